This is an optimization exercise on Yosys and OpenROAD, whose aim is small area and a short achievable clock period, not a production implementation. At most, simulation tests tie the RTL to the original design; equivalence was not proved. Order is by start time. A run may have started before the one above it ended, and the first run may already hold edits. Not every run is shown, and edits may drop behaviour that the tests do not exercise. The RTL of runs 2 to 6, 8 to 12 and 21 was laid out without a check of its function. Power is estimated from default activity; no workload was simulated.

==> design.v <==
module bit_population_counter #(
  parameter WIDTH = 24
)(
  input  logic                       clk_i,
  input  logic                       srst_i,
  input  logic [WIDTH - 1:0]         data_i,
  input  logic                       data_val_i,
  output logic [$clog2(WIDTH) - 1:0] data_o,
  output logic                       data_val_o
);
  localparam WIDTH_ALLIGNED     = 2**$clog2(WIDTH);
  localparam OUT_DATA_SIZE      = $clog2(WIDTH);
  localparam LNUMBER_OF_WINDOWS = $clog2(WIDTH_ALLIGNED / 4);
  localparam NUMBER_OF_BUFFERS  = LNUMBER_OF_WINDOWS + 1;
  logic [WIDTH_ALLIGNED - 1:0]                                                 data_i_buf;
  logic [LNUMBER_OF_WINDOWS - 1:0]                                             data_val_buf;
  logic [NUMBER_OF_BUFFERS - 1:0][WIDTH_ALLIGNED/4 - 1:0][OUT_DATA_SIZE - 1:0] buffers;
  assign data_i_buf = (WIDTH_ALLIGNED)'(data_i);
  genvar k;
  generate
    for ( k = 0; k < WIDTH_ALLIGNED / 4; k++ )
      begin: initial_count
        assign buffers[0][k] = data_i_buf[k*4] + data_i_buf[k*4 + 1] + data_i_buf[k*4 + 2] + data_i_buf[k*4 + 3];
      end
  endgenerate
  genvar i;
  generate
    for ( i = 1; i < LNUMBER_OF_WINDOWS + 1; i++ )
      begin: adding
        always_ff @( posedge clk_i )
          begin
            for ( int j = 0; j < WIDTH_ALLIGNED / (2**(2+i)); j++ )
              begin
                buffers[i][j] <= buffers[i - 1][j*2] + buffers[i - 1][j*2 + 1];
              end
          end
      end
  endgenerate
  assign data_o = buffers[NUMBER_OF_BUFFERS - 1][0];
  always_ff @( posedge clk_i )
    begin
      if ( srst_i )
        data_val_buf <= '0;
      else
        data_val_buf <= { data_val_buf[LNUMBER_OF_WINDOWS - 2:0], data_val_i };  
    end
  assign data_val_o = data_val_buf[LNUMBER_OF_WINDOWS - 1];
endmodule
module bit_population_counter_top (
  input  logic                    clk_i,
  input  logic                    srst_i,
  input  logic [127:0]             data_i,
  input  logic                     data_val_i,
  output logic [$clog2(128) - 1:0] data_o,
  output logic                     data_val_o
);
  logic                     srst;
  logic [127:0]              data;
  logic                      data_val;
  logic [$clog2(128) - 1:0] data_output;
  logic                     data_val_output;
  always_ff @( posedge clk_i )
    begin
      srst     <= srst_i;
      data     <= data_i;
      data_val <= data_val_i; 
    end 
  bit_population_counter #(
    .WIDTH      ( 128              )
  ) bit_population_counter (
    .clk_i      ( clk_i           ),
    .srst_i     ( srst            ),
    .data_i     ( data            ),
    .data_val_i ( data_val        ),
    .data_o     ( data_output     ),
    .data_val_o ( data_val_output )  
);
  always_ff @( posedge clk_i )
    begin
      data_o     <= data_output;
      data_val_o <= data_val_output;
    end
endmodule
==> run.sh <==
#!/bin/bash
# synth_recipe.tcl (not shown) runs the flow's synth.tcl, then flattens the netlist and writes it again
# the make line also repeats each setting of config.mk as NAME=value (left out here)
make -C /OpenROAD-flow-scripts/flow DESIGN_CONFIG=/design/flow/config.mk WORK_HOME=/design/flow/orfs CLKGATE_MAP_FILE= SYNTH_SCRIPT=/design/flow/synth_recipe.tcl finish
==> config.mk <==
export PLATFORM = sky130hd
export DESIGN_NAME = bit_population_counter_top
export DESIGN_NICKNAME = bit_population_counter_top
export VERILOG_FILES = /design/flow/design.v
export SDC_FILE = /design/flow/constraint.sdc
export NUM_CORES = 4
export LEC_CHECK = 0
export CAP_MARGIN = 20
export CORE_MARGIN = 2
export CORE_UTILIZATION = 40
export SLEW_MARGIN = 20
==> constraint.sdc <==
create_clock -name core_clock -period 2.6 [get_ports {clk_i}]
set_input_delay 0.5200 -clock core_clock [delete_from_list [all_inputs] [get_ports {clk_i}]]
set_output_delay 0.5200 -clock core_clock [all_outputs]
set_load 0.01 [all_outputs]
==> flow_metrics.env, run 1 <==
export IMPL_status="complete, no violations"
export IMPL_synth_nets=1372
export IMPL_die_area_um2=31300
export IMPL_ys_warn_count=2
export IMPL_p_leak_nw=7.28
export IMPL_slew_limit_headroom_pct=85.1
export IMPL_period_share_pct=96.1
export IMPL_cp_start_kind="flip-flop"
export IMPL_crit_top_cell="inv_1"
export IMPL_layout_commonest_cell="dfxtp_1"
export IMPL_cp_arrival_ns=2.89
export IMPL_max_freq_mhz=400
export IMPL_htreeDepth=2
export IMPL_design_core_area_um2=29500
export IMPL_grt_pass1_wl_um=29300
export IMPL_max_stage_delay_ns=0.52
export IMPL_drv_cap=0
export IMPL_gp_congestion=0.710
export IMPL_slew_violations=0
export IMPL_num_vias=6465
export IMPL_cts_made_buffers=34
export IMPL_initial_utilization_pct=40.5
export IMPL_grt_max_degree=14
export IMPL_dr_pass1_iters=4
export IMPL_drc=0
export IMPL_avgSynthCellArea_um2=12.2
export IMPL_setup_violations=0
export IMPL_io_buffers=138
export IMPL_end_kind="flip-flop"
export IMPL_drt_iter0_drc=133
export IMPL_clkLatencyLatePin_ns=0.49
export IMPL_ant_nets=0
export IMPL_die_h_um=177
export IMPL_num_fill_cells=2614
export IMPL_seq_area_um2=5850
export IMPL_grt_pass1_vias=6760
export IMPL_cpMaxStageDelayCell="fa_2"
export IMPL_grt_overflow=0
export IMPL_cts_sinks=292
export IMPL_chipWidth_um=177
export IMPL_diodes=0
export IMPL_skew_ns=0.0118
export IMPL_final_util_pct=51.0
export IMPL_tightest_slew_ns=0.223
export IMPL_finalCriticalPeriod_ns=2.50
export IMPL_wl_um=16300
export IMPL_cp_num_buf_inv=4
export IMPL_clkTransAtPathRegs_ns=0.06
export IMPL_dp_hpwl_um=12500
export IMPL_cts_tree="built"
export IMPL_vias_per_cell=4.13
export IMPL_layout_common_cells="dfxtp_1 (290), inv_1 (217), ha_1 (176), clkdlybuf4s50_1 (138), fa_1 (76)"
export IMPL_crit_required_ns=2.99
export IMPL_syn_inst=980
export IMPL_drive_gt1_share_pct=5.69
export IMPL_multiInputGateArea_um2=5320
export IMPL_wl_per_cell_um=10.4
export IMPL_layout_nets=1547
export IMPL_ys_ff_latch=292
export IMPL_cts_hold_buf=0
export IMPL_synth_distinct_cells=17
export IMPL_clock_tree_root_cell="clkbuf_16"
export IMPL_worstSetupPathType="reg -> reg"
export IMPL_syn_area_um2=11900
export IMPL_ir_drop_uv=525
export IMPL_crit_chain="ha_1 -> fa_1 -> inv_1 -> fa_1 -> inv_1 -> ha_2 -> inv_1 -> fa_2 -> inv_1"
export IMPL_hold_class="reg -> reg"
export IMPL_cp_max_fo=2
export IMPL_cellPowerDensity_nw_per_um2=1090
export IMPL_grt_usage_pct=11.3
export IMPL_final_hold_viol_count=0
export IMPL_io_pins=139
export IMPL_crit_family="adder cells"
export IMPL_clockBufferDepth=3
export IMPL_synth_seq_area_share_pct=48.9
export IMPL_reg2reg_slack_ns=0.10
export IMPL_tns_ns=0
export IMPL_syn_to_final_growth_pct=25.9
export IMPL_fp_row_count=63
export IMPL_antenna_found_initial=0
cell families after synthesis:
family | after synthesis | share of synthesized area (%)
simple gates | 39 | 1.79
compound gates | 118 | 6.29
flops | 292 | 48.9
buf+inv | 218 | 6.85
xor+xnor | 52 | 3.81
fa+ha+maj | 261 | 32.3
per-layer routing:
metal	global-route usage (%)	routed length (um)	part of all wire [%]
met3	2.66	856	5.2
met4	4.41	422	2.6
met1	14.6	7590	47
met2	18.5	7440	46
met5	0	0	0
area by class of cell:
class	count	share of cell area [%]
clock inverters	10	1.16
clock buffers	48	6.63
flip-flops and latches	292	38.9
inverters	218	5.44
well taps	390	3.25
repair buffers	139	9.24
multi-input cells	470	35.4
synth_stat cells (all sizes together):
cell type    n  area share (%)
a211oi      16             1.1
a21o        22             1.4
a21oi       36             1.5
dfxtp      292              49
fa          79              13
ha         182              19
inv        218             6.9
nand2b      14            0.73
nor2        12            0.38
nor2b       13            0.68
o21ai       24             1.0
o21bai      20             1.3
xnor2       34             2.5
xor2        18             1.3
final timing paths:
path,from,end,cells after the start
min,bit_population_counter.buffers[1124],data_o[4],0
max,data[61],bit_population_counter.buffers[274],9
max reg2reg,data[61],bit_population_counter.buffers[274],9
min reg2reg,bit_population_counter.buffers[1124],data_o[4],0
timing repair:
action | 4_1_cts | 5_1_grt
setup buffers | 0 | 1
resized for setup | 0 | 12
endpoints found under the setup margin | 0 | 6
worst register-to-register path, cell delays in order, from the launching register on:
cell     delay, ns
dfxtp_1       0.30
ha_1          0.30
fa_1          0.50
inv_1         0.05
fa_1          0.42
inv_1         0.07
ha_2          0.17
inv_1         0.05
fa_2          0.52
inv_1         0.04
state kept, by name, summed over array words and instances (netlist names):
| register | cells |
|---|---|
| data_val | 1 |
| bit_population_counter.data_val_buf | 5 |
| data_val_o | 1 |
| srst | 1 |
| data_o | 7 |
| data | 128 |
| bit_population_counter.buffers | 149 |
per-stage QoR:
stage	hold WS (ns)	std cells	power, mW	setup slack (ns)	area [um2]
4_1_cts	0.328	1566	16.6	0.0899	15000
5_1_grt	0.332	1567	17.8	-0.0104	15000
3_5_place_dp	0.313	1508	11.6	0.0770	13800
6_report	0.325	1567	16.3	0.100	15000
2_1_floorplan	0.310	980	10.2	0.176	11900
3_3_place_gp	0.312	1508	11.5	0.135	13800
power breakdown:
group | total, mW | switching [mW] | internal (mW)
Combinational | 5.15 | 2.50 | 2.64
Clock | 4.90 | 1.74 | 3.16
Sequential | 6.29 | 0.495 | 5.79
==> run 2: changes to the inputs <==
==> design.v (replaced) <==
module bit_population_counter_top (
  input  logic         clk_i,
  input  logic         srst_i,
  input  logic [127:0] data_i,
  input  logic         data_val_i,
  output logic [6:0]   data_o,
  output logic         data_val_o
);
  wire s1 = data_i[0] ^ data_i[100] ^ data_i[101];
  wire c2 = (data_i[0] & data_i[100]) | (data_i[0] & data_i[101]) | (data_i[100] & data_i[101]);
  wire s3 = data_i[102] ^ data_i[103] ^ data_i[104];
  wire c4 = (data_i[102] & data_i[103]) | (data_i[102] & data_i[104]) | (data_i[103] & data_i[104]);
  wire s5 = data_i[105] ^ data_i[106] ^ data_i[107];
  wire c6 = (data_i[105] & data_i[106]) | (data_i[105] & data_i[107]) | (data_i[106] & data_i[107]);
  wire s7 = data_i[108] ^ data_i[109] ^ data_i[10];
  wire c8 = (data_i[108] & data_i[109]) | (data_i[108] & data_i[10]) | (data_i[109] & data_i[10]);
  wire s9 = data_i[110] ^ data_i[111] ^ data_i[112];
  wire c10 = (data_i[110] & data_i[111]) | (data_i[110] & data_i[112]) | (data_i[111] & data_i[112]);
  wire s11 = data_i[113] ^ data_i[114] ^ data_i[115];
  wire c12 = (data_i[113] & data_i[114]) | (data_i[113] & data_i[115]) | (data_i[114] & data_i[115]);
  wire s13 = data_i[116] ^ data_i[117] ^ data_i[118];
  wire c14 = (data_i[116] & data_i[117]) | (data_i[116] & data_i[118]) | (data_i[117] & data_i[118]);
  wire s15 = data_i[119] ^ data_i[11] ^ data_i[120];
  wire c16 = (data_i[119] & data_i[11]) | (data_i[119] & data_i[120]) | (data_i[11] & data_i[120]);
  wire s17 = data_i[121] ^ data_i[122] ^ data_i[123];
  wire c18 = (data_i[121] & data_i[122]) | (data_i[121] & data_i[123]) | (data_i[122] & data_i[123]);
  wire s19 = data_i[124] ^ data_i[125] ^ data_i[126];
  wire c20 = (data_i[124] & data_i[125]) | (data_i[124] & data_i[126]) | (data_i[125] & data_i[126]);
  wire s21 = data_i[127] ^ data_i[12] ^ data_i[13];
  wire c22 = (data_i[127] & data_i[12]) | (data_i[127] & data_i[13]) | (data_i[12] & data_i[13]);
  wire s23 = data_i[14] ^ data_i[15] ^ data_i[16];
  wire c24 = (data_i[14] & data_i[15]) | (data_i[14] & data_i[16]) | (data_i[15] & data_i[16]);
  wire s25 = data_i[17] ^ data_i[18] ^ data_i[19];
  wire c26 = (data_i[17] & data_i[18]) | (data_i[17] & data_i[19]) | (data_i[18] & data_i[19]);
  wire s27 = data_i[1] ^ data_i[20] ^ data_i[21];
  wire c28 = (data_i[1] & data_i[20]) | (data_i[1] & data_i[21]) | (data_i[20] & data_i[21]);
  wire s29 = data_i[22] ^ data_i[23] ^ data_i[24];
  wire c30 = (data_i[22] & data_i[23]) | (data_i[22] & data_i[24]) | (data_i[23] & data_i[24]);
  wire s31 = data_i[25] ^ data_i[26] ^ data_i[27];
  wire c32 = (data_i[25] & data_i[26]) | (data_i[25] & data_i[27]) | (data_i[26] & data_i[27]);
  wire s33 = data_i[28] ^ data_i[29] ^ data_i[2];
  wire c34 = (data_i[28] & data_i[29]) | (data_i[28] & data_i[2]) | (data_i[29] & data_i[2]);
  wire s35 = data_i[30] ^ data_i[31] ^ data_i[32];
  wire c36 = (data_i[30] & data_i[31]) | (data_i[30] & data_i[32]) | (data_i[31] & data_i[32]);
  wire s37 = data_i[33] ^ data_i[34] ^ data_i[35];
  wire c38 = (data_i[33] & data_i[34]) | (data_i[33] & data_i[35]) | (data_i[34] & data_i[35]);
  wire s39 = data_i[36] ^ data_i[37] ^ data_i[38];
  wire c40 = (data_i[36] & data_i[37]) | (data_i[36] & data_i[38]) | (data_i[37] & data_i[38]);
  wire s41 = data_i[39] ^ data_i[3] ^ data_i[40];
  wire c42 = (data_i[39] & data_i[3]) | (data_i[39] & data_i[40]) | (data_i[3] & data_i[40]);
  wire s43 = data_i[41] ^ data_i[42] ^ data_i[43];
  wire c44 = (data_i[41] & data_i[42]) | (data_i[41] & data_i[43]) | (data_i[42] & data_i[43]);
  wire s45 = data_i[44] ^ data_i[45] ^ data_i[46];
  wire c46 = (data_i[44] & data_i[45]) | (data_i[44] & data_i[46]) | (data_i[45] & data_i[46]);
  wire s47 = data_i[47] ^ data_i[48] ^ data_i[49];
  wire c48 = (data_i[47] & data_i[48]) | (data_i[47] & data_i[49]) | (data_i[48] & data_i[49]);
  wire s49 = data_i[4] ^ data_i[50] ^ data_i[51];
  wire c50 = (data_i[4] & data_i[50]) | (data_i[4] & data_i[51]) | (data_i[50] & data_i[51]);
  wire s51 = data_i[52] ^ data_i[53] ^ data_i[54];
  wire c52 = (data_i[52] & data_i[53]) | (data_i[52] & data_i[54]) | (data_i[53] & data_i[54]);
  wire s53 = data_i[55] ^ data_i[56] ^ data_i[57];
  wire c54 = (data_i[55] & data_i[56]) | (data_i[55] & data_i[57]) | (data_i[56] & data_i[57]);
  wire s55 = data_i[58] ^ data_i[59] ^ data_i[5];
  wire c56 = (data_i[58] & data_i[59]) | (data_i[58] & data_i[5]) | (data_i[59] & data_i[5]);
  wire s57 = data_i[60] ^ data_i[61] ^ data_i[62];
  wire c58 = (data_i[60] & data_i[61]) | (data_i[60] & data_i[62]) | (data_i[61] & data_i[62]);
  wire s59 = data_i[63] ^ data_i[64] ^ data_i[65];
  wire c60 = (data_i[63] & data_i[64]) | (data_i[63] & data_i[65]) | (data_i[64] & data_i[65]);
  wire s61 = data_i[66] ^ data_i[67] ^ data_i[68];
  wire c62 = (data_i[66] & data_i[67]) | (data_i[66] & data_i[68]) | (data_i[67] & data_i[68]);
  wire s63 = data_i[69] ^ data_i[6] ^ data_i[70];
  wire c64 = (data_i[69] & data_i[6]) | (data_i[69] & data_i[70]) | (data_i[6] & data_i[70]);
  wire s65 = data_i[71] ^ data_i[72] ^ data_i[73];
  wire c66 = (data_i[71] & data_i[72]) | (data_i[71] & data_i[73]) | (data_i[72] & data_i[73]);
  wire s67 = data_i[74] ^ data_i[75] ^ data_i[76];
  wire c68 = (data_i[74] & data_i[75]) | (data_i[74] & data_i[76]) | (data_i[75] & data_i[76]);
  wire s69 = data_i[77] ^ data_i[78] ^ data_i[79];
  wire c70 = (data_i[77] & data_i[78]) | (data_i[77] & data_i[79]) | (data_i[78] & data_i[79]);
  wire s71 = data_i[7] ^ data_i[80] ^ data_i[81];
  wire c72 = (data_i[7] & data_i[80]) | (data_i[7] & data_i[81]) | (data_i[80] & data_i[81]);
  wire s73 = data_i[82] ^ data_i[83] ^ data_i[84];
  wire c74 = (data_i[82] & data_i[83]) | (data_i[82] & data_i[84]) | (data_i[83] & data_i[84]);
  wire s75 = data_i[85] ^ data_i[86] ^ data_i[87];
  wire c76 = (data_i[85] & data_i[86]) | (data_i[85] & data_i[87]) | (data_i[86] & data_i[87]);
  wire s77 = data_i[88] ^ data_i[89] ^ data_i[8];
  wire c78 = (data_i[88] & data_i[89]) | (data_i[88] & data_i[8]) | (data_i[89] & data_i[8]);
  wire s79 = data_i[90] ^ data_i[91] ^ data_i[92];
  wire c80 = (data_i[90] & data_i[91]) | (data_i[90] & data_i[92]) | (data_i[91] & data_i[92]);
  wire s81 = data_i[93] ^ data_i[94] ^ data_i[95];
  wire c82 = (data_i[93] & data_i[94]) | (data_i[93] & data_i[95]) | (data_i[94] & data_i[95]);
  wire s83 = data_i[96] ^ data_i[97] ^ data_i[98];
  wire c84 = (data_i[96] & data_i[97]) | (data_i[96] & data_i[98]) | (data_i[97] & data_i[98]);
  wire s85 = data_i[99] ^ data_i[9] ^ s1;
  wire c86 = (data_i[99] & data_i[9]) | (data_i[99] & s1) | (data_i[9] & s1);
  wire s87 = s11 ^ s13 ^ s15;
  wire c88 = (s11 & s13) | (s11 & s15) | (s13 & s15);
  wire s89 = s17 ^ s19 ^ s21;
  wire c90 = (s17 & s19) | (s17 & s21) | (s19 & s21);
  wire s91 = s23 ^ s25 ^ s27;
  wire c92 = (s23 & s25) | (s23 & s27) | (s25 & s27);
  wire s93 = s29 ^ s3 ^ s31;
  wire c94 = (s29 & s3) | (s29 & s31) | (s3 & s31);
  wire s95 = s33 ^ s35 ^ s37;
  wire c96 = (s33 & s35) | (s33 & s37) | (s35 & s37);
  wire s97 = s39 ^ s41 ^ s43;
  wire c98 = (s39 & s41) | (s39 & s43) | (s41 & s43);
  wire s99 = s45 ^ s47 ^ s49;
  wire c100 = (s45 & s47) | (s45 & s49) | (s47 & s49);
  wire s101 = s5 ^ s51 ^ s53;
  wire c102 = (s5 & s51) | (s5 & s53) | (s51 & s53);
  wire s103 = s55 ^ s57 ^ s59;
  wire c104 = (s55 & s57) | (s55 & s59) | (s57 & s59);
  wire s105 = s61 ^ s63 ^ s65;
  wire c106 = (s61 & s63) | (s61 & s65) | (s63 & s65);
  wire s107 = s67 ^ s69 ^ s7;
  wire c108 = (s67 & s69) | (s67 & s7) | (s69 & s7);
  wire s109 = s71 ^ s73 ^ s75;
  wire c110 = (s71 & s73) | (s71 & s75) | (s73 & s75);
  wire s111 = s77 ^ s79 ^ s81;
  wire c112 = (s77 & s79) | (s77 & s81) | (s79 & s81);
  wire s113 = s83 ^ s9 ^ s101;
  wire c114 = (s83 & s9) | (s83 & s101) | (s9 & s101);
  wire s115 = s103 ^ s105 ^ s107;
  wire c116 = (s103 & s105) | (s103 & s107) | (s105 & s107);
  wire s117 = s109 ^ s111 ^ s85;
  wire c118 = (s109 & s111) | (s109 & s85) | (s111 & s85);
  wire s119 = s87 ^ s89 ^ s91;
  wire c120 = (s87 & s89) | (s87 & s91) | (s89 & s91);
  wire s121 = s93 ^ s95 ^ s97;
  wire c122 = (s93 & s95) | (s93 & s97) | (s95 & s97);
  wire s123 = c10 ^ c12 ^ c14;
  wire c124 = (c10 & c12) | (c10 & c14) | (c12 & c14);
  wire s125 = c16 ^ c18 ^ c2;
  wire c126 = (c16 & c18) | (c16 & c2) | (c18 & c2);
  wire s127 = c20 ^ c22 ^ c24;
  wire c128 = (c20 & c22) | (c20 & c24) | (c22 & c24);
  wire s129 = c26 ^ c28 ^ c30;
  wire c130 = (c26 & c28) | (c26 & c30) | (c28 & c30);
  wire s131 = c32 ^ c34 ^ c36;
  wire c132 = (c32 & c34) | (c32 & c36) | (c34 & c36);
  wire s133 = c38 ^ c4 ^ c40;
  wire c134 = (c38 & c4) | (c38 & c40) | (c4 & c40);
  wire s135 = c42 ^ c44 ^ c46;
  wire c136 = (c42 & c44) | (c42 & c46) | (c44 & c46);
  wire s137 = c48 ^ c50 ^ c52;
  wire c138 = (c48 & c50) | (c48 & c52) | (c50 & c52);
  wire s139 = c54 ^ c56 ^ c58;
  wire c140 = (c54 & c56) | (c54 & c58) | (c56 & c58);
  wire s141 = c6 ^ c60 ^ c62;
  wire c142 = (c6 & c60) | (c6 & c62) | (c60 & c62);
  wire s143 = c64 ^ c66 ^ c68;
  wire c144 = (c64 & c66) | (c64 & c68) | (c66 & c68);
  wire s145 = c70 ^ c72 ^ c74;
  wire c146 = (c70 & c72) | (c70 & c74) | (c72 & c74);
  wire s147 = c76 ^ c78 ^ c8;
  wire c148 = (c76 & c78) | (c76 & c8) | (c78 & c8);
  wire s149 = c80 ^ c82 ^ c84;
  wire c150 = (c80 & c82) | (c80 & c84) | (c82 & c84);
  wire s151 = c100 ^ c102 ^ c104;
  wire c152 = (c100 & c102) | (c100 & c104) | (c102 & c104);
  wire s153 = c106 ^ c108 ^ c110;
  wire c154 = (c106 & c108) | (c106 & c110) | (c108 & c110);
  wire s155 = c112 ^ c86 ^ c88;
  wire c156 = (c112 & c86) | (c112 & c88) | (c86 & c88);
  wire s157 = c90 ^ c92 ^ c94;
  wire c158 = (c90 & c92) | (c90 & c94) | (c92 & c94);
  wire s159 = c96 ^ c98 ^ s123;
  wire c160 = (c96 & c98) | (c96 & s123) | (c98 & s123);
  wire s161 = s125 ^ s127 ^ s129;
  wire c162 = (s125 & s127) | (s125 & s129) | (s127 & s129);
  wire s163 = s131 ^ s133 ^ s135;
  wire c164 = (s131 & s133) | (s131 & s135) | (s133 & s135);
  wire s165 = s137 ^ s139 ^ s141;
  wire c166 = (s137 & s139) | (s137 & s141) | (s139 & s141);
  wire s167 = s143 ^ s145 ^ s147;
  wire c168 = (s143 & s145) | (s143 & s147) | (s145 & s147);
  wire s169 = c124 ^ c126 ^ c128;
  wire c170 = (c124 & c126) | (c124 & c128) | (c126 & c128);
  wire s171 = c130 ^ c132 ^ c134;
  wire c172 = (c130 & c132) | (c130 & c134) | (c132 & c134);
  wire s173 = c136 ^ c138 ^ c140;
  wire c174 = (c136 & c138) | (c136 & c140) | (c138 & c140);
  wire s175 = c142 ^ c144 ^ c146;
  wire c176 = (c142 & c144) | (c142 & c146) | (c144 & c146);
  logic [39:0] p0;
  wire s177 = p0[0] ^ p0[1] ^ p0[2];
  wire c178 = (p0[0] & p0[1]) | (p0[0] & p0[2]) | (p0[1] & p0[2]);
  wire s179 = p0[3] ^ p0[4] ^ p0[5];
  wire c180 = (p0[3] & p0[4]) | (p0[3] & p0[5]) | (p0[4] & p0[5]);
  wire s181 = p0[10] ^ p0[11] ^ p0[12];
  wire c182 = (p0[10] & p0[11]) | (p0[10] & p0[12]) | (p0[11] & p0[12]);
  wire s183 = p0[13] ^ p0[14] ^ p0[15];
  wire c184 = (p0[13] & p0[14]) | (p0[13] & p0[15]) | (p0[14] & p0[15]);
  wire s185 = p0[16] ^ p0[17] ^ p0[18];
  wire c186 = (p0[16] & p0[17]) | (p0[16] & p0[18]) | (p0[17] & p0[18]);
  wire s187 = p0[19] ^ p0[20] ^ p0[6];
  wire c188 = (p0[19] & p0[20]) | (p0[19] & p0[6]) | (p0[20] & p0[6]);
  wire s189 = p0[7] ^ p0[8] ^ p0[9];
  wire c190 = (p0[7] & p0[8]) | (p0[7] & p0[9]) | (p0[8] & p0[9]);
  wire s191 = c178 ^ c180 ^ s181;
  wire c192 = (c178 & c180) | (c178 & s181) | (c180 & s181);
  wire s193 = s183 ^ s185 ^ s187;
  wire c194 = (s183 & s185) | (s183 & s187) | (s185 & s187);
  wire s195 = s189 ^ s191 ^ s193;
  wire c196 = (s189 & s191) | (s189 & s193) | (s191 & s193);
  wire s197 = p0[21] ^ p0[22] ^ p0[23];
  wire c198 = (p0[21] & p0[22]) | (p0[21] & p0[23]) | (p0[22] & p0[23]);
  wire s199 = p0[24] ^ p0[25] ^ p0[26];
  wire c200 = (p0[24] & p0[25]) | (p0[24] & p0[26]) | (p0[25] & p0[26]);
  wire s201 = p0[27] ^ p0[28] ^ p0[29];
  wire c202 = (p0[27] & p0[28]) | (p0[27] & p0[29]) | (p0[28] & p0[29]);
  wire s203 = p0[30] ^ p0[31] ^ p0[32];
  wire c204 = (p0[30] & p0[31]) | (p0[30] & p0[32]) | (p0[31] & p0[32]);
  wire s205 = p0[33] ^ p0[34] ^ p0[35];
  wire c206 = (p0[33] & p0[34]) | (p0[33] & p0[35]) | (p0[34] & p0[35]);
  wire s207 = c182 ^ c184 ^ c186;
  wire c208 = (c182 & c184) | (c182 & c186) | (c184 & c186);
  wire s209 = c188 ^ c190 ^ s197;
  wire c210 = (c188 & c190) | (c188 & s197) | (c190 & s197);
  wire s211 = s199 ^ s201 ^ s203;
  wire c212 = (s199 & s201) | (s199 & s203) | (s201 & s203);
  wire s213 = s205 ^ c192 ^ c194;
  wire c214 = (s205 & c192) | (s205 & c194) | (c192 & c194);
  wire s215 = s207 ^ s209 ^ s211;
  wire c216 = (s207 & s209) | (s207 & s211) | (s209 & s211);
  wire s217 = p0[36] ^ p0[37] ^ p0[38];
  wire c218 = (p0[36] & p0[37]) | (p0[36] & p0[38]) | (p0[37] & p0[38]);
  wire s219 = p0[39] ^ c198 ^ c200;
  wire c220 = (p0[39] & c198) | (p0[39] & c200) | (c198 & c200);
  wire s221 = c202 ^ c204 ^ c206;
  wire c222 = (c202 & c204) | (c202 & c206) | (c204 & c206);
  wire s223 = s217 ^ c208 ^ c210;
  wire c224 = (s217 & c208) | (s217 & c210) | (c208 & c210);
  wire s225 = c212 ^ s219 ^ s221;
  wire c226 = (c212 & s219) | (c212 & s221) | (s219 & s221);
  wire s227 = c214 ^ c216 ^ s223;
  wire c228 = (c214 & c216) | (c214 & s223) | (c216 & s223);
  wire s229 = c218 ^ c220 ^ c222;
  wire c230 = (c218 & c220) | (c218 & c222) | (c220 & c222);
  wire s231 = c224 ^ c226 ^ s229;
  wire c232 = (c224 & c226) | (c224 & s229) | (c226 & s229);
  logic [11:0] p1;
  wire s233 = p1[3] ^ p1[4] ^ p1[5];
  wire c234 = (p1[3] & p1[4]) | (p1[3] & p1[5]) | (p1[4] & p1[5]);
  wire s235 = p1[6] ^ p1[7] ^ c234;
  wire c236 = (p1[6] & p1[7]) | (p1[6] & c234) | (p1[7] & c234);
  wire s237 = p1[8] ^ p1[9] ^ c236;
  wire c238 = (p1[8] & p1[9]) | (p1[8] & c236) | (p1[9] & c236);
  wire s239 = p1[10] ^ p1[11] ^ c238;
  wire c240 = (p1[10] & p1[11]) | (p1[10] & c238) | (p1[11] & c238);
  logic [7:0] p2;
  wire s241 = p2[0] ^ p2[1];
  wire c242 = p2[0] & p2[1];
  wire s243 = p2[2] ^ c242;
  wire c244 = p2[2] & c242;
  wire s245 = p2[3] ^ c244;
  wire c246 = p2[3] & c244;
  wire s247 = p2[4] ^ c246;
  wire c248 = p2[4] & c246;
  wire s249 = p2[5] ^ c248;
  wire c250 = p2[5] & c248;
  wire s251 = p2[6] ^ c250;
  wire c252 = p2[6] & c250;
  wire s253 = p2[7] ^ c252;
  always_ff @( posedge clk_i )
    begin
      p0[0] <= s99;
      p0[1] <= s113;
      p0[2] <= s115;
      p0[3] <= s117;
      p0[4] <= s119;
      p0[5] <= s121;
      p0[6] <= s149;
      p0[7] <= c114;
      p0[8] <= c116;
      p0[9] <= c118;
      p0[10] <= c120;
      p0[11] <= c122;
      p0[12] <= s151;
      p0[13] <= s153;
      p0[14] <= s155;
      p0[15] <= s157;
      p0[16] <= s159;
      p0[17] <= s161;
      p0[18] <= s163;
      p0[19] <= s165;
      p0[20] <= s167;
      p0[21] <= c148;
      p0[22] <= c150;
      p0[23] <= c152;
      p0[24] <= c154;
      p0[25] <= c156;
      p0[26] <= c158;
      p0[27] <= c160;
      p0[28] <= c162;
      p0[29] <= c164;
      p0[30] <= c166;
      p0[31] <= c168;
      p0[32] <= s169;
      p0[33] <= s171;
      p0[34] <= s173;
      p0[35] <= s175;
      p0[36] <= c170;
      p0[37] <= c172;
      p0[38] <= c174;
      p0[39] <= c176;
      p1[0] <= s177;
      p1[1] <= s179;
      p1[2] <= s195;
      p1[3] <= c196;
      p1[4] <= s213;
      p1[5] <= s215;
      p1[6] <= s225;
      p1[7] <= s227;
      p1[8] <= s231;
      p1[9] <= c228;
      p1[10] <= c230;
      p1[11] <= c232;
      p2[0] <= p1[0];
      p2[1] <= p1[1];
      p2[2] <= p1[2];
      p2[3] <= s233;
      p2[4] <= s235;
      p2[5] <= s237;
      p2[6] <= s239;
      p2[7] <= c240;
    end
  wire [6:0] count = {s253, s251, s249, s247, s245, s243, s241};
  logic [2:0] val;
  always_ff @( posedge clk_i )
    begin
      if ( srst_i )
        val <= '0;
      else
        val <= { val[1:0], data_val_i };
    end
  assign data_val_o = val[2];
  assign data_o = count;
endmodule
==> flow/run.sh (new file) <==
#!/bin/bash
# The standard layout, with plain buffers (instead of the default delay
# buffers) on the ports. Each tool's output goes to flow.log.
set -euo pipefail
cat >> config.mk <<'CFG'
export BUFFER_PORTS_ARGS = -buffer_cell sky130_fd_sc_hd__buf_2
CFG
bash standard.sh finish > flow.log 2>&1
==> standard.sh (new file) <==
#!/bin/bash
# synth_recipe.tcl (not shown) runs the flow's synth.tcl, then flattens the netlist and writes it again
# the make line also repeats each setting of config.mk as NAME=value (left out here)
make -C /OpenROAD-flow-scripts/flow DESIGN_CONFIG=/design/flow/config.mk WORK_HOME=/design/flow/orfs CLKGATE_MAP_FILE= SYNTH_SCRIPT=/design/flow/synth_recipe.tcl "${@:-finish}"
--- a/config.mk
+++ b/config.mk
@@ -9,3 +9,4 @@
 export CORE_MARGIN = 2
 export CORE_UTILIZATION = 40
 export SLEW_MARGIN = 20
+export BUFFER_PORTS_ARGS = -buffer_cell sky130_fd_sc_hd__buf_2
removed: run.sh
==> flow_metrics.env, run 2 <==
export IMPL_p_leak_nw=3.33
export IMPL_cpMaxStageDelayCell="dfxtp_1"
export IMPL_initial_utilization_pct=40.7
export IMPL_wl_per_cell_um=10.6
export IMPL_max_freq_mhz=407
export IMPL_max_stage_delay_ns=0.30
export IMPL_layout_nets=813
export IMPL_avgSynthCellArea_um2=11.2
export IMPL_hold_class="reg -> reg"
export IMPL_syn_inst=414
export IMPL_num_fill_cells=1002
export IMPL_clockBufferDepth=2
export IMPL_end_kind="output pin"
export IMPL_die_area_um2=12400
export IMPL_worstSetupPathType="reg -> out"
export IMPL_top_regs="p0 x40, p1 x12, p2 x8"
export IMPL_synth_distinct_cells=7
export IMPL_cp_num_buf_inv=1
export IMPL_setup_violations=0
export IMPL_grt_pass1_vias=3182
export IMPL_drive_gt1_share_pct=27.6
export IMPL_cp_max_fo=1
export IMPL_slew_violations=0
export IMPL_status="complete, no violations"
export IMPL_ys_top_cells_by_count="inv_1 (214), fa_1 (120), dfxtp_1 (63)"
export IMPL_rsz0062_at_grt="no"
export IMPL_vias_per_cell=3.90
export IMPL_cp_depth=8
export IMPL_reg2reg_slack_ns=0.15
export IMPL_grt_use_met2_pct=25.2
export IMPL_clock_tree_root_cell="clkbuf_16"
export IMPL_dp_hpwl_um=7120
export IMPL_io_pins=139
export IMPL_clkLatencyLatePin_ns=0.32
export IMPL_cp_start_kind="flip-flop"
export IMPL_synth_most_common_cell="inv_1"
export IMPL_grt_pass1_wl_um=13500
export IMPL_antenna_found_initial=0
export IMPL_cts_tree="built"
export IMPL_syn_area_um2=4620
export IMPL_finalCriticalPeriod_ns=2.46
export IMPL_hold_depth=0
export IMPL_grt_max_degree=12
export IMPL_final_util_pct=51.2
export IMPL_ir_drop_uv=783
export IMPL_gr_usage_met3_pct=3.65
export IMPL_hold_path_end="p2[2]"
export IMPL_drc=0
export IMPL_gp_congestion=0.766
export IMPL_io_buffers=138
export IMPL_r2r_start="p0[24]"
export IMPL_yosysTopAreaCell="fa_1"
export IMPL_met1_usage_pct=15.8
export IMPL_ys_ff_latch=63
export IMPL_layout_commonest_cell="inv_1"
export IMPL_design_core_area_um2=11400
export IMPL_largest_register_ffs=40
export IMPL_drt_iter0_drc=69
export IMPL_diodes=0
export IMPL_synth_nets=671
export IMPL_slew_limit_headroom_pct=91.3
export IMPL_cp_arrival_ns=1.94
export IMPL_crit_required_ns=2.08
export IMPL_final_hold_viol_count=0
export IMPL_synth_edf_count=0
export IMPL_crit_chain="ha_1 -> ha_1 -> ha_1 -> ha_2 -> ha_1 -> ha_2 -> xor2_1 -> buf_2"
export IMPL_min_delay_start="p1[2]"
export IMPL_ys_dominant_reg_cell="dfxtp_1"
export IMPL_rr_worst_depth=6
export IMPL_grt_usage_pct=13.9
export IMPL_htreeDepth=3
export IMPL_die_h_um=111
export IMPL_cellPowerDensity_nw_per_um2=1030
export IMPL_ys_warn_count=1
export IMPL_synth_top_cell_area_share_pct=52.0
export IMPL_skew_ns=0.00538
export IMPL_syn_to_final_growth_pct=25.8
export IMPL_crit_top_cell="ha_1"
export IMPL_cts_made_buffers=9
export IMPL_drv_cap=0
export IMPL_r2r_end="p1[7]"
export IMPL_wl_um=7460
export IMPL_num_vias=2743
export IMPL_grt_busiest_layer="met2"
export IMPL_tightest_slew_ns=0.131
export IMPL_period_share_pct=94.6
export IMPL_dr_pass1_iters=4
export IMPL_crit_family="adder cells"
export IMPL_grt_overflow=0
export IMPL_dpl_cell_area_um2=5440
export IMPL_fp_row_count=39
export IMPL_layout_common_cells="inv_1 (214), buf_2 (138), fa_1 (120), dfxtp_1 (63), clkbuf_16 (9)"
export IMPL_synth_seq_area_share_pct=27.3
export IMPL_clkTransAtPathRegs_ns=0.05
export IMPL_chipWidth_um=111
export IMPL_largest_register="p0"
export IMPL_cts_sinks=63
export IMPL_ant_nets=0
export IMPL_design_area_um2=5820
export IMPL_synthArstFlopShare_pct=0
export IMPL_synthTopCellsByArea="fa_1 (52%), dfxtp_1 (27%), inv_1 (17%)"
export IMPL_tns_ns=0
## run 2: cell type report
cell class                 instances  area [um2]  share of cell area (%)
multi-input combinational        130        2510                    43.2
sequential                        63        1260                    21.7
inverter                         214         803                    13.8
timing repair buffer             138         691                    11.9
clock buffer                      11         243                    4.17
tap                              143         179                    3.08
clock inverter                     5         129                    2.22
## run 2: routing by layer
metal / part of all wire, % / up-vias
met4: 1.9 / 0
li1: - / 1317
met2: 54 / 74
met1: 38 / 1341
met3: 5.2 / 11
met5: 0 / -
## run 2: stage by stage
stage / setup slack, ns / cells / hold WS, ns / power [mW]
2_1_floorplan: 0.229 / 414 / 0.310 / 3.76
3_3_place_gp: 0.199 / 688 / 0.314 / 4.50
3_5_place_dp: 0.125 / 688 / 0.313 / 4.70
4_1_cts: 0.0512 / 704 / 0.325 / 6.16
5_1_grt: 0.00467 / 704 / 0.337 / 6.76
6_report: 0.141 / 704 / 0.324 / 6.00
## run 2: timing repair
item,CTS,global route
endpoints found under the setup margin,0,1
hold buffers,0,0
resized for setup,0,2
setup buffers,0,0
## run 2: power by group
group          leakage, nW  switching, mW  internal [mW]
Sequential           0.531          0.179           1.50
Combinational         2.62           1.59           1.28
Clock                0.180          0.391           1.06
Total                 3.33           2.16           3.84
## run 2: kinds of logic after synthesis
| logic type | share of synthesized area (%) |
|---|---|
| xor+xnor | 0.190 |
| fa+ha+maj | 53.6 |
| buf+inv | 18.5 |
| flops | 27.3 |
| simple gates | 0.406 |
## run 2: worst max path at each step
stage	startpoint	endpoint
finish	p2[0]	data_o[6]
global route	p2[0]	data_o[6]
CTS	p2[0]	data_o[6]
detailed placement	p0[24]	p1[7]
global placement	data_i[0]	p0[3]
floorplan	p0[24]	p1[7]
==> run 3: changes to the inputs <==
==> run.sh (new file) <==
#!/bin/bash
# synth_recipe.tcl (not shown) runs the flow's synth.tcl, then flattens the netlist and writes it again
# the make line also repeats each setting of config.mk as NAME=value (left out here)
make -C /OpenROAD-flow-scripts/flow DESIGN_CONFIG=/design/flow/config.mk WORK_HOME=/design/flow/orfs CLKGATE_MAP_FILE= SYNTH_SCRIPT=/design/flow/synth_recipe.tcl finish
--- a/config.mk
+++ b/config.mk
@@ -9,4 +9,3 @@
 export CORE_MARGIN = 2
 export CORE_UTILIZATION = 40
 export SLEW_MARGIN = 20
-export BUFFER_PORTS_ARGS = -buffer_cell sky130_fd_sc_hd__buf_2
removed: flow/run.sh
removed: standard.sh
==> flow_metrics.env, run 3 <==
export IMPL_status="complete, no violations"
export IMPL_synth_most_common_cell="inv_1"
export IMPL_io_pins=139
export IMPL_antenna_found_initial=0
export IMPL_hold_depth=0
export IMPL_clock_tree_root_cell="clkbuf_16"
export IMPL_drc=0
export IMPL_synthArstFlopShare_pct=0
export IMPL_synth_edf_count=0
export IMPL_initial_utilization_pct=40.7
export IMPL_cp_depth=8
export IMPL_clockBufferDepth=2
export IMPL_place_ws_ns=-0.146
export IMPL_grt_overflow=0
export IMPL_synth_nets=671
export IMPL_max_stage_delay_ns=0.30
export IMPL_ys_ff_latch=63
export IMPL_skew_ns=0.00295
export IMPL_vias_per_cell=3.92
export IMPL_largest_register_ffs=40
export IMPL_synth_seq_area_share_pct=27.3
export IMPL_drive_gt1_share_pct=3.21
export IMPL_placed_cells=688
export IMPL_crit_family="adder cells"
export IMPL_cp_start_kind="flip-flop"
export IMPL_cpMaxStageDelayCell="dfxtp_1"
export IMPL_final_hold_viol_count=0
export IMPL_yosysTopAreaCell="fa_1"
export IMPL_ys_top_cells_by_count="inv_1 (214), fa_1 (120), dfxtp_1 (63)"
export IMPL_grt_pass1_wl_um=14200
export IMPL_io_buffers=138
export IMPL_p_clk_share_pct=19.6
export IMPL_die_area_um2=12400
export IMPL_layout_commonest_cell="inv_1"
export IMPL_r2r_end="p1[7]"
export IMPL_gp_congestion=0.816
export IMPL_finalWorstSetupSlack_ns=0.133
export IMPL_stdcell_count=704
export IMPL_layout_common_cells="inv_1 (214), clkdlybuf4s50_1 (135), fa_1 (120), dfxtp_1 (63), clkbuf_16 (9)"
export IMPL_wl_per_cell_um=11.4
export IMPL_design_area_um2=6410
export IMPL_chipWidth_um=111
export IMPL_num_vias=2760
export IMPL_p_int_mw=3.68
export IMPL_cts_setup_buffers=0
export IMPL_reg2reg_slack_ns=0.14
export IMPL_period_share_pct=94.9
export IMPL_crit_chain="ha_1 -> ha_2 -> ha_1 -> ha_1 -> ha_1 -> ha_2 -> xor2_1 -> buf_2"
export IMPL_grt_max_degree=11
export IMPL_diodes=0
export IMPL_clkLatencyLatePin_ns=0.32
export IMPL_worstSetupPathType="reg -> out"
export IMPL_synth_distinct_cells=7
export IMPL_htreeDepth=3
export IMPL_grt_pass1_vias=3365
export IMPL_design_core_area_um2=11400
export IMPL_dpl_cell_area_um2=6130
export IMPL_die_h_um=111
export IMPL_crit_required_ns=2.08
export IMPL_cts_sinks=63
export IMPL_p_leak_nw=3.29
export IMPL_ant_nets=0
export IMPL_p_comb_share_pct=51.6
export IMPL_power_share_switching_pct=36.9
export IMPL_startpoint="p2[0]"
export IMPL_top_regs="p0 x40, p1 x12, p2 x8"
export IMPL_wl_um=8050
export IMPL_layout_nets=813
export IMPL_hold_path_end="p2[1]"
export IMPL_cts_made_buffers=9
export IMPL_clkTransAtPathRegs_ns=0.05
export IMPL_avgSynthCellArea_um2=11.2
export IMPL_setup_violations=0
export IMPL_min_delay_start="p1[1]"
export IMPL_tightest_slew_ns=0.135
export IMPL_dr_pass1_iters=3
export IMPL_cellPowerDensity_nw_per_um2=909
export IMPL_drt_iter0_drc=46
export IMPL_drv_cap=0
export IMPL_rr_worst_depth=6
export IMPL_cp_num_buf_inv=1
export IMPL_dp_hpwl_um=7620
export IMPL_ys_warn_count=1
export IMPL_p_total_mw=5.83
export IMPL_crit_top_cell="ha_1"
export IMPL_slew_limit_headroom_pct=91.0
export IMPL_max_freq_mhz=405
export IMPL_ir_drop_uv=908
export IMPL_grt_usage_pct=14.6
export IMPL_syn_inst=414
export IMPL_syn_to_final_growth_pct=38.8
export IMPL_hold_class="reg -> reg"
export IMPL_ys_dominant_reg_cell="dfxtp_1"
export IMPL_synthTopCellsByArea="fa_1 (52%), dfxtp_1 (27%), inv_1 (17%)"
export IMPL_cts_tree="built"
export IMPL_rsz0062_at_grt="no"
export IMPL_fp_row_count=39
export IMPL_largest_register="p0"
export IMPL_seq_power_share_pct=28.8
export IMPL_whs_ns=0.325
export IMPL_syn_area_um2=4620
export IMPL_synth_top_cell_area_share_pct=52.0
export IMPL_p_sw_mw=2.15
export IMPL_slew_violations=0
export IMPL_end_kind="output pin"
export IMPL_cp_max_fo=1
export IMPL_r2r_start="p0[24]"
export IMPL_finalCriticalPeriod_ns=2.47
export IMPL_cp_arrival_ns=1.95
run 3: kinds of logic (layout without fill, tap and decap cells):
logic type	after synthesis	in the layout	share of synthesized area (%)
buffers and inverters	221	368	18.5
adders and majority gates	126	126	53.6
DFF	63	63	27.3
and+or+nand+nor	3	3	0.406
xor gates and xnor gates	1	1	0.190
run 3: layout make-up:
class                   count  area (um2)
inverters                 214         803
flip-flops and latches     63        1260
well taps                 143         179
clock buffers              12         246
repair buffers            138        1370
multi-input cells         130        2510
fillers                  1002        4950
clock inverters             4        45.0
run 3: what timing repair did:
item                                    4_1_cts  5_1_grt
endpoints found under the setup margin        3        2
hold buffers                                  0        0
gates resized for setup                       7        3
pin swaps                                     0        1
run 3: power by group through the flow:
stage | registers, mW | logic [mW] | clock network [mW]
final | 1.68 | 3.01 | 1.14
after global routing | 1.72 | 3.64 | 1.22
after CTS | 1.69 | 3.11 | 1.17
after detailed placement | 1.71 | 3.10 | 0
after global placement | 1.70 | 2.98 | 0
after floorplan | 1.64 | 2.12 | 0
run 3: per-stage QoR:
| step | setup TNS [ns] | util (%) |
|---|---|---|
| after floorplan | 0 | - |
| after global placement | -1.25 | 53.9 |
| after detailed placement | -1.46 | 53.9 |
| after CTS | 0 | 56.4 |
| after global routing | 0 | 56.4 |
| final | 0 | 56.4 |
run 3: worst max path at each step:
stage | to | slack, ns
after floorplan | p1[7] | 0.23
after global placement | p0[3] | -0.13
after detailed placement | p0[5] | -0.15
after CTS | data_o[5] | 0.003
after global routing | data_o[6] | 0.01
final | data_o[6] | 0.13
run 3: worst reg2reg max path, stage by stage (launching register included):
cell and delay, ns:
dfxtp_1 0.30, inv_1 0.05, fa_1 0.53, inv_1 0.05, fa_1 0.48, fa_1 0.46, fa_1 0.46
run 3: layer usage:
layer | vias up | GRT usage (%) | part of all wire (%)
li1 | 1314 | - | -
met1 | 1371 | 17.2 | 40
met2 | 67 | 26.9 | 55
met3 | 8 | 3.70 | 4.6
met4 | 0 | 3.46 | 0.93
met5 | - | 0 | 0
==> run 4: changes to the inputs <==
==> design.v (replaced) <==
module bit_population_counter_top (
  input  logic         clk_i,
  input  logic         srst_i,
  input  logic [127:0] data_i,
  input  logic         data_val_i,
  output logic [6:0]   data_o,
  output logic         data_val_o
);
  wire s1 = data_i[0] ^ data_i[100] ^ data_i[101];
  wire c2 = (data_i[0] & data_i[100]) | (data_i[0] & data_i[101]) | (data_i[100] & data_i[101]);
  wire s3 = data_i[102] ^ data_i[103] ^ data_i[104];
  wire c4 = (data_i[102] & data_i[103]) | (data_i[102] & data_i[104]) | (data_i[103] & data_i[104]);
  wire s5 = data_i[105] ^ data_i[106] ^ data_i[107];
  wire c6 = (data_i[105] & data_i[106]) | (data_i[105] & data_i[107]) | (data_i[106] & data_i[107]);
  wire s7 = data_i[108] ^ data_i[109] ^ data_i[10];
  wire c8 = (data_i[108] & data_i[109]) | (data_i[108] & data_i[10]) | (data_i[109] & data_i[10]);
  wire s9 = data_i[110] ^ data_i[111] ^ data_i[112];
  wire c10 = (data_i[110] & data_i[111]) | (data_i[110] & data_i[112]) | (data_i[111] & data_i[112]);
  wire s11 = data_i[113] ^ data_i[114] ^ data_i[115];
  wire c12 = (data_i[113] & data_i[114]) | (data_i[113] & data_i[115]) | (data_i[114] & data_i[115]);
  wire s13 = data_i[116] ^ data_i[117] ^ data_i[118];
  wire c14 = (data_i[116] & data_i[117]) | (data_i[116] & data_i[118]) | (data_i[117] & data_i[118]);
  wire s15 = data_i[119] ^ data_i[11] ^ data_i[120];
  wire c16 = (data_i[119] & data_i[11]) | (data_i[119] & data_i[120]) | (data_i[11] & data_i[120]);
  wire s17 = data_i[121] ^ data_i[122] ^ data_i[123];
  wire c18 = (data_i[121] & data_i[122]) | (data_i[121] & data_i[123]) | (data_i[122] & data_i[123]);
  wire s19 = data_i[124] ^ data_i[125] ^ data_i[126];
  wire c20 = (data_i[124] & data_i[125]) | (data_i[124] & data_i[126]) | (data_i[125] & data_i[126]);
  wire s21 = data_i[127] ^ data_i[12] ^ data_i[13];
  wire c22 = (data_i[127] & data_i[12]) | (data_i[127] & data_i[13]) | (data_i[12] & data_i[13]);
  wire s23 = data_i[14] ^ data_i[15] ^ data_i[16];
  wire c24 = (data_i[14] & data_i[15]) | (data_i[14] & data_i[16]) | (data_i[15] & data_i[16]);
  wire s25 = data_i[17] ^ data_i[18] ^ data_i[19];
  wire c26 = (data_i[17] & data_i[18]) | (data_i[17] & data_i[19]) | (data_i[18] & data_i[19]);
  wire s27 = data_i[1] ^ data_i[20] ^ data_i[21];
  wire c28 = (data_i[1] & data_i[20]) | (data_i[1] & data_i[21]) | (data_i[20] & data_i[21]);
  wire s29 = data_i[22] ^ data_i[23] ^ data_i[24];
  wire c30 = (data_i[22] & data_i[23]) | (data_i[22] & data_i[24]) | (data_i[23] & data_i[24]);
  wire s31 = data_i[25] ^ data_i[26] ^ data_i[27];
  wire c32 = (data_i[25] & data_i[26]) | (data_i[25] & data_i[27]) | (data_i[26] & data_i[27]);
  wire s33 = data_i[28] ^ data_i[29] ^ data_i[2];
  wire c34 = (data_i[28] & data_i[29]) | (data_i[28] & data_i[2]) | (data_i[29] & data_i[2]);
  wire s35 = data_i[30] ^ data_i[31] ^ data_i[32];
  wire c36 = (data_i[30] & data_i[31]) | (data_i[30] & data_i[32]) | (data_i[31] & data_i[32]);
  wire s37 = data_i[33] ^ data_i[34] ^ data_i[35];
  wire c38 = (data_i[33] & data_i[34]) | (data_i[33] & data_i[35]) | (data_i[34] & data_i[35]);
  wire s39 = data_i[36] ^ data_i[37] ^ data_i[38];
  wire c40 = (data_i[36] & data_i[37]) | (data_i[36] & data_i[38]) | (data_i[37] & data_i[38]);
  wire s41 = data_i[39] ^ data_i[3] ^ data_i[40];
  wire c42 = (data_i[39] & data_i[3]) | (data_i[39] & data_i[40]) | (data_i[3] & data_i[40]);
  wire s43 = data_i[41] ^ data_i[42] ^ data_i[43];
  wire c44 = (data_i[41] & data_i[42]) | (data_i[41] & data_i[43]) | (data_i[42] & data_i[43]);
  wire s45 = data_i[44] ^ data_i[45] ^ data_i[46];
  wire c46 = (data_i[44] & data_i[45]) | (data_i[44] & data_i[46]) | (data_i[45] & data_i[46]);
  wire s47 = data_i[47] ^ data_i[48] ^ data_i[49];
  wire c48 = (data_i[47] & data_i[48]) | (data_i[47] & data_i[49]) | (data_i[48] & data_i[49]);
  wire s49 = data_i[4] ^ data_i[50] ^ data_i[51];
  wire c50 = (data_i[4] & data_i[50]) | (data_i[4] & data_i[51]) | (data_i[50] & data_i[51]);
  wire s51 = data_i[52] ^ data_i[53] ^ data_i[54];
  wire c52 = (data_i[52] & data_i[53]) | (data_i[52] & data_i[54]) | (data_i[53] & data_i[54]);
  wire s53 = data_i[55] ^ data_i[56] ^ data_i[57];
  wire c54 = (data_i[55] & data_i[56]) | (data_i[55] & data_i[57]) | (data_i[56] & data_i[57]);
  wire s55 = data_i[58] ^ data_i[59] ^ data_i[5];
  wire c56 = (data_i[58] & data_i[59]) | (data_i[58] & data_i[5]) | (data_i[59] & data_i[5]);
  wire s57 = data_i[60] ^ data_i[61] ^ data_i[62];
  wire c58 = (data_i[60] & data_i[61]) | (data_i[60] & data_i[62]) | (data_i[61] & data_i[62]);
  wire s59 = data_i[63] ^ data_i[64] ^ data_i[65];
  wire c60 = (data_i[63] & data_i[64]) | (data_i[63] & data_i[65]) | (data_i[64] & data_i[65]);
  wire s61 = data_i[66] ^ data_i[67] ^ data_i[68];
  wire c62 = (data_i[66] & data_i[67]) | (data_i[66] & data_i[68]) | (data_i[67] & data_i[68]);
  wire s63 = data_i[69] ^ data_i[6] ^ data_i[70];
  wire c64 = (data_i[69] & data_i[6]) | (data_i[69] & data_i[70]) | (data_i[6] & data_i[70]);
  wire s65 = data_i[71] ^ data_i[72] ^ data_i[73];
  wire c66 = (data_i[71] & data_i[72]) | (data_i[71] & data_i[73]) | (data_i[72] & data_i[73]);
  wire s67 = data_i[74] ^ data_i[75] ^ data_i[76];
  wire c68 = (data_i[74] & data_i[75]) | (data_i[74] & data_i[76]) | (data_i[75] & data_i[76]);
  wire s69 = data_i[77] ^ data_i[78] ^ data_i[79];
  wire c70 = (data_i[77] & data_i[78]) | (data_i[77] & data_i[79]) | (data_i[78] & data_i[79]);
  wire s71 = data_i[7] ^ data_i[80] ^ data_i[81];
  wire c72 = (data_i[7] & data_i[80]) | (data_i[7] & data_i[81]) | (data_i[80] & data_i[81]);
  wire s73 = data_i[82] ^ data_i[83] ^ data_i[84];
  wire c74 = (data_i[82] & data_i[83]) | (data_i[82] & data_i[84]) | (data_i[83] & data_i[84]);
  wire s75 = data_i[85] ^ data_i[86] ^ data_i[87];
  wire c76 = (data_i[85] & data_i[86]) | (data_i[85] & data_i[87]) | (data_i[86] & data_i[87]);
  wire s77 = data_i[88] ^ data_i[89] ^ data_i[8];
  wire c78 = (data_i[88] & data_i[89]) | (data_i[88] & data_i[8]) | (data_i[89] & data_i[8]);
  wire s79 = data_i[90] ^ data_i[91] ^ data_i[92];
  wire c80 = (data_i[90] & data_i[91]) | (data_i[90] & data_i[92]) | (data_i[91] & data_i[92]);
  wire s81 = data_i[93] ^ data_i[94] ^ data_i[95];
  wire c82 = (data_i[93] & data_i[94]) | (data_i[93] & data_i[95]) | (data_i[94] & data_i[95]);
  wire s83 = data_i[96] ^ data_i[97] ^ data_i[98];
  wire c84 = (data_i[96] & data_i[97]) | (data_i[96] & data_i[98]) | (data_i[97] & data_i[98]);
  wire s85 = data_i[99] ^ data_i[9] ^ s1;
  wire c86 = (data_i[99] & data_i[9]) | (data_i[99] & s1) | (data_i[9] & s1);
  wire s87 = s11 ^ s13 ^ s15;
  wire c88 = (s11 & s13) | (s11 & s15) | (s13 & s15);
  wire s89 = s17 ^ s19 ^ s21;
  wire c90 = (s17 & s19) | (s17 & s21) | (s19 & s21);
  wire s91 = s23 ^ s25 ^ s27;
  wire c92 = (s23 & s25) | (s23 & s27) | (s25 & s27);
  wire s93 = s29 ^ s3 ^ s31;
  wire c94 = (s29 & s3) | (s29 & s31) | (s3 & s31);
  wire s95 = s33 ^ s35 ^ s37;
  wire c96 = (s33 & s35) | (s33 & s37) | (s35 & s37);
  wire s97 = s39 ^ s41 ^ s43;
  wire c98 = (s39 & s41) | (s39 & s43) | (s41 & s43);
  wire s99 = s45 ^ s47 ^ s49;
  wire c100 = (s45 & s47) | (s45 & s49) | (s47 & s49);
  wire s101 = s5 ^ s51 ^ s53;
  wire c102 = (s5 & s51) | (s5 & s53) | (s51 & s53);
  wire s103 = s55 ^ s57 ^ s59;
  wire c104 = (s55 & s57) | (s55 & s59) | (s57 & s59);
  wire s105 = s61 ^ s63 ^ s65;
  wire c106 = (s61 & s63) | (s61 & s65) | (s63 & s65);
  wire s107 = s67 ^ s69 ^ s7;
  wire c108 = (s67 & s69) | (s67 & s7) | (s69 & s7);
  wire s109 = s71 ^ s73 ^ s75;
  wire c110 = (s71 & s73) | (s71 & s75) | (s73 & s75);
  wire s111 = s77 ^ s79 ^ s81;
  wire c112 = (s77 & s79) | (s77 & s81) | (s79 & s81);
  wire s113 = c10 ^ c12 ^ c14;
  wire c114 = (c10 & c12) | (c10 & c14) | (c12 & c14);
  wire s115 = c16 ^ c18 ^ c2;
  wire c116 = (c16 & c18) | (c16 & c2) | (c18 & c2);
  wire s117 = c20 ^ c22 ^ c24;
  wire c118 = (c20 & c22) | (c20 & c24) | (c22 & c24);
  wire s119 = c26 ^ c28 ^ c30;
  wire c120 = (c26 & c28) | (c26 & c30) | (c28 & c30);
  wire s121 = c32 ^ c34 ^ c36;
  wire c122 = (c32 & c34) | (c32 & c36) | (c34 & c36);
  wire s123 = c38 ^ c4 ^ c40;
  wire c124 = (c38 & c4) | (c38 & c40) | (c4 & c40);
  wire s125 = c42 ^ c44 ^ c46;
  wire c126 = (c42 & c44) | (c42 & c46) | (c44 & c46);
  wire s127 = c48 ^ c50 ^ c52;
  wire c128 = (c48 & c50) | (c48 & c52) | (c50 & c52);
  wire s129 = c54 ^ c56 ^ c58;
  wire c130 = (c54 & c56) | (c54 & c58) | (c56 & c58);
  wire s131 = c6 ^ c60 ^ c62;
  wire c132 = (c6 & c60) | (c6 & c62) | (c60 & c62);
  wire s133 = c64 ^ c66 ^ c68;
  wire c134 = (c64 & c66) | (c64 & c68) | (c66 & c68);
  wire s135 = c70 ^ c72 ^ c74;
  wire c136 = (c70 & c72) | (c70 & c74) | (c72 & c74);
  wire s137 = c76 ^ c78 ^ c8;
  wire c138 = (c76 & c78) | (c76 & c8) | (c78 & c8);
  wire s139 = c80 ^ c82 ^ c84;
  wire c140 = (c80 & c82) | (c80 & c84) | (c82 & c84);
  logic [57:0] p0;
  wire s141 = p0[0] ^ p0[10] ^ p0[11];
  wire c142 = (p0[0] & p0[10]) | (p0[0] & p0[11]) | (p0[10] & p0[11]);
  wire s143 = p0[12] ^ p0[13] ^ p0[14];
  wire c144 = (p0[12] & p0[13]) | (p0[12] & p0[14]) | (p0[13] & p0[14]);
  wire s145 = p0[15] ^ p0[1] ^ p0[2];
  wire c146 = (p0[15] & p0[1]) | (p0[15] & p0[2]) | (p0[1] & p0[2]);
  wire s147 = p0[3] ^ p0[4] ^ p0[5];
  wire c148 = (p0[3] & p0[4]) | (p0[3] & p0[5]) | (p0[4] & p0[5]);
  wire s149 = p0[6] ^ p0[7] ^ p0[8];
  wire c150 = (p0[6] & p0[7]) | (p0[6] & p0[8]) | (p0[7] & p0[8]);
  wire s151 = p0[9] ^ s141 ^ s143;
  wire c152 = (p0[9] & s141) | (p0[9] & s143) | (s141 & s143);
  wire s153 = s145 ^ s147 ^ s149;
  wire c154 = (s145 & s147) | (s145 & s149) | (s147 & s149);
  wire s155 = p0[16] ^ p0[17] ^ p0[18];
  wire c156 = (p0[16] & p0[17]) | (p0[16] & p0[18]) | (p0[17] & p0[18]);
  wire s157 = p0[19] ^ p0[20] ^ p0[21];
  wire c158 = (p0[19] & p0[20]) | (p0[19] & p0[21]) | (p0[20] & p0[21]);
  wire s159 = p0[22] ^ p0[23] ^ p0[24];
  wire c160 = (p0[22] & p0[23]) | (p0[22] & p0[24]) | (p0[23] & p0[24]);
  wire s161 = p0[25] ^ p0[26] ^ p0[27];
  wire c162 = (p0[25] & p0[26]) | (p0[25] & p0[27]) | (p0[26] & p0[27]);
  wire s163 = p0[28] ^ p0[29] ^ p0[30];
  wire c164 = (p0[28] & p0[29]) | (p0[28] & p0[30]) | (p0[29] & p0[30]);
  wire s165 = p0[31] ^ p0[32] ^ p0[33];
  wire c166 = (p0[31] & p0[32]) | (p0[31] & p0[33]) | (p0[32] & p0[33]);
  wire s167 = p0[34] ^ p0[35] ^ p0[36];
  wire c168 = (p0[34] & p0[35]) | (p0[34] & p0[36]) | (p0[35] & p0[36]);
  wire s169 = p0[37] ^ p0[38] ^ p0[39];
  wire c170 = (p0[37] & p0[38]) | (p0[37] & p0[39]) | (p0[38] & p0[39]);
  wire s171 = p0[40] ^ p0[41] ^ p0[42];
  wire c172 = (p0[40] & p0[41]) | (p0[40] & p0[42]) | (p0[41] & p0[42]);
  wire s173 = p0[43] ^ c142 ^ c144;
  wire c174 = (p0[43] & c142) | (p0[43] & c144) | (c142 & c144);
  wire s175 = c146 ^ c148 ^ c150;
  wire c176 = (c146 & c148) | (c146 & c150) | (c148 & c150);
  wire s177 = s155 ^ s157 ^ s159;
  wire c178 = (s155 & s157) | (s155 & s159) | (s157 & s159);
  wire s179 = s161 ^ s163 ^ s165;
  wire c180 = (s161 & s163) | (s161 & s165) | (s163 & s165);
  wire s181 = s167 ^ s169 ^ s171;
  wire c182 = (s167 & s169) | (s167 & s171) | (s169 & s171);
  wire s183 = c152 ^ c154 ^ s173;
  wire c184 = (c152 & c154) | (c152 & s173) | (c154 & s173);
  wire s185 = s175 ^ s177 ^ s179;
  wire c186 = (s175 & s177) | (s175 & s179) | (s177 & s179);
  wire s187 = p0[44] ^ p0[45] ^ p0[46];
  wire c188 = (p0[44] & p0[45]) | (p0[44] & p0[46]) | (p0[45] & p0[46]);
  wire s189 = p0[47] ^ p0[48] ^ p0[49];
  wire c190 = (p0[47] & p0[48]) | (p0[47] & p0[49]) | (p0[48] & p0[49]);
  wire s191 = p0[50] ^ p0[51] ^ p0[52];
  wire c192 = (p0[50] & p0[51]) | (p0[50] & p0[52]) | (p0[51] & p0[52]);
  wire s193 = p0[53] ^ p0[54] ^ p0[55];
  wire c194 = (p0[53] & p0[54]) | (p0[53] & p0[55]) | (p0[54] & p0[55]);
  wire s195 = p0[56] ^ p0[57] ^ c156;
  wire c196 = (p0[56] & p0[57]) | (p0[56] & c156) | (p0[57] & c156);
  wire s197 = c158 ^ c160 ^ c162;
  wire c198 = (c158 & c160) | (c158 & c162) | (c160 & c162);
  wire s199 = c164 ^ c166 ^ c168;
  wire c200 = (c164 & c166) | (c164 & c168) | (c166 & c168);
  wire s201 = c170 ^ c172 ^ s187;
  wire c202 = (c170 & c172) | (c170 & s187) | (c172 & s187);
  wire s203 = s189 ^ s191 ^ s193;
  wire c204 = (s189 & s191) | (s189 & s193) | (s191 & s193);
  wire s205 = c174 ^ c176 ^ c178;
  wire c206 = (c174 & c176) | (c174 & c178) | (c176 & c178);
  wire s207 = c180 ^ c182 ^ s195;
  wire c208 = (c180 & c182) | (c180 & s195) | (c182 & s195);
  wire s209 = s197 ^ s199 ^ s201;
  wire c210 = (s197 & s199) | (s197 & s201) | (s199 & s201);
  wire s211 = c188 ^ c190 ^ c192;
  wire c212 = (c188 & c190) | (c188 & c192) | (c190 & c192);
  wire s213 = c194 ^ c196 ^ c198;
  wire c214 = (c194 & c196) | (c194 & c198) | (c196 & c198);
  wire s215 = c200 ^ c202 ^ c204;
  wire c216 = (c200 & c202) | (c200 & c204) | (c202 & c204);
  logic [19:0] p1;
  wire s217 = p1[2] ^ p1[3] ^ p1[4];
  wire c218 = (p1[2] & p1[3]) | (p1[2] & p1[4]) | (p1[3] & p1[4]);
  wire s219 = p1[10] ^ p1[5] ^ p1[6];
  wire c220 = (p1[10] & p1[5]) | (p1[10] & p1[6]) | (p1[5] & p1[6]);
  wire s221 = p1[7] ^ p1[8] ^ p1[9];
  wire c222 = (p1[7] & p1[8]) | (p1[7] & p1[9]) | (p1[8] & p1[9]);
  wire s223 = c218 ^ s219 ^ s221;
  wire c224 = (c218 & s219) | (c218 & s221) | (s219 & s221);
  wire s225 = p1[11] ^ p1[12] ^ p1[13];
  wire c226 = (p1[11] & p1[12]) | (p1[11] & p1[13]) | (p1[12] & p1[13]);
  wire s227 = p1[14] ^ p1[15] ^ p1[16];
  wire c228 = (p1[14] & p1[15]) | (p1[14] & p1[16]) | (p1[15] & p1[16]);
  wire s229 = c220 ^ c222 ^ s225;
  wire c230 = (c220 & c222) | (c220 & s225) | (c222 & s225);
  wire s231 = s227 ^ c224 ^ s229;
  wire c232 = (s227 & c224) | (s227 & s229) | (c224 & s229);
  wire s233 = p1[17] ^ p1[18] ^ p1[19];
  wire c234 = (p1[17] & p1[18]) | (p1[17] & p1[19]) | (p1[18] & p1[19]);
  wire s235 = c226 ^ c228 ^ s233;
  wire c236 = (c226 & c228) | (c226 & s233) | (c228 & s233);
  logic [9:0] p2;
  wire s237 = p2[5] ^ p2[6] ^ p2[7];
  wire c238 = (p2[5] & p2[6]) | (p2[5] & p2[7]) | (p2[6] & p2[7]);
  wire s239 = p2[8] ^ p2[9] ^ c238;
  wire c240 = (p2[8] & p2[9]) | (p2[8] & c238) | (p2[9] & c238);
  logic [7:0] p3;
  wire s241 = p3[0] ^ p3[1];
  wire c242 = p3[0] & p3[1];
  wire o243 = p3[2] ^ c242;
  wire g244 = (p3[2] & c242);
  wire o245 = p3[3] ^ g244;
  wire q246 = p3[3] & p3[2];
  wire g247 = (q246 & c242);
  wire o248 = p3[4] ^ g247;
  wire q249 = p3[4] & p3[3];
  wire g250 = (q249 & g244);
  wire o251 = p3[5] ^ g250;
  wire q252 = p3[5] & p3[4];
  wire q253 = q252 & p3[3];
  wire g254 = (q253 & g244);
  wire o255 = p3[6] ^ g254;
  wire q256 = p3[6] & p3[5];
  wire q257 = q256 & p3[4];
  wire g258 = (q257 & g247);
  wire o259 = p3[7] ^ g258;
  always_ff @( posedge clk_i )
    begin
      p0[0] <= s83;
      p0[1] <= s9;
      p0[2] <= s101;
      p0[3] <= s103;
      p0[4] <= s105;
      p0[5] <= s107;
      p0[6] <= s109;
      p0[7] <= s111;
      p0[8] <= s85;
      p0[9] <= s87;
      p0[10] <= s89;
      p0[11] <= s91;
      p0[12] <= s93;
      p0[13] <= s95;
      p0[14] <= s97;
      p0[15] <= s99;
      p0[16] <= c100;
      p0[17] <= c102;
      p0[18] <= c104;
      p0[19] <= c106;
      p0[20] <= c108;
      p0[21] <= c110;
      p0[22] <= c112;
      p0[23] <= c86;
      p0[24] <= c88;
      p0[25] <= c90;
      p0[26] <= c92;
      p0[27] <= c94;
      p0[28] <= c96;
      p0[29] <= c98;
      p0[30] <= s113;
      p0[31] <= s115;
      p0[32] <= s117;
      p0[33] <= s119;
      p0[34] <= s121;
      p0[35] <= s123;
      p0[36] <= s125;
      p0[37] <= s127;
      p0[38] <= s129;
      p0[39] <= s131;
      p0[40] <= s133;
      p0[41] <= s135;
      p0[42] <= s137;
      p0[43] <= s139;
      p0[44] <= c114;
      p0[45] <= c116;
      p0[46] <= c118;
      p0[47] <= c120;
      p0[48] <= c122;
      p0[49] <= c124;
      p0[50] <= c126;
      p0[51] <= c128;
      p0[52] <= c130;
      p0[53] <= c132;
      p0[54] <= c134;
      p0[55] <= c136;
      p0[56] <= c138;
      p0[57] <= c140;
      p1[0] <= s151;
      p1[1] <= s153;
      p1[2] <= s181;
      p1[3] <= s183;
      p1[4] <= s185;
      p1[5] <= s203;
      p1[6] <= c184;
      p1[7] <= c186;
      p1[8] <= s205;
      p1[9] <= s207;
      p1[10] <= s209;
      p1[11] <= s211;
      p1[12] <= c206;
      p1[13] <= c208;
      p1[14] <= s213;
      p1[15] <= c210;
      p1[16] <= s215;
      p1[17] <= c212;
      p1[18] <= c214;
      p1[19] <= c216;
      p2[0] <= p1[0];
      p2[1] <= p1[1];
      p2[2] <= s217;
      p2[3] <= s223;
      p2[4] <= s231;
      p2[5] <= c230;
      p2[6] <= s235;
      p2[7] <= c232;
      p2[8] <= c234;
      p2[9] <= c236;
      p3[0] <= p2[0];
      p3[1] <= p2[1];
      p3[2] <= p2[2];
      p3[3] <= p2[3];
      p3[4] <= p2[4];
      p3[5] <= s237;
      p3[6] <= s239;
      p3[7] <= c240;
    end
  wire [6:0] count = {o259, o255, o251, o248, o245, o243, s241};
  logic [3:0] val;
  always_ff @( posedge clk_i )
    begin
      if ( srst_i )
        val <= '0;
      else
        val <= { val[2:0], data_val_i };
    end
  assign data_val_o = val[3];
  assign data_o = count;
endmodule
==> flow/run.sh (new file) <==
#!/bin/bash
# The standard layout (standard.sh) with three changes to its settings:
#  - Yosys's synth runs without its early "abc -fast" pass (SYNTH_ARGS=-noabc),
#    so extract_fa keeps the RTL's full adders in their true polarity instead
#    of adding inverters around them; the registers are the same;
#  - ports are buffered with plain buf_1 cells instead of delay buffers;
#  - CTS inserts no dummy loads and uses small clock buffers.
# make's output (every step's log is also kept under orfs/logs) goes to flow.log.
set -euo pipefail
cat >> config.mk <<'CFG'
export SYNTH_ARGS = -noabc
export BUFFER_PORTS_ARGS = -buffer_cell sky130_fd_sc_hd__buf_1
export CTS_ARGS = -sink_clustering_enable -repair_clock_nets -dont_use_dummy_load -buf_list {sky130_fd_sc_hd__clkbuf_4 sky130_fd_sc_hd__clkbuf_8}
CFG
bash standard.sh finish > flow.log 2>&1
==> standard.sh (new file) <==
#!/bin/bash
# synth_recipe.tcl (not shown) runs the flow's synth.tcl, then flattens the netlist and writes it again
# the make line also repeats each setting of config.mk as NAME=value (left out here)
make -C /OpenROAD-flow-scripts/flow DESIGN_CONFIG=/design/flow/config.mk WORK_HOME=/design/flow/orfs CLKGATE_MAP_FILE= SYNTH_SCRIPT=/design/flow/synth_recipe.tcl "${@:-finish}"
--- a/config.mk
+++ b/config.mk
@@ -9,3 +9,6 @@
 export CORE_MARGIN = 2
 export CORE_UTILIZATION = 40
 export SLEW_MARGIN = 20
+export SYNTH_ARGS = -noabc
+export BUFFER_PORTS_ARGS = -buffer_cell sky130_fd_sc_hd__buf_1
+export CTS_ARGS = -sink_clustering_enable -repair_clock_nets -dont_use_dummy_load -buf_list {sky130_fd_sc_hd__clkbuf_4 sky130_fd_sc_hd__clkbuf_8}
removed: run.sh
==> flow_metrics.env, run 4 <==
export IMPL_seq_power_share_pct=45.4
export IMPL_clkLatencyLatePin_ns=0.36
export IMPL_layout_commonest_cell="buf_1"
export IMPL_cp_arrival_ns=1.50
export IMPL_io_pins=139
export IMPL_clockBufferDepth=2
export IMPL_layout_nets=638
export IMPL_p_sw_mw=1.87
export IMPL_synth_top_cell_area_share_pct=52.4
export IMPL_synth_edf_count=0
export IMPL_seq_area_um2=2000
export IMPL_num_vias=2204
export IMPL_synth_seq_area_share_pct=43.6
export IMPL_crit_required_ns=2.08
export IMPL_ys_warn_count=1
export IMPL_period_share_pct=77.7
export IMPL_p_int_mw=3.59
export IMPL_grt_pass1_vias=2700
export IMPL_antenna_found_initial=0
export IMPL_p_comb_share_pct=40.8
export IMPL_final_hold_viol_count=0
export IMPL_chipWidth_um=111
export IMPL_status="complete, no violations"
export IMPL_finalCriticalPeriod_ns=2.02
export IMPL_syn_inst=243
export IMPL_avgSynthCellArea_um2=18.9
export IMPL_post_cts_resized=0
export IMPL_grt_usage_pct=13.3
export IMPL_dr_pass1_iters=4
export IMPL_setup_violations=0
export IMPL_initial_utilization_pct=40.5
export IMPL_tightest_slew_ns=0.179
export IMPL_clock_tree_root_cell="clkbuf_8"
export IMPL_cp_max_fo=3
export IMPL_die_h_um=111
export IMPL_drive_gt1_share_pct=3.13
export IMPL_ant_nets=0
export IMPL_grt_overflow=0
export IMPL_final_util_pct=47.3
export IMPL_grt_max_degree=16
export IMPL_top_regs="p0 x58, p1 x20, p2 x10"
export IMPL_yosysTopAreaCell="fa_1"
export IMPL_largest_register_ffs=58
export IMPL_synth_distinct_cells=11
export IMPL_syn_area_um2=4590
export IMPL_ir_drop_uv=440
export IMPL_clkTransAtPathRegs_ns=0.08
export IMPL_cts_made_buffers=9
export IMPL_htreeDepth=3
export IMPL_ys_dominant_reg_cell="dfxtp_1"
export IMPL_max_freq_mhz=495
export IMPL_p_leak_nw=2.00
export IMPL_drv_cap=0
export IMPL_design_core_area_um2=11300
export IMPL_fp_row_count=39
export IMPL_tns_ns=0
export IMPL_p_clk_share_pct=13.8
export IMPL_cellPowerDensity_nw_per_um2=1020
export IMPL_num_fill_cells=995
export IMPL_layout_common_cells="buf_1 (138), fa_1 (120), dfxtp_1 (100), clkbuf_8 (9), nor2b_1 (4)"
export IMPL_rsz0062_at_grt="no"
export IMPL_ys_ff_latch=100
export IMPL_cts_tree="built"
export IMPL_design_area_um2=5360
export IMPL_dpl_cell_area_um2=5230
export IMPL_die_area_um2=12300
export IMPL_synthTopCellsByArea="fa_1 (52%), dfxtp_1 (44%), buf_4 (1.1%)"
export IMPL_syn_to_final_growth_pct=16.7
export IMPL_largest_register="p0"
export IMPL_power_share_switching_pct=34.2
export IMPL_worstSetupPathType="reg -> out"
export IMPL_finalWorstSetupSlack_ns=0.579
export IMPL_wl_per_cell_um=13.8
export IMPL_synth_most_common_cell="fa_1"
export IMPL_slew_limit_headroom_pct=88.0
export IMPL_cts_setup_buffers=0
export IMPL_cts_sinks=100
export IMPL_vias_per_cell=4.19
export IMPL_gp_congestion=0.734
export IMPL_drc=0
export IMPL_synthArstFlopShare_pct=0
export IMPL_drt_iter0_drc=55
export IMPL_multiInputGateArea_um2=2530
export IMPL_end_kind="output pin"
export IMPL_cp_start_kind="flip-flop"
export IMPL_grt_pass1_wl_um=12500
export IMPL_skew_ns=0.0233
export IMPL_place_ws_ns=0.610
export IMPL_wl_um=7270
export IMPL_hold_class="reg -> reg"
export IMPL_ys_top_cells_by_count="fa_1 (120), dfxtp_1 (100), buf_4 (7)"
export IMPL_cts_hold_buf=0
export IMPL_io_buffers=138
export IMPL_slew_violations=0
export IMPL_dp_hpwl_um=6600
export IMPL_diodes=0
export IMPL_synth_nets=496
export IMPL_whs_ns=0.331
run 4: path summary, 6_finish.rpt:
check | cells after the start | slack [ns] | end | start
hold reg to reg | 0 | 0.33 | p3[4] | p2[4]
setup reg to reg | 3 | 0.64 | p1[4] | p0[16]
setup / recovery | 5 | 0.58 | data_o[5] | p3[0]
hold / removal | 0 | 0.33 | p3[4] | p2[4]
run 4: metal layers:
metal	vias to the layer above	part of all wire [%]	track usage, %
met5	-	0	0
met3	9	4.1	3.34
met4	0	1.3	3.95
met1	1123	39	15.6
li1	1010	-	-
met2	62	55	24.1
run 4: cell families (layout without fill, tap and decap cells):
family                     Yosys count  count (layout)  share of synthesized area (%)
DFF                                100             100                           43.6
xor gates and xnor gates             5               5                          0.955
buffers and inverters                7             147                           1.15
and+or+nand+nor                      9               9                           1.36
adders and majority gates          122             122                           52.9
run 4: per-stage QoR:
stage	cells	total power, mW
6_report	526	5.45
5_1_grt	526	6.04
4_1_cts	526	5.61
3_5_place_dp	517	4.86
3_3_place_gp	517	4.75
2_1_floorplan	243	4.08
run 4: cell type report:
cell class	instances	share of cell area, %
Clock buffer	9	2.31
Sequential cell	100	37.4
Timing Repair Buffer	138	9.67
Multi-Input combinational cell	136	47.3
Tap cell	143	3.34
run 4: critical path, cell delays in order (launching register included):
cell	delay (ns)
dfxtp_1	0.34
ha_1	0.19
ha_1	0.21
nand4_1	0.11
xnor2_1	0.14
buf_1	0.16
run 4: power groups by stage:
stage | Clock, mW | Sequential (mW) | Combinational, mW
2_1_floorplan | 0 | 2.45 | 1.62
3_3_place_gp | 0 | 2.51 | 2.24
3_5_place_dp | 0 | 2.53 | 2.33
4_1_cts | 0.786 | 2.49 | 2.33
5_1_grt | 0.843 | 2.54 | 2.65
6_report | 0.753 | 2.47 | 2.22
==> run 5: changes to the inputs <==
==> design.v (replaced) <==
module bit_population_counter_top (
  input  logic         clk_i,
  input  logic         srst_i,
  input  logic [127:0] data_i,
  input  logic         data_val_i,
  output logic [6:0]   data_o,
  output logic         data_val_o
);
  wire s1 = data_i[0] ^ data_i[100] ^ data_i[101];
  wire c2 = (data_i[0] & data_i[100]) | (data_i[0] & data_i[101]) | (data_i[100] & data_i[101]);
  wire s3 = data_i[102] ^ data_i[103] ^ data_i[104];
  wire c4 = (data_i[102] & data_i[103]) | (data_i[102] & data_i[104]) | (data_i[103] & data_i[104]);
  wire s5 = data_i[105] ^ data_i[106] ^ data_i[107];
  wire c6 = (data_i[105] & data_i[106]) | (data_i[105] & data_i[107]) | (data_i[106] & data_i[107]);
  wire s7 = data_i[108] ^ data_i[109] ^ data_i[10];
  wire c8 = (data_i[108] & data_i[109]) | (data_i[108] & data_i[10]) | (data_i[109] & data_i[10]);
  wire s9 = data_i[110] ^ data_i[111] ^ data_i[112];
  wire c10 = (data_i[110] & data_i[111]) | (data_i[110] & data_i[112]) | (data_i[111] & data_i[112]);
  wire s11 = data_i[113] ^ data_i[114] ^ data_i[115];
  wire c12 = (data_i[113] & data_i[114]) | (data_i[113] & data_i[115]) | (data_i[114] & data_i[115]);
  wire s13 = data_i[116] ^ data_i[117] ^ data_i[118];
  wire c14 = (data_i[116] & data_i[117]) | (data_i[116] & data_i[118]) | (data_i[117] & data_i[118]);
  wire s15 = data_i[119] ^ data_i[11] ^ data_i[120];
  wire c16 = (data_i[119] & data_i[11]) | (data_i[119] & data_i[120]) | (data_i[11] & data_i[120]);
  wire s17 = data_i[121] ^ data_i[122] ^ data_i[123];
  wire c18 = (data_i[121] & data_i[122]) | (data_i[121] & data_i[123]) | (data_i[122] & data_i[123]);
  wire s19 = data_i[124] ^ data_i[125] ^ data_i[126];
  wire c20 = (data_i[124] & data_i[125]) | (data_i[124] & data_i[126]) | (data_i[125] & data_i[126]);
  wire s21 = data_i[127] ^ data_i[12] ^ data_i[13];
  wire c22 = (data_i[127] & data_i[12]) | (data_i[127] & data_i[13]) | (data_i[12] & data_i[13]);
  wire s23 = data_i[14] ^ data_i[15] ^ data_i[16];
  wire c24 = (data_i[14] & data_i[15]) | (data_i[14] & data_i[16]) | (data_i[15] & data_i[16]);
  wire s25 = data_i[17] ^ data_i[18] ^ data_i[19];
  wire c26 = (data_i[17] & data_i[18]) | (data_i[17] & data_i[19]) | (data_i[18] & data_i[19]);
  wire s27 = data_i[1] ^ data_i[20] ^ data_i[21];
  wire c28 = (data_i[1] & data_i[20]) | (data_i[1] & data_i[21]) | (data_i[20] & data_i[21]);
  wire s29 = data_i[22] ^ data_i[23] ^ data_i[24];
  wire c30 = (data_i[22] & data_i[23]) | (data_i[22] & data_i[24]) | (data_i[23] & data_i[24]);
  wire s31 = data_i[25] ^ data_i[26] ^ data_i[27];
  wire c32 = (data_i[25] & data_i[26]) | (data_i[25] & data_i[27]) | (data_i[26] & data_i[27]);
  wire s33 = data_i[28] ^ data_i[29] ^ data_i[2];
  wire c34 = (data_i[28] & data_i[29]) | (data_i[28] & data_i[2]) | (data_i[29] & data_i[2]);
  wire s35 = data_i[30] ^ data_i[31] ^ data_i[32];
  wire c36 = (data_i[30] & data_i[31]) | (data_i[30] & data_i[32]) | (data_i[31] & data_i[32]);
  wire s37 = data_i[33] ^ data_i[34] ^ data_i[35];
  wire c38 = (data_i[33] & data_i[34]) | (data_i[33] & data_i[35]) | (data_i[34] & data_i[35]);
  wire s39 = data_i[36] ^ data_i[37] ^ data_i[38];
  wire c40 = (data_i[36] & data_i[37]) | (data_i[36] & data_i[38]) | (data_i[37] & data_i[38]);
  wire s41 = data_i[39] ^ data_i[3] ^ data_i[40];
  wire c42 = (data_i[39] & data_i[3]) | (data_i[39] & data_i[40]) | (data_i[3] & data_i[40]);
  wire s43 = data_i[41] ^ data_i[42] ^ data_i[43];
  wire c44 = (data_i[41] & data_i[42]) | (data_i[41] & data_i[43]) | (data_i[42] & data_i[43]);
  wire s45 = data_i[44] ^ data_i[45] ^ data_i[46];
  wire c46 = (data_i[44] & data_i[45]) | (data_i[44] & data_i[46]) | (data_i[45] & data_i[46]);
  wire s47 = data_i[47] ^ data_i[48] ^ data_i[49];
  wire c48 = (data_i[47] & data_i[48]) | (data_i[47] & data_i[49]) | (data_i[48] & data_i[49]);
  wire s49 = data_i[4] ^ data_i[50] ^ data_i[51];
  wire c50 = (data_i[4] & data_i[50]) | (data_i[4] & data_i[51]) | (data_i[50] & data_i[51]);
  wire s51 = data_i[52] ^ data_i[53] ^ data_i[54];
  wire c52 = (data_i[52] & data_i[53]) | (data_i[52] & data_i[54]) | (data_i[53] & data_i[54]);
  wire s53 = data_i[55] ^ data_i[56] ^ data_i[57];
  wire c54 = (data_i[55] & data_i[56]) | (data_i[55] & data_i[57]) | (data_i[56] & data_i[57]);
  wire s55 = data_i[58] ^ data_i[59] ^ data_i[5];
  wire c56 = (data_i[58] & data_i[59]) | (data_i[58] & data_i[5]) | (data_i[59] & data_i[5]);
  wire s57 = data_i[60] ^ data_i[61] ^ data_i[62];
  wire c58 = (data_i[60] & data_i[61]) | (data_i[60] & data_i[62]) | (data_i[61] & data_i[62]);
  wire s59 = data_i[63] ^ data_i[64] ^ data_i[65];
  wire c60 = (data_i[63] & data_i[64]) | (data_i[63] & data_i[65]) | (data_i[64] & data_i[65]);
  wire s61 = data_i[66] ^ data_i[67] ^ data_i[68];
  wire c62 = (data_i[66] & data_i[67]) | (data_i[66] & data_i[68]) | (data_i[67] & data_i[68]);
  wire s63 = data_i[69] ^ data_i[6] ^ data_i[70];
  wire c64 = (data_i[69] & data_i[6]) | (data_i[69] & data_i[70]) | (data_i[6] & data_i[70]);
  wire s65 = data_i[71] ^ data_i[72] ^ data_i[73];
  wire c66 = (data_i[71] & data_i[72]) | (data_i[71] & data_i[73]) | (data_i[72] & data_i[73]);
  wire s67 = data_i[74] ^ data_i[75] ^ data_i[76];
  wire c68 = (data_i[74] & data_i[75]) | (data_i[74] & data_i[76]) | (data_i[75] & data_i[76]);
  wire s69 = data_i[77] ^ data_i[78] ^ data_i[79];
  wire c70 = (data_i[77] & data_i[78]) | (data_i[77] & data_i[79]) | (data_i[78] & data_i[79]);
  wire s71 = data_i[7] ^ data_i[80] ^ data_i[81];
  wire c72 = (data_i[7] & data_i[80]) | (data_i[7] & data_i[81]) | (data_i[80] & data_i[81]);
  wire s73 = data_i[82] ^ data_i[83] ^ data_i[84];
  wire c74 = (data_i[82] & data_i[83]) | (data_i[82] & data_i[84]) | (data_i[83] & data_i[84]);
  wire s75 = data_i[85] ^ data_i[86] ^ data_i[87];
  wire c76 = (data_i[85] & data_i[86]) | (data_i[85] & data_i[87]) | (data_i[86] & data_i[87]);
  wire s77 = data_i[88] ^ data_i[89] ^ data_i[8];
  wire c78 = (data_i[88] & data_i[89]) | (data_i[88] & data_i[8]) | (data_i[89] & data_i[8]);
  wire s79 = data_i[90] ^ data_i[91] ^ data_i[92];
  wire c80 = (data_i[90] & data_i[91]) | (data_i[90] & data_i[92]) | (data_i[91] & data_i[92]);
  wire s81 = data_i[93] ^ data_i[94] ^ data_i[95];
  wire c82 = (data_i[93] & data_i[94]) | (data_i[93] & data_i[95]) | (data_i[94] & data_i[95]);
  wire s83 = data_i[96] ^ data_i[97] ^ data_i[98];
  wire c84 = (data_i[96] & data_i[97]) | (data_i[96] & data_i[98]) | (data_i[97] & data_i[98]);
  wire s85 = data_i[99] ^ data_i[9] ^ s1;
  wire c86 = (data_i[99] & data_i[9]) | (data_i[99] & s1) | (data_i[9] & s1);
  wire s87 = s11 ^ s13 ^ s15;
  wire c88 = (s11 & s13) | (s11 & s15) | (s13 & s15);
  wire s89 = s17 ^ s19 ^ s21;
  wire c90 = (s17 & s19) | (s17 & s21) | (s19 & s21);
  wire s91 = s23 ^ s25 ^ s27;
  wire c92 = (s23 & s25) | (s23 & s27) | (s25 & s27);
  wire s93 = s29 ^ s3 ^ s31;
  wire c94 = (s29 & s3) | (s29 & s31) | (s3 & s31);
  wire s95 = s33 ^ s35 ^ s37;
  wire c96 = (s33 & s35) | (s33 & s37) | (s35 & s37);
  wire s97 = s39 ^ s41 ^ s43;
  wire c98 = (s39 & s41) | (s39 & s43) | (s41 & s43);
  wire s99 = s45 ^ s47 ^ s49;
  wire c100 = (s45 & s47) | (s45 & s49) | (s47 & s49);
  wire s101 = s5 ^ s51 ^ s53;
  wire c102 = (s5 & s51) | (s5 & s53) | (s51 & s53);
  wire s103 = s55 ^ s57 ^ s59;
  wire c104 = (s55 & s57) | (s55 & s59) | (s57 & s59);
  wire s105 = s61 ^ s63 ^ s65;
  wire c106 = (s61 & s63) | (s61 & s65) | (s63 & s65);
  wire s107 = s67 ^ s69 ^ s7;
  wire c108 = (s67 & s69) | (s67 & s7) | (s69 & s7);
  wire s109 = s71 ^ s73 ^ s75;
  wire c110 = (s71 & s73) | (s71 & s75) | (s73 & s75);
  wire s111 = s77 ^ s79 ^ s81;
  wire c112 = (s77 & s79) | (s77 & s81) | (s79 & s81);
  wire s113 = s83 ^ s9 ^ s101;
  wire c114 = (s83 & s9) | (s83 & s101) | (s9 & s101);
  wire s115 = s103 ^ s105 ^ s107;
  wire c116 = (s103 & s105) | (s103 & s107) | (s105 & s107);
  wire s117 = s109 ^ s111 ^ s85;
  wire c118 = (s109 & s111) | (s109 & s85) | (s111 & s85);
  wire s119 = s87 ^ s89 ^ s91;
  wire c120 = (s87 & s89) | (s87 & s91) | (s89 & s91);
  wire s121 = s93 ^ s95 ^ s97;
  wire c122 = (s93 & s95) | (s93 & s97) | (s95 & s97);
  wire s123 = c10 ^ c12 ^ c14;
  wire c124 = (c10 & c12) | (c10 & c14) | (c12 & c14);
  wire s125 = c16 ^ c18 ^ c2;
  wire c126 = (c16 & c18) | (c16 & c2) | (c18 & c2);
  wire s127 = c20 ^ c22 ^ c24;
  wire c128 = (c20 & c22) | (c20 & c24) | (c22 & c24);
  wire s129 = c26 ^ c28 ^ c30;
  wire c130 = (c26 & c28) | (c26 & c30) | (c28 & c30);
  wire s131 = c32 ^ c34 ^ c36;
  wire c132 = (c32 & c34) | (c32 & c36) | (c34 & c36);
  wire s133 = c38 ^ c4 ^ c40;
  wire c134 = (c38 & c4) | (c38 & c40) | (c4 & c40);
  wire s135 = c42 ^ c44 ^ c46;
  wire c136 = (c42 & c44) | (c42 & c46) | (c44 & c46);
  wire s137 = c48 ^ c50 ^ c52;
  wire c138 = (c48 & c50) | (c48 & c52) | (c50 & c52);
  wire s139 = c54 ^ c56 ^ c58;
  wire c140 = (c54 & c56) | (c54 & c58) | (c56 & c58);
  wire s141 = c6 ^ c60 ^ c62;
  wire c142 = (c6 & c60) | (c6 & c62) | (c60 & c62);
  wire s143 = c64 ^ c66 ^ c68;
  wire c144 = (c64 & c66) | (c64 & c68) | (c66 & c68);
  wire s145 = c70 ^ c72 ^ c74;
  wire c146 = (c70 & c72) | (c70 & c74) | (c72 & c74);
  wire s147 = c76 ^ c78 ^ c8;
  wire c148 = (c76 & c78) | (c76 & c8) | (c78 & c8);
  wire s149 = c80 ^ c82 ^ c84;
  wire c150 = (c80 & c82) | (c80 & c84) | (c82 & c84);
  wire s151 = c100 ^ c102 ^ c104;
  wire c152 = (c100 & c102) | (c100 & c104) | (c102 & c104);
  wire s153 = c106 ^ c108 ^ c110;
  wire c154 = (c106 & c108) | (c106 & c110) | (c108 & c110);
  wire s155 = c112 ^ c86 ^ c88;
  wire c156 = (c112 & c86) | (c112 & c88) | (c86 & c88);
  wire s157 = c90 ^ c92 ^ c94;
  wire c158 = (c90 & c92) | (c90 & c94) | (c92 & c94);
  wire s159 = c96 ^ c98 ^ s123;
  wire c160 = (c96 & c98) | (c96 & s123) | (c98 & s123);
  wire s161 = s125 ^ s127 ^ s129;
  wire c162 = (s125 & s127) | (s125 & s129) | (s127 & s129);
  wire s163 = s131 ^ s133 ^ s135;
  wire c164 = (s131 & s133) | (s131 & s135) | (s133 & s135);
  wire s165 = s137 ^ s139 ^ s141;
  wire c166 = (s137 & s139) | (s137 & s141) | (s139 & s141);
  wire s167 = s143 ^ s145 ^ s147;
  wire c168 = (s143 & s145) | (s143 & s147) | (s145 & s147);
  wire s169 = c124 ^ c126 ^ c128;
  wire c170 = (c124 & c126) | (c124 & c128) | (c126 & c128);
  wire s171 = c130 ^ c132 ^ c134;
  wire c172 = (c130 & c132) | (c130 & c134) | (c132 & c134);
  wire s173 = c136 ^ c138 ^ c140;
  wire c174 = (c136 & c138) | (c136 & c140) | (c138 & c140);
  wire s175 = c142 ^ c144 ^ c146;
  wire c176 = (c142 & c144) | (c142 & c146) | (c144 & c146);
  logic [39:0] p0;
  wire s177 = p0[0] ^ p0[1] ^ p0[2];
  wire c178 = (p0[0] & p0[1]) | (p0[0] & p0[2]) | (p0[1] & p0[2]);
  wire s179 = p0[3] ^ p0[4] ^ p0[5];
  wire c180 = (p0[3] & p0[4]) | (p0[3] & p0[5]) | (p0[4] & p0[5]);
  wire s181 = p0[10] ^ p0[11] ^ p0[12];
  wire c182 = (p0[10] & p0[11]) | (p0[10] & p0[12]) | (p0[11] & p0[12]);
  wire s183 = p0[13] ^ p0[14] ^ p0[15];
  wire c184 = (p0[13] & p0[14]) | (p0[13] & p0[15]) | (p0[14] & p0[15]);
  wire s185 = p0[16] ^ p0[17] ^ p0[18];
  wire c186 = (p0[16] & p0[17]) | (p0[16] & p0[18]) | (p0[17] & p0[18]);
  wire s187 = p0[19] ^ p0[20] ^ p0[6];
  wire c188 = (p0[19] & p0[20]) | (p0[19] & p0[6]) | (p0[20] & p0[6]);
  wire s189 = p0[7] ^ p0[8] ^ p0[9];
  wire c190 = (p0[7] & p0[8]) | (p0[7] & p0[9]) | (p0[8] & p0[9]);
  wire s191 = c178 ^ c180 ^ s181;
  wire c192 = (c178 & c180) | (c178 & s181) | (c180 & s181);
  wire s193 = s183 ^ s185 ^ s187;
  wire c194 = (s183 & s185) | (s183 & s187) | (s185 & s187);
  wire s195 = s189 ^ s191 ^ s193;
  wire c196 = (s189 & s191) | (s189 & s193) | (s191 & s193);
  wire s197 = p0[21] ^ p0[22] ^ p0[23];
  wire c198 = (p0[21] & p0[22]) | (p0[21] & p0[23]) | (p0[22] & p0[23]);
  wire s199 = p0[24] ^ p0[25] ^ p0[26];
  wire c200 = (p0[24] & p0[25]) | (p0[24] & p0[26]) | (p0[25] & p0[26]);
  wire s201 = p0[27] ^ p0[28] ^ p0[29];
  wire c202 = (p0[27] & p0[28]) | (p0[27] & p0[29]) | (p0[28] & p0[29]);
  wire s203 = p0[30] ^ p0[31] ^ p0[32];
  wire c204 = (p0[30] & p0[31]) | (p0[30] & p0[32]) | (p0[31] & p0[32]);
  wire s205 = p0[33] ^ p0[34] ^ p0[35];
  wire c206 = (p0[33] & p0[34]) | (p0[33] & p0[35]) | (p0[34] & p0[35]);
  wire s207 = c182 ^ c184 ^ c186;
  wire c208 = (c182 & c184) | (c182 & c186) | (c184 & c186);
  wire s209 = c188 ^ c190 ^ s197;
  wire c210 = (c188 & c190) | (c188 & s197) | (c190 & s197);
  wire s211 = s199 ^ s201 ^ s203;
  wire c212 = (s199 & s201) | (s199 & s203) | (s201 & s203);
  wire s213 = s205 ^ c192 ^ c194;
  wire c214 = (s205 & c192) | (s205 & c194) | (c192 & c194);
  wire s215 = s207 ^ s209 ^ s211;
  wire c216 = (s207 & s209) | (s207 & s211) | (s209 & s211);
  wire s217 = p0[36] ^ p0[37] ^ p0[38];
  wire c218 = (p0[36] & p0[37]) | (p0[36] & p0[38]) | (p0[37] & p0[38]);
  wire s219 = p0[39] ^ c198 ^ c200;
  wire c220 = (p0[39] & c198) | (p0[39] & c200) | (c198 & c200);
  wire s221 = c202 ^ c204 ^ c206;
  wire c222 = (c202 & c204) | (c202 & c206) | (c204 & c206);
  wire s223 = s217 ^ c208 ^ c210;
  wire c224 = (s217 & c208) | (s217 & c210) | (c208 & c210);
  wire s225 = c212 ^ s219 ^ s221;
  wire c226 = (c212 & s219) | (c212 & s221) | (s219 & s221);
  wire s227 = c218 ^ c220 ^ c222;
  wire c228 = (c218 & c220) | (c218 & c222) | (c220 & c222);
  logic [13:0] p1;
  wire s229 = p1[3] ^ p1[4] ^ p1[5];
  wire c230 = (p1[3] & p1[4]) | (p1[3] & p1[5]) | (p1[4] & p1[5]);
  wire s231 = p1[6] ^ p1[7] ^ p1[8];
  wire c232 = (p1[6] & p1[7]) | (p1[6] & p1[8]) | (p1[7] & p1[8]);
  wire s233 = p1[9] ^ c230 ^ s231;
  wire c234 = (p1[9] & c230) | (p1[9] & s231) | (c230 & s231);
  wire s235 = p1[10] ^ p1[11] ^ p1[12];
  wire c236 = (p1[10] & p1[11]) | (p1[10] & p1[12]) | (p1[11] & p1[12]);
  wire s237 = c232 ^ s235 ^ c234;
  wire c238 = (c232 & s235) | (c232 & c234) | (s235 & c234);
  logic [8:0] p2;
  wire s239 = p2[6] ^ p2[7] ^ p2[8];
  wire c240 = (p2[6] & p2[7]) | (p2[6] & p2[8]) | (p2[7] & p2[8]);
  wire s241 = p2[0] ^ p2[1];
  wire c242 = p2[0] & p2[1];
  wire o243 = p2[2] ^ c242;
  wire g244 = (p2[2] & c242);
  wire o245 = p2[3] ^ g244;
  wire q246 = p2[3] & p2[2];
  wire g247 = (q246 & c242);
  wire o248 = p2[4] ^ g247;
  wire q249 = p2[4] & p2[3];
  wire g250 = (q249 & g244);
  wire o251 = p2[5] ^ g250;
  wire q252 = p2[5] & p2[4];
  wire q253 = q252 & p2[3];
  wire g254 = (q253 & g244);
  wire o255 = s239 ^ g254;
  wire q256 = s239 & p2[5];
  wire q257 = q256 & p2[4];
  wire g258 = (q257 & g247);
  wire o259 = c240 ^ g258;
  always_ff @( posedge clk_i )
    begin
      p0[0] <= s99;
      p0[1] <= s113;
      p0[2] <= s115;
      p0[3] <= s117;
      p0[4] <= s119;
      p0[5] <= s121;
      p0[6] <= s149;
      p0[7] <= c114;
      p0[8] <= c116;
      p0[9] <= c118;
      p0[10] <= c120;
      p0[11] <= c122;
      p0[12] <= s151;
      p0[13] <= s153;
      p0[14] <= s155;
      p0[15] <= s157;
      p0[16] <= s159;
      p0[17] <= s161;
      p0[18] <= s163;
      p0[19] <= s165;
      p0[20] <= s167;
      p0[21] <= c148;
      p0[22] <= c150;
      p0[23] <= c152;
      p0[24] <= c154;
      p0[25] <= c156;
      p0[26] <= c158;
      p0[27] <= c160;
      p0[28] <= c162;
      p0[29] <= c164;
      p0[30] <= c166;
      p0[31] <= c168;
      p0[32] <= s169;
      p0[33] <= s171;
      p0[34] <= s173;
      p0[35] <= s175;
      p0[36] <= c170;
      p0[37] <= c172;
      p0[38] <= c174;
      p0[39] <= c176;
      p1[0] <= s177;
      p1[1] <= s179;
      p1[2] <= s195;
      p1[3] <= c196;
      p1[4] <= s213;
      p1[5] <= s215;
      p1[6] <= c214;
      p1[7] <= c216;
      p1[8] <= s223;
      p1[9] <= s225;
      p1[10] <= c224;
      p1[11] <= c226;
      p1[12] <= s227;
      p1[13] <= c228;
      p2[0] <= p1[0];
      p2[1] <= p1[1];
      p2[2] <= p1[2];
      p2[3] <= s229;
      p2[4] <= s233;
      p2[5] <= s237;
      p2[6] <= p1[13];
      p2[7] <= c236;
      p2[8] <= c238;
    end
  wire [6:0] count = {o259, o255, o251, o248, o245, o243, s241};
  logic [2:0] val;
  always_ff @( posedge clk_i )
    begin
      if ( srst_i )
        val <= '0;
      else
        val <= { val[1:0], data_val_i };
    end
  assign data_val_o = val[2];
  assign data_o = count;
endmodule
==> flow_metrics.env, run 5 <==
export IMPL_post_cts_resized=0
export IMPL_clockBufferDepth=2
export IMPL_dpl_cell_area_um2=4530
export IMPL_wl_per_cell_um=13.5
export IMPL_r2r_end="p1[2]"
export IMPL_layout_nets=603
export IMPL_ant_nets=0
export IMPL_num_vias=1985
export IMPL_clkTransAtPathRegs_ns=0.05
export IMPL_layout_common_cells="buf_1 (138), fa_1 (120), dfxtp_1 (66), clkbuf_8 (9)"
export IMPL_p_leak_nw=1.71
export IMPL_max_stage_delay_ns=0.57
export IMPL_tightest_slew_ns=0.231
export IMPL_largest_register="p0"
export IMPL_initial_utilization_pct=40.6
export IMPL_crit_end="data_o[6]"
export IMPL_io_buffers=138
export IMPL_clock_tree_root_cell="clkbuf_8"
export IMPL_worstSetupPathType="reg -> out"
export IMPL_grt_usage_pct=14.5
export IMPL_synth_distinct_cells=11
export IMPL_wl_um=6510
export IMPL_antenna_found_initial=0
export IMPL_synth_most_common_cell="fa_1"
export IMPL_syn_area_um2=3900
export IMPL_drt_iter0_drc=46
export IMPL_design_core_area_um2=9590
export IMPL_diodes=0
export IMPL_max_freq_mhz=454
export IMPL_layout_commonest_cell="buf_1"
export IMPL_cts_sinks=66
export IMPL_yosysTopAreaCell="fa_1"
export IMPL_end_kind="output pin"
export IMPL_cts_setup_buffers=0
export IMPL_r2r_start="p0[0]"
export IMPL_top_regs="p0 x40, p1 x14, p2 x9"
export IMPL_synth_edf_count=0
export IMPL_reg2reg_slack_ns=0.66
export IMPL_grt_pass1_wl_um=10800
export IMPL_skew_ns=0.0212
export IMPL_final_hold_viol_count=0
export IMPL_cp_start_kind="flip-flop"
export IMPL_syn_inst=208
export IMPL_startpoint="p2[6]"
export IMPL_rr_worst_depth=3
export IMPL_cp_arrival_ns=1.68
export IMPL_synth_nets=461
export IMPL_synthTopCellsByArea="fa_1 (62%), dfxtp_1 (34%), buf_4 (1.3%)"
export IMPL_dr_pass1_iters=4
export IMPL_rsz0062_at_grt="no"
export IMPL_synth_seq_area_share_pct=33.9
export IMPL_ys_dominant_reg_cell="dfxtp_1"
export IMPL_ys_top_cells_by_count="fa_1 (120), dfxtp_1 (66), buf_4 (7)"
export IMPL_die_area_um2=10500
export IMPL_largest_register_ffs=40
export IMPL_slew_limit_headroom_pct=84.6
export IMPL_vias_per_cell=4.13
export IMPL_setup_violations=0
export IMPL_period_share_pct=84.7
export IMPL_drc=0
export IMPL_design_area_um2=4650
export IMPL_tns_ns=0
export IMPL_clkLatencyLatePin_ns=0.34
export IMPL_synthArstFlopShare_pct=0
export IMPL_slew_violations=0
export IMPL_hold_class="reg -> reg"
export IMPL_cp_max_fo=2
export IMPL_die_h_um=103
export IMPL_grt_overflow=0
export IMPL_crit_chain="fa_1 -> nand3_1 -> nor2_2 -> xor2_1 -> buf_1"
export IMPL_gp_congestion=0.802
export IMPL_stdcell_count=481
export IMPL_cellPowerDensity_nw_per_um2=1030
export IMPL_ir_drop_uv=415
export IMPL_num_fill_cells=857
export IMPL_dp_hpwl_um=6200
export IMPL_status="complete, no violations"
export IMPL_synth_top_cell_area_share_pct=61.7
export IMPL_placed_cells=472
export IMPL_ys_warn_count=1
export IMPL_finalCriticalPeriod_ns=2.20
export IMPL_cts_tree="built"
export IMPL_avgSynthCellArea_um2=18.7
export IMPL_drive_gt1_share_pct=3.16
export IMPL_grt_max_degree=13
export IMPL_syn_to_final_growth_pct=19.4
export IMPL_cpMaxStageDelayCell="fa_1"
export IMPL_chipWidth_um=103
export IMPL_crit_family="adder cells"
export IMPL_drv_cap=0
export IMPL_ys_ff_latch=66
export IMPL_cts_made_buffers=9
export IMPL_fp_row_count=36
export IMPL_crit_required_ns=2.08
export IMPL_cts_hold_buf=0
export IMPL_cp_depth=5
export IMPL_grt_pass1_vias=2330
export IMPL_htreeDepth=3
export IMPL_io_pins=139
export IMPL_cp_num_buf_inv=1
==> run 5: changes by cell type in the layout (fill, tap and decap cells not counted) <==
cell,change
dfxtp_1,-34
nand3_1,+1
nor2b_1,-1
nand3_2,-1
==> run 5: routing by layer <==
metal  part of all wire [%]  track usage [%]
met5                      0                0
met4                    1.3             4.31
met3                    5.8             3.86
met2                     54             24.8
met1                     39             18.2
==> run 5: how the worst min path moves through the flow <==
stage | from | end | cells past startpoint
2_1_floorplan | p1[0] | p2[0] | 0
3_3_place_gp | p1[1] | p2[1] | 0
3_5_place_dp | p1[0] | p2[0] | 0
4_1_cts | p1[2] | p2[2] | 0
5_1_grt | p1[2] | p2[2] | 0
6_report | p1[2] | p2[2] | 0
==> run 5: kinds of logic (layout without fill, tap and decap cells) <==
family                   after synthesis  after routing  synth area share, %
adder cells (fa/ha/maj)              122            122                 62.3
flip-flops                            66             66                 33.9
AND/OR/NAND/NOR                        8              8                 1.32
buffers and inverters                  7            147                 1.35
XOR/XNOR                               5              5                 1.12
==> run 5: worst reg2reg max path: stages (launching register included) <==
cell and delay [ns]:
dfxtp_1 0.32, fa_1 0.49, fa_1 0.59, fa_1 0.41
==> run 5: layout make-up <==
cell class | count | area [um2] | area share (%)
flip-flops and latches | 66 | 1320 | 28.4
multi-input cells | 135 | 2520 | 54.2
well taps | 133 | 166 | 3.58
clock buffers | 9 | 124 | 2.66
repair buffers | 138 | 518 | 11.1
==> run 5: metrics by stage <==
step | setup WS, ns | hold slack [ns] | util (%) | total power, mW
floorplan | 0.483 | 0.310 | - | 3.57
global placement | 0.296 | 0.311 | 47.2 | 4.23
detailed placement | 0.278 | 0.312 | 47.2 | 4.34
CTS | 0.353 | 0.329 | 48.5 | 4.96
global route | 0.259 | 0.331 | 48.5 | 5.43
finish | 0.397 | 0.326 | 48.5 | 4.80
==> run 5: power by group <==
group          switching [mW]  internal [mW]  leakage (nW)  total (mW)
clock network           0.309          0.307        0.0647       0.616
logic                    1.20           1.16          1.08        2.36
registers               0.269           1.56         0.556        1.83
total                    1.78           3.02          1.71        4.80
==> run 6: changes to the inputs <==
--- a/design.v
+++ b/design.v
@@ -335,14 +335,15 @@
       p2[8] <= c238;
     end
   wire [6:0] count = {o259, o255, o251, o248, o245, o243, s241};
-  logic [2:0] val;
+  logic [3:0] val;
   always_ff @( posedge clk_i )
     begin
       if ( srst_i )
         val <= '0;
       else
-        val <= { val[1:0], data_val_i };
+        val <= { val[2:0], data_val_i };
     end
-  assign data_val_o = val[2];
-  assign data_o = count;
+  assign data_val_o = val[3];
+  always_ff @( posedge clk_i )
+    data_o <= count;
 endmodule
==> flow_metrics.env, run 6 <==
export IMPL_stdcell_count=490
export IMPL_synth_seq_area_share_pct=37.0
export IMPL_final_hold_viol_count=0
export IMPL_drt_iter0_drc=56
export IMPL_grt_max_degree=13
export IMPL_largest_register="p0"
export IMPL_status="complete, no violations"
export IMPL_clockBufferDepth=2
export IMPL_p_leak_nw=1.78
export IMPL_wl_per_cell_um=14.0
export IMPL_hold_depth=0
export IMPL_setup_violations=0
export IMPL_synth_nets=463
export IMPL_reg2reg_slack_ns=0.68
export IMPL_synth_edf_count=0
export IMPL_antenna_found_initial=0
export IMPL_post_cts_resized=0
export IMPL_place_ws_ns=0.286
export IMPL_r2r_start="p0[13]"
export IMPL_finalCriticalPeriod_ns=1.96
export IMPL_ys_ff_latch=74
export IMPL_cts_tree="built"
export IMPL_drc=0
export IMPL_cts_setup_buffers=0
export IMPL_p_int_mw=3.19
export IMPL_dp_hpwl_um=6390
export IMPL_ant_nets=0
export IMPL_grt_pass1_wl_um=11500
export IMPL_fp_row_count=36
export IMPL_io_buffers=138
export IMPL_placed_cells=481
export IMPL_r2r_end="p1[2]"
export IMPL_cp_max_fo=1
export IMPL_design_core_area_um2=9730
export IMPL_tightest_slew_ns=0.188
export IMPL_dpl_cell_area_um2=4690
export IMPL_grt_usage_pct=14.0
export IMPL_htreeDepth=3
export IMPL_chipWidth_um=104
export IMPL_grt_overflow=0
export IMPL_worstSetupPathType="in -> reg"
export IMPL_skew_ns=0.0109
export IMPL_max_stage_delay_ns=0.62
export IMPL_cts_hold_buf=0
export IMPL_tns_ns=0
export IMPL_startpoint="data_i[0]"
export IMPL_drv_cap=0
export IMPL_cellPowerDensity_nw_per_um2=1030
export IMPL_design_area_um2=4810
export IMPL_syn_inst=210
export IMPL_cp_arrival_ns=2.17
export IMPL_yosysTopAreaCell="fa_1"
export IMPL_ys_warn_count=1
export IMPL_period_share_pct=75.3
export IMPL_ys_dominant_reg_cell="dfxtp_1"
export IMPL_cp_num_buf_inv=1
export IMPL_seq_power_share_pct=40.8
export IMPL_clock_tree_root_cell="clkbuf_8"
export IMPL_initial_utilization_pct=41.2
export IMPL_die_h_um=104
export IMPL_synthTopCellsByArea="fa_1 (60%), dfxtp_1 (37%), xnor2_1 (0.87%)"
export IMPL_ir_drop_uv=451
export IMPL_cts_made_buffers=9
export IMPL_num_vias=2046
export IMPL_synth_most_common_cell="fa_1"
export IMPL_die_area_um2=10800
export IMPL_cpMaxStageDelayCell="fa_1"
export IMPL_p_sw_mw=1.76
export IMPL_rsz0062_at_grt="no"
export IMPL_dr_pass1_iters=4
export IMPL_p_total_mw=4.96
export IMPL_gp_congestion=0.798
export IMPL_layout_nets=612
export IMPL_p_comb_share_pct=46.2
export IMPL_multiInputGateArea_um2=2520
export IMPL_max_freq_mhz=511
export IMPL_syn_to_final_growth_pct=20.2
export IMPL_clkTransAtPathRegs_ns=0.07
export IMPL_end_kind="flip-flop"
export IMPL_synth_top_cell_area_share_pct=60.0
export IMPL_vias_per_cell=4.18
export IMPL_cp_start_kind="primary input"
export IMPL_p_clk_share_pct=13.0
export IMPL_grt_pass1_vias=2496
export IMPL_slew_violations=0
export IMPL_hold_class="reg -> reg"
export IMPL_crit_chain="buf_1 -> fa_1 -> fa_1 -> fa_1"
export IMPL_largest_register_ffs=40
export IMPL_finalWorstSetupSlack_ns=0.642
export IMPL_diodes=0
export IMPL_crit_family="adder cells"
export IMPL_synth_distinct_cells=10
export IMPL_avgSynthCellArea_um2=19.1
export IMPL_cts_sinks=74
export IMPL_power_share_switching_pct=35.5
export IMPL_min_delay_start="p1[0]"
export IMPL_slew_limit_headroom_pct=87.4
export IMPL_synthArstFlopShare_pct=0
export IMPL_layout_commonest_cell="buf_1"
export IMPL_ys_top_cells_by_count="fa_1 (120), dfxtp_1 (74), nor2b_1 (4), xnor2_1 (4)"
export IMPL_crit_required_ns=2.81
export IMPL_clkLatencyLatePin_ns=0.33
export IMPL_hold_path_end="p2[0]"
export IMPL_top_regs="p0 x40, p1 x14, p2 x9"
export IMPL_num_fill_cells=877
export IMPL_io_pins=139
export IMPL_seq_area_um2=1480
export IMPL_layout_common_cells="buf_1 (138), fa_1 (120), dfxtp_1 (74), clkbuf_8 (9)"
export IMPL_crit_top_cell="fa_1"
export IMPL_drive_gt1_share_pct=2.52
export IMPL_rr_worst_depth=3
export IMPL_syn_area_um2=4000
export IMPL_wl_um=6840
[run 6: how the worst max path moves through the flow]
stage | end | slack (ns) | cells after the start
floorplan | p0[2] | 0.48 | 3
global placement | p0[3] | 0.29 | 4
detailed placement | p0[3] | 0.29 | 4
CTS | p0[3] | 0.65 | 4
global route | p0[3] | 0.59 | 4
finish | p0[3] | 0.64 | 4
[run 6: cells by family after synthesis]
kind of cell | count (synthesis) | synth area share (%)
adder cells (fa/ha/maj) | 122 | 60.6
flip-flops | 74 | 37.0
AND/OR/NAND/NOR | 9 | 1.28
XOR/XNOR | 5 | 1.09
[run 6: area by class of cell]
cell class                      instances  share of cell area [%]
Sequential cell                        74                    30.8
Timing Repair Buffer                  138                    10.8
Tap cell                              133                    3.46
Multi-Input combinational cell        136                    52.4
Clock buffer                            9                    2.57
[run 6: stage by stage]
step                      hold slack, ns  utilization (%)
final                              0.321             49.5
after global routing               0.341             49.5
after detailed placement           0.312             48.2
after floorplan                    0.310                -
after CTS                          0.321             49.5
after global placement             0.311             48.2
[run 6: routing by layer]
metal	wire length (um)	vias to the layer above	GRT usage, %	part of all wire [%]
met2	3720	75	25.4	54
met4	53	0	3.47	0.77
li1	-	933	-	-
met1	2700	1031	16.8	39
met3	362	7	3.45	5.3
met5	0	-	0	0
[run 6: power by group through the flow]
stage / combinational, mW / sequential, mW / clock, mW
3_5_place_dp: 2.37 / 2.06 / 0
2_1_floorplan: 1.57 / 2.00 / 0
5_1_grt: 2.75 / 2.08 / 0.709
6_report: 2.29 / 2.02 / 0.644
4_1_cts: 2.37 / 2.04 / 0.672
3_3_place_gp: 2.30 / 2.04 / 0
==> run 7: changes to the inputs <==
==> design.v (replaced) <==
module bit_population_counter_top (
  input  logic         clk_i,
  input  logic         srst_i,
  input  logic [127:0] data_i,
  input  logic         data_val_i,
  output logic [6:0]   data_o,
  output logic         data_val_o
);
  wire s1 = data_i[0] ^ data_i[100] ^ data_i[101];
  wire c2 = (data_i[0] & data_i[100]) | (data_i[0] & data_i[101]) | (data_i[100] & data_i[101]);
  wire s3 = data_i[102] ^ data_i[103] ^ data_i[104];
  wire c4 = (data_i[102] & data_i[103]) | (data_i[102] & data_i[104]) | (data_i[103] & data_i[104]);
  wire s5 = data_i[105] ^ data_i[106] ^ data_i[107];
  wire c6 = (data_i[105] & data_i[106]) | (data_i[105] & data_i[107]) | (data_i[106] & data_i[107]);
  wire s7 = data_i[108] ^ data_i[109] ^ data_i[10];
  wire c8 = (data_i[108] & data_i[109]) | (data_i[108] & data_i[10]) | (data_i[109] & data_i[10]);
  wire s9 = data_i[110] ^ data_i[111] ^ data_i[112];
  wire c10 = (data_i[110] & data_i[111]) | (data_i[110] & data_i[112]) | (data_i[111] & data_i[112]);
  wire s11 = data_i[113] ^ data_i[114] ^ data_i[115];
  wire c12 = (data_i[113] & data_i[114]) | (data_i[113] & data_i[115]) | (data_i[114] & data_i[115]);
  wire s13 = data_i[116] ^ data_i[117] ^ data_i[118];
  wire c14 = (data_i[116] & data_i[117]) | (data_i[116] & data_i[118]) | (data_i[117] & data_i[118]);
  wire s15 = data_i[119] ^ data_i[11] ^ data_i[120];
  wire c16 = (data_i[119] & data_i[11]) | (data_i[119] & data_i[120]) | (data_i[11] & data_i[120]);
  wire s17 = data_i[121] ^ data_i[122] ^ data_i[123];
  wire c18 = (data_i[121] & data_i[122]) | (data_i[121] & data_i[123]) | (data_i[122] & data_i[123]);
  wire s19 = data_i[124] ^ data_i[125] ^ data_i[126];
  wire c20 = (data_i[124] & data_i[125]) | (data_i[124] & data_i[126]) | (data_i[125] & data_i[126]);
  wire s21 = data_i[127] ^ data_i[12] ^ data_i[13];
  wire c22 = (data_i[127] & data_i[12]) | (data_i[127] & data_i[13]) | (data_i[12] & data_i[13]);
  wire s23 = data_i[14] ^ data_i[15] ^ data_i[16];
  wire c24 = (data_i[14] & data_i[15]) | (data_i[14] & data_i[16]) | (data_i[15] & data_i[16]);
  wire s25 = data_i[17] ^ data_i[18] ^ data_i[19];
  wire c26 = (data_i[17] & data_i[18]) | (data_i[17] & data_i[19]) | (data_i[18] & data_i[19]);
  wire s27 = data_i[1] ^ data_i[20] ^ data_i[21];
  wire c28 = (data_i[1] & data_i[20]) | (data_i[1] & data_i[21]) | (data_i[20] & data_i[21]);
  wire s29 = data_i[22] ^ data_i[23] ^ data_i[24];
  wire c30 = (data_i[22] & data_i[23]) | (data_i[22] & data_i[24]) | (data_i[23] & data_i[24]);
  wire s31 = data_i[25] ^ data_i[26] ^ data_i[27];
  wire c32 = (data_i[25] & data_i[26]) | (data_i[25] & data_i[27]) | (data_i[26] & data_i[27]);
  wire s33 = data_i[28] ^ data_i[29] ^ data_i[2];
  wire c34 = (data_i[28] & data_i[29]) | (data_i[28] & data_i[2]) | (data_i[29] & data_i[2]);
  wire s35 = data_i[30] ^ data_i[31] ^ data_i[32];
  wire c36 = (data_i[30] & data_i[31]) | (data_i[30] & data_i[32]) | (data_i[31] & data_i[32]);
  wire s37 = data_i[33] ^ data_i[34] ^ data_i[35];
  wire c38 = (data_i[33] & data_i[34]) | (data_i[33] & data_i[35]) | (data_i[34] & data_i[35]);
  wire s39 = data_i[36] ^ data_i[37] ^ data_i[38];
  wire c40 = (data_i[36] & data_i[37]) | (data_i[36] & data_i[38]) | (data_i[37] & data_i[38]);
  wire s41 = data_i[39] ^ data_i[3] ^ data_i[40];
  wire c42 = (data_i[39] & data_i[3]) | (data_i[39] & data_i[40]) | (data_i[3] & data_i[40]);
  wire s43 = data_i[41] ^ data_i[42] ^ data_i[43];
  wire c44 = (data_i[41] & data_i[42]) | (data_i[41] & data_i[43]) | (data_i[42] & data_i[43]);
  wire s45 = data_i[44] ^ data_i[45] ^ data_i[46];
  wire c46 = (data_i[44] & data_i[45]) | (data_i[44] & data_i[46]) | (data_i[45] & data_i[46]);
  wire s47 = data_i[47] ^ data_i[48] ^ data_i[49];
  wire c48 = (data_i[47] & data_i[48]) | (data_i[47] & data_i[49]) | (data_i[48] & data_i[49]);
  wire s49 = data_i[4] ^ data_i[50] ^ data_i[51];
  wire c50 = (data_i[4] & data_i[50]) | (data_i[4] & data_i[51]) | (data_i[50] & data_i[51]);
  wire s51 = data_i[52] ^ data_i[53] ^ data_i[54];
  wire c52 = (data_i[52] & data_i[53]) | (data_i[52] & data_i[54]) | (data_i[53] & data_i[54]);
  wire s53 = data_i[55] ^ data_i[56] ^ data_i[57];
  wire c54 = (data_i[55] & data_i[56]) | (data_i[55] & data_i[57]) | (data_i[56] & data_i[57]);
  wire s55 = data_i[58] ^ data_i[59] ^ data_i[5];
  wire c56 = (data_i[58] & data_i[59]) | (data_i[58] & data_i[5]) | (data_i[59] & data_i[5]);
  wire s57 = data_i[60] ^ data_i[61] ^ data_i[62];
  wire c58 = (data_i[60] & data_i[61]) | (data_i[60] & data_i[62]) | (data_i[61] & data_i[62]);
  wire s59 = data_i[63] ^ data_i[64] ^ data_i[65];
  wire c60 = (data_i[63] & data_i[64]) | (data_i[63] & data_i[65]) | (data_i[64] & data_i[65]);
  wire s61 = data_i[66] ^ data_i[67] ^ data_i[68];
  wire c62 = (data_i[66] & data_i[67]) | (data_i[66] & data_i[68]) | (data_i[67] & data_i[68]);
  wire s63 = data_i[69] ^ data_i[6] ^ data_i[70];
  wire c64 = (data_i[69] & data_i[6]) | (data_i[69] & data_i[70]) | (data_i[6] & data_i[70]);
  wire s65 = data_i[71] ^ data_i[72] ^ data_i[73];
  wire c66 = (data_i[71] & data_i[72]) | (data_i[71] & data_i[73]) | (data_i[72] & data_i[73]);
  wire s67 = data_i[74] ^ data_i[75] ^ data_i[76];
  wire c68 = (data_i[74] & data_i[75]) | (data_i[74] & data_i[76]) | (data_i[75] & data_i[76]);
  wire s69 = data_i[77] ^ data_i[78] ^ data_i[79];
  wire c70 = (data_i[77] & data_i[78]) | (data_i[77] & data_i[79]) | (data_i[78] & data_i[79]);
  wire s71 = data_i[7] ^ data_i[80] ^ data_i[81];
  wire c72 = (data_i[7] & data_i[80]) | (data_i[7] & data_i[81]) | (data_i[80] & data_i[81]);
  wire s73 = data_i[82] ^ data_i[83] ^ data_i[84];
  wire c74 = (data_i[82] & data_i[83]) | (data_i[82] & data_i[84]) | (data_i[83] & data_i[84]);
  wire s75 = data_i[85] ^ data_i[86] ^ data_i[87];
  wire c76 = (data_i[85] & data_i[86]) | (data_i[85] & data_i[87]) | (data_i[86] & data_i[87]);
  wire s77 = data_i[88] ^ data_i[89] ^ data_i[8];
  wire c78 = (data_i[88] & data_i[89]) | (data_i[88] & data_i[8]) | (data_i[89] & data_i[8]);
  wire s79 = data_i[90] ^ data_i[91] ^ data_i[92];
  wire c80 = (data_i[90] & data_i[91]) | (data_i[90] & data_i[92]) | (data_i[91] & data_i[92]);
  wire s81 = data_i[93] ^ data_i[94] ^ data_i[95];
  wire c82 = (data_i[93] & data_i[94]) | (data_i[93] & data_i[95]) | (data_i[94] & data_i[95]);
  wire s83 = data_i[96] ^ data_i[97] ^ data_i[98];
  wire c84 = (data_i[96] & data_i[97]) | (data_i[96] & data_i[98]) | (data_i[97] & data_i[98]);
  wire s85 = data_i[99] ^ data_i[9] ^ s1;
  wire c86 = (data_i[99] & data_i[9]) | (data_i[99] & s1) | (data_i[9] & s1);
  wire s87 = s11 ^ s13 ^ s15;
  wire c88 = (s11 & s13) | (s11 & s15) | (s13 & s15);
  wire s89 = s17 ^ s19 ^ s21;
  wire c90 = (s17 & s19) | (s17 & s21) | (s19 & s21);
  wire s91 = s23 ^ s25 ^ s27;
  wire c92 = (s23 & s25) | (s23 & s27) | (s25 & s27);
  wire s93 = s29 ^ s3 ^ s31;
  wire c94 = (s29 & s3) | (s29 & s31) | (s3 & s31);
  wire s95 = s33 ^ s35 ^ s37;
  wire c96 = (s33 & s35) | (s33 & s37) | (s35 & s37);
  wire s97 = s39 ^ s41 ^ s43;
  wire c98 = (s39 & s41) | (s39 & s43) | (s41 & s43);
  wire s99 = s45 ^ s47 ^ s49;
  wire c100 = (s45 & s47) | (s45 & s49) | (s47 & s49);
  wire s101 = s5 ^ s51 ^ s53;
  wire c102 = (s5 & s51) | (s5 & s53) | (s51 & s53);
  wire s103 = s55 ^ s57 ^ s59;
  wire c104 = (s55 & s57) | (s55 & s59) | (s57 & s59);
  wire s105 = s61 ^ s63 ^ s65;
  wire c106 = (s61 & s63) | (s61 & s65) | (s63 & s65);
  wire s107 = s67 ^ s69 ^ s7;
  wire c108 = (s67 & s69) | (s67 & s7) | (s69 & s7);
  wire s109 = s71 ^ s73 ^ s75;
  wire c110 = (s71 & s73) | (s71 & s75) | (s73 & s75);
  wire s111 = s77 ^ s79 ^ s81;
  wire c112 = (s77 & s79) | (s77 & s81) | (s79 & s81);
  wire s113 = c10 ^ c12 ^ c14;
  wire c114 = (c10 & c12) | (c10 & c14) | (c12 & c14);
  wire s115 = c16 ^ c18 ^ c2;
  wire c116 = (c16 & c18) | (c16 & c2) | (c18 & c2);
  wire s117 = c20 ^ c22 ^ c24;
  wire c118 = (c20 & c22) | (c20 & c24) | (c22 & c24);
  wire s119 = c26 ^ c28 ^ c30;
  wire c120 = (c26 & c28) | (c26 & c30) | (c28 & c30);
  wire s121 = c32 ^ c34 ^ c36;
  wire c122 = (c32 & c34) | (c32 & c36) | (c34 & c36);
  wire s123 = c38 ^ c4 ^ c40;
  wire c124 = (c38 & c4) | (c38 & c40) | (c4 & c40);
  wire s125 = c42 ^ c44 ^ c46;
  wire c126 = (c42 & c44) | (c42 & c46) | (c44 & c46);
  wire s127 = c48 ^ c50 ^ c52;
  wire c128 = (c48 & c50) | (c48 & c52) | (c50 & c52);
  wire s129 = c54 ^ c56 ^ c58;
  wire c130 = (c54 & c56) | (c54 & c58) | (c56 & c58);
  wire s131 = c6 ^ c60 ^ c62;
  wire c132 = (c6 & c60) | (c6 & c62) | (c60 & c62);
  wire s133 = c64 ^ c66 ^ c68;
  wire c134 = (c64 & c66) | (c64 & c68) | (c66 & c68);
  wire s135 = c70 ^ c72 ^ c74;
  wire c136 = (c70 & c72) | (c70 & c74) | (c72 & c74);
  wire s137 = c76 ^ c78 ^ c8;
  wire c138 = (c76 & c78) | (c76 & c8) | (c78 & c8);
  wire s139 = c80 ^ c82 ^ c84;
  wire c140 = (c80 & c82) | (c80 & c84) | (c82 & c84);
  logic [57:0] p0;
  wire s141 = p0[0] ^ p0[10] ^ p0[11];
  wire c142 = (p0[0] & p0[10]) | (p0[0] & p0[11]) | (p0[10] & p0[11]);
  wire s143 = p0[12] ^ p0[13] ^ p0[14];
  wire c144 = (p0[12] & p0[13]) | (p0[12] & p0[14]) | (p0[13] & p0[14]);
  wire s145 = p0[15] ^ p0[1] ^ p0[2];
  wire c146 = (p0[15] & p0[1]) | (p0[15] & p0[2]) | (p0[1] & p0[2]);
  wire s147 = p0[3] ^ p0[4] ^ p0[5];
  wire c148 = (p0[3] & p0[4]) | (p0[3] & p0[5]) | (p0[4] & p0[5]);
  wire s149 = p0[6] ^ p0[7] ^ p0[8];
  wire c150 = (p0[6] & p0[7]) | (p0[6] & p0[8]) | (p0[7] & p0[8]);
  wire s151 = p0[9] ^ s141 ^ s143;
  wire c152 = (p0[9] & s141) | (p0[9] & s143) | (s141 & s143);
  wire s153 = s145 ^ s147 ^ s149;
  wire c154 = (s145 & s147) | (s145 & s149) | (s147 & s149);
  wire s155 = p0[16] ^ p0[17] ^ p0[18];
  wire c156 = (p0[16] & p0[17]) | (p0[16] & p0[18]) | (p0[17] & p0[18]);
  wire s157 = p0[19] ^ p0[20] ^ p0[21];
  wire c158 = (p0[19] & p0[20]) | (p0[19] & p0[21]) | (p0[20] & p0[21]);
  wire s159 = p0[22] ^ p0[23] ^ p0[24];
  wire c160 = (p0[22] & p0[23]) | (p0[22] & p0[24]) | (p0[23] & p0[24]);
  wire s161 = p0[25] ^ p0[26] ^ p0[27];
  wire c162 = (p0[25] & p0[26]) | (p0[25] & p0[27]) | (p0[26] & p0[27]);
  wire s163 = p0[28] ^ p0[29] ^ p0[30];
  wire c164 = (p0[28] & p0[29]) | (p0[28] & p0[30]) | (p0[29] & p0[30]);
  wire s165 = p0[31] ^ p0[32] ^ p0[33];
  wire c166 = (p0[31] & p0[32]) | (p0[31] & p0[33]) | (p0[32] & p0[33]);
  wire s167 = p0[34] ^ p0[35] ^ p0[36];
  wire c168 = (p0[34] & p0[35]) | (p0[34] & p0[36]) | (p0[35] & p0[36]);
  wire s169 = p0[37] ^ p0[38] ^ p0[39];
  wire c170 = (p0[37] & p0[38]) | (p0[37] & p0[39]) | (p0[38] & p0[39]);
  wire s171 = p0[40] ^ p0[41] ^ p0[42];
  wire c172 = (p0[40] & p0[41]) | (p0[40] & p0[42]) | (p0[41] & p0[42]);
  wire s173 = p0[43] ^ c142 ^ c144;
  wire c174 = (p0[43] & c142) | (p0[43] & c144) | (c142 & c144);
  wire s175 = c146 ^ c148 ^ c150;
  wire c176 = (c146 & c148) | (c146 & c150) | (c148 & c150);
  wire s177 = s155 ^ s157 ^ s159;
  wire c178 = (s155 & s157) | (s155 & s159) | (s157 & s159);
  wire s179 = s161 ^ s163 ^ s165;
  wire c180 = (s161 & s163) | (s161 & s165) | (s163 & s165);
  wire s181 = s167 ^ s169 ^ s171;
  wire c182 = (s167 & s169) | (s167 & s171) | (s169 & s171);
  wire s183 = p0[44] ^ p0[45] ^ p0[46];
  wire c184 = (p0[44] & p0[45]) | (p0[44] & p0[46]) | (p0[45] & p0[46]);
  wire s185 = p0[47] ^ p0[48] ^ p0[49];
  wire c186 = (p0[47] & p0[48]) | (p0[47] & p0[49]) | (p0[48] & p0[49]);
  wire s187 = p0[50] ^ p0[51] ^ p0[52];
  wire c188 = (p0[50] & p0[51]) | (p0[50] & p0[52]) | (p0[51] & p0[52]);
  wire s189 = p0[53] ^ p0[54] ^ p0[55];
  wire c190 = (p0[53] & p0[54]) | (p0[53] & p0[55]) | (p0[54] & p0[55]);
  wire s191 = p0[56] ^ p0[57] ^ c156;
  wire c192 = (p0[56] & p0[57]) | (p0[56] & c156) | (p0[57] & c156);
  wire s193 = c158 ^ c160 ^ c162;
  wire c194 = (c158 & c160) | (c158 & c162) | (c160 & c162);
  wire s195 = c164 ^ c166 ^ c168;
  wire c196 = (c164 & c166) | (c164 & c168) | (c166 & c168);
  wire s197 = c170 ^ c172 ^ s183;
  wire c198 = (c170 & c172) | (c170 & s183) | (c172 & s183);
  wire s199 = s185 ^ s187 ^ s189;
  wire c200 = (s185 & s187) | (s185 & s189) | (s187 & s189);
  wire s201 = c184 ^ c186 ^ c188;
  wire c202 = (c184 & c186) | (c184 & c188) | (c186 & c188);
  logic [26:0] p1;
  wire s203 = p1[2] ^ p1[3] ^ p1[4];
  wire c204 = (p1[2] & p1[3]) | (p1[2] & p1[4]) | (p1[3] & p1[4]);
  wire s205 = p1[5] ^ p1[6] ^ p1[7];
  wire c206 = (p1[5] & p1[6]) | (p1[5] & p1[7]) | (p1[6] & p1[7]);
  wire s207 = p1[8] ^ s203 ^ s205;
  wire c208 = (p1[8] & s203) | (p1[8] & s205) | (s203 & s205);
  wire s209 = p1[10] ^ p1[11] ^ p1[12];
  wire c210 = (p1[10] & p1[11]) | (p1[10] & p1[12]) | (p1[11] & p1[12]);
  wire s211 = p1[13] ^ p1[14] ^ p1[15];
  wire c212 = (p1[13] & p1[14]) | (p1[13] & p1[15]) | (p1[14] & p1[15]);
  wire s213 = p1[16] ^ p1[17] ^ p1[18];
  wire c214 = (p1[16] & p1[17]) | (p1[16] & p1[18]) | (p1[17] & p1[18]);
  wire s215 = p1[9] ^ c204 ^ c206;
  wire c216 = (p1[9] & c204) | (p1[9] & c206) | (c204 & c206);
  wire s217 = s209 ^ s211 ^ s213;
  wire c218 = (s209 & s211) | (s209 & s213) | (s211 & s213);
  wire s219 = p1[19] ^ p1[20] ^ p1[21];
  wire c220 = (p1[19] & p1[20]) | (p1[19] & p1[21]) | (p1[20] & p1[21]);
  wire s221 = p1[22] ^ p1[23] ^ p1[24];
  wire c222 = (p1[22] & p1[23]) | (p1[22] & p1[24]) | (p1[23] & p1[24]);
  wire s223 = p1[25] ^ c210 ^ c212;
  wire c224 = (p1[25] & c210) | (p1[25] & c212) | (c210 & c212);
  wire s225 = c214 ^ s219 ^ s221;
  wire c226 = (c214 & s219) | (c214 & s221) | (s219 & s221);
  wire s227 = p1[26] ^ c220 ^ c222;
  wire c228 = (p1[26] & c220) | (p1[26] & c222) | (c220 & c222);
  logic [13:0] p2;
  wire s229 = p2[3] ^ p2[4] ^ p2[5];
  wire c230 = (p2[3] & p2[4]) | (p2[3] & p2[5]) | (p2[4] & p2[5]);
  wire s231 = p2[6] ^ p2[7] ^ p2[8];
  wire c232 = (p2[6] & p2[7]) | (p2[6] & p2[8]) | (p2[7] & p2[8]);
  wire s233 = p2[9] ^ c230 ^ s231;
  wire c234 = (p2[9] & c230) | (p2[9] & s231) | (c230 & s231);
  wire s235 = p2[10] ^ p2[11] ^ p2[12];
  wire c236 = (p2[10] & p2[11]) | (p2[10] & p2[12]) | (p2[11] & p2[12]);
  logic [9:0] p3;
  wire s237 = p3[5] ^ p3[6] ^ p3[7];
  wire c238 = (p3[5] & p3[6]) | (p3[5] & p3[7]) | (p3[6] & p3[7]);
  wire s239 = p3[8] ^ p3[9] ^ c238;
  wire c240 = (p3[8] & p3[9]) | (p3[8] & c238) | (p3[9] & c238);
  logic [7:0] p4;
  wire s241 = p4[0] ^ p4[1];
  wire c242 = p4[0] & p4[1];
  wire o243 = p4[2] ^ c242;
  wire g244 = (p4[2] & c242);
  wire o245 = p4[3] ^ g244;
  wire q246 = p4[3] & p4[2];
  wire g247 = (q246 & c242);
  wire o248 = p4[4] ^ g247;
  wire q249 = p4[4] & p4[3];
  wire g250 = (q249 & g244);
  wire o251 = p4[5] ^ g250;
  wire q252 = p4[5] & p4[4];
  wire q253 = q252 & p4[3];
  wire g254 = (q253 & g244);
  wire o255 = p4[6] ^ g254;
  wire q256 = p4[6] & p4[5];
  wire q257 = q256 & p4[4];
  wire g258 = (q257 & g247);
  wire o259 = p4[7] ^ g258;
  always_ff @( posedge clk_i )
    begin
      p0[0] <= s83;
      p0[1] <= s9;
      p0[2] <= s101;
      p0[3] <= s103;
      p0[4] <= s105;
      p0[5] <= s107;
      p0[6] <= s109;
      p0[7] <= s111;
      p0[8] <= s85;
      p0[9] <= s87;
      p0[10] <= s89;
      p0[11] <= s91;
      p0[12] <= s93;
      p0[13] <= s95;
      p0[14] <= s97;
      p0[15] <= s99;
      p0[16] <= c100;
      p0[17] <= c102;
      p0[18] <= c104;
      p0[19] <= c106;
      p0[20] <= c108;
      p0[21] <= c110;
      p0[22] <= c112;
      p0[23] <= c86;
      p0[24] <= c88;
      p0[25] <= c90;
      p0[26] <= c92;
      p0[27] <= c94;
      p0[28] <= c96;
      p0[29] <= c98;
      p0[30] <= s113;
      p0[31] <= s115;
      p0[32] <= s117;
      p0[33] <= s119;
      p0[34] <= s121;
      p0[35] <= s123;
      p0[36] <= s125;
      p0[37] <= s127;
      p0[38] <= s129;
      p0[39] <= s131;
      p0[40] <= s133;
      p0[41] <= s135;
      p0[42] <= s137;
      p0[43] <= s139;
      p0[44] <= c114;
      p0[45] <= c116;
      p0[46] <= c118;
      p0[47] <= c120;
      p0[48] <= c122;
      p0[49] <= c124;
      p0[50] <= c126;
      p0[51] <= c128;
      p0[52] <= c130;
      p0[53] <= c132;
      p0[54] <= c134;
      p0[55] <= c136;
      p0[56] <= c138;
      p0[57] <= c140;
      p1[0] <= s151;
      p1[1] <= s153;
      p1[2] <= c152;
      p1[3] <= c154;
      p1[4] <= s173;
      p1[5] <= s175;
      p1[6] <= s177;
      p1[7] <= s179;
      p1[8] <= s181;
      p1[9] <= c174;
      p1[10] <= c176;
      p1[11] <= c178;
      p1[12] <= c180;
      p1[13] <= c182;
      p1[14] <= s191;
      p1[15] <= s193;
      p1[16] <= s195;
      p1[17] <= s197;
      p1[18] <= s199;
      p1[19] <= c190;
      p1[20] <= c192;
      p1[21] <= c194;
      p1[22] <= c196;
      p1[23] <= c198;
      p1[24] <= c200;
      p1[25] <= s201;
      p1[26] <= c202;
      p2[0] <= p1[0];
      p2[1] <= p1[1];
      p2[2] <= s207;
      p2[3] <= c208;
      p2[4] <= s215;
      p2[5] <= s217;
      p2[6] <= c216;
      p2[7] <= c218;
      p2[8] <= s223;
      p2[9] <= s225;
      p2[10] <= c224;
      p2[11] <= c226;
      p2[12] <= s227;
      p2[13] <= c228;
      p3[0] <= p2[0];
      p3[1] <= p2[1];
      p3[2] <= p2[2];
      p3[3] <= s229;
      p3[4] <= s233;
      p3[5] <= c232;
      p3[6] <= s235;
      p3[7] <= c234;
      p3[8] <= p2[13];
      p3[9] <= c236;
      p4[0] <= p3[0];
      p4[1] <= p3[1];
      p4[2] <= p3[2];
      p4[3] <= p3[3];
      p4[4] <= p3[4];
      p4[5] <= s237;
      p4[6] <= s239;
      p4[7] <= c240;
    end
  wire [6:0] count = {o259, o255, o251, o248, o245, o243, s241};
  logic [5:0] val;
  always_ff @( posedge clk_i )
    begin
      if ( srst_i )
        val <= '0;
      else
        val <= { val[4:0], data_val_i };
    end
  assign data_val_o = val[5];
  always_ff @( posedge clk_i )
    data_o <= count;
endmodule
==> flow_metrics.env, run 7 <==
export IMPL_status="complete, no violations"
export IMPL_cts_made_buffers=17
export IMPL_synth_most_common_cell="dfxtp_1"
export IMPL_r2r_end="p1[8]"
export IMPL_initial_utilization_pct=40.9
export IMPL_grt_pass1_wl_um=13400
export IMPL_hold_class="reg -> reg"
export IMPL_yosysTopAreaCell="dfxtp_1"
export IMPL_min_delay_start="p2[0]"
export IMPL_die_h_um=117
export IMPL_wl_um=7920
export IMPL_place_ws_ns=0.790
export IMPL_grt_max_degree=17
export IMPL_ys_warn_count=1
export IMPL_ys_ff_latch=130
export IMPL_largest_register_ffs=58
export IMPL_design_area_um2=6100
export IMPL_startpoint="p0[34]"
export IMPL_dp_hpwl_um=6970
export IMPL_synth_distinct_cells=10
export IMPL_top_regs="p0 x58, p1 x27, p2 x14"
export IMPL_largest_register="p0"
export IMPL_rr_worst_depth=2
export IMPL_cp_start_kind="flip-flop"
export IMPL_synth_seq_area_share_pct=50.7
export IMPL_max_freq_mhz=659
export IMPL_tns_ns=0
export IMPL_period_share_pct=58.4
export IMPL_tightest_slew_ns=0.216
export IMPL_io_pins=139
export IMPL_wl_per_cell_um=13.3
export IMPL_synthArstFlopShare_pct=0
export IMPL_htreeDepth=4
export IMPL_worstSetupPathType="reg -> reg"
export IMPL_syn_inst=268
export IMPL_cts_sinks=130
export IMPL_synth_nets=521
export IMPL_cp_max_fo=1
export IMPL_design_core_area_um2=12600
export IMPL_skew_ns=0.0233
export IMPL_layout_nets=678
export IMPL_grt_overflow=0
export IMPL_drt_iter0_drc=60
export IMPL_setup_violations=0
export IMPL_slew_violations=0
export IMPL_layout_common_cells="buf_1 (138), dfxtp_1 (130), fa_1 (120), clkbuf_8 (17), nor2b_1 (6)"
export IMPL_avgSynthCellArea_um2=19.2
export IMPL_diodes=0
export IMPL_grt_usage_pct=13.0
export IMPL_finalCriticalPeriod_ns=1.52
export IMPL_cellPowerDensity_nw_per_um2=1020
export IMPL_syn_area_um2=5140
export IMPL_ys_top_cells_by_count="dfxtp_1 (130), fa_1 (120), nor2b_1 (6)"
export IMPL_r2r_start="p0[34]"
export IMPL_io_buffers=138
export IMPL_ys_dominant_reg_cell="dfxtp_1"
export IMPL_max_stage_delay_ns=0.53
export IMPL_vias_per_cell=4.10
export IMPL_synth_edf_count=0
export IMPL_syn_to_final_growth_pct=18.8
export IMPL_ir_drop_uv=400
export IMPL_synth_top_cell_area_share_pct=50.7
export IMPL_rsz0062_at_grt="no"
export IMPL_final_hold_viol_count=0
export IMPL_end_kind="flip-flop"
export IMPL_gp_congestion=0.766
export IMPL_synthTopCellsByArea="dfxtp_1 (51%), fa_1 (47%), nor2b_1 (0.73%)"
export IMPL_drc=0
export IMPL_cp_depth=2
export IMPL_crit_top_cell="fa_1"
export IMPL_grt_pass1_vias=2862
export IMPL_cts_hold_buf=0
export IMPL_antenna_found_initial=0
export IMPL_clockBufferDepth=2
export IMPL_crit_chain="fa_1 -> fa_1"
export IMPL_cts_tree="built"
export IMPL_dr_pass1_iters=4
export IMPL_slew_limit_headroom_pct=85.6
export IMPL_cts_setup_buffers=0
export IMPL_reg2reg_slack_ns=1.08
export IMPL_cpMaxStageDelayCell="fa_1"
export IMPL_p_leak_nw=2.31
export IMPL_cp_arrival_ns=1.76
export IMPL_ant_nets=0
export IMPL_post_cts_resized=0
export IMPL_cp_num_buf_inv=0
export IMPL_fp_row_count=41
export IMPL_num_vias=2440
export IMPL_clkLatencyLatePin_ns=0.40
export IMPL_clkTransAtPathRegs_ns=0.06
export IMPL_drive_gt1_share_pct=4.02
export IMPL_dpl_cell_area_um2=5870
export IMPL_p_total_mw=6.23
export IMPL_layout_commonest_cell="buf_1"
export IMPL_die_area_um2=13800
export IMPL_finalWorstSetupSlack_ns=1.08
export IMPL_drv_cap=0
export IMPL_clock_tree_root_cell="clkbuf_8"
export IMPL_hold_path_end="p3[0]"
export IMPL_placed_cells=578
export IMPL_stdcell_count=595
export IMPL_hold_depth=0
export IMPL_crit_family="adder cells"
export IMPL_crit_required_ns=2.84
export IMPL_chipWidth_um=117
run 7: metal layers:
| layer | wire length, um | GRT usage (%) | vias up |
|---|---|---|---|
| met5 | 0 | 0 | - |
| met4 | 139 | 3.61 | 0 |
| met3 | 407 | 4.23 | 7 |
| met2 | 4400 | 23.6 | 77 |
| met1 | 2970 | 14.6 | 1232 |
| li1 | - | - | 1124 |
run 7: cell type report:
type                            instances  area (um2)
Timing Repair Buffer                  138         518
Clock buffer                           17         234
Tap cell                              172         215
Sequential cell                       130        2600
Fill cell                            1097        6460
Multi-Input combinational cell        138        2530
run 7: through the flow:
stage | hold slack (ns) | utilization (%)
detailed placement | 0.312 | 46.7
global placement | 0.311 | 46.7
floorplan | 0.310 | -
CTS | 0.318 | 48.6
finish | 0.324 | 48.6
global route | 0.312 | 48.6
run 7: where the power goes:
group	leakage [nW]	switching, mW	internal, mW	total [mW]
clock	0.122	0.592	0.574	1.17
sequential	1.10	0.388	2.86	3.25
combinational	1.09	0.906	0.904	1.81
total	2.31	1.89	4.34	6.23
run 7: worst max path at each step:
stage | to | slack [ns]
floorplan | p0[10] | 0.99
global placement | p0[8] | 0.78
detailed placement | p0[8] | 0.79
CTS | p1[8] | 1.05
global route | p1[8] | 1.03
finish | p1[8] | 1.08
run 7: kinds of logic after synthesis:
| family | synth area share (%) |
|---|---|
| xor gates and xnor gates | 0.852 |
| adders and majority gates | 47.2 |
| and+or+nand+nor | 1.24 |
| DFF | 50.7 |
run 7: worst register-to-register path, cell delays in order, from the launching register on:
cell and delay [ns]:
dfxtp_1 0.32, fa_1 0.53, fa_1 0.52
==> run 8: changes to the inputs <==
==> design.v (replaced) <==
module bit_population_counter_top (
  input  logic         clk_i,
  input  logic         srst_i,
  input  logic [127:0] data_i,
  input  logic         data_val_i,
  output logic [6:0]   data_o,
  output logic         data_val_o
);
  wire s1 = data_i[0] ^ data_i[100] ^ data_i[101];
  wire c2 = (data_i[0] & data_i[100]) | (data_i[0] & data_i[101]) | (data_i[100] & data_i[101]);
  wire s3 = data_i[102] ^ data_i[103] ^ data_i[104];
  wire c4 = (data_i[102] & data_i[103]) | (data_i[102] & data_i[104]) | (data_i[103] & data_i[104]);
  wire s5 = data_i[105] ^ data_i[106] ^ data_i[107];
  wire c6 = (data_i[105] & data_i[106]) | (data_i[105] & data_i[107]) | (data_i[106] & data_i[107]);
  wire s7 = data_i[108] ^ data_i[109] ^ data_i[10];
  wire c8 = (data_i[108] & data_i[109]) | (data_i[108] & data_i[10]) | (data_i[109] & data_i[10]);
  wire s9 = data_i[110] ^ data_i[111] ^ data_i[112];
  wire c10 = (data_i[110] & data_i[111]) | (data_i[110] & data_i[112]) | (data_i[111] & data_i[112]);
  wire s11 = data_i[113] ^ data_i[114] ^ data_i[115];
  wire c12 = (data_i[113] & data_i[114]) | (data_i[113] & data_i[115]) | (data_i[114] & data_i[115]);
  wire s13 = data_i[116] ^ data_i[117] ^ data_i[118];
  wire c14 = (data_i[116] & data_i[117]) | (data_i[116] & data_i[118]) | (data_i[117] & data_i[118]);
  wire s15 = data_i[119] ^ data_i[11] ^ data_i[120];
  wire c16 = (data_i[119] & data_i[11]) | (data_i[119] & data_i[120]) | (data_i[11] & data_i[120]);
  wire s17 = data_i[121] ^ data_i[122] ^ data_i[123];
  wire c18 = (data_i[121] & data_i[122]) | (data_i[121] & data_i[123]) | (data_i[122] & data_i[123]);
  wire s19 = data_i[124] ^ data_i[125] ^ data_i[126];
  wire c20 = (data_i[124] & data_i[125]) | (data_i[124] & data_i[126]) | (data_i[125] & data_i[126]);
  wire s21 = data_i[127] ^ data_i[12] ^ data_i[13];
  wire c22 = (data_i[127] & data_i[12]) | (data_i[127] & data_i[13]) | (data_i[12] & data_i[13]);
  wire s23 = data_i[14] ^ data_i[15] ^ data_i[16];
  wire c24 = (data_i[14] & data_i[15]) | (data_i[14] & data_i[16]) | (data_i[15] & data_i[16]);
  wire s25 = data_i[17] ^ data_i[18] ^ data_i[19];
  wire c26 = (data_i[17] & data_i[18]) | (data_i[17] & data_i[19]) | (data_i[18] & data_i[19]);
  wire s27 = data_i[1] ^ data_i[20] ^ data_i[21];
  wire c28 = (data_i[1] & data_i[20]) | (data_i[1] & data_i[21]) | (data_i[20] & data_i[21]);
  wire s29 = data_i[22] ^ data_i[23] ^ data_i[24];
  wire c30 = (data_i[22] & data_i[23]) | (data_i[22] & data_i[24]) | (data_i[23] & data_i[24]);
  wire s31 = data_i[25] ^ data_i[26] ^ data_i[27];
  wire c32 = (data_i[25] & data_i[26]) | (data_i[25] & data_i[27]) | (data_i[26] & data_i[27]);
  wire s33 = data_i[28] ^ data_i[29] ^ data_i[2];
  wire c34 = (data_i[28] & data_i[29]) | (data_i[28] & data_i[2]) | (data_i[29] & data_i[2]);
  wire s35 = data_i[30] ^ data_i[31] ^ data_i[32];
  wire c36 = (data_i[30] & data_i[31]) | (data_i[30] & data_i[32]) | (data_i[31] & data_i[32]);
  wire s37 = data_i[33] ^ data_i[34] ^ data_i[35];
  wire c38 = (data_i[33] & data_i[34]) | (data_i[33] & data_i[35]) | (data_i[34] & data_i[35]);
  wire s39 = data_i[36] ^ data_i[37] ^ data_i[38];
  wire c40 = (data_i[36] & data_i[37]) | (data_i[36] & data_i[38]) | (data_i[37] & data_i[38]);
  wire s41 = data_i[39] ^ data_i[3] ^ data_i[40];
  wire c42 = (data_i[39] & data_i[3]) | (data_i[39] & data_i[40]) | (data_i[3] & data_i[40]);
  wire s43 = data_i[41] ^ data_i[42] ^ data_i[43];
  wire c44 = (data_i[41] & data_i[42]) | (data_i[41] & data_i[43]) | (data_i[42] & data_i[43]);
  wire s45 = data_i[44] ^ data_i[45] ^ data_i[46];
  wire c46 = (data_i[44] & data_i[45]) | (data_i[44] & data_i[46]) | (data_i[45] & data_i[46]);
  wire s47 = data_i[47] ^ data_i[48] ^ data_i[49];
  wire c48 = (data_i[47] & data_i[48]) | (data_i[47] & data_i[49]) | (data_i[48] & data_i[49]);
  wire s49 = data_i[4] ^ data_i[50] ^ data_i[51];
  wire c50 = (data_i[4] & data_i[50]) | (data_i[4] & data_i[51]) | (data_i[50] & data_i[51]);
  wire s51 = data_i[52] ^ data_i[53] ^ data_i[54];
  wire c52 = (data_i[52] & data_i[53]) | (data_i[52] & data_i[54]) | (data_i[53] & data_i[54]);
  wire s53 = data_i[55] ^ data_i[56] ^ data_i[57];
  wire c54 = (data_i[55] & data_i[56]) | (data_i[55] & data_i[57]) | (data_i[56] & data_i[57]);
  wire s55 = data_i[58] ^ data_i[59] ^ data_i[5];
  wire c56 = (data_i[58] & data_i[59]) | (data_i[58] & data_i[5]) | (data_i[59] & data_i[5]);
  wire s57 = data_i[60] ^ data_i[61] ^ data_i[62];
  wire c58 = (data_i[60] & data_i[61]) | (data_i[60] & data_i[62]) | (data_i[61] & data_i[62]);
  wire s59 = data_i[63] ^ data_i[64] ^ data_i[65];
  wire c60 = (data_i[63] & data_i[64]) | (data_i[63] & data_i[65]) | (data_i[64] & data_i[65]);
  wire s61 = data_i[66] ^ data_i[67] ^ data_i[68];
  wire c62 = (data_i[66] & data_i[67]) | (data_i[66] & data_i[68]) | (data_i[67] & data_i[68]);
  wire s63 = data_i[69] ^ data_i[6] ^ data_i[70];
  wire c64 = (data_i[69] & data_i[6]) | (data_i[69] & data_i[70]) | (data_i[6] & data_i[70]);
  wire s65 = data_i[71] ^ data_i[72] ^ data_i[73];
  wire c66 = (data_i[71] & data_i[72]) | (data_i[71] & data_i[73]) | (data_i[72] & data_i[73]);
  wire s67 = data_i[74] ^ data_i[75] ^ data_i[76];
  wire c68 = (data_i[74] & data_i[75]) | (data_i[74] & data_i[76]) | (data_i[75] & data_i[76]);
  wire s69 = data_i[77] ^ data_i[78] ^ data_i[79];
  wire c70 = (data_i[77] & data_i[78]) | (data_i[77] & data_i[79]) | (data_i[78] & data_i[79]);
  wire s71 = data_i[7] ^ data_i[80] ^ data_i[81];
  wire c72 = (data_i[7] & data_i[80]) | (data_i[7] & data_i[81]) | (data_i[80] & data_i[81]);
  wire s73 = data_i[82] ^ data_i[83] ^ data_i[84];
  wire c74 = (data_i[82] & data_i[83]) | (data_i[82] & data_i[84]) | (data_i[83] & data_i[84]);
  wire s75 = data_i[85] ^ data_i[86] ^ data_i[87];
  wire c76 = (data_i[85] & data_i[86]) | (data_i[85] & data_i[87]) | (data_i[86] & data_i[87]);
  wire s77 = data_i[88] ^ data_i[89] ^ data_i[8];
  wire c78 = (data_i[88] & data_i[89]) | (data_i[88] & data_i[8]) | (data_i[89] & data_i[8]);
  wire s79 = data_i[90] ^ data_i[91] ^ data_i[92];
  wire c80 = (data_i[90] & data_i[91]) | (data_i[90] & data_i[92]) | (data_i[91] & data_i[92]);
  wire s81 = data_i[93] ^ data_i[94] ^ data_i[95];
  wire c82 = (data_i[93] & data_i[94]) | (data_i[93] & data_i[95]) | (data_i[94] & data_i[95]);
  wire s83 = data_i[96] ^ data_i[97] ^ data_i[98];
  wire c84 = (data_i[96] & data_i[97]) | (data_i[96] & data_i[98]) | (data_i[97] & data_i[98]);
  wire s85 = data_i[99] ^ data_i[9] ^ s1;
  wire c86 = (data_i[99] & data_i[9]) | (data_i[99] & s1) | (data_i[9] & s1);
  wire s87 = s11 ^ s13 ^ s15;
  wire c88 = (s11 & s13) | (s11 & s15) | (s13 & s15);
  wire s89 = s17 ^ s19 ^ s21;
  wire c90 = (s17 & s19) | (s17 & s21) | (s19 & s21);
  wire s91 = s23 ^ s25 ^ s27;
  wire c92 = (s23 & s25) | (s23 & s27) | (s25 & s27);
  wire s93 = s29 ^ s3 ^ s31;
  wire c94 = (s29 & s3) | (s29 & s31) | (s3 & s31);
  wire s95 = s33 ^ s35 ^ s37;
  wire c96 = (s33 & s35) | (s33 & s37) | (s35 & s37);
  wire s97 = s39 ^ s41 ^ s43;
  wire c98 = (s39 & s41) | (s39 & s43) | (s41 & s43);
  wire s99 = s45 ^ s47 ^ s49;
  wire c100 = (s45 & s47) | (s45 & s49) | (s47 & s49);
  wire s101 = s5 ^ s51 ^ s53;
  wire c102 = (s5 & s51) | (s5 & s53) | (s51 & s53);
  wire s103 = s55 ^ s57 ^ s59;
  wire c104 = (s55 & s57) | (s55 & s59) | (s57 & s59);
  wire s105 = s61 ^ s63 ^ s65;
  wire c106 = (s61 & s63) | (s61 & s65) | (s63 & s65);
  wire s107 = s67 ^ s69 ^ s7;
  wire c108 = (s67 & s69) | (s67 & s7) | (s69 & s7);
  wire s109 = s71 ^ s73 ^ s75;
  wire c110 = (s71 & s73) | (s71 & s75) | (s73 & s75);
  wire s111 = s77 ^ s79 ^ s81;
  wire c112 = (s77 & s79) | (s77 & s81) | (s79 & s81);
  wire s113 = s83 ^ s9 ^ s101;
  wire c114 = (s83 & s9) | (s83 & s101) | (s9 & s101);
  wire s115 = s103 ^ s105 ^ s107;
  wire c116 = (s103 & s105) | (s103 & s107) | (s105 & s107);
  wire s117 = s109 ^ s111 ^ s85;
  wire c118 = (s109 & s111) | (s109 & s85) | (s111 & s85);
  wire s119 = s87 ^ s89 ^ s91;
  wire c120 = (s87 & s89) | (s87 & s91) | (s89 & s91);
  wire s121 = s93 ^ s95 ^ s97;
  wire c122 = (s93 & s95) | (s93 & s97) | (s95 & s97);
  wire s123 = c10 ^ c12 ^ c14;
  wire c124 = (c10 & c12) | (c10 & c14) | (c12 & c14);
  wire s125 = c16 ^ c18 ^ c2;
  wire c126 = (c16 & c18) | (c16 & c2) | (c18 & c2);
  wire s127 = c20 ^ c22 ^ c24;
  wire c128 = (c20 & c22) | (c20 & c24) | (c22 & c24);
  wire s129 = c26 ^ c28 ^ c30;
  wire c130 = (c26 & c28) | (c26 & c30) | (c28 & c30);
  wire s131 = c32 ^ c34 ^ c36;
  wire c132 = (c32 & c34) | (c32 & c36) | (c34 & c36);
  wire s133 = c38 ^ c4 ^ c40;
  wire c134 = (c38 & c4) | (c38 & c40) | (c4 & c40);
  wire s135 = c42 ^ c44 ^ c46;
  wire c136 = (c42 & c44) | (c42 & c46) | (c44 & c46);
  wire s137 = c48 ^ c50 ^ c52;
  wire c138 = (c48 & c50) | (c48 & c52) | (c50 & c52);
  wire s139 = c54 ^ c56 ^ c58;
  wire c140 = (c54 & c56) | (c54 & c58) | (c56 & c58);
  wire s141 = c6 ^ c60 ^ c62;
  wire c142 = (c6 & c60) | (c6 & c62) | (c60 & c62);
  wire s143 = c64 ^ c66 ^ c68;
  wire c144 = (c64 & c66) | (c64 & c68) | (c66 & c68);
  wire s145 = c70 ^ c72 ^ c74;
  wire c146 = (c70 & c72) | (c70 & c74) | (c72 & c74);
  wire s147 = c76 ^ c78 ^ c8;
  wire c148 = (c76 & c78) | (c76 & c8) | (c78 & c8);
  wire s149 = c80 ^ c82 ^ c84;
  wire c150 = (c80 & c82) | (c80 & c84) | (c82 & c84);
  wire s151 = c100 ^ c102 ^ c104;
  wire c152 = (c100 & c102) | (c100 & c104) | (c102 & c104);
  wire s153 = c106 ^ c108 ^ c110;
  wire c154 = (c106 & c108) | (c106 & c110) | (c108 & c110);
  wire s155 = c112 ^ c86 ^ c88;
  wire c156 = (c112 & c86) | (c112 & c88) | (c86 & c88);
  wire s157 = c90 ^ c92 ^ c94;
  wire c158 = (c90 & c92) | (c90 & c94) | (c92 & c94);
  wire s159 = c96 ^ c98 ^ s123;
  wire c160 = (c96 & c98) | (c96 & s123) | (c98 & s123);
  wire s161 = s125 ^ s127 ^ s129;
  wire c162 = (s125 & s127) | (s125 & s129) | (s127 & s129);
  wire s163 = s131 ^ s133 ^ s135;
  wire c164 = (s131 & s133) | (s131 & s135) | (s133 & s135);
  wire s165 = s137 ^ s139 ^ s141;
  wire c166 = (s137 & s139) | (s137 & s141) | (s139 & s141);
  wire s167 = s143 ^ s145 ^ s147;
  wire c168 = (s143 & s145) | (s143 & s147) | (s145 & s147);
  wire s169 = c124 ^ c126 ^ c128;
  wire c170 = (c124 & c126) | (c124 & c128) | (c126 & c128);
  wire s171 = c130 ^ c132 ^ c134;
  wire c172 = (c130 & c132) | (c130 & c134) | (c132 & c134);
  wire s173 = c136 ^ c138 ^ c140;
  wire c174 = (c136 & c138) | (c136 & c140) | (c138 & c140);
  wire s175 = c142 ^ c144 ^ c146;
  wire c176 = (c142 & c144) | (c142 & c146) | (c144 & c146);
  logic [39:0] p0;
  wire s177 = p0[0] ^ p0[1] ^ p0[2];
  wire c178 = (p0[0] & p0[1]) | (p0[0] & p0[2]) | (p0[1] & p0[2]);
  wire s179 = p0[3] ^ p0[4] ^ p0[5];
  wire c180 = (p0[3] & p0[4]) | (p0[3] & p0[5]) | (p0[4] & p0[5]);
  wire s181 = p0[10] ^ p0[11] ^ p0[12];
  wire c182 = (p0[10] & p0[11]) | (p0[10] & p0[12]) | (p0[11] & p0[12]);
  wire s183 = p0[13] ^ p0[14] ^ p0[15];
  wire c184 = (p0[13] & p0[14]) | (p0[13] & p0[15]) | (p0[14] & p0[15]);
  wire s185 = p0[16] ^ p0[17] ^ p0[18];
  wire c186 = (p0[16] & p0[17]) | (p0[16] & p0[18]) | (p0[17] & p0[18]);
  wire s187 = p0[19] ^ p0[20] ^ p0[6];
  wire c188 = (p0[19] & p0[20]) | (p0[19] & p0[6]) | (p0[20] & p0[6]);
  wire s189 = p0[7] ^ p0[8] ^ p0[9];
  wire c190 = (p0[7] & p0[8]) | (p0[7] & p0[9]) | (p0[8] & p0[9]);
  wire s191 = c178 ^ c180 ^ s181;
  wire c192 = (c178 & c180) | (c178 & s181) | (c180 & s181);
  wire s193 = s183 ^ s185 ^ s187;
  wire c194 = (s183 & s185) | (s183 & s187) | (s185 & s187);
  wire s195 = s189 ^ s191 ^ s193;
  wire c196 = (s189 & s191) | (s189 & s193) | (s191 & s193);
  wire s197 = p0[21] ^ p0[22] ^ p0[23];
  wire c198 = (p0[21] & p0[22]) | (p0[21] & p0[23]) | (p0[22] & p0[23]);
  wire s199 = p0[24] ^ p0[25] ^ p0[26];
  wire c200 = (p0[24] & p0[25]) | (p0[24] & p0[26]) | (p0[25] & p0[26]);
  wire s201 = p0[27] ^ p0[28] ^ p0[29];
  wire c202 = (p0[27] & p0[28]) | (p0[27] & p0[29]) | (p0[28] & p0[29]);
  wire s203 = p0[30] ^ p0[31] ^ p0[32];
  wire c204 = (p0[30] & p0[31]) | (p0[30] & p0[32]) | (p0[31] & p0[32]);
  wire s205 = p0[33] ^ p0[34] ^ p0[35];
  wire c206 = (p0[33] & p0[34]) | (p0[33] & p0[35]) | (p0[34] & p0[35]);
  wire s207 = c182 ^ c184 ^ c186;
  wire c208 = (c182 & c184) | (c182 & c186) | (c184 & c186);
  wire s209 = c188 ^ c190 ^ s197;
  wire c210 = (c188 & c190) | (c188 & s197) | (c190 & s197);
  wire s211 = s199 ^ s201 ^ s203;
  wire c212 = (s199 & s201) | (s199 & s203) | (s201 & s203);
  wire s213 = s205 ^ c192 ^ c194;
  wire c214 = (s205 & c192) | (s205 & c194) | (c192 & c194);
  wire s215 = s207 ^ s209 ^ s211;
  wire c216 = (s207 & s209) | (s207 & s211) | (s209 & s211);
  wire s217 = p0[36] ^ p0[37] ^ p0[38];
  wire c218 = (p0[36] & p0[37]) | (p0[36] & p0[38]) | (p0[37] & p0[38]);
  wire s219 = p0[39] ^ c198 ^ c200;
  wire c220 = (p0[39] & c198) | (p0[39] & c200) | (c198 & c200);
  wire s221 = c202 ^ c204 ^ c206;
  wire c222 = (c202 & c204) | (c202 & c206) | (c204 & c206);
  wire s223 = s217 ^ c208 ^ c210;
  wire c224 = (s217 & c208) | (s217 & c210) | (c208 & c210);
  wire s225 = c212 ^ s219 ^ s221;
  wire c226 = (c212 & s219) | (c212 & s221) | (s219 & s221);
  wire s227 = c218 ^ c220 ^ c222;
  wire c228 = (c218 & c220) | (c218 & c222) | (c220 & c222);
  logic [13:0] p1;
  wire s229 = p1[3] ^ p1[4] ^ p1[5];
  wire c230 = (p1[3] & p1[4]) | (p1[3] & p1[5]) | (p1[4] & p1[5]);
  wire s231 = p1[6] ^ p1[7] ^ p1[8];
  wire c232 = (p1[6] & p1[7]) | (p1[6] & p1[8]) | (p1[7] & p1[8]);
  wire s233 = p1[9] ^ c230 ^ s231;
  wire c234 = (p1[9] & c230) | (p1[9] & s231) | (c230 & s231);
  wire s235 = p1[10] ^ p1[11] ^ p1[12];
  wire c236 = (p1[10] & p1[11]) | (p1[10] & p1[12]) | (p1[11] & p1[12]);
  wire s237 = c232 ^ s235 ^ c234;
  wire c238 = (c232 & s235) | (c232 & c234) | (s235 & c234);
  logic [8:0] p2;
  wire s239 = p2[6] ^ p2[7] ^ p2[8];
  wire c240 = (p2[6] & p2[7]) | (p2[6] & p2[8]) | (p2[7] & p2[8]);
  logic [7:0] p3;
  wire s241 = p3[0] ^ p3[1];
  wire c242 = p3[0] & p3[1];
  wire o243 = p3[2] ^ c242;
  wire g244 = (p3[2] & c242);
  wire o245 = p3[3] ^ g244;
  wire q246 = p3[3] & p3[2];
  wire g247 = (q246 & c242);
  wire o248 = p3[4] ^ g247;
  wire q249 = p3[4] & p3[3];
  wire g250 = (q249 & g244);
  wire o251 = p3[5] ^ g250;
  wire q252 = p3[5] & p3[4];
  wire q253 = q252 & p3[3];
  wire g254 = (q253 & g244);
  wire o255 = p3[6] ^ g254;
  wire q256 = p3[6] & p3[5];
  wire q257 = q256 & p3[4];
  wire g258 = (q257 & g247);
  wire o259 = p3[7] ^ g258;
  always_ff @( posedge clk_i )
    begin
      p0[0] <= s99;
      p0[1] <= s113;
      p0[2] <= s115;
      p0[3] <= s117;
      p0[4] <= s119;
      p0[5] <= s121;
      p0[6] <= s149;
      p0[7] <= c114;
      p0[8] <= c116;
      p0[9] <= c118;
      p0[10] <= c120;
      p0[11] <= c122;
      p0[12] <= s151;
      p0[13] <= s153;
      p0[14] <= s155;
      p0[15] <= s157;
      p0[16] <= s159;
      p0[17] <= s161;
      p0[18] <= s163;
      p0[19] <= s165;
      p0[20] <= s167;
      p0[21] <= c148;
      p0[22] <= c150;
      p0[23] <= c152;
      p0[24] <= c154;
      p0[25] <= c156;
      p0[26] <= c158;
      p0[27] <= c160;
      p0[28] <= c162;
      p0[29] <= c164;
      p0[30] <= c166;
      p0[31] <= c168;
      p0[32] <= s169;
      p0[33] <= s171;
      p0[34] <= s173;
      p0[35] <= s175;
      p0[36] <= c170;
      p0[37] <= c172;
      p0[38] <= c174;
      p0[39] <= c176;
      p1[0] <= s177;
      p1[1] <= s179;
      p1[2] <= s195;
      p1[3] <= c196;
      p1[4] <= s213;
      p1[5] <= s215;
      p1[6] <= c214;
      p1[7] <= c216;
      p1[8] <= s223;
      p1[9] <= s225;
      p1[10] <= c224;
      p1[11] <= c226;
      p1[12] <= s227;
      p1[13] <= c228;
      p2[0] <= p1[0];
      p2[1] <= p1[1];
      p2[2] <= p1[2];
      p2[3] <= s229;
      p2[4] <= s233;
      p2[5] <= s237;
      p2[6] <= p1[13];
      p2[7] <= c236;
      p2[8] <= c238;
      p3[0] <= p2[0];
      p3[1] <= p2[1];
      p3[2] <= p2[2];
      p3[3] <= p2[3];
      p3[4] <= p2[4];
      p3[5] <= p2[5];
      p3[6] <= s239;
      p3[7] <= c240;
    end
  wire [6:0] count = {o259, o255, o251, o248, o245, o243, s241};
  logic [3:0] val;
  always_ff @( posedge clk_i )
    begin
      if ( srst_i )
        val <= '0;
      else
        val <= { val[2:0], data_val_i };
    end
  assign data_val_o = val[3];
  assign data_o = count;
endmodule
==> flow_metrics.env, run 8 <==
export IMPL_drc=0
export IMPL_chipWidth_um=105
export IMPL_final_hold_viol_count=0
export IMPL_ys_warn_count=1
export IMPL_cp_arrival_ns=1.51
export IMPL_cp_start_kind="flip-flop"
export IMPL_gp_congestion=0.792
export IMPL_largest_register="p0"
export IMPL_fp_row_count=36
export IMPL_tns_ns=0
export IMPL_io_buffers=138
export IMPL_layout_nets=613
export IMPL_tightest_slew_ns=0.164
export IMPL_skew_ns=0.0151
export IMPL_num_vias=2047
export IMPL_yosys_area_share_adder_pct=59.5
export IMPL_drive_gt1_share_pct=3.07
export IMPL_vias_per_cell=4.17
export IMPL_setup_violations=0
export IMPL_design_area_um2=4840
export IMPL_hold_class="reg -> reg"
export IMPL_cellPowerDensity_nw_per_um2=1020
export IMPL_post_cts_resized=0
export IMPL_end_kind="output pin"
export IMPL_clockBufferDepth=2
export IMPL_synth_xor_area_share_pct=1.07
export IMPL_cts_hold_buf=0
export IMPL_layout_commonest_cell="buf_1"
export IMPL_crit_required_ns=2.08
export IMPL_die_h_um=105
export IMPL_period_share_pct=78.3
export IMPL_syn_to_final_growth_pct=18.5
export IMPL_grt_overflow=0
export IMPL_grt_pass1_vias=2522
export IMPL_seq_power_share_pct=41.4
export IMPL_ir_drop_uv=462
export IMPL_antenna_found_initial=0
export IMPL_yosysTopAreaCell="fa_1"
export IMPL_synth_compound_area_share_pct=0
export IMPL_finalWorstSetupSlack_ns=0.565
export IMPL_drv_cap=0
export IMPL_htreeDepth=3
export IMPL_syn_inst=218
export IMPL_rsz0062_at_grt="no"
export IMPL_avgSynthCellArea_um2=18.7
export IMPL_die_area_um2=11000
export IMPL_wl_um=6690
export IMPL_ys_top_cells_by_count="fa_1 (120), dfxtp_1 (75), buf_4 (7)"
export IMPL_diodes=0
export IMPL_place_ws_ns=0.274
export IMPL_syn_area_um2=4080
export IMPL_stdcell_count=491
export IMPL_synthArstFlopShare_pct=0
export IMPL_cts_sinks=75
export IMPL_synth_distinct_cells=11
export IMPL_cts_made_buffers=9
export IMPL_clkTransAtPathRegs_ns=0.07
export IMPL_clkLatencyLatePin_ns=0.33
export IMPL_p_clk_share_pct=12.8
export IMPL_largest_register_ffs=40
export IMPL_p_sw_mw=1.75
export IMPL_ys_ff_latch=75
export IMPL_synth_seq_area_share_pct=36.8
export IMPL_grt_usage_pct=14.1
export IMPL_p_comb_share_pct=45.8
export IMPL_drt_iter0_drc=65
export IMPL_grt_max_degree=13
export IMPL_p_leak_nw=1.78
export IMPL_placed_cells=482
export IMPL_cp_max_fo=3
export IMPL_cts_tree="built"
export IMPL_wl_per_cell_um=13.6
export IMPL_io_pins=139
export IMPL_max_freq_mhz=491
export IMPL_status="complete, no violations"
export IMPL_dpl_cell_area_um2=4710
export IMPL_synth_top_cell_area_share_pct=58.8
export IMPL_grt_pass1_wl_um=11700
export IMPL_p_int_mw=3.19
export IMPL_synth_most_common_cell="fa_1"
export IMPL_ys_dominant_reg_cell="dfxtp_1"
export IMPL_clock_tree_root_cell="clkbuf_8"
export IMPL_finalCriticalPeriod_ns=2.03
export IMPL_synth_edf_count=0
export IMPL_ant_nets=0
export IMPL_dp_hpwl_um=6290
export IMPL_worstSetupPathType="reg -> out"
export IMPL_slew_violations=0
export IMPL_design_core_area_um2=9820
export IMPL_synth_top_family_by_area="adder cells"
export IMPL_initial_utilization_pct=41.6
export IMPL_slew_limit_headroom_pct=89.1
export IMPL_power_share_switching_pct=35.4
export IMPL_synthTopCellsByArea="fa_1 (59%), dfxtp_1 (37%), buf_4 (1.3%)"
export IMPL_layout_common_cells="buf_1 (138), fa_1 (120), dfxtp_1 (75), clkbuf_8 (9), nor2b_1 (4)"
export IMPL_top_regs="p0 x40, p1 x14, p2 x9"
export IMPL_cts_setup_buffers=0
export IMPL_reg2reg_slack_ns=0.67
export IMPL_dr_pass1_iters=4
export IMPL_muxShareOfSynthArea_pct=0
export IMPL_synth_simple_area_share_pct=1.41
export IMPL_synth_nets=471
## run 8: metal layers
| metal | vias to the layer above | global-route usage [%] | wire length [um] |
|---|---|---|---|
| met5 | - | 0 | 0 |
| met4 | 0 | 3.43 | 44 |
| met3 | 4 | 4.05 | 392 |
| met2 | 74 | 24.7 | 3650 |
| met1 | 1033 | 17.0 | 2610 |
| li1 | 936 | - | - |
## run 8: path summary, 6_finish.rpt
kind | end | cells after the start | from
min reg2reg | p2[1] | 0 | p1[1]
max reg2reg | p1[5] | 3 | p0[24]
min | p2[1] | 0 | p1[1]
max | data_o[5] | 5 | p3[0]
## run 8: cell type report
class,count,area (um2)
clock buffers,9,124
multi-input cells,136,2530
fillers,875,4980
flip-flops and latches,75,1500
well taps,133,166
repair buffers,138,518
## run 8: per-stage QoR
stage	util (%)	hold WS (ns)	power, mW
after floorplan	-	0.310	3.71
after global placement	48.0	0.310	4.36
after detailed placement	48.0	0.312	4.44
after CTS	49.3	0.317	5.08
after global routing	49.3	0.336	5.55
final	49.3	0.320	4.94
## run 8: critical path, cell delays in order, from the launching register on
cell and delay (ns):
dfxtp_1 0.32, ha_1 0.19, ha_1 0.23, nand4_1 0.13, xnor2_1 0.14, buf_1 0.16
## run 8: kinds of logic after synthesis
logic type	Yosys count
fa+ha+maj	122
xor+xnor	5
flops	75
buf+inv	7
simple gates	9
## run 8: power by group through the flow
stage	clock, mW	combinational, mW	sequential, mW
after floorplan	0	1.71	2.00
after global placement	0	2.29	2.07
after detailed placement	0	2.36	2.08
after CTS	0.666	2.36	2.06
after global routing	0.709	2.74	2.10
final	0.630	2.26	2.05
==> run 9: changes to the inputs <==
==> design.v (replaced) <==
module bit_population_counter_top (
  input  logic         clk_i,
  input  logic         srst_i,
  input  logic [127:0] data_i,
  input  logic         data_val_i,
  output logic [6:0]   data_o,
  output logic         data_val_o
);
  wire t3 = data_i[0] ^ data_i[100];
  wire s1 = t3 ^ data_i[101];
  wire c2 = t3 ? data_i[101] : data_i[0];
  wire t6 = data_i[102] ^ data_i[103];
  wire s4 = t6 ^ data_i[104];
  wire c5 = t6 ? data_i[104] : data_i[102];
  wire t9 = data_i[105] ^ data_i[106];
  wire s7 = t9 ^ data_i[107];
  wire c8 = t9 ? data_i[107] : data_i[105];
  wire t12 = data_i[108] ^ data_i[109];
  wire s10 = t12 ^ data_i[10];
  wire c11 = t12 ? data_i[10] : data_i[108];
  wire t15 = data_i[110] ^ data_i[111];
  wire s13 = t15 ^ data_i[112];
  wire c14 = t15 ? data_i[112] : data_i[110];
  wire t18 = data_i[113] ^ data_i[114];
  wire s16 = t18 ^ data_i[115];
  wire c17 = t18 ? data_i[115] : data_i[113];
  wire t21 = data_i[116] ^ data_i[117];
  wire s19 = t21 ^ data_i[118];
  wire c20 = t21 ? data_i[118] : data_i[116];
  wire t24 = data_i[119] ^ data_i[11];
  wire s22 = t24 ^ data_i[120];
  wire c23 = t24 ? data_i[120] : data_i[119];
  wire t27 = data_i[121] ^ data_i[122];
  wire s25 = t27 ^ data_i[123];
  wire c26 = t27 ? data_i[123] : data_i[121];
  wire t30 = data_i[124] ^ data_i[125];
  wire s28 = t30 ^ data_i[126];
  wire c29 = t30 ? data_i[126] : data_i[124];
  wire t33 = data_i[127] ^ data_i[12];
  wire s31 = t33 ^ data_i[13];
  wire c32 = t33 ? data_i[13] : data_i[127];
  wire t36 = data_i[14] ^ data_i[15];
  wire s34 = t36 ^ data_i[16];
  wire c35 = t36 ? data_i[16] : data_i[14];
  wire t39 = data_i[17] ^ data_i[18];
  wire s37 = t39 ^ data_i[19];
  wire c38 = t39 ? data_i[19] : data_i[17];
  wire t42 = data_i[1] ^ data_i[20];
  wire s40 = t42 ^ data_i[21];
  wire c41 = t42 ? data_i[21] : data_i[1];
  wire t45 = data_i[22] ^ data_i[23];
  wire s43 = t45 ^ data_i[24];
  wire c44 = t45 ? data_i[24] : data_i[22];
  wire t48 = data_i[25] ^ data_i[26];
  wire s46 = t48 ^ data_i[27];
  wire c47 = t48 ? data_i[27] : data_i[25];
  wire t51 = data_i[28] ^ data_i[29];
  wire s49 = t51 ^ data_i[2];
  wire c50 = t51 ? data_i[2] : data_i[28];
  wire t54 = data_i[30] ^ data_i[31];
  wire s52 = t54 ^ data_i[32];
  wire c53 = t54 ? data_i[32] : data_i[30];
  wire t57 = data_i[33] ^ data_i[34];
  wire s55 = t57 ^ data_i[35];
  wire c56 = t57 ? data_i[35] : data_i[33];
  wire t60 = data_i[36] ^ data_i[37];
  wire s58 = t60 ^ data_i[38];
  wire c59 = t60 ? data_i[38] : data_i[36];
  wire t63 = data_i[39] ^ data_i[3];
  wire s61 = t63 ^ data_i[40];
  wire c62 = t63 ? data_i[40] : data_i[39];
  wire t66 = data_i[41] ^ data_i[42];
  wire s64 = t66 ^ data_i[43];
  wire c65 = t66 ? data_i[43] : data_i[41];
  wire t69 = data_i[44] ^ data_i[45];
  wire s67 = t69 ^ data_i[46];
  wire c68 = t69 ? data_i[46] : data_i[44];
  wire t72 = data_i[47] ^ data_i[48];
  wire s70 = t72 ^ data_i[49];
  wire c71 = t72 ? data_i[49] : data_i[47];
  wire t75 = data_i[4] ^ data_i[50];
  wire s73 = t75 ^ data_i[51];
  wire c74 = t75 ? data_i[51] : data_i[4];
  wire t78 = data_i[52] ^ data_i[53];
  wire s76 = t78 ^ data_i[54];
  wire c77 = t78 ? data_i[54] : data_i[52];
  wire t81 = data_i[55] ^ data_i[56];
  wire s79 = t81 ^ data_i[57];
  wire c80 = t81 ? data_i[57] : data_i[55];
  wire t84 = data_i[58] ^ data_i[59];
  wire s82 = t84 ^ data_i[5];
  wire c83 = t84 ? data_i[5] : data_i[58];
  wire t87 = data_i[60] ^ data_i[61];
  wire s85 = t87 ^ data_i[62];
  wire c86 = t87 ? data_i[62] : data_i[60];
  wire t90 = data_i[63] ^ data_i[64];
  wire s88 = t90 ^ data_i[65];
  wire c89 = t90 ? data_i[65] : data_i[63];
  wire t93 = data_i[66] ^ data_i[67];
  wire s91 = t93 ^ data_i[68];
  wire c92 = t93 ? data_i[68] : data_i[66];
  wire t96 = data_i[69] ^ data_i[6];
  wire s94 = t96 ^ data_i[70];
  wire c95 = t96 ? data_i[70] : data_i[69];
  wire t99 = data_i[71] ^ data_i[72];
  wire s97 = t99 ^ data_i[73];
  wire c98 = t99 ? data_i[73] : data_i[71];
  wire t102 = data_i[74] ^ data_i[75];
  wire s100 = t102 ^ data_i[76];
  wire c101 = t102 ? data_i[76] : data_i[74];
  wire t105 = data_i[77] ^ data_i[78];
  wire s103 = t105 ^ data_i[79];
  wire c104 = t105 ? data_i[79] : data_i[77];
  wire t108 = data_i[7] ^ data_i[80];
  wire s106 = t108 ^ data_i[81];
  wire c107 = t108 ? data_i[81] : data_i[7];
  wire t111 = data_i[82] ^ data_i[83];
  wire s109 = t111 ^ data_i[84];
  wire c110 = t111 ? data_i[84] : data_i[82];
  wire t114 = data_i[85] ^ data_i[86];
  wire s112 = t114 ^ data_i[87];
  wire c113 = t114 ? data_i[87] : data_i[85];
  wire t117 = data_i[88] ^ data_i[89];
  wire s115 = t117 ^ data_i[8];
  wire c116 = t117 ? data_i[8] : data_i[88];
  wire t120 = data_i[90] ^ data_i[91];
  wire s118 = t120 ^ data_i[92];
  wire c119 = t120 ? data_i[92] : data_i[90];
  wire t123 = data_i[93] ^ data_i[94];
  wire s121 = t123 ^ data_i[95];
  wire c122 = t123 ? data_i[95] : data_i[93];
  wire t126 = data_i[96] ^ data_i[97];
  wire s124 = t126 ^ data_i[98];
  wire c125 = t126 ? data_i[98] : data_i[96];
  wire t129 = data_i[99] ^ data_i[9];
  wire s127 = t129 ^ s1;
  wire c128 = t129 ? s1 : data_i[99];
  wire t132 = s10 ^ s100;
  wire s130 = t132 ^ s103;
  wire c131 = t132 ? s103 : s10;
  wire t135 = s106 ^ s109;
  wire s133 = t135 ^ s112;
  wire c134 = t135 ? s112 : s106;
  wire t138 = s115 ^ s118;
  wire s136 = t138 ^ s121;
  wire c137 = t138 ? s121 : s115;
  wire t141 = s124 ^ s13;
  wire s139 = t141 ^ s16;
  wire c140 = t141 ? s16 : s124;
  wire t144 = s19 ^ s22;
  wire s142 = t144 ^ s25;
  wire c143 = t144 ? s25 : s19;
  wire t147 = s28 ^ s31;
  wire s145 = t147 ^ s34;
  wire c146 = t147 ? s34 : s28;
  wire t150 = s37 ^ s4;
  wire s148 = t150 ^ s40;
  wire c149 = t150 ? s40 : s37;
  wire t153 = s43 ^ s46;
  wire s151 = t153 ^ s49;
  wire c152 = t153 ? s49 : s43;
  wire t156 = s52 ^ s55;
  wire s154 = t156 ^ s58;
  wire c155 = t156 ? s58 : s52;
  wire t159 = s61 ^ s64;
  wire s157 = t159 ^ s67;
  wire c158 = t159 ? s67 : s61;
  wire t162 = s7 ^ s70;
  wire s160 = t162 ^ s73;
  wire c161 = t162 ? s73 : s7;
  wire t165 = s76 ^ s79;
  wire s163 = t165 ^ s82;
  wire c164 = t165 ? s82 : s76;
  wire t168 = s85 ^ s88;
  wire s166 = t168 ^ s91;
  wire c167 = t168 ? s91 : s85;
  wire t171 = s94 ^ s97;
  wire s169 = t171 ^ s127;
  wire c170 = t171 ? s127 : s94;
  wire t174 = c101 ^ c104;
  wire s172 = t174 ^ c107;
  wire c173 = t174 ? c107 : c101;
  wire t177 = c11 ^ c110;
  wire s175 = t177 ^ c113;
  wire c176 = t177 ? c113 : c11;
  wire t180 = c116 ^ c119;
  wire s178 = t180 ^ c122;
  wire c179 = t180 ? c122 : c116;
  wire t183 = c125 ^ c14;
  wire s181 = t183 ^ c17;
  wire c182 = t183 ? c17 : c125;
  wire t186 = c2 ^ c20;
  wire s184 = t186 ^ c23;
  wire c185 = t186 ? c23 : c2;
  wire t189 = c26 ^ c29;
  wire s187 = t189 ^ c32;
  wire c188 = t189 ? c32 : c26;
  wire t192 = c35 ^ c38;
  wire s190 = t192 ^ c41;
  wire c191 = t192 ? c41 : c35;
  wire t195 = c44 ^ c47;
  wire s193 = t195 ^ c5;
  wire c194 = t195 ? c5 : c44;
  wire t198 = c50 ^ c53;
  wire s196 = t198 ^ c56;
  wire c197 = t198 ? c56 : c50;
  wire t201 = c59 ^ c62;
  wire s199 = t201 ^ c65;
  wire c200 = t201 ? c65 : c59;
  wire t204 = c68 ^ c71;
  wire s202 = t204 ^ c74;
  wire c203 = t204 ? c74 : c68;
  wire t207 = c77 ^ c8;
  wire s205 = t207 ^ c80;
  wire c206 = t207 ? c80 : c77;
  wire t210 = c83 ^ c86;
  wire s208 = t210 ^ c89;
  wire c209 = t210 ? c89 : c83;
  wire t213 = c92 ^ c95;
  wire s211 = t213 ^ c98;
  wire c212 = t213 ? c98 : c92;
  wire t216 = c128 ^ c131;
  wire s214 = t216 ^ c134;
  wire c215 = t216 ? c134 : c128;
  wire t219 = c137 ^ c140;
  wire s217 = t219 ^ c143;
  wire c218 = t219 ? c143 : c137;
  wire t222 = c146 ^ c149;
  wire s220 = t222 ^ c152;
  wire c221 = t222 ? c152 : c146;
  wire t225 = c155 ^ c158;
  wire s223 = t225 ^ c161;
  wire c224 = t225 ? c161 : c155;
  wire t228 = c164 ^ c167;
  wire s226 = t228 ^ s172;
  wire c227 = t228 ? s172 : c164;
  wire t231 = s175 ^ s178;
  wire s229 = t231 ^ s181;
  wire c230 = t231 ? s181 : s175;
  wire t234 = s184 ^ s187;
  wire s232 = t234 ^ s190;
  wire c233 = t234 ? s190 : s184;
  wire t237 = s193 ^ s196;
  wire s235 = t237 ^ s199;
  wire c236 = t237 ? s199 : s193;
  wire t240 = s202 ^ s205;
  wire s238 = t240 ^ s208;
  wire c239 = t240 ? s208 : s202;
  wire t243 = c173 ^ c176;
  wire s241 = t243 ^ c179;
  wire c242 = t243 ? c179 : c173;
  wire t246 = c182 ^ c185;
  wire s244 = t246 ^ c188;
  wire c245 = t246 ? c188 : c182;
  wire t249 = c191 ^ c194;
  wire s247 = t249 ^ c197;
  wire c248 = t249 ? c197 : c191;
  wire t252 = c200 ^ c203;
  wire s250 = t252 ^ c206;
  wire c251 = t252 ? c206 : c200;
  logic [43:0] p0;
  wire t255 = p0[0] ^ p0[10];
  wire s253 = t255 ^ p0[11];
  wire c254 = t255 ? p0[11] : p0[0];
  wire t258 = p0[12] ^ p0[13];
  wire s256 = t258 ^ p0[1];
  wire c257 = t258 ? p0[1] : p0[12];
  wire t261 = p0[2] ^ p0[3];
  wire s259 = t261 ^ p0[4];
  wire c260 = t261 ? p0[4] : p0[2];
  wire t264 = p0[5] ^ p0[6];
  wire s262 = t264 ^ p0[7];
  wire c263 = t264 ? p0[7] : p0[5];
  wire t267 = p0[8] ^ p0[9];
  wire s265 = t267 ^ s253;
  wire c266 = t267 ? s253 : p0[8];
  wire t270 = s256 ^ s259;
  wire s268 = t270 ^ s262;
  wire c269 = t270 ? s262 : s256;
  wire t273 = p0[14] ^ p0[15];
  wire s271 = t273 ^ p0[16];
  wire c272 = t273 ? p0[16] : p0[14];
  wire t276 = p0[17] ^ p0[18];
  wire s274 = t276 ^ p0[19];
  wire c275 = t276 ? p0[19] : p0[17];
  wire t279 = p0[20] ^ p0[21];
  wire s277 = t279 ^ p0[22];
  wire c278 = t279 ? p0[22] : p0[20];
  wire t282 = p0[23] ^ p0[24];
  wire s280 = t282 ^ c254;
  wire c281 = t282 ? c254 : p0[23];
  wire t285 = c257 ^ c260;
  wire s283 = t285 ^ c263;
  wire c284 = t285 ? c263 : c257;
  wire t288 = s271 ^ s274;
  wire s286 = t288 ^ s277;
  wire c287 = t288 ? s277 : s271;
  wire t291 = s280 ^ c266;
  wire s289 = t291 ^ c269;
  wire c290 = t291 ? c269 : s280;
  wire t294 = p0[25] ^ p0[26];
  wire s292 = t294 ^ p0[27];
  wire c293 = t294 ? p0[27] : p0[25];
  wire t297 = p0[28] ^ p0[29];
  wire s295 = t297 ^ p0[30];
  wire c296 = t297 ? p0[30] : p0[28];
  wire t300 = p0[31] ^ p0[32];
  wire s298 = t300 ^ p0[33];
  wire c299 = t300 ? p0[33] : p0[31];
  wire t303 = p0[34] ^ p0[35];
  wire s301 = t303 ^ p0[36];
  wire c302 = t303 ? p0[36] : p0[34];
  wire t306 = p0[37] ^ p0[38];
  wire s304 = t306 ^ p0[39];
  wire c305 = t306 ? p0[39] : p0[37];
  wire t309 = c272 ^ c275;
  wire s307 = t309 ^ c278;
  wire c308 = t309 ? c278 : c272;
  wire t312 = s292 ^ s295;
  wire s310 = t312 ^ s298;
  wire c311 = t312 ? s298 : s292;
  wire t315 = s301 ^ s304;
  wire s313 = t315 ^ c281;
  wire c314 = t315 ? c281 : s301;
  wire t318 = c284 ^ c287;
  wire s316 = t318 ^ s307;
  wire c317 = t318 ? s307 : c284;
  wire t321 = p0[40] ^ p0[41];
  wire s319 = t321 ^ p0[42];
  wire c320 = t321 ? p0[42] : p0[40];
  wire t324 = p0[43] ^ c293;
  wire s322 = t324 ^ c296;
  wire c323 = t324 ? c296 : p0[43];
  wire t327 = c299 ^ c302;
  wire s325 = t327 ^ c305;
  wire c326 = t327 ? c305 : c299;
  wire t330 = s319 ^ c308;
  wire s328 = t330 ^ c311;
  wire c329 = t330 ? c311 : s319;
  wire t333 = c314 ^ s322;
  wire s331 = t333 ^ s325;
  wire c332 = t333 ? s325 : c314;
  wire t336 = c320 ^ c323;
  wire s334 = t336 ^ c326;
  wire c335 = t336 ? c326 : c320;
  logic [15:0] p1;
  wire t339 = p1[2] ^ p1[3];
  wire s337 = t339 ^ p1[4];
  wire c338 = t339 ? p1[4] : p1[2];
  wire t342 = p1[5] ^ p1[6];
  wire s340 = t342 ^ p1[7];
  wire c341 = t342 ? p1[7] : p1[5];
  wire t345 = p1[8] ^ c338;
  wire s343 = t345 ^ s340;
  wire c344 = t345 ? s340 : p1[8];
  wire t348 = p1[10] ^ p1[11];
  wire s346 = t348 ^ p1[9];
  wire c347 = t348 ? p1[9] : p1[10];
  wire t351 = c341 ^ s346;
  wire s349 = t351 ^ c344;
  wire c350 = t351 ? c344 : c341;
  wire t354 = p1[12] ^ p1[13];
  wire s352 = t354 ^ p1[14];
  wire c353 = t354 ? p1[14] : p1[12];
  wire t357 = c347 ^ s352;
  wire s355 = t357 ^ c350;
  wire c356 = t357 ? c350 : c347;
  logic [8:0] p2;
  wire t360 = p2[6] ^ p2[7];
  wire s358 = t360 ^ p2[8];
  wire c359 = t360 ? p2[8] : p2[6];
  wire s361 = p2[0] ^ p2[1];
  wire c362 = p2[0] & p2[1];
  wire o363 = p2[2] ^ c362;
  wire g364 = (p2[2] & c362);
  wire o365 = p2[3] ^ g364;
  wire q366 = p2[3] & p2[2];
  wire g367 = (q366 & c362);
  wire o368 = p2[4] ^ g367;
  wire q369 = p2[4] & p2[3];
  wire g370 = (q369 & g364);
  wire o371 = p2[5] ^ g370;
  wire q372 = p2[5] & p2[4];
  wire q373 = q372 & p2[3];
  wire g374 = (q373 & g364);
  wire o375 = s358 ^ g374;
  wire q376 = s358 & p2[5];
  wire q377 = q376 & p2[4];
  wire g378 = (q377 & g367);
  wire o379 = c359 ^ g378;
  always_ff @( posedge clk_i )
    begin
      p0[0] <= s130;
      p0[1] <= s133;
      p0[2] <= s136;
      p0[3] <= s139;
      p0[4] <= s142;
      p0[5] <= s145;
      p0[6] <= s148;
      p0[7] <= s151;
      p0[8] <= s154;
      p0[9] <= s157;
      p0[10] <= s160;
      p0[11] <= s163;
      p0[12] <= s166;
      p0[13] <= s169;
      p0[14] <= s211;
      p0[15] <= c170;
      p0[16] <= s214;
      p0[17] <= s217;
      p0[18] <= s220;
      p0[19] <= s223;
      p0[20] <= s226;
      p0[21] <= s229;
      p0[22] <= s232;
      p0[23] <= s235;
      p0[24] <= s238;
      p0[25] <= c209;
      p0[26] <= c212;
      p0[27] <= c215;
      p0[28] <= c218;
      p0[29] <= c221;
      p0[30] <= c224;
      p0[31] <= c227;
      p0[32] <= c230;
      p0[33] <= c233;
      p0[34] <= c236;
      p0[35] <= c239;
      p0[36] <= s241;
      p0[37] <= s244;
      p0[38] <= s247;
      p0[39] <= s250;
      p0[40] <= c242;
      p0[41] <= c245;
      p0[42] <= c248;
      p0[43] <= c251;
      p1[0] <= s265;
      p1[1] <= s268;
      p1[2] <= s283;
      p1[3] <= s286;
      p1[4] <= s289;
      p1[5] <= s310;
      p1[6] <= s313;
      p1[7] <= c290;
      p1[8] <= s316;
      p1[9] <= c317;
      p1[10] <= s328;
      p1[11] <= s331;
      p1[12] <= c329;
      p1[13] <= c332;
      p1[14] <= s334;
      p1[15] <= c335;
      p2[0] <= p1[0];
      p2[1] <= p1[1];
      p2[2] <= s337;
      p2[3] <= s343;
      p2[4] <= s349;
      p2[5] <= s355;
      p2[6] <= p1[15];
      p2[7] <= c353;
      p2[8] <= c356;
    end
  wire [6:0] count = {o379, o375, o371, o368, o365, o363, s361};
  logic [3:0] val;
  always_ff @( posedge clk_i )
    begin
      if ( srst_i )
        val <= '0;
      else
        val <= { val[2:0], data_val_i };
    end
  assign data_val_o = val[3];
  always_ff @( posedge clk_i )
    data_o <= count;
endmodule
==> flow_metrics.env, run 9 <==
export IMPL_status="complete, no violations"
export IMPL_clkLatencyLatePin_ns=0.35
export IMPL_synthTopCellsByArea="xnor2_1 (31%), dfxtp_1 (30%), maj3_1 (19%)"
export IMPL_top_regs="p0 x44, p1 x16, p2 x9"
export IMPL_io_pins=139
export IMPL_largest_register_ffs=44
export IMPL_p_leak_nw=1.98
export IMPL_synthArstFlopShare_pct=0
export IMPL_cts_tree="built"
export IMPL_num_fill_cells=1252
export IMPL_crit_required_ns=2.85
export IMPL_cp_num_buf_inv=0
export IMPL_num_vias=3799
export IMPL_drv_cap=0
export IMPL_dpl_cell_area_um2=5980
export IMPL_drive_gt1_share_pct=2.01
export IMPL_tightest_slew_ns=0.524
export IMPL_seq_power_share_pct=32.7
export IMPL_cp_arrival_ns=2.23
export IMPL_diodes=0
export IMPL_power_share_switching_pct=38.4
export IMPL_syn_inst=506
export IMPL_ys_ff_latch=80
export IMPL_clockBufferDepth=2
export IMPL_ant_nets=0
export IMPL_synth_nets=639
export IMPL_ir_drop_uv=455
export IMPL_syn_to_final_growth_pct=15.9
export IMPL_drc=0
export IMPL_dr_pass1_iters=4
export IMPL_max_stage_delay_ns=0.48
export IMPL_synth_top_cell_area_share_pct=31.4
export IMPL_largest_register="p0"
export IMPL_wl_per_cell_um=12.0
export IMPL_cts_made_buffers=9
export IMPL_final_util_pct=48.0
export IMPL_grt_pass1_vias=3840
export IMPL_avgSynthCellArea_um2=10.4
export IMPL_p_sw_mw=2.72
export IMPL_placed_cells=811
export IMPL_max_freq_mhz=506
export IMPL_end_kind="flip-flop"
export IMPL_tns_ns=0
export IMPL_whs_ns=0.335
export IMPL_initial_utilization_pct=41.4
export IMPL_synth_most_common_cell="xnor2_1"
export IMPL_cp_max_fo=7
export IMPL_clock_tree_root_cell="clkbuf_8"
export IMPL_htreeDepth=3
export IMPL_synth_seq_area_share_pct=30.4
export IMPL_synth_edf_count=0
export IMPL_skew_ns=0.0285
export IMPL_p_comb_share_pct=57.7
export IMPL_cts_sinks=80
export IMPL_drt_iter0_drc=70
export IMPL_setup_violations=0
export IMPL_period_share_pct=76.0
export IMPL_ys_dominant_reg_cell="dfxtp_1"
export IMPL_rsz0062_at_grt="no"
export IMPL_fp_row_count=41
export IMPL_grt_usage_pct=14.3
export IMPL_grt_pass1_wl_um=16400
export IMPL_finalCriticalPeriod_ns=1.98
export IMPL_design_area_um2=6110
export IMPL_crit_family="adder cells"
export IMPL_clkTransAtPathRegs_ns=0.08
export IMPL_hold_class="reg -> reg"
export IMPL_die_h_um=119
export IMPL_ys_top_cells_by_count="xnor2_1 (189), maj3_1 (99), dfxtp_1 (80)"
export IMPL_grt_max_degree=16
export IMPL_p_total_mw=7.09
export IMPL_cpMaxStageDelayCell="nor3_1"
export IMPL_slew_violations=0
export IMPL_design_core_area_um2=12700
export IMPL_stdcell_count=820
export IMPL_gp_congestion=0.826
export IMPL_ys_warn_count=1
export IMPL_p_int_mw=4.37
export IMPL_wl_um=9830
export IMPL_worstSetupPathType="reg -> reg"
export IMPL_slew_limit_headroom_pct=64.8
export IMPL_grt_overflow=0
export IMPL_cellPowerDensity_nw_per_um2=1160
export IMPL_layout_common_cells="xnor2_1 (189), buf_1 (138), maj3_1 (99), dfxtp_1 (80), xor2_1 (31)"
export IMPL_crit_chain="maj3_4 -> a2111oi_1 -> nor3_1 -> o21ai_0 -> maj3_1 -> a21oi_1"
export IMPL_final_hold_viol_count=0
export IMPL_post_cts_resized=0
export IMPL_layout_nets=783
export IMPL_io_buffers=138
export IMPL_die_area_um2=14100
export IMPL_p_clk_share_pct=9.6
export IMPL_layout_commonest_cell="xnor2_1"
export IMPL_cp_start_kind="flip-flop"
export IMPL_syn_area_um2=5270
export IMPL_chipWidth_um=119
export IMPL_cts_hold_buf=0
export IMPL_cts_setup_buffers=0
export IMPL_vias_per_cell=4.63
export IMPL_place_ws_ns=0.626
export IMPL_antenna_found_initial=0
export IMPL_finalWorstSetupSlack_ns=0.624
export IMPL_synth_distinct_cells=29
export IMPL_yosysTopAreaCell="xnor2_1"
export IMPL_dp_hpwl_um=8680
run 9: cell count changes in the layout (fill, tap and decap cells not counted), moves of 4 or more:
cell	delta
maj3_1	+99
o21ai_0	+4
nor2_1	+22
dfxtp_1	+5
a21oi_1	+14
xnor2_1	+186
xor3_1	+10
nand2_1	+18
xor2_1	+29
fa_1	-120
run 9: layout make-up:
| type | instances | area, um2 | share of cell area [%] |
|---|---|---|---|
| multi-input cells | 418 | 3640 | 59.5 |
| flip-flops and latches | 80 | 1600 | 26.2 |
| repair buffers | 138 | 518 | 8.48 |
| well taps | 172 | 215 | 3.52 |
| clock buffers | 9 | 124 | 2.03 |
| inverters | 3 | 11.3 | 0.184 |
run 9: final timing paths:
path	from	endpoint	slack [ns]	cells past startpoint
max	p1[3]	p2[8]	0.62	6
min	p1[0]	p2[0]	0.34	0
max reg2reg	p1[3]	p2[8]	0.62	6
min reg2reg	p1[0]	p2[0]	0.34	0
run 9: per-layer routing:
layer / wire [um] / global-route usage, %
met1: 4070 / 15.7
met2: 5250 / 27.3
met3: 316 / 2.32
met4: 191 / 5.21
met5: 0 / 0
run 9: power groups by stage:
stage / Combinational (mW) / Sequential [mW] / Clock [mW]
after detailed placement: 4.12 / 2.35 / 0
after floorplan: 3.45 / 2.21 / 0
after global routing: 4.53 / 2.39 / 0.755
final: 4.09 / 2.32 / 0.681
after CTS: 4.16 / 2.32 / 0.709
after global placement: 4.03 / 2.32 / 0
run 9: cell families after synthesis:
family | after synthesis | synth area share (%)
and+or+nand+nor | 59 | 5.15
buffers and inverters | 8 | 0.593
adders and majority gates | 102 | 19.5
AOI/OAI and AO/OA | 27 | 3.23
xor gates and xnor gates | 230 | 41.1
DFF | 80 | 30.4
==> run 10: changes to the inputs <==
==> design.v (replaced) <==
module bit_population_counter_top (
  input  logic         clk_i,
  input  logic         srst_i,
  input  logic [127:0] data_i,
  input  logic         data_val_i,
  output logic [6:0]   data_o,
  output logic         data_val_o
);
  wire s1 = data_i[0] ^ data_i[100] ^ data_i[101];
  wire c2 = (data_i[0] & data_i[100]) | (data_i[0] & data_i[101]) | (data_i[100] & data_i[101]);
  wire s3 = data_i[102] ^ data_i[103] ^ data_i[104];
  wire c4 = (data_i[102] & data_i[103]) | (data_i[102] & data_i[104]) | (data_i[103] & data_i[104]);
  wire s5 = data_i[105] ^ data_i[106] ^ data_i[107];
  wire c6 = (data_i[105] & data_i[106]) | (data_i[105] & data_i[107]) | (data_i[106] & data_i[107]);
  wire s7 = data_i[108] ^ data_i[109] ^ data_i[10];
  wire c8 = (data_i[108] & data_i[109]) | (data_i[108] & data_i[10]) | (data_i[109] & data_i[10]);
  wire s9 = data_i[110] ^ data_i[111] ^ data_i[112];
  wire c10 = (data_i[110] & data_i[111]) | (data_i[110] & data_i[112]) | (data_i[111] & data_i[112]);
  wire s11 = data_i[113] ^ data_i[114] ^ data_i[115];
  wire c12 = (data_i[113] & data_i[114]) | (data_i[113] & data_i[115]) | (data_i[114] & data_i[115]);
  wire s13 = data_i[116] ^ data_i[117] ^ data_i[118];
  wire c14 = (data_i[116] & data_i[117]) | (data_i[116] & data_i[118]) | (data_i[117] & data_i[118]);
  wire s15 = data_i[119] ^ data_i[11] ^ data_i[120];
  wire c16 = (data_i[119] & data_i[11]) | (data_i[119] & data_i[120]) | (data_i[11] & data_i[120]);
  wire s17 = data_i[121] ^ data_i[122] ^ data_i[123];
  wire c18 = (data_i[121] & data_i[122]) | (data_i[121] & data_i[123]) | (data_i[122] & data_i[123]);
  wire s19 = data_i[124] ^ data_i[125] ^ data_i[126];
  wire c20 = (data_i[124] & data_i[125]) | (data_i[124] & data_i[126]) | (data_i[125] & data_i[126]);
  wire s21 = data_i[127] ^ data_i[12] ^ data_i[13];
  wire c22 = (data_i[127] & data_i[12]) | (data_i[127] & data_i[13]) | (data_i[12] & data_i[13]);
  wire s23 = data_i[14] ^ data_i[15] ^ data_i[16];
  wire c24 = (data_i[14] & data_i[15]) | (data_i[14] & data_i[16]) | (data_i[15] & data_i[16]);
  wire s25 = data_i[17] ^ data_i[18] ^ data_i[19];
  wire c26 = (data_i[17] & data_i[18]) | (data_i[17] & data_i[19]) | (data_i[18] & data_i[19]);
  wire s27 = data_i[1] ^ data_i[20] ^ data_i[21];
  wire c28 = (data_i[1] & data_i[20]) | (data_i[1] & data_i[21]) | (data_i[20] & data_i[21]);
  wire s29 = data_i[22] ^ data_i[23] ^ data_i[24];
  wire c30 = (data_i[22] & data_i[23]) | (data_i[22] & data_i[24]) | (data_i[23] & data_i[24]);
  wire s31 = data_i[25] ^ data_i[26] ^ data_i[27];
  wire c32 = (data_i[25] & data_i[26]) | (data_i[25] & data_i[27]) | (data_i[26] & data_i[27]);
  wire s33 = data_i[28] ^ data_i[29] ^ data_i[2];
  wire c34 = (data_i[28] & data_i[29]) | (data_i[28] & data_i[2]) | (data_i[29] & data_i[2]);
  wire s35 = data_i[30] ^ data_i[31] ^ data_i[32];
  wire c36 = (data_i[30] & data_i[31]) | (data_i[30] & data_i[32]) | (data_i[31] & data_i[32]);
  wire s37 = data_i[33] ^ data_i[34] ^ data_i[35];
  wire c38 = (data_i[33] & data_i[34]) | (data_i[33] & data_i[35]) | (data_i[34] & data_i[35]);
  wire s39 = data_i[36] ^ data_i[37] ^ data_i[38];
  wire c40 = (data_i[36] & data_i[37]) | (data_i[36] & data_i[38]) | (data_i[37] & data_i[38]);
  wire s41 = data_i[39] ^ data_i[3] ^ data_i[40];
  wire c42 = (data_i[39] & data_i[3]) | (data_i[39] & data_i[40]) | (data_i[3] & data_i[40]);
  wire s43 = data_i[41] ^ data_i[42] ^ data_i[43];
  wire c44 = (data_i[41] & data_i[42]) | (data_i[41] & data_i[43]) | (data_i[42] & data_i[43]);
  wire s45 = data_i[44] ^ data_i[45] ^ data_i[46];
  wire c46 = (data_i[44] & data_i[45]) | (data_i[44] & data_i[46]) | (data_i[45] & data_i[46]);
  wire s47 = data_i[47] ^ data_i[48] ^ data_i[49];
  wire c48 = (data_i[47] & data_i[48]) | (data_i[47] & data_i[49]) | (data_i[48] & data_i[49]);
  wire s49 = data_i[4] ^ data_i[50] ^ data_i[51];
  wire c50 = (data_i[4] & data_i[50]) | (data_i[4] & data_i[51]) | (data_i[50] & data_i[51]);
  wire s51 = data_i[52] ^ data_i[53] ^ data_i[54];
  wire c52 = (data_i[52] & data_i[53]) | (data_i[52] & data_i[54]) | (data_i[53] & data_i[54]);
  wire s53 = data_i[55] ^ data_i[56] ^ data_i[57];
  wire c54 = (data_i[55] & data_i[56]) | (data_i[55] & data_i[57]) | (data_i[56] & data_i[57]);
  wire s55 = data_i[58] ^ data_i[59] ^ data_i[5];
  wire c56 = (data_i[58] & data_i[59]) | (data_i[58] & data_i[5]) | (data_i[59] & data_i[5]);
  wire s57 = data_i[60] ^ data_i[61] ^ data_i[62];
  wire c58 = (data_i[60] & data_i[61]) | (data_i[60] & data_i[62]) | (data_i[61] & data_i[62]);
  wire s59 = data_i[63] ^ data_i[64] ^ data_i[65];
  wire c60 = (data_i[63] & data_i[64]) | (data_i[63] & data_i[65]) | (data_i[64] & data_i[65]);
  wire s61 = data_i[66] ^ data_i[67] ^ data_i[68];
  wire c62 = (data_i[66] & data_i[67]) | (data_i[66] & data_i[68]) | (data_i[67] & data_i[68]);
  wire s63 = data_i[69] ^ data_i[6] ^ data_i[70];
  wire c64 = (data_i[69] & data_i[6]) | (data_i[69] & data_i[70]) | (data_i[6] & data_i[70]);
  wire s65 = data_i[71] ^ data_i[72] ^ data_i[73];
  wire c66 = (data_i[71] & data_i[72]) | (data_i[71] & data_i[73]) | (data_i[72] & data_i[73]);
  wire s67 = data_i[74] ^ data_i[75] ^ data_i[76];
  wire c68 = (data_i[74] & data_i[75]) | (data_i[74] & data_i[76]) | (data_i[75] & data_i[76]);
  wire s69 = data_i[77] ^ data_i[78] ^ data_i[79];
  wire c70 = (data_i[77] & data_i[78]) | (data_i[77] & data_i[79]) | (data_i[78] & data_i[79]);
  wire s71 = data_i[7] ^ data_i[80] ^ data_i[81];
  wire c72 = (data_i[7] & data_i[80]) | (data_i[7] & data_i[81]) | (data_i[80] & data_i[81]);
  wire s73 = data_i[82] ^ data_i[83] ^ data_i[84];
  wire c74 = (data_i[82] & data_i[83]) | (data_i[82] & data_i[84]) | (data_i[83] & data_i[84]);
  wire s75 = data_i[85] ^ data_i[86] ^ data_i[87];
  wire c76 = (data_i[85] & data_i[86]) | (data_i[85] & data_i[87]) | (data_i[86] & data_i[87]);
  wire s77 = data_i[88] ^ data_i[89] ^ data_i[8];
  wire c78 = (data_i[88] & data_i[89]) | (data_i[88] & data_i[8]) | (data_i[89] & data_i[8]);
  wire s79 = data_i[90] ^ data_i[91] ^ data_i[92];
  wire c80 = (data_i[90] & data_i[91]) | (data_i[90] & data_i[92]) | (data_i[91] & data_i[92]);
  wire s81 = data_i[93] ^ data_i[94] ^ data_i[95];
  wire c82 = (data_i[93] & data_i[94]) | (data_i[93] & data_i[95]) | (data_i[94] & data_i[95]);
  wire s83 = data_i[96] ^ data_i[97] ^ data_i[98];
  wire c84 = (data_i[96] & data_i[97]) | (data_i[96] & data_i[98]) | (data_i[97] & data_i[98]);
  wire s85 = data_i[99] ^ data_i[9] ^ s1;
  wire c86 = (data_i[99] & data_i[9]) | (data_i[99] & s1) | (data_i[9] & s1);
  wire s87 = s11 ^ s13 ^ s15;
  wire c88 = (s11 & s13) | (s11 & s15) | (s13 & s15);
  wire s89 = s17 ^ s19 ^ s21;
  wire c90 = (s17 & s19) | (s17 & s21) | (s19 & s21);
  wire s91 = s23 ^ s25 ^ s27;
  wire c92 = (s23 & s25) | (s23 & s27) | (s25 & s27);
  wire s93 = s29 ^ s3 ^ s31;
  wire c94 = (s29 & s3) | (s29 & s31) | (s3 & s31);
  wire s95 = s33 ^ s35 ^ s37;
  wire c96 = (s33 & s35) | (s33 & s37) | (s35 & s37);
  wire s97 = s39 ^ s41 ^ s43;
  wire c98 = (s39 & s41) | (s39 & s43) | (s41 & s43);
  wire s99 = s45 ^ s47 ^ s49;
  wire c100 = (s45 & s47) | (s45 & s49) | (s47 & s49);
  wire s101 = s5 ^ s51 ^ s53;
  wire c102 = (s5 & s51) | (s5 & s53) | (s51 & s53);
  wire s103 = s55 ^ s57 ^ s59;
  wire c104 = (s55 & s57) | (s55 & s59) | (s57 & s59);
  wire s105 = s61 ^ s63 ^ s65;
  wire c106 = (s61 & s63) | (s61 & s65) | (s63 & s65);
  wire s107 = s67 ^ s69 ^ s7;
  wire c108 = (s67 & s69) | (s67 & s7) | (s69 & s7);
  wire s109 = s71 ^ s73 ^ s75;
  wire c110 = (s71 & s73) | (s71 & s75) | (s73 & s75);
  wire s111 = s77 ^ s79 ^ s81;
  wire c112 = (s77 & s79) | (s77 & s81) | (s79 & s81);
  wire t115 = s83 ^ s9;
  wire s113 = t115 ^ s101;
  wire c114 = t115 ? s101 : s83;
  wire s116 = c10 ^ c12 ^ c14;
  wire c117 = (c10 & c12) | (c10 & c14) | (c12 & c14);
  wire s118 = c16 ^ c18 ^ c2;
  wire c119 = (c16 & c18) | (c16 & c2) | (c18 & c2);
  wire s120 = c20 ^ c22 ^ c24;
  wire c121 = (c20 & c22) | (c20 & c24) | (c22 & c24);
  wire s122 = c26 ^ c28 ^ c30;
  wire c123 = (c26 & c28) | (c26 & c30) | (c28 & c30);
  wire s124 = c32 ^ c34 ^ c36;
  wire c125 = (c32 & c34) | (c32 & c36) | (c34 & c36);
  wire s126 = c38 ^ c4 ^ c40;
  wire c127 = (c38 & c4) | (c38 & c40) | (c4 & c40);
  wire s128 = c42 ^ c44 ^ c46;
  wire c129 = (c42 & c44) | (c42 & c46) | (c44 & c46);
  wire s130 = c48 ^ c50 ^ c52;
  wire c131 = (c48 & c50) | (c48 & c52) | (c50 & c52);
  wire s132 = c54 ^ c56 ^ c58;
  wire c133 = (c54 & c56) | (c54 & c58) | (c56 & c58);
  wire s134 = c6 ^ c60 ^ c62;
  wire c135 = (c6 & c60) | (c6 & c62) | (c60 & c62);
  wire s136 = c64 ^ c66 ^ c68;
  wire c137 = (c64 & c66) | (c64 & c68) | (c66 & c68);
  wire s138 = c70 ^ c72 ^ c74;
  wire c139 = (c70 & c72) | (c70 & c74) | (c72 & c74);
  wire s140 = c76 ^ c78 ^ c8;
  wire c141 = (c76 & c78) | (c76 & c8) | (c78 & c8);
  wire s142 = c80 ^ c82 ^ c84;
  wire c143 = (c80 & c82) | (c80 & c84) | (c82 & c84);
  wire t146 = c100 ^ c102;
  wire s144 = t146 ^ c104;
  wire c145 = t146 ? c104 : c100;
  wire t149 = c106 ^ c108;
  wire s147 = t149 ^ c110;
  wire c148 = t149 ? c110 : c106;
  wire t152 = c112 ^ c86;
  wire s150 = t152 ^ c88;
  wire c151 = t152 ? c88 : c112;
  wire t155 = c90 ^ c92;
  wire s153 = t155 ^ c94;
  wire c154 = t155 ? c94 : c90;
  wire t158 = c96 ^ c98;
  wire s156 = t158 ^ s116;
  wire c157 = t158 ? s116 : c96;
  wire t161 = s118 ^ s120;
  wire s159 = t161 ^ s122;
  wire c160 = t161 ? s122 : s118;
  wire t164 = s124 ^ s126;
  wire s162 = t164 ^ s128;
  wire c163 = t164 ? s128 : s124;
  wire t167 = s130 ^ s132;
  wire s165 = t167 ^ s134;
  wire c166 = t167 ? s134 : s130;
  wire t170 = s136 ^ s138;
  wire s168 = t170 ^ s140;
  wire c169 = t170 ? s140 : s136;
  wire t173 = c117 ^ c119;
  wire s171 = t173 ^ c121;
  wire c172 = t173 ? c121 : c117;
  wire t176 = c123 ^ c125;
  wire s174 = t176 ^ c127;
  wire c175 = t176 ? c127 : c123;
  wire t179 = c129 ^ c131;
  wire s177 = t179 ^ c133;
  wire c178 = t179 ? c133 : c129;
  wire t182 = c135 ^ c137;
  wire s180 = t182 ^ c139;
  wire c181 = t182 ? c139 : c135;
  logic [43:0] p0;
  wire s183 = p0[0] ^ p0[10] ^ p0[11];
  wire c184 = (p0[0] & p0[10]) | (p0[0] & p0[11]) | (p0[10] & p0[11]);
  wire s185 = p0[12] ^ p0[13] ^ p0[1];
  wire c186 = (p0[12] & p0[13]) | (p0[12] & p0[1]) | (p0[13] & p0[1]);
  wire s187 = p0[2] ^ p0[3] ^ p0[4];
  wire c188 = (p0[2] & p0[3]) | (p0[2] & p0[4]) | (p0[3] & p0[4]);
  wire s189 = p0[5] ^ p0[6] ^ p0[7];
  wire c190 = (p0[5] & p0[6]) | (p0[5] & p0[7]) | (p0[6] & p0[7]);
  wire s191 = p0[8] ^ p0[9] ^ s183;
  wire c192 = (p0[8] & p0[9]) | (p0[8] & s183) | (p0[9] & s183);
  wire s193 = s185 ^ s187 ^ s189;
  wire c194 = (s185 & s187) | (s185 & s189) | (s187 & s189);
  wire s195 = p0[14] ^ p0[15] ^ p0[16];
  wire c196 = (p0[14] & p0[15]) | (p0[14] & p0[16]) | (p0[15] & p0[16]);
  wire s197 = p0[17] ^ p0[18] ^ p0[19];
  wire c198 = (p0[17] & p0[18]) | (p0[17] & p0[19]) | (p0[18] & p0[19]);
  wire s199 = p0[20] ^ p0[21] ^ p0[22];
  wire c200 = (p0[20] & p0[21]) | (p0[20] & p0[22]) | (p0[21] & p0[22]);
  wire s201 = p0[23] ^ p0[24] ^ c184;
  wire c202 = (p0[23] & p0[24]) | (p0[23] & c184) | (p0[24] & c184);
  wire s203 = c186 ^ c188 ^ c190;
  wire c204 = (c186 & c188) | (c186 & c190) | (c188 & c190);
  wire s205 = s195 ^ s197 ^ s199;
  wire c206 = (s195 & s197) | (s195 & s199) | (s197 & s199);
  wire t209 = c192 ^ c194;
  wire s207 = t209 ^ s201;
  wire c208 = t209 ? s201 : c192;
  wire s210 = p0[25] ^ p0[26] ^ p0[27];
  wire c211 = (p0[25] & p0[26]) | (p0[25] & p0[27]) | (p0[26] & p0[27]);
  wire s212 = p0[28] ^ p0[29] ^ p0[30];
  wire c213 = (p0[28] & p0[29]) | (p0[28] & p0[30]) | (p0[29] & p0[30]);
  wire s214 = p0[31] ^ p0[32] ^ p0[33];
  wire c215 = (p0[31] & p0[32]) | (p0[31] & p0[33]) | (p0[32] & p0[33]);
  wire s216 = p0[34] ^ p0[35] ^ p0[36];
  wire c217 = (p0[34] & p0[35]) | (p0[34] & p0[36]) | (p0[35] & p0[36]);
  wire s218 = p0[37] ^ p0[38] ^ p0[39];
  wire c219 = (p0[37] & p0[38]) | (p0[37] & p0[39]) | (p0[38] & p0[39]);
  wire s220 = c196 ^ c198 ^ c200;
  wire c221 = (c196 & c198) | (c196 & c200) | (c198 & c200);
  wire s222 = s210 ^ s212 ^ s214;
  wire c223 = (s210 & s212) | (s210 & s214) | (s212 & s214);
  wire t226 = s216 ^ s218;
  wire s224 = t226 ^ c202;
  wire c225 = t226 ? c202 : s216;
  wire t229 = c204 ^ c206;
  wire s227 = t229 ^ s220;
  wire c228 = t229 ? s220 : c204;
  wire s230 = p0[40] ^ p0[41] ^ p0[42];
  wire c231 = (p0[40] & p0[41]) | (p0[40] & p0[42]) | (p0[41] & p0[42]);
  wire s232 = p0[43] ^ c211 ^ c213;
  wire c233 = (p0[43] & c211) | (p0[43] & c213) | (c211 & c213);
  wire s234 = c215 ^ c217 ^ c219;
  wire c235 = (c215 & c217) | (c215 & c219) | (c217 & c219);
  wire t238 = s230 ^ c221;
  wire s236 = t238 ^ c223;
  wire c237 = t238 ? c223 : s230;
  wire t241 = s232 ^ s234;
  wire s239 = t241 ^ c225;
  wire c240 = t241 ? c225 : s232;
  wire t244 = c231 ^ c233;
  wire s242 = t244 ^ c235;
  wire c243 = t244 ? c235 : c231;
  logic [15:0] p1;
  wire s245 = p1[2] ^ p1[3] ^ p1[4];
  wire c246 = (p1[2] & p1[3]) | (p1[2] & p1[4]) | (p1[3] & p1[4]);
  wire s247 = p1[5] ^ p1[6] ^ p1[7];
  wire c248 = (p1[5] & p1[6]) | (p1[5] & p1[7]) | (p1[6] & p1[7]);
  wire s249 = p1[8] ^ c246 ^ s247;
  wire c250 = (p1[8] & c246) | (p1[8] & s247) | (c246 & s247);
  wire s251 = p1[10] ^ p1[11] ^ p1[9];
  wire c252 = (p1[10] & p1[11]) | (p1[10] & p1[9]) | (p1[11] & p1[9]);
  wire t255 = c248 ^ s251;
  wire s253 = t255 ^ c250;
  wire c254 = t255 ? c250 : c248;
  wire s256 = p1[12] ^ p1[13] ^ p1[14];
  wire c257 = (p1[12] & p1[13]) | (p1[12] & p1[14]) | (p1[13] & p1[14]);
  wire t260 = c252 ^ s256;
  wire s258 = t260 ^ c254;
  wire c259 = t260 ? c254 : c252;
  logic [8:0] p2;
  wire s261 = p2[6] ^ p2[7] ^ p2[8];
  wire c262 = (p2[6] & p2[7]) | (p2[6] & p2[8]) | (p2[7] & p2[8]);
  wire s263 = p2[0] ^ p2[1];
  wire c264 = p2[0] & p2[1];
  wire o265 = p2[2] ^ c264;
  wire g266 = (p2[2] & c264);
  wire o267 = p2[3] ^ g266;
  wire q268 = p2[3] & p2[2];
  wire g269 = (q268 & c264);
  wire o270 = p2[4] ^ g269;
  wire q271 = p2[4] & p2[3];
  wire g272 = (q271 & g266);
  wire o273 = p2[5] ^ g272;
  wire q274 = p2[5] & p2[4];
  wire q275 = q274 & p2[3];
  wire g276 = (q275 & g266);
  wire o277 = s261 ^ g276;
  wire q278 = s261 & p2[5];
  wire q279 = q278 & p2[4];
  wire g280 = (q279 & g269);
  wire o281 = c262 ^ g280;
  always_ff @( posedge clk_i )
    begin
      p0[0] <= s103;
      p0[1] <= s105;
      p0[2] <= s107;
      p0[3] <= s109;
      p0[4] <= s111;
      p0[5] <= s85;
      p0[6] <= s87;
      p0[7] <= s89;
      p0[8] <= s91;
      p0[9] <= s93;
      p0[10] <= s95;
      p0[11] <= s97;
      p0[12] <= s99;
      p0[13] <= s113;
      p0[14] <= s142;
      p0[15] <= c114;
      p0[16] <= s144;
      p0[17] <= s147;
      p0[18] <= s150;
      p0[19] <= s153;
      p0[20] <= s156;
      p0[21] <= s159;
      p0[22] <= s162;
      p0[23] <= s165;
      p0[24] <= s168;
      p0[25] <= c141;
      p0[26] <= c143;
      p0[27] <= s171;
      p0[28] <= s174;
      p0[29] <= s177;
      p0[30] <= s180;
      p0[31] <= c145;
      p0[32] <= c148;
      p0[33] <= c151;
      p0[34] <= c154;
      p0[35] <= c157;
      p0[36] <= c160;
      p0[37] <= c163;
      p0[38] <= c166;
      p0[39] <= c169;
      p0[40] <= c172;
      p0[41] <= c175;
      p0[42] <= c178;
      p0[43] <= c181;
      p1[0] <= s191;
      p1[1] <= s193;
      p1[2] <= s203;
      p1[3] <= s205;
      p1[4] <= s207;
      p1[5] <= s222;
      p1[6] <= s224;
      p1[7] <= c208;
      p1[8] <= s227;
      p1[9] <= s236;
      p1[10] <= c228;
      p1[11] <= s239;
      p1[12] <= c237;
      p1[13] <= s242;
      p1[14] <= c240;
      p1[15] <= c243;
      p2[0] <= p1[0];
      p2[1] <= p1[1];
      p2[2] <= s245;
      p2[3] <= s249;
      p2[4] <= s253;
      p2[5] <= s258;
      p2[6] <= p1[15];
      p2[7] <= c257;
      p2[8] <= c259;
    end
  wire [6:0] count = {o281, o277, o273, o270, o267, o265, s263};
  logic [3:0] val;
  always_ff @( posedge clk_i )
    begin
      if ( srst_i )
        val <= '0;
      else
        val <= { val[2:0], data_val_i };
    end
  assign data_val_o = val[3];
  always_ff @( posedge clk_i )
    data_o <= count;
endmodule
==> flow_metrics.env, run 10 <==
export IMPL_antenna_found_initial=0
export IMPL_drt_iter0_drc=41
export IMPL_ys_top_cells_by_count="fa_1 (98), dfxtp_1 (80), xnor2_1 (47)"
export IMPL_place_ws_ns=0.405
export IMPL_finalWorstSetupSlack_ns=0.583
export IMPL_layout_commonest_cell="buf_1"
export IMPL_io_buffers=138
export IMPL_r2r_start="p0[0]"
export IMPL_initial_utilization_pct=41.4
export IMPL_max_freq_mhz=496
export IMPL_largest_register_ffs=44
export IMPL_fp_row_count=37
export IMPL_tightest_slew_ns=0.238
export IMPL_rr_worst_depth=4
export IMPL_cts_hold_buf=0
export IMPL_wl_per_cell_um=13.6
export IMPL_syn_to_final_growth_pct=18.9
export IMPL_r2r_end="p1[14]"
export IMPL_synth_most_common_cell="fa_1"
export IMPL_largest_register="p0"
export IMPL_p_comb_share_pct=52.3
export IMPL_clkTransAtPathRegs_ns=0.07
export IMPL_worstSetupPathType="reg -> reg"
export IMPL_htreeDepth=3
export IMPL_grt_pass1_vias=2793
export IMPL_syn_area_um2=4290
export IMPL_clkLatencyLatePin_ns=0.35
export IMPL_gp_congestion=0.765
export IMPL_finalCriticalPeriod_ns=2.02
export IMPL_grt_pass1_wl_um=12600
export IMPL_cts_tree="built"
export IMPL_vias_per_cell=4.39
export IMPL_design_core_area_um2=10400
export IMPL_seq_power_share_pct=36.5
export IMPL_dr_pass1_iters=4
export IMPL_synthArstFlopShare_pct=0
export IMPL_power_share_switching_pct=34.6
export IMPL_end_kind="flip-flop"
export IMPL_clock_tree_root_cell="clkbuf_8"
export IMPL_syn_inst=260
export IMPL_cp_start_kind="flip-flop"
export IMPL_top_regs="p0 x44, p1 x16, p2 x9"
export IMPL_rsz0062_at_grt="no"
export IMPL_skew_ns=0.0199
export IMPL_num_vias=2382
export IMPL_cp_arrival_ns=2.23
export IMPL_layout_common_cells="buf_1 (138), fa_1 (98), dfxtp_1 (80), xnor2_1 (47), maj3_1 (18)"
export IMPL_synth_top_cell_area_share_pct=45.7
export IMPL_crit_chain="fa_1 -> fa_1 -> maj3_2 -> maj3_2"
export IMPL_io_pins=139
export IMPL_cts_setup_buffers=0
export IMPL_cts_made_buffers=9
export IMPL_cp_max_fo=2
export IMPL_wl_um=7390
export IMPL_reg2reg_slack_ns=0.58
export IMPL_status="complete, no violations"
export IMPL_tns_ns=0
export IMPL_ir_drop_uv=489
export IMPL_synthTopCellsByArea="fa_1 (46%), dfxtp_1 (37%), xnor2_1 (9.6%)"
export IMPL_drive_gt1_share_pct=3.19
export IMPL_slew_limit_headroom_pct=84.0
export IMPL_die_h_um=108
export IMPL_synth_edf_count=0
export IMPL_grt_overflow=0
export IMPL_cellPowerDensity_nw_per_um2=1160
export IMPL_setup_violations=0
export IMPL_grt_usage_pct=14.5
export IMPL_whs_ns=0.331
export IMPL_p_int_mw=3.88
export IMPL_p_clk_share_pct=11.2
export IMPL_cts_sinks=80
export IMPL_ys_warn_count=1
export IMPL_placed_cells=534
export IMPL_ys_dominant_reg_cell="dfxtp_1"
export IMPL_synth_nets=491
export IMPL_max_stage_delay_ns=0.47
export IMPL_yosysTopAreaCell="fa_1"
export IMPL_cpMaxStageDelayCell="fa_1"
export IMPL_chipWidth_um=108
export IMPL_diodes=0
export IMPL_grt_max_degree=14
export IMPL_p_sw_mw=2.05
export IMPL_final_hold_viol_count=0
export IMPL_crit_end="p1[14]"
export IMPL_ys_ff_latch=80
export IMPL_synth_seq_area_share_pct=37.3
export IMPL_avgSynthCellArea_um2=16.5
export IMPL_drv_cap=0
export IMPL_post_cts_resized=0
export IMPL_period_share_pct=77.6
export IMPL_p_leak_nw=1.81
export IMPL_ant_nets=0
export IMPL_clockBufferDepth=2
export IMPL_layout_nets=640
export IMPL_crit_required_ns=2.81
export IMPL_drc=0
export IMPL_synth_distinct_cells=11
export IMPL_slew_violations=0
export IMPL_stdcell_count=543
export IMPL_startpoint="p0[0]"
export IMPL_dp_hpwl_um=6830
export IMPL_hold_class="reg -> reg"
export IMPL_die_area_um2=11600
## run 10: cell types whose count changed in the layout (fill, tap and decap cells not counted), moves of 3 or more
cell	previous run	this run
a21oi_1	14	0
fa_1	0	98
inv_1	3	0
maj3_1	99	18
maj3_2	0	4
nand2_1	18	0
nand4_1	4	1
nor2_1	22	1
o21ai_0	4	0
xnor2_1	189	47
xor2_1	31	2
xor3_1	10	0
## run 10: through the flow
stage	utilization (%)	instance area, um2	total power, mW
5_1_grt	49.2	5100	6.54
2_1_floorplan	-	4290	4.57
6_report	49.2	5100	5.93
3_5_place_dp	48.0	4980	5.40
4_1_cts	49.2	5100	6.07
3_3_place_gp	48.0	4980	5.32
## run 10: cell type report
type	instances	area (um2)
Fill cell	938	5270
Multi-Input combinational cell	180	2690
Sequential cell	80	1600
Timing Repair Buffer	138	518
Tap cell	136	170
Clock buffer	9	124
## run 10: worst min-delay path by stage
stage / startpoint / to / depth (start not counted)
CTS: p1[1] / p2[1] / 0
floorplan: p1[0] / p2[0] / 0
detailed placement: p1[0] / p2[0] / 0
global route: p1[1] / p2[1] / 0
finish: p1[1] / p2[1] / 0
global placement: p1[1] / p2[1] / 0
## run 10: logic make-up after synthesis
kind of cell               synth area share, %
xor gates and xnor gates                  10.0
adders and majority gates                 51.5
DFF                                       37.3
and+or+nand+nor                           1.17
## run 10: critical path: cells and delay by family, from the launching register on
kind,cells,cell delay (ns)
DFF,1,0.32
adders and majority gates,4,1.58
## run 10: power by group through the flow
stage          logic, mW  clock network, mW  registers, mW
6_report            3.10              0.667           2.17
5_1_grt             3.57              0.741           2.23
4_1_cts             3.19              0.698           2.18
3_5_place_dp        3.19                  0           2.21
3_3_place_gp        3.13                  0           2.19
2_1_floorplan       2.42                  0           2.16
## run 10: metal layers
metal	global-route usage (%)	wire, um	up-vias
li1	-	-	1109
met1	15.8	2660	1194
met2	27.0	4270	70
met3	4.54	379	9
met4	3.85	84	0
met5	0	0	-
==> run 11: changes to the inputs <==
==> design.v (replaced) <==
module bit_population_counter_top (
  input  logic         clk_i,
  input  logic         srst_i,
  input  logic [127:0] data_i,
  input  logic         data_val_i,
  output logic [6:0]   data_o,
  output logic         data_val_o
);
  wire s1 = data_i[0] ^ data_i[100] ^ data_i[101];
  wire c2 = (data_i[0] & data_i[100]) | (data_i[0] & data_i[101]) | (data_i[100] & data_i[101]);
  wire s3 = data_i[102] ^ data_i[103] ^ data_i[104];
  wire c4 = (data_i[102] & data_i[103]) | (data_i[102] & data_i[104]) | (data_i[103] & data_i[104]);
  wire s5 = data_i[105] ^ data_i[106] ^ data_i[107];
  wire c6 = (data_i[105] & data_i[106]) | (data_i[105] & data_i[107]) | (data_i[106] & data_i[107]);
  wire s7 = data_i[108] ^ data_i[109] ^ data_i[10];
  wire c8 = (data_i[108] & data_i[109]) | (data_i[108] & data_i[10]) | (data_i[109] & data_i[10]);
  wire s9 = data_i[110] ^ data_i[111] ^ data_i[112];
  wire c10 = (data_i[110] & data_i[111]) | (data_i[110] & data_i[112]) | (data_i[111] & data_i[112]);
  wire s11 = data_i[113] ^ data_i[114] ^ data_i[115];
  wire c12 = (data_i[113] & data_i[114]) | (data_i[113] & data_i[115]) | (data_i[114] & data_i[115]);
  wire s13 = data_i[116] ^ data_i[117] ^ data_i[118];
  wire c14 = (data_i[116] & data_i[117]) | (data_i[116] & data_i[118]) | (data_i[117] & data_i[118]);
  wire s15 = data_i[119] ^ data_i[11] ^ data_i[120];
  wire c16 = (data_i[119] & data_i[11]) | (data_i[119] & data_i[120]) | (data_i[11] & data_i[120]);
  wire s17 = data_i[121] ^ data_i[122] ^ data_i[123];
  wire c18 = (data_i[121] & data_i[122]) | (data_i[121] & data_i[123]) | (data_i[122] & data_i[123]);
  wire s19 = data_i[124] ^ data_i[125] ^ data_i[126];
  wire c20 = (data_i[124] & data_i[125]) | (data_i[124] & data_i[126]) | (data_i[125] & data_i[126]);
  wire s21 = data_i[127] ^ data_i[12] ^ data_i[13];
  wire c22 = (data_i[127] & data_i[12]) | (data_i[127] & data_i[13]) | (data_i[12] & data_i[13]);
  wire s23 = data_i[14] ^ data_i[15] ^ data_i[16];
  wire c24 = (data_i[14] & data_i[15]) | (data_i[14] & data_i[16]) | (data_i[15] & data_i[16]);
  wire s25 = data_i[17] ^ data_i[18] ^ data_i[19];
  wire c26 = (data_i[17] & data_i[18]) | (data_i[17] & data_i[19]) | (data_i[18] & data_i[19]);
  wire s27 = data_i[1] ^ data_i[20] ^ data_i[21];
  wire c28 = (data_i[1] & data_i[20]) | (data_i[1] & data_i[21]) | (data_i[20] & data_i[21]);
  wire s29 = data_i[22] ^ data_i[23] ^ data_i[24];
  wire c30 = (data_i[22] & data_i[23]) | (data_i[22] & data_i[24]) | (data_i[23] & data_i[24]);
  wire s31 = data_i[25] ^ data_i[26] ^ data_i[27];
  wire c32 = (data_i[25] & data_i[26]) | (data_i[25] & data_i[27]) | (data_i[26] & data_i[27]);
  wire s33 = data_i[28] ^ data_i[29] ^ data_i[2];
  wire c34 = (data_i[28] & data_i[29]) | (data_i[28] & data_i[2]) | (data_i[29] & data_i[2]);
  wire s35 = data_i[30] ^ data_i[31] ^ data_i[32];
  wire c36 = (data_i[30] & data_i[31]) | (data_i[30] & data_i[32]) | (data_i[31] & data_i[32]);
  wire s37 = data_i[33] ^ data_i[34] ^ data_i[35];
  wire c38 = (data_i[33] & data_i[34]) | (data_i[33] & data_i[35]) | (data_i[34] & data_i[35]);
  wire s39 = data_i[36] ^ data_i[37] ^ data_i[38];
  wire c40 = (data_i[36] & data_i[37]) | (data_i[36] & data_i[38]) | (data_i[37] & data_i[38]);
  wire s41 = data_i[39] ^ data_i[3] ^ data_i[40];
  wire c42 = (data_i[39] & data_i[3]) | (data_i[39] & data_i[40]) | (data_i[3] & data_i[40]);
  wire s43 = data_i[41] ^ data_i[42] ^ data_i[43];
  wire c44 = (data_i[41] & data_i[42]) | (data_i[41] & data_i[43]) | (data_i[42] & data_i[43]);
  wire s45 = data_i[44] ^ data_i[45] ^ data_i[46];
  wire c46 = (data_i[44] & data_i[45]) | (data_i[44] & data_i[46]) | (data_i[45] & data_i[46]);
  wire s47 = data_i[47] ^ data_i[48] ^ data_i[49];
  wire c48 = (data_i[47] & data_i[48]) | (data_i[47] & data_i[49]) | (data_i[48] & data_i[49]);
  wire s49 = data_i[4] ^ data_i[50] ^ data_i[51];
  wire c50 = (data_i[4] & data_i[50]) | (data_i[4] & data_i[51]) | (data_i[50] & data_i[51]);
  wire s51 = data_i[52] ^ data_i[53] ^ data_i[54];
  wire c52 = (data_i[52] & data_i[53]) | (data_i[52] & data_i[54]) | (data_i[53] & data_i[54]);
  wire s53 = data_i[55] ^ data_i[56] ^ data_i[57];
  wire c54 = (data_i[55] & data_i[56]) | (data_i[55] & data_i[57]) | (data_i[56] & data_i[57]);
  wire s55 = data_i[58] ^ data_i[59] ^ data_i[5];
  wire c56 = (data_i[58] & data_i[59]) | (data_i[58] & data_i[5]) | (data_i[59] & data_i[5]);
  wire s57 = data_i[60] ^ data_i[61] ^ data_i[62];
  wire c58 = (data_i[60] & data_i[61]) | (data_i[60] & data_i[62]) | (data_i[61] & data_i[62]);
  wire s59 = data_i[63] ^ data_i[64] ^ data_i[65];
  wire c60 = (data_i[63] & data_i[64]) | (data_i[63] & data_i[65]) | (data_i[64] & data_i[65]);
  wire s61 = data_i[66] ^ data_i[67] ^ data_i[68];
  wire c62 = (data_i[66] & data_i[67]) | (data_i[66] & data_i[68]) | (data_i[67] & data_i[68]);
  wire s63 = data_i[69] ^ data_i[6] ^ data_i[70];
  wire c64 = (data_i[69] & data_i[6]) | (data_i[69] & data_i[70]) | (data_i[6] & data_i[70]);
  wire s65 = data_i[71] ^ data_i[72] ^ data_i[73];
  wire c66 = (data_i[71] & data_i[72]) | (data_i[71] & data_i[73]) | (data_i[72] & data_i[73]);
  wire s67 = data_i[74] ^ data_i[75] ^ data_i[76];
  wire c68 = (data_i[74] & data_i[75]) | (data_i[74] & data_i[76]) | (data_i[75] & data_i[76]);
  wire s69 = data_i[77] ^ data_i[78] ^ data_i[79];
  wire c70 = (data_i[77] & data_i[78]) | (data_i[77] & data_i[79]) | (data_i[78] & data_i[79]);
  wire s71 = data_i[7] ^ data_i[80] ^ data_i[81];
  wire c72 = (data_i[7] & data_i[80]) | (data_i[7] & data_i[81]) | (data_i[80] & data_i[81]);
  wire s73 = data_i[82] ^ data_i[83] ^ data_i[84];
  wire c74 = (data_i[82] & data_i[83]) | (data_i[82] & data_i[84]) | (data_i[83] & data_i[84]);
  wire s75 = data_i[85] ^ data_i[86] ^ data_i[87];
  wire c76 = (data_i[85] & data_i[86]) | (data_i[85] & data_i[87]) | (data_i[86] & data_i[87]);
  wire s77 = data_i[88] ^ data_i[89] ^ data_i[8];
  wire c78 = (data_i[88] & data_i[89]) | (data_i[88] & data_i[8]) | (data_i[89] & data_i[8]);
  wire s79 = data_i[90] ^ data_i[91] ^ data_i[92];
  wire c80 = (data_i[90] & data_i[91]) | (data_i[90] & data_i[92]) | (data_i[91] & data_i[92]);
  wire s81 = data_i[93] ^ data_i[94] ^ data_i[95];
  wire c82 = (data_i[93] & data_i[94]) | (data_i[93] & data_i[95]) | (data_i[94] & data_i[95]);
  wire s83 = data_i[96] ^ data_i[97] ^ data_i[98];
  wire c84 = (data_i[96] & data_i[97]) | (data_i[96] & data_i[98]) | (data_i[97] & data_i[98]);
  wire t87 = data_i[99] ^ data_i[9];
  wire s85 = t87 ^ s1;
  wire c86 = t87 ? s1 : data_i[99];
  wire t90 = s11 ^ s13;
  wire s88 = t90 ^ s15;
  wire c89 = t90 ? s15 : s11;
  wire t93 = s17 ^ s19;
  wire s91 = t93 ^ s21;
  wire c92 = t93 ? s21 : s17;
  wire t96 = s23 ^ s25;
  wire s94 = t96 ^ s27;
  wire c95 = t96 ? s27 : s23;
  wire t99 = s29 ^ s3;
  wire s97 = t99 ^ s31;
  wire c98 = t99 ? s31 : s29;
  wire t102 = s33 ^ s35;
  wire s100 = t102 ^ s37;
  wire c101 = t102 ? s37 : s33;
  wire t105 = s39 ^ s41;
  wire s103 = t105 ^ s43;
  wire c104 = t105 ? s43 : s39;
  wire t108 = s45 ^ s47;
  wire s106 = t108 ^ s49;
  wire c107 = t108 ? s49 : s45;
  wire t111 = s5 ^ s51;
  wire s109 = t111 ^ s53;
  wire c110 = t111 ? s53 : s5;
  wire t114 = s55 ^ s57;
  wire s112 = t114 ^ s59;
  wire c113 = t114 ? s59 : s55;
  wire t117 = s61 ^ s63;
  wire s115 = t117 ^ s65;
  wire c116 = t117 ? s65 : s61;
  wire t120 = s67 ^ s69;
  wire s118 = t120 ^ s7;
  wire c119 = t120 ? s7 : s67;
  wire t123 = s71 ^ s73;
  wire s121 = t123 ^ s75;
  wire c122 = t123 ? s75 : s71;
  wire t126 = s77 ^ s79;
  wire s124 = t126 ^ s81;
  wire c125 = t126 ? s81 : s77;
  wire t129 = s83 ^ s9;
  wire s127 = t129 ^ s85;
  wire c128 = t129 ? s85 : s83;
  wire t132 = c10 ^ c12;
  wire s130 = t132 ^ c14;
  wire c131 = t132 ? c14 : c10;
  wire t135 = c16 ^ c18;
  wire s133 = t135 ^ c2;
  wire c134 = t135 ? c2 : c16;
  wire t138 = c20 ^ c22;
  wire s136 = t138 ^ c24;
  wire c137 = t138 ? c24 : c20;
  wire t141 = c26 ^ c28;
  wire s139 = t141 ^ c30;
  wire c140 = t141 ? c30 : c26;
  wire t144 = c32 ^ c34;
  wire s142 = t144 ^ c36;
  wire c143 = t144 ? c36 : c32;
  wire t147 = c38 ^ c4;
  wire s145 = t147 ^ c40;
  wire c146 = t147 ? c40 : c38;
  wire t150 = c42 ^ c44;
  wire s148 = t150 ^ c46;
  wire c149 = t150 ? c46 : c42;
  wire t153 = c48 ^ c50;
  wire s151 = t153 ^ c52;
  wire c152 = t153 ? c52 : c48;
  wire t156 = c54 ^ c56;
  wire s154 = t156 ^ c58;
  wire c155 = t156 ? c58 : c54;
  wire t159 = c6 ^ c60;
  wire s157 = t159 ^ c62;
  wire c158 = t159 ? c62 : c6;
  wire t162 = c64 ^ c66;
  wire s160 = t162 ^ c68;
  wire c161 = t162 ? c68 : c64;
  wire t165 = c70 ^ c72;
  wire s163 = t165 ^ c74;
  wire c164 = t165 ? c74 : c70;
  wire t168 = c76 ^ c78;
  wire s166 = t168 ^ c8;
  wire c167 = t168 ? c8 : c76;
  wire t171 = c80 ^ c82;
  wire s169 = t171 ^ c84;
  wire c170 = t171 ? c84 : c80;
  logic [56:0] p0;
  wire s172 = p0[0] ^ p0[10] ^ p0[11];
  wire c173 = (p0[0] & p0[10]) | (p0[0] & p0[11]) | (p0[10] & p0[11]);
  wire s174 = p0[12] ^ p0[13] ^ p0[1];
  wire c175 = (p0[12] & p0[13]) | (p0[12] & p0[1]) | (p0[13] & p0[1]);
  wire s176 = p0[2] ^ p0[3] ^ p0[4];
  wire c177 = (p0[2] & p0[3]) | (p0[2] & p0[4]) | (p0[3] & p0[4]);
  wire s178 = p0[5] ^ p0[6] ^ p0[7];
  wire c179 = (p0[5] & p0[6]) | (p0[5] & p0[7]) | (p0[6] & p0[7]);
  wire t182 = p0[8] ^ p0[9];
  wire s180 = t182 ^ s172;
  wire c181 = t182 ? s172 : p0[8];
  wire t185 = s174 ^ s176;
  wire s183 = t185 ^ s178;
  wire c184 = t185 ? s178 : s174;
  wire s186 = p0[14] ^ p0[15] ^ p0[16];
  wire c187 = (p0[14] & p0[15]) | (p0[14] & p0[16]) | (p0[15] & p0[16]);
  wire s188 = p0[17] ^ p0[18] ^ p0[19];
  wire c189 = (p0[17] & p0[18]) | (p0[17] & p0[19]) | (p0[18] & p0[19]);
  wire s190 = p0[20] ^ p0[21] ^ p0[22];
  wire c191 = (p0[20] & p0[21]) | (p0[20] & p0[22]) | (p0[21] & p0[22]);
  wire s192 = p0[23] ^ p0[24] ^ p0[25];
  wire c193 = (p0[23] & p0[24]) | (p0[23] & p0[25]) | (p0[24] & p0[25]);
  wire s194 = p0[26] ^ p0[27] ^ p0[28];
  wire c195 = (p0[26] & p0[27]) | (p0[26] & p0[28]) | (p0[27] & p0[28]);
  wire s196 = p0[29] ^ p0[30] ^ p0[31];
  wire c197 = (p0[29] & p0[30]) | (p0[29] & p0[31]) | (p0[30] & p0[31]);
  wire s198 = p0[32] ^ p0[33] ^ p0[34];
  wire c199 = (p0[32] & p0[33]) | (p0[32] & p0[34]) | (p0[33] & p0[34]);
  wire s200 = p0[35] ^ p0[36] ^ p0[37];
  wire c201 = (p0[35] & p0[36]) | (p0[35] & p0[37]) | (p0[36] & p0[37]);
  wire s202 = p0[38] ^ p0[39] ^ p0[40];
  wire c203 = (p0[38] & p0[39]) | (p0[38] & p0[40]) | (p0[39] & p0[40]);
  wire t206 = p0[41] ^ p0[42];
  wire s204 = t206 ^ c173;
  wire c205 = t206 ? c173 : p0[41];
  wire t209 = c175 ^ c177;
  wire s207 = t209 ^ c179;
  wire c208 = t209 ? c179 : c175;
  wire t212 = s186 ^ s188;
  wire s210 = t212 ^ s190;
  wire c211 = t212 ? s190 : s186;
  wire t215 = s192 ^ s194;
  wire s213 = t215 ^ s196;
  wire c214 = t215 ? s196 : s192;
  wire t218 = s198 ^ s200;
  wire s216 = t218 ^ s202;
  wire c217 = t218 ? s202 : s198;
  wire s219 = p0[43] ^ p0[44] ^ p0[45];
  wire c220 = (p0[43] & p0[44]) | (p0[43] & p0[45]) | (p0[44] & p0[45]);
  wire s221 = p0[46] ^ p0[47] ^ p0[48];
  wire c222 = (p0[46] & p0[47]) | (p0[46] & p0[48]) | (p0[47] & p0[48]);
  wire s223 = p0[49] ^ p0[50] ^ p0[51];
  wire c224 = (p0[49] & p0[50]) | (p0[49] & p0[51]) | (p0[50] & p0[51]);
  wire s225 = p0[52] ^ p0[53] ^ p0[54];
  wire c226 = (p0[52] & p0[53]) | (p0[52] & p0[54]) | (p0[53] & p0[54]);
  wire t229 = p0[55] ^ p0[56];
  wire s227 = t229 ^ c187;
  wire c228 = t229 ? c187 : p0[55];
  wire t232 = c189 ^ c191;
  wire s230 = t232 ^ c193;
  wire c231 = t232 ? c193 : c189;
  wire t235 = c195 ^ c197;
  wire s233 = t235 ^ c199;
  wire c234 = t235 ? c199 : c195;
  wire t238 = c201 ^ c203;
  wire s236 = t238 ^ s219;
  wire c237 = t238 ? s219 : c201;
  wire t241 = s221 ^ s223;
  wire s239 = t241 ^ s225;
  wire c240 = t241 ? s225 : s221;
  wire t244 = c220 ^ c222;
  wire s242 = t244 ^ c224;
  wire c243 = t244 ? c224 : c220;
  logic [26:0] p1;
  wire s245 = p1[2] ^ p1[3] ^ p1[4];
  wire c246 = (p1[2] & p1[3]) | (p1[2] & p1[4]) | (p1[3] & p1[4]);
  wire s247 = p1[5] ^ p1[6] ^ p1[7];
  wire c248 = (p1[5] & p1[6]) | (p1[5] & p1[7]) | (p1[6] & p1[7]);
  wire t251 = p1[8] ^ s245;
  wire s249 = t251 ^ s247;
  wire c250 = t251 ? s247 : p1[8];
  wire s252 = p1[10] ^ p1[11] ^ p1[12];
  wire c253 = (p1[10] & p1[11]) | (p1[10] & p1[12]) | (p1[11] & p1[12]);
  wire s254 = p1[13] ^ p1[14] ^ p1[15];
  wire c255 = (p1[13] & p1[14]) | (p1[13] & p1[15]) | (p1[14] & p1[15]);
  wire s256 = p1[16] ^ p1[17] ^ p1[18];
  wire c257 = (p1[16] & p1[17]) | (p1[16] & p1[18]) | (p1[17] & p1[18]);
  wire t260 = p1[9] ^ c246;
  wire s258 = t260 ^ c248;
  wire c259 = t260 ? c248 : p1[9];
  wire t263 = s252 ^ s254;
  wire s261 = t263 ^ s256;
  wire c262 = t263 ? s256 : s252;
  wire s264 = p1[19] ^ p1[20] ^ p1[21];
  wire c265 = (p1[19] & p1[20]) | (p1[19] & p1[21]) | (p1[20] & p1[21]);
  wire s266 = p1[22] ^ p1[23] ^ p1[24];
  wire c267 = (p1[22] & p1[23]) | (p1[22] & p1[24]) | (p1[23] & p1[24]);
  wire t270 = p1[25] ^ c253;
  wire s268 = t270 ^ c255;
  wire c269 = t270 ? c255 : p1[25];
  wire t273 = c257 ^ s264;
  wire s271 = t273 ^ s266;
  wire c272 = t273 ? s266 : c257;
  wire t276 = p1[26] ^ c265;
  wire s274 = t276 ^ c267;
  wire c275 = t276 ? c267 : p1[26];
  logic [13:0] p2;
  wire s277 = p2[3] ^ p2[4] ^ p2[5];
  wire c278 = (p2[3] & p2[4]) | (p2[3] & p2[5]) | (p2[4] & p2[5]);
  wire s279 = p2[6] ^ p2[7] ^ p2[8];
  wire c280 = (p2[6] & p2[7]) | (p2[6] & p2[8]) | (p2[7] & p2[8]);
  wire t283 = p2[9] ^ c278;
  wire s281 = t283 ^ s279;
  wire c282 = t283 ? s279 : p2[9];
  wire s284 = p2[10] ^ p2[11] ^ p2[12];
  wire c285 = (p2[10] & p2[11]) | (p2[10] & p2[12]) | (p2[11] & p2[12]);
  logic [9:0] p3;
  wire s286 = p3[5] ^ p3[6] ^ p3[7];
  wire c287 = (p3[5] & p3[6]) | (p3[5] & p3[7]) | (p3[6] & p3[7]);
  wire t290 = p3[8] ^ p3[9];
  wire s288 = t290 ^ c287;
  wire c289 = t290 ? c287 : p3[8];
  logic [7:0] p4;
  wire s291 = p4[0] ^ p4[1];
  wire c292 = p4[0] & p4[1];
  wire o293 = p4[2] ^ c292;
  wire g294 = (p4[2] & c292);
  wire o295 = p4[3] ^ g294;
  wire q296 = p4[3] & p4[2];
  wire g297 = (q296 & c292);
  wire o298 = p4[4] ^ g297;
  wire q299 = p4[4] & p4[3];
  wire g300 = (q299 & g294);
  wire o301 = p4[5] ^ g300;
  wire q302 = p4[5] & p4[4];
  wire q303 = q302 & p4[3];
  wire g304 = (q303 & g294);
  wire o305 = p4[6] ^ g304;
  wire q306 = p4[6] & p4[5];
  wire q307 = q306 & p4[4];
  wire g308 = (q307 & g297);
  wire o309 = p4[7] ^ g308;
  always_ff @( posedge clk_i )
    begin
      p0[0] <= s100;
      p0[1] <= s103;
      p0[2] <= s106;
      p0[3] <= s109;
      p0[4] <= s112;
      p0[5] <= s115;
      p0[6] <= s118;
      p0[7] <= s121;
      p0[8] <= s124;
      p0[9] <= s127;
      p0[10] <= s88;
      p0[11] <= s91;
      p0[12] <= s94;
      p0[13] <= s97;
      p0[14] <= c86;
      p0[15] <= s130;
      p0[16] <= s133;
      p0[17] <= s136;
      p0[18] <= s139;
      p0[19] <= s142;
      p0[20] <= s145;
      p0[21] <= s148;
      p0[22] <= s151;
      p0[23] <= s154;
      p0[24] <= s157;
      p0[25] <= s160;
      p0[26] <= s163;
      p0[27] <= s166;
      p0[28] <= s169;
      p0[29] <= c101;
      p0[30] <= c104;
      p0[31] <= c107;
      p0[32] <= c110;
      p0[33] <= c113;
      p0[34] <= c116;
      p0[35] <= c119;
      p0[36] <= c122;
      p0[37] <= c125;
      p0[38] <= c89;
      p0[39] <= c92;
      p0[40] <= c95;
      p0[41] <= c98;
      p0[42] <= c128;
      p0[43] <= c131;
      p0[44] <= c134;
      p0[45] <= c137;
      p0[46] <= c140;
      p0[47] <= c143;
      p0[48] <= c146;
      p0[49] <= c149;
      p0[50] <= c152;
      p0[51] <= c155;
      p0[52] <= c158;
      p0[53] <= c161;
      p0[54] <= c164;
      p0[55] <= c167;
      p0[56] <= c170;
      p1[0] <= s180;
      p1[1] <= s183;
      p1[2] <= s204;
      p1[3] <= c181;
      p1[4] <= s207;
      p1[5] <= c184;
      p1[6] <= s210;
      p1[7] <= s213;
      p1[8] <= s216;
      p1[9] <= c205;
      p1[10] <= s227;
      p1[11] <= c208;
      p1[12] <= s230;
      p1[13] <= s233;
      p1[14] <= s236;
      p1[15] <= c211;
      p1[16] <= c214;
      p1[17] <= c217;
      p1[18] <= s239;
      p1[19] <= c226;
      p1[20] <= c228;
      p1[21] <= c231;
      p1[22] <= c234;
      p1[23] <= c237;
      p1[24] <= s242;
      p1[25] <= c240;
      p1[26] <= c243;
      p2[0] <= p1[0];
      p2[1] <= p1[1];
      p2[2] <= s249;
      p2[3] <= s258;
      p2[4] <= c250;
      p2[5] <= s261;
      p2[6] <= c259;
      p2[7] <= s268;
      p2[8] <= c262;
      p2[9] <= s271;
      p2[10] <= c269;
      p2[11] <= s274;
      p2[12] <= c272;
      p2[13] <= c275;
      p3[0] <= p2[0];
      p3[1] <= p2[1];
      p3[2] <= p2[2];
      p3[3] <= s277;
      p3[4] <= s281;
      p3[5] <= c280;
      p3[6] <= s284;
      p3[7] <= c282;
      p3[8] <= p2[13];
      p3[9] <= c285;
      p4[0] <= p3[0];
      p4[1] <= p3[1];
      p4[2] <= p3[2];
      p4[3] <= p3[3];
      p4[4] <= p3[4];
      p4[5] <= s286;
      p4[6] <= s288;
      p4[7] <= c289;
    end
  wire [6:0] count = {o309, o305, o301, o298, o295, o293, s291};
  logic [5:0] val;
  always_ff @( posedge clk_i )
    begin
      if ( srst_i )
        val <= '0;
      else
        val <= { val[4:0], data_val_i };
    end
  assign data_val_o = val[5];
  always_ff @( posedge clk_i )
    data_o <= count;
endmodule
==> flow_metrics.env, run 11 <==
export IMPL_status="complete, no violations"
export IMPL_syn_inst=367
export IMPL_grt_max_degree=17
export IMPL_worstSetupPathType="in -> reg"
export IMPL_dp_hpwl_um=7440
export IMPL_ys_top_cells_by_count="dfxtp_1 (129), xnor2_1 (103), fa_1 (70)"
export IMPL_rsz0062_at_grt="no"
export IMPL_dr_pass1_iters=4
export IMPL_drive_gt1_share_pct=3.45
export IMPL_tightest_slew_ns=0.269
export IMPL_tns_ns=0
export IMPL_die_h_um=121
export IMPL_largest_register_ffs=57
export IMPL_cp_start_kind="primary input"
export IMPL_syn_area_um2=5490
export IMPL_ys_warn_count=1
export IMPL_design_core_area_um2=13300
export IMPL_grt_pass1_wl_um=14300
export IMPL_stdcell_count=698
export IMPL_grt_pass1_vias=3236
export IMPL_top_regs="p0 x57, p1 x27, p2 x14"
export IMPL_hold_class="reg -> reg"
export IMPL_grt_overflow=0
export IMPL_clkTransAtPathRegs_ns=0.06
export IMPL_die_area_um2=14700
export IMPL_num_fill_cells=1251
export IMPL_p_leak_nw=2.25
export IMPL_syn_to_final_growth_pct=17.7
export IMPL_synth_edf_count=0
export IMPL_antenna_found_initial=0
export IMPL_cp_max_fo=2
export IMPL_layout_nets=727
export IMPL_period_share_pct=56.7
export IMPL_ant_nets=0
export IMPL_final_hold_viol_count=0
export IMPL_drv_cap=0
export IMPL_slew_limit_headroom_pct=81.9
export IMPL_gp_congestion=0.798
export IMPL_vias_per_cell=4.29
export IMPL_synth_top_cell_area_share_pct=47.0
export IMPL_multiInputGateArea_um2=2910
export IMPL_drc=0
export IMPL_hold_depth=0
export IMPL_cts_setup_buffers=0
export IMPL_largest_register="p0"
export IMPL_synth_nets=570
export IMPL_ys_dominant_reg_cell="dfxtp_1"
export IMPL_post_cts_resized=0
export IMPL_fp_row_count=42
export IMPL_wl_um=8480
export IMPL_cp_arrival_ns=1.76
export IMPL_skew_ns=0.0223
export IMPL_crit_required_ns=2.89
export IMPL_wl_per_cell_um=12.1
export IMPL_cts_sinks=129
export IMPL_io_buffers=138
export IMPL_ir_drop_uv=502
export IMPL_cts_made_buffers=17
export IMPL_slew_violations=0
export IMPL_chipWidth_um=121
export IMPL_cts_tree="built"
export IMPL_synth_distinct_cells=11
export IMPL_max_freq_mhz=678
export IMPL_clockBufferDepth=2
export IMPL_io_pins=139
export IMPL_cellPowerDensity_nw_per_um2=1150
export IMPL_clkLatencyLatePin_ns=0.41
export IMPL_ys_ff_latch=129
export IMPL_grt_usage_pct=12.9
export IMPL_placed_cells=681
export IMPL_synth_seq_area_share_pct=47.0
export IMPL_htreeDepth=4
export IMPL_yosysTopAreaCell="dfxtp_1"
export IMPL_seq_area_um2=2580
export IMPL_avgSynthCellArea_um2=15.0
export IMPL_synth_most_common_cell="dfxtp_1"
export IMPL_setup_violations=0
export IMPL_initial_utilization_pct=41.2
export IMPL_layout_commonest_cell="buf_1"
export IMPL_drt_iter0_drc=58
export IMPL_finalCriticalPeriod_ns=1.47
export IMPL_synthArstFlopShare_pct=0
export IMPL_num_vias=2996
export IMPL_end_kind="flip-flop"
export IMPL_clock_tree_root_cell="clkbuf_8"
export IMPL_cts_hold_buf=0
export IMPL_diodes=0
export IMPL_synthTopCellsByArea="dfxtp_1 (47%), fa_1 (26%), xnor2_1 (16%)"
export IMPL_layout_common_cells="buf_1 (138), dfxtp_1 (129), xnor2_1 (103), fa_1 (70), maj3_1 (49)"
export IMPL_rr_worst_depth=2
==> run 11: cell types whose count changed after synthesis <==
cell	before	now
maj3_1	18	49
maj3_2	4	1
fa_1	98	70
dfxtp_1	80	129
nor2b_1	4	6
xnor2_1	47	103
==> run 11: final cells by class <==
cell class	count	share of cell area (%)
flip-flops and latches	129	39.9
well taps	176	3.41
clock buffers	17	3.62
multi-input cells	238	45.0
repair buffers	138	8.01
==> run 11: kinds of logic (layout without fill, tap and decap cells) <==
family | after synthesis | in the layout | share of synthesized area, %
flip-flops | 129 | 129 | 47.0
adder cells (fa/ha/maj) | 122 | 122 | 35.1
buffers and inverters | 0 | 155 | 0
XOR/XNOR | 105 | 105 | 16.7
AND/OR/NAND/NOR | 11 | 11 | 1.14
==> run 11: path summary, 6_finish.rpt <==
path,start,endpoint,slack [ns]
worst max-delay path,data_i[0],p0[42],1.13
worst max register to register,p0[38],p1[17],1.25
worst min-delay path,p3[4],p4[4],0.32
worst min register to register,p3[4],p4[4],0.32
==> run 11: worst max-delay path, cell delays in order <==
cell and delay, ns:
buf_1 0.09, fa_1 0.57, xnor2_1 0.14, xnor2_1 0.13, maj3_2 0.31
==> run 11: power by group <==
group,leakage [nW],internal (mW),switching (mW)
clock,0.122,0.574,0.590
combinational,1.04,1.74,1.29
sequential,1.09,2.85,0.413
==> run 11: through the flow <==
stage	cell area, um2	utilization (%)	setup WS [ns]	total power [mW]	hold slack, ns
finish	6460	48.4	1.13	7.46	0.319
detailed placement	6230	46.7	0.706	6.42	0.315
global route	6460	48.4	1.09	8.07	0.316
global placement	6230	46.7	0.717	6.33	0.311
floorplan	5490	-	0.856	5.68	0.310
CTS	6460	48.4	1.14	7.59	0.320
==> run 11: metal layers <==
layer | vias up | part of all wire [%] | global-route usage, %
met5 | - | 0 | 0
met1 | 1428 | 40 | 14.7
met3 | 8 | 5.0 | 3.85
met4 | 0 | 1.1 | 5.39
met2 | 81 | 54 | 22.6
li1 | 1479 | - | -
==> run 12: changes to the inputs <==
==> design.v (replaced) <==
module bit_population_counter_top (
  input  logic         clk_i,
  input  logic         srst_i,
  input  logic [127:0] data_i,
  input  logic         data_val_i,
  output logic [6:0]   data_o,
  output logic         data_val_o
);
  wire s1 = data_i[0] ^ data_i[100] ^ data_i[101];
  wire c2 = (data_i[0] & data_i[100]) | (data_i[0] & data_i[101]) | (data_i[100] & data_i[101]);
  wire s3 = data_i[102] ^ data_i[103] ^ data_i[104];
  wire c4 = (data_i[102] & data_i[103]) | (data_i[102] & data_i[104]) | (data_i[103] & data_i[104]);
  wire s5 = data_i[105] ^ data_i[106] ^ data_i[107];
  wire c6 = (data_i[105] & data_i[106]) | (data_i[105] & data_i[107]) | (data_i[106] & data_i[107]);
  wire s7 = data_i[108] ^ data_i[109] ^ data_i[10];
  wire c8 = (data_i[108] & data_i[109]) | (data_i[108] & data_i[10]) | (data_i[109] & data_i[10]);
  wire s9 = data_i[110] ^ data_i[111] ^ data_i[112];
  wire c10 = (data_i[110] & data_i[111]) | (data_i[110] & data_i[112]) | (data_i[111] & data_i[112]);
  wire s11 = data_i[113] ^ data_i[114] ^ data_i[115];
  wire c12 = (data_i[113] & data_i[114]) | (data_i[113] & data_i[115]) | (data_i[114] & data_i[115]);
  wire s13 = data_i[116] ^ data_i[117] ^ data_i[118];
  wire c14 = (data_i[116] & data_i[117]) | (data_i[116] & data_i[118]) | (data_i[117] & data_i[118]);
  wire s15 = data_i[119] ^ data_i[11] ^ data_i[120];
  wire c16 = (data_i[119] & data_i[11]) | (data_i[119] & data_i[120]) | (data_i[11] & data_i[120]);
  wire s17 = data_i[121] ^ data_i[122] ^ data_i[123];
  wire c18 = (data_i[121] & data_i[122]) | (data_i[121] & data_i[123]) | (data_i[122] & data_i[123]);
  wire s19 = data_i[124] ^ data_i[125] ^ data_i[126];
  wire c20 = (data_i[124] & data_i[125]) | (data_i[124] & data_i[126]) | (data_i[125] & data_i[126]);
  wire s21 = data_i[127] ^ data_i[12] ^ data_i[13];
  wire c22 = (data_i[127] & data_i[12]) | (data_i[127] & data_i[13]) | (data_i[12] & data_i[13]);
  wire s23 = data_i[14] ^ data_i[15] ^ data_i[16];
  wire c24 = (data_i[14] & data_i[15]) | (data_i[14] & data_i[16]) | (data_i[15] & data_i[16]);
  wire s25 = data_i[17] ^ data_i[18] ^ data_i[19];
  wire c26 = (data_i[17] & data_i[18]) | (data_i[17] & data_i[19]) | (data_i[18] & data_i[19]);
  wire s27 = data_i[1] ^ data_i[20] ^ data_i[21];
  wire c28 = (data_i[1] & data_i[20]) | (data_i[1] & data_i[21]) | (data_i[20] & data_i[21]);
  wire s29 = data_i[22] ^ data_i[23] ^ data_i[24];
  wire c30 = (data_i[22] & data_i[23]) | (data_i[22] & data_i[24]) | (data_i[23] & data_i[24]);
  wire s31 = data_i[25] ^ data_i[26] ^ data_i[27];
  wire c32 = (data_i[25] & data_i[26]) | (data_i[25] & data_i[27]) | (data_i[26] & data_i[27]);
  wire s33 = data_i[28] ^ data_i[29] ^ data_i[2];
  wire c34 = (data_i[28] & data_i[29]) | (data_i[28] & data_i[2]) | (data_i[29] & data_i[2]);
  wire s35 = data_i[30] ^ data_i[31] ^ data_i[32];
  wire c36 = (data_i[30] & data_i[31]) | (data_i[30] & data_i[32]) | (data_i[31] & data_i[32]);
  wire s37 = data_i[33] ^ data_i[34] ^ data_i[35];
  wire c38 = (data_i[33] & data_i[34]) | (data_i[33] & data_i[35]) | (data_i[34] & data_i[35]);
  wire s39 = data_i[36] ^ data_i[37] ^ data_i[38];
  wire c40 = (data_i[36] & data_i[37]) | (data_i[36] & data_i[38]) | (data_i[37] & data_i[38]);
  wire s41 = data_i[39] ^ data_i[3] ^ data_i[40];
  wire c42 = (data_i[39] & data_i[3]) | (data_i[39] & data_i[40]) | (data_i[3] & data_i[40]);
  wire s43 = data_i[41] ^ data_i[42] ^ data_i[43];
  wire c44 = (data_i[41] & data_i[42]) | (data_i[41] & data_i[43]) | (data_i[42] & data_i[43]);
  wire s45 = data_i[44] ^ data_i[45] ^ data_i[46];
  wire c46 = (data_i[44] & data_i[45]) | (data_i[44] & data_i[46]) | (data_i[45] & data_i[46]);
  wire s47 = data_i[47] ^ data_i[48] ^ data_i[49];
  wire c48 = (data_i[47] & data_i[48]) | (data_i[47] & data_i[49]) | (data_i[48] & data_i[49]);
  wire s49 = data_i[4] ^ data_i[50] ^ data_i[51];
  wire c50 = (data_i[4] & data_i[50]) | (data_i[4] & data_i[51]) | (data_i[50] & data_i[51]);
  wire s51 = data_i[52] ^ data_i[53] ^ data_i[54];
  wire c52 = (data_i[52] & data_i[53]) | (data_i[52] & data_i[54]) | (data_i[53] & data_i[54]);
  wire s53 = data_i[55] ^ data_i[56] ^ data_i[57];
  wire c54 = (data_i[55] & data_i[56]) | (data_i[55] & data_i[57]) | (data_i[56] & data_i[57]);
  wire s55 = data_i[58] ^ data_i[59] ^ data_i[5];
  wire c56 = (data_i[58] & data_i[59]) | (data_i[58] & data_i[5]) | (data_i[59] & data_i[5]);
  wire s57 = data_i[60] ^ data_i[61] ^ data_i[62];
  wire c58 = (data_i[60] & data_i[61]) | (data_i[60] & data_i[62]) | (data_i[61] & data_i[62]);
  wire s59 = data_i[63] ^ data_i[64] ^ data_i[65];
  wire c60 = (data_i[63] & data_i[64]) | (data_i[63] & data_i[65]) | (data_i[64] & data_i[65]);
  wire s61 = data_i[66] ^ data_i[67] ^ data_i[68];
  wire c62 = (data_i[66] & data_i[67]) | (data_i[66] & data_i[68]) | (data_i[67] & data_i[68]);
  wire s63 = data_i[69] ^ data_i[6] ^ data_i[70];
  wire c64 = (data_i[69] & data_i[6]) | (data_i[69] & data_i[70]) | (data_i[6] & data_i[70]);
  wire s65 = data_i[71] ^ data_i[72] ^ data_i[73];
  wire c66 = (data_i[71] & data_i[72]) | (data_i[71] & data_i[73]) | (data_i[72] & data_i[73]);
  wire s67 = data_i[74] ^ data_i[75] ^ data_i[76];
  wire c68 = (data_i[74] & data_i[75]) | (data_i[74] & data_i[76]) | (data_i[75] & data_i[76]);
  wire s69 = data_i[77] ^ data_i[78] ^ data_i[79];
  wire c70 = (data_i[77] & data_i[78]) | (data_i[77] & data_i[79]) | (data_i[78] & data_i[79]);
  wire s71 = data_i[7] ^ data_i[80] ^ data_i[81];
  wire c72 = (data_i[7] & data_i[80]) | (data_i[7] & data_i[81]) | (data_i[80] & data_i[81]);
  wire s73 = data_i[82] ^ data_i[83] ^ data_i[84];
  wire c74 = (data_i[82] & data_i[83]) | (data_i[82] & data_i[84]) | (data_i[83] & data_i[84]);
  wire s75 = data_i[85] ^ data_i[86] ^ data_i[87];
  wire c76 = (data_i[85] & data_i[86]) | (data_i[85] & data_i[87]) | (data_i[86] & data_i[87]);
  wire s77 = data_i[88] ^ data_i[89] ^ data_i[8];
  wire c78 = (data_i[88] & data_i[89]) | (data_i[88] & data_i[8]) | (data_i[89] & data_i[8]);
  wire s79 = data_i[90] ^ data_i[91] ^ data_i[92];
  wire c80 = (data_i[90] & data_i[91]) | (data_i[90] & data_i[92]) | (data_i[91] & data_i[92]);
  wire s81 = data_i[93] ^ data_i[94] ^ data_i[95];
  wire c82 = (data_i[93] & data_i[94]) | (data_i[93] & data_i[95]) | (data_i[94] & data_i[95]);
  wire s83 = data_i[96] ^ data_i[97] ^ data_i[98];
  wire c84 = (data_i[96] & data_i[97]) | (data_i[96] & data_i[98]) | (data_i[97] & data_i[98]);
  wire s85 = data_i[99] ^ data_i[9] ^ s1;
  wire c86 = (data_i[99] & data_i[9]) | (data_i[99] & s1) | (data_i[9] & s1);
  wire s87 = s11 ^ s13 ^ s15;
  wire c88 = (s11 & s13) | (s11 & s15) | (s13 & s15);
  wire s89 = s17 ^ s19 ^ s21;
  wire c90 = (s17 & s19) | (s17 & s21) | (s19 & s21);
  wire s91 = s23 ^ s25 ^ s27;
  wire c92 = (s23 & s25) | (s23 & s27) | (s25 & s27);
  wire s93 = s29 ^ s3 ^ s31;
  wire c94 = (s29 & s3) | (s29 & s31) | (s3 & s31);
  wire s95 = s33 ^ s35 ^ s37;
  wire c96 = (s33 & s35) | (s33 & s37) | (s35 & s37);
  wire s97 = s39 ^ s41 ^ s43;
  wire c98 = (s39 & s41) | (s39 & s43) | (s41 & s43);
  wire s99 = s45 ^ s47 ^ s49;
  wire c100 = (s45 & s47) | (s45 & s49) | (s47 & s49);
  wire s101 = s5 ^ s51 ^ s53;
  wire c102 = (s5 & s51) | (s5 & s53) | (s51 & s53);
  wire s103 = s55 ^ s57 ^ s59;
  wire c104 = (s55 & s57) | (s55 & s59) | (s57 & s59);
  wire s105 = s61 ^ s63 ^ s65;
  wire c106 = (s61 & s63) | (s61 & s65) | (s63 & s65);
  wire s107 = s67 ^ s69 ^ s7;
  wire c108 = (s67 & s69) | (s67 & s7) | (s69 & s7);
  wire s109 = s71 ^ s73 ^ s75;
  wire c110 = (s71 & s73) | (s71 & s75) | (s73 & s75);
  wire s111 = s77 ^ s79 ^ s81;
  wire c112 = (s77 & s79) | (s77 & s81) | (s79 & s81);
  wire s113 = s83 ^ s9 ^ s101;
  wire c114 = (s83 & s9) | (s83 & s101) | (s9 & s101);
  wire s115 = s103 ^ s105 ^ s107;
  wire c116 = (s103 & s105) | (s103 & s107) | (s105 & s107);
  wire s117 = s109 ^ s111 ^ s85;
  wire c118 = (s109 & s111) | (s109 & s85) | (s111 & s85);
  wire s119 = s87 ^ s89 ^ s91;
  wire c120 = (s87 & s89) | (s87 & s91) | (s89 & s91);
  wire s121 = s93 ^ s95 ^ s97;
  wire c122 = (s93 & s95) | (s93 & s97) | (s95 & s97);
  wire s123 = c10 ^ c12 ^ c14;
  wire c124 = (c10 & c12) | (c10 & c14) | (c12 & c14);
  wire s125 = c16 ^ c18 ^ c2;
  wire c126 = (c16 & c18) | (c16 & c2) | (c18 & c2);
  wire s127 = c20 ^ c22 ^ c24;
  wire c128 = (c20 & c22) | (c20 & c24) | (c22 & c24);
  wire s129 = c26 ^ c28 ^ c30;
  wire c130 = (c26 & c28) | (c26 & c30) | (c28 & c30);
  wire s131 = c32 ^ c34 ^ c36;
  wire c132 = (c32 & c34) | (c32 & c36) | (c34 & c36);
  wire s133 = c38 ^ c4 ^ c40;
  wire c134 = (c38 & c4) | (c38 & c40) | (c4 & c40);
  wire s135 = c42 ^ c44 ^ c46;
  wire c136 = (c42 & c44) | (c42 & c46) | (c44 & c46);
  wire s137 = c48 ^ c50 ^ c52;
  wire c138 = (c48 & c50) | (c48 & c52) | (c50 & c52);
  wire s139 = c54 ^ c56 ^ c58;
  wire c140 = (c54 & c56) | (c54 & c58) | (c56 & c58);
  wire s141 = c6 ^ c60 ^ c62;
  wire c142 = (c6 & c60) | (c6 & c62) | (c60 & c62);
  wire s143 = c64 ^ c66 ^ c68;
  wire c144 = (c64 & c66) | (c64 & c68) | (c66 & c68);
  wire s145 = c70 ^ c72 ^ c74;
  wire c146 = (c70 & c72) | (c70 & c74) | (c72 & c74);
  wire s147 = c76 ^ c78 ^ c8;
  wire c148 = (c76 & c78) | (c76 & c8) | (c78 & c8);
  wire s149 = c80 ^ c82 ^ c84;
  wire c150 = (c80 & c82) | (c80 & c84) | (c82 & c84);
  wire s151 = c100 ^ c102 ^ c104;
  wire c152 = (c100 & c102) | (c100 & c104) | (c102 & c104);
  wire s153 = c106 ^ c108 ^ c110;
  wire c154 = (c106 & c108) | (c106 & c110) | (c108 & c110);
  wire s155 = c112 ^ c86 ^ c88;
  wire c156 = (c112 & c86) | (c112 & c88) | (c86 & c88);
  wire s157 = c90 ^ c92 ^ c94;
  wire c158 = (c90 & c92) | (c90 & c94) | (c92 & c94);
  wire s159 = c96 ^ c98 ^ s123;
  wire c160 = (c96 & c98) | (c96 & s123) | (c98 & s123);
  wire s161 = s125 ^ s127 ^ s129;
  wire c162 = (s125 & s127) | (s125 & s129) | (s127 & s129);
  wire s163 = s131 ^ s133 ^ s135;
  wire c164 = (s131 & s133) | (s131 & s135) | (s133 & s135);
  wire s165 = s137 ^ s139 ^ s141;
  wire c166 = (s137 & s139) | (s137 & s141) | (s139 & s141);
  wire s167 = s143 ^ s145 ^ s147;
  wire c168 = (s143 & s145) | (s143 & s147) | (s145 & s147);
  wire s169 = c124 ^ c126 ^ c128;
  wire c170 = (c124 & c126) | (c124 & c128) | (c126 & c128);
  wire s171 = c130 ^ c132 ^ c134;
  wire c172 = (c130 & c132) | (c130 & c134) | (c132 & c134);
  wire s173 = c136 ^ c138 ^ c140;
  wire c174 = (c136 & c138) | (c136 & c140) | (c138 & c140);
  wire s175 = c142 ^ c144 ^ c146;
  wire c176 = (c142 & c144) | (c142 & c146) | (c144 & c146);
  logic [39:0] p0;
  wire s177 = p0[0] ^ p0[1] ^ p0[2];
  wire c178 = (p0[0] & p0[1]) | (p0[0] & p0[2]) | (p0[1] & p0[2]);
  wire s179 = p0[3] ^ p0[4] ^ p0[5];
  wire c180 = (p0[3] & p0[4]) | (p0[3] & p0[5]) | (p0[4] & p0[5]);
  wire s181 = p0[10] ^ p0[11] ^ p0[12];
  wire c182 = (p0[10] & p0[11]) | (p0[10] & p0[12]) | (p0[11] & p0[12]);
  wire s183 = p0[13] ^ p0[14] ^ p0[15];
  wire c184 = (p0[13] & p0[14]) | (p0[13] & p0[15]) | (p0[14] & p0[15]);
  wire s185 = p0[16] ^ p0[17] ^ p0[18];
  wire c186 = (p0[16] & p0[17]) | (p0[16] & p0[18]) | (p0[17] & p0[18]);
  wire s187 = p0[19] ^ p0[20] ^ p0[6];
  wire c188 = (p0[19] & p0[20]) | (p0[19] & p0[6]) | (p0[20] & p0[6]);
  wire s189 = p0[7] ^ p0[8] ^ p0[9];
  wire c190 = (p0[7] & p0[8]) | (p0[7] & p0[9]) | (p0[8] & p0[9]);
  wire s191 = c178 ^ c180 ^ s181;
  wire c192 = (c178 & c180) | (c178 & s181) | (c180 & s181);
  wire s193 = s183 ^ s185 ^ s187;
  wire c194 = (s183 & s185) | (s183 & s187) | (s185 & s187);
  wire s195 = p0[21] ^ p0[22] ^ p0[23];
  wire c196 = (p0[21] & p0[22]) | (p0[21] & p0[23]) | (p0[22] & p0[23]);
  wire s197 = p0[24] ^ p0[25] ^ p0[26];
  wire c198 = (p0[24] & p0[25]) | (p0[24] & p0[26]) | (p0[25] & p0[26]);
  wire s199 = p0[27] ^ p0[28] ^ p0[29];
  wire c200 = (p0[27] & p0[28]) | (p0[27] & p0[29]) | (p0[28] & p0[29]);
  wire s201 = p0[30] ^ p0[31] ^ p0[32];
  wire c202 = (p0[30] & p0[31]) | (p0[30] & p0[32]) | (p0[31] & p0[32]);
  wire s203 = p0[33] ^ p0[34] ^ p0[35];
  wire c204 = (p0[33] & p0[34]) | (p0[33] & p0[35]) | (p0[34] & p0[35]);
  wire s205 = c182 ^ c184 ^ c186;
  wire c206 = (c182 & c184) | (c182 & c186) | (c184 & c186);
  wire s207 = c188 ^ c190 ^ s195;
  wire c208 = (c188 & c190) | (c188 & s195) | (c190 & s195);
  wire s209 = s197 ^ s199 ^ s201;
  wire c210 = (s197 & s199) | (s197 & s201) | (s199 & s201);
  wire s211 = s203 ^ c192 ^ c194;
  wire c212 = (s203 & c192) | (s203 & c194) | (c192 & c194);
  wire s213 = p0[36] ^ p0[37] ^ p0[38];
  wire c214 = (p0[36] & p0[37]) | (p0[36] & p0[38]) | (p0[37] & p0[38]);
  wire s215 = p0[39] ^ c196 ^ c198;
  wire c216 = (p0[39] & c196) | (p0[39] & c198) | (c196 & c198);
  wire s217 = c200 ^ c202 ^ c204;
  wire c218 = (c200 & c202) | (c200 & c204) | (c202 & c204);
  wire s219 = s213 ^ c206 ^ c208;
  wire c220 = (s213 & c206) | (s213 & c208) | (c206 & c208);
  wire s221 = c210 ^ s215 ^ s217;
  wire c222 = (c210 & s215) | (c210 & s217) | (s215 & s217);
  wire s223 = c214 ^ c216 ^ c218;
  wire c224 = (c214 & c216) | (c214 & c218) | (c216 & c218);
  wire s225 = s189 ^ s191;
  wire c226 = s189 & s191;
  wire s227 = s205 ^ s207;
  wire c228 = s205 & s207;
  wire s229 = s209 ^ c226;
  wire c230 = s209 & c226;
  logic [15:0] p1;
  wire s231 = p1[4] ^ p1[5] ^ p1[6];
  wire c232 = (p1[4] & p1[5]) | (p1[4] & p1[6]) | (p1[5] & p1[6]);
  wire s233 = p1[10] ^ p1[11] ^ p1[7];
  wire c234 = (p1[10] & p1[11]) | (p1[10] & p1[7]) | (p1[11] & p1[7]);
  wire s235 = p1[8] ^ p1[9] ^ c232;
  wire c236 = (p1[8] & p1[9]) | (p1[8] & c232) | (p1[9] & c232);
  wire s237 = p1[12] ^ p1[13] ^ p1[14];
  wire c238 = (p1[12] & p1[13]) | (p1[12] & p1[14]) | (p1[13] & p1[14]);
  wire s239 = c234 ^ s237 ^ c236;
  wire c240 = (c234 & s237) | (c234 & c236) | (s237 & c236);
  wire s241 = p1[15] ^ c238;
  wire c242 = p1[15] & c238;
  logic [10:0] p2;
  wire s243 = p2[0] ^ p2[1];
  wire c244 = p2[0] & p2[1];
  wire s245 = p2[2] ^ p2[3];
  wire c246 = p2[2] & p2[3];
  wire s247 = p2[5] ^ p2[6];
  wire c248 = p2[5] & p2[6];
  wire s249 = p2[8] ^ p2[9];
  wire c250 = p2[8] & p2[9];
  wire o251 = s245 ^ c244;
  wire g252 = (s245 & c244) | c246;
  wire o253 = p2[4] ^ g252;
  wire g254 = (p2[4] & c246);
  wire q255 = p2[4] & s245;
  wire g256 = (q255 & c244) | g254;
  wire o257 = s247 ^ g256;
  wire q258 = s247 & p2[4];
  wire g259 = (q258 & g252) | c248;
  wire o260 = p2[7] ^ g259;
  wire g261 = (p2[7] & c248);
  wire q262 = p2[7] & s247;
  wire q263 = q262 & p2[4];
  wire g264 = (q263 & g252) | g261;
  wire o265 = s249 ^ g264;
  wire q266 = s249 & p2[7];
  wire g267 = (q266 & c248) | c250;
  wire q268 = q266 & s247;
  wire g269 = (q268 & g256) | g267;
  wire o270 = p2[10] ^ g269;
  always_ff @( posedge clk_i )
    begin
      p0[0] <= s99;
      p0[1] <= s113;
      p0[2] <= s115;
      p0[3] <= s117;
      p0[4] <= s119;
      p0[5] <= s121;
      p0[6] <= s149;
      p0[7] <= c114;
      p0[8] <= c116;
      p0[9] <= c118;
      p0[10] <= c120;
      p0[11] <= c122;
      p0[12] <= s151;
      p0[13] <= s153;
      p0[14] <= s155;
      p0[15] <= s157;
      p0[16] <= s159;
      p0[17] <= s161;
      p0[18] <= s163;
      p0[19] <= s165;
      p0[20] <= s167;
      p0[21] <= c148;
      p0[22] <= c150;
      p0[23] <= c152;
      p0[24] <= c154;
      p0[25] <= c156;
      p0[26] <= c158;
      p0[27] <= c160;
      p0[28] <= c162;
      p0[29] <= c164;
      p0[30] <= c166;
      p0[31] <= c168;
      p0[32] <= s169;
      p0[33] <= s171;
      p0[34] <= s173;
      p0[35] <= s175;
      p0[36] <= c170;
      p0[37] <= c172;
      p0[38] <= c174;
      p0[39] <= c176;
      p1[0] <= s177;
      p1[1] <= s179;
      p1[2] <= s193;
      p1[3] <= s225;
      p1[4] <= s227;
      p1[5] <= s211;
      p1[6] <= s229;
      p1[7] <= c228;
      p1[8] <= c230;
      p1[9] <= c212;
      p1[10] <= s219;
      p1[11] <= s221;
      p1[12] <= c220;
      p1[13] <= c222;
      p1[14] <= s223;
      p1[15] <= c224;
      p2[0] <= p1[0];
      p2[1] <= p1[1];
      p2[2] <= p1[2];
      p2[3] <= p1[3];
      p2[4] <= s231;
      p2[5] <= s233;
      p2[6] <= s235;
      p2[7] <= s239;
      p2[8] <= s241;
      p2[9] <= c240;
      p2[10] <= c242;
    end
  wire [6:0] count = {o270, o265, o260, o257, o253, o251, s243};
  logic [3:0] val;
  always_ff @( posedge clk_i )
    begin
      if ( srst_i )
        val <= '0;
      else
        val <= { val[2:0], data_val_i };
    end
  assign data_val_o = val[3];
  always_ff @( posedge clk_i )
    data_o <= count;
endmodule
==> flow_metrics.env, run 12 <==
export IMPL_status="complete, no violations"
export IMPL_reg2reg_slack_ns=0.71
export IMPL_clkTransAtPathRegs_ns=0.07
export IMPL_post_cts_resized=0
export IMPL_drt_iter0_drc=90
export IMPL_ys_top_cells_by_count="fa_1 (118), dfxtp_1 (78), ha_1 (8)"
export IMPL_grt_overflow=0
export IMPL_finalCriticalPeriod_ns=1.96
export IMPL_syn_inst=220
export IMPL_synth_nets=477
export IMPL_cts_hold_buf=0
export IMPL_ant_nets=0
export IMPL_num_vias=2099
export IMPL_hold_class="reg -> reg"
export IMPL_setup_violations=0
export IMPL_synth_distinct_cells=13
export IMPL_cts_tree="built"
export IMPL_layout_common_cells="buf_1 (138), fa_1 (118), dfxtp_1 (78), clkbuf_8 (9), ha_1 (8)"
export IMPL_die_area_um2=11200
export IMPL_dp_hpwl_um=6440
export IMPL_placed_cells=494
export IMPL_layout_commonest_cell="buf_1"
export IMPL_cp_arrival_ns=2.15
export IMPL_synthTopCellsByArea="fa_1 (57%), dfxtp_1 (38%), ha_1 (2.4%)"
export IMPL_layout_nets=626
export IMPL_ys_ff_latch=78
export IMPL_cts_made_buffers=9
export IMPL_stdcell_count=503
export IMPL_final_hold_viol_count=0
export IMPL_slew_limit_headroom_pct=81.7
export IMPL_grt_pass1_wl_um=11300
export IMPL_drv_cap=0
export IMPL_dr_pass1_iters=3
export IMPL_grt_max_degree=13
export IMPL_end_kind="flip-flop"
export IMPL_htreeDepth=3
export IMPL_cellPowerDensity_nw_per_um2=1010
export IMPL_max_freq_mhz=511
export IMPL_r2r_end="p1[5]"
export IMPL_tightest_slew_ns=0.273
export IMPL_yosysTopAreaCell="fa_1"
export IMPL_clockBufferDepth=2
export IMPL_synth_seq_area_share_pct=37.7
export IMPL_worstSetupPathType="in -> reg"
export IMPL_cp_max_fo=1
export IMPL_synth_most_common_cell="fa_1"
export IMPL_diodes=0
export IMPL_avgSynthCellArea_um2=18.8
export IMPL_antenna_found_initial=0
export IMPL_grt_pass1_vias=2430
export IMPL_top_regs="p0 x40, p1 x16, p2 x11"
export IMPL_grt_usage_pct=13.7
export IMPL_wl_um=6840
export IMPL_slew_violations=0
export IMPL_skew_ns=0.0121
export IMPL_syn_area_um2=4150
export IMPL_period_share_pct=75.3
export IMPL_hold_depth=0
export IMPL_ir_drop_uv=412
export IMPL_r2r_start="p0[0]"
export IMPL_largest_register="p0"
export IMPL_min_delay_start="p1[3]"
export IMPL_drc=0
export IMPL_cp_start_kind="primary input"
export IMPL_ys_dominant_reg_cell="dfxtp_1"
export IMPL_io_pins=139
export IMPL_hold_path_end="p2[3]"
export IMPL_cts_setup_buffers=0
export IMPL_chipWidth_um=106
export IMPL_largest_register_ffs=40
export IMPL_clkLatencyLatePin_ns=0.33
export IMPL_drive_gt1_share_pct=3.00
export IMPL_io_buffers=138
export IMPL_synth_edf_count=0
export IMPL_syn_to_final_growth_pct=19.6
export IMPL_tns_ns=0
export IMPL_vias_per_cell=4.17
export IMPL_die_h_um=106
export IMPL_cts_sinks=78
export IMPL_crit_required_ns=2.80
export IMPL_wl_per_cell_um=13.6
export IMPL_p_leak_nw=1.86
export IMPL_ys_warn_count=1
export IMPL_synthArstFlopShare_pct=0
export IMPL_fp_row_count=37
export IMPL_rsz0062_at_grt="no"
export IMPL_rr_worst_depth=3
export IMPL_synth_top_cell_area_share_pct=57.0
export IMPL_initial_utilization_pct=40.7
export IMPL_design_core_area_um2=10200
export IMPL_gp_congestion=0.777
export IMPL_clock_tree_root_cell="clkbuf_8"
export IMPL_num_fill_cells=914
-- run 12: area by class of cell --
class | count | area (um2) | area share (%)
clock buffers | 9 | 124 | 2.50
multi-input cells | 142 | 2580 | 52.1
flip-flops and latches | 78 | 1560 | 31.5
well taps | 136 | 170 | 3.43
repair buffers | 138 | 518 | 10.4
-- run 12: stage by stage --
step / hold WS, ns / worst slack (ns) / total power [mW] / util (%) / instance area, um2
after floorplan: 0.310 / 0.483 / 3.62 / - / 4150
after global placement: 0.311 / 0.305 / 4.42 / 47.5 / 4830
after detailed placement: 0.312 / 0.283 / 4.48 / 47.5 / 4830
after CTS: 0.315 / 0.634 / 5.16 / 48.7 / 4960
after global routing: 0.328 / 0.618 / 5.57 / 48.7 / 4960
final: 0.316 / 0.641 / 5.01 / 48.7 / 4960
-- run 12: report_power, final --
part | switching (mW) | internal [mW]
registers | 0.271 | 1.83
logic | 1.13 | 1.13
clock network | 0.337 | 0.309
total | 1.74 | 3.26
-- run 12: worst max-delay path by stage --
stage          startpoint  endpoint  slack (ns)  cells past startpoint
2_1_floorplan   data_i[5]     p0[2]        0.48                      3
3_3_place_gp    data_i[0]     p0[3]        0.30                      4
3_5_place_dp    data_i[0]     p0[3]        0.28                      4
4_1_cts         data_i[0]     p0[3]        0.63                      4
5_1_grt         data_i[0]     p0[3]        0.62                      4
6_report        data_i[0]     p0[3]        0.64                      4
-- run 12: cell families after synthesis --
kind of cell,synth area share (%)
xor gates and xnor gates,1.06
DFF,37.7
adders and majority gates,59.4
AOI/OAI and AO/OA,0.755
and+or+nand+nor,1.12
-- run 12: worst max-delay path, cell delays in order --
cell	delay, ns
buf_1	0.09
fa_1	0.60
fa_1	0.46
fa_1	0.49
-- run 12: metal layers --
layer  vias up  global-route usage (%)  part of all wire [%]
met3         6                    4.21                   5.0
met2        74                    23.2                    53
li1        972                       -                     -
met4         0                    3.76                   1.7
met1      1047                    17.1                    40
met5         -                       0                     0
==> run 13: changes to the inputs <==
==> design.v (replaced) <==
module bit_population_counter_top (
  input  logic         clk_i,
  input  logic         srst_i,
  input  logic [127:0] data_i,
  input  logic         data_val_i,
  output logic [6:0]   data_o,
  output logic         data_val_o
);
  wire s1 = data_i[0] ^ data_i[100] ^ data_i[101];
  wire c2 = (data_i[0] & data_i[100]) | (data_i[0] & data_i[101]) | (data_i[100] & data_i[101]);
  wire s3 = data_i[102] ^ data_i[103] ^ data_i[104];
  wire c4 = (data_i[102] & data_i[103]) | (data_i[102] & data_i[104]) | (data_i[103] & data_i[104]);
  wire s5 = data_i[105] ^ data_i[106] ^ data_i[107];
  wire c6 = (data_i[105] & data_i[106]) | (data_i[105] & data_i[107]) | (data_i[106] & data_i[107]);
  wire s7 = data_i[108] ^ data_i[109] ^ data_i[10];
  wire c8 = (data_i[108] & data_i[109]) | (data_i[108] & data_i[10]) | (data_i[109] & data_i[10]);
  wire s9 = data_i[110] ^ data_i[111] ^ data_i[112];
  wire c10 = (data_i[110] & data_i[111]) | (data_i[110] & data_i[112]) | (data_i[111] & data_i[112]);
  wire s11 = data_i[113] ^ data_i[114] ^ data_i[115];
  wire c12 = (data_i[113] & data_i[114]) | (data_i[113] & data_i[115]) | (data_i[114] & data_i[115]);
  wire s13 = data_i[116] ^ data_i[117] ^ data_i[118];
  wire c14 = (data_i[116] & data_i[117]) | (data_i[116] & data_i[118]) | (data_i[117] & data_i[118]);
  wire s15 = data_i[119] ^ data_i[11] ^ data_i[120];
  wire c16 = (data_i[119] & data_i[11]) | (data_i[119] & data_i[120]) | (data_i[11] & data_i[120]);
  wire s17 = data_i[121] ^ data_i[122] ^ data_i[123];
  wire c18 = (data_i[121] & data_i[122]) | (data_i[121] & data_i[123]) | (data_i[122] & data_i[123]);
  wire s19 = data_i[124] ^ data_i[125] ^ data_i[126];
  wire c20 = (data_i[124] & data_i[125]) | (data_i[124] & data_i[126]) | (data_i[125] & data_i[126]);
  wire s21 = data_i[127] ^ data_i[12] ^ data_i[13];
  wire c22 = (data_i[127] & data_i[12]) | (data_i[127] & data_i[13]) | (data_i[12] & data_i[13]);
  wire s23 = data_i[14] ^ data_i[15] ^ data_i[16];
  wire c24 = (data_i[14] & data_i[15]) | (data_i[14] & data_i[16]) | (data_i[15] & data_i[16]);
  wire s25 = data_i[17] ^ data_i[18] ^ data_i[19];
  wire c26 = (data_i[17] & data_i[18]) | (data_i[17] & data_i[19]) | (data_i[18] & data_i[19]);
  wire s27 = data_i[1] ^ data_i[20] ^ data_i[21];
  wire c28 = (data_i[1] & data_i[20]) | (data_i[1] & data_i[21]) | (data_i[20] & data_i[21]);
  wire s29 = data_i[22] ^ data_i[23] ^ data_i[24];
  wire c30 = (data_i[22] & data_i[23]) | (data_i[22] & data_i[24]) | (data_i[23] & data_i[24]);
  wire s31 = data_i[25] ^ data_i[26] ^ data_i[27];
  wire c32 = (data_i[25] & data_i[26]) | (data_i[25] & data_i[27]) | (data_i[26] & data_i[27]);
  wire s33 = data_i[28] ^ data_i[29] ^ data_i[2];
  wire c34 = (data_i[28] & data_i[29]) | (data_i[28] & data_i[2]) | (data_i[29] & data_i[2]);
  wire s35 = data_i[30] ^ data_i[31] ^ data_i[32];
  wire c36 = (data_i[30] & data_i[31]) | (data_i[30] & data_i[32]) | (data_i[31] & data_i[32]);
  wire s37 = data_i[33] ^ data_i[34] ^ data_i[35];
  wire c38 = (data_i[33] & data_i[34]) | (data_i[33] & data_i[35]) | (data_i[34] & data_i[35]);
  wire s39 = data_i[36] ^ data_i[37] ^ data_i[38];
  wire c40 = (data_i[36] & data_i[37]) | (data_i[36] & data_i[38]) | (data_i[37] & data_i[38]);
  wire s41 = data_i[39] ^ data_i[3] ^ data_i[40];
  wire c42 = (data_i[39] & data_i[3]) | (data_i[39] & data_i[40]) | (data_i[3] & data_i[40]);
  wire s43 = data_i[41] ^ data_i[42] ^ data_i[43];
  wire c44 = (data_i[41] & data_i[42]) | (data_i[41] & data_i[43]) | (data_i[42] & data_i[43]);
  wire s45 = data_i[44] ^ data_i[45] ^ data_i[46];
  wire c46 = (data_i[44] & data_i[45]) | (data_i[44] & data_i[46]) | (data_i[45] & data_i[46]);
  wire s47 = data_i[47] ^ data_i[48] ^ data_i[49];
  wire c48 = (data_i[47] & data_i[48]) | (data_i[47] & data_i[49]) | (data_i[48] & data_i[49]);
  wire s49 = data_i[4] ^ data_i[50] ^ data_i[51];
  wire c50 = (data_i[4] & data_i[50]) | (data_i[4] & data_i[51]) | (data_i[50] & data_i[51]);
  wire s51 = data_i[52] ^ data_i[53] ^ data_i[54];
  wire c52 = (data_i[52] & data_i[53]) | (data_i[52] & data_i[54]) | (data_i[53] & data_i[54]);
  wire s53 = data_i[55] ^ data_i[56] ^ data_i[57];
  wire c54 = (data_i[55] & data_i[56]) | (data_i[55] & data_i[57]) | (data_i[56] & data_i[57]);
  wire s55 = data_i[58] ^ data_i[59] ^ data_i[5];
  wire c56 = (data_i[58] & data_i[59]) | (data_i[58] & data_i[5]) | (data_i[59] & data_i[5]);
  wire s57 = data_i[60] ^ data_i[61] ^ data_i[62];
  wire c58 = (data_i[60] & data_i[61]) | (data_i[60] & data_i[62]) | (data_i[61] & data_i[62]);
  wire s59 = data_i[63] ^ data_i[64] ^ data_i[65];
  wire c60 = (data_i[63] & data_i[64]) | (data_i[63] & data_i[65]) | (data_i[64] & data_i[65]);
  wire s61 = data_i[66] ^ data_i[67] ^ data_i[68];
  wire c62 = (data_i[66] & data_i[67]) | (data_i[66] & data_i[68]) | (data_i[67] & data_i[68]);
  wire s63 = data_i[69] ^ data_i[6] ^ data_i[70];
  wire c64 = (data_i[69] & data_i[6]) | (data_i[69] & data_i[70]) | (data_i[6] & data_i[70]);
  wire s65 = data_i[71] ^ data_i[72] ^ data_i[73];
  wire c66 = (data_i[71] & data_i[72]) | (data_i[71] & data_i[73]) | (data_i[72] & data_i[73]);
  wire s67 = data_i[74] ^ data_i[75] ^ data_i[76];
  wire c68 = (data_i[74] & data_i[75]) | (data_i[74] & data_i[76]) | (data_i[75] & data_i[76]);
  wire s69 = data_i[77] ^ data_i[78] ^ data_i[79];
  wire c70 = (data_i[77] & data_i[78]) | (data_i[77] & data_i[79]) | (data_i[78] & data_i[79]);
  wire s71 = data_i[7] ^ data_i[80] ^ data_i[81];
  wire c72 = (data_i[7] & data_i[80]) | (data_i[7] & data_i[81]) | (data_i[80] & data_i[81]);
  wire s73 = data_i[82] ^ data_i[83] ^ data_i[84];
  wire c74 = (data_i[82] & data_i[83]) | (data_i[82] & data_i[84]) | (data_i[83] & data_i[84]);
  wire s75 = data_i[85] ^ data_i[86] ^ data_i[87];
  wire c76 = (data_i[85] & data_i[86]) | (data_i[85] & data_i[87]) | (data_i[86] & data_i[87]);
  wire s77 = data_i[88] ^ data_i[89] ^ data_i[8];
  wire c78 = (data_i[88] & data_i[89]) | (data_i[88] & data_i[8]) | (data_i[89] & data_i[8]);
  wire s79 = data_i[90] ^ data_i[91] ^ data_i[92];
  wire c80 = (data_i[90] & data_i[91]) | (data_i[90] & data_i[92]) | (data_i[91] & data_i[92]);
  wire s81 = data_i[93] ^ data_i[94] ^ data_i[95];
  wire c82 = (data_i[93] & data_i[94]) | (data_i[93] & data_i[95]) | (data_i[94] & data_i[95]);
  wire s83 = data_i[96] ^ data_i[97] ^ data_i[98];
  wire c84 = (data_i[96] & data_i[97]) | (data_i[96] & data_i[98]) | (data_i[97] & data_i[98]);
  wire s85 = data_i[99] ^ data_i[9] ^ s1;
  wire c86 = (data_i[99] & data_i[9]) | (data_i[99] & s1) | (data_i[9] & s1);
  wire s87 = s11 ^ s13 ^ s15;
  wire c88 = (s11 & s13) | (s11 & s15) | (s13 & s15);
  wire s89 = s17 ^ s19 ^ s21;
  wire c90 = (s17 & s19) | (s17 & s21) | (s19 & s21);
  wire s91 = s23 ^ s25 ^ s27;
  wire c92 = (s23 & s25) | (s23 & s27) | (s25 & s27);
  wire s93 = s29 ^ s3 ^ s31;
  wire c94 = (s29 & s3) | (s29 & s31) | (s3 & s31);
  wire s95 = s33 ^ s35 ^ s37;
  wire c96 = (s33 & s35) | (s33 & s37) | (s35 & s37);
  wire s97 = s39 ^ s41 ^ s43;
  wire c98 = (s39 & s41) | (s39 & s43) | (s41 & s43);
  wire s99 = s45 ^ s47 ^ s49;
  wire c100 = (s45 & s47) | (s45 & s49) | (s47 & s49);
  wire s101 = s5 ^ s51 ^ s53;
  wire c102 = (s5 & s51) | (s5 & s53) | (s51 & s53);
  wire s103 = s55 ^ s57 ^ s59;
  wire c104 = (s55 & s57) | (s55 & s59) | (s57 & s59);
  wire s105 = s61 ^ s63 ^ s65;
  wire c106 = (s61 & s63) | (s61 & s65) | (s63 & s65);
  wire s107 = s67 ^ s69 ^ s7;
  wire c108 = (s67 & s69) | (s67 & s7) | (s69 & s7);
  wire s109 = s71 ^ s73 ^ s75;
  wire c110 = (s71 & s73) | (s71 & s75) | (s73 & s75);
  wire s111 = s77 ^ s79 ^ s81;
  wire c112 = (s77 & s79) | (s77 & s81) | (s79 & s81);
  wire s113 = c10 ^ c12 ^ c14;
  wire c114 = (c10 & c12) | (c10 & c14) | (c12 & c14);
  wire s115 = c16 ^ c18 ^ c2;
  wire c116 = (c16 & c18) | (c16 & c2) | (c18 & c2);
  wire s117 = c20 ^ c22 ^ c24;
  wire c118 = (c20 & c22) | (c20 & c24) | (c22 & c24);
  wire s119 = c26 ^ c28 ^ c30;
  wire c120 = (c26 & c28) | (c26 & c30) | (c28 & c30);
  wire s121 = c32 ^ c34 ^ c36;
  wire c122 = (c32 & c34) | (c32 & c36) | (c34 & c36);
  wire s123 = c38 ^ c4 ^ c40;
  wire c124 = (c38 & c4) | (c38 & c40) | (c4 & c40);
  wire s125 = c42 ^ c44 ^ c46;
  wire c126 = (c42 & c44) | (c42 & c46) | (c44 & c46);
  wire s127 = c48 ^ c50 ^ c52;
  wire c128 = (c48 & c50) | (c48 & c52) | (c50 & c52);
  wire s129 = c54 ^ c56 ^ c58;
  wire c130 = (c54 & c56) | (c54 & c58) | (c56 & c58);
  wire s131 = c6 ^ c60 ^ c62;
  wire c132 = (c6 & c60) | (c6 & c62) | (c60 & c62);
  wire s133 = c64 ^ c66 ^ c68;
  wire c134 = (c64 & c66) | (c64 & c68) | (c66 & c68);
  wire s135 = c70 ^ c72 ^ c74;
  wire c136 = (c70 & c72) | (c70 & c74) | (c72 & c74);
  wire s137 = c76 ^ c78 ^ c8;
  wire c138 = (c76 & c78) | (c76 & c8) | (c78 & c8);
  wire s139 = c80 ^ c82 ^ c84;
  wire c140 = (c80 & c82) | (c80 & c84) | (c82 & c84);
  logic [57:0] p0;
  wire s141 = p0[0] ^ p0[10] ^ p0[11];
  wire c142 = (p0[0] & p0[10]) | (p0[0] & p0[11]) | (p0[10] & p0[11]);
  wire s143 = p0[12] ^ p0[13] ^ p0[14];
  wire c144 = (p0[12] & p0[13]) | (p0[12] & p0[14]) | (p0[13] & p0[14]);
  wire s145 = p0[15] ^ p0[1] ^ p0[2];
  wire c146 = (p0[15] & p0[1]) | (p0[15] & p0[2]) | (p0[1] & p0[2]);
  wire s147 = p0[3] ^ p0[4] ^ p0[5];
  wire c148 = (p0[3] & p0[4]) | (p0[3] & p0[5]) | (p0[4] & p0[5]);
  wire s149 = p0[6] ^ p0[7] ^ p0[8];
  wire c150 = (p0[6] & p0[7]) | (p0[6] & p0[8]) | (p0[7] & p0[8]);
  wire s151 = p0[9] ^ s141 ^ s143;
  wire c152 = (p0[9] & s141) | (p0[9] & s143) | (s141 & s143);
  wire s153 = s145 ^ s147 ^ s149;
  wire c154 = (s145 & s147) | (s145 & s149) | (s147 & s149);
  wire s155 = p0[16] ^ p0[17] ^ p0[18];
  wire c156 = (p0[16] & p0[17]) | (p0[16] & p0[18]) | (p0[17] & p0[18]);
  wire s157 = p0[19] ^ p0[20] ^ p0[21];
  wire c158 = (p0[19] & p0[20]) | (p0[19] & p0[21]) | (p0[20] & p0[21]);
  wire s159 = p0[22] ^ p0[23] ^ p0[24];
  wire c160 = (p0[22] & p0[23]) | (p0[22] & p0[24]) | (p0[23] & p0[24]);
  wire s161 = p0[25] ^ p0[26] ^ p0[27];
  wire c162 = (p0[25] & p0[26]) | (p0[25] & p0[27]) | (p0[26] & p0[27]);
  wire s163 = p0[28] ^ p0[29] ^ p0[30];
  wire c164 = (p0[28] & p0[29]) | (p0[28] & p0[30]) | (p0[29] & p0[30]);
  wire s165 = p0[31] ^ p0[32] ^ p0[33];
  wire c166 = (p0[31] & p0[32]) | (p0[31] & p0[33]) | (p0[32] & p0[33]);
  wire s167 = p0[34] ^ p0[35] ^ p0[36];
  wire c168 = (p0[34] & p0[35]) | (p0[34] & p0[36]) | (p0[35] & p0[36]);
  wire s169 = p0[37] ^ p0[38] ^ p0[39];
  wire c170 = (p0[37] & p0[38]) | (p0[37] & p0[39]) | (p0[38] & p0[39]);
  wire s171 = p0[40] ^ p0[41] ^ p0[42];
  wire c172 = (p0[40] & p0[41]) | (p0[40] & p0[42]) | (p0[41] & p0[42]);
  wire s173 = p0[43] ^ c142 ^ c144;
  wire c174 = (p0[43] & c142) | (p0[43] & c144) | (c142 & c144);
  wire s175 = c146 ^ c148 ^ c150;
  wire c176 = (c146 & c148) | (c146 & c150) | (c148 & c150);
  wire s177 = s155 ^ s157 ^ s159;
  wire c178 = (s155 & s157) | (s155 & s159) | (s157 & s159);
  wire s179 = s161 ^ s163 ^ s165;
  wire c180 = (s161 & s163) | (s161 & s165) | (s163 & s165);
  wire s181 = s167 ^ s169 ^ s171;
  wire c182 = (s167 & s169) | (s167 & s171) | (s169 & s171);
  wire s183 = p0[44] ^ p0[45] ^ p0[46];
  wire c184 = (p0[44] & p0[45]) | (p0[44] & p0[46]) | (p0[45] & p0[46]);
  wire s185 = p0[47] ^ p0[48] ^ p0[49];
  wire c186 = (p0[47] & p0[48]) | (p0[47] & p0[49]) | (p0[48] & p0[49]);
  wire s187 = p0[50] ^ p0[51] ^ p0[52];
  wire c188 = (p0[50] & p0[51]) | (p0[50] & p0[52]) | (p0[51] & p0[52]);
  wire s189 = p0[53] ^ p0[54] ^ p0[55];
  wire c190 = (p0[53] & p0[54]) | (p0[53] & p0[55]) | (p0[54] & p0[55]);
  wire s191 = p0[56] ^ p0[57] ^ c156;
  wire c192 = (p0[56] & p0[57]) | (p0[56] & c156) | (p0[57] & c156);
  wire s193 = c158 ^ c160 ^ c162;
  wire c194 = (c158 & c160) | (c158 & c162) | (c160 & c162);
  wire s195 = c164 ^ c166 ^ c168;
  wire c196 = (c164 & c166) | (c164 & c168) | (c166 & c168);
  wire s197 = c170 ^ c172 ^ s183;
  wire c198 = (c170 & c172) | (c170 & s183) | (c172 & s183);
  wire s199 = s185 ^ s187 ^ s189;
  wire c200 = (s185 & s187) | (s185 & s189) | (s187 & s189);
  wire s201 = c184 ^ c186 ^ c188;
  wire c202 = (c184 & c186) | (c184 & c188) | (c186 & c188);
  logic [26:0] p1;
  wire s203 = p1[2] ^ p1[3] ^ p1[4];
  wire c204 = (p1[2] & p1[3]) | (p1[2] & p1[4]) | (p1[3] & p1[4]);
  wire s205 = p1[5] ^ p1[6] ^ p1[7];
  wire c206 = (p1[5] & p1[6]) | (p1[5] & p1[7]) | (p1[6] & p1[7]);
  wire s207 = p1[8] ^ s203 ^ s205;
  wire c208 = (p1[8] & s203) | (p1[8] & s205) | (s203 & s205);
  wire s209 = p1[10] ^ p1[11] ^ p1[12];
  wire c210 = (p1[10] & p1[11]) | (p1[10] & p1[12]) | (p1[11] & p1[12]);
  wire s211 = p1[13] ^ p1[14] ^ p1[15];
  wire c212 = (p1[13] & p1[14]) | (p1[13] & p1[15]) | (p1[14] & p1[15]);
  wire s213 = p1[16] ^ p1[17] ^ p1[18];
  wire c214 = (p1[16] & p1[17]) | (p1[16] & p1[18]) | (p1[17] & p1[18]);
  wire s215 = p1[9] ^ c204 ^ c206;
  wire c216 = (p1[9] & c204) | (p1[9] & c206) | (c204 & c206);
  wire s217 = s209 ^ s211 ^ s213;
  wire c218 = (s209 & s211) | (s209 & s213) | (s211 & s213);
  wire s219 = p1[19] ^ p1[20] ^ p1[21];
  wire c220 = (p1[19] & p1[20]) | (p1[19] & p1[21]) | (p1[20] & p1[21]);
  wire s221 = p1[22] ^ p1[23] ^ p1[24];
  wire c222 = (p1[22] & p1[23]) | (p1[22] & p1[24]) | (p1[23] & p1[24]);
  wire s223 = p1[25] ^ c210 ^ c212;
  wire c224 = (p1[25] & c210) | (p1[25] & c212) | (c210 & c212);
  wire s225 = c214 ^ s219 ^ s221;
  wire c226 = (c214 & s219) | (c214 & s221) | (s219 & s221);
  wire s227 = p1[26] ^ c220 ^ c222;
  wire c228 = (p1[26] & c220) | (p1[26] & c222) | (c220 & c222);
  logic [13:0] p2;
  wire s229 = p2[3] ^ p2[4] ^ p2[5];
  wire c230 = (p2[3] & p2[4]) | (p2[3] & p2[5]) | (p2[4] & p2[5]);
  wire s231 = p2[6] ^ p2[7] ^ p2[8];
  wire c232 = (p2[6] & p2[7]) | (p2[6] & p2[8]) | (p2[7] & p2[8]);
  wire s233 = p2[9] ^ c230 ^ s231;
  wire c234 = (p2[9] & c230) | (p2[9] & s231) | (c230 & s231);
  wire s235 = p2[10] ^ p2[11] ^ p2[12];
  wire c236 = (p2[10] & p2[11]) | (p2[10] & p2[12]) | (p2[11] & p2[12]);
  wire s237 = c232 ^ s235;
  wire c238 = c232 & s235;
  wire s239 = p2[13] ^ c236;
  wire c240 = p2[13] & c236;
  logic [9:0] p3;
  wire s241 = p3[0] ^ p3[1];
  wire c242 = p3[0] & p3[1];
  wire s243 = p3[5] ^ p3[6];
  wire c244 = p3[5] & p3[6];
  wire s245 = p3[7] ^ p3[8];
  wire c246 = p3[7] & p3[8];
  wire o247 = p3[2] ^ c242;
  wire g248 = (p3[2] & c242);
  wire o249 = p3[3] ^ g248;
  wire q250 = p3[3] & p3[2];
  wire g251 = (q250 & c242);
  wire o252 = p3[4] ^ g251;
  wire q253 = p3[4] & p3[3];
  wire g254 = (q253 & g248);
  wire o255 = s243 ^ g254;
  wire q256 = s243 & p3[4];
  wire q257 = q256 & p3[3];
  wire g258 = (q257 & g248) | c244;
  wire o259 = s245 ^ g258;
  wire g260 = (s245 & c244) | c246;
  wire q261 = s245 & s243;
  wire q262 = q261 & p3[4];
  wire g263 = (q262 & g251) | g260;
  wire o264 = p3[9] ^ g263;
  always_ff @( posedge clk_i )
    begin
      p0[0] <= s83;
      p0[1] <= s9;
      p0[2] <= s101;
      p0[3] <= s103;
      p0[4] <= s105;
      p0[5] <= s107;
      p0[6] <= s109;
      p0[7] <= s111;
      p0[8] <= s85;
      p0[9] <= s87;
      p0[10] <= s89;
      p0[11] <= s91;
      p0[12] <= s93;
      p0[13] <= s95;
      p0[14] <= s97;
      p0[15] <= s99;
      p0[16] <= c100;
      p0[17] <= c102;
      p0[18] <= c104;
      p0[19] <= c106;
      p0[20] <= c108;
      p0[21] <= c110;
      p0[22] <= c112;
      p0[23] <= c86;
      p0[24] <= c88;
      p0[25] <= c90;
      p0[26] <= c92;
      p0[27] <= c94;
      p0[28] <= c96;
      p0[29] <= c98;
      p0[30] <= s113;
      p0[31] <= s115;
      p0[32] <= s117;
      p0[33] <= s119;
      p0[34] <= s121;
      p0[35] <= s123;
      p0[36] <= s125;
      p0[37] <= s127;
      p0[38] <= s129;
      p0[39] <= s131;
      p0[40] <= s133;
      p0[41] <= s135;
      p0[42] <= s137;
      p0[43] <= s139;
      p0[44] <= c114;
      p0[45] <= c116;
      p0[46] <= c118;
      p0[47] <= c120;
      p0[48] <= c122;
      p0[49] <= c124;
      p0[50] <= c126;
      p0[51] <= c128;
      p0[52] <= c130;
      p0[53] <= c132;
      p0[54] <= c134;
      p0[55] <= c136;
      p0[56] <= c138;
      p0[57] <= c140;
      p1[0] <= s151;
      p1[1] <= s153;
      p1[2] <= c152;
      p1[3] <= c154;
      p1[4] <= s173;
      p1[5] <= s175;
      p1[6] <= s177;
      p1[7] <= s179;
      p1[8] <= s181;
      p1[9] <= c174;
      p1[10] <= c176;
      p1[11] <= c178;
      p1[12] <= c180;
      p1[13] <= c182;
      p1[14] <= s191;
      p1[15] <= s193;
      p1[16] <= s195;
      p1[17] <= s197;
      p1[18] <= s199;
      p1[19] <= c190;
      p1[20] <= c192;
      p1[21] <= c194;
      p1[22] <= c196;
      p1[23] <= c198;
      p1[24] <= c200;
      p1[25] <= s201;
      p1[26] <= c202;
      p2[0] <= p1[0];
      p2[1] <= p1[1];
      p2[2] <= s207;
      p2[3] <= c208;
      p2[4] <= s215;
      p2[5] <= s217;
      p2[6] <= c216;
      p2[7] <= c218;
      p2[8] <= s223;
      p2[9] <= s225;
      p2[10] <= c224;
      p2[11] <= c226;
      p2[12] <= s227;
      p2[13] <= c228;
      p3[0] <= p2[0];
      p3[1] <= p2[1];
      p3[2] <= p2[2];
      p3[3] <= s229;
      p3[4] <= s233;
      p3[5] <= s237;
      p3[6] <= c234;
      p3[7] <= c238;
      p3[8] <= s239;
      p3[9] <= c240;
    end
  wire [6:0] count = {o264, o259, o255, o252, o249, o247, s241};
  logic [4:0] val;
  always_ff @( posedge clk_i )
    begin
      if ( srst_i )
        val <= '0;
      else
        val <= { val[3:0], data_val_i };
    end
  assign data_val_o = val[4];
  always_ff @( posedge clk_i )
    data_o <= count;
endmodule
==> flow_metrics.env, run 13 <==
export IMPL_status="complete, no violations"
export IMPL_cp_max_fo=1
export IMPL_num_vias=2399
export IMPL_cts_setup_buffers=0
export IMPL_clockBufferDepth=2
export IMPL_tightest_slew_ns=0.217
export IMPL_cts_made_buffers=17
export IMPL_chipWidth_um=116
export IMPL_slew_limit_headroom_pct=85.3
export IMPL_grt_overflow=0
export IMPL_die_area_um2=13300
export IMPL_antenna_found_initial=0
export IMPL_drv_cap=0
export IMPL_cts_tree="built"
export IMPL_yosysTopAreaCell="dfxtp_1"
export IMPL_crit_top_cell="fa_1"
export IMPL_end_kind="flip-flop"
export IMPL_power_share_switching_pct=31.3
export IMPL_synth_xor_area_share_pct=0.881
export IMPL_synth_top_family_by_area="adder cells"
export IMPL_grt_pass1_vias=2773
export IMPL_final_hold_viol_count=0
export IMPL_seq_power_share_pct=49.5
export IMPL_top_regs="p0 x58, p1 x27, p2 x14"
export IMPL_synth_compound_area_share_pct=0.377
export IMPL_cts_sinks=121
export IMPL_synth_nets=517
export IMPL_diodes=0
export IMPL_grt_usage_pct=13.4
export IMPL_rsz0062_at_grt="no"
export IMPL_io_buffers=138
export IMPL_synth_most_common_cell="dfxtp_1"
export IMPL_synth_top_cell_area_share_pct=48.7
export IMPL_ir_drop_uv=428
export IMPL_muxShareOfSynthArea_pct=0
export IMPL_initial_utilization_pct=41.2
export IMPL_die_h_um=116
export IMPL_p_sw_mw=1.90
export IMPL_crit_chain="fa_1 -> fa_1"
export IMPL_layout_common_cells="buf_1 (138), dfxtp_1 (121), fa_1 (118), clkbuf_8 (17), ha_1 (6)"
export IMPL_crit_family="adder cells"
export IMPL_drt_iter0_drc=49
export IMPL_cp_arrival_ns=1.77
export IMPL_grt_pass1_wl_um=12800
export IMPL_synth_seq_area_share_pct=48.7
export IMPL_ys_dominant_reg_cell="dfxtp_1"
export IMPL_skew_ns=0.0200
export IMPL_clkTransAtPathRegs_ns=0.07
export IMPL_avgSynthCellArea_um2=19.0
export IMPL_cpMaxStageDelayCell="fa_1"
export IMPL_cp_start_kind="flip-flop"
export IMPL_ant_nets=0
export IMPL_synth_edf_count=0
export IMPL_drc=0
export IMPL_dr_pass1_iters=4
export IMPL_syn_inst=262
export IMPL_p_int_mw=4.19
export IMPL_layout_commonest_cell="buf_1"
export IMPL_period_share_pct=57.0
export IMPL_crit_required_ns=2.88
export IMPL_syn_area_um2=4970
export IMPL_cellPowerDensity_nw_per_um2=1030
export IMPL_p_clk_share_pct=18.7
export IMPL_synthTopCellsByArea="dfxtp_1 (49%), fa_1 (47%), ha_1 (1.5%)"
export IMPL_synth_simple_area_share_pct=1.03
export IMPL_vias_per_cell=4.10
export IMPL_yosys_area_share_adder_pct=49.0
export IMPL_syn_to_final_growth_pct=19.3
export IMPL_synthArstFlopShare_pct=0
export IMPL_largest_register_ffs=58
export IMPL_htreeDepth=4
export IMPL_ys_warn_count=1
export IMPL_p_comb_share_pct=31.8
export IMPL_hold_class="in -> reg"
export IMPL_synth_distinct_cells=10
export IMPL_wl_um=7790
export IMPL_p_leak_nw=2.25
export IMPL_clkLatencyLatePin_ns=0.41
export IMPL_clock_tree_root_cell="clkbuf_8"
export IMPL_dp_hpwl_um=6910
export IMPL_io_pins=139
export IMPL_tns_ns=0
export IMPL_gp_congestion=0.778
export IMPL_setup_violations=0
export IMPL_ys_ff_latch=121
export IMPL_reg2reg_slack_ns=1.12
export IMPL_wl_per_cell_um=13.3
export IMPL_whs_ns=0.320
export IMPL_p_total_mw=6.09
export IMPL_design_core_area_um2=12100
export IMPL_grt_max_degree=17
export IMPL_drive_gt1_share_pct=4.08
export IMPL_ys_top_cells_by_count="dfxtp_1 (121), fa_1 (118), ha_1 (6)"
export IMPL_layout_nets=674
export IMPL_fp_row_count=40
export IMPL_max_freq_mhz=675
export IMPL_cts_hold_buf=0
export IMPL_cp_num_buf_inv=0
export IMPL_max_stage_delay_ns=0.58
export IMPL_post_cts_resized=0
export IMPL_largest_register="p0"
export IMPL_finalCriticalPeriod_ns=1.48
export IMPL_worstSetupPathType="reg -> reg"
export IMPL_slew_violations=0
==> run 13: final cells by class <==
| type | instances | area (um2) |
|---|---|---|
| Timing Repair Buffer | 138 | 518 |
| Clock buffer | 17 | 234 |
| Tap cell | 168 | 210 |
| Sequential cell | 121 | 2420 |
| Multi-Input combinational cell | 141 | 2550 |
| Fill cell | 1054 | 6130 |
==> run 13: logic make-up (layout without fill, tap and decap cells) <==
kind of cell / after synthesis / after routing
XOR/XNOR: 5 / 5
AO/OA/AOI/OAI: 3 / 3
AND/OR/NAND/NOR: 9 / 9
flip-flops: 121 / 121
buffers and inverters: 0 / 155
adder cells (fa/ha/maj): 124 / 124
==> run 13: worst paths after layout <==
path         startpoint      to  depth (start not counted)
max              p1[19]   p2[9]                          2
max reg2reg      p1[19]   p2[9]                          2
min          data_val_i  val[0]                          2
min reg2reg       p2[0]   p3[0]                          0
==> run 13: per-layer routing <==
layer / vias to the layer above / GRT usage [%] / wire length (um)
met3: 8 / 5.60 / 430
met1: 1202 / 15.6 / 2970
met2: 75 / 22.3 / 4290
met4: 0 / 5.46 / 105
li1: 1114 / - / -
met5: - / 0 / 0
==> run 13: power groups by stage <==
stage          clock, mW  combinational [mW]  sequential (mW)
2_1_floorplan          0                1.25             3.01
3_3_place_gp           0                1.93             3.07
3_5_place_dp           0                2.01             3.08
4_1_cts             1.18                2.03             3.04
5_1_grt             1.27                2.34             3.11
6_report            1.14                1.94             3.02
==> run 13: stage by stage <==
step                      setup slack (ns)  area [um2]  instances  util, %
after floorplan                      0.995        4970        262        -
after global placement               0.775        5700        568     47.3
after detailed placement             0.773        5700        568     47.3
after CTS                             1.11        5940        585     49.2
after global routing                  1.09        5940        585     49.2
final                                 1.12        5940        585     49.2
==> run 14: changes to the inputs <==
--- a/flow/run.sh
+++ b/flow/run.sh
@@ -10,6 +10,6 @@
 cat >> config.mk <<'CFG'
 export SYNTH_ARGS = -noabc
 export BUFFER_PORTS_ARGS = -buffer_cell sky130_fd_sc_hd__buf_1
-export CTS_ARGS = -sink_clustering_enable -repair_clock_nets -dont_use_dummy_load -buf_list {sky130_fd_sc_hd__clkbuf_4 sky130_fd_sc_hd__clkbuf_8}
+export CTS_ARGS = -sink_clustering_enable -repair_clock_nets -dont_use_dummy_load -buf_list {sky130_fd_sc_hd__clkbuf_8} -sink_clustering_size 30 -sink_clustering_max_diameter 120
 CFG
 bash standard.sh finish > flow.log 2>&1
--- a/config.mk
+++ b/config.mk
@@ -11,4 +11,4 @@
 export SLEW_MARGIN = 20
 export SYNTH_ARGS = -noabc
 export BUFFER_PORTS_ARGS = -buffer_cell sky130_fd_sc_hd__buf_1
-export CTS_ARGS = -sink_clustering_enable -repair_clock_nets -dont_use_dummy_load -buf_list {sky130_fd_sc_hd__clkbuf_4 sky130_fd_sc_hd__clkbuf_8}
+export CTS_ARGS = -sink_clustering_enable -repair_clock_nets -dont_use_dummy_load -buf_list {sky130_fd_sc_hd__clkbuf_8} -sink_clustering_size 30 -sink_clustering_max_diameter 120
==> flow_metrics.env, run 14 <==
export IMPL_post_cts_resized=0
export IMPL_slew_violations=0
export IMPL_ys_ff_latch=121
export IMPL_drv_cap=0
export IMPL_cts_tree="built"
export IMPL_layout_nets=674
export IMPL_ys_warn_count=1
export IMPL_ys_dominant_reg_cell="dfxtp_1"
export IMPL_antenna_found_initial=0
export IMPL_final_hold_viol_count=0
export IMPL_p_leak_nw=2.25
export IMPL_top_regs="p0 x58, p1 x27, p2 x14"
export IMPL_dpl_cell_area_um2=5700
export IMPL_largest_register="p0"
export IMPL_multiInputGateArea_um2=2550
export IMPL_drt_iter0_drc=49
export IMPL_cpMaxStageDelayCell="fa_1"
export IMPL_finalWorstSetupSlack_ns=1.12
export IMPL_grt_pass1_vias=2773
export IMPL_num_vias=2399
export IMPL_diodes=0
export IMPL_vias_per_cell=4.10
export IMPL_design_area_um2=5940
export IMPL_fp_row_count=40
export IMPL_cts_sinks=121
export IMPL_drive_gt1_share_pct=4.08
export IMPL_max_freq_mhz=675
export IMPL_synth_most_common_cell="dfxtp_1"
export IMPL_syn_area_um2=4970
export IMPL_io_buffers=138
export IMPL_crit_required_ns=2.88
export IMPL_ir_drop_uv=428
export IMPL_cp_start_kind="flip-flop"
export IMPL_cellPowerDensity_nw_per_um2=1030
export IMPL_crit_top_cell="fa_1"
export IMPL_dr_pass1_iters=4
export IMPL_synthArstFlopShare_pct=0
export IMPL_place_ws_ns=0.773
export IMPL_die_area_um2=13300
export IMPL_grt_pass1_wl_um=12800
export IMPL_hold_class="in -> reg"
export IMPL_layout_commonest_cell="buf_1"
export IMPL_drc=0
export IMPL_max_stage_delay_ns=0.58
export IMPL_wl_um=7790
export IMPL_clock_tree_root_cell="clkbuf_8"
export IMPL_clkTransAtPathRegs_ns=0.07
export IMPL_syn_inst=262
export IMPL_wl_per_cell_um=13.3
export IMPL_yosysTopAreaCell="dfxtp_1"
export IMPL_finalCriticalPeriod_ns=1.48
export IMPL_cts_hold_buf=0
export IMPL_ant_nets=0
export IMPL_layout_common_cells="buf_1 (138), dfxtp_1 (121), fa_1 (118), clkbuf_8 (17), ha_1 (6)"
export IMPL_crit_chain="fa_1 -> fa_1"
export IMPL_slew_limit_headroom_pct=85.3
export IMPL_rsz0062_at_grt="no"
export IMPL_largest_register_ffs=58
export IMPL_grt_usage_pct=13.4
export IMPL_initial_utilization_pct=41.2
export IMPL_io_pins=139
export IMPL_clockBufferDepth=2
export IMPL_gp_congestion=0.778
export IMPL_cp_max_fo=1
export IMPL_period_share_pct=57.0
export IMPL_avgSynthCellArea_um2=19.0
export IMPL_synth_nets=517
export IMPL_cp_arrival_ns=1.77
export IMPL_setup_violations=0
export IMPL_synth_top_cell_area_share_pct=48.7
export IMPL_num_fill_cells=1054
export IMPL_tightest_slew_ns=0.217
export IMPL_ys_top_cells_by_count="dfxtp_1 (121), fa_1 (118), ha_1 (6)"
export IMPL_die_h_um=116
export IMPL_synth_seq_area_share_pct=48.7
export IMPL_end_kind="flip-flop"
export IMPL_synth_edf_count=0
export IMPL_synthTopCellsByArea="dfxtp_1 (49%), fa_1 (47%), ha_1 (1.5%)"
export IMPL_htreeDepth=4
export IMPL_syn_to_final_growth_pct=19.3
export IMPL_synth_distinct_cells=10
export IMPL_worstSetupPathType="reg -> reg"
export IMPL_clkLatencyLatePin_ns=0.41
export IMPL_grt_overflow=0
export IMPL_skew_ns=0.0200
export IMPL_seq_area_um2=2420
export IMPL_status="complete, no violations"
export IMPL_tns_ns=0
export IMPL_cts_made_buffers=17
export IMPL_chipWidth_um=116
export IMPL_dp_hpwl_um=6910
export IMPL_grt_max_degree=17
export IMPL_design_core_area_um2=12100
export IMPL_cts_setup_buffers=0
-- run 14: cell type report --
| cell class | instances | area share [%] |
|---|---|---|
| timing repair buffer | 138 | 8.73 |
| sequential | 121 | 40.8 |
| multi-input combinational | 141 | 43.0 |
| clock buffer | 17 | 3.94 |
| tap | 168 | 3.54 |
-- run 14: kinds of logic (layout without fill, tap and decap cells) --
kind of cell	Yosys count	in the layout	share of synthesized area [%]
xor gates and xnor gates	5	5	0.881
buffers and inverters	0	155	0
adders and majority gates	124	124	49.0
AOI/OAI and AO/OA	3	3	0.377
DFF	121	121	48.7
and+or+nand+nor	9	9	1.03
-- run 14: layer usage --
layer	vias up	wire [um]	global-route usage (%)
met5	-	0	0
met4	0	105	5.46
met3	8	430	5.60
met2	75	4290	22.3
met1	1202	2970	15.6
li1	1114	-	-
-- run 14: worst paths after layout --
kind	end	start	slack (ns)	cells past startpoint
worst max register to register	p2[9]	p1[19]	1.12	2
worst max-delay path	p2[9]	p1[19]	1.12	2
worst min-delay path	val[0]	data_val_i	0.32	2
worst min register to register	p3[0]	p2[0]	0.33	0
-- run 14: critical path: cells and delay by family (launching register included) --
kind       cells  cell delay, ns
fa+ha+maj      2            1.03
flops          1            0.32
-- run 14: per-stage QoR --
step	total power, mW	cells	hold slack [ns]	utilization [%]
after detailed placement	5.09	568	0.314	47.3
after floorplan	4.26	262	0.310	-
after global routing	6.72	585	0.318	49.2
after global placement	5.00	568	0.313	47.3
final	6.09	585	0.320	49.2
after CTS	6.25	585	0.301	49.2
-- run 14: report_power, final --
part,internal [mW],total [mW],switching (mW)
sequential,2.66,3.02,0.363
clock,0.572,1.14,0.565
combinational,0.963,1.94,0.976
total,4.19,6.09,1.90
==> run 15: changes to the inputs <==
--- a/flow/run.sh
+++ b/flow/run.sh
@@ -10,6 +10,6 @@
 cat >> config.mk <<'CFG'
 export SYNTH_ARGS = -noabc
 export BUFFER_PORTS_ARGS = -buffer_cell sky130_fd_sc_hd__buf_1
-export CTS_ARGS = -sink_clustering_enable -repair_clock_nets -dont_use_dummy_load -buf_list {sky130_fd_sc_hd__clkbuf_8} -sink_clustering_size 30 -sink_clustering_max_diameter 120
+export CTS_ARGS = -sink_clustering_enable -repair_clock_nets -dont_use_dummy_load -buf_list {sky130_fd_sc_hd__clkbuf_4 sky130_fd_sc_hd__clkbuf_8}
 CFG
 bash standard.sh finish > flow.log 2>&1
==> config.mk (replaced) <==
export PLATFORM = sky130hd
export DESIGN_NAME = bit_population_counter_top
export DESIGN_NICKNAME = bit_population_counter_top
export VERILOG_FILES = /design/flow/design.v
export SDC_FILE = /design/flow/constraint.sdc
export NUM_CORES = 4
export LEC_CHECK = 0
export CAP_MARGIN = 20
export CORE_MARGIN = 2
export CORE_UTILIZATION = 65
export PLACE_DENSITY = 0.8
export SLEW_MARGIN = 20
export SYNTH_ARGS = -noabc
export BUFFER_PORTS_ARGS = -buffer_cell sky130_fd_sc_hd__buf_1
export CTS_ARGS = -sink_clustering_enable -repair_clock_nets -dont_use_dummy_load -buf_list {sky130_fd_sc_hd__clkbuf_4 sky130_fd_sc_hd__clkbuf_8}
==> flow_metrics.env, run 15 <==
export IMPL_status="complete, no violations"
export IMPL_cts_setup_buffers=0
export IMPL_io_buffers=138
export IMPL_design_area_um2=5850
export IMPL_initial_utilization_pct=67.8
export IMPL_num_fill_cells=408
export IMPL_largest_register="p0"
export IMPL_hold_class="in -> reg"
export IMPL_synth_distinct_cells=10
export IMPL_ys_top_cells_by_count="dfxtp_1 (121), fa_1 (118), ha_1 (6)"
export IMPL_top_regs="p0 x58, p1 x27, p2 x14"
export IMPL_layout_common_cells="buf_1 (138), dfxtp_1 (121), fa_1 (118), clkbuf_8 (17), ha_1 (6)"
export IMPL_skew_ns=0.0180
export IMPL_diodes=0
export IMPL_cts_sinks=121
export IMPL_cp_arrival_ns=1.76
export IMPL_drt_iter0_drc=55
export IMPL_multiInputGateArea_um2=2550
export IMPL_setup_violations=0
export IMPL_ys_ff_latch=121
export IMPL_fp_row_count=31
export IMPL_crit_family="adder cells"
export IMPL_crit_top_cell="fa_1"
export IMPL_cts_hold_buf=0
export IMPL_tns_ns=0
export IMPL_clockBufferDepth=2
export IMPL_ir_drop_uv=555
export IMPL_ys_dominant_reg_cell="dfxtp_1"
export IMPL_clkTransAtPathRegs_ns=0.06
export IMPL_synthArstFlopShare_pct=0
export IMPL_num_vias=2465
export IMPL_end_kind="flip-flop"
export IMPL_clock_tree_root_cell="clkbuf_8"
export IMPL_design_core_area_um2=7330
export IMPL_grt_pass1_vias=3044
export IMPL_crit_chain="fa_1 -> fa_1"
export IMPL_wl_per_cell_um=16.0
export IMPL_synth_most_common_cell="dfxtp_1"
export IMPL_synthTopCellsByArea="dfxtp_1 (49%), fa_1 (47%), ha_1 (1.5%)"
export IMPL_largest_register_ffs=58
export IMPL_synth_edf_count=0
export IMPL_layout_commonest_cell="buf_1"
export IMPL_dp_hpwl_um=7000
export IMPL_seq_area_um2=2420
export IMPL_cellPowerDensity_nw_per_um2=1060
export IMPL_slew_limit_headroom_pct=86.0
export IMPL_dpl_cell_area_um2=5620
export IMPL_htreeDepth=4
export IMPL_grt_overflow=0
export IMPL_vias_per_cell=4.78
export IMPL_cts_tree="built"
export IMPL_cpMaxStageDelayCell="fa_1"
export IMPL_ys_warn_count=1
export IMPL_p_leak_nw=2.25
export IMPL_dr_pass1_iters=4
export IMPL_chipWidth_um=91.5
export IMPL_worstSetupPathType="reg -> reg"
export IMPL_clkLatencyLatePin_ns=0.41
export IMPL_slew_violations=0
export IMPL_layout_nets=674
export IMPL_drv_cap=0
export IMPL_ant_nets=0
export IMPL_p_total_mw=6.21
export IMPL_grt_pass1_wl_um=13800
export IMPL_gp_congestion=0.805
export IMPL_io_pins=139
export IMPL_crit_required_ns=2.87
export IMPL_yosysTopAreaCell="dfxtp_1"
export IMPL_grt_max_degree=17
export IMPL_final_hold_viol_count=0
export IMPL_period_share_pct=57.2
export IMPL_syn_inst=262
export IMPL_drc=0
export IMPL_max_stage_delay_ns=0.59
export IMPL_die_area_um2=8370
export IMPL_synth_seq_area_share_pct=48.7
export IMPL_syn_area_um2=4970
export IMPL_cp_max_fo=1
export IMPL_cts_made_buffers=17
export IMPL_cp_num_buf_inv=0
export IMPL_max_freq_mhz=672
export IMPL_synth_top_cell_area_share_pct=48.7
export IMPL_cp_start_kind="flip-flop"
export IMPL_grt_usage_pct=23.0
export IMPL_synth_nets=517
export IMPL_syn_to_final_growth_pct=17.6
export IMPL_avgSynthCellArea_um2=19.0
export IMPL_die_h_um=91.5
export IMPL_drive_gt1_share_pct=4.08
export IMPL_post_cts_resized=0
export IMPL_finalCriticalPeriod_ns=1.49
export IMPL_tightest_slew_ns=0.207
export IMPL_rsz0062_at_grt="no"
export IMPL_antenna_found_initial=0
export IMPL_wl_um=8240
## run 15: cell counts after synthesis
No cell type changed its count.
## run 15: worst reg2reg max path, delay by kind of cell, from the launching register on
kind	cells	cell delay [ns]
fa+ha+maj	2	1.04
flops	1	0.32
## run 15: final timing paths
path,slack (ns),startpoint,cells past startpoint,end
hold / removal,0.32,data_val_i,2,val[0]
setup / recovery,1.11,p0[37],2,p1[8]
hold reg to reg,0.33,p2[2],0,p3[2]
setup reg to reg,1.11,p0[37],2,p1[8]
## run 15: where the power goes
group | total, mW | internal, mW | switching (mW)
logic | 2.02 | 1.00 | 1.02
clock network | 1.14 | 0.572 | 0.566
registers | 3.05 | 2.66 | 0.390
## run 15: through the flow
stage | util [%] | setup WS (ns) | cells | hold WS, ns
finish | 79.8 | 1.11 | 516 | 0.317
global route | 79.8 | 1.07 | 516 | 0.322
CTS | 79.8 | 1.10 | 516 | 0.292
detailed placement | 76.6 | 0.788 | 499 | 0.316
global placement | 76.6 | 0.815 | 499 | 0.313
floorplan | - | 0.995 | 262 | 0.310
## run 15: kinds of logic after synthesis
group / count (synthesis) / synth area share (%)
simple gates: 9 / 1.03
fa+ha+maj: 124 / 49.0
flops: 121 / 48.7
compound gates: 3 / 0.377
xor+xnor: 5 / 0.881
## run 15: area by class of cell
type	count	area share, %
Multi-Input combinational cell	141	43.6
Tap cell	99	2.12
Clock buffer	17	4.00
Sequential cell	121	41.4
Timing Repair Buffer	138	8.86
## run 15: per-layer routing
layer,vias up,GRT usage [%],part of all wire [%]
li1,1111,-,-
met1,1244,25.1,35
met2,89,41.2,57
met3,21,8.13,5.0
met4,0,8.46,2.3
met5,-,0,0
==> run 16: changes to the inputs <==
--- a/flow/run.sh
+++ b/flow/run.sh
@@ -10,6 +10,6 @@
 cat >> config.mk <<'CFG'
 export SYNTH_ARGS = -noabc
 export BUFFER_PORTS_ARGS = -buffer_cell sky130_fd_sc_hd__buf_1
-export CTS_ARGS = -sink_clustering_enable -repair_clock_nets -dont_use_dummy_load -buf_list {sky130_fd_sc_hd__clkbuf_4 sky130_fd_sc_hd__clkbuf_8}
+export CTS_ARGS = -sink_clustering_enable -repair_clock_nets -dont_use_dummy_load -buf_list {sky130_fd_sc_hd__clkbuf_4}
 CFG
 bash standard.sh finish > flow.log 2>&1
==> config.mk (replaced) <==
export PLATFORM = sky130hd
export DESIGN_NAME = bit_population_counter_top
export DESIGN_NICKNAME = bit_population_counter_top
export VERILOG_FILES = /design/flow/design.v
export SDC_FILE = /design/flow/constraint.sdc
export NUM_CORES = 4
export LEC_CHECK = 0
export CAP_MARGIN = 20
export CORE_MARGIN = 2
export CORE_UTILIZATION = 40
export SETUP_SLACK_MARGIN = 1.25
export SLEW_MARGIN = 20
export SYNTH_ARGS = -noabc
export BUFFER_PORTS_ARGS = -buffer_cell sky130_fd_sc_hd__buf_1
export CTS_ARGS = -sink_clustering_enable -repair_clock_nets -dont_use_dummy_load -buf_list {sky130_fd_sc_hd__clkbuf_4}
==> flow_metrics.env, run 16 <==
export IMPL_synth_nets=517
export IMPL_syn_inst=262
export IMPL_r2r_start="p0[37]"
export IMPL_cp_depth=2
export IMPL_hold_class="in -> reg"
export IMPL_synth_top_cell_area_share_pct=48.7
export IMPL_cellPowerDensity_nw_per_um2=980
export IMPL_wl_um=7870
export IMPL_max_stage_delay_ns=0.58
export IMPL_cts_tree="built"
export IMPL_grt_pass1_wl_um=12800
export IMPL_crit_required_ns=2.90
export IMPL_placed_cells=568
export IMPL_ir_drop_uv=380
export IMPL_finalCriticalPeriod_ns=1.52
export IMPL_chipWidth_um=116
export IMPL_whs_ns=0.255
export IMPL_io_buffers=138
export IMPL_final_hold_viol_count=0
export IMPL_crit_end="p1[8]"
export IMPL_design_core_area_um2=12100
export IMPL_die_h_um=116
export IMPL_layout_common_cells="buf_1 (130), dfxtp_1 (86), fa_2 (83), fa_1 (35), dfxtp_2 (35)"
export IMPL_num_fill_cells=1029
export IMPL_period_share_pct=58.4
export IMPL_fp_row_count=40
export IMPL_clock_tree_root_cell="clkbuf_4"
export IMPL_reg2reg_slack_ns=1.08
export IMPL_wl_per_cell_um=13.4
export IMPL_antenna_found_initial=0
export IMPL_htreeDepth=4
export IMPL_drc=0
export IMPL_grt_max_degree=17
export IMPL_initial_utilization_pct=41.2
export IMPL_dp_hpwl_um=6890
export IMPL_grt_usage_pct=13.4
export IMPL_stdcell_count=585
export IMPL_crit_chain="fa_2 -> fa_1"
export IMPL_status="complete, no violations"
export IMPL_met1_usage_pct=15.6
export IMPL_ant_nets=0
export IMPL_cts_hold_buf=0
export IMPL_clkTransAtPathRegs_ns=0.11
export IMPL_cts_setup_buffers=0
export IMPL_layout_nets=674
export IMPL_cp_start_kind="flip-flop"
export IMPL_gp_congestion=0.799
export IMPL_clkLatencyLatePin_ns=0.47
export IMPL_cp_max_fo=1
export IMPL_tightest_slew_ns=0.212
export IMPL_tns_ns=0
export IMPL_ys_top_cells_by_count="dfxtp_1 (121), fa_1 (118), ha_1 (6)"
export IMPL_die_area_um2=13300
export IMPL_synthArstFlopShare_pct=0
export IMPL_worstSetupPathType="reg -> reg"
export IMPL_synth_most_common_cell="dfxtp_1"
export IMPL_slew_limit_headroom_pct=85.7
export IMPL_cts_sinks=121
export IMPL_synth_seq_area_share_pct=48.7
export IMPL_rsz0062_at_grt="yes"
export IMPL_setup_violations=0
export IMPL_ys_ff_latch=121
export IMPL_max_freq_mhz=659
export IMPL_layout_commonest_cell="buf_1"
export IMPL_cpMaxStageDelayCell="fa_2"
export IMPL_grt_busiest_layer="met2"
export IMPL_end_kind="flip-flop"
export IMPL_drv_cap=0
export IMPL_cp_arrival_ns=1.82
export IMPL_cp_num_buf_inv=0
export IMPL_syn_to_final_growth_pct=22.7
export IMPL_largest_register="p0"
export IMPL_startpoint="p0[37]"
export IMPL_grt_overflow=0
export IMPL_r2r_end="p1[8]"
export IMPL_io_pins=139
export IMPL_drt_iter0_drc=53
export IMPL_synth_distinct_cells=10
export IMPL_gr_usage_met3_pct=4.50
export IMPL_ys_warn_count=1
export IMPL_top_regs="p0 x58, p1 x27, p2 x14"
export IMPL_synth_edf_count=0
export IMPL_p_leak_nw=2.17
export IMPL_diodes=0
export IMPL_skew_ns=0.0301
export IMPL_clockBufferDepth=2
export IMPL_dr_pass1_iters=4
export IMPL_cts_made_buffers=17
export IMPL_avgSynthCellArea_um2=19.0
export IMPL_syn_area_um2=4970
export IMPL_vias_per_cell=4.14
export IMPL_synthTopCellsByArea="dfxtp_1 (49%), fa_1 (47%), ha_1 (1.5%)"
export IMPL_num_vias=2424
export IMPL_largest_register_ffs=58
export IMPL_ys_dominant_reg_cell="dfxtp_1"
export IMPL_drive_gt1_share_pct=34.3
export IMPL_grt_use_met2_pct=22.7
export IMPL_crit_family="adder cells"
export IMPL_yosysTopAreaCell="dfxtp_1"
export IMPL_slew_violations=0
export IMPL_grt_pass1_vias=2753
export IMPL_rr_worst_depth=2
-- run 16: cell count changes in the layout (fill, tap and decap cells not counted), moves of 6 or more --
cell,change
fa_2,+83
dfxtp_2,+35
clkbuf_4,+17
fa_1,-83
buf_2,+6
clkbuf_8,-17
buf_1,-8
dfxtp_1,-35
-- run 16: stage by stage --
| step | area, um2 | setup slack [ns] | power, mW | util, % |
|---|---|---|---|---|
| 6_report | 6100 | 1.08 | 5.98 | 50.6 |
| 5_1_grt | 6100 | 1.05 | 6.67 | 50.6 |
| 4_1_cts | 6050 | 1.08 | 6.06 | 50.1 |
| 3_5_place_dp | 5840 | 0.773 | 5.11 | 48.4 |
| 3_3_place_gp | 5840 | 0.811 | 5.03 | 48.4 |
| 2_1_floorplan | 5110 | 0.995 | 4.28 | - |
-- run 16: worst reg2reg max path, delay by kind of cell (launching register included) --
| family | cells | cell delay [ns] |
|---|---|---|
| fa+ha+maj | 2 | 1.03 |
| flops | 1 | 0.33 |
-- run 16: layer usage --
| metal | vias up | wire, um |
|---|---|---|
| li1 | 1114 | - |
| met1 | 1227 | 3050 |
| met2 | 72 | 4290 |
| met3 | 11 | 385 |
| met4 | 0 | 138 |
| met5 | - | 0 |
-- run 16: power by group --
| part | total (mW) | internal [mW] | switching (mW) |
|---|---|---|---|
| registers | 3.08 | 2.69 | 0.389 |
| logic | 2.08 | 1.09 | 0.993 |
| clock network | 0.822 | 0.299 | 0.523 |
-- run 16: cells by family after synthesis --
| kind of cell | synth area share [%] |
|---|---|
| XOR/XNOR | 0.881 |
| flip-flops | 48.7 |
| AO/OA/AOI/OAI | 0.377 |
| AND/OR/NAND/NOR | 1.03 |
| adder cells (fa/ha/maj) | 49.0 |
-- run 16: cell type report --
| cell class | count | area [um2] | area share, % |
|---|---|---|---|
| Multi-Input combinational cell | 141 | 2760 | 45.2 |
| Tap cell | 168 | 210 | 3.44 |
| Clock buffer | 17 | 128 | 2.09 |
| Sequential cell | 121 | 2470 | 40.4 |
| Timing Repair Buffer | 138 | 541 | 8.86 |
-- run 16: worst min path at each step --
stage / start / to / cells past startpoint
after floorplan: p1[0] / p2[0] / 0
after global placement: p2[2] / p3[2] / 0
after detailed placement: p2[1] / p3[1] / 0
after CTS: data_val_i / val[0] / 2
after global routing: data_val_i / val[0] / 2
final: data_val_i / val[0] / 2
-- run 16: what timing repair did --
| item | 4_1_cts | 5_1_grt |
|---|---|---|
| resized for setup | 44 | 28 |
| endpoints found under the setup margin | 37 | 34 |
| pin swaps | 24 | 12 |
==> run 17: changes to the inputs <==
--- a/config.mk
+++ b/config.mk
@@ -8,7 +8,7 @@
 export CAP_MARGIN = 20
 export CORE_MARGIN = 2
 export CORE_UTILIZATION = 40
-export SETUP_SLACK_MARGIN = 1.25
+export SETUP_SLACK_MARGIN = 1.4
 export SLEW_MARGIN = 20
 export SYNTH_ARGS = -noabc
 export BUFFER_PORTS_ARGS = -buffer_cell sky130_fd_sc_hd__buf_1
==> flow_metrics.env, run 17 <==
export IMPL_status="complete, no violations"
export IMPL_grt_max_degree=17
export IMPL_cellPowerDensity_nw_per_um2=980
export IMPL_synthArstFlopShare_pct=0
export IMPL_wl_per_cell_um=13.8
export IMPL_wl_um=8070
export IMPL_syn_inst=262
export IMPL_clkTransAtPathRegs_ns=0.08
export IMPL_drc=0
export IMPL_top_regs="p0 x58, p1 x27, p2 x14"
export IMPL_num_fill_cells=1008
export IMPL_io_pins=139
export IMPL_grt_overflow=0
export IMPL_place_ws_ns=0.773
export IMPL_ir_drop_uv=302
export IMPL_drt_iter0_drc=43
export IMPL_clockBufferDepth=2
export IMPL_layout_nets=674
export IMPL_layout_common_cells="buf_1 (111), fa_2 (100), dfxtp_1 (69), dfxtp_2 (52)"
export IMPL_seq_area_um2=2490
export IMPL_grt_pass1_vias=2850
export IMPL_placed_cells=568
export IMPL_crit_required_ns=2.93
export IMPL_worstSetupPathType="reg -> reg"
export IMPL_dr_pass1_iters=4
export IMPL_avgSynthCellArea_um2=19.0
export IMPL_cp_max_fo=1
export IMPL_ys_dominant_reg_cell="dfxtp_1"
export IMPL_multiInputGateArea_um2=2840
export IMPL_diodes=0
export IMPL_htreeDepth=4
export IMPL_synth_edf_count=0
export IMPL_cts_hold_buf=0
export IMPL_drive_gt1_share_pct=48.4
export IMPL_slew_limit_headroom_pct=85.9
export IMPL_synth_top_cell_area_share_pct=48.7
export IMPL_tightest_slew_ns=0.211
export IMPL_cts_tree="built"
export IMPL_cp_arrival_ns=1.83
export IMPL_finalCriticalPeriod_ns=1.50
export IMPL_finalWorstSetupSlack_ns=1.10
export IMPL_layout_commonest_cell="buf_1"
export IMPL_cp_start_kind="flip-flop"
export IMPL_ys_ff_latch=121
export IMPL_whs_ns=0.264
export IMPL_fp_row_count=40
export IMPL_syn_area_um2=4970
export IMPL_rsz0062_at_grt="yes"
export IMPL_ys_top_cells_by_count="dfxtp_1 (121), fa_1 (118), ha_1 (6)"
export IMPL_num_vias=2438
export IMPL_grt_pass1_wl_um=13100
export IMPL_die_area_um2=13300
export IMPL_synthTopCellsByArea="dfxtp_1 (49%), fa_1 (47%), ha_1 (1.5%)"
export IMPL_tns_ns=0
export IMPL_p_leak_nw=2.24
export IMPL_slew_violations=0
export IMPL_stdcell_count=585
export IMPL_design_core_area_um2=12100
export IMPL_vias_per_cell=4.17
export IMPL_clkLatencyLatePin_ns=0.47
export IMPL_skew_ns=0.0318
export IMPL_final_hold_viol_count=0
export IMPL_setup_violations=0
export IMPL_largest_register="p0"
export IMPL_largest_register_ffs=58
export IMPL_cts_made_buffers=17
export IMPL_cts_sinks=121
export IMPL_io_buffers=138
export IMPL_die_h_um=116
export IMPL_synth_seq_area_share_pct=48.7
export IMPL_drv_cap=0
export IMPL_end_kind="flip-flop"
export IMPL_synth_nets=517
export IMPL_period_share_pct=57.6
export IMPL_gp_congestion=0.788
export IMPL_dp_hpwl_um=6970
export IMPL_synth_distinct_cells=10
export IMPL_clock_tree_root_cell="clkbuf_4"
export IMPL_antenna_found_initial=0
export IMPL_ys_warn_count=1
export IMPL_initial_utilization_pct=41.2
export IMPL_chipWidth_um=116
export IMPL_synth_most_common_cell="dfxtp_1"
export IMPL_syn_to_final_growth_pct=27.3
export IMPL_ant_nets=0
export IMPL_yosysTopAreaCell="dfxtp_1"
export IMPL_max_freq_mhz=668
export IMPL_hold_class="in -> reg"
export IMPL_grt_usage_pct=13.7
run 17: changes by cell type in the layout (fill, tap and decap cells not counted), moves of 3 or more:
cell	change
ha_1	-3
fa_1	-17
buf_6	+16
buf_1	-19
dfxtp_1	-17
fa_2	+17
dfxtp_2	+17
run 17: critical path, stage by stage (launching register included):
cell and delay (ns):
dfxtp_2 0.33, fa_2 0.62, fa_2 0.42
run 17: stage by stage:
| stage | util (%) | cell area [um2] | power [mW] |
|---|---|---|---|
| floorplan | - | 5200 | 4.42 |
| global placement | 49.2 | 5930 | 5.20 |
| detailed placement | 49.2 | 5930 | 5.31 |
| CTS | 51.6 | 6220 | 6.26 |
| global route | 52.5 | 6330 | 6.89 |
| finish | 52.5 | 6330 | 6.20 |
run 17: per-layer routing:
| layer | vias up | global-route usage (%) | routed length (um) |
|---|---|---|---|
| li1 | 1116 | - | - |
| met5 | - | 0 | 0 |
| met2 | 71 | 23.6 | 4540 |
| met4 | 0 | 5.14 | 102 |
| met1 | 1244 | 15.8 | 3050 |
| met3 | 7 | 4.71 | 374 |
run 17: layout make-up:
type	instances	area share, %
Clock buffer	17	2.02
Multi-Input combinational cell	141	44.9
Sequential cell	121	39.3
Tap cell	168	3.32
Timing Repair Buffer	138	10.5
run 17: final timing paths:
kind | start | to | slack (ns) | cells after the start
worst max-delay path | p0[15] | p1[1] | 1.10 | 2
worst min-delay path | data_val_i | val[0] | 0.26 | 2
worst max register to register | p0[15] | p1[1] | 1.10 | 2
worst min register to register | p1[1] | p2[1] | 0.32 | 0
run 17: kinds of logic after synthesis:
logic type | Yosys count | share of synthesized area [%]
compound gates | 3 | 0.377
xor+xnor | 5 | 0.881
flops | 121 | 48.7
fa+ha+maj | 124 | 49.0
simple gates | 9 | 1.03
run 17: where the power goes:
group	internal (mW)	switching (mW)
clock	0.299	0.525
sequential	2.71	0.417
combinational	1.21	1.04
run 17: repair_timing:
action / CTS / global route
pin swaps: 50 / 24
endpoints found under the hold margin: 0 / 0
buffers inserted: 0 / 0
endpoints found under the setup margin: 61 / 59
resized for setup: 76 / 38
==> run 18: changes to the inputs <==
--- a/config.mk
+++ b/config.mk
@@ -8,7 +8,6 @@
 export CAP_MARGIN = 20
 export CORE_MARGIN = 2
 export CORE_UTILIZATION = 40
-export SETUP_SLACK_MARGIN = 1.4
 export SLEW_MARGIN = 20
 export SYNTH_ARGS = -noabc
 export BUFFER_PORTS_ARGS = -buffer_cell sky130_fd_sc_hd__buf_1
==> flow_metrics.env, run 18 <==
export IMPL_largest_register="p0"
export IMPL_die_area_um2=13300
export IMPL_design_core_area_um2=12100
export IMPL_ys_ff_latch=121
export IMPL_layout_nets=674
export IMPL_drive_gt1_share_pct=4.08
export IMPL_yosys_area_share_adder_pct=49.0
export IMPL_avgSynthCellArea_um2=19.0
export IMPL_finalCriticalPeriod_ns=1.48
export IMPL_p_comb_share_pct=33.5
export IMPL_chipWidth_um=116
export IMPL_ys_top_cells_by_count="dfxtp_1 (121), fa_1 (118), ha_1 (6)"
export IMPL_crit_required_ns=3.00
export IMPL_drv_cap=0
export IMPL_crit_chain="fa_1 -> fa_1"
export IMPL_p_int_mw=3.91
export IMPL_clock_tree_root_cell="clkbuf_4"
export IMPL_cts_setup_buffers=0
export IMPL_layout_commonest_cell="buf_1"
export IMPL_syn_area_um2=4970
export IMPL_synthArstFlopShare_pct=0
export IMPL_cellPowerDensity_nw_per_um2=986
export IMPL_top_regs="p0 x58, p1 x27, p2 x14"
export IMPL_seq_power_share_pct=52.4
export IMPL_io_buffers=138
export IMPL_cts_hold_buf=0
export IMPL_cpMaxStageDelayCell="fa_1"
export IMPL_hold_class="in -> reg"
export IMPL_num_vias=2403
export IMPL_cts_made_buffers=17
export IMPL_clkLatencyLatePin_ns=0.47
export IMPL_dr_pass1_iters=4
export IMPL_ant_nets=0
export IMPL_period_share_pct=57.0
export IMPL_synth_most_common_cell="dfxtp_1"
export IMPL_stdcell_count=585
export IMPL_cp_max_fo=1
export IMPL_syn_to_final_growth_pct=17.2
export IMPL_grt_pass1_vias=2783
export IMPL_wl_per_cell_um=13.1
export IMPL_tns_ns=0
export IMPL_grt_usage_pct=13.3
export IMPL_max_stage_delay_ns=0.56
export IMPL_crit_top_cell="fa_1"
export IMPL_ys_warn_count=1
export IMPL_dp_hpwl_um=6910
export IMPL_layout_common_cells="buf_1 (138), dfxtp_1 (121), fa_1 (118), clkbuf_4 (17), ha_1 (6)"
export IMPL_initial_utilization_pct=41.2
export IMPL_cp_arrival_ns=1.89
export IMPL_synth_distinct_cells=10
export IMPL_cts_sinks=121
export IMPL_worstSetupPathType="reg -> reg"
export IMPL_synth_seq_area_share_pct=48.7
export IMPL_skew_ns=0.0320
export IMPL_syn_inst=262
export IMPL_fp_row_count=40
export IMPL_end_kind="flip-flop"
export IMPL_p_sw_mw=1.84
export IMPL_synth_simple_area_share_pct=1.03
export IMPL_status="complete, no violations"
export IMPL_final_hold_viol_count=0
export IMPL_p_clk_share_pct=14.1
export IMPL_synth_edf_count=0
export IMPL_clockBufferDepth=2
export IMPL_vias_per_cell=4.11
export IMPL_synth_top_cell_area_share_pct=48.7
export IMPL_tightest_slew_ns=0.217
export IMPL_synth_top_family_by_area="adder cells"
export IMPL_placed_cells=568
export IMPL_synth_nets=517
export IMPL_wl_um=7660
export IMPL_grt_pass1_wl_um=12800
export IMPL_drc=0
export IMPL_power_share_switching_pct=32.0
export IMPL_max_freq_mhz=674
export IMPL_rsz0062_at_grt="no"
export IMPL_slew_limit_headroom_pct=85.3
export IMPL_muxShareOfSynthArea_pct=0
export IMPL_die_h_um=116
export IMPL_clkTransAtPathRegs_ns=0.08
export IMPL_setup_violations=0
export IMPL_drt_iter0_drc=70
export IMPL_diodes=0
export IMPL_gp_congestion=0.778
export IMPL_p_leak_nw=2.21
export IMPL_synth_compound_area_share_pct=0.377
export IMPL_io_pins=139
export IMPL_synth_xor_area_share_pct=0.881
export IMPL_synthTopCellsByArea="dfxtp_1 (49%), fa_1 (47%), ha_1 (1.5%)"
export IMPL_grt_overflow=0
export IMPL_antenna_found_initial=0
export IMPL_post_cts_resized=0
export IMPL_slew_violations=0
export IMPL_grt_max_degree=17
export IMPL_cts_tree="built"
export IMPL_cp_start_kind="flip-flop"
export IMPL_yosysTopAreaCell="dfxtp_1"
export IMPL_largest_register_ffs=58
export IMPL_ys_dominant_reg_cell="dfxtp_1"
export IMPL_ir_drop_uv=323
export IMPL_htreeDepth=4
==> run 18: cell types whose count changed in the layout (fill, tap and decap cells not counted), sizes merged <==
cell,previous run,this run
clkbuf,18,17
buf,137,138
==> run 18: critical path, delay by kind of cell, from the launching register on <==
kind | cells | cell delay [ns]
fa+ha+maj | 2 | 1.11
flops | 1 | 0.33
==> run 18: cells by family (layout without fill, tap and decap cells) <==
| logic type | Yosys count | in the layout |
|---|---|---|
| adders and majority gates | 124 | 124 |
| DFF | 121 | 121 |
| and+or+nand+nor | 9 | 9 |
| xor gates and xnor gates | 5 | 5 |
| AOI/OAI and AO/OA | 3 | 3 |
| buffers and inverters | 0 | 155 |
==> run 18: final timing paths <==
kind	slack, ns	from	end	cells after the start
setup / recovery	1.12	p0[1]	p1[1]	2
hold / removal	0.27	data_val_i	val[0]	2
setup reg to reg	1.12	p0[1]	p1[1]	2
hold reg to reg	0.33	p2[0]	p3[0]	0
==> run 18: final cells by class <==
| cell class | instances | area (um2) |
|---|---|---|
| multi-input combinational | 141 | 2550 |
| tap | 168 | 210 |
| timing repair buffer | 138 | 518 |
| clock buffer | 17 | 128 |
| sequential | 121 | 2420 |
| fill | 1068 | 6230 |
==> run 18: power by group through the flow <==
stage / logic [mW] / registers (mW) / clock network, mW
3_3_place_gp: 1.93 / 3.07 / 0
4_1_cts: 2.02 / 3.03 / 0.862
2_1_floorplan: 1.25 / 3.01 / 0
5_1_grt: 2.34 / 3.11 / 0.943
3_5_place_dp: 2.01 / 3.08 / 0
6_report: 1.93 / 3.01 / 0.809
==> run 18: per-layer routing <==
layer  routed length (um)  vias up  GRT usage [%]
li1                     -     1119              -
met1                 2950     1208           15.6
met2                 4260       70           22.1
met3                  358        6           4.97
met4                   93        0           5.94
met5                    0        -              0
==> run 18: stage by stage <==
| stage | hold WS [ns] | setup WS (ns) | util, % | power, mW | area (um2) |
|---|---|---|---|---|---|
| after global placement | 0.313 | 0.775 | 47.3 | 5.00 | 5700 |
| after CTS | 0.210 | 1.08 | 48.3 | 5.91 | 5830 |
| after floorplan | 0.310 | 0.995 | - | 4.26 | 4970 |
| final | 0.271 | 1.12 | 48.3 | 5.75 | 5830 |
| after detailed placement | 0.314 | 0.773 | 47.3 | 5.09 | 5700 |
| after global routing | 0.221 | 1.03 | 48.3 | 6.39 | 5830 |
==> run 19: changes to the inputs <==
--- a/flow/run.sh
+++ b/flow/run.sh
@@ -10,6 +10,6 @@
 cat >> config.mk <<'CFG'
 export SYNTH_ARGS = -noabc
 export BUFFER_PORTS_ARGS = -buffer_cell sky130_fd_sc_hd__buf_1
-export CTS_ARGS = -sink_clustering_enable -repair_clock_nets -dont_use_dummy_load -buf_list {sky130_fd_sc_hd__clkbuf_4}
+export CTS_ARGS = -repair_clock_nets -dont_use_dummy_load -buf_list {sky130_fd_sc_hd__clkbuf_4}
 CFG
 bash standard.sh finish > flow.log 2>&1
--- a/config.mk
+++ b/config.mk
@@ -11,4 +11,4 @@
 export SLEW_MARGIN = 20
 export SYNTH_ARGS = -noabc
 export BUFFER_PORTS_ARGS = -buffer_cell sky130_fd_sc_hd__buf_1
-export CTS_ARGS = -sink_clustering_enable -repair_clock_nets -dont_use_dummy_load -buf_list {sky130_fd_sc_hd__clkbuf_4}
+export CTS_ARGS = -repair_clock_nets -dont_use_dummy_load -buf_list {sky130_fd_sc_hd__clkbuf_4}
==> flow_metrics.env, run 19 <==
export IMPL_whs_ns=0.271
export IMPL_diodes=0
export IMPL_cts_setup_buffers=0
export IMPL_yosysTopAreaCell="dfxtp_1"
export IMPL_clkLatencyLatePin_ns=0.47
export IMPL_syn_inst=262
export IMPL_place_ws_ns=0.773
export IMPL_design_core_area_um2=12100
export IMPL_synth_seq_area_share_pct=48.7
export IMPL_layout_commonest_cell="buf_1"
export IMPL_layout_nets=674
export IMPL_grt_pass1_wl_um=12800
export IMPL_cts_tree="built"
export IMPL_cts_sinks=121
export IMPL_fp_row_count=40
export IMPL_design_area_um2=5830
export IMPL_cts_hold_buf=0
export IMPL_num_fill_cells=1068
export IMPL_cts_made_buffers=17
export IMPL_die_area_um2=13300
export IMPL_r2r_end="p1[1]"
export IMPL_syn_area_um2=4970
export IMPL_cp_start_kind="flip-flop"
export IMPL_wl_per_cell_um=13.1
export IMPL_tns_ns=0
export IMPL_p_leak_nw=2.21
export IMPL_drv_cap=0
export IMPL_syn_to_final_growth_pct=17.2
export IMPL_ys_dominant_reg_cell="dfxtp_1"
export IMPL_chipWidth_um=116
export IMPL_largest_register_ffs=58
export IMPL_dpl_cell_area_um2=5700
export IMPL_worstSetupPathType="reg -> reg"
export IMPL_slew_limit_headroom_pct=85.3
export IMPL_placed_cells=568
export IMPL_drive_gt1_share_pct=4.08
export IMPL_io_buffers=138
export IMPL_grt_overflow=0
export IMPL_r2r_start="p0[1]"
export IMPL_max_freq_mhz=674
export IMPL_status="complete, no violations"
export IMPL_avgSynthCellArea_um2=19.0
export IMPL_wl_um=7660
export IMPL_clkTransAtPathRegs_ns=0.08
export IMPL_grt_usage_pct=13.3
export IMPL_final_hold_viol_count=0
export IMPL_end_kind="flip-flop"
export IMPL_skew_ns=0.0320
export IMPL_synth_edf_count=0
export IMPL_ys_top_cells_by_count="dfxtp_1 (121), fa_1 (118), ha_1 (6)"
export IMPL_top_regs="p0 x58, p1 x27, p2 x14"
export IMPL_htreeDepth=4
export IMPL_dr_pass1_iters=4
export IMPL_largest_register="p0"
export IMPL_setup_violations=0
export IMPL_stdcell_count=585
export IMPL_clock_tree_root_cell="clkbuf_4"
export IMPL_startpoint="p0[1]"
export IMPL_initial_utilization_pct=41.2
export IMPL_drc=0
export IMPL_synth_distinct_cells=10
export IMPL_crit_end="p1[1]"
export IMPL_synth_top_cell_area_share_pct=48.7
export IMPL_antenna_found_initial=0
export IMPL_die_h_um=116
export IMPL_grt_pass1_vias=2783
export IMPL_crit_required_ns=3.00
export IMPL_ys_warn_count=1
export IMPL_layout_common_cells="buf_1 (138), dfxtp_1 (121), fa_1 (118), clkbuf_4 (17), ha_1 (6)"
export IMPL_ys_ff_latch=121
export IMPL_period_share_pct=57.0
export IMPL_seq_area_um2=2420
export IMPL_synthTopCellsByArea="dfxtp_1 (49%), fa_1 (47%), ha_1 (1.5%)"
export IMPL_vias_per_cell=4.11
export IMPL_post_cts_resized=0
export IMPL_drt_iter0_drc=70
export IMPL_reg2reg_slack_ns=1.12
export IMPL_min_delay_start="data_val_i"
export IMPL_cellPowerDensity_nw_per_um2=986
export IMPL_synthArstFlopShare_pct=0
export IMPL_synth_nets=517
export IMPL_num_vias=2403
export IMPL_gp_congestion=0.778
export IMPL_tightest_slew_ns=0.217
export IMPL_multiInputGateArea_um2=2550
export IMPL_grt_max_degree=17
export IMPL_cp_arrival_ns=1.89
export IMPL_dp_hpwl_um=6910
export IMPL_finalCriticalPeriod_ns=1.48
export IMPL_rsz0062_at_grt="no"
export IMPL_synth_most_common_cell="dfxtp_1"
export IMPL_slew_violations=0
export IMPL_cp_max_fo=1
export IMPL_ant_nets=0
export IMPL_finalWorstSetupSlack_ns=1.12
export IMPL_rr_worst_depth=2
export IMPL_ir_drop_uv=323
export IMPL_io_pins=139
export IMPL_hold_class="in -> reg"
export IMPL_clockBufferDepth=2
[run 19: report_power, final]
group	switching, mW	total (mW)	internal (mW)	leakage (nW)
registers	0.362	3.01	2.65	1.02
logic	0.968	1.93	0.957	1.11
clock network	0.511	0.809	0.299	0.0782
total	1.84	5.75	3.91	2.21
[run 19: worst min path at each step]
stage | to | slack [ns] | cells past startpoint
2_1_floorplan | p2[0] | 0.31 | 0
3_3_place_gp | p3[2] | 0.31 | 0
3_5_place_dp | p3[1] | 0.31 | 0
4_1_cts | val[0] | 0.21 | 2
5_1_grt | val[0] | 0.22 | 2
6_report | val[0] | 0.27 | 2
[run 19: logic make-up after synthesis]
kind of cell,synth area share (%)
xor gates and xnor gates,0.881
and+or+nand+nor,1.03
AOI/OAI and AO/OA,0.377
DFF,48.7
adders and majority gates,49.0
[run 19: critical path: stages (launching register included)]
cell and delay [ns]:
dfxtp_1 0.33, fa_1 0.56, fa_1 0.55
[run 19: layout make-up]
| class | instances | share of cell area, % |
|---|---|---|
| clock buffer | 17 | 2.19 |
| multi-input combinational | 141 | 43.8 |
| sequential | 121 | 41.6 |
| tap | 168 | 3.61 |
| timing repair buffer | 138 | 8.89 |
[run 19: routing by layer]
layer | GRT usage [%] | routed length, um
met1 | 15.6 | 2950
met2 | 22.1 | 4260
met3 | 4.97 | 358
met4 | 5.94 | 93
met5 | 0 | 0
[run 19: metrics by stage]
stage	util, %	power (mW)
5_1_grt	48.3	6.39
3_5_place_dp	47.3	5.09
4_1_cts	48.3	5.91
3_3_place_gp	47.3	5.00
6_report	48.3	5.75
2_1_floorplan	-	4.26
==> run 20: changes to the inputs <==
--- a/flow/run.sh
+++ b/flow/run.sh
@@ -10,6 +10,6 @@
 cat >> config.mk <<'CFG'
 export SYNTH_ARGS = -noabc
 export BUFFER_PORTS_ARGS = -buffer_cell sky130_fd_sc_hd__buf_1
-export CTS_ARGS = -repair_clock_nets -dont_use_dummy_load -buf_list {sky130_fd_sc_hd__clkbuf_4}
+export CTS_ARGS = -repair_clock_nets -dont_use_dummy_load -sink_clustering_enable -buf_list {sky130_fd_sc_hd__clkbuf_4 sky130_fd_sc_hd__clkbuf_16} -sink_clustering_size 40 -sink_clustering_max_diameter 200 -sink_clustering_levels 1
 CFG
 bash standard.sh finish > flow.log 2>&1
--- a/config.mk
+++ b/config.mk
@@ -11,4 +11,4 @@
 export SLEW_MARGIN = 20
 export SYNTH_ARGS = -noabc
 export BUFFER_PORTS_ARGS = -buffer_cell sky130_fd_sc_hd__buf_1
-export CTS_ARGS = -repair_clock_nets -dont_use_dummy_load -buf_list {sky130_fd_sc_hd__clkbuf_4}
+export CTS_ARGS = -repair_clock_nets -dont_use_dummy_load -sink_clustering_enable -buf_list {sky130_fd_sc_hd__clkbuf_4 sky130_fd_sc_hd__clkbuf_16} -sink_clustering_size 40 -sink_clustering_max_diameter 200 -sink_clustering_levels 1
==> flow_metrics.env, run 20 <==
export IMPL_status="complete, no violations"
export IMPL_cts_sinks=121
export IMPL_synthTopCellsByArea="dfxtp_1 (49%), fa_1 (47%), ha_1 (1.5%)"
export IMPL_synth_edf_count=0
export IMPL_grt_usage_pct=13.7
export IMPL_tns_ns=0
export IMPL_antenna_found_initial=0
export IMPL_yosysTopAreaCell="dfxtp_1"
export IMPL_dp_hpwl_um=6910
export IMPL_drc=0
export IMPL_cp_arrival_ns=1.75
export IMPL_gp_congestion=0.778
export IMPL_synth_seq_area_share_pct=48.7
export IMPL_hold_class="reg -> reg"
export IMPL_end_kind="flip-flop"
export IMPL_max_freq_mhz=675
export IMPL_crit_chain="fa_1 -> fa_1"
export IMPL_finalWorstSetupSlack_ns=1.12
export IMPL_chipWidth_um=116
export IMPL_fp_row_count=40
export IMPL_slew_limit_headroom_pct=85.3
export IMPL_diodes=0
export IMPL_drive_gt1_share_pct=4.08
export IMPL_tightest_slew_ns=0.217
export IMPL_crit_required_ns=2.87
export IMPL_clkLatencyLatePin_ns=0.40
export IMPL_layout_commonest_cell="buf_1"
export IMPL_p_total_mw=6.75
export IMPL_dr_pass1_iters=4
export IMPL_grt_pass1_wl_um=13000
export IMPL_synth_nets=517
export IMPL_worstSetupPathType="reg -> reg"
export IMPL_wl_um=7920
export IMPL_die_area_um2=13300
export IMPL_crit_family="adder cells"
export IMPL_synthArstFlopShare_pct=0
export IMPL_period_share_pct=57.0
export IMPL_top_regs="p0 x58, p1 x27, p2 x14"
export IMPL_max_stage_delay_ns=0.56
export IMPL_grt_pass1_vias=2827
export IMPL_synth_top_cell_area_share_pct=48.7
export IMPL_cts_setup_buffers=0
export IMPL_design_area_um2=6130
export IMPL_crit_top_cell="fa_1"
export IMPL_dpl_cell_area_um2=5700
export IMPL_layout_common_cells="buf_1 (138), dfxtp_1 (121), fa_1 (118), clkbuf_16 (17), ha_1 (6)"
export IMPL_cp_num_buf_inv=0
export IMPL_clockBufferDepth=2
export IMPL_cp_max_fo=1
export IMPL_largest_register_ffs=58
export IMPL_clkTransAtPathRegs_ns=0.05
export IMPL_grt_max_degree=17
export IMPL_p_leak_nw=2.34
export IMPL_syn_area_um2=4970
export IMPL_design_core_area_um2=12100
export IMPL_avgSynthCellArea_um2=19.0
export IMPL_cts_made_buffers=17
export IMPL_drv_cap=0
export IMPL_final_util_pct=50.8
export IMPL_skew_ns=0.0142
export IMPL_finalCriticalPeriod_ns=1.48
export IMPL_vias_per_cell=4.12
export IMPL_stdcell_count=585
export IMPL_grt_overflow=0
export IMPL_cts_tree="built"
export IMPL_layout_nets=674
export IMPL_ant_nets=0
export IMPL_synth_most_common_cell="dfxtp_1"
export IMPL_slew_violations=0
export IMPL_syn_to_final_growth_pct=23.2
export IMPL_ys_top_cells_by_count="dfxtp_1 (121), fa_1 (118), ha_1 (6)"
export IMPL_ys_dominant_reg_cell="dfxtp_1"
export IMPL_wl_per_cell_um=13.5
export IMPL_largest_register="p0"
export IMPL_setup_violations=0
export IMPL_placed_cells=568
export IMPL_synth_distinct_cells=10
export IMPL_ys_ff_latch=121
export IMPL_io_pins=139
export IMPL_die_h_um=116
export IMPL_cp_start_kind="flip-flop"
export IMPL_final_hold_viol_count=0
export IMPL_cpMaxStageDelayCell="fa_1"
export IMPL_syn_inst=262
export IMPL_initial_utilization_pct=41.2
export IMPL_htreeDepth=4
export IMPL_drt_iter0_drc=75
export IMPL_post_cts_resized=0
export IMPL_num_fill_cells=1036
export IMPL_cellPowerDensity_nw_per_um2=1100
export IMPL_num_vias=2408
export IMPL_ys_warn_count=1
export IMPL_cts_hold_buf=0
export IMPL_ir_drop_uv=532
export IMPL_clock_tree_root_cell="clkbuf_16"
export IMPL_whs_ns=0.322
export IMPL_io_buffers=138
export IMPL_rsz0062_at_grt="no"
export IMPL_place_ws_ns=0.773
-- run 20: kinds of logic after synthesis --
family | Yosys count | synth area share [%]
AO/OA/AOI/OAI | 3 | 0.377
XOR/XNOR | 5 | 0.881
adder cells (fa/ha/maj) | 124 | 49.0
flip-flops | 121 | 48.7
AND/OR/NAND/NOR | 9 | 1.03
-- run 20: worst reg2reg max path: stages (launching register included) --
cell and delay, ns:
dfxtp_1 0.31, fa_1 0.56, fa_1 0.49
-- run 20: final cells by class --
| type | instances | area, um2 | share of cell area (%) |
|---|---|---|---|
| multi-input cells | 141 | 2550 | 41.6 |
| flip-flops and latches | 121 | 2420 | 39.5 |
| repair buffers | 138 | 518 | 8.45 |
| clock buffers | 17 | 425 | 6.94 |
| well taps | 168 | 210 | 3.43 |
-- run 20: path summary, 6_finish.rpt --
check	from	endpoint	slack, ns	cells after the start
hold reg to reg	p2[1]	p3[1]	0.32	0
hold / removal	p2[1]	p3[1]	0.32	0
setup reg to reg	p0[1]	p1[1]	1.12	2
setup / recovery	p0[1]	p1[1]	1.12	2
-- run 20: where the power goes --
group	internal (mW)	switching, mW
sequential	2.66	0.365
clock	1.12	0.645
combinational	0.970	0.984
-- run 20: per-layer routing --
layer  routed length [um]  share of wire, %  track usage [%]
met1                 3030                38             15.7
met2                 4320                55             23.0
met3                  379               4.8             4.65
met4                  192               2.4             6.99
met5                    0                 0                0
## Run 21: large edit since run 20, in outline
design.v: 401 -> 770 lines; modules unchanged: 0
  bit_population_counter_top: edited, 401 -> 770 lines, shown in part
==> module bit_population_counter_top as of run 21, first 84 of 770 lines <==
module bit_population_counter_top (
  input  logic         clk_i,
  input  logic         srst_i,
  input  logic [127:0] data_i,
  input  logic         data_val_i,
  output logic [6:0]   data_o,
  output logic         data_val_o
);
  logic r0000_p0_0;
  logic r0001_p0_3;
  logic r0002_p0_6;
  logic r0003_p0_9;
  logic r0004_p0_11;
  logic r0005_p0_14;
  logic r0006_p0_16;
  logic r0007_p0_19;
  logic r0008_p0_22;
  logic r0009_p0_25;
  logic r0010_p0_28;
  logic r0011_p0_31;
  logic r0012_p0_34;
  logic r0013_p0_37;
  logic r0014_p0_40;
  logic r0015_p0_43;
  logic r0016_p0_44;
  logic r0017_p0_47;
  logic r0018_p0_50;
  logic r0019_p0_53;
  logic r0020_p0_56;
  logic r0021_p1_0;
  logic r0022_p1_1;
  logic r0023_p1_2;
  logic r0024_p1_5;
  logic r0025_p1_8;
  logic r0026_p1_9;
  logic r0027_p1_10;
  logic r0028_p1_13;
  logic r0029_p1_16;
  logic r0030_p1_19;
  logic r0031_p1_22;
  logic r0032_p1_25;
  logic r0033_p1_26;
  logic r0034_p2_0;
  logic r0035_p2_1;
  logic r0036_p2_2;
  logic r0037_p2_3;
  logic r0038_p2_6;
  logic r0039_p2_9;
  logic r0040_p2_10;
  logic r0041_p2_13;
  logic r0042_p3_0;
  logic r0043_p3_1;
  logic r0044_p3_2;
  logic r0045_p3_3;
  logic r0046_p3_4;
  logic r0047_p3_5;
  logic r0048_p3_6;
  logic r0049_p3_7;
  logic r0050_p3_8;
  logic r0051_p3_9;
  logic r0052_p0_1;
  logic r0053_p0_4;
  logic r0054_p0_7;
  logic r0055_p0_12;
  logic r0056_p0_15;
  logic r0057_p0_17;
  logic r0058_p0_20;
  logic r0059_p0_23;
  logic r0060_p0_26;
  logic r0061_p0_29;
  logic r0062_p0_32;
  logic r0063_p0_35;
  logic r0064_p0_38;
  logic r0065_p0_41;
  logic r0066_p0_45;
  logic r0067_p0_48;
  logic r0068_p0_51;
  logic r0069_p0_54;
  logic r0070_p0_57;
  logic r0071_p1_3;
  logic r0072_p1_6;
  logic r0073_p1_11;
  logic r0074_p1_14;
  logic r0075_p1_17;
--- a/flow/run.sh
+++ b/flow/run.sh
@@ -10,6 +10,6 @@
 cat >> config.mk <<'CFG'
 export SYNTH_ARGS = -noabc
 export BUFFER_PORTS_ARGS = -buffer_cell sky130_fd_sc_hd__buf_1
-export CTS_ARGS = -repair_clock_nets -dont_use_dummy_load -sink_clustering_enable -buf_list {sky130_fd_sc_hd__clkbuf_4 sky130_fd_sc_hd__clkbuf_16} -sink_clustering_size 40 -sink_clustering_max_diameter 200 -sink_clustering_levels 1
+export CTS_ARGS = -sink_clustering_enable -repair_clock_nets -dont_use_dummy_load -buf_list {sky130_fd_sc_hd__clkbuf_4}
 CFG
 bash standard.sh finish > flow.log 2>&1
--- a/config.mk
+++ b/config.mk
@@ -11,4 +11,4 @@
 export SLEW_MARGIN = 20
 export SYNTH_ARGS = -noabc
 export BUFFER_PORTS_ARGS = -buffer_cell sky130_fd_sc_hd__buf_1
-export CTS_ARGS = -repair_clock_nets -dont_use_dummy_load -sink_clustering_enable -buf_list {sky130_fd_sc_hd__clkbuf_4 sky130_fd_sc_hd__clkbuf_16} -sink_clustering_size 40 -sink_clustering_max_diameter 200 -sink_clustering_levels 1
+export CTS_ARGS = -sink_clustering_enable -repair_clock_nets -dont_use_dummy_load -buf_list {sky130_fd_sc_hd__clkbuf_4}
==> flow_metrics.env, run 21 <==
export IMPL_status="complete, no violations"
export IMPL_cts_setup_buffers=0
export IMPL_ys_top_cells_by_count="dfxtp_1 (121), fa_1 (118), ha_1 (6)"
export IMPL_cts_made_buffers=17
export IMPL_syn_area_um2=4970
export IMPL_synth_xor_area_share_pct=0.881
export IMPL_drt_iter0_drc=37
export IMPL_ys_warn_count=1
export IMPL_ys_ff_latch=121
export IMPL_fp_row_count=40
export IMPL_wl_met2_um=4150
export IMPL_r2r_end="r0022_p1_1"
export IMPL_drv_cap=0
export IMPL_hold_path_end="val[0]"
export IMPL_wl_met1_um=2940
export IMPL_place_ws_ns=0.788
export IMPL_grt_pass1_wl_um=12900
export IMPL_synth_nets=516
export IMPL_hold_class="in -> reg"
export IMPL_layout_nets=673
export IMPL_crit_family="adder cells"
export IMPL_clkLatencyLatePin_ns=0.48
export IMPL_dr_pass1_iters=3
export IMPL_grt_overflow=0
export IMPL_grt_max_degree=17
export IMPL_reg2reg_slack_ns=1.08
export IMPL_wl_met3_um=398
export IMPL_design_core_area_um2=12100
export IMPL_cp_start_kind="flip-flop"
export IMPL_grt_pass1_vias=2808
export IMPL_initial_utilization_pct=41.2
export IMPL_antenna_found_initial=0
export IMPL_syn_to_final_growth_pct=17.2
export IMPL_skew_ns=0.0333
export IMPL_slew_limit_headroom_pct=86.4
export IMPL_chipWidth_um=116
export IMPL_top_regs="data_o x7, val x5"
export IMPL_vias_per_cell=4.14
export IMPL_synthTopCellsByArea="dfxtp_1 (49%), fa_1 (47%), ha_1 (1.5%)"
export IMPL_max_freq_mhz=660
export IMPL_synthArstFlopShare_pct=0
export IMPL_io_buffers=138
export IMPL_cp_num_buf_inv=0
export IMPL_muxShareOfSynthArea_pct=0
export IMPL_slew_violations=0
export IMPL_tns_ns=0
export IMPL_period_share_pct=58.3
export IMPL_end_kind="flip-flop"
export IMPL_crit_required_ns=2.94
export IMPL_clock_tree_root_cell="clkbuf_4"
export IMPL_largest_register_ffs=7
export IMPL_synth_top_cell_area_share_pct=48.7
export IMPL_grt_usage_pct=13.3
export IMPL_synth_top_family_by_area="adder cells"
export IMPL_whs_ns=0.270
export IMPL_wl_per_cell_um=13.0
export IMPL_rsz0062_at_grt="no"
export IMPL_cpMaxStageDelayCell="fa_1"
export IMPL_layout_common_cells="buf_1 (138), dfxtp_1 (121), fa_1 (118), clkbuf_4 (17), ha_1 (6)"
export IMPL_finalWorstSetupSlack_ns=1.08
export IMPL_rr_worst_depth=2
export IMPL_io_pins=139
export IMPL_syn_inst=261
export IMPL_max_stage_delay_ns=0.60
export IMPL_crit_chain="fa_1 -> fa_1"
export IMPL_tightest_slew_ns=0.201
export IMPL_ys_dominant_reg_cell="dfxtp_1"
export IMPL_cp_max_fo=1
export IMPL_drive_gt1_share_pct=4.33
export IMPL_hold_depth=2
export IMPL_die_h_um=116
export IMPL_min_delay_start="data_val_i"
export IMPL_setup_violations=0
export IMPL_synth_seq_area_share_pct=48.7
export IMPL_design_area_um2=5830
export IMPL_cellPowerDensity_nw_per_um2=990
export IMPL_crit_top_cell="fa_1"
export IMPL_cts_tree="built"
export IMPL_final_hold_viol_count=0
export IMPL_num_vias=2415
export IMPL_synth_simple_area_share_pct=1.03
export IMPL_ir_drop_uv=331
export IMPL_htreeDepth=4
export IMPL_post_cts_resized=0
export IMPL_largest_register="data_o"
export IMPL_cp_arrival_ns=1.85
export IMPL_wl_um=7610
export IMPL_drc=0
export IMPL_ant_nets=0
export IMPL_diodes=0
export IMPL_dpl_cell_area_um2=5700
export IMPL_p_leak_nw=2.21
export IMPL_synth_compound_area_share_pct=0.377
export IMPL_gp_congestion=0.772
export IMPL_synth_most_common_cell="dfxtp_1"
export IMPL_worstSetupPathType="reg -> reg"
export IMPL_top_layer="met4"
export IMPL_cts_hold_buf=0
export IMPL_clkTransAtPathRegs_ns=0.10
export IMPL_clockBufferDepth=2
export IMPL_layout_commonest_cell="buf_1"
export IMPL_r2r_start="r0001_p0_3"
export IMPL_yosys_area_share_adder_pct=49.0
export IMPL_finalCriticalPeriod_ns=1.52
export IMPL_yosysTopAreaCell="dfxtp_1"
export IMPL_dp_hpwl_um=6680
export IMPL_synth_edf_count=0
export IMPL_die_area_um2=13300
export IMPL_avgSynthCellArea_um2=19.1
export IMPL_synth_distinct_cells=11
export IMPL_cts_sinks=121
[run 21: changes by cell type after synthesis, sizes merged]
cell / delta
nand3: -1
[run 21: worst max path at each step]
stage	startpoint	to	slack (ns)	cells past startpoint
floorplan	data_i[5]	r0001_p0_3	0.99	2
global placement	data_i[8]	r0054_p0_7	0.80	3
detailed placement	data_i[8]	r0054_p0_7	0.79	3
CTS	r0001_p0_3	r0022_p1_1	1.06	2
global route	val[4]	data_val_o	1.02	1
finish	r0001_p0_3	r0022_p1_1	1.08	2
[run 21: layer usage]
layer / track usage (%) / vias to the layer above
met3: 4.76 / 9
met2: 22.9 / 73
met5: 0 / -
li1: - / 1112
met1: 15.3 / 1221
met4: 5.22 / 0
[run 21: area by class of cell]
class	instances	area [um2]
repair buffers	138	518
well taps	168	210
flip-flops and latches	121	2420
fillers	1065	6230
clock buffers	17	128
multi-input cells	140	2550
[run 21: through the flow]
stage / cells / util [%] / power (mW)
global placement: 567 / 47.3 / 5.04
detailed placement: 567 / 47.3 / 5.10
CTS: 584 / 48.3 / 5.93
global route: 584 / 48.3 / 6.44
floorplan: 261 / - / 4.26
finish: 584 / 48.3 / 5.77
[run 21: power by group]
part	switching (mW)	internal, mW
Combinational	0.983	0.971
Clock	0.517	0.299
Sequential	0.355	2.65
Total	1.85	3.92
[run 21: logic make-up after synthesis]
family	Yosys count
compound gates	3
xor+xnor	5
fa+ha+maj	124
flops	121
simple gates	8
==> run 22: changes to the inputs <==
==> design.v: back to that of run 13 <==
--- a/flow/run.sh
+++ b/flow/run.sh
@@ -10,6 +10,6 @@
 cat >> config.mk <<'CFG'
 export SYNTH_ARGS = -noabc
 export BUFFER_PORTS_ARGS = -buffer_cell sky130_fd_sc_hd__buf_1
-export CTS_ARGS = -sink_clustering_enable -repair_clock_nets -dont_use_dummy_load -buf_list {sky130_fd_sc_hd__clkbuf_4}
+export CTS_ARGS = -repair_clock_nets -dont_use_dummy_load -sink_clustering_enable -buf_list {sky130_fd_sc_hd__clkbuf_4} -sink_clustering_size 50 -sink_clustering_max_diameter 300 -sink_clustering_buffer sky130_fd_sc_hd__clkbuf_8
 CFG
 bash standard.sh finish > flow.log 2>&1
--- a/config.mk
+++ b/config.mk
@@ -11,4 +11,4 @@
 export SLEW_MARGIN = 20
 export SYNTH_ARGS = -noabc
 export BUFFER_PORTS_ARGS = -buffer_cell sky130_fd_sc_hd__buf_1
-export CTS_ARGS = -sink_clustering_enable -repair_clock_nets -dont_use_dummy_load -buf_list {sky130_fd_sc_hd__clkbuf_4}
+export CTS_ARGS = -repair_clock_nets -dont_use_dummy_load -sink_clustering_enable -buf_list {sky130_fd_sc_hd__clkbuf_4} -sink_clustering_size 50 -sink_clustering_max_diameter 300 -sink_clustering_buffer sky130_fd_sc_hd__clkbuf_8
==> flow_metrics.env, run 22 <==
export IMPL_rsz0062_at_grt="no"
export IMPL_antenna_found_initial=0
export IMPL_placed_cells=568
export IMPL_synth_distinct_cells=10
export IMPL_clkLatencyLatePin_ns=0.47
export IMPL_grt_max_degree=17
export IMPL_cp_num_buf_inv=0
export IMPL_crit_family="adder cells"
export IMPL_drive_gt1_share_pct=4.08
export IMPL_io_pins=139
export IMPL_post_cts_resized=0
export IMPL_grt_usage_pct=13.3
export IMPL_finalCriticalPeriod_ns=1.48
export IMPL_ant_nets=0
export IMPL_design_area_um2=5830
export IMPL_skew_ns=0.0320
export IMPL_grt_pass1_wl_um=12800
export IMPL_tightest_slew_ns=0.217
export IMPL_max_freq_mhz=674
export IMPL_crit_required_ns=3.00
export IMPL_ys_dominant_reg_cell="dfxtp_1"
export IMPL_synthArstFlopShare_pct=0
export IMPL_layout_common_cells="buf_1 (138), dfxtp_1 (121), fa_1 (118), clkbuf_4 (17), ha_1 (6)"
export IMPL_place_ws_ns=0.773
export IMPL_whs_ns=0.271
export IMPL_drv_cap=0
export IMPL_largest_register="p0"
export IMPL_max_stage_delay_ns=0.56
export IMPL_cp_max_fo=1
export IMPL_diodes=0
export IMPL_num_vias=2403
export IMPL_io_buffers=138
export IMPL_die_area_um2=13300
export IMPL_stdcell_count=585
export IMPL_cpMaxStageDelayCell="fa_1"
export IMPL_grt_pass1_vias=2783
export IMPL_ys_warn_count=1
export IMPL_syn_area_um2=4970
export IMPL_clkTransAtPathRegs_ns=0.08
export IMPL_synth_xor_area_share_pct=0.881
export IMPL_chipWidth_um=116
export IMPL_wl_per_cell_um=13.1
export IMPL_ys_ff_latch=121
export IMPL_synth_seq_area_share_pct=48.7
export IMPL_synth_edf_count=0
export IMPL_ys_top_cells_by_count="dfxtp_1 (121), fa_1 (118), ha_1 (6)"
export IMPL_cts_made_buffers=17
export IMPL_wl_um=7660
export IMPL_r2r_start="p0[1]"
export IMPL_layout_commonest_cell="buf_1"
export IMPL_p_leak_nw=2.21
export IMPL_top_regs="p0 x58, p1 x27, p2 x14"
export IMPL_dr_pass1_iters=4
export IMPL_slew_limit_headroom_pct=85.3
export IMPL_initial_utilization_pct=41.2
export IMPL_vias_per_cell=4.11
export IMPL_min_delay_start="data_val_i"
export IMPL_dpl_cell_area_um2=5700
export IMPL_worstSetupPathType="reg -> reg"
export IMPL_status="complete, no violations"
export IMPL_multiInputGateArea_um2=2550
export IMPL_cts_setup_buffers=0
export IMPL_clockBufferDepth=2
export IMPL_finalWorstSetupSlack_ns=1.12
export IMPL_synth_nets=517
export IMPL_crit_top_cell="fa_1"
export IMPL_slew_violations=0
export IMPL_layout_nets=674
export IMPL_yosysTopAreaCell="dfxtp_1"
export IMPL_die_h_um=116
export IMPL_drt_iter0_drc=70
export IMPL_cellPowerDensity_nw_per_um2=986
export IMPL_cp_arrival_ns=1.89
export IMPL_synth_compound_area_share_pct=0.377
export IMPL_crit_chain="fa_1 -> fa_1"
export IMPL_synth_top_cell_area_share_pct=48.7
export IMPL_hold_class="in -> reg"
export IMPL_avgSynthCellArea_um2=19.0
export IMPL_hold_depth=2
export IMPL_ir_drop_uv=323
export IMPL_end_kind="flip-flop"
export IMPL_cp_start_kind="flip-flop"
export IMPL_reg2reg_slack_ns=1.12
export IMPL_num_fill_cells=1068
export IMPL_p_total_mw=5.75
export IMPL_seq_area_um2=2420
export IMPL_design_core_area_um2=12100
export IMPL_tns_ns=0
export IMPL_synthTopCellsByArea="dfxtp_1 (49%), fa_1 (47%), ha_1 (1.5%)"
export IMPL_yosys_area_share_adder_pct=49.0
export IMPL_setup_violations=0
export IMPL_syn_inst=262
export IMPL_htreeDepth=4
export IMPL_muxShareOfSynthArea_pct=0
export IMPL_cts_tree="built"
export IMPL_cp_depth=2
export IMPL_gp_congestion=0.778
export IMPL_clock_tree_root_cell="clkbuf_4"
export IMPL_synth_most_common_cell="dfxtp_1"
export IMPL_cts_sinks=121
export IMPL_hold_path_end="val[0]"
export IMPL_synth_top_family_by_area="adder cells"
export IMPL_final_hold_viol_count=0
export IMPL_rr_worst_depth=2
export IMPL_drc=0
export IMPL_grt_overflow=0
export IMPL_largest_register_ffs=58
export IMPL_syn_to_final_growth_pct=17.2
export IMPL_period_share_pct=57.0
export IMPL_fp_row_count=40
export IMPL_r2r_end="p1[1]"
export IMPL_synth_simple_area_share_pct=1.03
export IMPL_cts_hold_buf=0
export IMPL_final_util_pct=48.3
export IMPL_dp_hpwl_um=6910
run 22: cell count changes in the layout (fill, tap and decap cells not counted):
cell     before  now
nand3_1       2    4
nand3_2       1    0
run 22: logic make-up after synthesis:
| group | count (synthesis) |
|---|---|
| XOR/XNOR | 5 |
| adder cells (fa/ha/maj) | 124 |
| AND/OR/NAND/NOR | 9 |
| AO/OA/AOI/OAI | 3 |
| flip-flops | 121 |
run 22: worst max-delay path by stage:
stage                      from        end  slack (ns)
floorplan           data_i[121]     p0[10]        0.99
global placement      data_i[0]      p0[8]        0.78
detailed placement    data_i[0]      p0[8]        0.77
CTS                   data_o[6]  data_o[6]        1.08
global route          data_o[3]  data_o[3]        1.03
finish                    p0[1]      p1[1]        1.12
run 22: cell type report:
type	count	area share, %
Multi-Input combinational cell	141	43.8
Sequential cell	121	41.6
Timing Repair Buffer	138	8.89
Tap cell	168	3.61
Clock buffer	17	2.19
run 22: power by group:
group          total, mW  switching, mW  internal, mW
combinational       1.93          0.968         0.957
clock              0.809          0.511         0.299
sequential          3.01          0.362          2.65
total               5.75           1.84          3.91
run 22: metal layers:
metal,share of wire (%),GRT usage [%]
met5,0,0
met3,4.7,4.97
met4,1.2,5.94
met2,56,22.1
met1,38,15.6
==> run 23: changes to the inputs <==
--- a/flow/run.sh
+++ b/flow/run.sh
@@ -10,6 +10,6 @@
 cat >> config.mk <<'CFG'
 export SYNTH_ARGS = -noabc
 export BUFFER_PORTS_ARGS = -buffer_cell sky130_fd_sc_hd__buf_1
-export CTS_ARGS = -repair_clock_nets -dont_use_dummy_load -sink_clustering_enable -buf_list {sky130_fd_sc_hd__clkbuf_4} -sink_clustering_size 50 -sink_clustering_max_diameter 300 -sink_clustering_buffer sky130_fd_sc_hd__clkbuf_8
+export CTS_ARGS = -repair_clock_nets -dont_use_dummy_load -sink_clustering_enable -buf_list {sky130_fd_sc_hd__clkbuf_4} -wire_unit 50
 CFG
 bash standard.sh finish > flow.log 2>&1
--- a/config.mk
+++ b/config.mk
@@ -11,4 +11,4 @@
 export SLEW_MARGIN = 20
 export SYNTH_ARGS = -noabc
 export BUFFER_PORTS_ARGS = -buffer_cell sky130_fd_sc_hd__buf_1
-export CTS_ARGS = -repair_clock_nets -dont_use_dummy_load -sink_clustering_enable -buf_list {sky130_fd_sc_hd__clkbuf_4} -sink_clustering_size 50 -sink_clustering_max_diameter 300 -sink_clustering_buffer sky130_fd_sc_hd__clkbuf_8
+export CTS_ARGS = -repair_clock_nets -dont_use_dummy_load -sink_clustering_enable -buf_list {sky130_fd_sc_hd__clkbuf_4} -wire_unit 50
==> flow_metrics.env, run 23 <==
export IMPL_layout_common_cells="buf_1 (138), dfxtp_1 (121), fa_1 (118), clkbuf_4 (25), ha_1 (6)"
export IMPL_io_buffers=138
export IMPL_dp_hpwl_um=6910
export IMPL_hold_class="in -> reg"
export IMPL_synth_most_common_cell="dfxtp_1"
export IMPL_drt_iter0_drc=54
export IMPL_wl_um=7730
export IMPL_end_kind="flip-flop"
export IMPL_largest_register="p0"
export IMPL_cts_tree="built"
export IMPL_p_leak_nw=2.24
export IMPL_dr_pass1_iters=4
export IMPL_io_pins=139
export IMPL_grt_pass1_vias=2866
export IMPL_synth_seq_area_share_pct=48.7
export IMPL_die_h_um=116
export IMPL_tightest_slew_ns=0.217
export IMPL_cp_start_kind="flip-flop"
export IMPL_htreeDepth=4
export IMPL_cellPowerDensity_nw_per_um2=1010
export IMPL_syn_inst=262
export IMPL_num_fill_cells=1076
export IMPL_clockBufferDepth=3
export IMPL_vias_per_cell=4.11
export IMPL_grt_usage_pct=13.1
export IMPL_layout_commonest_cell="buf_1"
export IMPL_wl_per_cell_um=13.0
export IMPL_drv_cap=0
export IMPL_cts_setup_buffers=0
export IMPL_grt_pass1_wl_um=13000
export IMPL_synth_edf_count=0
export IMPL_stdcell_count=593
export IMPL_tns_ns=0
export IMPL_ys_dominant_reg_cell="dfxtp_1"
export IMPL_drc=0
export IMPL_crit_required_ns=2.97
export IMPL_cts_sinks=121
export IMPL_rsz0062_at_grt="no"
export IMPL_ys_ff_latch=121
export IMPL_initial_utilization_pct=41.2
export IMPL_slew_limit_headroom_pct=85.3
export IMPL_top_regs="p0 x58, p1 x27, p2 x14"
export IMPL_worstSetupPathType="reg -> reg"
export IMPL_startpoint="p0[1]"
export IMPL_syn_area_um2=4970
export IMPL_cts_made_buffers=25
export IMPL_ys_warn_count=1
export IMPL_num_vias=2437
export IMPL_final_util_pct=48.8
export IMPL_synth_nets=517
export IMPL_synthTopCellsByArea="dfxtp_1 (49%), fa_1 (47%), ha_1 (1.5%)"
export IMPL_chipWidth_um=116
export IMPL_largest_register_ffs=58
export IMPL_antenna_found_initial=0
export IMPL_ant_nets=0
export IMPL_clkTransAtPathRegs_ns=0.08
export IMPL_avgSynthCellArea_um2=19.0
export IMPL_period_share_pct=57.1
export IMPL_cp_arrival_ns=1.85
export IMPL_status="complete, no violations"
export IMPL_synth_distinct_cells=10
export IMPL_min_delay_start="data_val_i"
export IMPL_layout_nets=682
export IMPL_r2r_start="p0[1]"
export IMPL_grt_overflow=0
export IMPL_synth_top_cell_area_share_pct=48.7
export IMPL_design_core_area_um2=12100
export IMPL_cts_hold_buf=0
export IMPL_ir_drop_uv=355
export IMPL_final_hold_viol_count=0
export IMPL_finalCriticalPeriod_ns=1.48
export IMPL_max_freq_mhz=674
export IMPL_drive_gt1_share_pct=5.88
export IMPL_diodes=0
export IMPL_clock_tree_root_cell="clkbuf_4"
export IMPL_fp_row_count=40
export IMPL_slew_violations=0
export IMPL_yosysTopAreaCell="dfxtp_1"
export IMPL_die_area_um2=13300
export IMPL_ys_top_cells_by_count="dfxtp_1 (121), fa_1 (118), ha_1 (6)"
export IMPL_setup_violations=0
export IMPL_syn_to_final_growth_pct=18.4
export IMPL_grt_max_degree=11
export IMPL_synthArstFlopShare_pct=0
export IMPL_placed_cells=568
export IMPL_skew_ns=0.0377
export IMPL_cp_max_fo=1
export IMPL_post_cts_resized=0
export IMPL_clkLatencyLatePin_ns=0.50
export IMPL_gp_congestion=0.778
-- run 23: cell count changes in the layout (fill, tap and decap cells not counted), sizes merged --
cell / delta
clkbuf: +8
-- run 23: power breakdown --
group / switching (mW) / internal, mW / total [mW]
Sequential: 0.362 / 2.65 / 3.01
Clock: 0.548 / 0.443 / 0.991
Combinational: 0.970 / 0.960 / 1.93
Total: 1.88 / 4.05 / 5.93
-- run 23: worst paths after layout --
path / endpoint / depth (start not counted) / slack (ns)
worst max-delay path: p1[1] / 2 / 1.12
worst min-delay path: val[0] / 2 / 0.24
worst max register to register: p1[1] / 2 / 1.12
worst min register to register: p3[0] / 0 / 0.33
-- run 23: routing by layer --
layer	vias up	share of wire, %	GRT usage (%)
li1	1142	-	-
met1	1207	38	15.7
met2	76	55	22.1
met3	12	4.7	3.87
met4	0	1.9	5.78
met5	-	0	0
-- run 23: kinds of logic after synthesis --
family,share of synthesized area [%]
compound gates,0.377
xor+xnor,0.881
fa+ha+maj,49.0
flops,48.7
simple gates,1.03
-- run 23: cell type report --
| type | count | area, um2 | area share, % |
|---|---|---|---|
| Sequential cell | 121 | 2420 | 41.1 |
| Multi-Input combinational cell | 141 | 2550 | 43.3 |
| Clock buffer | 25 | 188 | 3.19 |
| Tap cell | 168 | 210 | 3.57 |
| Timing Repair Buffer | 138 | 518 | 8.80 |
-- run 23: per-stage QoR --
stage	hold WS (ns)	instance area (um2)	setup slack (ns)	total power, mW
final	0.244	5890	1.12	5.93
after global routing	0.215	5890	1.02	6.60
after CTS	0.211	5890	1.09	6.10
after detailed placement	0.314	5700	0.773	5.09
after global placement	0.313	5700	0.775	5.00
after floorplan	0.310	4970	0.995	4.26
-- run 23: critical path, cell delays in order, from the launching register on --
cell,delay [ns]
dfxtp_1,0.32
fa_1,0.56
fa_1,0.49
==> run 24: changes to the inputs <==
--- a/flow/run.sh
+++ b/flow/run.sh
@@ -10,6 +10,6 @@
 cat >> config.mk <<'CFG'
 export SYNTH_ARGS = -noabc
 export BUFFER_PORTS_ARGS = -buffer_cell sky130_fd_sc_hd__buf_1
-export CTS_ARGS = -repair_clock_nets -dont_use_dummy_load -sink_clustering_enable -buf_list {sky130_fd_sc_hd__clkbuf_4} -wire_unit 50
+export CTS_ARGS = -sink_clustering_enable -repair_clock_nets -buf_list {sky130_fd_sc_hd__clkbuf_4}
 CFG
 bash standard.sh finish > flow.log 2>&1
--- a/config.mk
+++ b/config.mk
@@ -11,4 +11,4 @@
 export SLEW_MARGIN = 20
 export SYNTH_ARGS = -noabc
 export BUFFER_PORTS_ARGS = -buffer_cell sky130_fd_sc_hd__buf_1
-export CTS_ARGS = -repair_clock_nets -dont_use_dummy_load -sink_clustering_enable -buf_list {sky130_fd_sc_hd__clkbuf_4} -wire_unit 50
+export CTS_ARGS = -sink_clustering_enable -repair_clock_nets -buf_list {sky130_fd_sc_hd__clkbuf_4}
==> flow_metrics.env, run 24 <==
export IMPL_layout_nets=674
export IMPL_cts_made_buffers=17
export IMPL_htreeDepth=4
export IMPL_end_kind="flip-flop"
export IMPL_cp_arrival_ns=1.86
export IMPL_finalCriticalPeriod_ns=1.49
export IMPL_wl_per_cell_um=13.0
export IMPL_crit_top_cell="fa_1"
export IMPL_cellPowerDensity_nw_per_um2=1030
export IMPL_wl_um=7780
export IMPL_tightest_slew_ns=0.218
export IMPL_cts_sinks=121
export IMPL_ys_top_cells_by_count="dfxtp_1 (121), fa_1 (118), ha_1 (6)"
export IMPL_synthTopCellsByArea="dfxtp_1 (49%), fa_1 (47%), ha_1 (1.5%)"
export IMPL_final_hold_viol_count=0
export IMPL_setup_violations=0
export IMPL_synthArstFlopShare_pct=0
export IMPL_die_area_um2=13300
export IMPL_gp_congestion=0.778
export IMPL_initial_utilization_pct=41.2
export IMPL_crit_chain="fa_1 -> fa_1"
export IMPL_cts_setup_buffers=0
export IMPL_yosys_area_share_adder_pct=49.0
export IMPL_syn_inst=262
export IMPL_largest_register_ffs=58
export IMPL_die_h_um=116
export IMPL_ant_nets=0
export IMPL_grt_pass1_wl_um=12900
export IMPL_finalWorstSetupSlack_ns=1.11
export IMPL_tns_ns=0
export IMPL_grt_max_degree=17
export IMPL_io_buffers=138
export IMPL_fp_row_count=40
export IMPL_diodes=0
export IMPL_dp_hpwl_um=6910
export IMPL_clkLatencyLatePin_ns=0.49
export IMPL_max_freq_mhz=669
export IMPL_slew_limit_headroom_pct=85.3
export IMPL_chipWidth_um=116
export IMPL_cts_tree="built"
export IMPL_yosysTopAreaCell="dfxtp_1"
export IMPL_drive_gt1_share_pct=6.48
export IMPL_synth_edf_count=0
export IMPL_synth_top_family_by_area="adder cells"
export IMPL_clock_tree_root_cell="clkbuf_4"
export IMPL_synth_distinct_cells=10
export IMPL_p_leak_nw=2.27
export IMPL_avgSynthCellArea_um2=19.0
export IMPL_max_stage_delay_ns=0.53
export IMPL_drc=0
export IMPL_ys_warn_count=1
export IMPL_syn_to_final_growth_pct=19.9
export IMPL_vias_per_cell=4.05
export IMPL_ir_drop_uv=357
export IMPL_largest_register="p0"
export IMPL_synth_seq_area_share_pct=48.7
export IMPL_syn_area_um2=4970
export IMPL_worstSetupPathType="reg -> reg"
export IMPL_crit_required_ns=2.97
export IMPL_grt_pass1_vias=2822
export IMPL_synth_compound_area_share_pct=0.377
export IMPL_final_util_pct=49.5
export IMPL_num_vias=2431
export IMPL_status="complete, no violations"
export IMPL_ys_ff_latch=121
export IMPL_drv_cap=0
export IMPL_grt_overflow=0
export IMPL_skew_ns=0.0174
export IMPL_post_cts_resized=0
export IMPL_cpMaxStageDelayCell="fa_1"
export IMPL_io_pins=139
export IMPL_slew_violations=0
export IMPL_top_regs="p0 x58, p1 x27, p2 x14"
export IMPL_clkTransAtPathRegs_ns=0.10
export IMPL_hold_class="in -> reg"
export IMPL_synth_xor_area_share_pct=0.881
export IMPL_muxShareOfSynthArea_pct=0
export IMPL_grt_usage_pct=13.6
export IMPL_ys_dominant_reg_cell="dfxtp_1"
export IMPL_period_share_pct=57.5
export IMPL_dr_pass1_iters=4
export IMPL_drt_iter0_drc=70
export IMPL_synth_top_cell_area_share_pct=48.7
export IMPL_cts_hold_buf=0
export IMPL_layout_common_cells="buf_1 (138), dfxtp_1 (121), fa_1 (118), clkbuf_4 (21), ha_1 (6)"
export IMPL_cp_start_kind="flip-flop"
export IMPL_synth_nets=517
export IMPL_antenna_found_initial=0
export IMPL_rsz0062_at_grt="no"
export IMPL_layout_commonest_cell="buf_1"
export IMPL_cp_max_fo=1
export IMPL_clockBufferDepth=2
export IMPL_synth_simple_area_share_pct=1.03
export IMPL_synth_most_common_cell="dfxtp_1"
export IMPL_design_core_area_um2=12100
export IMPL_place_ws_ns=0.773
run 24: per-layer routing:
layer	track usage, %	wire length (um)
met4	6.18	117
met5	0	0
met3	5.28	374
met1	15.6	3020
met2	22.5	4270
run 24: per-stage QoR:
step	area, um2	hold slack, ns	power, mW	instances
2_1_floorplan	4970	0.310	4.26	262
3_3_place_gp	5700	0.313	5.00	568
3_5_place_dp	5700	0.314	5.09	568
4_1_cts	5960	0.185	6.31	600
5_1_grt	5960	0.190	6.80	600
6_report	5960	0.241	6.15	600
run 24: cells by family after synthesis:
family	after synthesis
flops	121
compound gates	3
simple gates	9
xor+xnor	5
fa+ha+maj	124
run 24: layout make-up:
type                    instances  area [um2]
clock buffers                  21         158
clock inverters                11         105
fillers                      1065        6100
multi-input cells             141        2550
flip-flops and latches        121        2420
well taps                     168         210
repair buffers                138         518
run 24: path summary, 6_finish.rpt:
kind / startpoint / endpoint / slack, ns / cells past startpoint
worst max-delay path: p0[34] / p1[8] / 1.11 / 2
worst min-delay path: data_val_i / val[0] / 0.24 / 2
worst min register to register: p2[1] / p3[1] / 0.34 / 0
worst max register to register: p0[34] / p1[8] / 1.11 / 2
run 24: power by group:
| group | total (mW) | internal (mW) | switching [mW] |
|---|---|---|---|
| sequential | 3.01 | 2.65 | 0.363 |
| combinational | 1.93 | 0.959 | 0.971 |
| clock | 1.21 | 0.596 | 0.614 |
run 24: worst max-delay path, delay by kind of cell, from the launching register on:
kind                     cells  cell delay [ns]
adder cells (fa/ha/maj)      2             1.05
flip-flops                   1             0.33

==> what the ideal ports hide <==
No port has a modelled driver above. Below, the same layouts with a new extraction and two added sets of constraints. Step 1: set_driving_cell puts a clkbuf_16 on clk_i and a buf_2 on each other input, an assumption about the parent block. Step 2 adds t to the input delays and takes it off the output delays; t is the mean of the earliest and latest rising clock arrival at the registers after step 1. Input paths then give back, and output paths get back, about the clock's delay inside the block. a / b / c = ideal ports / drivers / drivers and shift; a / b = the first two.
run | t, ns | setup slack, ns | hold slack, ns | worst slew at a driven data input, ns
run 1 | 0.536 | 0.100 / 0.100 / 0.100 | 0.325 / 0.325 / 0.325 | 0.05
run 2 | 0.355 | 0.141 / 0.105 / 0.152 | 0.324 / 0.324 / 0.324 | 0.04
run 3 | 0.354 | 0.133 / 0.098 / -0.129 | 0.325 / 0.325 / 0.325 | 0.05
run 4 | 0.374 | 0.579 / 0.549 / 0.641 | 0.331 / 0.331 / 0.331 | 0.04
run 5 | 0.355 | 0.397 / 0.368 / 0.283 | 0.326 / 0.326 / 0.326 | 0.04
run 6 | 0.354 | 0.642 / 0.650 / 0.296 | 0.321 / 0.321 / 0.321 | 0.04
run 7 | 0.424 | 1.083 / 1.083 / 0.775 | 0.324 / 0.324 / 0.324 | 0.04
run 8 | 0.353 | 0.565 / 0.535 / 0.312 | 0.320 / 0.320 / 0.320 | 0.04
run 9 | 0.367 | 0.624 / 0.624 / 0.595 | 0.335 / 0.335 / 0.335 | 0.05
run 10 | 0.366 | 0.583 / 0.583 / 0.376 | 0.331 / 0.331 / 0.331 | 0.04
run 11 | 0.432 | 1.125 / 1.139 / 0.707 | 0.319 / 0.319 / 0.319 | 0.04
run 12 | 0.353 | 0.641 / 0.651 / 0.298 | 0.316 / 0.316 / 0.316 | 0.04
run 13 | 0.436 | 1.119 / 1.119 / 0.809 | 0.320 / 0.311 / 0.326 | 0.04
run 14 | 0.436 | 1.119 / 1.119 / 0.809 | 0.320 / 0.311 / 0.326 | 0.04
run 15 | 0.431 | 1.112 / 1.112 / 0.790 | 0.317 / 0.314 / 0.327 | 0.05
run 16 | 0.485 | 1.083 / 1.083 / 0.833 | 0.255 / 0.245 / 0.329 | 0.04
run 17 | 0.491 | 1.102 / 1.102 / 0.800 | 0.264 / 0.253 / 0.320 | 0.05
run 18 | 0.485 | 1.117 / 1.117 / 0.818 | 0.271 / 0.261 / 0.330 | 0.04
run 19 | 0.485 | 1.117 / 1.117 / 0.818 | 0.271 / 0.261 / 0.330 | 0.04
run 20 | 0.430 | 1.118 / 1.118 / 0.807 | 0.322 / 0.317 / 0.322 | 0.04
run 21 | 0.491 | 1.085 / 1.085 / 0.818 | 0.270 / 0.262 / 0.326 | 0.04
run 22 | 0.485 | 1.117 / 1.117 / 0.818 | 0.271 / 0.261 / 0.330 | 0.04
run 23 | 0.516 | 1.116 / 1.109 / 0.818 | 0.244 / 0.235 / 0.330 | 0.04
run 24 | 0.516 | 1.106 / 1.104 / 0.813 | 0.241 / 0.231 / 0.337 | 0.04
With both steps, setup timing fails in run 3, where it was met with ideal ports. The setup slack of run 11, which loses most, moves by +0.014 ns with the drivers and by -0.418 ns with both steps.
